Source: an optimization exercise on an open RTL-to-GDS flow (aim: small area, a short achievable clock period and few clock cycles per item). Production flows keep margins and buffers that such runs may drop.
Where RTL was checked, it was by simulation tests only, not by an equivalence proof against the original.
Runs are listed by start time; runs that overlapped did not see each other's results, and the first one shown may already differ from the original design.
The series may have gaps, and a smaller design here may also do less where the tests do not look.
For runs 2 to 9, 11, 12, 14, 19, 25, 27, 28 and 35, only the layout was checked, not whether the RTL still works.

File: flow/config.mk
export PLATFORM = sky130hd
export DESIGN_NAME = Raptor64Mult
export DESIGN_NICKNAME = Raptor64Mult
export VERILOG_FILES = /design/flow/design.v
export SDC_FILE = /design/flow/constraint.sdc
export NUM_CORES = 4
export LEC_CHECK = 0
export CAP_MARGIN = 20
export CORE_MARGIN = 2
export CORE_UTILIZATION = 40
export SLEW_MARGIN = 20
File: flow/constraint.sdc
create_clock -name core_clock -period 10.0 [get_ports {clk}]
set_input_delay 2.0000 -clock core_clock [delete_from_list [all_inputs] [get_ports {clk}]]
set_output_delay 2.0000 -clock core_clock [all_outputs]
set_load 0.01 [all_outputs]
File: flow/design.v
module Raptor64Mult(rst, clk, ld, sgn, isMuli, a, b, imm, o, done);
parameter SGNADJO=3'd2;
parameter MULT=3'd3;
parameter IDLE=3'd4;
parameter DONE=3'd5;
input clk;
input rst;
input ld;
input sgn;
input isMuli;
input [63:0] a;
input [63:0] b;
input [63:0] imm;
output [127:0] o;
reg [127:0] o;
output done;
reg [63:0] aa,bb;
reg so;
reg [2:0] state;
reg [7:0] cnt;
wire cnt_done = cnt==8'd0;
assign done = state==DONE;
reg ce1;
reg [127:0] prod;
wire [79:0] p1 = bb * aa[15:0] + prod[127:64];
always @(posedge clk)
if (rst) begin
	aa <= 64'd0;
	bb <= 64'd0;
	prod <= 128'd0;
	o <= 128'd0;
	state <= IDLE;
end
else
begin
if (!cnt_done)
	cnt <= cnt - 8'd1;
case(state)
IDLE:
	if (ld) begin
		if (sgn) begin
			aa <= a[63] ? -a : a;
			bb <= isMuli ? (imm[63] ? -imm : imm) :(b[63] ? -b : b);
			so <= isMuli ? a[63] ^ imm[63] : a[63] ^ b[63];
		end
		else begin
			aa <= a;
			bb <= isMuli ? imm : b;
			so <= 1'b0;
		end
		prod <= 128'd0;
		cnt <= 8'd4;
		state <= MULT;
	end
MULT:
	if (!cnt_done) begin
		aa <= {16'b0,aa[63:16]};
		prod <= {16'b0,prod[127:16]};
		prod[127:48] <= p1;
	end
	else begin
		if (sgn) begin
			if (so)
				o <= -prod;
			else
				o <= prod;
		end
		else
			o <= prod;
		state <= DONE;
	end
DONE:
	state <= IDLE;
endcase
end
endmodule
File: flow/run.sh
#!/bin/bash
# synth_recipe.tcl (not shown) runs the flow's synth.tcl, then flattens the netlist and writes it again
# the make line also repeats each setting of config.mk as NAME=value (left out here)
make -C /OpenROAD-flow-scripts/flow DESIGN_CONFIG=/design/flow/config.mk WORK_HOME=/design/flow/orfs CLKGATE_MAP_FILE= SYNTH_SCRIPT=/design/flow/synth_recipe.tcl finish
==> flow_metrics.env, run 1 <==
export IMPL_outcome="finished clean"
export IMPL_ys_seq_area_share_pct=14.45
export IMPL_synth_top_family_by_area="adder cells"
export IMPL_netlist_top_cell_by_area="fa_1"
export IMPL_num_rows=136
export IMPL_grt_max_degree=211
export IMPL_ios=326
export IMPL_hold_violations=0
export IMPL_grt_pass1_vias=50243
export IMPL_drt_initial_drc_count=3503
export IMPL_nets=8179
export IMPL_rsz0062_at_grt="false"
export IMPL_clock_latency_ps=680
export IMPL_cts_tree="built"
export IMPL_setup_viol=0
export IMPL_relSlewSlack_pct=28.00
export IMPL_syn_area_mm2=0.05548
export IMPL_yosysMostFrequentCell="inv_1"
export IMPL_grt_pass1_wl_um=297200
export IMPL_crit_arrival_ps=8640
export IMPL_syn2layout_area_growth_pct=10.78
export IMPL_die_y_um=376.4
export IMPL_crit_required_ps=10520
export IMPL_drc=0
export IMPL_setup_tns_final_ps=0
export IMPL_route_vias_total=47638
export IMPL_crit_type="reg -> reg"
export IMPL_fmaxAchievable_mhz=123.2
export IMPL_synth_compound_area_share_pct=12.05
export IMPL_gp_congestion=0.9572
export IMPL_worst_slew_pin_slew_ps=1080
export IMPL_cts_hold_buf=0
export IMPL_coreArea_mm2=0.1375
export IMPL_synth_warnings=1
export IMPL_hold_class="reg -> reg"
export IMPL_cts_max_level=2
export IMPL_drt_wl_total_um=187400
export IMPL_rr_endpoint="prod[123]"
export IMPL_clockBufferDepth=3
export IMPL_r2r_cells=20
export IMPL_finalClockSkew_ps=49.50
export IMPL_cp_start_kind="flip-flop"
export IMPL_start_util_pct=40.35
export IMPL_synthTopCellsByCount="1213 x inv_1, 1165 x nand2_1, 930 x fa_1"
export IMPL_num_fill_cells=13809
export IMPL_antenna_found_initial=2
export IMPL_period_share_pct=81.20
export IMPL_crit_reg2reg_launch="aa[11]"
export IMPL_min_path_cells=2
export IMPL_synth_fa_ha_area_share_pct=37.17
export IMPL_postCtsSetupRepairBufs=0
export IMPL_synthMuxAreaShare_pct=0.07217
export IMPL_synth_xor_xnor_area_share_pct=5.652
export IMPL_min_to="o[124]"
export IMPL_die_x_um=376.4
export IMPL_drv_cap=0
export IMPL_synthTopCellsByArea="fa_1 34%, dfxtp_1 14%, inv_1 8.2%"
export IMPL_post_drt_wl_per_cell_um=21.48
export IMPL_syn_area_per_cell_um2=8.049
export IMPL_grt_overflow=0
export IMPL_synth_simple_area_share_pct=19.58
export IMPL_io_buffers=325
export IMPL_cp_max_fo=65
export IMPL_synth_edff_count=9
export IMPL_holdCritStartpoint="o[124]"
export IMPL_cts_resized=0
export IMPL_synth_top_area_share_pct=33.56
export IMPL_finalCriticalPeriod_ps=8120
export IMPL_clock_root_buffer="clkbuf_16"
export IMPL_ys_ff_latch=396
export IMPL_vias_per_cell=5.461
export IMPL_synth_cell_types=86
export IMPL_syn_instance_count=6893
export IMPL_ant_nets=0
export IMPL_cp_end_kind="flip-flop"
export IMPL_regArea_mm2=0.008068
export IMPL_drtPass1Iterations=6
export IMPL_yosys_most_used_dff="dfxtp_1"
export IMPL_grt_total_usage_pct=26.96
export IMPL_drv_slew=0
export IMPL_drive_gt1_share_pct=2.656
export IMPL_worst_r2r_setup_slack_ps=1880
export IMPL_clk_pin_slew_ps=70
export IMPL_multi_input_area_mm2=0.04139
export IMPL_clock_sinks=396
export IMPL_hpwl_um=145500
export IMPL_numCtsBuffers=47
export IMPL_synthArstFlopShare_pct=0
export IMPL_dieArea_mm2=0.1417
-- kinds of logic (layout without fill, tap and decap cells) --
kind of cell             Yosys count  count (layout)
AO/OA/AOI/OAI                   1080            1080
XOR/XNOR                         358             358
adder cells (fa/ha/maj)         1090            1090
buffers and inverters           1628            1663
flip-flops                       396             396
multiplexers                       4               4
other                              0               2
AND/OR/NAND/NOR                 2337            2337
-- worst max-delay path, stage by stage, from the launching register on --
cell      delay (ps)
dfxtp_4         1020
nand2_1          200
fa_1             560
inv_1             50
fa_1             470
fa_1             540
fa_1             550
fa_1             550
inv_1             60
fa_1             580
inv_1             50
ha_1             410
and4_1           260
nand2_1           60
nor3_1           420
o21ai_0          260
a21oi_1          770
o21ai_0          340
o311ai_0         520
xnor2_1          170
o21ai_0          100
-- metal layers --
| metal | part of all wire (%) | GRT usage [%] | vias up | wire [um] |
|---|---|---|---|---|
| met3 | 5.3 | 3.108 | 411 | 9871 |
| met4 | 5.5 | 13.07 | 0 | 10250 |
| met1 | 40 | 33.42 | 24117 | 74530 |
| met5 | 0 | 0 | - | 0 |
| li1 | - | - | 21539 | - |
| met2 | 50 | 46.58 | 1571 | 92780 |
-- area by class of cell --
type	count	share of cell area [%]
Clock buffer	64	2.150
Timing Repair Buffer	365	5.826
Sequential cell	396	13.13
Tap cell	1794	3.652
Multi-Input combinational cell	4869	67.34
Antenna cell	2	0.008143
Inverter	1213	7.408
Clock inverter	21	0.4886
-- placed cells by master, fill, tap and decap left out, types with 10 or more instances in the layout --
cell type           n
or3_1              54
a31oi_1            37
nand3_1           135
or2_2              11
clkbuf_16          48
xnor2_1           214
and3_1             32
inv_1            1213
nand2b_1           18
a21oi_1           412
ha_1              160
xor2_1            144
clkbuf_1           10
fa_1              930
o21a_1             11
buf_4              39
dfxtp_1           371
and2_1            349
a221oi_1           14
a21o_1             58
o41ai_1            19
nand2_1          1162
o21ai_0           217
a22oi_1            41
a211oi_1           86
nor4_1             37
and4_1             11
or4_1              26
o21bai_1           20
o211ai_1           27
dfxtp_4            12
o31ai_1            47
clkdlybuf4s50_1   323
nand4_1            41
nor3_1             82
nor2_1            317
-- state kept, by name (all words and copies together), names as in the netlist --
name	count
so	1
aa	64
o	128
prod	128
bb	64
state	3
cnt	8
-- how the worst max path moves through the flow --
stage | start | to | cells past startpoint
finish | aa[11] | prod[123] | 20
CTS | aa[9] | prod[113] | 24
global placement | aa[12] | prod[113] | 22
floorplan | aa[12] | prod[113] | 23
detailed placement | aa[9] | prod[113] | 24
global route | aa[12] | prod[113] | 21
-- metrics by stage --
step                      hold slack (ps)  std cells  setup slack, ps  area (um2)  util, %
after global routing                473.4       8722             1579       61460    44.70
after global placement              437.0       8636             2104       59820    43.51
after CTS                           452.0       8721             2022       61440    44.69
after detailed placement            442.4       8636             2094       59820    43.51
after floorplan                     424.0       6893             3033       55480        -
final                               450.9       8724             1880       61460    44.70
Testbench counts, summed over its fixed seeds: cycles 16,800, items 2,400.
Power of run 1 is not shown: the default activity estimate is doubtful for this run.
==> run 2: too many edits to list; what changed since run 1 <==
flow/design.v: 76 -> 1642 lines; modules unchanged: 0
  Raptor64Mult: edited, 76 -> 1642 lines, shown in part
==> module Raptor64Mult, changes in run 2, first 78 of 1703 lines <==
@@ -1,8 +1,4 @@
 module Raptor64Mult(rst, clk, ld, sgn, isMuli, a, b, imm, o, done);
-parameter SGNADJO=3'd2;
-parameter MULT=3'd3;
-parameter IDLE=3'd4;
-parameter DONE=3'd5;
 input clk;
 input rst;
 input ld;
@@ -12,65 +8,1635 @@
 input [63:0] b;
 input [63:0] imm;
 output [127:0] o;
-reg [127:0] o;
 output done;
-reg [63:0] aa,bb;
-reg so;
-reg [2:0] state;
-reg [7:0] cnt;
-wire cnt_done = cnt==8'd0;
-assign done = state==DONE;
-reg ce1;
-reg [127:0] prod;
-wire [79:0] p1 = bb * aa[15:0] + prod[127:64];
-always @(posedge clk)
-if (rst) begin
-	aa <= 64'd0;
-	bb <= 64'd0;
-	prod <= 128'd0;
-	o <= 128'd0;
-	state <= IDLE;
+reg [3:0] ph;             
+reg [64:0] ar;             
+reg [65:0] dr;             
+reg dprev;                 
+reg [65:0] sr, cr;         
+reg cin;                   
+wire [63:0] d = isMuli ? imm : b;
+wire first = ph[0];
+assign done = ph[3];
+always @(posedge clk) begin
+	if (rst)
+		ph <= 4'd0;
+	else
+		ph <= {ph[2:0], ld};
+	ar <= {sgn & a[63], a};
 end
-else
-begin
-if (!cnt_done)
-	cnt <= cnt - 8'd1;
-case(state)
-IDLE:
-	if (ld) begin
-		if (sgn) begin
-			aa <= a[63] ? -a : a;
-			bb <= isMuli ? (imm[63] ? -imm : imm) :(b[63] ? -b : b);
-			so <= isMuli ? a[63] ^ imm[63] : a[63] ^ b[63];
-		end
-		else begin
-			aa <= a;
-			bb <= isMuli ? imm : b;
-			so <= 1'b0;
-		end
-		prod <= 128'd0;
-		cnt <= 8'd4;
-		state <= MULT;
-	end
-MULT:
-	if (!cnt_done) begin
-		aa <= {16'b0,aa[63:16]};
-		prod <= {16'b0,prod[127:16]};
-		prod[127:48] <= p1;
-	end
-	else begin
-		if (sgn) begin
-			if (so)
-				o <= -prod;
==> run 2 against run 1 <==
Compared with the run above:
- flip-flop and latch count is 140 lower
- worst hold slack worse by 6.4 ps
- first-iteration DRC count is 130% higher
- critical endpoint is now dr[63]
- wire length is 35% higher
- synthesized area is 3.2% higher
- register-to-register slack better by 470 ps
- utilization is 1.1 points lower
==> flow_metrics.env, run 2 <==
export IMPL_min_path_cells=1
export IMPL_ios=326
export IMPL_drt_wl_total_um=252700
export IMPL_setup_slack_ps=2350
export IMPL_grt_total_usage_pct=33.34
export IMPL_dieArea_mm2=0.1462
export IMPL_grt_pass1_wl_um=369600
export IMPL_setup_tns_final_ps=0
export IMPL_drtPass1Iterations=9
export IMPL_grt_pass1_vias=54304
export IMPL_die_x_um=382.3
export IMPL_route_vias_total=59011
export IMPL_synth_simple_area_share_pct=12.40
export IMPL_netlist_top_cell_by_area="fa_1"
export IMPL_largest_register_ffs=66
export IMPL_clk_pin_slew_ps=60
export IMPL_cp_max_fo=64
export IMPL_ys_ff_latch=256
export IMPL_nets=8106
export IMPL_drc=0
export IMPL_final_cell_mix="761 x nand2_1, 707 x inv_1, 699 x a21oi_1, 699 x fa_1, 530 x o22ai_1"
export IMPL_ant_nets=0
export IMPL_critPathSlowestCell="dfxtp_2"
export IMPL_synth_top_family_by_area="adder cells"
export IMPL_cts_resized=0
export IMPL_clock_latency_ps=630
export IMPL_clock_root_buffer="clkbuf_16"
export IMPL_fmaxAchievable_mhz=130.7
export IMPL_synthTopCellsByArea="fa_1 24%, dfxtp_1 9.0%, maj3_1 6.9%"
export IMPL_start_util_pct=40.39
export IMPL_cts_hold_buf=0
export IMPL_cts_max_level=2
export IMPL_cp_start_kind="flip-flop"
export IMPL_synthArstFlopShare_pct=0
export IMPL_coreArea_mm2=0.1418
export IMPL_regMostFlops="dr"
export IMPL_drt_initial_drc_count=8119
export IMPL_crit_type="reg -> reg"
export IMPL_crit_arrival_ps=8120
export IMPL_clockBufferDepth=3
export IMPL_hold_violations=0
export IMPL_vias_per_cell=6.528
export IMPL_cts_tree="built"
export IMPL_drv_cap=0
export IMPL_top_regs="dr: 66 flops, ar: 65 flops, sr: 64 flops"
export IMPL_grt_max_degree=190
export IMPL_cp_common_cell="fa_1"
export IMPL_yosys_most_used_dff="dfxtp_1"
export IMPL_synth_warnings=1
export IMPL_clock_sinks=256
export IMPL_finalCriticalPeriod_ps=7650
export IMPL_synth_edff_count=0
export IMPL_grt_overflow=0
export IMPL_num_fill_cells=14299
export IMPL_finalClockSkew_ps=27.66
export IMPL_synth_compound_area_share_pct=30.16
export IMPL_slowest_delay_ps=950
export IMPL_ys_seq_area_share_pct=8.951
export IMPL_synth_fa_ha_area_share_pct=33.43
export IMPL_r2r_cells=21
export IMPL_synthTopCellsByCount="877 x clkbuf_1, 765 x nand2_1, 708 x inv_1"
export IMPL_cp_end_kind="flip-flop"
export IMPL_postCtsSetupRepairBufs=0
export IMPL_path_cells="clkinv_2 -> nand2_1 -> nand3b_1 -> o21ai_4 -> buf_4 -> a22oi_1 -> xor2_1 -> fa_1 -> fa_1 -> inv_1 -> fa_1 -> fa_1 -> ha_1 -> a21oi_1 -> o21ai_0 -> a21o_1 -> a21oi_1 -> o21bai_1 -> a221oi_1 -> xor2_1 -> o21ai_0"
export IMPL_outcome="finished clean"
export IMPL_worst_slew_pin_slew_ps=1199
export IMPL_yosysMostFrequentCell="clkbuf_1"
export IMPL_io_buffers=325
export IMPL_period_share_pct=76.50
export IMPL_synth_cell_types=81
export IMPL_num_rows=138
export IMPL_syn_instance_count=7625
export IMPL_antenna_found_initial=9
export IMPL_syn_area_per_cell_um2=7.509
export IMPL_numCtsBuffers=39
export IMPL_post_drt_wl_per_cell_um=27.96
export IMPL_syn_area_mm2=0.05726
export IMPL_drive_gt1_share_pct=4.814
export IMPL_die_y_um=382.3
export IMPL_layout_commonest_cell="nand2_1"
export IMPL_relSlewSlack_pct=19.19
export IMPL_synth_top_area_share_pct=24.44
export IMPL_setup_viol=0
export IMPL_hpwl_um=176800
export IMPL_synth_xor_xnor_area_share_pct=2.386
export IMPL_gp_congestion=1.000
export IMPL_rsz0062_at_grt="false"
export IMPL_synthMuxAreaShare_pct=1.095
export IMPL_crit_required_ps=10480
export IMPL_syn2layout_area_growth_pct=7.893
export IMPL_hold_class="reg -> reg"
export IMPL_drv_slew=0
export IMPL_pre_cts_slack_ps=2486
run 2: cell type report:
class                      instances  area, um2  share of cell area [%]
antenna                            3      7.507                 0.01215
clock buffer                      47       1056                   1.709
clock inverter                    24      359.1                  0.5813
inverter                         715       2685                   4.346
multi-input combinational       5629      45610                   73.83
sequential                       256       5255                   8.507
tap                             1890       2365                   3.828
timing repair buffer             475       4439                   7.186
run 2: worst paths after layout:
| kind | start | to | slack [ps] |
|---|---|---|---|
| worst max-delay path | ph[0] | dr[63] | 2350 |
| worst min-delay path | ph[1] | ph[2] | 440 |
| worst max register to register | ph[0] | dr[63] | 2350 |
| worst min register to register | ph[1] | ph[2] | 440 |
run 2: kinds of logic after synthesis:
group,after synthesis
adders and majority gates,1190
buffers and inverters,1740
xor gates and xnor gates,156
and+or+nand+nor,1578
muxes,62
DFF,256
AOI/OAI and AO/OA,2643
run 2: layer usage:
metal  vias up  share of wire [%]  global-route usage (%)  routed length, um
met3       711                 14                   11.03              34370
met4         8                5.8                   15.81              14720
met1     28779                 38                   43.54              96970
met5         -              0.078                  0.7937                198
met2      3964                 42                   49.38             106400
li1      25549                  -                       -                  -
run 2: per-stage QoR:
step | utilization (%) | hold slack (ps) | std cells | instance area (um2)
after CTS | 43.55 | 450.7 | 9035 | 61740
after detailed placement | 42.56 | 435.0 | 8964 | 60330
after global placement | 42.54 | 419.3 | 8963 | 60310
after floorplan | - | 350.1 | 7625 | 57260
after global routing | 43.57 | 463.3 | 9036 | 61770
final | 43.58 | 444.5 | 9039 | 61780
run 2: worst max-delay path: cells and delay by family (launching register included):
family                     cells  cell delay, ps
AOI/OAI and AO/OA              9            1560
buffers and inverters          3            1460
xor gates and xnor gates       2             390
adders and majority gates      5            2410
DFF                            1             950
and+or+nand+nor                2             610
Power of run 2 is not shown: default switching activity piles up to over one toggle a cycle in this logic, so the estimate is an artifact.
## Run 3: large edit since run 2, in outline
flow/design.v: 1642 -> 1346 lines; modules unchanged: 0
  Raptor64Mult: edited, 1642 -> 1346 lines, shown in part
==> module Raptor64Mult, changes in run 3, first 49 of 2417 lines <==
@@ -9,21 +9,23 @@
 input [63:0] imm;
 output [127:0] o;
 output done;
-reg [3:0] ph;             
+reg [4:0] ph;             
 reg [64:0] ar;             
-reg [65:0] dr;             
+reg [63:0] dr;             
 reg dprev;                 
 reg [65:0] sr, cr;         
 reg cin;                   
+reg corr;                  
 wire [63:0] d = isMuli ? imm : b;
 wire first = ph[0];
-assign done = ph[3];
+assign done = ph[4];
 always @(posedge clk) begin
 	if (rst)
-		ph <= 4'd0;
+		ph <= 5'd0;
 	else
-		ph <= {ph[2:0], ld};
+		ph <= {ph[3:0], ld};
 	ar <= {sgn & a[63], a};
+	corr <= ~sgn & d[63];
 end
 wire x0_0 = dprev & ~first, x1_0 = dr[0], x2_0 = dr[1];
 wire one_0 = x1_0 ^ x0_0;
@@ -81,27 +83,7 @@
 wire [65:0] m_7;
 assign m_7 = ({66{one_7}} & {ar[64], ar}) | ({66{two_7}} & {ar, 1'b0});
 wire [65:0] r_7 = m_7 ^ {66{neg_7}};
-wire x0_8 = dr[15], x1_8 = dr[16], x2_8 = dr[17];
-wire one_8 = x1_8 ^ x0_8;
-wire two_8 = (x2_8 & ~x1_8 & ~x0_8) | (~x2_8 & x1_8 & x0_8);
-wire neg_8 = x2_8;
-wire [65:0] m_8;
-assign m_8 = ({66{one_8}} & {ar[64], ar}) | ({66{two_8}} & {ar, 1'b0});
-wire [65:0] r_8 = m_8 ^ {66{neg_8}};
-wire x0_9 = dr[17], x1_9 = dr[18], x2_9 = dr[19];
-wire one_9 = x1_9 ^ x0_9;
-wire two_9 = (x2_9 & ~x1_9 & ~x0_9) | (~x2_9 & x1_9 & x0_9);
-wire neg_9 = x2_9;
-wire [65:0] m_9;
-assign m_9 = ({66{one_9}} & {ar[64], ar}) | ({66{two_9}} & {ar, 1'b0});
-wire [65:0] r_9 = m_9 ^ {66{neg_9}};
-wire x0_10 = dr[19], x1_10 = dr[20], x2_10 = dr[21];
-wire one_10 = x1_10 ^ x0_10;
==> run 3 against run 2 <==
Compared with the run above:
- flip-flop and latch count up 3
- final area is 22% lower
- clock skew grew 1.8 ps
- critical path depth shrank 8
- synthesized area decreased by 23%
- wire length decreased by 33%
- sequential share of layout area rose by 2.4 points
- worst hold slack better by 7.1 ps
- synthesized cell count shrank 25%
- non-clock buffer count is 33 lower
- first-iteration DRC count shrank 38%
- fmax is 5.6% higher
==> flow_metrics.env, run 3 <==
export IMPL_outcome="finished clean"
export IMPL_drive_gt1_share_pct=4.428
export IMPL_synth_xor_xnor_area_share_pct=2.937
export IMPL_met1_usage_pct=39.54
export IMPL_finalCriticalPeriod_ps=7247
export IMPL_synth_fa_ha_area_share_pct=31.45
export IMPL_num_rows=121
export IMPL_setup_viol=0
export IMPL_top_regs="ar: 65 flops, dr: 64 flops, sr: 64 flops"
export IMPL_synth_top_area_share_pct=26.12
export IMPL_hold_class="reg -> reg"
export IMPL_die_y_um=335.1
export IMPL_hpwl_um=120800
export IMPL_nets=6274
export IMPL_synthTopCellsByArea="fa_1 26%, dfxtp_1 12%, a22oi_1 6.4%"
export IMPL_period_share_pct=72.47
export IMPL_antenna_found_initial=3
export IMPL_synth_top_family_by_area="adder cells"
export IMPL_rsz0062_at_grt="false"
export IMPL_num_fill_cells=10875
export IMPL_finalClockSkew_ps=29.43
export IMPL_crit_required_ps=8000
export IMPL_use_met3_pct=7.496
export IMPL_final_cell_mix="572 x fa_1, 556 x inv_1, 480 x a21oi_1"
export IMPL_numCtsBuffers=34
export IMPL_dpl_instance_area_mm2=0.04698
export IMPL_largest_register_ffs=65
export IMPL_grt_overflow=0
export IMPL_critPathSlowestCell="o31ai_1"
export IMPL_crit_type="reg -> out"
export IMPL_drt_initial_drc_count=5071
export IMPL_clockBufferDepth=3
export IMPL_synth_cell_types=82
export IMPL_drv_slew=0
export IMPL_cts_tree="built"
export IMPL_route_vias_total=41991
export IMPL_cts_resized=0
export IMPL_yosysMostFrequentCell="clkbuf_1"
export IMPL_coreArea_mm2=0.1089
export IMPL_synthMuxAreaShare_pct=1.444
export IMPL_use_met2_pct=45.87
export IMPL_ant_nets=0
export IMPL_ios=326
export IMPL_path_cells="ha_1 -> inv_1 -> fa_1 -> nand2b_1 -> a21oi_1 -> o211ai_2 -> nand4_1 -> a21oi_2 -> o31ai_1 -> nand3_1 -> o21ai_0 -> xnor2_1 -> clkdlybuf4s50_1"
export IMPL_die_x_um=335.1
export IMPL_dieArea_mm2=0.1123
export IMPL_synth_compound_area_share_pct=28.90
export IMPL_syn_area_per_cell_um2=7.716
export IMPL_fmaxAchievable_mhz=138.0
export IMPL_clock_root_buffer="clkbuf_16"
export IMPL_netlist_top_cell_by_area="fa_1"
export IMPL_clk_pin_slew_ps=60
export IMPL_drc=0
export IMPL_worst_r2r_setup_slack_ps=3260
export IMPL_yosys_most_used_dff="dfxtp_1"
export IMPL_cp_max_fo=6
export IMPL_slowest_delay_ps=1080
export IMPL_cts_hold_buf=0
export IMPL_synth_edff_count=0
export IMPL_syn_instance_count=5682
export IMPL_grt_max_degree=114
export IMPL_synthTopCellsByCount="623 x clkbuf_1, 572 x fa_1, 558 x inv_1"
export IMPL_cts_max_level=2
export IMPL_drtPass1Iterations=6
export IMPL_io_buffers=325
export IMPL_crit_arrival_ps=5250
export IMPL_design_area_mm2=0.04815
export IMPL_postCtsSetupRepairBufs=0
export IMPL_ys_ff_latch=259
export IMPL_synthArstFlopShare_pct=0
export IMPL_cp_end_kind="output port"
export IMPL_syn2layout_area_growth_pct=9.823
export IMPL_synth_warnings=1
export IMPL_start_util_pct=40.28
export IMPL_synth_simple_area_share_pct=12.03
export IMPL_regMostFlops="ar"
export IMPL_post_drt_wl_per_cell_um=24.58
export IMPL_hold_violations=0
export IMPL_setup_tns_final_ps=0
export IMPL_gp_congestion=0.9575
export IMPL_worst_slew_pin_slew_ps=1236
export IMPL_drt_wl_total_um=168700
export IMPL_layout_commonest_cell="fa_1"
export IMPL_vias_per_cell=6.119
export IMPL_clock_sinks=259
export IMPL_grt_pass1_wl_um=255800
export IMPL_ys_seq_area_share_pct=11.83
export IMPL_relSlewSlack_pct=16.91
export IMPL_drv_cap=0
export IMPL_syn_area_mm2=0.04384
export IMPL_top_usage_layer="met2"
export IMPL_clock_latency_ps=600
export IMPL_grt_total_usage_pct=29.60
export IMPL_grt_pass1_vias=39728
export IMPL_cp_start_kind="flip-flop"
## run 3: path summary, 6_finish.rpt
check                end  startpoint  cells after the start
setup / recovery  o[110]         cin                     13
hold / removal     ph[3]       ph[2]                      1
setup reg to reg  dr[63]       dr[1]                     16
hold reg to reg    ph[3]       ph[2]                      1
## run 3: per-layer routing
metal	part of all wire (%)	vias up	wire length, um
met1	40	20628	68130
li1	-	19038	-
met5	0	-	0
met2	45	2023	76060
met3	10	302	17120
met4	4.4	0	7361
## run 3: critical path, delay by kind of cell, from the launching register on
kind | cells | cell delay, ps
simple gates | 3 | 770
fa+ha+maj | 2 | 630
buf+inv | 2 | 640
xor+xnor | 1 | 150
flops | 1 | 390
compound gates | 5 | 2070
## run 3: kinds of logic after synthesis
logic type               after synthesis
adder cells (fa/ha/maj)              784
multiplexers                          63
XOR/XNOR                             147
buffers and inverters               1301
AND/OR/NAND/NOR                     1152
AO/OA/AOI/OAI                       1976
flip-flops                           259
## run 3: area by class of cell
cell class | instances | area (um2) | share of cell area (%)
sequential | 259 | 5243 | 10.89
clock buffer | 47 | 950.9 | 1.975
tap | 1414 | 1769 | 3.674
inverter | 559 | 2100 | 4.360
timing repair buffer | 442 | 4134 | 8.586
multi-input combinational | 4122 | 33750 | 70.10
clock inverter | 14 | 188.9 | 0.3924
antenna | 5 | 12.51 | 0.02599
## run 3: metrics by stage
step	hold slack, ps	util [%]	setup slack, ps	std cells
floorplan	393.8	-	4950	5682
global placement	421.1	43.16	3374	6796
detailed placement	445.2	43.16	3330	6796
CTS	458.3	44.20	3023	6857
global route	475.6	44.22	2563	6857
finish	451.6	44.23	2753	6862
Power of run 3 is not shown: the default activity estimate is doubtful for this run.
==> run 4: too many edits to list; what changed since run 3 <==
flow/design.v: 1346 -> 1066 lines; modules unchanged: 0
  Raptor64Mult: edited, 1346 -> 1044 lines, shown in part
  bsel: new, 5 lines
  bseln: new, 5 lines
  fa3: new, 6 lines
  fa1c: new, 6 lines
==> module Raptor64Mult, changes in run 4, first 20 of 2253 lines <==
@@ -9,81 +9,506 @@
 input [63:0] imm;
 output [127:0] o;
 output done;
-reg [4:0] ph;             
-reg [64:0] ar;             
-reg [63:0] dr;             
-reg dprev;                 
-reg [65:0] sr, cr;         
-reg cin;                   
-reg corr;                  
+reg [6:0] ph;        
+reg [64:0] ar;        
+reg [69:0] dr;        
+reg [65:0] sr, cr;    
+reg [13:0] lsr, lcr;  
+reg [6:0] lneg;      
+reg cin;              
+reg [6:0] one0, two0, neg0;  
+reg [57:0] oh;        
==> module bsel as of run 4 <==
module bsel(a1, a0, one, two, neg, r);
input a1, a0, one, two, neg;
output r;
assign r = ((one & a1) | (two & a0)) ^ neg;
endmodule
==> module bseln as of run 4 <==
module bseln(a1, a0, one, two, neg, r);
input a1, a0, one, two, neg;
output r;
assign r = ~(((one & a1) | (two & a0)) ^ neg);
endmodule
==> module fa3 as of run 4 <==
module fa3(x, y, z, s, c);
input x, y, z;
output s, c;
assign s = x ^ y ^ z;
assign c = (x & y) | (x & z) | (y & z);
endmodule
==> module fa1c as of run 4 <==
module fa1c(x, y, s, c);
input x, y;
output s, c;
assign s = ~(x ^ y);
assign c = x | y;
endmodule
--- a/flow/config.mk
+++ b/flow/config.mk
@@ -5,7 +5,11 @@
 export SDC_FILE = /design/flow/constraint.sdc
 export NUM_CORES = 4
 export LEC_CHECK = 0
+export ABC_CLOCK_PERIOD_IN_PS = 3500
 export CAP_MARGIN = 20
 export CORE_MARGIN = 2
-export CORE_UTILIZATION = 40
+export CORE_UTILIZATION = 55
+export SETUP_SLACK_MARGIN = 5
 export SLEW_MARGIN = 20
+export SYNTH_HIERARCHICAL = 1
+export SYNTH_MINIMUM_KEEP_SIZE = 0
==> run 4 against run 3 <==
Compared with the run above:
- register-to-register slack better by 1900 ps
- non-clock buffer count is 84 lower
- final area is 20% lower
- sequential share of layout area is 8.6 points higher
- clock skew is 10 ps higher
- fmax is 49% higher
- synthesized cell count is 52% lower
- worst setup slack better by 2400 ps
- die area is 45% lower
- worst hold slack worse by 12 ps
- highest routed layer is now met5
==> flow_metrics.env, run 4 <==
export IMPL_hold_class="reg -> reg"
export IMPL_path_cells="inv_1 -> fa_1 -> inv_1 -> fa_2 -> a21o_1 -> a21oi_2 -> o21bai_1 -> a21oi_2 -> o21bai_2 -> nand2b_1 -> nand2_2 -> o41ai_4 -> o21ai_2 -> fa_2 -> a211oi_4 -> o21ai_2 -> a21oi_4 -> o21ai_4 -> a31oi_4 -> o21ai_4 -> and3_4 -> o311ai_2 -> a21o_1 -> xnor2_1"
export IMPL_synth_top_area_share_pct=27.89
export IMPL_drtPass1Iterations=5
export IMPL_gp_congestion=0.9365
export IMPL_netlist_top_cell_by_area="fa_1"
export IMPL_syn_area_per_cell_um2=12.01
export IMPL_drv_cap=0
export IMPL_synthTopCellsByCount="500 x xnor2_1, 455 x a22oi_2, 454 x fa_1"
export IMPL_critPathSlowestCell="fa_2"
export IMPL_die_x_um=247.4
export IMPL_route_vias_total=24361
export IMPL_ant_nets=0
export IMPL_crit_arrival_ps=5380
export IMPL_ys_seq_area_share_pct=22.86
export IMPL_holdCritStartpoint="ph[5]"
export IMPL_clk_pin_slew_ps=60
export IMPL_drt_wl_total_um=114500
export IMPL_synth_cell_types=64
export IMPL_syn2layout_area_growth_pct=18.56
export IMPL_grt_pass1_wl_um=168200
export IMPL_clock_latency_ps=610
export IMPL_grt_overflow=0
export IMPL_hold_violations=0
export IMPL_num_fill_cells=4570
export IMPL_syn_instance_count=2714
export IMPL_regArea_mm2=0.007530
export IMPL_cts_max_level=2
export IMPL_yosysMostFrequentCell="xnor2_1"
export IMPL_synth_edff_count=0
export IMPL_worst_r2r_setup_slack_ps=5140
export IMPL_yosys_most_used_dff="dfxtp_1"
export IMPL_place_inst=3797
export IMPL_grt_max_degree=93
export IMPL_setup_viol=0
export IMPL_numCtsBuffers=45
export IMPL_crit_reg2reg_launch="lsr[0]"
export IMPL_drv_slew=0
export IMPL_hpwl_um=79030
export IMPL_syn_area_mm2=0.03258
export IMPL_slowest_delay_ps=430
export IMPL_grt_pass1_vias=25959
export IMPL_outcome="finished clean"
export IMPL_crit_required_ps=10520
export IMPL_cp_start_kind="flip-flop"
export IMPL_crit_type="reg -> reg"
export IMPL_synthArstFlopShare_pct=0
export IMPL_rsz0062_at_grt="false"
export IMPL_die_y_um=247.4
export IMPL_clock_sinks=372
export IMPL_final_cell_mix="500 x xnor2_1, 455 x a22oi_2, 451 x fa_1"
export IMPL_setup_tns_final_ps=0
export IMPL_start_util_pct=55.42
export IMPL_fin_hold_ws_ps=439.9
export IMPL_multi_input_area_mm2=0.02491
export IMPL_drt_initial_drc_count=2277
export IMPL_min_path_cells=1
export IMPL_synthTopCellsByArea="fa_1 28%, dfxtp_1 23%, a22oi_2 17%"
export IMPL_setup_worst_path_start="lsr[0]"
export IMPL_layout_commonest_cell="xnor2_1"
export IMPL_io_buffers=325
export IMPL_utilization_pct=65.70
export IMPL_cp_end_kind="flip-flop"
export IMPL_ios=326
export IMPL_largest_register_ffs=70
export IMPL_vias_per_cell=6.269
export IMPL_finalCriticalPeriod_ps=4856
export IMPL_grt_total_usage_pct=37.32
export IMPL_ys_ff_latch=372
export IMPL_nets=3801
export IMPL_cts_tree="built"
export IMPL_r2r_cells=24
export IMPL_fmaxAchievable_mhz=205.9
export IMPL_period_share_pct=48.56
export IMPL_cp_max_fo=4
export IMPL_regMostFlops="dr"
export IMPL_worst_slew_pin_slew_ps=1170
export IMPL_finalClockSkew_ps=39.56
export IMPL_clock_root_buffer="clkbuf_16"
export IMPL_synth_warnings=7
export IMPL_drive_gt1_share_pct=20.19
export IMPL_antenna_found_initial=4
export IMPL_dieArea_mm2=0.06121
export IMPL_post_drt_wl_per_cell_um=29.46
export IMPL_coreArea_mm2=0.05880
export IMPL_top_regs="dr: 70 flops, ar: 65 flops, sr: 64 flops"
export IMPL_relSlewSlack_pct=21.90
export IMPL_cts_hold_buf=0
export IMPL_num_rows=89
export IMPL_instances_no_fill=3886
export IMPL_drc=0
export IMPL_clockBufferDepth=3
run 4: cell types whose count changed after synthesis, moves of 125 or more:
cell and delta:
nand2_1 -275, o22ai_1 -369, a21oi_1 -360, nor2_1 -342, maj3_1 -125, a22oi_1 -373, inv_1 -500, xnor2_1 +387
o21ai_0 -297, clkbuf_1 -589, a22oi_2 +455
run 4: area by class of cell:
| type | instances | share of cell area, % |
|---|---|---|
| diodes | 2 | 0.01296 |
| inverters | 59 | 0.5733 |
| flip-flops and latches | 372 | 19.49 |
| well taps | 773 | 2.504 |
| clock inverters | 24 | 0.6121 |
| repair buffers | 358 | 9.059 |
| multi-input cells | 2241 | 64.48 |
| clock buffers | 57 | 3.271 |
run 4: what timing repair did:
item | 4_1_cts | 5_1_grt
gates cloned | 0 | 0
pin swaps | 3 | 16
setup endpoints to repair | 24 | 25
buffers inserted | 1 | 5
gates resized for setup | 9 | 21
run 4: critical path: cells and delay by family, from the launching register on:
| family | cells | cell delay [ps] |
|---|---|---|
| AOI/OAI and AO/OA | 15 | 2920 |
| xor gates and xnor gates | 1 | 130 |
| adders and majority gates | 3 | 980 |
| buffers and inverters | 2 | 130 |
| DFF | 1 | 300 |
| and+or+nand+nor | 3 | 360 |
run 4: cells by family after synthesis:
kind of cell             count (synthesis)  synth area share, %
buffers and inverters                  107                1.263
flip-flops                             372                22.86
adder cells (fa/ha/maj)                527                30.70
other                                    1              0.01151
AND/OR/NAND/NOR                        360                5.760
multiplexers                            65                2.004
XOR/XNOR                               536                14.41
AO/OA/AOI/OAI                          746                23.00
run 4: metrics by stage:
step	worst slack, ps	cell area, um2
after floorplan	5016	32630
after global placement	4579	36920
after detailed placement	4448	36920
after CTS	5013	38470
after global routing	4930	38630
final	5144	38630
run 4: worst paths after layout:
check,end
min,ph[6]
min reg2reg,ph[6]
max reg2reg,oh[57]
max,oh[57]
run 4: routing by layer:
| metal | vias to the layer above | part of all wire [%] | GRT usage (%) |
|---|---|---|---|
| met1 | 12491 | 41 | 50.73 |
| met3 | 263 | 9.0 | 9.040 |
| met2 | 1286 | 46 | 58.22 |
| li1 | 10319 | - | - |
| met4 | 2 | 3.6 | 13.47 |
| met5 | - | 0.0079 | 0 |
run 4: Yosys stat by module, one instance, submodules excluded:
module | area (um2) | cells | flip-flops and latches
bseln | 21.27 | 2 | 0
fa3 | 20.02 | 1 | 0
fa1c | 27.53 | 5 | 0
Raptor64Mult | 13730 | 1324 | 372
bsel | 21.27 | 2 | 0
Power of run 4 is not shown: the default activity estimate is doubtful for this run.
--- run 5: outline of the changes from run 4 ---
flow/design.v: 1066 -> 1625 lines; modules unchanged: 4
  Raptor64Mult: edited, 1044 -> 1603 lines, shown in part
==> module Raptor64Mult, changes in run 5, first 45 of 1447 lines <==
@@ -9,32 +9,31 @@
 input [63:0] imm;
 output [127:0] o;
 output done;
-reg [6:0] ph;        
+reg [3:0] ph;        
 reg [64:0] ar;        
-reg [69:0] dr;        
+reg [65:0] dr;        
 reg [65:0] sr, cr;    
-reg [13:0] lsr, lcr;  
-reg [6:0] lneg;      
+reg [21:0] lsr, lcr;  
+reg [10:0] lneg;      
 reg cin;              
-reg [6:0] one0, two0, neg0;  
-reg [57:0] oh;        
+reg [10:0] one0, two0, neg0;  
 wire [63:0] d = isMuli ? imm : b;
-wire [84:0] dx = {{20{sgn & d[63]}}, d, 1'b0};   
+wire [88:0] dx = {{24{sgn & d[63]}}, d, 1'b0};   
 wire first = ph[0];
-assign done = ph[6];
-wire [14:0] nx = ld ? dx[14:0] : dr[14:0];
-wire [6:0] one_n, two_n, neg_n;
+assign done = ph[3];
+wire [22:0] nx = ld ? dx[22:0] : dr[22:0];
+wire [10:0] one_n, two_n, neg_n;
 genvar k;
-generate for (k = 0; k < 7; k = k + 1) begin : enc
+generate for (k = 0; k < 11; k = k + 1) begin : enc
 	assign one_n[k] = nx[2*k+1] ^ nx[2*k];
 	assign two_n[k] = (nx[2*k+2] & ~nx[2*k+1] & ~nx[2*k]) | (~nx[2*k+2] & nx[2*k+1] & nx[2*k]);
 	assign neg_n[k] = nx[2*k+2];
 end endgenerate
 always @(posedge clk) begin
 	if (rst)
-		ph <= 7'd0;
+		ph <= 4'd0;
 	else
-		ph <= {ph[5:0], ld};
+		ph <= {ph[2:0], ld};
 	ar <= {sgn & a[63], a};
 	one0 <= one_n;
 	two0 <= two_n;
--- a/flow/config.mk
+++ b/flow/config.mk
@@ -5,7 +5,7 @@
 export SDC_FILE = /design/flow/constraint.sdc
 export NUM_CORES = 4
 export LEC_CHECK = 0
-export ABC_CLOCK_PERIOD_IN_PS = 3500
+export ABC_CLOCK_PERIOD_IN_PS = 4000
 export CAP_MARGIN = 20
 export CORE_MARGIN = 2
 export CORE_UTILIZATION = 55
==> run 5 against run 4 <==
Compared with the run above:
- still clean on timing, DRC and antenna
- fmax fell by 15%
- synthesized cell count rose by 41%
- utilization rose by 0.83 points
- non-clock buffer count rose by 172
- cell count rose by 39%
- flip-flop and latch count fell by 41
- register-to-register slack got worse by 90 ps
- global-route usage rose by 4.1 points
- highest routed layer unchanged
==> flow_metrics.env, run 5 <==
export IMPL_outcome="finished clean"
export IMPL_clock_sinks=331
export IMPL_regMostFlops="dr"
export IMPL_ys_seq_area_share_pct=14.83
export IMPL_drive_gt1_share_pct=30.85
export IMPL_synth_edff_count=0
export IMPL_synthArstFlopShare_pct=0
export IMPL_yosysMostFrequentCell="xnor2_1"
export IMPL_io_buffers=325
export IMPL_grt_overflow=0
export IMPL_largest_register_ffs=66
export IMPL_ant_nets=0
export IMPL_grt_pass1_wl_um=249800
export IMPL_numCtsBuffers=42
export IMPL_finalCriticalPeriod_ps=5730
export IMPL_drc=0
export IMPL_drtPass1Iterations=5
export IMPL_cp_start_kind="flip-flop"
export IMPL_antenna_found_initial=2
export IMPL_syn_area_mm2=0.04468
export IMPL_clock_root_buffer="clkbuf_16"
export IMPL_syn2layout_area_growth_pct=19.75
export IMPL_instances_no_fill=5390
export IMPL_die_y_um=289.0
export IMPL_crit_type="reg -> out"
export IMPL_clock_latency_ps=600
export IMPL_min_path_cells=1
export IMPL_r2r_cells=8
export IMPL_synth_warnings=7
export IMPL_top_regs="dr: 66 flops, ar: 65 flops, sr: 64 flops"
export IMPL_coreArea_mm2=0.08042
export IMPL_cts_tree="built"
export IMPL_num_fill_cells=6448
export IMPL_regArea_mm2=0.006775
export IMPL_layout_commonest_cell="xnor2_1"
export IMPL_pre_cts_slack_ps=3763
export IMPL_place_inst=5228
export IMPL_clockBufferDepth=3
export IMPL_clk_pin_slew_ps=60
export IMPL_cp_max_fo=5
export IMPL_grt_max_degree=92
export IMPL_hpwl_um=123300
export IMPL_yosys_most_used_dff="dfxtp_1"
export IMPL_setup_slack_ps=4270
export IMPL_multi_input_area_mm2=0.03886
export IMPL_synth_top_area_share_pct=31.72
export IMPL_setup_viol=0
export IMPL_ios=326
export IMPL_die_x_um=289.0
export IMPL_finalClockSkew_ps=32.24
export IMPL_num_rows=104
export IMPL_hold_violations=0
export IMPL_crit_arrival_ps=3730
export IMPL_ys_ff_latch=331
export IMPL_cts_hold_buf=0
export IMPL_drt_initial_drc_count=3166
export IMPL_rsz0062_at_grt="true"
export IMPL_dieArea_mm2=0.08354
export IMPL_vias_per_cell=6.587
export IMPL_post_drt_wl_per_cell_um=32.74
export IMPL_gp_congestion=0.9889
export IMPL_grt_pass1_vias=36540
export IMPL_nets=5284
export IMPL_syn_instance_count=3840
export IMPL_cp_end_kind="output port"
export IMPL_fmaxAchievable_mhz=174.5
export IMPL_setup_tns_final_ps=0
export IMPL_hold_class="reg -> reg"
export IMPL_drt_wl_total_um=176500
export IMPL_relSlewSlack_pct=29.77
export IMPL_cts_max_level=2
export IMPL_route_vias_total=35504
export IMPL_netlist_top_cell_by_area="fa_1"
export IMPL_synthTopCellsByCount="764 x xnor2_1, 715 x a22oi_2, 708 x fa_1"
export IMPL_final_cell_mix="736 x xnor2_1, 717 x a22oi_2, 706 x fa_1"
export IMPL_worst_slew_pin_slew_ps=1053
export IMPL_synthTopCellsByArea="fa_1 32%, a22oi_2 20%, xnor2_1 15%"
export IMPL_synth_cell_types=81
export IMPL_grt_total_usage_pct=41.46
export IMPL_syn_area_per_cell_um2=11.64
export IMPL_drv_cap=0
export IMPL_drv_slew=0
export IMPL_period_share_pct=57.30
export IMPL_start_util_pct=55.56
export IMPL_crit_required_ps=8000
## run 5: cell types whose count changed in the layout (fill, tap and decap cells not counted), moves of 31 or more
cell and delta:
clkdlybuf4s50_1 -76, ha_1 -31, nand2_1 +58, dfxtp_1 -70
fa_1 +255, xnor2_1 +236, buf_4 +121, buf_2 +48
buf_6 +56, a22oi_2 +262
## run 5: area by class of cell
class / count / area share, %
flip-flops and latches: 331 / 12.66
multi-input cells: 3307 / 72.63
well taps: 1060 / 2.479
diodes: 3 / 0.01403
inverters: 83 / 0.5823
repair buffers: 530 / 9.082
clock inverters: 20 / 0.3344
clock buffers: 56 / 2.214
## run 5: routing by layer
metal	share of wire, %	global-route usage, %
met2	46	66.16
met5	0.0068	0
met3	9.8	9.039
met4	7.9	27.50
met1	36	50.75
## run 5: modules after synthesis (local to each module, per instance)
module	copies in the design	cell area (um2)	cells
Raptor64Mult	1	15060	1654
fa1c	10	27.53	5
bseln	11	21.27	2
fa3	706	20.02	1
bsel	704	21.27	2
## run 5: path summary, 6_finish.rpt
kind,from,to,slack [ps]
hold / removal,ph[1],ph[2],430
setup / recovery,cr[2],o[121],4270
setup reg to reg,neg0[1],cr[9],5050
hold reg to reg,ph[1],ph[2],430
## run 5: cells by family after synthesis
logic type	synth area share (%)
other cells	0.008393
compound gates	25.49
xor+xnor	15.86
fa+ha+maj	34.07
simple gates	6.063
mux	1.487
buf+inv	2.190
flops	14.83
## run 5: per-stage QoR
| step | util [%] | cell area (um2) | hold slack [ps] |
|---|---|---|---|
| after detailed placement | 61.77 | 49670 | 426.6 |
| after global placement | 61.77 | 49670 | 419.3 |
| after floorplan | - | 44760 | 413.8 |
| after global routing | 66.53 | 53500 | 467.6 |
| final | 66.54 | 53510 | 434.8 |
| after CTS | 65.28 | 52500 | 441.2 |
## run 5: timing repair
action,in CTS,in global routing
setup buffers,52,31
pin swaps,89,77
gates cloned,0,0
endpoints found under the setup margin,90,92
resized for setup,537,155
endpoints found under the hold margin,0,0
## run 5: worst max-delay path, stage by stage, from the launching register on
cell	delay (ps)
dfxtp_2	330
ha_4	270
a2111oi_4	340
o221a_1	270
nor3_2	60
or3_4	370
nor4_4	310
buf_4	170
nor3_4	60
o31ai_4	260
buf_4	180
a2111oi_4	60
a311o_1	340
buf_2	140
Power of run 5 is left out: the tool's default activity adds up to more than one toggle a clock period on the data nets, which glitch-free logic cannot reach.
--- run 6: outline of the changes from run 5 ---
flow/design.v: 1625 -> 2000 lines; modules unchanged: 2
  Raptor64Mult: edited, 1603 -> 1967 lines, shown in part
  bmx: new, 5 lines
  bx: new, 5 lines
  bxn: new, 5 lines
  ha2: new, 6 lines
  removed: bsel, bseln
==> module Raptor64Mult, changes in run 6, first 27 of 3408 lines <==
@@ -9,773 +9,1424 @@
 input [63:0] imm;
 output [127:0] o;
 output done;
-reg [3:0] ph;        
+reg [6:0] ph;        
 reg [64:0] ar;        
-reg [65:0] dr;        
+reg [69:0] dr;        
 reg [65:0] sr, cr;    
-reg [21:0] lsr, lcr;  
-reg [10:0] lneg;      
-reg cin;              
-reg [10:0] one0, two0, neg0;  
+reg [13:0] lsr, lcr;  
+reg [6:0] lneg;      
+reg [1:0] cin;        
+reg [6:0] one0, two0, neg0;  
+reg [6:0] one1, two1, neg1;  
+reg [6:0] one2, two2, neg2;  
+reg [57:0] oh;        
 wire [63:0] d = isMuli ? imm : b;
-wire [88:0] dx = {{24{sgn & d[63]}}, d, 1'b0};   
+wire [84:0] dx = {{20{sgn & d[63]}}, d, 1'b0};   
 wire first = ph[0];
-assign done = ph[3];
-wire [22:0] nx = ld ? dx[22:0] : dr[22:0];
==> module bmx as of run 6 <==
module bmx(a1, a0, one, two, m);
input a1, a0, one, two;
output m;
assign m = (one & a1) | (two & a0);
endmodule
==> module bx as of run 6 <==
module bx(m, neg, r);
input m, neg;
output r;
assign r = m ^ neg;
endmodule
==> module bxn as of run 6 <==
module bxn(m, neg, r);
input m, neg;
output r;
assign r = ~(m ^ neg);
endmodule
==> module ha2 as of run 6 <==
module ha2(x, y, s, c);
input x, y;
output s, c;
assign s = x ^ y;
assign c = x & y;
endmodule
--- a/flow/config.mk
+++ b/flow/config.mk
@@ -5,7 +5,7 @@
 export SDC_FILE = /design/flow/constraint.sdc
 export NUM_CORES = 4
 export LEC_CHECK = 0
-export ABC_CLOCK_PERIOD_IN_PS = 4000
+export ABC_CLOCK_PERIOD_IN_PS = 3000
 export CAP_MARGIN = 20
 export CORE_MARGIN = 2
 export CORE_UTILIZATION = 55
==> run 6 against run 5 <==
Compared with the run above:
- via count fell by 26%
- register-to-register slack improved by 210 ps
- sequential share of layout area rose by 7.5 points
- clock-buffer cell count decreased by 1
- largest cell class unchanged
==> flow_metrics.env, run 6 <==
export IMPL_outcome="finished clean"
export IMPL_relSlewSlack_pct=16.54
export IMPL_pre_cts_slack_ps=5508
export IMPL_dr_max_layer_used="met4"
export IMPL_vias_per_cell=6.422
export IMPL_crit_arrival_ps=2840
export IMPL_yosysMostFrequentCell="xor2_1"
export IMPL_clock_sinks=385
export IMPL_post_drt_wl_per_cell_um=27.91
export IMPL_yosys_most_used_dff="dfxtp_1"
export IMPL_start_util_pct=55.45
export IMPL_die_x_um=247.7
export IMPL_finalClockSkew_ps=43.22
export IMPL_period_share_pct=48.43
export IMPL_ys_ff_latch=385
export IMPL_io_buffers=325
export IMPL_setup_viol=0
export IMPL_drv_slew=0
export IMPL_setup_tns_final_ps=0
export IMPL_cp_end_kind="output port"
export IMPL_antenna_found_initial=6
export IMPL_synth_top_family_by_area="adder cells"
export IMPL_synth_edff_count=0
export IMPL_drt_wl_total_um=113900
export IMPL_nets=4062
export IMPL_top_regs="dr: 70 flops, ar: 65 flops"
export IMPL_cts_max_level=2
export IMPL_met3WireLength_um=11900
export IMPL_clock_root_buffer="clkbuf_16"
export IMPL_syn_area_per_cell_um2=11.14
export IMPL_drtPass1Iterations=5
export IMPL_rsz0062_at_grt="false"
export IMPL_grt_max_degree=92
export IMPL_gp_congestion=0.9713
export IMPL_setup_slack_ps=5157
export IMPL_synth_cell_types=69
export IMPL_cts_resized=0
export IMPL_drc=0
export IMPL_met1Wirelength_um=45560
export IMPL_synth_top_area_share_pct=27.64
export IMPL_worst_slew_pin_slew_ps=1239
export IMPL_hpwl_um=80150
export IMPL_syn_area_mm2=0.03266
export IMPL_design_area_mm2=0.03858
export IMPL_ys_seq_area_share_pct=23.60
export IMPL_crit_buf_inv=2
export IMPL_synth_compound_area_share_pct=18.64
export IMPL_cts_hold_buf=0
export IMPL_finalCriticalPeriod_ps=4843
export IMPL_postCtsSetupRepairBufs=0
export IMPL_synth_simple_area_share_pct=6.872
export IMPL_die_y_um=247.7
export IMPL_cp_max_fo=39
export IMPL_clk_pin_slew_ps=60
export IMPL_route_vias_total=26213
export IMPL_clock_latency_ps=610
export IMPL_instances_no_fill=4082
export IMPL_drv_cap=0
export IMPL_critPathSlowestCell="dfxtp_4"
export IMPL_cp_top_family="buffers and inverters"
export IMPL_synthMuxAreaShare_pct=2.034
export IMPL_drive_gt1_share_pct=4.324
export IMPL_crit_required_ps=8000
export IMPL_dieArea_mm2=0.06136
export IMPL_cts_tree="built"
export IMPL_grt_total_usage_pct=36.81
export IMPL_wl_met2_um=51120
export IMPL_synthTopCellsByArea="fa_1 28%, dfxtp_1 24%, xor2_1 13%"
export IMPL_syn2layout_area_growth_pct=18.10
export IMPL_clockBufferDepth=3
export IMPL_hold_violations=0
export IMPL_synthTopCellsByCount="479 x xor2_1, 455 x a22o_1, 451 x fa_1"
export IMPL_final_cell_mix="479 x xor2_1, 455 x a22o_1, 451 x fa_1"
export IMPL_drt_initial_drc_count=2428
export IMPL_crit_type="reg -> out"
export IMPL_layout_commonest_cell="xor2_1"
export IMPL_grt_pass1_wl_um=169100
export IMPL_cp_start_kind="flip-flop"
export IMPL_synthArstFlopShare_pct=0
export IMPL_largest_register_ffs=70
export IMPL_grt_overflow=0
export IMPL_place_inst=3995
export IMPL_synth_warnings=7
export IMPL_dpl_instance_area_mm2=0.03688
export IMPL_numCtsBuffers=46
export IMPL_slowest_delay_ps=780
export IMPL_regMostFlops="dr"
export IMPL_path_cells="buf_4 -> clkdlybuf4s50_1"
export IMPL_hold_class="reg -> reg"
export IMPL_synth_fa_ha_area_share_pct=33.16
export IMPL_ant_nets=0
export IMPL_num_rows=89
export IMPL_fmaxAchievable_mhz=206.5
export IMPL_netlist_top_cell_by_area="fa_1"
export IMPL_ios=326
export IMPL_synth_xor_xnor_area_share_pct=14.40
export IMPL_syn_instance_count=2933
export IMPL_grt_pass1_vias=27110
export IMPL_coreArea_mm2=0.05891
run 6: area by class of cell:
cell class / instances / area, um2
Multi-Input combinational cell: 2438 / 24540
Sequential cell: 385 / 7777
Fill cell: 4649 / 20330
Clock inverter: 30 / 441.7
Timing Repair Buffer: 345 / 3398
Clock buffer: 55 / 1245
Inverter: 54 / 202.7
Tap cell: 773 / 967.2
Antenna cell: 2 / 5.005
run 6: worst paths after layout:
kind | from | end | slack [ps] | cells past startpoint
worst min register to register | ph[2] | ph[3] | 440 | 1
worst min-delay path | ph[2] | ph[3] | 440 | 1
worst max register to register | lsr[4] | oh[35] | 5260 | 13
worst max-delay path | dr[0] | o[0] | 5160 | 2
run 6: through the flow:
stage / util [%] / hold WS, ps
finish: 65.49 / 442.4
global route: 65.48 / 462.6
CTS: 65.48 / 449.0
detailed placement: 62.61 / 429.5
global placement: 62.61 / 426.6
floorplan: - / 413.8
run 6: per-layer routing:
layer  vias to the layer above  GRT usage, %
met3                       305         8.488
li1                      11143             -
met2                      1694         56.04
met4                         0         16.56
met1                     13071         50.17
met5                         -             0
run 6: cell families after synthesis:
logic type | count (synthesis)
buffers and inverters | 111
adder cells (fa/ha/maj) | 595
multiplexers | 66
other | 1
AO/OA/AOI/OAI | 802
flip-flops | 385
AND/OR/NAND/NOR | 436
XOR/XNOR | 537
run 6: modules after synthesis, one instance, submodules excluded:
module / cells inside / times used
fa3: 1 / 442
fa1c: 5 / 2
bxn: 1 / 7
ha2: 1 / 8
bx: 1 / 448
Raptor64Mult: 1563 / 1
bmx: 1 / 455
Power of run 6 is not shown: the default activity estimate is doubtful for this run.
## Run 7: large edit since run 6, in outline
flow/design.v: 2000 -> 3082 lines; modules unchanged: 6
  Raptor64Mult: edited, 1967 -> 3049 lines, shown in part
==> module Raptor64Mult, changes in run 7, first 53 of 2094 lines <==
@@ -9,34 +9,34 @@
 input [63:0] imm;
 output [127:0] o;
 output done;
-reg [6:0] ph;        
+reg [4:0] ph;        
 reg [64:0] ar;        
-reg [69:0] dr;        
+reg [65:0] dr;        
 reg [65:0] sr, cr;    
-reg [13:0] lsr, lcr;  
-reg [6:0] lneg;      
+reg [21:0] lsr, lcr;  
+reg [10:0] lneg;      
 reg [1:0] cin;        
-reg [6:0] one0, two0, neg0;  
-reg [6:0] one1, two1, neg1;  
-reg [6:0] one2, two2, neg2;  
-reg [57:0] oh;        
+reg [10:0] one0, two0, neg0;  
+reg [10:0] one1, two1, neg1;  
+reg [10:0] one2, two2, neg2;  
+reg [61:0] oh;        
 wire [63:0] d = isMuli ? imm : b;
-wire [84:0] dx = {{20{sgn & d[63]}}, d, 1'b0};   
+wire [88:0] dx = {{24{sgn & d[63]}}, d, 1'b0};   
 wire first = ph[0];
-assign done = ph[6];
-wire [14:0] nx = ld ? dx[14:0] : dr[14:0];
-wire [6:0] one_n, two_n, neg_n;
+assign done = ph[4];
+wire [22:0] nx = ld ? dx[22:0] : dr[22:0];
+wire [10:0] one_n, two_n, neg_n;
 genvar k;
-generate for (k = 0; k < 7; k = k + 1) begin : enc
+generate for (k = 0; k < 11; k = k + 1) begin : enc
 	assign one_n[k] = nx[2*k+1] ^ nx[2*k];
 	assign two_n[k] = (nx[2*k+2] & ~nx[2*k+1] & ~nx[2*k]) | (~nx[2*k+2] & nx[2*k+1] & nx[2*k]);
 	assign neg_n[k] = nx[2*k+2];
 end endgenerate
 always @(posedge clk) begin
 	if (rst)
-		ph <= 7'd0;
+		ph <= 5'd0;
 	else
-		ph <= {ph[5:0], ld};
+		ph <= {ph[3:0], ld};
 	ar <= {sgn & a[63], a};
 	one0 <= one_n;
 	two0 <= two_n;
@@ -1427,6 +1427,794 @@
 wire m_6_65;
 bmx u_m6_65 (.a1(ar[64]), .a0(ar[64]), .one(one2[6]), .two(two2[6]), .m(m_6_65));
==> run 7 against run 6 <==
Compared with the run above:
- wire length up 50%
- critical endpoint unchanged
- synthesized area up 36%
- utilization down 1.6 points
- fmax up 1.1%
- flip-flop and latch count up 30
- clock skew down 0.54 ps
- cell count up 34%
- synthesized cell count up 36%
- first-iteration DRC count up 32%
==> flow_metrics.env, run 7 <==
export IMPL_outcome="finished clean"
export IMPL_critPathSlowestCell="dfxtp_4"
export IMPL_coreArea_mm2=0.08042
export IMPL_drv_cap=0
export IMPL_ant_nets=0
export IMPL_start_util_pct=55.41
export IMPL_drive_gt1_share_pct=5.964
export IMPL_drv_slew=0
export IMPL_synthTopCellsByArea="fa_1 32%, dfxtp_1 19%, xor2_1 15%"
export IMPL_hold_class="reg -> reg"
export IMPL_synth_cell_types=83
export IMPL_grt_overflow=0
export IMPL_gp_congestion=0.9012
export IMPL_final_cell_mix="743 x xor2_1, 715 x a22o_1, 704 x fa_1"
export IMPL_synth_warnings=7
export IMPL_drt_initial_drc_count=3206
export IMPL_drt_wl_total_um=170700
export IMPL_synth_top_family_by_area="adder cells"
export IMPL_die_x_um=288.6
export IMPL_finalCriticalPeriod_ps=4792
export IMPL_cts_max_level=2
export IMPL_cp_end_kind="output port"
export IMPL_synth_edff_count=0
export IMPL_clock_latency_ps=660
export IMPL_nets=5444
export IMPL_grt_pass1_vias=37259
export IMPL_synthMuxAreaShare_pct=1.558
export IMPL_grt_pass1_wl_um=247200
export IMPL_grt_total_usage_pct=40.73
export IMPL_syn_area_mm2=0.04456
export IMPL_route_vias_total=35792
export IMPL_synthArstFlopShare_pct=0
export IMPL_drtPass1Iterations=7
export IMPL_ios=326
export IMPL_path_cells="buf_6 -> clkdlybuf4s50_1"
export IMPL_top_regs="dr: 66 flops, ar: 65 flops"
export IMPL_clk_pin_slew_ps=70
export IMPL_clockBufferDepth=3
export IMPL_die_y_um=288.6
export IMPL_worst_r2r_setup_slack_ps=5320
export IMPL_synth_xor_xnor_area_share_pct=16.02
export IMPL_synth_compound_area_share_pct=19.86
export IMPL_slowest_delay_ps=790
export IMPL_io_buffers=325
export IMPL_synthTopCellsByCount="743 x xor2_1, 715 x a22o_1, 704 x fa_1"
export IMPL_ys_ff_latch=415
export IMPL_cts_tree="built"
export IMPL_finalClockSkew_ps=42.69
export IMPL_syn_instance_count=3977
export IMPL_cp_start_kind="flip-flop"
export IMPL_synth_simple_area_share_pct=5.933
export IMPL_ys_seq_area_share_pct=18.64
export IMPL_clock_root_buffer="clkbuf_16"
export IMPL_crit_arrival_ps=2790
export IMPL_drc=0
export IMPL_largest_register_ffs=66
export IMPL_crit_required_ps=8000
export IMPL_regMostFlops="dr"
export IMPL_synth_fa_ha_area_share_pct=36.51
export IMPL_num_rows=104
export IMPL_yosys_most_used_dff="dfxtp_1"
export IMPL_rsz0062_at_grt="false"
export IMPL_post_drt_wl_per_cell_um=31.15
export IMPL_crit_type="reg -> out"
export IMPL_setup_tns_final_ps=0
export IMPL_vias_per_cell=6.534
export IMPL_worst_slew_pin_slew_ps=1252
export IMPL_layout_commonest_cell="xor2_1"
export IMPL_syn_area_per_cell_um2=11.20
export IMPL_hold_violations=0
export IMPL_period_share_pct=47.92
export IMPL_syn2layout_area_growth_pct=15.35
export IMPL_antenna_found_initial=8
export IMPL_yosysMostFrequentCell="xor2_1"
export IMPL_dieArea_mm2=0.08331
export IMPL_setup_viol=0
export IMPL_netlist_top_cell_by_area="fa_1"
export IMPL_synth_top_area_share_pct=31.63
export IMPL_grt_max_degree=80
export IMPL_clock_sinks=415
export IMPL_relSlewSlack_pct=16.56
export IMPL_hpwl_um=111100
export IMPL_fmaxAchievable_mhz=208.7
export IMPL_numCtsBuffers=51
export IMPL_cp_max_fo=45
==> run 7: changes by cell type in the layout (fill, tap and decap cells not counted), sizes merged, moves of 37 or more <==
cell	previous run	this run
a22o	455	715
xor2	479	743
fa	451	704
o21ai	74	116
buf	22	92
nand2	89	126
==> run 7: final cells by class <==
type / instances / area [um2]
timing repair buffer: 415 / 3935
tap: 1060 / 1326
antenna: 8 / 20.02
fill: 6611 / 29020
sequential: 415 / 8386
inverter: 83 / 311.5
clock buffer: 68 / 1430
clock inverter: 26 / 379.1
multi-input combinational: 3403 / 35610
==> run 7: per-stage QoR <==
| stage | utilization, % | worst slack, ps | hold slack, ps | std cells | cell area [um2] |
|---|---|---|---|---|---|
| after floorplan | - | 5189 | 413.8 | 3978 | 44580 |
| after global placement | 61.60 | 5467 | 440.7 | 5375 | 49540 |
| after detailed placement | 61.61 | 5409 | 430.7 | 5375 | 49550 |
| after CTS | 63.87 | 5247 | 443.5 | 5469 | 51360 |
| after global routing | 63.91 | 5208 | 459.4 | 5475 | 51390 |
| final | 63.92 | 5208 | 438.6 | 5478 | 51400 |
==> run 7: kinds of logic after synthesis <==
logic type,after synthesis
xor gates and xnor gates,815
AOI/OAI and AO/OA,1129
other,1
buffers and inverters,160
muxes,69
adders and majority gates,878
and+or+nand+nor,510
DFF,415
==> run 7: critical path, delay by kind of cell (launching register included) <==
family | cells | cell delay, ps
DFF | 1 | 790
buffers and inverters | 2 | 1320
==> run 7: per-layer routing <==
| layer | vias up | global-route usage (%) | share of wire [%] |
|---|---|---|---|
| li1 | 14997 | - | - |
| met1 | 17705 | 46.61 | 35 |
| met2 | 2347 | 65.13 | 46 |
| met3 | 737 | 10.21 | 9.9 |
| met4 | 6 | 32.71 | 9.4 |
| met5 | - | 0 | 0.018 |
==> run 7: worst paths after layout <==
| check | startpoint | to | cells past startpoint |
|---|---|---|---|
| setup reg to reg | one2[4] | sr[23] | 8 |
| hold reg to reg | ph[1] | ph[2] | 1 |
| setup / recovery | dr[0] | o[0] | 2 |
| hold / removal | ph[1] | ph[2] | 1 |
==> run 7: timing repair <==
action | 4_1_cts | 5_1_grt
setup endpoints to repair | 1 | 0
hold buffers | 0 | 0
setup buffers | 0 | 0
gates resized for setup | 1 | 0
==> run 7: Yosys stat by module (local to each module, per instance) <==
module / cells inside / copies in the design / area, um2 / flip-flops and latches
bx: 1 / 704 / 8.758 / 0
fa3: 1 / 691 / 20.02 / 0
bxn: 1 / 11 / 8.758 / 0
ha2: 1 / 15 / 12.51 / 0
bmx: 1 / 715 / 8.758 / 0
fa1c: 5 / 5 / 27.53 / 0
Raptor64Mult: 1816 / 1 / 17880 / 415
Power of run 7 is not shown: default switching activity piles up to over one toggle a cycle in this logic, so the estimate is an artifact.
==> run 8: too many edits to list; what changed since run 7 <==
flow/design.v: 3082 -> 2014 lines; modules unchanged: 6
  Raptor64Mult: edited, 3049 -> 1981 lines, shown in part
==> module Raptor64Mult, changes in run 8, first 54 of 2110 lines <==
@@ -9,34 +9,34 @@
 input [63:0] imm;
 output [127:0] o;
 output done;
-reg [4:0] ph;        
+reg [6:0] ph;        
 reg [64:0] ar;        
-reg [65:0] dr;        
+reg [69:0] dr;        
 reg [65:0] sr, cr;    
-reg [21:0] lsr, lcr;  
-reg [10:0] lneg;      
-reg [1:0] cin;        
-reg [10:0] one0, two0, neg0;  
-reg [10:0] one1, two1, neg1;  
-reg [10:0] one2, two2, neg2;  
-reg [61:0] oh;        
+reg [13:0] lsr, lcr;  
+reg nbit;             
+reg ca, cb;           
+reg [6:0] one0, two0, neg0;  
+reg [6:0] one1, two1, neg1;  
+reg [6:0] one2, two2, neg2;  
+reg [57:0] oh;        
 wire [63:0] d = isMuli ? imm : b;
-wire [88:0] dx = {{24{sgn & d[63]}}, d, 1'b0};   
+wire [84:0] dx = {{20{sgn & d[63]}}, d, 1'b0};   
 wire first = ph[0];
-assign done = ph[4];
-wire [22:0] nx = ld ? dx[22:0] : dr[22:0];
-wire [10:0] one_n, two_n, neg_n;
+assign done = ph[6];
+wire [14:0] nx = ld ? dx[14:0] : dr[14:0];
+wire [6:0] one_n, two_n, neg_n;
 genvar k;
-generate for (k = 0; k < 11; k = k + 1) begin : enc
+generate for (k = 0; k < 7; k = k + 1) begin : enc
 	assign one_n[k] = nx[2*k+1] ^ nx[2*k];
 	assign two_n[k] = (nx[2*k+2] & ~nx[2*k+1] & ~nx[2*k]) | (~nx[2*k+2] & nx[2*k+1] & nx[2*k]);
-	assign neg_n[k] = nx[2*k+2];
+	assign neg_n[k] = nx[2*k+2] & ~(nx[2*k+1] & nx[2*k]);
 end endgenerate
 always @(posedge clk) begin
 	if (rst)
-		ph <= 5'd0;
+		ph <= 7'd0;
 	else
-		ph <= {ph[3:0], ld};
+		ph <= {ph[5:0], ld};
 	ar <= {sgn & a[63], a};
 	one0 <= one_n;
 	two0 <= two_n;
@@ -1427,794 +1427,6 @@
 wire m_6_65;
==> run 8 against run 7 <==
Compared with the run above:
- global-route usage decreased by 4.7 points
- register-to-register slack better by 490 ps
- flip-flop and latch count down 34
- wire length decreased by 34%
- critical path type is now reg -> reg
- highest routed layer unchanged
==> flow_metrics.env, run 8 <==
export IMPL_cp_start_kind="flip-flop"
export IMPL_drtPass1Iterations=6
export IMPL_vias_per_cell=6.342
export IMPL_clockBufferDepth=3
export IMPL_drc=0
export IMPL_synthTopCellsByArea="fa_1 28%, dfxtp_1 23%, xor2_1 13%"
export IMPL_yosysMostFrequentCell="xor2_1"
export IMPL_syn_area_per_cell_um2=10.99
export IMPL_num_antenna_cells=0
export IMPL_ys_ff_latch=381
export IMPL_largest_register_ffs=70
export IMPL_grt_total_usage_pct=36.07
export IMPL_setup_worst_path_start="neg2[5]"
export IMPL_drv_cap=0
export IMPL_cts_hold_buf=0
export IMPL_relSlewSlack_pct=22.61
export IMPL_ys_seq_area_share_pct=23.19
export IMPL_cts_tree="built"
export IMPL_post_drt_wl_per_cell_um=27.21
export IMPL_synthTopCellsByCount="470 x xor2_1, 463 x fa_1, 457 x a22o_1"
export IMPL_rsz0062_at_grt="false"
export IMPL_top_regs="dr: 70 flops, sr: 66 flops, ar: 65 flops"
export IMPL_ant_nets=0
export IMPL_dieArea_mm2=0.06176
export IMPL_grt_max_degree=92
export IMPL_finalClockSkew_ps=22.72
export IMPL_syn2layout_area_growth_pct=17.24
export IMPL_hold_class="reg -> reg"
export IMPL_cp_common_cell="fa_1"
export IMPL_antenna_found_initial=1
export IMPL_hpwl_um=78750
export IMPL_regMostFlops="dr"
export IMPL_drv_slew=0
export IMPL_cts_resized=0
export IMPL_io_buffers=325
export IMPL_synth_top_area_share_pct=28.18
export IMPL_ios=326
export IMPL_setup_tns_final_ps=0
export IMPL_die_x_um=248.5
export IMPL_endpoint="sr[22]"
export IMPL_cp_max_fo=47
export IMPL_drt_initial_drc_count=2445
export IMPL_cp_end_kind="flip-flop"
export IMPL_num_rows=89
export IMPL_gp_congestion=0.9632
export IMPL_postCtsSetupRepairBufs=0
export IMPL_min_path_cells=1
export IMPL_grt_pass1_vias=27698
export IMPL_finalCriticalPeriod_ps=4188
export IMPL_yosys_most_used_dff="dfxtp_1"
export IMPL_clock_latency_ps=620
export IMPL_cts_max_level=2
export IMPL_hold_violations=0
export IMPL_start_util_pct=55.72
export IMPL_rr_endpoint="sr[22]"
export IMPL_numCtsBuffers=46
export IMPL_worst_slew_pin_slew_ps=1161
export IMPL_drt_wl_total_um=112200
export IMPL_syn_area_mm2=0.03289
export IMPL_outcome="finished clean"
export IMPL_synthArstFlopShare_pct=0
export IMPL_synth_edff_count=0
export IMPL_fmaxAchievable_mhz=238.8
export IMPL_layout_commonest_cell="xor2_1"
export IMPL_clk_pin_slew_ps=60
export IMPL_path_cells="buf_4 -> xor2_1 -> fa_1 -> fa_1 -> fa_1 -> fa_1 -> nor2b_1"
export IMPL_syn_instance_count=2993
export IMPL_crit_required_ps=10470
export IMPL_route_vias_total=26154
export IMPL_worst_r2r_setup_slack_ps=5810
export IMPL_r2r_cells=7
export IMPL_synth_cell_types=83
export IMPL_clock_root_buffer="clkbuf_16"
export IMPL_netlist_top_cell_by_area="fa_1"
export IMPL_nets=4079
export IMPL_final_cell_mix="470 x xor2_1, 463 x fa_1, 457 x a22o_1"
export IMPL_coreArea_mm2=0.05902
export IMPL_crit_reg2reg_launch="neg2[5]"
export IMPL_clock_sinks=381
export IMPL_grt_overflow=0
export IMPL_crit_arrival_ps=4660
export IMPL_die_y_um=248.5
export IMPL_drive_gt1_share_pct=4.566
export IMPL_slowest_delay_ps=860
export IMPL_crit_type="reg -> reg"
export IMPL_grt_pass1_wl_um=170600
export IMPL_period_share_pct=41.88
export IMPL_critPathSlowestCell="buf_4"
export IMPL_setup_viol=0
export IMPL_synth_warnings=7
-- run 8: layer usage --
layer	part of all wire [%]	up-vias	track usage [%]
li1	-	11252	-
met1	37	13002	44.68
met2	48	1529	60.60
met3	8.2	369	5.757
met4	6.1	2	19.26
met5	0.0089	-	0
-- run 8: critical path: cells and delay by family (launching register included) --
family,cells,cell delay (ps)
adder cells (fa/ha/maj),4,2050
flip-flops,1,710
XOR/XNOR,1,220
AND/OR/NAND/NOR,1,140
buffers and inverters,1,860
-- run 8: logic make-up after synthesis --
logic type / after synthesis / share of synthesized area [%]
AOI/OAI and AO/OA: 808 / 18.94
xor gates and xnor gates: 524 / 13.96
adders and majority gates: 568 / 32.18
buffers and inverters: 159 / 1.978
DFF: 381 / 23.19
muxes: 64 / 1.952
other: 1 / 0.01140
and+or+nand+nor: 488 / 7.788
-- run 8: worst min-delay path by stage --
stage,to,slack (ps),startpoint
2_1_floorplan,ph[1],410,ph[0]
4_1_cts,ph[6],430,ph[5]
6_report,ph[6],430,ph[5]
3_3_place_gp,ph[1],430,ph[0]
5_1_grt,ph[3],460,ph[2]
3_5_place_dp,ph[1],420,ph[0]
-- run 8: cell type report --
| type | instances | area (um2) |
|---|---|---|
| clock buffers | 61 | 1308 |
| clock inverters | 24 | 257.7 |
| fillers | 4763 | 20460 |
| inverters | 86 | 322.8 |
| multi-input cells | 2454 | 24610 |
| flip-flops and latches | 381 | 7684 |
| well taps | 773 | 967.2 |
| repair buffers | 345 | 3406 |
-- run 8: Yosys stat by module (local to each module, per instance) --
| module | flip-flops and latches | copies in the design |
|---|---|---|
| bmx | 0 | 455 |
| ha2 | 0 | 13 |
| fa3 | 0 | 449 |
| fa1c | 0 | 2 |
| Raptor64Mult | 381 | 1 |
| bxn | 0 | 7 |
| bx | 0 | 448 |
-- run 8: stage by stage --
| step | util, % | instances | setup slack (ps) | cell area (um2) | hold WS [ps] |
|---|---|---|---|---|---|
| CTS | 65.33 | 4124 | 5890 | 38560 | 430.5 |
| floorplan | - | 2994 | 5197 | 32890 | 413.8 |
| global route | 65.33 | 4124 | 5712 | 38560 | 457.4 |
| detailed placement | 62.68 | 4039 | 5766 | 36990 | 423.1 |
| global placement | 62.68 | 4039 | 5852 | 36990 | 426.0 |
| finish | 65.33 | 4124 | 5812 | 38560 | 425.2 |
Power of run 8 is not shown: the default activity estimate is doubtful for this run.
--- run 9: outline of the changes from run 8 ---
flow/design.v: 2014 -> 3101 lines; modules unchanged: 6
  Raptor64Mult: edited, 1981 -> 3068 lines, not shown
==> run 9 against run 8 <==
Compared with the run above:
- clock skew is 26 ps higher
- first-iteration DRC count rose by 60%
- wire length up 61%
- final area is 35% higher
- global-route usage grew 7.2 points
- worst setup slack got worse by 2300 ps
- sequential share of layout area decreased by 6.5 points
- flip-flop and latch count decreased by 37
- utilization is 0.39 points higher
- synthesized area increased by 34%
- fmax shrank 36%
- worst hold slack better by 15 ps
- largest cell class unchanged
- highest routed layer unchanged
==> flow_metrics.env, run 9 <==
export IMPL_post_drt_wl_per_cell_um=32.59
export IMPL_fmaxAchievable_mhz=153.8
export IMPL_yosys_most_used_dff="dfxtp_1"
export IMPL_clk_pin_slew_ps=60
export IMPL_numCtsBuffers=45
export IMPL_drtPass1Iterations=6
export IMPL_rr_endpoint="sr[8]"
export IMPL_r2r_cells=8
export IMPL_cp_end_kind="output port"
export IMPL_drv_cap=0
export IMPL_clockBufferDepth=3
export IMPL_start_util_pct=55.65
export IMPL_num_rows=103
export IMPL_die_x_um=286.9
export IMPL_synth_edff_count=0
export IMPL_synth_cell_types=74
export IMPL_ant_nets=0
export IMPL_clock_root_buffer="clkbuf_16"
export IMPL_cp_max_fo=4
export IMPL_gp_congestion=0.9978
export IMPL_ys_seq_area_share_pct=15.64
export IMPL_rsz0062_at_grt="true"
export IMPL_syn_area_mm2=0.04403
export IMPL_relSlewSlack_pct=14.32
export IMPL_synthTopCellsByCount="748 x xor2_1, 724 x fa_1, 716 x a22o_1"
export IMPL_hold_violations=0
export IMPL_hpwl_um=121600
export IMPL_grt_total_usage_pct=43.29
export IMPL_vias_per_cell=6.717
export IMPL_drt_initial_drc_count=3900
export IMPL_drc=0
export IMPL_grt_pass1_wl_um=260500
export IMPL_grt_pass1_vias=38765
export IMPL_yosysMostFrequentCell="xor2_1"
export IMPL_setup_viol=0
export IMPL_grt_overflow=0
export IMPL_final_cell_mix="732 x xor2_1, 716 x a22o_1, 716 x fa_1"
export IMPL_top_regs="dr: 66 flops, sr: 66 flops, ar: 65 flops"
export IMPL_synthArstFlopShare_pct=0
export IMPL_worst_r2r_setup_slack_ps=5050
export IMPL_min_path_cells=1
export IMPL_ios=326
export IMPL_period_share_pct=65.03
export IMPL_route_vias_total=37192
export IMPL_syn_instance_count=4029
export IMPL_netlist_top_cell_by_area="fa_1"
export IMPL_syn2layout_area_growth_pct=18.11
export IMPL_cts_tree="built"
export IMPL_synth_warnings=7
export IMPL_crit_arrival_ps=4500
export IMPL_cp_start_kind="flip-flop"
export IMPL_syn_area_per_cell_um2=10.93
export IMPL_cts_hold_buf=0
export IMPL_dieArea_mm2=0.08234
export IMPL_coreArea_mm2=0.07913
export IMPL_io_buffers=325
export IMPL_finalClockSkew_ps=48.43
export IMPL_die_y_um=286.9
export IMPL_crit_type="reg -> out"
export IMPL_worst_slew_pin_slew_ps=1285
export IMPL_finalCriticalPeriod_ps=6503
export IMPL_drive_gt1_share_pct=11.68
export IMPL_crit_reg2reg_launch="neg2[0]"
export IMPL_setup_tns_final_ps=0
export IMPL_ys_ff_latch=344
export IMPL_drv_slew=0
export IMPL_holdCritStartpoint="ph[0]"
export IMPL_synth_top_area_share_pct=32.92
export IMPL_min_to="ph[1]"
export IMPL_nets=5514
export IMPL_drt_wl_total_um=180400
export IMPL_grt_max_degree=211
export IMPL_outcome="finished clean"
export IMPL_crit_required_ps=8000
export IMPL_cts_max_level=2
export IMPL_hold_class="reg -> reg"
export IMPL_layout_commonest_cell="xor2_1"
export IMPL_clock_latency_ps=620
export IMPL_antenna_found_initial=4
export IMPL_synthTopCellsByArea="fa_1 33%, dfxtp_1 16%, xor2_1 15%"
export IMPL_clock_sinks=344
run 9: worst max path at each step:
stage | depth (start not counted) | endpoint | slack [ps] | from
3_3_place_gp | 12 | o[123] | 3290 | lsr[1]
2_1_floorplan | 12 | o[110] | 4780 | lsr[6]
5_1_grt | 15 | o[112] | 3420 | lsr[6]
3_5_place_dp | 12 | o[123] | 3220 | lsr[1]
4_1_cts | 15 | o[112] | 3460 | lsr[6]
6_report | 15 | o[112] | 3500 | lsr[6]
run 9: kinds of logic (layout without fill, tap and decap cells):
kind of cell             Yosys count  after routing  share of synthesized area [%]
buffers and inverters            227            683                          2.341
multiplexers                      66             66                          1.506
AND/OR/NAND/NOR                  573            573                          6.763
XOR/XNOR                         817            817                          16.25
adder cells (fa/ha/maj)          867            867                          36.98
other                              1              3                       0.008516
AO/OA/AOI/OAI                   1134           1134                          20.51
flip-flops                       344            344                          15.64
run 9: per-layer routing:
layer	track usage, %	wire length (um)	up-vias
met1	51.42	62900	18370
met2	68.05	81730	2774
met4	33.14	16520	2
met3	10.39	19270	856
li1	-	-	15190
met5	0	12	-
run 9: cell type report:
| type | instances | area, um2 |
|---|---|---|
| multi-input cells | 3459 | 37310 |
| flip-flops and latches | 344 | 6987 |
| repair buffers | 504 | 4563 |
| inverters | 96 | 360.3 |
| clock inverters | 24 | 252.7 |
| well taps | 1050 | 1314 |
| fillers | 6416 | 27120 |
| diodes | 1 | 2.502 |
| clock buffers | 59 | 1219 |
run 9: metrics by stage:
| step | hold WS, ps | instance area [um2] | setup slack [ps] | cells | utilization, % |
|---|---|---|---|---|---|
| final | 440.6 | 52000 | 3497 | 5537 | 65.72 |
| after global routing | 454.6 | 52000 | 3423 | 5536 | 65.72 |
| after CTS | 436.5 | 51350 | 3457 | 5506 | 64.89 |
| after detailed placement | 423.9 | 48790 | 3216 | 5365 | 61.66 |
| after global placement | 415.9 | 48790 | 3288 | 5365 | 61.65 |
| after floorplan | 413.8 | 44130 | 4781 | 4030 | - |
run 9: Yosys stat by module, one instance, submodules excluded:
module / times used / cell area (um2)
Raptor64Mult: 1 / 17020
ha2: 24 / 12.51
fa3: 702 / 20.02
bx: 704 / 8.758
bmx: 715 / 8.758
fa1c: 5 / 27.53
bxn: 11 / 8.758
run 9: repair_timing:
item                                   CTS  global route
resized for setup                      441           119
endpoints found under the hold margin    0             0
pin swaps                               79            66
setup buffers                           58            30
setup endpoints to repair               81           123
run 9: worst max-delay path: stages, from the launching register on:
cell and delay [ps]:
dfxtp_2 360, ha_4 140, inv_2 30, fa_2 360, a21boi_4 150, a31o_4 230
or4_4 570, a2111oi_4 470, o211ai_1 290, buf_4 220, a2111oi_4 300, a211oi_2 80
buf_6 170, o21bai_1 150, xor2_1 230, buf_2 170
Power of run 9 is left out: the tool's default activity adds up to more than one toggle a clock period on the data nets, which glitch-free logic cannot reach.
## Run 10: large edit since run 9, in outline
flow/design.v: 3101 -> 2540 lines; modules unchanged: 6
  Raptor64Mult: edited, 3068 -> 2480 lines, shown in part
  pgc: new, 6 lines
  gpn: new, 6 lines
  gn: new, 5 lines
  digq: new, 10 lines
==> module Raptor64Mult, changes in run 10, first 31 of 2647 lines <==
@@ -9,44 +9,43 @@
 input [63:0] imm;
 output [127:0] o;
 output done;
-reg [3:0] ph;        
+reg [6:0] ph;        
 reg [64:0] ar;        
-reg [65:0] dr;        
+reg [69:0] dr;        
 reg [65:0] sr, cr;    
-reg [21:0] lsr, lcr;  
+reg [13:0] lsr, lcr;  
+reg busy;            
+reg shf;             
 reg nbit;             
 reg ca, cb;           
-reg [10:0] one0, two0, neg0;  
-reg [10:0] one1, two1, neg1;  
-reg [10:0] one2, two2, neg2;  
+wire [6:0] one0, two0, neg0;  
+wire [6:0] one1, two1, neg1;  
+wire [6:0] one2, two2, neg2;  
+reg [57:0] oh;        
 wire [63:0] d = isMuli ? imm : b;
-wire [88:0] dx = {{24{sgn & d[63]}}, d, 1'b0};   
+wire [84:0] dx = {{20{sgn & d[63]}}, d, 1'b0};   
 wire first = ph[0];
-assign done = ph[3];
-wire [22:0] nx = ld ? dx[22:0] : dr[22:0];
-wire [10:0] one_n, two_n, neg_n;
+assign done = ph[6];
==> module pgc as of run 10 <==
module pgc(a, b, p, g);
input a, b;
output p, g;
assign p = a ^ b;
assign g = a & b;
endmodule
==> module gpn as of run 10 <==
module gpn(gh, ph, gl, pl, go, po);
input gh, ph, gl, pl;
output go, po;
assign go = gh | (ph & gl);
assign po = ph & pl;
endmodule
==> module gn as of run 10 <==
module gn(gh, ph, gl, go);
input gh, ph, gl;
output go;
assign go = gh | (ph & gl);
endmodule
==> module digq as of run 10 <==
module digq(clk, one_n, two_n, neg_n, one, two, neg);
input clk;
input [6:0] one_n, two_n, neg_n;
output reg [6:0] one, two, neg;
always @(posedge clk) begin
	one <= one_n;
	two <= two_n;
	neg <= neg_n;
end
endmodule
==> run 10 against run 9 <==
Compared with the run above:
- still clean
- worst setup slack improved by 2600 ps
- non-clock buffer count is 153 lower
- critical path depth fell by 8
- worst hold slack better by 17 ps
- final area shrank 25%
- register-to-register slack better by 1000 ps
==> flow_metrics.env, run 10 <==
export IMPL_outcome="finished clean"
export IMPL_num_fill_cells=4752
export IMPL_postCtsSetupRepairBufs=0
export IMPL_finalCriticalPeriod_ps=3907
export IMPL_finalClockSkew_ps=42.33
export IMPL_syn_area_mm2=0.03326
export IMPL_drv_slew=0
export IMPL_place_inst=3953
export IMPL_drc=0
export IMPL_syn_area_per_cell_um2=11.62
export IMPL_numCtsBuffers=50
export IMPL_vias_per_cell=6.050
export IMPL_synth_top_area_share_pct=27.21
export IMPL_route_vias_total=24483
export IMPL_clk_pin_slew_ps=60
export IMPL_drt_wl_total_um=103200
export IMPL_crit_required_ps=10530
export IMPL_ys_seq_area_share_pct=25.58
export IMPL_grt_total_usage_pct=33.30
export IMPL_grt_pass1_vias=26117
export IMPL_synth_cell_types=55
export IMPL_pre_cts_slack_ps=5657
export IMPL_die_y_um=249.9
export IMPL_start_util_pct=55.41
export IMPL_regMostFlops="dr"
export IMPL_drt_initial_drc_count=1847
export IMPL_cts_resized=0
export IMPL_rsz0062_at_grt="false"
export IMPL_yosys_most_used_dff="dfxtp_1"
export IMPL_synth_warnings=8
export IMPL_clock_root_buffer="clkbuf_16"
export IMPL_multi_input_area_mm2=0.02446
export IMPL_hpwl_um=74910
export IMPL_clock_latency_ps=640
export IMPL_grt_overflow=0
export IMPL_clock_sinks=425
export IMPL_utilization_pct=65.40
export IMPL_cts_hold_buf=0
export IMPL_ys_ff_latch=425
export IMPL_drive_gt1_share_pct=3.953
export IMPL_setup_slack_ps=6093
export IMPL_synthTopCellsByCount="512 x xor2_1, 455 x a22o_1, 452 x fa_1"
export IMPL_regArea_mm2=0.008523
export IMPL_nets=3992
export IMPL_cp_start_kind="flip-flop"
export IMPL_final_cell_mix="512 x xor2_1, 455 x a22o_1, 452 x fa_1"
export IMPL_netlist_top_cell_by_area="fa_1"
export IMPL_cp_max_fo=22
export IMPL_num_rows=90
export IMPL_post_drt_wl_per_cell_um=25.50
export IMPL_synthTopCellsByArea="fa_1 27%, dfxtp_1 26%, xor2_1 13%"
export IMPL_antenna_found_initial=2
export IMPL_ios=326
export IMPL_drtPass1Iterations=6
export IMPL_io_buffers=325
export IMPL_clockBufferDepth=3
export IMPL_layout_commonest_cell="xor2_1"
export IMPL_yosysMostFrequentCell="xor2_1"
export IMPL_top_regs="dr: 70 flops, sr: 66 flops, ar: 65 flops"
export IMPL_largest_register_ffs=70
export IMPL_fmaxAchievable_mhz=255.9
export IMPL_syn2layout_area_growth_pct=18.02
export IMPL_setup_tns_final_ps=0
export IMPL_setup_viol=0
export IMPL_crit_type="reg -> reg"
export IMPL_synth_edff_count=0
export IMPL_syn_instance_count=2862
export IMPL_drv_cap=0
export IMPL_grt_max_degree=121
export IMPL_die_x_um=249.9
export IMPL_cts_tree="built"
export IMPL_instances_no_fill=4047
export IMPL_period_share_pct=39.07
export IMPL_grt_pass1_wl_um=159200
export IMPL_ant_nets=0
export IMPL_relSlewSlack_pct=18.41
export IMPL_coreArea_mm2=0.06002
export IMPL_gp_congestion=0.9027
export IMPL_hold_violations=0
export IMPL_synthArstFlopShare_pct=0
export IMPL_dieArea_mm2=0.06245
export IMPL_hold_class="reg -> reg"
export IMPL_cts_max_level=2
export IMPL_cp_end_kind="flip-flop"
export IMPL_worst_slew_pin_slew_ps=1222
export IMPL_crit_arrival_ps=4430
-- run 10: final timing paths --
path | startpoint | end | slack (ps) | cells past startpoint
max | u_q1.two[4] | sr[23] | 6090 | 7
min | ph[4] | ph[5] | 460 | 1
max reg2reg | u_q1.two[4] | sr[23] | 6090 | 7
min reg2reg | ph[4] | ph[5] | 460 | 1
-- run 10: logic make-up (layout without fill, tap and decap cells) --
kind of cell / after synthesis / after routing / share of synthesized area, %
AOI/OAI and AO/OA: 770 / 770 / 18.60
adders and majority gates: 571 / 571 / 31.69
xor gates and xnor gates: 527 / 527 / 13.88
and+or+nand+nor: 432 / 432 / 7.333
DFF: 425 / 425 / 25.58
buffers and inverters: 69 / 469 / 0.8804
muxes: 67 / 67 / 2.032
other: 1 / 4 / 0.01128
-- run 10: routing by layer --
metal | up-vias | routed length (um) | GRT usage, %
met5 | - | 0 | 0
met4 | 0 | 4043 | 12.00
met3 | 242 | 8335 | 6.373
met2 | 1179 | 48740 | 54.56
met1 | 12253 | 42080 | 44.11
li1 | 10809 | - | -
-- run 10: through the flow --
step	hold slack, ps	cell area [um2]
4_1_cts	461.0	39220
3_3_place_gp	443.2	37500
3_5_place_dp	438.7	37500
5_1_grt	476.6	39250
2_1_floorplan	359.3	33260
6_report	457.6	39250
-- run 10: critical path: stages (launching register included) --
cell	delay, ps
dfxtp_1	1130
a22o_1	270
xor2_1	230
fa_1	510
fa_1	460
fa_1	490
fa_1	530
and2_1	180
-- run 10: layout make-up --
class / count / area share (%)
Inverter: 27 / 0.2582
Tap cell: 782 / 2.493
Multi-Input combinational cell: 2369 / 62.32
Sequential cell: 425 / 21.71
Clock buffer: 61 / 3.395
Timing Repair Buffer: 351 / 8.811
Clock inverter: 30 / 1.001
Antenna cell: 2 / 0.01275
-- run 10: Yosys stat by module, one instance, submodules excluded, a selection --
| module | cells inside | area (um2) |
|---|---|---|
| Raptor64Mult | 1010 | 11570 |
| bmx | 1 | 8.758 |
| bx | 1 | 8.758 |
| bxn | 1 | 8.758 |
| digq | 21 | 420.4 |
| fa1c | 5 | 27.53 |
| fa3 | 1 | 20.02 |
| gn | 1 | 7.507 |
| ha2 | 1 | 12.51 |
| pgc | 1 | 12.51 |
Testbench counts for the RTL of run 10, summed over its fixed seeds: cycles 19,200, items 2,400.
Power of run 10 is not shown: the default activity estimate is doubtful for this run.
--- run 11: outline of the changes from run 10 ---
flow/design.v: 2540 -> 3724 lines; modules unchanged: 9
  Raptor64Mult: edited, 2480 -> 3664 lines, shown in part
  digq: edited, 10 -> 10 lines
==> module Raptor64Mult, changes in run 11, first 43 of 2395 lines <==
@@ -9,38 +9,38 @@
 input [63:0] imm;
 output [127:0] o;
 output done;
-reg [6:0] ph;        
+reg [4:0] ph;        
 reg [64:0] ar;        
-reg [69:0] dr;        
+reg [65:0] dr;        
 reg [65:0] sr, cr;    
-reg [13:0] lsr, lcr;  
+reg [21:0] lsr, lcr;  
 reg busy;            
 reg shf;             
 reg nbit;             
 reg ca, cb;           
-wire [6:0] one0, two0, neg0;  
-wire [6:0] one1, two1, neg1;  
-wire [6:0] one2, two2, neg2;  
-reg [57:0] oh;        
+wire [10:0] one0, two0, neg0;  
+wire [10:0] one1, two1, neg1;  
+wire [10:0] one2, two2, neg2;  
+reg [61:0] oh;        
 wire [63:0] d = isMuli ? imm : b;
-wire [84:0] dx = {{20{sgn & d[63]}}, d, 1'b0};   
+wire [88:0] dx = {{24{sgn & d[63]}}, d, 1'b0};   
 wire first = ph[0];
-assign done = ph[6];
-wire [14:0] nx = busy ? dr[14:0] : dx[14:0];
-wire [6:0] one_n, two_n, neg_n;
+assign done = ph[4];
+wire [22:0] nx = busy ? dr[22:0] : dx[22:0];
+wire [10:0] one_n, two_n, neg_n;
 genvar k;
-generate for (k = 0; k < 7; k = k + 1) begin : enc
+generate for (k = 0; k < 11; k = k + 1) begin : enc
 	assign one_n[k] = nx[2*k+1] ^ nx[2*k];
 	assign two_n[k] = (nx[2*k+2] & ~nx[2*k+1] & ~nx[2*k]) | (~nx[2*k+2] & nx[2*k+1] & nx[2*k]);
 	assign neg_n[k] = nx[2*k+2] & ~(nx[2*k+1] & nx[2*k]);
 end endgenerate
 always @(posedge clk) begin
 	if (rst)
==> module digq as of run 11 <==
module digq(clk, one_n, two_n, neg_n, one, two, neg);
input clk;
input [10:0] one_n, two_n, neg_n;
output reg [10:0] one, two, neg;
always @(posedge clk) begin
	one <= one_n;
	two <= two_n;
	neg <= neg_n;
end
endmodule
==> run 11 against run 10 <==
Compared with the run above:
- utilization down 0.82 points
- cell count up 36%
- still clean on timing, DRC and antenna
- synthesized cell count up 37%
- clock skew down 17 ps
- sequential share of layout area down 3.7 points
- worst setup slack worse by 550 ps
- final area up 35%
- register-to-register slack worse by 550 ps
- synthesized area up 37%
- non-clock buffer count up 91
- fmax down 12%
- via count up 43%
==> flow_metrics.env, run 11 <==
export IMPL_vias_per_cell=6.366
export IMPL_outcome="finished clean"
export IMPL_final_cell_mix="772 x xor2_1, 715 x a22o_1, 705 x fa_1"
export IMPL_finalClockSkew_ps=25.81
export IMPL_num_antenna_cells=0
export IMPL_crit_type="reg -> reg"
export IMPL_hold_class="reg -> reg"
export IMPL_io_buffers=325
export IMPL_yosysMostFrequentCell="xor2_1"
export IMPL_cp_start_kind="flip-flop"
export IMPL_drv_slew=0
export IMPL_coreArea_mm2=0.08211
export IMPL_die_y_um=292.0
export IMPL_clock_latency_ps=670
export IMPL_gp_congestion=0.9756
export IMPL_crit_arrival_ps=5000
export IMPL_postCtsSetupRepairBufs=0
export IMPL_syn_instance_count=3921
export IMPL_cp_common_cell="fa_1"
export IMPL_synthArstFlopShare_pct=0
export IMPL_grt_max_degree=98
export IMPL_setup_tns_final_ps=0
export IMPL_ys_ff_latch=475
export IMPL_cts_resized=0
export IMPL_dpl_instance_area_mm2=0.05087
export IMPL_netlist_top_cell_by_area="fa_1"
export IMPL_die_x_um=292.0
export IMPL_grt_pass1_vias=36260
export IMPL_synth_top_area_share_pct=30.93
export IMPL_cts_hold_buf=0
export IMPL_ys_seq_area_share_pct=20.84
export IMPL_rsz0062_at_grt="false"
export IMPL_post_drt_wl_per_cell_um=30.27
export IMPL_ios=326
export IMPL_syn_area_mm2=0.04563
export IMPL_drt_initial_drc_count=3478
export IMPL_drv_cap=0
export IMPL_clockBufferDepth=3
export IMPL_clock_sinks=475
export IMPL_num_rows=105
export IMPL_drtPass1Iterations=5
export IMPL_drt_wl_total_um=166200
export IMPL_top_regs="dr: 66 flops, sr: 66 flops, ar: 65 flops"
export IMPL_cp_top_family="adder cells"
export IMPL_grt_total_usage_pct=39.16
export IMPL_dieArea_mm2=0.08529
export IMPL_cp_max_fo=22
export IMPL_grt_overflow=0
export IMPL_worst_slew_pin_slew_ps=1292
export IMPL_synthTopCellsByCount="772 x xor2_1, 715 x a22o_1, 705 x fa_1"
export IMPL_setup_viol=0
export IMPL_fmaxAchievable_mhz=224.3
export IMPL_hold_violations=0
export IMPL_slowest_delay_ps=1140
export IMPL_drc=0
export IMPL_clock_root_buffer="clkbuf_16"
export IMPL_clk_pin_slew_ps=60
export IMPL_crit_buf_inv=0
export IMPL_relSlewSlack_pct=13.72
export IMPL_yosys_most_used_dff="dfxtp_1"
export IMPL_setup_slack_ps=5542
export IMPL_critPathSlowestCell="dfxtp_1"
export IMPL_syn2layout_area_growth_pct=16.20
export IMPL_path_cells="a22o_1 -> xor2_1 -> fa_1 -> fa_1 -> fa_1 -> fa_1 -> fa_1 -> and2_1"
export IMPL_syn_area_per_cell_um2=11.64
export IMPL_synth_cell_types=59
export IMPL_numCtsBuffers=57
export IMPL_hpwl_um=115300
export IMPL_utilization_pct=64.58
export IMPL_antenna_found_initial=4
export IMPL_ant_nets=0
export IMPL_cts_max_level=2
export IMPL_nets=5438
export IMPL_synth_warnings=8
export IMPL_cp_end_kind="flip-flop"
export IMPL_drive_gt1_share_pct=5.860
export IMPL_pre_cts_slack_ps=5374
export IMPL_period_share_pct=44.58
export IMPL_layout_commonest_cell="xor2_1"
export IMPL_design_area_mm2=0.05302
export IMPL_finalCriticalPeriod_ps=4458
export IMPL_synthTopCellsByArea="fa_1 31%, dfxtp_1 21%, xor2_1 15%"
export IMPL_start_util_pct=55.57
export IMPL_grt_pass1_wl_um=246800
export IMPL_crit_required_ps=10540
export IMPL_cts_tree="built"
export IMPL_synth_edff_count=0
export IMPL_num_fill_cells=6645
export IMPL_route_vias_total=34948
[run 11: cell type report]
cell class	instances	area [um2]	area share [%]
clock buffer	67	1514	2.855
clock inverter	41	619.3	1.168
inverter	45	168.9	0.3186
timing repair buffer	442	4136	7.801
sequential	475	9534	17.98
tap	1070	1339	2.525
multi-input combinational	3350	35710	67.35
[run 11: cells by family (layout without fill, tap and decap cells)]
kind of cell | after synthesis | after routing | share of synthesized area [%]
AOI/OAI and AO/OA | 1101 | 1101 | 19.64
adders and majority gates | 870 | 870 | 35.45
xor gates and xnor gates | 798 | 798 | 15.32
and+or+nand+nor | 511 | 511 | 6.337
DFF | 475 | 475 | 20.84
buffers and inverters | 97 | 595 | 0.9076
muxes | 68 | 68 | 1.503
other | 1 | 2 | 0.008218
[run 11: layer usage]
metal | up-vias | wire length (um) | global-route usage (%)
met5 | - | 11 | 0
met4 | 2 | 8332 | 16.56
met3 | 401 | 15330 | 7.688
met2 | 2038 | 74680 | 60.44
met1 | 17686 | 67810 | 54.02
li1 | 14821 | - | -
[run 11: Yosys stat by module, one instance, submodules excluded]
module / cell area (um2) / times used / flops+latches
Raptor64Mult: 12880 / 1 / 376
bx: 8.758 / 704 / 0
digq: 660.6 / 3 / 33
bxn: 8.758 / 11 / 0
gpn: 13.76 / 160 / 0
bmx: 8.758 / 715 / 0
ha2: 12.51 / 24 / 0
gn: 7.507 / 66 / 0
pgc: 12.51 / 84 / 0
fa1c: 27.53 / 5 / 0
fa3: 20.02 / 702 / 0
[run 11: per-stage QoR]
step                      cells  hold slack (ps)
final                      5490            448.7
after detailed placement   5381            428.7
after global routing       5490            463.1
after global placement     5381            419.7
after CTS                  5489            432.7
after floorplan            3922            329.0
[run 11: worst paths after layout]
| kind | startpoint | end | slack (ps) | cells past startpoint |
|---|---|---|---|---|
| worst min register to register | ph[3] | ph[4] | 450 | 1 |
| worst max-delay path | u_q2.two[2] | sr[28] | 5540 | 8 |
| worst max register to register | u_q2.two[2] | sr[28] | 5540 | 8 |
| worst min-delay path | ph[3] | ph[4] | 450 | 1 |
[run 11: worst register-to-register path, stage by stage, from the launching register on]
cell	delay [ps]
dfxtp_1	1140
a22o_1	290
xor2_1	320
fa_1	510
fa_1	480
fa_1	430
fa_1	560
fa_1	440
and2_1	180
Power of run 11 is left out: the tool's default activity adds up to more than one toggle a clock period on the data nets, which glitch-free logic cannot reach.
--- run 12: outline of the changes from run 11 ---
flow/design.v: 3724 -> 2544 lines; modules unchanged: 9
  Raptor64Mult: edited, 3664 -> 2484 lines, shown in part
  digq: edited, 10 -> 10 lines
==> module Raptor64Mult, changes in run 12, first 42 of 4126 lines <==
@@ -9,43 +9,47 @@
 input [63:0] imm;
 output [127:0] o;
 output done;
-reg [4:0] ph;        
+reg [6:0] ph;        
 reg [64:0] ar;        
-reg [65:0] dr;        
+reg [69:0] dr;        
 reg [65:0] sr, cr;    
-reg [21:0] lsr, lcr;  
+reg [13:0] lsr, lcr;  
 reg busy;            
 reg shf;             
 reg nbit;             
 reg ca, cb;           
-wire [10:0] one0, two0, neg0;  
-wire [10:0] one1, two1, neg1;  
-wire [10:0] one2, two2, neg2;  
-reg [61:0] oh;        
+wire [6:0] one0, two0, neg0;  
+wire [6:0] one1, two1, neg1;  
+wire [6:0] one2, two2, neg2;  
+wire [6:0] one3, two3, neg3;  
+wire [6:0] one4, two4, neg4;  
+reg [57:0] oh;        
 wire [63:0] d = isMuli ? imm : b;
-wire [88:0] dx = {{24{sgn & d[63]}}, d, 1'b0};   
+wire [84:0] dx = {{20{sgn & d[63]}}, d, 1'b0};   
 wire first = ph[0];
-assign done = ph[4];
-wire [22:0] nx = busy ? dr[22:0] : dx[22:0];
-wire [10:0] one_n, two_n, neg_n;
+assign done = ph[6];
+wire [14:0] nx = busy ? dr[14:0] : dx[14:0];
+wire [6:0] one_n, two_n, neg_n;
 genvar k;
-generate for (k = 0; k < 11; k = k + 1) begin : enc
+generate for (k = 0; k < 7; k = k + 1) begin : enc
 	assign one_n[k] = nx[2*k+1] ^ nx[2*k];
 	assign two_n[k] = (nx[2*k+2] & ~nx[2*k+1] & ~nx[2*k]) | (~nx[2*k+2] & nx[2*k+1] & nx[2*k]);
 	assign neg_n[k] = nx[2*k+2] & ~(nx[2*k+1] & nx[2*k]);
==> module digq as of run 12 <==
module digq(clk, one_n, two_n, neg_n, one, two, neg);
input clk;
input [6:0] one_n, two_n, neg_n;
output reg [6:0] one, two, neg;
always @(posedge clk) begin
	one <= one_n;
	two <= two_n;
	neg <= neg_n;
end
endmodule
==> run 12 against run 11 <==
Compared with the run above:
- register-to-register slack improved by 810 ps
- fmax grew 20%
- critical path type is now in -> reg
- utilization rose by 0.46 points
- critical path depth fell by 3
- sequential share of layout area increased by 5.4 points
- clock-buffer cell count is 3 lower
- global-route usage down 5.9 points
- highest routed layer is now met4
- critical endpoint is now u_q2.two[4]
- worst setup slack better by 760 ps
- synthesized cell count down 26%
- worst hold slack improved by 7.4 ps
==> flow_metrics.env, run 12 <==
export IMPL_outcome="finished clean"
export IMPL_cts_tree="built"
export IMPL_syn_area_mm2=0.03410
export IMPL_crit_type="in -> reg"
export IMPL_hpwl_um=79440
export IMPL_syn2layout_area_growth_pct=17.28
export IMPL_setup_viol=0
export IMPL_cp_end_kind="flip-flop"
export IMPL_io_buffers=325
export IMPL_drt_initial_drc_count=1874
export IMPL_netlist_top_cell_by_area="dfxtp_1"
export IMPL_grt_pass1_vias=25884
export IMPL_yosys_most_used_dff="dfxtp_1"
export IMPL_hold_class="reg -> reg"
export IMPL_cp_max_fo=64
export IMPL_clock_sinks=467
export IMPL_cts_max_level=2
export IMPL_drv_slew=0
export IMPL_worst_slew_pin_slew_ps=1128
export IMPL_final_cell_mix="512 x xor2_1, 463 x dfxtp_1, 455 x a22o_1"
export IMPL_num_antenna_cells=0
export IMPL_period_share_pct=37.01
export IMPL_synth_top_area_share_pct=27.42
export IMPL_cp_start_kind="input pin"
export IMPL_setup_worst_path_start="isMuli"
export IMPL_setup_slack_ps=6299
export IMPL_synth_edff_count=0
export IMPL_antenna_found_initial=0
export IMPL_grt_max_degree=112
export IMPL_fmaxAchievable_mhz=270.2
export IMPL_post_drt_wl_per_cell_um=25.66
export IMPL_grt_total_usage_pct=33.30
export IMPL_synthArstFlopShare_pct=0
export IMPL_num_fill_cells=4928
export IMPL_worst_r2r_setup_slack_ps=6350
export IMPL_finalClockSkew_ps=22.27
export IMPL_clk_pin_slew_ps=70
export IMPL_regMostFlops="dr"
export IMPL_synthTopCellsByArea="dfxtp_1 27%, fa_1 27%, xor2_1 13%"
export IMPL_route_vias_total=24341
export IMPL_crit_arrival_ps=4140
export IMPL_synth_warnings=8
export IMPL_clock_latency_ps=630
export IMPL_crit_required_ps=10440
export IMPL_rsz0062_at_grt="false"
export IMPL_ant_nets=0
export IMPL_pre_cts_slack_ps=5689
export IMPL_drc=0
export IMPL_grt_pass1_wl_um=160800
export IMPL_clockBufferDepth=3
export IMPL_syn_instance_count=2904
export IMPL_coreArea_mm2=0.06148
export IMPL_drv_cap=0
export IMPL_hold_violations=0
export IMPL_die_x_um=253.0
export IMPL_setup_tns_final_ps=0
export IMPL_drive_gt1_share_pct=3.076
export IMPL_syn_area_per_cell_um2=11.74
export IMPL_drt_wl_total_um=104500
export IMPL_yosysMostFrequentCell="xor2_1"
export IMPL_ys_seq_area_share_pct=27.42
export IMPL_vias_per_cell=5.976
export IMPL_num_rows=91
export IMPL_numCtsBuffers=50
export IMPL_cts_resized=0
export IMPL_cts_hold_buf=0
export IMPL_gp_congestion=0.9005
export IMPL_top_regs="dr: 70 flops, sr: 66 flops, ar: 65 flops"
export IMPL_relSlewSlack_pct=24.67
export IMPL_die_y_um=253.0
export IMPL_dieArea_mm2=0.06400
export IMPL_postCtsSetupRepairBufs=0
export IMPL_layout_commonest_cell="xor2_1"
export IMPL_synth_cell_types=55
export IMPL_nets=4013
export IMPL_drtPass1Iterations=6
export IMPL_synthTopCellsByCount="512 x xor2_1, 467 x dfxtp_1, 455 x a22o_1"
export IMPL_finalCriticalPeriod_ps=3701
export IMPL_grt_overflow=0
export IMPL_ios=326
export IMPL_holdCritStartpoint="ph[5]"
export IMPL_start_util_pct=55.46
export IMPL_crit_reg2reg_launch="u_q0.neg[0]"
export IMPL_clock_root_buffer="clkbuf_16"
export IMPL_ys_ff_latch=467
export IMPL_largest_register_ffs=70
## run 12: critical path, stage by stage
cell	delay, ps
buf_4	790
mux2i_1	390
o21a_1	270
inv_1	110
o31ai_1	570
## run 12: worst paths after layout
kind / depth (start not counted) / endpoint
worst max-delay path: 5 / u_q2.two[4]
worst max register to register: 6 / lsr[12]
worst min-delay path: 1 / ph[6]
worst min register to register: 1 / ph[6]
## run 12: stage by stage
step | std cells | hold slack [ps] | utilization, % | area [um2]
4_1_cts | 4073 | 455.8 | 65.04 | 39990
3_5_place_dp | 3983 | 442.7 | 62.12 | 38190
2_1_floorplan | 2905 | 359.3 | - | 34100
5_1_grt | 4073 | 470.0 | 65.04 | 39990
3_3_place_gp | 3983 | 445.0 | 62.12 | 38190
6_report | 4073 | 456.2 | 65.04 | 39990
## run 12: per-module statistics from Yosys (local to each module, per instance), a selection
module | copies in the design | area (um2) | flip-flops and latches
Raptor64Mult | 1 | 11570 | 362
bx | 448 | 8.758 | 0
bxn | 7 | 8.758 | 0
digq | 5 | 420.4 | 21
fa1c | 2 | 27.53 | 0
gn | 61 | 7.507 | 0
gpn | 137 | 13.76 | 0
ha2 | 13 | 12.51 | 0
pgc | 72 | 12.51 | 0
## run 12: cell families after synthesis
kind of cell / Yosys count / share of synthesized area [%]
compound gates: 770 / 18.14
fa+ha+maj: 571 / 30.90
xor+xnor: 527 / 13.54
flops: 467 / 27.42
simple gates: 432 / 7.152
buf+inv: 69 / 0.8587
mux: 67 / 1.981
other cells: 1 / 0.01100
## run 12: area by class of cell
type                    count  area, um2  share of cell area [%]
clock buffers              64       1354                   3.385
flip-flops and latches    467       9359                   23.40
well taps                 790      988.4                   2.472
repair buffers            330       3288                   8.223
inverters                  27      101.3                  0.2534
clock inverters            26      439.2                   1.098
multi-input cells        2369      24460                   61.17
## run 12: layer usage
| metal | track usage [%] | share of wire [%] |
|---|---|---|
| met1 | 44.41 | 41 |
| met2 | 53.96 | 47 |
| met3 | 6.990 | 8.3 |
| met4 | 11.53 | 3.6 |
| met5 | 0 | 0 |
Power of run 12 is not shown: the default activity estimate is doubtful for this run.
==> run 13: changes to the inputs <==
==> flow/design.v: back to that of run 10 <==
==> flow/flow/run.sh (new file) <==
#!/bin/bash
# Own layout flow: the standard layout (standard.sh, unchanged synthesis and
# steps), run with a larger setup repair margin than config.mk accepts, so that
# repair_timing keeps working on paths until they fit in a shorter period.
# The clock, constraints and design are the standard flow's; only the repair target moves.
set -euo pipefail
MARGIN=$(cat flow/margin.txt)
sed -e "s/SETUP_SLACK_MARGIN=[-0-9.]*/SETUP_SLACK_MARGIN=${MARGIN}/" standard.sh > standard_margin.sh
grep -q "SETUP_SLACK_MARGIN=${MARGIN}" standard_margin.sh
bash standard_margin.sh > standard_margin.log 2>&1
==> flow/flow/margin.txt (new file) <==
6.8
==> flow/standard.sh (new file) <==
#!/bin/bash
# synth_recipe.tcl (not shown) runs the flow's synth.tcl, then flattens the netlist and writes it again
# the make line also repeats each setting of config.mk as NAME=value (left out here)
make -C /OpenROAD-flow-scripts/flow DESIGN_CONFIG=/design/flow/config.mk WORK_HOME=/design/flow/orfs CLKGATE_MAP_FILE= SYNTH_SCRIPT=/design/flow/synth_recipe.tcl "${@:-finish}"
--- a/flow/config.mk
+++ b/flow/config.mk
@@ -6,10 +6,10 @@
 export NUM_CORES = 4
 export LEC_CHECK = 0
 export ABC_CLOCK_PERIOD_IN_PS = 3000
-export CAP_MARGIN = 20
+export CAP_MARGIN = 50
 export CORE_MARGIN = 2
 export CORE_UTILIZATION = 55
 export SETUP_SLACK_MARGIN = 5
-export SLEW_MARGIN = 20
+export SLEW_MARGIN = 70
 export SYNTH_HIERARCHICAL = 1
 export SYNTH_MINIMUM_KEEP_SIZE = 0
removed: flow/run.sh
==> run 13 against run 12 <==
Compared with the run above:
- non-clock buffer count rose by 201
- register-to-register slack gained 320 ps
- clock-buffer cell count fell by 7
- critical endpoint is now sr[34]
- still clean
- worst hold slack worse by 18 ps
- synthesized cell count is 1.4% lower
- cell count rose by 3.7%
- utilization increased by 8.5 points
- worst setup slack improved by 370 ps
- final area is 10% higher
- critical path depth up 3
==> flow_metrics.env, run 13 <==
export IMPL_grt_overflow=0
export IMPL_multi_input_area_mm2=0.02649
export IMPL_clock_root_buffer="clkbuf_16"
export IMPL_synthTopCellsByArea="fa_1 27%, dfxtp_1 26%, xor2_1 13%"
export IMPL_drt_initial_drc_count=2818
export IMPL_synth_top_area_share_pct=27.21
export IMPL_drive_gt1_share_pct=27.51
export IMPL_ys_ff_latch=425
export IMPL_antenna_found_initial=1
export IMPL_synth_cell_types=55
export IMPL_yosysMostFrequentCell="xor2_1"
export IMPL_ys_seq_area_share_pct=25.58
export IMPL_regMostFlops="dr"
export IMPL_final_cell_mix="441 x a22o_1, 327 x xor2_1, 291 x and2_1"
export IMPL_synth_warnings=8
export IMPL_netlist_top_cell_by_area="fa_1"
export IMPL_grt_total_usage_pct=35.67
export IMPL_io_buffers=325
export IMPL_coreArea_mm2=0.06002
export IMPL_ios=326
export IMPL_cts_hold_buf=0
export IMPL_drv_slew=0
export IMPL_path_cells="buf_12 -> a22o_1 -> xor2_2 -> fa_2 -> fa_2 -> fa_2 -> fa_1 -> and2_1"
export IMPL_die_x_um=249.9
export IMPL_ant_nets=0
export IMPL_synthArstFlopShare_pct=0
export IMPL_num_fill_cells=4054
export IMPL_cp_max_fo=11
export IMPL_hold_class="reg -> reg"
export IMPL_die_y_um=249.9
export IMPL_dieArea_mm2=0.06245
export IMPL_critPathSlowestCell="fa_2"
export IMPL_cp_end_kind="flip-flop"
export IMPL_period_share_pct=33.34
export IMPL_setup_tns_final_ps=0
export IMPL_nets=4171
export IMPL_largest_register_ffs=70
export IMPL_numCtsBuffers=49
export IMPL_cts_max_level=2
export IMPL_syn_instance_count=2862
export IMPL_synthTopCellsByCount="512 x xor2_1, 455 x a22o_1, 452 x fa_1"
export IMPL_slowest_delay_ps=610
export IMPL_hold_violations=0
export IMPL_cp_common_cell="fa_2"
export IMPL_grt_pass1_vias=27242
export IMPL_clock_sinks=425
export IMPL_clockBufferDepth=3
export IMPL_rsz0062_at_grt="true"
export IMPL_worst_slew_pin_slew_ps=543.9
export IMPL_grt_max_degree=54
export IMPL_clk_pin_slew_ps=70
export IMPL_cp_start_kind="flip-flop"
export IMPL_yosys_most_used_dff="dfxtp_1"
export IMPL_gp_congestion=0.8997
export IMPL_finalCriticalPeriod_ps=3334
export IMPL_drv_cap=0
export IMPL_crit_type="reg -> reg"
export IMPL_post_drt_wl_per_cell_um=28.24
export IMPL_route_vias_total=26679
export IMPL_drt_wl_total_um=119300
export IMPL_cts_tree="built"
export IMPL_drtPass1Iterations=6
export IMPL_syn_area_mm2=0.03326
export IMPL_num_rows=90
export IMPL_utilization_pct=73.55
export IMPL_fmaxAchievable_mhz=300.0
export IMPL_outcome="finished clean"
export IMPL_syn2layout_area_growth_pct=32.74
export IMPL_crit_arrival_ps=3840
export IMPL_relSlewSlack_pct=63.43
export IMPL_syn_area_per_cell_um2=11.62
export IMPL_finalClockSkew_ps=53.89
export IMPL_start_util_pct=55.41
export IMPL_synth_edff_count=0
export IMPL_clock_latency_ps=630
export IMPL_hpwl_um=77080
export IMPL_top_regs="dr: 70 flops, sr: 66 flops, ar: 65 flops"
export IMPL_grt_pass1_wl_um=168800
export IMPL_vias_per_cell=6.316
export IMPL_setup_viol=0
export IMPL_layout_commonest_cell="a22o_1"
export IMPL_regArea_mm2=0.009027
export IMPL_crit_required_ps=10510
export IMPL_fin_hold_ws_ps=438.1
export IMPL_num_antenna_cells=0
export IMPL_drc=0
run 13: cells by family after synthesis:
| kind of cell | after synthesis | share of synthesized area, % |
|---|---|---|
| AOI/OAI and AO/OA | 770 | 18.60 |
| and+or+nand+nor | 432 | 7.333 |
| xor gates and xnor gates | 527 | 13.88 |
| adders and majority gates | 571 | 31.69 |
| buffers and inverters | 69 | 0.8804 |
| muxes | 67 | 2.032 |
| other | 1 | 0.01128 |
| DFF | 425 | 25.58 |
run 13: cell type report:
type / instances / share of cell area, %
Inverter: 27 / 0.2296
Clock buffer: 57 / 2.891
Tap cell: 782 / 2.216
Multi-Input combinational cell: 2369 / 60.01
Timing Repair Buffer: 531 / 13.34
Sequential cell: 425 / 20.45
Clock inverter: 33 / 0.8616
run 13: metal layers:
metal  track usage [%]  vias up  part of all wire (%)
met4             15.82        2                   6.2
met2             57.83     1866                    46
met5                 0        -                 0.011
li1                  -    10995                     -
met1             45.58    13349                    37
met3             8.385      467                    11
run 13: path summary, 6_finish.rpt:
path / endpoint / slack [ps] / cells past startpoint / start
hold reg to reg: ph[6] / 440 / 1 / ph[5]
setup / recovery: sr[34] / 6670 / 8 / u_q1.one[2]
hold / removal: ph[6] / 440 / 1 / ph[5]
setup reg to reg: sr[34] / 6670 / 8 / u_q1.one[2]
run 13: timing repair:
item	CTS	global route
buffers inserted	81	82
pin swaps	34	221
gates resized for setup	564	401
hold endpoints to repair	0	0
setup endpoints to repair	175	122
run 13: per-stage QoR:
stage                     cells  worst slack [ps]  instance area [um2]
after floorplan            2863              6827                33290
after global placement     3937              5919                37400
after detailed placement   3963              6390                38360
after CTS                  4134              6573                41190
after global routing       4224              6465                44140
final                      4224              6666                44140
run 13: Yosys stat by module, one instance, submodules excluded:
module	cells	flops+latches	copies in the design
pgc	1	0	72
bmx	1	0	455
ha2	1	0	13
gpn	2	0	137
Raptor64Mult	1010	362	1
digq	21	21	3
bx	1	0	448
fa1c	5	0	2
gn	1	0	61
bxn	1	0	7
fa3	1	0	449
run 13: critical path: cells and delay by family (launching register included):
kind / cells / cell delay, ps
fa+ha+maj: 4 / 1980
buf+inv: 1 / 170
flops: 1 / 400
xor+xnor: 1 / 240
compound gates: 1 / 260
simple gates: 1 / 170
Testbench counts for the RTL of run 13, summed over its fixed seeds: cycles 19,200, items 2,400.
Power of run 13 is not shown: the default activity estimate is doubtful for this run.
==> run 14: changes to the inputs <==
==> flow/design.v: back to that of run 12 <==
==> flow/run.sh (new file) <==
#!/bin/bash
# synth_recipe.tcl (not shown) runs the flow's synth.tcl, then flattens the netlist and writes it again
# the make line also repeats each setting of config.mk as NAME=value (left out here)
make -C /OpenROAD-flow-scripts/flow DESIGN_CONFIG=/design/flow/config.mk WORK_HOME=/design/flow/orfs CLKGATE_MAP_FILE= SYNTH_SCRIPT=/design/flow/synth_recipe.tcl finish
removed: flow/flow/run.sh
removed: flow/flow/margin.txt
removed: flow/standard.sh
==> run 14 against run 13 <==
Compared with the run above:
- still clean
- utilization shrank 7.5 points
- first-iteration DRC count shrank 28%
- via count shrank 7.8%
- sequential share of layout area grew 3.3 points
- worst hold slack gained 27 ps
- final area shrank 8.0%
- clock skew shrank 20 ps
- cell count shrank 3.1%
- fmax shrank 10%
- synthesized cell count grew 1.5%
- wire length shrank 11%
==> flow_metrics.env, run 14 <==
export IMPL_synthArstFlopShare_pct=0
export IMPL_yosysMostFrequentCell="xor2_1"
export IMPL_slowest_delay_ps=670
export IMPL_ys_seq_area_share_pct=27.42
export IMPL_cp_top_family="buffers and inverters"
export IMPL_crit_required_ps=8000
export IMPL_cts_resized=0
export IMPL_holdCritStartpoint="dr[21]"
export IMPL_clock_root_buffer="clkbuf_16"
export IMPL_hold_class="reg -> reg"
export IMPL_io_buffers=325
export IMPL_hpwl_um=80750
export IMPL_grt_overflow=0
export IMPL_crit_arrival_ps=1710
export IMPL_period_share_pct=37.07
export IMPL_rr_endpoint="sr[28]"
export IMPL_outcome="finished clean"
export IMPL_layout_commonest_cell="xor2_1"
export IMPL_drt_wl_total_um=105700
export IMPL_cts_hold_buf=0
export IMPL_synthTopCellsByCount="512 x xor2_1, 467 x dfxtp_1, 455 x a22o_1"
export IMPL_synth_cell_types=55
export IMPL_fmaxAchievable_mhz=269.8
export IMPL_numCtsBuffers=51
export IMPL_vias_per_cell=6.009
export IMPL_syn_area_mm2=0.03410
export IMPL_grt_total_usage_pct=33.69
export IMPL_clockBufferDepth=3
export IMPL_cts_max_level=2
export IMPL_r2r_cells=7
export IMPL_cts_tree="built"
export IMPL_crit_type="reg -> out"
export IMPL_syn_instance_count=2904
export IMPL_postCtsSetupRepairBufs=0
export IMPL_synth_top_area_share_pct=27.42
export IMPL_synth_warnings=8
export IMPL_cp_max_fo=2
export IMPL_ant_nets=0
export IMPL_post_drt_wl_per_cell_um=25.83
export IMPL_yosys_most_used_dff="dfxtp_1"
export IMPL_min_to="dr[7]"
export IMPL_hold_violations=0
export IMPL_drv_cap=0
export IMPL_die_x_um=253.0
export IMPL_drc=0
export IMPL_grt_max_degree=50
export IMPL_ios=326
export IMPL_route_vias_total=24593
export IMPL_worst_r2r_setup_slack_ps=6650
export IMPL_gp_congestion=0.9005
export IMPL_synthTopCellsByArea="dfxtp_1 27%, fa_1 27%, xor2_1 13%"
export IMPL_largest_register_ffs=70
export IMPL_antenna_found_initial=0
export IMPL_syn2layout_area_growth_pct=19.16
export IMPL_clock_sinks=467
export IMPL_top_regs="dr: 70 flops, sr: 66 flops, ar: 65 flops"
export IMPL_drv_slew=0
export IMPL_die_y_um=253.0
export IMPL_clk_pin_slew_ps=70
export IMPL_start_util_pct=55.46
export IMPL_critPathSlowestCell="clkdlybuf4s50_1"
export IMPL_finalCriticalPeriod_ps=3707
export IMPL_netlist_top_cell_by_area="dfxtp_1"
export IMPL_synth_edff_count=0
export IMPL_drtPass1Iterations=6
export IMPL_finalClockSkew_ps=34.10
export IMPL_crit_buf_inv=1
export IMPL_path_cells="clkdlybuf4s50_1"
export IMPL_setup_tns_final_ps=0
export IMPL_drt_initial_drc_count=2033
export IMPL_syn_area_per_cell_um2=11.74
export IMPL_final_cell_mix="512 x xor2_1, 455 x a22o_1, 452 x fa_1"
export IMPL_rsz0062_at_grt="false"
export IMPL_crit_reg2reg_launch="ar[39]"
export IMPL_num_rows=91
export IMPL_regMostFlops="dr"
export IMPL_cp_end_kind="output port"
export IMPL_coreArea_mm2=0.06148
export IMPL_setup_viol=0
export IMPL_grt_pass1_wl_um=162100
export IMPL_nets=4027
export IMPL_min_path_cells=2
export IMPL_grt_pass1_vias=26115
export IMPL_drive_gt1_share_pct=9.116
export IMPL_ys_ff_latch=467
export IMPL_dieArea_mm2=0.06400
export IMPL_cp_start_kind="flip-flop"
export IMPL_clock_latency_ps=650
run 14: cell type report:
cell class | instances | area (um2)
antenna | 1 | 2.502
clock buffer | 58 | 1343
clock inverter | 38 | 480.5
fill | 4834 | 20850
inverter | 27 | 101.3
multi-input combinational | 2369 | 24490
sequential | 467 | 9641
tap | 790 | 988.4
timing repair buffer | 343 | 3581
run 14: logic make-up after synthesis:
| logic type | count (synthesis) | synth area share, % |
|---|---|---|
| AO/OA/AOI/OAI | 770 | 18.14 |
| XOR/XNOR | 527 | 13.54 |
| adder cells (fa/ha/maj) | 571 | 30.90 |
| buffers and inverters | 69 | 0.8587 |
| flip-flops | 467 | 27.42 |
| multiplexers | 67 | 1.981 |
| other | 1 | 0.01100 |
| AND/OR/NAND/NOR | 432 | 7.152 |
run 14: worst max-delay path by stage:
stage	start	end	slack [ps]	depth (start not counted)
6_report	dr[9]	o[9]	6290	1
2_1_floorplan	isMuli	dr[68]	6830	5
3_3_place_gp	isMuli	u_q0.two[4]	5800	5
3_5_place_dp	imm[7]	u_q4.two[4]	6240	5
5_1_grt	dr[9]	o[9]	6250	1
4_1_cts	dr[9]	o[9]	6280	1
run 14: per-stage QoR:
| step | hold WS [ps] | area, um2 | worst slack, ps | util, % | cells |
|---|---|---|---|---|---|
| final | 465.4 | 40630 | 6293 | 66.08 | 4093 |
| after global routing | 481.8 | 40630 | 6254 | 66.08 | 4092 |
| after CTS | 461.0 | 40570 | 6283 | 65.98 | 4091 |
| after detailed placement | 446.7 | 38740 | 6245 | 63.01 | 3995 |
| after global placement | 445.0 | 38190 | 5798 | 62.12 | 3983 |
| after floorplan | 359.3 | 34100 | 6827 | - | 2905 |
run 14: modules after synthesis, one instance, submodules excluded, excerpt:
module	cells	cell area [um2]
Raptor64Mult	1010	11570
bmx	1	8.758
bx	1	8.758
bxn	1	8.758
digq	21	420.4
fa1c	5	27.53
gn	1	7.507
gpn	2	13.76
ha2	1	12.51
pgc	1	12.51
run 14: routing by layer:
layer	up-vias	share of wire (%)	GRT usage (%)	wire (um)
met3	210	7.7	6.671	8145
li1	10902	-	-	-
met4	0	3.5	10.55	3714
met2	1077	48	55.56	50410
met5	-	0	0	0
met1	12404	41	44.83	43450
Power of run 14 is not shown: the default activity estimate is doubtful for this run.
==> run 15: changes to the inputs <==
==> flow/design.v: back to that of run 10 <==
==> run 15 against run 14 <==
Compared with the run above:
- synthesized cell count fell by 1.4%
- utilization increased by 0.52 points
- still clean on timing, DRC and antenna
- flip-flop and latch count is 42 lower
- non-clock buffer count rose by 21
==> flow_metrics.env, run 15 <==
export IMPL_ys_ff_latch=425
export IMPL_antenna_found_initial=1
export IMPL_top_regs="dr: 70 flops, sr: 66 flops, ar: 65 flops"
export IMPL_worst_r2r_setup_slack_ps=6650
export IMPL_syn_area_mm2=0.03326
export IMPL_crit_buf_inv=1
export IMPL_slowest_delay_ps=640
export IMPL_hold_class="reg -> reg"
export IMPL_largest_register_ffs=70
export IMPL_num_fill_cells=4627
export IMPL_grt_pass1_wl_um=160700
export IMPL_route_vias_total=24631
export IMPL_drt_wl_total_um=104000
export IMPL_grt_overflow=0
export IMPL_io_buffers=325
export IMPL_regMostFlops="dr"
export IMPL_synthArstFlopShare_pct=0
export IMPL_gp_congestion=0.9027
export IMPL_drv_cap=0
export IMPL_layout_commonest_cell="xor2_1"
export IMPL_synth_top_family_by_area="adder cells"
export IMPL_hold_violations=0
export IMPL_rsz0062_at_grt="false"
export IMPL_ios=326
export IMPL_crit_arrival_ps=1650
export IMPL_start_util_pct=55.41
export IMPL_drc=0
export IMPL_clk_pin_slew_ps=60
export IMPL_finalCriticalPeriod_ps=3646
export IMPL_synthTopCellsByCount="512 x xor2_1, 455 x a22o_1, 452 x fa_1"
export IMPL_cp_max_fo=3
export IMPL_die_y_um=249.9
export IMPL_clock_sinks=425
export IMPL_synth_cell_types=55
export IMPL_synthMuxAreaShare_pct=2.032
export IMPL_path_cells="clkdlybuf4s50_1"
export IMPL_drtPass1Iterations=5
export IMPL_cp_end_kind="output port"
export IMPL_setup_tns_final_ps=0
export IMPL_hpwl_um=76020
export IMPL_ys_seq_area_share_pct=25.58
export IMPL_crit_required_ps=8000
export IMPL_setup_viol=0
export IMPL_vias_per_cell=6.067
export IMPL_dieArea_mm2=0.06245
export IMPL_ant_nets=0
export IMPL_yosysMostFrequentCell="xor2_1"
export IMPL_numCtsBuffers=49
export IMPL_post_drt_wl_per_cell_um=25.62
export IMPL_drv_slew=0
export IMPL_synth_top_area_share_pct=27.21
export IMPL_critPathSlowestCell="clkdlybuf4s50_1"
export IMPL_final_cell_mix="512 x xor2_1, 455 x a22o_1, 452 x fa_1"
export IMPL_cts_resized=0
export IMPL_synth_xor_xnor_area_share_pct=13.88
export IMPL_die_x_um=249.9
export IMPL_fmaxAchievable_mhz=274.3
export IMPL_cts_tree="built"
export IMPL_drt_initial_drc_count=2050
export IMPL_coreArea_mm2=0.06002
export IMPL_synth_simple_area_share_pct=7.333
export IMPL_synth_compound_area_share_pct=18.60
export IMPL_crit_type="reg -> out"
export IMPL_outcome="finished clean"
export IMPL_syn2layout_area_growth_pct=20.20
export IMPL_synth_warnings=8
export IMPL_synth_edff_count=0
export IMPL_synth_fa_ha_area_share_pct=31.69
export IMPL_clockBufferDepth=3
export IMPL_period_share_pct=36.46
export IMPL_grt_pass1_vias=26306
export IMPL_cp_top_family="buffers and inverters"
export IMPL_synthTopCellsByArea="fa_1 27%, dfxtp_1 26%, xor2_1 13%"
export IMPL_netlist_top_cell_by_area="fa_1"
export IMPL_clock_root_buffer="clkbuf_16"
export IMPL_grt_max_degree=66
export IMPL_postCtsSetupRepairBufs=0
export IMPL_clock_latency_ps=640
export IMPL_cts_max_level=2
export IMPL_syn_area_per_cell_um2=11.62
export IMPL_cp_start_kind="flip-flop"
export IMPL_num_rows=90
export IMPL_finalClockSkew_ps=36.16
export IMPL_drive_gt1_share_pct=7.629
export IMPL_cts_hold_buf=0
export IMPL_grt_total_usage_pct=33.56
export IMPL_yosys_most_used_dff="dfxtp_1"
export IMPL_syn_instance_count=2862
export IMPL_nets=4004
[run 15: worst paths after layout]
kind,cells past startpoint,startpoint,to
max,1,dr[2],o[2]
max reg2reg,8,u_q0.one[0],lsr[13]
min,2,dr[69],dr[55]
min reg2reg,2,dr[69],dr[55]
[run 15: kinds of logic after synthesis]
logic type | after synthesis
fa+ha+maj | 571
flops | 425
simple gates | 432
mux | 67
compound gates | 770
buf+inv | 69
other cells | 1
xor+xnor | 527
[run 15: per-module statistics from Yosys (local to each module, per instance), a selection]
module	times used	area, um2
gn	61	7.507
digq	3	420.4
Raptor64Mult	1	11570
pgc	72	12.51
bmx	455	8.758
ha2	13	12.51
fa3	449	20.02
gpn	137	13.76
fa1c	2	27.53
bx	448	8.758
[run 15: final cells by class]
class / count / area (um2) / area share [%]
clock inverters: 31 / 455.4 / 1.139
clock buffers: 61 / 1341 / 3.355
multi-input cells: 2369 / 24490 / 61.26
flip-flops and latches: 425 / 8760 / 21.91
inverters: 27 / 101.3 / 0.2535
repair buffers: 364 / 3847 / 9.625
well taps: 782 / 978.4 / 2.448
diodes: 1 / 2.502 / 0.006260
[run 15: through the flow]
step                hold slack, ps  cell area (um2)  util [%]  setup slack, ps  std cells
floorplan                    359.3            33260         -             6622       2863
global placement             443.2            37500     62.48             5707       3953
detailed placement           440.7            38110     63.49             6039       3966
CTS                          457.1            39900     66.48             6306       4058
global route                 468.2            39970     66.60             6279       4059
finish                       454.1            39970     66.60             6354       4060
[run 15: layer usage]
layer	vias to the layer above	part of all wire (%)	global-route usage, %
met5	-	0	0
met4	0	4.0	13.03
met3	208	8.2	6.216
met2	1204	47	54.19
met1	12380	41	44.91
li1	10839	-	-
Testbench counts for the RTL of run 15, summed over its fixed seeds: cycles 19,200, items 2,400.
Power of run 15 is not shown: the default activity estimate is doubtful for this run.
==> run 16: changes to the inputs <==
--- a/flow/design.v
+++ b/flow/design.v
@@ -26,13 +26,24 @@
 wire [84:0] dx = {{20{sgn & d[63]}}, d, 1'b0};   
 wire first = ph[0];
 assign done = ph[6];
-wire [14:0] nx = busy ? dr[14:0] : dx[14:0];
+wire [14:0] xr = dr[14:0];
+wire [14:0] xb = {b[13:0], 1'b0};
+wire [14:0] xi = {imm[13:0], 1'b0};
 wire [6:0] one_n, two_n, neg_n;
 genvar k;
 generate for (k = 0; k < 7; k = k + 1) begin : enc
-	assign one_n[k] = nx[2*k+1] ^ nx[2*k];
-	assign two_n[k] = (nx[2*k+2] & ~nx[2*k+1] & ~nx[2*k]) | (~nx[2*k+2] & nx[2*k+1] & nx[2*k]);
-	assign neg_n[k] = nx[2*k+2] & ~(nx[2*k+1] & nx[2*k]);
+	wire one_r = xr[2*k+1] ^ xr[2*k];
+	wire two_r = (xr[2*k+2] & ~xr[2*k+1] & ~xr[2*k]) | (~xr[2*k+2] & xr[2*k+1] & xr[2*k]);
+	wire neg_r = xr[2*k+2] & ~(xr[2*k+1] & xr[2*k]);
+	wire one_b = xb[2*k+1] ^ xb[2*k];
+	wire two_b = (xb[2*k+2] & ~xb[2*k+1] & ~xb[2*k]) | (~xb[2*k+2] & xb[2*k+1] & xb[2*k]);
+	wire neg_b = xb[2*k+2] & ~(xb[2*k+1] & xb[2*k]);
+	wire one_i = xi[2*k+1] ^ xi[2*k];
+	wire two_i = (xi[2*k+2] & ~xi[2*k+1] & ~xi[2*k]) | (~xi[2*k+2] & xi[2*k+1] & xi[2*k]);
+	wire neg_i = xi[2*k+2] & ~(xi[2*k+1] & xi[2*k]);
+	assign one_n[k] = busy ? one_r : isMuli ? one_i : one_b;
+	assign two_n[k] = busy ? two_r : isMuli ? two_i : two_b;
+	assign neg_n[k] = busy ? neg_r : isMuli ? neg_i : neg_b;
 end endgenerate
 always @(posedge clk) begin
 	if (rst)
@@ -1484,178 +1495,178 @@
 wire s897, c898, s899, c900, s901, c902, s903, c904, s905, c906, s907, c908, s909, c910, s911, c912;
 wire s913, c914, s915, c916, s917, c918, s919, c920, s921, c922, s923, c924, s925, c926, s927, c928;
 wire s929, c930, s931, c932, s933, c934, s935, c936;
-ha2 u_s1 (.x(sr[6]), .y(cr[6]), .s(s1), .c(c2));
-ha2 u_s3 (.x(sr[7]), .y(cr[7]), .s(s3), .c(c4));
-fa3 u_s5 (.x(sr[8]), .y(cr[8]), .z(neg2[4]), .s(s5), .c(c6));
+ha2 u_s1 (.x((sr[6] & ~first)), .y((cr[6] & ~first)), .s(s1), .c(c2));
+ha2 u_s3 (.x((sr[7] & ~first)), .y((cr[7] & ~first)), .s(s3), .c(c4));
+fa3 u_s5 (.x((sr[8] & ~first)), .y((cr[8] & ~first)), .z(neg2[4]), .s(s5), .c(c6));
 ha2 u_s7 (.x(r_0[8]), .y(r_1[6]), .s(s7), .c(c8));
-fa3 u_s9 (.x(sr[9]), .y(cr[9]), .z(r_0[9]), .s(s9), .c(c10));
+fa3 u_s9 (.x((sr[9] & ~first)), .y((cr[9] & ~first)), .z(r_0[9]), .s(s9), .c(c10));
 ha2 u_s11 (.x(r_1[7]), .y(r_2[5]), .s(s11), .c(c12));
-fa3 u_s13 (.x(sr[10]), .y(cr[10]), .z(neg2[5]), .s(s13), .c(c14));
+fa3 u_s13 (.x((sr[10] & ~first)), .y((cr[10] & ~first)), .z(neg2[5]), .s(s13), .c(c14));
 fa3 u_s15 (.x(r_0[10]), .y(r_1[8]), .z(r_2[6]), .s(s15), .c(c16));
 ha2 u_s17 (.x(r_3[4]), .y(r_4[2]), .s(s17), .c(c18));
-fa3 u_s19 (.x(sr[11]), .y(cr[11]), .z(r_0[11]), .s(s19), .c(c20));
+fa3 u_s19 (.x((sr[11] & ~first)), .y((cr[11] & ~first)), .z(r_0[11]), .s(s19), .c(c20));
 fa3 u_s21 (.x(r_1[9]), .y(r_2[7]), .z(r_3[5]), .s(s21), .c(c22));
 ha2 u_s23 (.x(r_4[3]), .y(r_5[1]), .s(s23), .c(c24));
-fa3 u_s25 (.x(sr[12]), .y(cr[12]), .z(r_0[12]), .s(s25), .c(c26));
+fa3 u_s25 (.x((sr[12] & ~first)), .y((cr[12] & ~first)), .z(r_0[12]), .s(s25), .c(c26));
 fa3 u_s27 (.x(r_1[10]), .y(r_2[8]), .z(r_3[6]), .s(s27), .c(c28));
 fa3 u_s29 (.x(r_4[4]), .y(r_5[2]), .z(r_6[0]), .s(s29), .c(c30));
-fa3 u_s31 (.x(sr[13]), .y(cr[13]), .z(r_0[13]), .s(s31), .c(c32));
+fa3 u_s31 (.x((sr[13] & ~first)), .y((cr[13] & ~first)), .z(r_0[13]), .s(s31), .c(c32));
 fa3 u_s33 (.x(r_1[11]), .y(r_2[9]), .z(r_3[7]), .s(s33), .c(c34));
 fa3 u_s35 (.x(r_4[5]), .y(r_5[3]), .z(r_6[1]), .s(s35), .c(c36));
-fa3 u_s37 (.x(sr[14]), .y(cr[14]), .z(r_0[14]), .s(s37), .c(c38));
+fa3 u_s37 (.x((sr[14] & ~first)), .y((cr[14] & ~first)), .z(r_0[14]), .s(s37), .c(c38));
 fa3 u_s39 (.x(r_1[12]), .y(r_2[10]), .z(r_3[8]), .s(s39), .c(c40));
 fa3 u_s41 (.x(r_4[6]), .y(r_5[4]), .z(r_6[2]), .s(s41), .c(c42));
-fa3 u_s43 (.x(sr[15]), .y(cr[15]), .z(r_0[15]), .s(s43), .c(c44));
+fa3 u_s43 (.x((sr[15] & ~first)), .y((cr[15] & ~first)), .z(r_0[15]), .s(s43), .c(c44));
 fa3 u_s45 (.x(r_1[13]), .y(r_2[11]), .z(r_3[9]), .s(s45), .c(c46));
 fa3 u_s47 (.x(r_4[7]), .y(r_5[5]), .z(r_6[3]), .s(s47), .c(c48));
-fa3 u_s49 (.x(sr[16]), .y(cr[16]), .z(r_0[16]), .s(s49), .c(c50));
+fa3 u_s49 (.x((sr[16] & ~first)), .y((cr[16] & ~first)), .z(r_0[16]), .s(s49), .c(c50));
 fa3 u_s51 (.x(r_1[14]), .y(r_2[12]), .z(r_3[10]), .s(s51), .c(c52));
 fa3 u_s53 (.x(r_4[8]), .y(r_5[6]), .z(r_6[4]), .s(s53), .c(c54));
-fa3 u_s55 (.x(sr[17]), .y(cr[17]), .z(r_0[17]), .s(s55), .c(c56));
+fa3 u_s55 (.x((sr[17] & ~first)), .y((cr[17] & ~first)), .z(r_0[17]), .s(s55), .c(c56));
 fa3 u_s57 (.x(r_1[15]), .y(r_2[13]), .z(r_3[11]), .s(s57), .c(c58));
 fa3 u_s59 (.x(r_4[9]), .y(r_5[7]), .z(r_6[5]), .s(s59), .c(c60));
-fa3 u_s61 (.x(sr[18]), .y(cr[18]), .z(r_0[18]), .s(s61), .c(c62));
+fa3 u_s61 (.x((sr[18] & ~first)), .y((cr[18] & ~first)), .z(r_0[18]), .s(s61), .c(c62));
 fa3 u_s63 (.x(r_1[16]), .y(r_2[14]), .z(r_3[12]), .s(s63), .c(c64));
 fa3 u_s65 (.x(r_4[10]), .y(r_5[8]), .z(r_6[6]), .s(s65), .c(c66));
-fa3 u_s67 (.x(sr[19]), .y(cr[19]), .z(r_0[19]), .s(s67), .c(c68));
+fa3 u_s67 (.x((sr[19] & ~first)), .y((cr[19] & ~first)), .z(r_0[19]), .s(s67), .c(c68));
 fa3 u_s69 (.x(r_1[17]), .y(r_2[15]), .z(r_3[13]), .s(s69), .c(c70));
 fa3 u_s71 (.x(r_4[11]), .y(r_5[9]), .z(r_6[7]), .s(s71), .c(c72));
-fa3 u_s73 (.x(sr[20]), .y(cr[20]), .z(r_0[20]), .s(s73), .c(c74));
+fa3 u_s73 (.x((sr[20] & ~first)), .y((cr[20] & ~first)), .z(r_0[20]), .s(s73), .c(c74));
 fa3 u_s75 (.x(r_1[18]), .y(r_2[16]), .z(r_3[14]), .s(s75), .c(c76));
 fa3 u_s77 (.x(r_4[12]), .y(r_5[10]), .z(r_6[8]), .s(s77), .c(c78));
-fa3 u_s79 (.x(sr[21]), .y(cr[21]), .z(r_0[21]), .s(s79), .c(c80));
+fa3 u_s79 (.x((sr[21] & ~first)), .y((cr[21] & ~first)), .z(r_0[21]), .s(s79), .c(c80));
 fa3 u_s81 (.x(r_1[19]), .y(r_2[17]), .z(r_3[15]), .s(s81), .c(c82));
 fa3 u_s83 (.x(r_4[13]), .y(r_5[11]), .z(r_6[9]), .s(s83), .c(c84));
-fa3 u_s85 (.x(sr[22]), .y(cr[22]), .z(r_0[22]), .s(s85), .c(c86));
+fa3 u_s85 (.x((sr[22] & ~first)), .y((cr[22] & ~first)), .z(r_0[22]), .s(s85), .c(c86));
 fa3 u_s87 (.x(r_1[20]), .y(r_2[18]), .z(r_3[16]), .s(s87), .c(c88));
 fa3 u_s89 (.x(r_4[14]), .y(r_5[12]), .z(r_6[10]), .s(s89), .c(c90));
-fa3 u_s91 (.x(sr[23]), .y(cr[23]), .z(r_0[23]), .s(s91), .c(c92));
+fa3 u_s91 (.x((sr[23] & ~first)), .y((cr[23] & ~first)), .z(r_0[23]), .s(s91), .c(c92));
 fa3 u_s93 (.x(r_1[21]), .y(r_2[19]), .z(r_3[17]), .s(s93), .c(c94));
 fa3 u_s95 (.x(r_4[15]), .y(r_5[13]), .z(r_6[11]), .s(s95), .c(c96));
-fa3 u_s97 (.x(sr[24]), .y(cr[24]), .z(r_0[24]), .s(s97), .c(c98));
+fa3 u_s97 (.x((sr[24] & ~first)), .y((cr[24] & ~first)), .z(r_0[24]), .s(s97), .c(c98));
 fa3 u_s99 (.x(r_1[22]), .y(r_2[20]), .z(r_3[18]), .s(s99), .c(c100));
 fa3 u_s101 (.x(r_4[16]), .y(r_5[14]), .z(r_6[12]), .s(s101), .c(c102));
-fa3 u_s103 (.x(sr[25]), .y(cr[25]), .z(r_0[25]), .s(s103), .c(c104));
+fa3 u_s103 (.x((sr[25] & ~first)), .y((cr[25] & ~first)), .z(r_0[25]), .s(s103), .c(c104));
 fa3 u_s105 (.x(r_1[23]), .y(r_2[21]), .z(r_3[19]), .s(s105), .c(c106));
 fa3 u_s107 (.x(r_4[17]), .y(r_5[15]), .z(r_6[13]), .s(s107), .c(c108));
-fa3 u_s109 (.x(sr[26]), .y(cr[26]), .z(r_0[26]), .s(s109), .c(c110));
+fa3 u_s109 (.x((sr[26] & ~first)), .y((cr[26] & ~first)), .z(r_0[26]), .s(s109), .c(c110));
 fa3 u_s111 (.x(r_1[24]), .y(r_2[22]), .z(r_3[20]), .s(s111), .c(c112));
 fa3 u_s113 (.x(r_4[18]), .y(r_5[16]), .z(r_6[14]), .s(s113), .c(c114));
-fa3 u_s115 (.x(sr[27]), .y(cr[27]), .z(r_0[27]), .s(s115), .c(c116));
+fa3 u_s115 (.x((sr[27] & ~first)), .y((cr[27] & ~first)), .z(r_0[27]), .s(s115), .c(c116));
 fa3 u_s117 (.x(r_1[25]), .y(r_2[23]), .z(r_3[21]), .s(s117), .c(c118));
 fa3 u_s119 (.x(r_4[19]), .y(r_5[17]), .z(r_6[15]), .s(s119), .c(c120));
-fa3 u_s121 (.x(sr[28]), .y(cr[28]), .z(r_0[28]), .s(s121), .c(c122));
+fa3 u_s121 (.x((sr[28] & ~first)), .y((cr[28] & ~first)), .z(r_0[28]), .s(s121), .c(c122));
 fa3 u_s123 (.x(r_1[26]), .y(r_2[24]), .z(r_3[22]), .s(s123), .c(c124));
 fa3 u_s125 (.x(r_4[20]), .y(r_5[18]), .z(r_6[16]), .s(s125), .c(c126));
-fa3 u_s127 (.x(sr[29]), .y(cr[29]), .z(r_0[29]), .s(s127), .c(c128));
+fa3 u_s127 (.x((sr[29] & ~first)), .y((cr[29] & ~first)), .z(r_0[29]), .s(s127), .c(c128));
 fa3 u_s129 (.x(r_1[27]), .y(r_2[25]), .z(r_3[23]), .s(s129), .c(c130));
 fa3 u_s131 (.x(r_4[21]), .y(r_5[19]), .z(r_6[17]), .s(s131), .c(c132));
-fa3 u_s133 (.x(sr[30]), .y(cr[30]), .z(r_0[30]), .s(s133), .c(c134));
+fa3 u_s133 (.x((sr[30] & ~first)), .y((cr[30] & ~first)), .z(r_0[30]), .s(s133), .c(c134));
 fa3 u_s135 (.x(r_1[28]), .y(r_2[26]), .z(r_3[24]), .s(s135), .c(c136));
 fa3 u_s137 (.x(r_4[22]), .y(r_5[20]), .z(r_6[18]), .s(s137), .c(c138));
-fa3 u_s139 (.x(sr[31]), .y(cr[31]), .z(r_0[31]), .s(s139), .c(c140));
+fa3 u_s139 (.x((sr[31] & ~first)), .y((cr[31] & ~first)), .z(r_0[31]), .s(s139), .c(c140));
 fa3 u_s141 (.x(r_1[29]), .y(r_2[27]), .z(r_3[25]), .s(s141), .c(c142));
 fa3 u_s143 (.x(r_4[23]), .y(r_5[21]), .z(r_6[19]), .s(s143), .c(c144));
-fa3 u_s145 (.x(sr[32]), .y(cr[32]), .z(r_0[32]), .s(s145), .c(c146));
+fa3 u_s145 (.x((sr[32] & ~first)), .y((cr[32] & ~first)), .z(r_0[32]), .s(s145), .c(c146));
 fa3 u_s147 (.x(r_1[30]), .y(r_2[28]), .z(r_3[26]), .s(s147), .c(c148));
 fa3 u_s149 (.x(r_4[24]), .y(r_5[22]), .z(r_6[20]), .s(s149), .c(c150));
-fa3 u_s151 (.x(sr[33]), .y(cr[33]), .z(r_0[33]), .s(s151), .c(c152));
+fa3 u_s151 (.x((sr[33] & ~first)), .y((cr[33] & ~first)), .z(r_0[33]), .s(s151), .c(c152));
 fa3 u_s153 (.x(r_1[31]), .y(r_2[29]), .z(r_3[27]), .s(s153), .c(c154));
 fa3 u_s155 (.x(r_4[25]), .y(r_5[23]), .z(r_6[21]), .s(s155), .c(c156));
-fa3 u_s157 (.x(sr[34]), .y(cr[34]), .z(r_0[34]), .s(s157), .c(c158));
+fa3 u_s157 (.x((sr[34] & ~first)), .y((cr[34] & ~first)), .z(r_0[34]), .s(s157), .c(c158));
 fa3 u_s159 (.x(r_1[32]), .y(r_2[30]), .z(r_3[28]), .s(s159), .c(c160));
 fa3 u_s161 (.x(r_4[26]), .y(r_5[24]), .z(r_6[22]), .s(s161), .c(c162));
-fa3 u_s163 (.x(sr[35]), .y(cr[35]), .z(r_0[35]), .s(s163), .c(c164));
+fa3 u_s163 (.x((sr[35] & ~first)), .y((cr[35] & ~first)), .z(r_0[35]), .s(s163), .c(c164));
 fa3 u_s165 (.x(r_1[33]), .y(r_2[31]), .z(r_3[29]), .s(s165), .c(c166));
 fa3 u_s167 (.x(r_4[27]), .y(r_5[25]), .z(r_6[23]), .s(s167), .c(c168));
-fa3 u_s169 (.x(sr[36]), .y(cr[36]), .z(r_0[36]), .s(s169), .c(c170));
+fa3 u_s169 (.x((sr[36] & ~first)), .y((cr[36] & ~first)), .z(r_0[36]), .s(s169), .c(c170));
 fa3 u_s171 (.x(r_1[34]), .y(r_2[32]), .z(r_3[30]), .s(s171), .c(c172));
 fa3 u_s173 (.x(r_4[28]), .y(r_5[26]), .z(r_6[24]), .s(s173), .c(c174));
-fa3 u_s175 (.x(sr[37]), .y(cr[37]), .z(r_0[37]), .s(s175), .c(c176));
+fa3 u_s175 (.x((sr[37] & ~first)), .y((cr[37] & ~first)), .z(r_0[37]), .s(s175), .c(c176));
 fa3 u_s177 (.x(r_1[35]), .y(r_2[33]), .z(r_3[31]), .s(s177), .c(c178));
 fa3 u_s179 (.x(r_4[29]), .y(r_5[27]), .z(r_6[25]), .s(s179), .c(c180));
-fa3 u_s181 (.x(sr[38]), .y(cr[38]), .z(r_0[38]), .s(s181), .c(c182));
+fa3 u_s181 (.x((sr[38] & ~first)), .y((cr[38] & ~first)), .z(r_0[38]), .s(s181), .c(c182));
 fa3 u_s183 (.x(r_1[36]), .y(r_2[34]), .z(r_3[32]), .s(s183), .c(c184));
 fa3 u_s185 (.x(r_4[30]), .y(r_5[28]), .z(r_6[26]), .s(s185), .c(c186));
-fa3 u_s187 (.x(sr[39]), .y(cr[39]), .z(r_0[39]), .s(s187), .c(c188));
+fa3 u_s187 (.x((sr[39] & ~first)), .y((cr[39] & ~first)), .z(r_0[39]), .s(s187), .c(c188));
 fa3 u_s189 (.x(r_1[37]), .y(r_2[35]), .z(r_3[33]), .s(s189), .c(c190));
 fa3 u_s191 (.x(r_4[31]), .y(r_5[29]), .z(r_6[27]), .s(s191), .c(c192));
-fa3 u_s193 (.x(sr[40]), .y(cr[40]), .z(r_0[40]), .s(s193), .c(c194));
+fa3 u_s193 (.x((sr[40] & ~first)), .y((cr[40] & ~first)), .z(r_0[40]), .s(s193), .c(c194));
 fa3 u_s195 (.x(r_1[38]), .y(r_2[36]), .z(r_3[34]), .s(s195), .c(c196));
 fa3 u_s197 (.x(r_4[32]), .y(r_5[30]), .z(r_6[28]), .s(s197), .c(c198));
-fa3 u_s199 (.x(sr[41]), .y(cr[41]), .z(r_0[41]), .s(s199), .c(c200));
+fa3 u_s199 (.x((sr[41] & ~first)), .y((cr[41] & ~first)), .z(r_0[41]), .s(s199), .c(c200));
 fa3 u_s201 (.x(r_1[39]), .y(r_2[37]), .z(r_3[35]), .s(s201), .c(c202));
 fa3 u_s203 (.x(r_4[33]), .y(r_5[31]), .z(r_6[29]), .s(s203), .c(c204));
-fa3 u_s205 (.x(sr[42]), .y(cr[42]), .z(r_0[42]), .s(s205), .c(c206));
+fa3 u_s205 (.x((sr[42] & ~first)), .y((cr[42] & ~first)), .z(r_0[42]), .s(s205), .c(c206));
 fa3 u_s207 (.x(r_1[40]), .y(r_2[38]), .z(r_3[36]), .s(s207), .c(c208));
 fa3 u_s209 (.x(r_4[34]), .y(r_5[32]), .z(r_6[30]), .s(s209), .c(c210));
-fa3 u_s211 (.x(sr[43]), .y(cr[43]), .z(r_0[43]), .s(s211), .c(c212));
+fa3 u_s211 (.x((sr[43] & ~first)), .y((cr[43] & ~first)), .z(r_0[43]), .s(s211), .c(c212));
 fa3 u_s213 (.x(r_1[41]), .y(r_2[39]), .z(r_3[37]), .s(s213), .c(c214));
 fa3 u_s215 (.x(r_4[35]), .y(r_5[33]), .z(r_6[31]), .s(s215), .c(c216));
-fa3 u_s217 (.x(sr[44]), .y(cr[44]), .z(r_0[44]), .s(s217), .c(c218));
+fa3 u_s217 (.x((sr[44] & ~first)), .y((cr[44] & ~first)), .z(r_0[44]), .s(s217), .c(c218));
 fa3 u_s219 (.x(r_1[42]), .y(r_2[40]), .z(r_3[38]), .s(s219), .c(c220));
 fa3 u_s221 (.x(r_4[36]), .y(r_5[34]), .z(r_6[32]), .s(s221), .c(c222));
-fa3 u_s223 (.x(sr[45]), .y(cr[45]), .z(r_0[45]), .s(s223), .c(c224));
+fa3 u_s223 (.x((sr[45] & ~first)), .y((cr[45] & ~first)), .z(r_0[45]), .s(s223), .c(c224));
 fa3 u_s225 (.x(r_1[43]), .y(r_2[41]), .z(r_3[39]), .s(s225), .c(c226));
 fa3 u_s227 (.x(r_4[37]), .y(r_5[35]), .z(r_6[33]), .s(s227), .c(c228));
-fa3 u_s229 (.x(sr[46]), .y(cr[46]), .z(r_0[46]), .s(s229), .c(c230));
+fa3 u_s229 (.x((sr[46] & ~first)), .y((cr[46] & ~first)), .z(r_0[46]), .s(s229), .c(c230));
 fa3 u_s231 (.x(r_1[44]), .y(r_2[42]), .z(r_3[40]), .s(s231), .c(c232));
 fa3 u_s233 (.x(r_4[38]), .y(r_5[36]), .z(r_6[34]), .s(s233), .c(c234));
-fa3 u_s235 (.x(sr[47]), .y(cr[47]), .z(r_0[47]), .s(s235), .c(c236));
+fa3 u_s235 (.x((sr[47] & ~first)), .y((cr[47] & ~first)), .z(r_0[47]), .s(s235), .c(c236));
 fa3 u_s237 (.x(r_1[45]), .y(r_2[43]), .z(r_3[41]), .s(s237), .c(c238));
 fa3 u_s239 (.x(r_4[39]), .y(r_5[37]), .z(r_6[35]), .s(s239), .c(c240));
-fa3 u_s241 (.x(sr[48]), .y(cr[48]), .z(r_0[48]), .s(s241), .c(c242));
+fa3 u_s241 (.x((sr[48] & ~first)), .y((cr[48] & ~first)), .z(r_0[48]), .s(s241), .c(c242));
 fa3 u_s243 (.x(r_1[46]), .y(r_2[44]), .z(r_3[42]), .s(s243), .c(c244));
 fa3 u_s245 (.x(r_4[40]), .y(r_5[38]), .z(r_6[36]), .s(s245), .c(c246));
-fa3 u_s247 (.x(sr[49]), .y(cr[49]), .z(r_0[49]), .s(s247), .c(c248));
+fa3 u_s247 (.x((sr[49] & ~first)), .y((cr[49] & ~first)), .z(r_0[49]), .s(s247), .c(c248));
 fa3 u_s249 (.x(r_1[47]), .y(r_2[45]), .z(r_3[43]), .s(s249), .c(c250));
 fa3 u_s251 (.x(r_4[41]), .y(r_5[39]), .z(r_6[37]), .s(s251), .c(c252));
-fa3 u_s253 (.x(sr[50]), .y(cr[50]), .z(r_0[50]), .s(s253), .c(c254));
+fa3 u_s253 (.x((sr[50] & ~first)), .y((cr[50] & ~first)), .z(r_0[50]), .s(s253), .c(c254));
 fa3 u_s255 (.x(r_1[48]), .y(r_2[46]), .z(r_3[44]), .s(s255), .c(c256));
 fa3 u_s257 (.x(r_4[42]), .y(r_5[40]), .z(r_6[38]), .s(s257), .c(c258));
-fa3 u_s259 (.x(sr[51]), .y(cr[51]), .z(r_0[51]), .s(s259), .c(c260));
+fa3 u_s259 (.x((sr[51] & ~first)), .y((cr[51] & ~first)), .z(r_0[51]), .s(s259), .c(c260));
 fa3 u_s261 (.x(r_1[49]), .y(r_2[47]), .z(r_3[45]), .s(s261), .c(c262));
 fa3 u_s263 (.x(r_4[43]), .y(r_5[41]), .z(r_6[39]), .s(s263), .c(c264));
-fa3 u_s265 (.x(sr[52]), .y(cr[52]), .z(r_0[52]), .s(s265), .c(c266));
+fa3 u_s265 (.x((sr[52] & ~first)), .y((cr[52] & ~first)), .z(r_0[52]), .s(s265), .c(c266));
 fa3 u_s267 (.x(r_1[50]), .y(r_2[48]), .z(r_3[46]), .s(s267), .c(c268));
 fa3 u_s269 (.x(r_4[44]), .y(r_5[42]), .z(r_6[40]), .s(s269), .c(c270));
-fa3 u_s271 (.x(sr[53]), .y(cr[53]), .z(r_0[53]), .s(s271), .c(c272));
+fa3 u_s271 (.x((sr[53] & ~first)), .y((cr[53] & ~first)), .z(r_0[53]), .s(s271), .c(c272));
 fa3 u_s273 (.x(r_1[51]), .y(r_2[49]), .z(r_3[47]), .s(s273), .c(c274));
 fa3 u_s275 (.x(r_4[45]), .y(r_5[43]), .z(r_6[41]), .s(s275), .c(c276));
-fa3 u_s277 (.x(sr[54]), .y(cr[54]), .z(r_0[54]), .s(s277), .c(c278));
+fa3 u_s277 (.x((sr[54] & ~first)), .y((cr[54] & ~first)), .z(r_0[54]), .s(s277), .c(c278));
 fa3 u_s279 (.x(r_1[52]), .y(r_2[50]), .z(r_3[48]), .s(s279), .c(c280));
 fa3 u_s281 (.x(r_4[46]), .y(r_5[44]), .z(r_6[42]), .s(s281), .c(c282));
-fa3 u_s283 (.x(sr[55]), .y(cr[55]), .z(r_0[55]), .s(s283), .c(c284));
+fa3 u_s283 (.x((sr[55] & ~first)), .y((cr[55] & ~first)), .z(r_0[55]), .s(s283), .c(c284));
 fa3 u_s285 (.x(r_1[53]), .y(r_2[51]), .z(r_3[49]), .s(s285), .c(c286));
 fa3 u_s287 (.x(r_4[47]), .y(r_5[45]), .z(r_6[43]), .s(s287), .c(c288));
-fa3 u_s289 (.x(sr[56]), .y(cr[56]), .z(r_0[56]), .s(s289), .c(c290));
+fa3 u_s289 (.x((sr[56] & ~first)), .y((cr[56] & ~first)), .z(r_0[56]), .s(s289), .c(c290));
 fa3 u_s291 (.x(r_1[54]), .y(r_2[52]), .z(r_3[50]), .s(s291), .c(c292));
 fa3 u_s293 (.x(r_4[48]), .y(r_5[46]), .z(r_6[44]), .s(s293), .c(c294));
-fa3 u_s295 (.x(sr[57]), .y(cr[57]), .z(r_0[57]), .s(s295), .c(c296));
+fa3 u_s295 (.x((sr[57] & ~first)), .y((cr[57] & ~first)), .z(r_0[57]), .s(s295), .c(c296));
 fa3 u_s297 (.x(r_1[55]), .y(r_2[53]), .z(r_3[51]), .s(s297), .c(c298));
 fa3 u_s299 (.x(r_4[49]), .y(r_5[47]), .z(r_6[45]), .s(s299), .c(c300));
-fa3 u_s301 (.x(sr[58]), .y(cr[58]), .z(r_0[58]), .s(s301), .c(c302));
+fa3 u_s301 (.x((sr[58] & ~first)), .y((cr[58] & ~first)), .z(r_0[58]), .s(s301), .c(c302));
 fa3 u_s303 (.x(r_1[56]), .y(r_2[54]), .z(r_3[52]), .s(s303), .c(c304));
 fa3 u_s305 (.x(r_4[50]), .y(r_5[48]), .z(r_6[46]), .s(s305), .c(c306));
-fa3 u_s307 (.x(sr[59]), .y(cr[59]), .z(r_0[59]), .s(s307), .c(c308));
+fa3 u_s307 (.x((sr[59] & ~first)), .y((cr[59] & ~first)), .z(r_0[59]), .s(s307), .c(c308));
 fa3 u_s309 (.x(r_1[57]), .y(r_2[55]), .z(r_3[53]), .s(s309), .c(c310));
 fa3 u_s311 (.x(r_4[51]), .y(r_5[49]), .z(r_6[47]), .s(s311), .c(c312));
-fa3 u_s313 (.x(sr[60]), .y(cr[60]), .z(r_0[60]), .s(s313), .c(c314));
+fa3 u_s313 (.x((sr[60] & ~first)), .y((cr[60] & ~first)), .z(r_0[60]), .s(s313), .c(c314));
 fa3 u_s315 (.x(r_1[58]), .y(r_2[56]), .z(r_3[54]), .s(s315), .c(c316));
 fa3 u_s317 (.x(r_4[52]), .y(r_5[50]), .z(r_6[48]), .s(s317), .c(c318));
-fa3 u_s319 (.x(sr[61]), .y(cr[61]), .z(r_0[61]), .s(s319), .c(c320));
+fa3 u_s319 (.x((sr[61] & ~first)), .y((cr[61] & ~first)), .z(r_0[61]), .s(s319), .c(c320));
 fa3 u_s321 (.x(r_1[59]), .y(r_2[57]), .z(r_3[55]), .s(s321), .c(c322));
 fa3 u_s323 (.x(r_4[53]), .y(r_5[51]), .z(r_6[49]), .s(s323), .c(c324));
-fa3 u_s325 (.x(sr[62]), .y(cr[62]), .z(r_0[62]), .s(s325), .c(c326));
+fa3 u_s325 (.x((sr[62] & ~first)), .y((cr[62] & ~first)), .z(r_0[62]), .s(s325), .c(c326));
 fa3 u_s327 (.x(r_1[60]), .y(r_2[58]), .z(r_3[56]), .s(s327), .c(c328));
 fa3 u_s329 (.x(r_4[54]), .y(r_5[52]), .z(r_6[50]), .s(s329), .c(c330));
-fa3 u_s331 (.x(sr[63]), .y(cr[63]), .z(r_0[63]), .s(s331), .c(c332));
+fa3 u_s331 (.x((sr[63] & ~first)), .y((cr[63] & ~first)), .z(r_0[63]), .s(s331), .c(c332));
 fa3 u_s333 (.x(r_1[61]), .y(r_2[59]), .z(r_3[57]), .s(s333), .c(c334));
 fa3 u_s335 (.x(r_4[55]), .y(r_5[53]), .z(r_6[51]), .s(s335), .c(c336));
-fa3 u_s337 (.x(sr[64]), .y(cr[64]), .z(r_0[64]), .s(s337), .c(c338));
+fa3 u_s337 (.x((sr[64] & ~first)), .y((cr[64] & ~first)), .z(r_0[64]), .s(s337), .c(c338));
 fa3 u_s339 (.x(r_1[62]), .y(r_2[60]), .z(r_3[58]), .s(s339), .c(c340));
 fa3 u_s341 (.x(r_4[56]), .y(r_5[54]), .z(r_6[52]), .s(s341), .c(c342));
-fa3 u_s343 (.x(sr[65]), .y(cr[65]), .z(r_0[65]), .s(s343), .c(c344));
+fa3 u_s343 (.x((sr[65] | first)), .y((cr[65] & ~first)), .z(r_0[65]), .s(s343), .c(c344));
 fa3 u_s345 (.x(r_1[63]), .y(r_2[61]), .z(r_3[59]), .s(s345), .c(c346));
 fa3 u_s347 (.x(r_4[57]), .y(r_5[55]), .z(r_6[53]), .s(s347), .c(c348));
 fa1c u_s349 (.x(r_1[64]), .y(r_2[62]), .s(s349), .c(c350));
@@ -1663,11 +1674,11 @@
 fa3 u_s353 (.x(r_1[65]), .y(r_2[63]), .z(r_3[61]), .s(s353), .c(c354));
 assign s355 = ~r_2[64];
 assign c356 = r_2[64];
-ha2 u_s357 (.x(sr[2]), .y(cr[2]), .s(s357), .c(c358));
-ha2 u_s359 (.x(sr[3]), .y(cr[3]), .s(s359), .c(c360));
-fa3 u_s361 (.x(sr[4]), .y(cr[4]), .z(neg2[2]), .s(s361), .c(c362));
+ha2 u_s357 (.x((sr[2] & ~first)), .y((cr[2] & ~first)), .s(s357), .c(c358));
+ha2 u_s359 (.x((sr[3] & ~first)), .y((cr[3] & ~first)), .s(s359), .c(c360));
+fa3 u_s361 (.x((sr[4] & ~first)), .y((cr[4] & ~first)), .z(neg2[2]), .s(s361), .c(c362));
 ha2 u_s363 (.x(r_0[4]), .y(r_1[2]), .s(s363), .c(c364));
-fa3 u_s365 (.x(sr[5]), .y(cr[5]), .z(r_0[5]), .s(s365), .c(c366));
+fa3 u_s365 (.x((sr[5] & ~first)), .y((cr[5] & ~first)), .z(r_0[5]), .s(s365), .c(c366));
 ha2 u_s367 (.x(r_1[3]), .y(r_2[1]), .s(s367), .c(c368));
 fa3 u_s369 (.x(neg2[3]), .y(s1), .z(r_0[6]), .s(s369), .c(c370));
 fa3 u_s371 (.x(r_1[4]), .y(r_2[2]), .z(r_3[0]), .s(s371), .c(c372));
@@ -1802,8 +1813,8 @@
 fa3 u_s629 (.x(r_3[65]), .y(r_4[63]), .z(r_5[61]), .s(s629), .c(c630));
 assign s631 = ~r_4[64];
 assign c632 = r_4[64];
-ha2 u_s633 (.x(sr[0]), .y(cr[0]), .s(s633), .c(c634));
-ha2 u_s635 (.x(sr[1]), .y(cr[1]), .s(s635), .c(c636));
+ha2 u_s633 (.x((sr[0] & ~first)), .y((cr[0] & ~first)), .s(s633), .c(c634));
+ha2 u_s635 (.x((sr[1] & ~first)), .y((cr[1] & ~first)), .s(s635), .c(c636));
 fa3 u_s637 (.x(neg2[1]), .y(s357), .z(r_0[2]), .s(s637), .c(c638));
 fa3 u_s639 (.x(c358), .y(s359), .z(r_0[3]), .s(s639), .c(c640));
 fa3 u_s641 (.x(c360), .y(r_2[0]), .z(s361), .s(s641), .c(c642));
@@ -1958,16 +1969,16 @@
 assign c936 = r_6[64];
 wire [79:0] ts = {1'b0, 1'b1, r_6[65], s935, s933, s931, s929, s927, s925, s923, s921, s919, s917, s915, s913, s911, s909, s907, s905, s903, s901, s899, s897, s895, s893, s891, s889, s887, s885, s883, s881, s879, s877, s875, s873, s871, s869, s867, s865, s863, s861, s859, s857, s855, s853, s851, s849, s847, s845, s843, s841, s839, s837, s835, s833, s831, s829, s827, s825, s823, s821, s819, s817, s815, s813, s811, s809, s807, s805, s803, s801, s799, s797, s795, s793, s791, s789, s787, s785, s783};
 wire [79:0] tc = {1'b0, 1'b0, c936, c934, c932, c930, c928, c926, c924, c922, c920, c918, c916, c914, c912, c910, c908, c906, c904, c902, c900, c898, c896, c894, c892, c890, c888, c886, c884, c882, c880, c878, c876, c874, c872, c870, c868, c866, c864, c862, c860, c858, c856, c854, c852, c850, c848, c846, c844, c842, c840, c838, c836, c834, c832, c830, c828, c826, c824, c822, c820, c818, c816, c814, c812, c810, c808, c806, c804, c802, c800, c798, c796, c794, c792, c790, c788, c786, c784, 1'b0};
-wire [15:0] lo = lsr + {lcr[13:1], ca} + {nbit, 12'b0} + cb;
+wire [15:0] lo = (lsr & {14{~first}}) + ({lcr[13:1], ca} & {14{~first}}) + {nbit, 12'b0} + cb;
 always @(posedge clk) begin
 	if (shf)
 		dr <= {lo[13:0], dr[69:14]};
 	else
 		dr <= dx[83:14];
-	sr <= busy ? ts[79:14] : 66'h20000000000000000;
-	cr <= busy ? tc[79:14] : 66'h0;
-	lsr <= busy ? ts[13:0] : 14'h0;
-	lcr <= busy ? tc[13:0] : 14'h0;
+	sr <= ts[79:14];
+	cr <= tc[79:14];
+	lsr <= ts[13:0];
+	lcr <= tc[13:0];
 	nbit <= busy & neg2[6];
 	ca <= busy & (lo[15] | lo[14]);
 	cb <= busy & lo[15];
==> run 16 against run 15 <==
Compared with the run above:
- clock-buffer cell count rose by 8
- worst hold slack got worse by 8.7 ps
- fmax fell by 5.2%
- global-route usage rose by 1.4 points
- non-clock buffer count fell by 1
- largest cell class unchanged
- highest routed layer unchanged
==> flow_metrics.env, run 16 <==
export IMPL_die_x_um=251.5
export IMPL_vias_per_cell=6.220
export IMPL_nets=4103
export IMPL_crit_buf_inv=1
export IMPL_grt_pass1_vias=26949
export IMPL_ys_seq_area_share_pct=25.13
export IMPL_synthTopCellsByCount="512 x xor2_1, 455 x a22o_1, 452 x fa_1"
export IMPL_rr_endpoint="dr[67]"
export IMPL_regMostFlops="dr"
export IMPL_setup_worst_path_start="dr[4]"
export IMPL_synthTopCellsByArea="fa_1 27%, dfxtp_1 25%, xor2_1 13%"
export IMPL_synth_top_area_share_pct=26.85
export IMPL_endpoint="o[4]"
export IMPL_path_cells="clkdlybuf4s50_1"
export IMPL_ant_nets=0
export IMPL_cts_max_level=2
export IMPL_hold_violations=0
export IMPL_finalCriticalPeriod_ps=3845
export IMPL_setup_viol=0
export IMPL_cp_max_fo=7
export IMPL_final_cell_mix="512 x xor2_1, 455 x a22o_1, 452 x fa_1"
export IMPL_outcome="finished clean"
export IMPL_grt_max_degree=89
export IMPL_slowest_delay_ps=660
export IMPL_relSlewSlack_pct=65.51
export IMPL_crit_type="reg -> out"
export IMPL_clock_sinks=423
export IMPL_cts_resized=0
export IMPL_coreArea_mm2=0.06047
export IMPL_regArea_mm2=0.008757
export IMPL_synth_cell_types=58
export IMPL_io_buffers=325
export IMPL_clockBufferDepth=3
export IMPL_die_y_um=251.5
export IMPL_hold_class="reg -> reg"
export IMPL_cts_hold_buf=0
export IMPL_post_drt_wl_per_cell_um=26.93
export IMPL_num_fill_cells=4691
export IMPL_postCtsSetupRepairBufs=0
export IMPL_cp_depth=1
export IMPL_route_vias_total=25790
export IMPL_clk_pin_slew_ps=60
export IMPL_top_regs="dr: 70 flops, ar: 65 flops"
export IMPL_gp_congestion=0.9402
export IMPL_drt_wl_total_um=111700
export IMPL_yosys_most_used_dff="dfxtp_1"
export IMPL_syn_area_mm2=0.03370
export IMPL_drv_cap=0
export IMPL_hpwl_um=81630
export IMPL_syn2layout_area_growth_pct=19.80
export IMPL_antenna_found_initial=0
export IMPL_period_share_pct=38.45
export IMPL_netlist_top_cell_by_area="fa_1"
export IMPL_grt_pass1_wl_um=166800
export IMPL_largest_register_ffs=70
export IMPL_multi_input_area_mm2=0.02494
export IMPL_clock_latency_ps=620
export IMPL_syn_instance_count=2956
export IMPL_start_util_pct=55.74
export IMPL_finalClockSkew_ps=27.95
export IMPL_worst_slew_pin_slew_ps=503.0
export IMPL_worst_r2r_setup_slack_ps=6630
export IMPL_dieArea_mm2=0.06327
export IMPL_drt_initial_drc_count=2672
export IMPL_drc=0
export IMPL_crit_reg2reg_launch="ph[0]"
export IMPL_synth_edff_count=0
export IMPL_synth_warnings=8
export IMPL_cts_tree="built"
export IMPL_r2r_cells=12
export IMPL_crit_required_ps=8000
export IMPL_num_rows=90
export IMPL_drive_gt1_share_pct=7.699
export IMPL_ios=326
export IMPL_fmaxAchievable_mhz=260.1
export IMPL_grt_total_usage_pct=34.97
export IMPL_crit_arrival_ps=1840
export IMPL_yosysMostFrequentCell="xor2_1"
export IMPL_syn_area_per_cell_um2=11.40
export IMPL_cp_end_kind="output port"
export IMPL_cp_top_family="buffers and inverters"
export IMPL_rsz0062_at_grt="false"
export IMPL_cp_start_kind="flip-flop"
export IMPL_clock_root_buffer="clkbuf_16"
export IMPL_num_antenna_cells=0
export IMPL_setup_tns_final_ps=0
export IMPL_critPathSlowestCell="clkdlybuf4s50_1"
export IMPL_drtPass1Iterations=5
export IMPL_synthArstFlopShare_pct=0
export IMPL_grt_overflow=0
export IMPL_drv_slew=0
export IMPL_numCtsBuffers=49
export IMPL_layout_commonest_cell="xor2_1"
export IMPL_ys_ff_latch=423
## run 16: changes by cell type in the layout (fill, tap and decap cells not counted), moves of 7 or more
| cell | previous run | this run |
|---|---|---|
| nor2b_1 | 9 | 161 |
| ha_1 | 119 | 131 |
| mux2i_1 | 63 | 56 |
| nand2_1 | 89 | 135 |
| and2_1 | 293 | 138 |
| o22ai_1 | 0 | 7 |
| o21ai_0 | 46 | 84 |
| nor2_1 | 16 | 23 |
| o21ai_1 | 23 | 8 |
| dfxtp_4 | 46 | 54 |
| dfxtp_1 | 316 | 300 |
## run 16: through the flow
| step | std cells | util (%) | worst slack [ps] | hold WS [ps] | cell area [um2] |
|---|---|---|---|---|---|
| 2_1_floorplan | 2957 | - | 6657 | 413.8 | 33710 |
| 3_3_place_gp | 4036 | 62.67 | 5983 | 430.4 | 37900 |
| 3_5_place_dp | 4048 | 63.71 | 6332 | 432.9 | 38530 |
| 4_1_cts | 4140 | 66.52 | 6116 | 446.4 | 40220 |
| 5_1_grt | 4146 | 66.77 | 6121 | 475.0 | 40380 |
| 6_report | 4146 | 66.77 | 6155 | 445.4 | 40380 |
## run 16: per-module statistics from Yosys (local to each module, per instance), excerpt
module	cells inside	times used
bx	1	448
gn	1	61
fa3	1	449
bmx	1	455
pgc	1	72
ha2	1	13
gpn	2	137
bxn	1	7
digq	21	3
## run 16: logic make-up (layout without fill, tap and decap cells)
family / Yosys count / after routing / share of synthesized area, %
simple gates: 483 / 483 / 7.785
mux: 59 / 59 / 1.760
compound gates: 803 / 803 / 18.97
other cells: 1 / 2 / 0.01113
buf+inv: 77 / 484 / 0.9466
fa+ha+maj: 583 / 583 / 31.71
flops: 423 / 423 / 25.13
xor+xnor: 527 / 527 / 13.69
## run 16: worst min path at each step
stage,from,end,slack (ps),cells after the start
after global routing,ph[5],ph[6],480,1
final,ph[5],ph[6],450,1
after global placement,ph[5],ph[6],430,1
after detailed placement,ph[5],ph[6],430,1
after CTS,ph[5],ph[6],450,1
after floorplan,ph[5],ph[6],410,1
## run 16: per-layer routing
layer / global-route usage (%) / up-vias / wire length, um
li1: - / 11163 / -
met1: 47.59 / 12973 / 45820
met2: 54.89 / 1398 / 51180
met3: 8.150 / 256 / 10450
met4: 12.30 / 0 / 4220
met5: 0 / - / 0
## run 16: layout make-up
class / count / share of cell area [%]
clock buffer: 69 / 3.502
clock inverter: 23 / 0.6972
inverter: 29 / 0.2696
multi-input combinational: 2457 / 61.76
sequential: 423 / 21.69
tap: 782 / 2.423
timing repair buffer: 363 / 9.659
Testbench counts for the RTL of run 16, summed over its fixed seeds: cycles 19,200, items 2,400.
Power of run 16 is not shown: the default activity estimate is doubtful for this run.
==> run 17: changes to the inputs <==
==> flow/flow/run.sh (new file) <==
#!/bin/bash
# Own layout flow: the standard layout (standard.sh, unchanged synthesis and
# steps), run with a larger setup repair margin than config.mk accepts, so that
# repair_timing keeps working on paths until they fit in a shorter period.
# The clock, constraints and design are the standard flow's; only the repair target moves.
set -euo pipefail
MARGIN=$(cat flow/margin.txt)
sed -e "s/SETUP_SLACK_MARGIN=[-0-9.]*/SETUP_SLACK_MARGIN=${MARGIN}/" standard.sh > standard_margin.sh
grep -q "SETUP_SLACK_MARGIN=${MARGIN}" standard_margin.sh
bash standard_margin.sh > standard_margin.log 2>&1
==> flow/flow/margin.txt (new file) <==
6.6
==> flow/standard.sh (new file) <==
#!/bin/bash
# synth_recipe.tcl (not shown) runs the flow's synth.tcl, then flattens the netlist and writes it again
# the make line also repeats each setting of config.mk as NAME=value (left out here)
make -C /OpenROAD-flow-scripts/flow DESIGN_CONFIG=/design/flow/config.mk WORK_HOME=/design/flow/orfs CLKGATE_MAP_FILE= SYNTH_SCRIPT=/design/flow/synth_recipe.tcl "${@:-finish}"
removed: flow/run.sh
==> run 17 against run 16 <==
Compared with the run above:
- still clean on timing, DRC and antenna
- wire length increased by 0.16%
- fmax is 14% higher
- critical path depth is the same
- die area unchanged
- flip-flop and latch count is the same
- synthesized area is the same
- highest routed layer unchanged
==> flow_metrics.env, run 17 <==
export IMPL_outcome="finished clean"
export IMPL_path_cells="dlygate4sd2_1"
export IMPL_largest_register_ffs=70
export IMPL_syn_area_mm2=0.03370
export IMPL_drive_gt1_share_pct=8.108
export IMPL_num_fill_cells=4750
export IMPL_grt_total_usage_pct=34.97
export IMPL_synth_cell_types=58
export IMPL_grt_pass1_vias=26986
export IMPL_crit_arrival_ps=1370
export IMPL_final_cell_mix="512 x xor2_1, 455 x a22o_1, 452 x fa_1"
export IMPL_holdCritStartpoint="ph[5]"
export IMPL_io_buffers=325
export IMPL_coreArea_mm2=0.06047
export IMPL_nets=4106
export IMPL_grt_overflow=0
export IMPL_hpwl_um=81630
export IMPL_synthTopCellsByArea="fa_1 27%, dfxtp_1 25%, xor2_1 13%"
export IMPL_ys_ff_latch=423
export IMPL_cts_max_level=2
export IMPL_min_path_cells=1
export IMPL_finalClockSkew_ps=28.66
export IMPL_regMostFlops="dr"
export IMPL_num_rows=90
export IMPL_start_util_pct=55.74
export IMPL_ant_nets=0
export IMPL_setup_tns_final_ps=0
export IMPL_hold_class="reg -> reg"
export IMPL_slowest_delay_ps=430
export IMPL_synth_warnings=8
export IMPL_crit_buf_inv=1
export IMPL_syn2layout_area_growth_pct=19.50
export IMPL_synth_edff_count=0
export IMPL_cts_hold_buf=0
export IMPL_drc=0
export IMPL_drv_cap=0
export IMPL_use_met2_pct=55.00
export IMPL_rr_endpoint="sr[42]"
export IMPL_worst_r2r_setup_slack_ps=6770
export IMPL_netlist_top_cell_by_area="fa_1"
export IMPL_drt_wl_total_um=111800
export IMPL_ios=326
export IMPL_relSlewSlack_pct=65.73
export IMPL_drt_initial_drc_count=2655
export IMPL_syn_instance_count=2956
export IMPL_cts_tree="built"
export IMPL_clock_sinks=423
export IMPL_finalCriticalPeriod_ps=3366
export IMPL_grt_max_degree=89
export IMPL_gp_congestion=0.9402
export IMPL_setup_viol=0
export IMPL_crit_type="reg -> out"
export IMPL_crit_reg2reg_launch="ar[43]"
export IMPL_syn_area_per_cell_um2=11.40
export IMPL_cp_start_kind="flip-flop"
export IMPL_min_to="ph[6]"
export IMPL_synth_top_area_share_pct=26.85
export IMPL_cp_top_family="flip-flops"
export IMPL_worst_slew_pin_slew_ps=499.8
export IMPL_yosysMostFrequentCell="xor2_1"
export IMPL_crit_required_ps=8000
export IMPL_fmaxAchievable_mhz=297.1
export IMPL_route_vias_total=25911
export IMPL_synthArstFlopShare_pct=0
export IMPL_post_drt_wl_per_cell_um=26.95
export IMPL_cp_end_kind="output port"
export IMPL_numCtsBuffers=49
export IMPL_ys_seq_area_share_pct=25.13
export IMPL_rsz0062_at_grt="false"
export IMPL_cp_max_fo=7
export IMPL_yosys_most_used_dff="dfxtp_1"
export IMPL_layout_commonest_cell="xor2_1"
export IMPL_use_met3_pct=8.078
export IMPL_dieArea_mm2=0.06327
export IMPL_critPathSlowestCell="dfxtp_2"
export IMPL_met1_usage_pct=47.61
export IMPL_die_y_um=251.5
export IMPL_drtPass1Iterations=5
export IMPL_hold_violations=0
export IMPL_drv_slew=0
export IMPL_clockBufferDepth=3
export IMPL_r2r_cells=6
export IMPL_top_regs="dr: 70 flops, ar: 65 flops"
export IMPL_clk_pin_slew_ps=60
export IMPL_top_usage_layer="met2"
export IMPL_grt_pass1_wl_um=166900
export IMPL_die_x_um=251.5
export IMPL_clock_latency_ps=620
export IMPL_clock_root_buffer="clkbuf_16"
export IMPL_synthTopCellsByCount="512 x xor2_1, 455 x a22o_1, 452 x fa_1"
export IMPL_period_share_pct=33.66
export IMPL_vias_per_cell=6.244
export IMPL_antenna_found_initial=0
-- run 17: timing repair --
item                                    CTS  global route
endpoints found under the setup margin  129            18
buffers inserted                          0             3
resized for setup                       150             6
-- run 17: per-stage QoR --
stage               hold WS (ps)  instance area [um2]  setup WS [ps]  std cells  util, %
finish                     445.3                40280           6634       4150    66.61
CTS                        446.4                40100           6560       4140    66.31
floorplan                  413.8                33710           6657       2957        -
global route               468.7                40270           6604       4149    66.60
detailed placement         432.9                38530           6332       4048    63.71
global placement           430.4                37900           5983       4036    62.67
-- run 17: cell type report --
type                       count  area [um2]  share of cell area [%]
tap                          782       978.4                   2.429
timing repair buffer         366        3760                   9.335
multi-input combinational   2457       24940                   61.91
sequential                   423        8791                   21.83
inverter                      29       112.6                  0.2796
clock inverter                23       281.5                  0.6990
clock buffer                  69        1414                   3.510
antenna                        1       2.502                0.006213
-- run 17: cell families after synthesis --
group,after synthesis,synth area share (%)
compound gates,803,18.97
fa+ha+maj,583,31.71
xor+xnor,527,13.69
flops,423,25.13
mux,59,1.760
simple gates,483,7.785
other cells,1,0.01113
buf+inv,77,0.9466
-- run 17: worst max-delay path by stage --
stage | from | endpoint | slack, ps | cells after the start
3_3_place_gp | isMuli | u_q2.one[2] | 5980 | 4
6_report | dr[2] | o[2] | 6630 | 1
5_1_grt | dr[2] | o[2] | 6600 | 1
2_1_floorplan | ph[0] | lsr[10] | 6660 | 8
3_5_place_dp | isMuli | dr[68] | 6330 | 5
4_1_cts | dr[4] | o[4] | 6560 | 1
-- run 17: Yosys stat by module, one instance, submodules excluded, a selection --
module        cells inside  flip-flops and latches  cell area [um2]
gn                       1                       0            7.507
pgc                      1                       0            12.51
Raptor64Mult          1104                     360            12020
fa3                      1                       0            20.02
bmx                      1                       0            8.758
digq                    21                      21            420.4
bx                       1                       0            8.758
bxn                      1                       0            8.758
-- run 17: routing by layer --
metal / vias up / routed length [um]
li1: 11170 / -
met1: 13072 / 45670
met2: 1438 / 51340
met3: 231 / 10810
met4: 0 / 4020
met5: - / 0
Power of run 17 is not shown: the default activity estimate is doubtful for this run.
==> run 18: changes to the inputs <==
==> flow/flow/margin.txt (replaced) <==
6.9
==> run 18 against run 17 <==
Compared with the run above:
- still clean on timing, DRC and antenna
- sequential share of layout area shrank 0.79 points
- clock skew shrank 9.8 ps
- cell count grew 3.3%
- utilization grew 4.6 points
- register-to-register slack gained 99 ps
- critical path depth grew 7
- fmax grew 7.5%
- first-iteration DRC count grew 7.9%
- flip-flop and latch count is the same
- worst hold slack lost 0.90 ps
- wire length grew 10%
- worst setup slack gained 240 ps
- critical endpoint is now lsr[13]
==> flow_metrics.env, run 18 <==
export IMPL_clk_pin_slew_ps=60
export IMPL_min_to="dr[7]"
export IMPL_clock_sinks=423
export IMPL_synth_top_area_share_pct=26.85
export IMPL_start_util_pct=55.74
export IMPL_rr_endpoint="lsr[13]"
export IMPL_hold_violations=0
export IMPL_grt_total_usage_pct=37.50
export IMPL_drc=0
export IMPL_holdCritStartpoint="dr[21]"
export IMPL_finalClockSkew_ps=18.87
export IMPL_r2r_cells=8
export IMPL_syn_instance_count=2956
export IMPL_yosysMostFrequentCell="xor2_1"
export IMPL_grt_max_degree=46
export IMPL_outcome="finished clean"
export IMPL_clockBufferDepth=3
export IMPL_drv_slew=0
export IMPL_numCtsBuffers=50
export IMPL_ant_nets=0
export IMPL_die_x_um=251.5
export IMPL_netlist_top_cell_by_area="fa_1"
export IMPL_ios=326
export IMPL_drt_wl_total_um=123600
export IMPL_setup_viol=0
export IMPL_drive_gt1_share_pct=21.02
export IMPL_dieArea_mm2=0.06327
export IMPL_rsz0062_at_grt="true"
export IMPL_clock_latency_ps=620
export IMPL_coreArea_mm2=0.06047
export IMPL_route_vias_total=27457
export IMPL_setup_tns_final_ps=0
export IMPL_synthTopCellsByCount="512 x xor2_1, 455 x a22o_1, 452 x fa_1"
export IMPL_synth_cell_types=58
export IMPL_post_drt_wl_per_cell_um=28.84
export IMPL_syn_area_mm2=0.03370
export IMPL_grt_pass1_wl_um=177000
export IMPL_final_cell_mix="459 x xor2_1, 452 x a22o_1, 389 x fa_1"
export IMPL_num_fill_cells=4355
export IMPL_utilization_pct=71.18
export IMPL_die_y_um=251.5
export IMPL_drtPass1Iterations=7
export IMPL_regMostFlops="dr"
export IMPL_num_rows=90
export IMPL_gp_congestion=0.9479
export IMPL_top_regs="dr: 70 flops, ar: 65 flops"
export IMPL_min_path_cells=2
export IMPL_synth_edff_count=0
export IMPL_vias_per_cell=6.408
export IMPL_io_buffers=325
export IMPL_worst_r2r_setup_slack_ps=6870
export IMPL_finalCriticalPeriod_ps=3131
export IMPL_cp_max_fo=13
export IMPL_antenna_found_initial=2
export IMPL_cts_max_level=2
export IMPL_hold_class="reg -> reg"
export IMPL_ys_ff_latch=423
export IMPL_syn2layout_area_growth_pct=27.71
export IMPL_grt_pass1_vias=27920
export IMPL_hpwl_um=83080
export IMPL_clock_root_buffer="clkbuf_16"
export IMPL_period_share_pct=31.31
export IMPL_layout_commonest_cell="xor2_1"
export IMPL_crit_arrival_ps=3620
export IMPL_cp_start_kind="flip-flop"
export IMPL_yosys_most_used_dff="dfxtp_1"
export IMPL_grt_overflow=0
export IMPL_fmaxAchievable_mhz=319.4
export IMPL_crit_reg2reg_launch="ph[0]"
export IMPL_synthTopCellsByArea="fa_1 27%, dfxtp_1 25%, xor2_1 13%"
export IMPL_crit_required_ps=10490
export IMPL_crit_type="reg -> reg"
export IMPL_largest_register_ffs=70
export IMPL_cp_end_kind="flip-flop"
export IMPL_ys_seq_area_share_pct=25.13
export IMPL_nets=4241
export IMPL_syn_area_per_cell_um2=11.40
export IMPL_synth_warnings=8
export IMPL_drv_cap=0
export IMPL_synthArstFlopShare_pct=0
export IMPL_drt_initial_drc_count=2866
export IMPL_cts_tree="built"
-- run 18: modules after synthesis (local to each module, per instance), a selection --
module / times used / cell area, um2
bmx: 455 / 8.758
bx: 448 / 8.758
bxn: 7 / 8.758
digq: 3 / 420.4
fa1c: 2 / 27.53
gn: 61 / 7.507
gpn: 137 / 13.76
pgc: 72 / 12.51
-- run 18: timing repair --
item,CTS,global route
hold buffers,0,0
endpoints found under the setup margin,215,111
setup buffers,70,53
pin swaps,24,69
gates cloned,7,4
endpoints found under the hold margin,0,0
resized for setup,731,153
-- run 18: final cells by class --
type	instances	area, um2	share of cell area (%)
multi-input combinational	2457	25570	59.39
sequential	423	9056	21.04
timing repair buffer	500	5537	12.86
clock buffer	61	1376	3.197
tap	782	978.4	2.273
clock inverter	32	415.4	0.9651
inverter	29	112.6	0.2616
antenna	1	2.502	0.005814
-- run 18: worst max-delay path by stage --
stage | startpoint | endpoint | slack, ps | cells past startpoint
after floorplan | u_q0.neg[4] | lsr[13] | 6910 | 5
after global placement | isMuli | dr[68] | 5690 | 6
after detailed placement | isMuli | dr[68] | 6160 | 6
after CTS | dr[5] | o[5] | 6860 | 1
after global routing | u_q2.one[4] | sr[46] | 6820 | 7
final | ph[0] | lsr[13] | 6870 | 8
-- run 18: cells by family after synthesis --
logic type / share of synthesized area [%]
AO/OA/AOI/OAI: 18.97
XOR/XNOR: 13.69
adder cells (fa/ha/maj): 31.71
buffers and inverters: 0.9466
flip-flops: 25.13
multiplexers: 1.760
other: 0.01113
AND/OR/NAND/NOR: 7.785
-- run 18: layer usage --
layer  vias up  global-route usage (%)  share of wire [%]
met5         -                       0              0.022
met4         4                   16.80                5.8
met3       477                   11.36                 12
met2      1870                   57.12                 44
met1     13706                   49.37                 38
li1      11400                       -                  -
-- run 18: critical path, cell delays in order, from the launching register on --
cell	delay, ps
dfxtp_4	370
buf_12	170
buf_16	180
buf_16	170
nor2b_1	80
fa_1	450
fa_1	480
fa_1	630
fa_1	440
-- run 18: through the flow --
step / std cells / worst slack [ps] / hold slack, ps / cell area, um2
floorplan: 2957 / 6911 / 413.8 / 33750
detailed placement: 4052 / 6161 / 426.5 / 38800
global placement: 4026 / 5694 / 433.4 / 37840
CTS: 4222 / 6862 / 450.9 / 41590
finish: 4285 / 6869 / 444.4 / 43040
global route: 4284 / 6821 / 467.6 / 43040
Power of run 18 is not shown: the default activity estimate is doubtful for this run.
## Run 19: large edit since run 18, in outline
flow/design.v: 2551 -> 2549 lines; modules unchanged: 10
  Raptor64Mult: edited, 2491 -> 2489 lines, not shown
==> flow/flow/margin.txt (replaced) <==
6.6
--- a/flow/config.mk
+++ b/flow/config.mk
@@ -8,7 +8,7 @@
 export ABC_CLOCK_PERIOD_IN_PS = 3000
 export CAP_MARGIN = 50
 export CORE_MARGIN = 2
-export CORE_UTILIZATION = 55
+export CORE_UTILIZATION = 65
 export SETUP_SLACK_MARGIN = 5
 export SLEW_MARGIN = 70
 export SYNTH_HIERARCHICAL = 1
==> run 19 against run 18 <==
Compared with the run above:
- first-iteration DRC count is 13% higher
- clock-buffer cell count is 6 higher
- synthesized cell count is 0.71% lower
- critical path type is now reg -> out
- global-route usage is 4.3 points higher
- non-clock buffer count is 114 lower
- worst hold slack better by 2.4 ps
- highest routed layer unchanged
- via count is 1.0% lower
==> flow_metrics.env, run 19 <==
export IMPL_fin_hold_ws_ps=446.8
export IMPL_synth_warnings=8
export IMPL_drv_slew=0
export IMPL_num_rows=82
export IMPL_numCtsBuffers=48
export IMPL_grt_pass1_vias=28704
export IMPL_r2r_cells=7
export IMPL_largest_register_ffs=70
export IMPL_ant_nets=0
export IMPL_clockBufferDepth=3
export IMPL_cp_depth=1
export IMPL_syn_instance_count=2935
export IMPL_grt_total_usage_pct=41.80
export IMPL_syn_area_mm2=0.03328
export IMPL_cp_end_kind="output port"
export IMPL_dieArea_mm2=0.05303
export IMPL_worst_r2r_setup_slack_ps=6650
export IMPL_route_vias_total=27170
export IMPL_synth_cell_types=58
export IMPL_coreArea_mm2=0.05038
export IMPL_ys_ff_latch=402
export IMPL_cp_max_fo=4
export IMPL_gp_congestion=1.030
export IMPL_vias_per_cell=6.730
export IMPL_path_cells="dlygate4sd2_1"
export IMPL_die_y_um=230.3
export IMPL_grt_overflow=0
export IMPL_yosysMostFrequentCell="xor2_1"
export IMPL_setup_tns_final_ps=0
export IMPL_synthTopCellsByCount="512 x xor2_1, 455 x a22o_1, 452 x fa_1"
export IMPL_grt_max_degree=64
export IMPL_syn_area_per_cell_um2=11.34
export IMPL_drt_wl_total_um=111000
export IMPL_start_util_pct=66.07
export IMPL_hold_violations=0
export IMPL_crit_type="reg -> out"
export IMPL_outcome="finished clean"
export IMPL_cts_max_level=2
export IMPL_final_cell_mix="512 x xor2_1, 455 x a22o_1, 452 x fa_1"
export IMPL_clock_sinks=402
export IMPL_die_x_um=230.3
export IMPL_synthTopCellsByArea="fa_1 27%, dfxtp_1 24%, xor2_1 13%"
export IMPL_ys_seq_area_share_pct=24.18
export IMPL_period_share_pct=33.64
export IMPL_regMostFlops="dr"
export IMPL_drv_cap=0
export IMPL_clock_root_buffer="clkbuf_16"
export IMPL_setup_viol=0
export IMPL_cp_start_kind="flip-flop"
export IMPL_clk_pin_slew_ps=60
export IMPL_post_drt_wl_per_cell_um=27.50
export IMPL_drt_initial_drc_count=3244
export IMPL_layout_commonest_cell="xor2_1"
export IMPL_synthArstFlopShare_pct=0
export IMPL_hpwl_um=76970
export IMPL_pre_cts_slack_ps=6361
export IMPL_crit_arrival_ps=1360
export IMPL_synth_top_area_share_pct=27.19
export IMPL_finalCriticalPeriod_ps=3364
export IMPL_antenna_found_initial=7
export IMPL_hold_class="reg -> reg"
export IMPL_crit_buf_inv=1
export IMPL_critPathSlowestCell="dfxtp_1"
export IMPL_ios=326
export IMPL_cp_top_family="flip-flops"
export IMPL_yosys_most_used_dff="dfxtp_1"
export IMPL_drc=0
export IMPL_synth_edff_count=0
export IMPL_setup_slack_ps=6636
export IMPL_clock_latency_ps=630
export IMPL_min_path_cells=1
export IMPL_grt_pass1_wl_um=169000
export IMPL_slowest_delay_ps=430
export IMPL_top_regs="dr: 70 flops, ar: 65 flops"
export IMPL_io_buffers=325
export IMPL_rsz0062_at_grt="false"
export IMPL_netlist_top_cell_by_area="fa_1"
export IMPL_finalClockSkew_ps=20.79
export IMPL_fmaxAchievable_mhz=297.2
export IMPL_syn2layout_area_growth_pct=20.26
export IMPL_crit_required_ps=8000
export IMPL_drive_gt1_share_pct=7.878
export IMPL_drtPass1Iterations=6
export IMPL_nets=4104
export IMPL_cts_tree="built"
[run 19: cell count changes in the layout (fill, tap and decap cells not counted), sizes merged, moves of 3 or more]
| cell | change |
|---|---|
| buf | -237 |
| dlygate4sd2 | +128 |
| dfxtp | -21 |
| clkinv | -7 |
| bufbuf | -4 |
| bufinv | -3 |
| clkbuf | +3 |
[run 19: repair_timing]
item                                    4_1_cts  5_1_grt
cloned                                        0        0
endpoints found under the setup margin      131       44
hold buffers                                  0        0
buffers inserted                              0        1
resized for setup                           142        4
[run 19: kinds of logic after synthesis]
logic type                 Yosys count  share of synthesized area, %
buffers and inverters               77                        0.9586
adders and majority gates          583                         32.11
and+or+nand+nor                    483                         7.883
xor gates and xnor gates           527                         13.87
other                                1                       0.01127
DFF                                402                         24.18
AOI/OAI and AO/OA                  803                         19.21
muxes                               59                         1.782
[run 19: modules after synthesis (local to each module, per instance)]
| module | cells inside | flip-flops and latches | area [um2] | times used |
|---|---|---|---|---|
| pgc | 1 | 0 | 12.51 | 72 |
| ha2 | 1 | 0 | 12.51 | 13 |
| fa1c | 5 | 0 | 27.53 | 2 |
| bmx | 1 | 0 | 8.758 | 455 |
| Raptor64Mult | 1104 | 360 | 12020 | 1 |
| gn | 1 | 0 | 7.507 | 61 |
| fa3 | 1 | 0 | 20.02 | 449 |
| bxn | 1 | 0 | 8.758 | 7 |
| digq | 21 | 21 | 420.4 | 2 |
| bx | 1 | 0 | 8.758 | 448 |
| gpn | 2 | 0 | 13.76 | 137 |
[run 19: through the flow]
step                      util (%)  instances  area, um2
after detailed placement     76.00       3942      38290
after CTS                    79.14       4032      39870
after floorplan                  -       2936      33300
after global routing         79.45       4037      40030
after global placement       74.36       3919      37460
final                        79.45       4037      40030
[run 19: final timing paths]
path,startpoint,endpoint
max,dr[11],o[11]
min,ph[5],ph[6]
max reg2reg,u_q0.one[6],sr[1]
min reg2reg,ph[5],ph[6]
[run 19: layout make-up]
class                      instances  area [um2]
antenna                            1       2.502
clock buffer                      67        1405
clock inverter                    23       306.5
fill                            3211       10350
inverter                          29       112.6
multi-input combinational       2457       24950
sequential                       402        8237
tap                              672       840.8
timing repair buffer             386        4174
[run 19: layer usage]
layer  routed length [um]  share of wire [%]  vias to the layer above  track usage, %
met1                40530                 37                    13522           53.31
met5                   52              0.047                        -               0
met4                 6724                6.1                        6           20.50
li1                     -                  -                    11134               -
met2                51600                 46                     1992           66.63
met3                12090                 11                      516           10.52
Power of run 19 is not shown: the default activity estimate is doubtful for this run.
==> run 20: changes to the inputs <==
==> flow/design.v: back to that of run 16 <==
==> flow/flow/run.sh (replaced) <==
#!/bin/bash
set -euo pipefail
MARGIN=$(cat flow/margin.txt)
export BUFFER_PORTS_ARGS="-buffer_cell $(cat flow/bufcell.txt)"
sed -e "s/SETUP_SLACK_MARGIN=[-0-9.]*/SETUP_SLACK_MARGIN=${MARGIN}/" standard.sh > standard_margin.sh
grep -q "SETUP_SLACK_MARGIN=${MARGIN}" standard_margin.sh
bash standard_margin.sh > standard_margin.log 2>&1
==> flow/flow/bufcell.txt (new file) <==
sky130_fd_sc_hd__buf_1
--- a/flow/config.mk
+++ b/flow/config.mk
@@ -8,7 +8,7 @@
 export ABC_CLOCK_PERIOD_IN_PS = 3000
 export CAP_MARGIN = 50
 export CORE_MARGIN = 2
-export CORE_UTILIZATION = 65
+export CORE_UTILIZATION = 55
 export SETUP_SLACK_MARGIN = 5
 export SLEW_MARGIN = 70
 export SYNTH_HIERARCHICAL = 1
==> run 20 against run 19 <==
Compared with the run above:
- clock-buffer cell count rose by 1
- non-clock buffer count fell by 15
- final area decreased by 3.8%
- worst setup slack gained 5.2 ps
- still clean
- critical path type unchanged
==> flow_metrics.env, run 20 <==
export IMPL_crit_buf_inv=1
export IMPL_synth_edff_count=0
export IMPL_crit_type="reg -> out"
export IMPL_hold_violations=0
export IMPL_clock_latency_ps=630
export IMPL_cp_max_fo=7
export IMPL_setup_viol=0
export IMPL_syn_area_per_cell_um2=11.40
export IMPL_synthTopCellsByCount="512 x xor2_1, 455 x a22o_1, 452 x fa_1"
export IMPL_post_drt_wl_per_cell_um=26.85
export IMPL_met1Wirelength_um=45330
export IMPL_synthTopCellsByArea="fa_1 27%, dfxtp_1 25%, xor2_1 13%"
export IMPL_clock_root_buffer="clkbuf_16"
export IMPL_ant_nets=0
export IMPL_cp_top_family="flip-flops"
export IMPL_regMostFlops="dr"
export IMPL_drc=0
export IMPL_top_regs="dr: 70 flops, ar: 65 flops"
export IMPL_vias_per_cell=6.215
export IMPL_synthArstFlopShare_pct=0
export IMPL_netlist_top_cell_by_area="fa_1"
export IMPL_design_area_mm2=0.03851
export IMPL_period_share_pct=33.59
export IMPL_grt_overflow=0
export IMPL_start_util_pct=55.74
export IMPL_ios=326
export IMPL_layout_commonest_cell="xor2_1"
export IMPL_gp_congestion=0.9503
export IMPL_setup_tns_final_ps=0
export IMPL_setup_slack_ps=6641
export IMPL_yosys_most_used_dff="dfxtp_1"
export IMPL_hpwl_um=81250
export IMPL_num_rows=90
export IMPL_crit_required_ps=8000
export IMPL_outcome="finished clean"
export IMPL_utilization_pct=63.68
export IMPL_dr_max_layer_used="met5"
export IMPL_synth_cell_types=58
export IMPL_largest_register_ffs=70
export IMPL_final_cell_mix="512 x xor2_1, 455 x a22o_1, 452 x fa_1"
export IMPL_dpl_instance_area_mm2=0.03652
export IMPL_grt_pass1_vias=26841
export IMPL_cp_start_kind="flip-flop"
export IMPL_drive_gt1_share_pct=8.180
export IMPL_clock_sinks=423
export IMPL_crit_arrival_ps=1360
export IMPL_critPathSlowestCell="dfxtp_1"
export IMPL_rsz0062_at_grt="false"
export IMPL_drv_cap=0
export IMPL_fmaxAchievable_mhz=297.7
export IMPL_cp_end_kind="output port"
export IMPL_route_vias_total=25840
export IMPL_drt_wl_total_um=111600
export IMPL_clk_pin_slew_ps=60
export IMPL_coreArea_mm2=0.06047
export IMPL_nets=4112
export IMPL_grt_max_degree=60
export IMPL_numCtsBuffers=50
export IMPL_dieArea_mm2=0.06327
export IMPL_finalClockSkew_ps=21.73
export IMPL_syn2layout_area_growth_pct=14.25
export IMPL_drtPass1Iterations=8
export IMPL_wl_met2_um=49910
export IMPL_hold_class="reg -> reg"
export IMPL_path_cells="buf_2"
export IMPL_grt_pass1_wl_um=167400
export IMPL_syn_instance_count=2956
export IMPL_synth_top_area_share_pct=26.85
export IMPL_antenna_found_initial=9
export IMPL_cts_hold_buf=0
export IMPL_finalCriticalPeriod_ps=3359
export IMPL_clockBufferDepth=3
export IMPL_yosysMostFrequentCell="xor2_1"
export IMPL_grt_total_usage_pct=35.06
export IMPL_die_x_um=251.5
export IMPL_ys_ff_latch=423
export IMPL_slowest_delay_ps=480
export IMPL_ys_seq_area_share_pct=25.13
export IMPL_cts_max_level=2
export IMPL_drv_slew=0
export IMPL_syn_area_mm2=0.03370
export IMPL_pre_cts_slack_ps=6275
export IMPL_cts_tree="built"
export IMPL_die_y_um=251.5
export IMPL_met3WireLength_um=11200
export IMPL_drt_initial_drc_count=2419
export IMPL_synth_warnings=8
export IMPL_io_buffers=325
## run 20: metal layers
layer | GRT usage, % | vias up
met5 | 0 | -
met4 | 14.81 | 12
met3 | 9.656 | 301
met2 | 53.64 | 1444
met1 | 46.94 | 12912
li1 | - | 11171
## run 20: worst paths after layout
path                            startpoint       to  cells after the start  slack (ps)
worst max register to register       ph[0]  lsr[10]                      7        6720
worst min-delay path                 ph[5]    ph[6]                      1         440
worst max-delay path                 dr[6]     o[6]                      1        6640
worst min register to register       ph[5]    ph[6]                      1         440
## run 20: cell families (layout without fill, tap and decap cells)
family                   count (synthesis)  in the layout  share of synthesized area, %
AND/OR/NAND/NOR                        483            483                         7.785
other                                    1              4                       0.01113
AO/OA/AOI/OAI                          803            803                         18.97
buffers and inverters                   77            494                        0.9466
XOR/XNOR                               527            527                         13.69
adder cells (fa/ha/maj)                583            583                         31.71
flip-flops                             423            423                         25.13
multiplexers                            59             59                         1.760
## run 20: area by class of cell
class                   count  area [um2]
diodes                      2       5.005
clock buffers              68        1461
clock inverters            26       305.3
fillers                  4889       21960
inverters                  29       112.6
multi-input cells        2457       24940
flip-flops and latches    423        8740
well taps                 782       978.4
repair buffers            371        1963
## run 20: metrics by stage
stage          instances  hold slack, ps
2_1_floorplan       2957           413.8
3_3_place_gp        4043           431.5
3_5_place_dp        4056           434.1
4_1_cts             4150           447.7
5_1_grt             4156           465.8
6_report            4158           444.5
## run 20: modules after synthesis, one instance, submodules excluded
module        cell area, um2  times used
Raptor64Mult           12020           1
digq                   420.4           3
fa1c                   27.53           2
fa3                    20.02         449
gpn                    13.76         137
ha2                    12.51          13
pgc                    12.51          72
bmx                    8.758         455
bx                     8.758         448
bxn                    8.758           7
gn                     7.507          61
## run 20: timing repair
item / 4_1_cts / 5_1_grt
setup endpoints to repair: 56 / 26
pin swaps: 0 / 0
cloned: 0 / 1
resized for setup: 11 / 7
setup buffers: 0 / 2
Testbench counts for the RTL of run 20, summed over its fixed seeds: cycles 19,200, items 2,400.
Power of run 20 is not shown: the default activity estimate is doubtful for this run.
==> run 21: changes to the inputs <==
--- a/flow/design.v
+++ b/flow/design.v
@@ -2056,435 +2056,327 @@
 pgc u_fa_pg69 (.a(sr[55]), .b(cr[55]), .p(fa_p[69]), .g(fa_g[69]));
 pgc u_fa_pg70 (.a(sr[56]), .b(cr[56]), .p(fa_p[70]), .g(fa_g[70]));
 pgc u_fa_pg71 (.a(sr[57]), .b(cr[57]), .p(fa_p[71]), .g(fa_g[71]));
-wire fa_G0_1;
-gn u_fa_G0_1 (.gh(fa_g[0]), .ph(fa_p[0]), .gl(cb), .go(fa_G0_1));
-wire fa_G0_3, fa_P0_3;
-gpn u_fa_G0_3 (.gh(fa_g[2]), .ph(fa_p[2]), .gl(fa_g[1]), .pl(fa_p[1]), .go(fa_G0_3), .po(fa_P0_3));
-wire fa_G0_5, fa_P0_5;
-gpn u_fa_G0_5 (.gh(fa_g[4]), .ph(fa_p[4]), .gl(fa_g[3]), .pl(fa_p[3]), .go(fa_G0_5), .po(fa_P0_5));
-wire fa_G0_7, fa_P0_7;
-gpn u_fa_G0_7 (.gh(fa_g[6]), .ph(fa_p[6]), .gl(fa_g[5]), .pl(fa_p[5]), .go(fa_G0_7), .po(fa_P0_7));
-wire fa_G0_9, fa_P0_9;
-gpn u_fa_G0_9 (.gh(fa_g[8]), .ph(fa_p[8]), .gl(fa_g[7]), .pl(fa_p[7]), .go(fa_G0_9), .po(fa_P0_9));
-wire fa_G0_11, fa_P0_11;
-gpn u_fa_G0_11 (.gh(fa_g[10]), .ph(fa_p[10]), .gl(fa_g[9]), .pl(fa_p[9]), .go(fa_G0_11), .po(fa_P0_11));
-wire fa_G0_13, fa_P0_13;
-gpn u_fa_G0_13 (.gh(fa_g[12]), .ph(fa_p[12]), .gl(fa_g[11]), .pl(fa_p[11]), .go(fa_G0_13), .po(fa_P0_13));
-wire fa_G0_15, fa_P0_15;
-gpn u_fa_G0_15 (.gh(fa_g[14]), .ph(fa_p[14]), .gl(fa_g[13]), .pl(fa_p[13]), .go(fa_G0_15), .po(fa_P0_15));
-wire fa_G0_17, fa_P0_17;
-gpn u_fa_G0_17 (.gh(fa_g[16]), .ph(fa_p[16]), .gl(fa_g[15]), .pl(fa_p[15]), .go(fa_G0_17), .po(fa_P0_17));
-wire fa_G0_19, fa_P0_19;
-gpn u_fa_G0_19 (.gh(fa_g[18]), .ph(fa_p[18]), .gl(fa_g[17]), .pl(fa_p[17]), .go(fa_G0_19), .po(fa_P0_19));
-wire fa_G0_21, fa_P0_21;
-gpn u_fa_G0_21 (.gh(fa_g[20]), .ph(fa_p[20]), .gl(fa_g[19]), .pl(fa_p[19]), .go(fa_G0_21), .po(fa_P0_21));
-wire fa_G0_23, fa_P0_23;
-gpn u_fa_G0_23 (.gh(fa_g[22]), .ph(fa_p[22]), .gl(fa_g[21]), .pl(fa_p[21]), .go(fa_G0_23), .po(fa_P0_23));
-wire fa_G0_25, fa_P0_25;
-gpn u_fa_G0_25 (.gh(fa_g[24]), .ph(fa_p[24]), .gl(fa_g[23]), .pl(fa_p[23]), .go(fa_G0_25), .po(fa_P0_25));
-wire fa_G0_27, fa_P0_27;
-gpn u_fa_G0_27 (.gh(fa_g[26]), .ph(fa_p[26]), .gl(fa_g[25]), .pl(fa_p[25]), .go(fa_G0_27), .po(fa_P0_27));
-wire fa_G0_29, fa_P0_29;
-gpn u_fa_G0_29 (.gh(fa_g[28]), .ph(fa_p[28]), .gl(fa_g[27]), .pl(fa_p[27]), .go(fa_G0_29), .po(fa_P0_29));
-wire fa_G0_31, fa_P0_31;
-gpn u_fa_G0_31 (.gh(fa_g[30]), .ph(fa_p[30]), .gl(fa_g[29]), .pl(fa_p[29]), .go(fa_G0_31), .po(fa_P0_31));
-wire fa_G0_33, fa_P0_33;
-gpn u_fa_G0_33 (.gh(fa_g[32]), .ph(fa_p[32]), .gl(fa_g[31]), .pl(fa_p[31]), .go(fa_G0_33), .po(fa_P0_33));
-wire fa_G0_35, fa_P0_35;
-gpn u_fa_G0_35 (.gh(fa_g[34]), .ph(fa_p[34]), .gl(fa_g[33]), .pl(fa_p[33]), .go(fa_G0_35), .po(fa_P0_35));
-wire fa_G0_37, fa_P0_37;
-gpn u_fa_G0_37 (.gh(fa_g[36]), .ph(fa_p[36]), .gl(fa_g[35]), .pl(fa_p[35]), .go(fa_G0_37), .po(fa_P0_37));
-wire fa_G0_39, fa_P0_39;
-gpn u_fa_G0_39 (.gh(fa_g[38]), .ph(fa_p[38]), .gl(fa_g[37]), .pl(fa_p[37]), .go(fa_G0_39), .po(fa_P0_39));
-wire fa_G0_41, fa_P0_41;
-gpn u_fa_G0_41 (.gh(fa_g[40]), .ph(fa_p[40]), .gl(fa_g[39]), .pl(fa_p[39]), .go(fa_G0_41), .po(fa_P0_41));
-wire fa_G0_43, fa_P0_43;
-gpn u_fa_G0_43 (.gh(fa_g[42]), .ph(fa_p[42]), .gl(fa_g[41]), .pl(fa_p[41]), .go(fa_G0_43), .po(fa_P0_43));
-wire fa_G0_45, fa_P0_45;
-gpn u_fa_G0_45 (.gh(fa_g[44]), .ph(fa_p[44]), .gl(fa_g[43]), .pl(fa_p[43]), .go(fa_G0_45), .po(fa_P0_45));
-wire fa_G0_47, fa_P0_47;
-gpn u_fa_G0_47 (.gh(fa_g[46]), .ph(fa_p[46]), .gl(fa_g[45]), .pl(fa_p[45]), .go(fa_G0_47), .po(fa_P0_47));
-wire fa_G0_49, fa_P0_49;
-gpn u_fa_G0_49 (.gh(fa_g[48]), .ph(fa_p[48]), .gl(fa_g[47]), .pl(fa_p[47]), .go(fa_G0_49), .po(fa_P0_49));
-wire fa_G0_51, fa_P0_51;
-gpn u_fa_G0_51 (.gh(fa_g[50]), .ph(fa_p[50]), .gl(fa_g[49]), .pl(fa_p[49]), .go(fa_G0_51), .po(fa_P0_51));
-wire fa_G0_53, fa_P0_53;
-gpn u_fa_G0_53 (.gh(fa_g[52]), .ph(fa_p[52]), .gl(fa_g[51]), .pl(fa_p[51]), .go(fa_G0_53), .po(fa_P0_53));
-wire fa_G0_55, fa_P0_55;
-gpn u_fa_G0_55 (.gh(fa_g[54]), .ph(fa_p[54]), .gl(fa_g[53]), .pl(fa_p[53]), .go(fa_G0_55), .po(fa_P0_55));
-wire fa_G0_57, fa_P0_57;
-gpn u_fa_G0_57 (.gh(fa_g[56]), .ph(fa_p[56]), .gl(fa_g[55]), .pl(fa_p[55]), .go(fa_G0_57), .po(fa_P0_57));
-wire fa_G0_59, fa_P0_59;
-gpn u_fa_G0_59 (.gh(fa_g[58]), .ph(fa_p[58]), .gl(fa_g[57]), .pl(fa_p[57]), .go(fa_G0_59), .po(fa_P0_59));
-wire fa_G0_61, fa_P0_61;
-gpn u_fa_G0_61 (.gh(fa_g[60]), .ph(fa_p[60]), .gl(fa_g[59]), .pl(fa_p[59]), .go(fa_G0_61), .po(fa_P0_61));
-wire fa_G0_63, fa_P0_63;
-gpn u_fa_G0_63 (.gh(fa_g[62]), .ph(fa_p[62]), .gl(fa_g[61]), .pl(fa_p[61]), .go(fa_G0_63), .po(fa_P0_63));
-wire fa_G0_65, fa_P0_65;
-gpn u_fa_G0_65 (.gh(fa_g[64]), .ph(fa_p[64]), .gl(fa_g[63]), .pl(fa_p[63]), .go(fa_G0_65), .po(fa_P0_65));
-wire fa_G0_67, fa_P0_67;
-gpn u_fa_G0_67 (.gh(fa_g[66]), .ph(fa_p[66]), .gl(fa_g[65]), .pl(fa_p[65]), .go(fa_G0_67), .po(fa_P0_67));
-wire fa_G0_69, fa_P0_69;
-gpn u_fa_G0_69 (.gh(fa_g[68]), .ph(fa_p[68]), .gl(fa_g[67]), .pl(fa_p[67]), .go(fa_G0_69), .po(fa_P0_69));
-wire fa_G0_71, fa_P0_71;
-gpn u_fa_G0_71 (.gh(fa_g[70]), .ph(fa_p[70]), .gl(fa_g[69]), .pl(fa_p[69]), .go(fa_G0_71), .po(fa_P0_71));
-wire fa_G1_2;
-gn u_fa_G1_2 (.gh(fa_g[1]), .ph(fa_p[1]), .gl(fa_G0_1), .go(fa_G1_2));
-wire fa_G1_3;
-gn u_fa_G1_3 (.gh(fa_G0_3), .ph(fa_P0_3), .gl(fa_G0_1), .go(fa_G1_3));
-wire fa_G1_6, fa_P1_6;
-gpn u_fa_G1_6 (.gh(fa_g[5]), .ph(fa_p[5]), .gl(fa_G0_5), .pl(fa_P0_5), .go(fa_G1_6), .po(fa_P1_6));
-wire fa_G1_7, fa_P1_7;
-gpn u_fa_G1_7 (.gh(fa_G0_7), .ph(fa_P0_7), .gl(fa_G0_5), .pl(fa_P0_5), .go(fa_G1_7), .po(fa_P1_7));
-wire fa_G1_10, fa_P1_10;
-gpn u_fa_G1_10 (.gh(fa_g[9]), .ph(fa_p[9]), .gl(fa_G0_9), .pl(fa_P0_9), .go(fa_G1_10), .po(fa_P1_10));
-wire fa_G1_11, fa_P1_11;
-gpn u_fa_G1_11 (.gh(fa_G0_11), .ph(fa_P0_11), .gl(fa_G0_9), .pl(fa_P0_9), .go(fa_G1_11), .po(fa_P1_11));
-wire fa_G1_14, fa_P1_14;
-gpn u_fa_G1_14 (.gh(fa_g[13]), .ph(fa_p[13]), .gl(fa_G0_13), .pl(fa_P0_13), .go(fa_G1_14), .po(fa_P1_14));
-wire fa_G1_15, fa_P1_15;
-gpn u_fa_G1_15 (.gh(fa_G0_15), .ph(fa_P0_15), .gl(fa_G0_13), .pl(fa_P0_13), .go(fa_G1_15), .po(fa_P1_15));
-wire fa_G1_18, fa_P1_18;
-gpn u_fa_G1_18 (.gh(fa_g[17]), .ph(fa_p[17]), .gl(fa_G0_17), .pl(fa_P0_17), .go(fa_G1_18), .po(fa_P1_18));
-wire fa_G1_19, fa_P1_19;
-gpn u_fa_G1_19 (.gh(fa_G0_19), .ph(fa_P0_19), .gl(fa_G0_17), .pl(fa_P0_17), .go(fa_G1_19), .po(fa_P1_19));
-wire fa_G1_22, fa_P1_22;
-gpn u_fa_G1_22 (.gh(fa_g[21]), .ph(fa_p[21]), .gl(fa_G0_21), .pl(fa_P0_21), .go(fa_G1_22), .po(fa_P1_22));
-wire fa_G1_23, fa_P1_23;
-gpn u_fa_G1_23 (.gh(fa_G0_23), .ph(fa_P0_23), .gl(fa_G0_21), .pl(fa_P0_21), .go(fa_G1_23), .po(fa_P1_23));
-wire fa_G1_26, fa_P1_26;
-gpn u_fa_G1_26 (.gh(fa_g[25]), .ph(fa_p[25]), .gl(fa_G0_25), .pl(fa_P0_25), .go(fa_G1_26), .po(fa_P1_26));
-wire fa_G1_27, fa_P1_27;
-gpn u_fa_G1_27 (.gh(fa_G0_27), .ph(fa_P0_27), .gl(fa_G0_25), .pl(fa_P0_25), .go(fa_G1_27), .po(fa_P1_27));
-wire fa_G1_30, fa_P1_30;
-gpn u_fa_G1_30 (.gh(fa_g[29]), .ph(fa_p[29]), .gl(fa_G0_29), .pl(fa_P0_29), .go(fa_G1_30), .po(fa_P1_30));
-wire fa_G1_31, fa_P1_31;
-gpn u_fa_G1_31 (.gh(fa_G0_31), .ph(fa_P0_31), .gl(fa_G0_29), .pl(fa_P0_29), .go(fa_G1_31), .po(fa_P1_31));
-wire fa_G1_34, fa_P1_34;
-gpn u_fa_G1_34 (.gh(fa_g[33]), .ph(fa_p[33]), .gl(fa_G0_33), .pl(fa_P0_33), .go(fa_G1_34), .po(fa_P1_34));
-wire fa_G1_35, fa_P1_35;
-gpn u_fa_G1_35 (.gh(fa_G0_35), .ph(fa_P0_35), .gl(fa_G0_33), .pl(fa_P0_33), .go(fa_G1_35), .po(fa_P1_35));
-wire fa_G1_38, fa_P1_38;
-gpn u_fa_G1_38 (.gh(fa_g[37]), .ph(fa_p[37]), .gl(fa_G0_37), .pl(fa_P0_37), .go(fa_G1_38), .po(fa_P1_38));
-wire fa_G1_39, fa_P1_39;
-gpn u_fa_G1_39 (.gh(fa_G0_39), .ph(fa_P0_39), .gl(fa_G0_37), .pl(fa_P0_37), .go(fa_G1_39), .po(fa_P1_39));
-wire fa_G1_42, fa_P1_42;
-gpn u_fa_G1_42 (.gh(fa_g[41]), .ph(fa_p[41]), .gl(fa_G0_41), .pl(fa_P0_41), .go(fa_G1_42), .po(fa_P1_42));
-wire fa_G1_43, fa_P1_43;
-gpn u_fa_G1_43 (.gh(fa_G0_43), .ph(fa_P0_43), .gl(fa_G0_41), .pl(fa_P0_41), .go(fa_G1_43), .po(fa_P1_43));
-wire fa_G1_46, fa_P1_46;
-gpn u_fa_G1_46 (.gh(fa_g[45]), .ph(fa_p[45]), .gl(fa_G0_45), .pl(fa_P0_45), .go(fa_G1_46), .po(fa_P1_46));
-wire fa_G1_47, fa_P1_47;
-gpn u_fa_G1_47 (.gh(fa_G0_47), .ph(fa_P0_47), .gl(fa_G0_45), .pl(fa_P0_45), .go(fa_G1_47), .po(fa_P1_47));
-wire fa_G1_50, fa_P1_50;
-gpn u_fa_G1_50 (.gh(fa_g[49]), .ph(fa_p[49]), .gl(fa_G0_49), .pl(fa_P0_49), .go(fa_G1_50), .po(fa_P1_50));
-wire fa_G1_51, fa_P1_51;
-gpn u_fa_G1_51 (.gh(fa_G0_51), .ph(fa_P0_51), .gl(fa_G0_49), .pl(fa_P0_49), .go(fa_G1_51), .po(fa_P1_51));
-wire fa_G1_54, fa_P1_54;
-gpn u_fa_G1_54 (.gh(fa_g[53]), .ph(fa_p[53]), .gl(fa_G0_53), .pl(fa_P0_53), .go(fa_G1_54), .po(fa_P1_54));
-wire fa_G1_55, fa_P1_55;
-gpn u_fa_G1_55 (.gh(fa_G0_55), .ph(fa_P0_55), .gl(fa_G0_53), .pl(fa_P0_53), .go(fa_G1_55), .po(fa_P1_55));
-wire fa_G1_58, fa_P1_58;
-gpn u_fa_G1_58 (.gh(fa_g[57]), .ph(fa_p[57]), .gl(fa_G0_57), .pl(fa_P0_57), .go(fa_G1_58), .po(fa_P1_58));
-wire fa_G1_59, fa_P1_59;
-gpn u_fa_G1_59 (.gh(fa_G0_59), .ph(fa_P0_59), .gl(fa_G0_57), .pl(fa_P0_57), .go(fa_G1_59), .po(fa_P1_59));
-wire fa_G1_62, fa_P1_62;
-gpn u_fa_G1_62 (.gh(fa_g[61]), .ph(fa_p[61]), .gl(fa_G0_61), .pl(fa_P0_61), .go(fa_G1_62), .po(fa_P1_62));
-wire fa_G1_63, fa_P1_63;
-gpn u_fa_G1_63 (.gh(fa_G0_63), .ph(fa_P0_63), .gl(fa_G0_61), .pl(fa_P0_61), .go(fa_G1_63), .po(fa_P1_63));
-wire fa_G1_66, fa_P1_66;
-gpn u_fa_G1_66 (.gh(fa_g[65]), .ph(fa_p[65]), .gl(fa_G0_65), .pl(fa_P0_65), .go(fa_G1_66), .po(fa_P1_66));
-wire fa_G1_67, fa_P1_67;
-gpn u_fa_G1_67 (.gh(fa_G0_67), .ph(fa_P0_67), .gl(fa_G0_65), .pl(fa_P0_65), .go(fa_G1_67), .po(fa_P1_67));
-wire fa_G1_70, fa_P1_70;
-gpn u_fa_G1_70 (.gh(fa_g[69]), .ph(fa_p[69]), .gl(fa_G0_69), .pl(fa_P0_69), .go(fa_G1_70), .po(fa_P1_70));
-wire fa_G1_71, fa_P1_71;
-gpn u_fa_G1_71 (.gh(fa_G0_71), .ph(fa_P0_71), .gl(fa_G0_69), .pl(fa_P0_69), .go(fa_G1_71), .po(fa_P1_71));
-wire fa_G2_4;
-gn u_fa_G2_4 (.gh(fa_g[3]), .ph(fa_p[3]), .gl(fa_G1_3), .go(fa_G2_4));
-wire fa_G2_5;
-gn u_fa_G2_5 (.gh(fa_G0_5), .ph(fa_P0_5), .gl(fa_G1_3), .go(fa_G2_5));
-wire fa_G2_6;
-gn u_fa_G2_6 (.gh(fa_G1_6), .ph(fa_P1_6), .gl(fa_G1_3), .go(fa_G2_6));
-wire fa_G2_7;
-gn u_fa_G2_7 (.gh(fa_G1_7), .ph(fa_P1_7), .gl(fa_G1_3), .go(fa_G2_7));
-wire fa_G2_12, fa_P2_12;
-gpn u_fa_G2_12 (.gh(fa_g[11]), .ph(fa_p[11]), .gl(fa_G1_11), .pl(fa_P1_11), .go(fa_G2_12), .po(fa_P2_12));
-wire fa_G2_13, fa_P2_13;
-gpn u_fa_G2_13 (.gh(fa_G0_13), .ph(fa_P0_13), .gl(fa_G1_11), .pl(fa_P1_11), .go(fa_G2_13), .po(fa_P2_13));
-wire fa_G2_14, fa_P2_14;
-gpn u_fa_G2_14 (.gh(fa_G1_14), .ph(fa_P1_14), .gl(fa_G1_11), .pl(fa_P1_11), .go(fa_G2_14), .po(fa_P2_14));
-wire fa_G2_15, fa_P2_15;
-gpn u_fa_G2_15 (.gh(fa_G1_15), .ph(fa_P1_15), .gl(fa_G1_11), .pl(fa_P1_11), .go(fa_G2_15), .po(fa_P2_15));
-wire fa_G2_20, fa_P2_20;
-gpn u_fa_G2_20 (.gh(fa_g[19]), .ph(fa_p[19]), .gl(fa_G1_19), .pl(fa_P1_19), .go(fa_G2_20), .po(fa_P2_20));
-wire fa_G2_21, fa_P2_21;
-gpn u_fa_G2_21 (.gh(fa_G0_21), .ph(fa_P0_21), .gl(fa_G1_19), .pl(fa_P1_19), .go(fa_G2_21), .po(fa_P2_21));
-wire fa_G2_22, fa_P2_22;
-gpn u_fa_G2_22 (.gh(fa_G1_22), .ph(fa_P1_22), .gl(fa_G1_19), .pl(fa_P1_19), .go(fa_G2_22), .po(fa_P2_22));
-wire fa_G2_23, fa_P2_23;
-gpn u_fa_G2_23 (.gh(fa_G1_23), .ph(fa_P1_23), .gl(fa_G1_19), .pl(fa_P1_19), .go(fa_G2_23), .po(fa_P2_23));
-wire fa_G2_28, fa_P2_28;
-gpn u_fa_G2_28 (.gh(fa_g[27]), .ph(fa_p[27]), .gl(fa_G1_27), .pl(fa_P1_27), .go(fa_G2_28), .po(fa_P2_28));
-wire fa_G2_29, fa_P2_29;
-gpn u_fa_G2_29 (.gh(fa_G0_29), .ph(fa_P0_29), .gl(fa_G1_27), .pl(fa_P1_27), .go(fa_G2_29), .po(fa_P2_29));
-wire fa_G2_30, fa_P2_30;
-gpn u_fa_G2_30 (.gh(fa_G1_30), .ph(fa_P1_30), .gl(fa_G1_27), .pl(fa_P1_27), .go(fa_G2_30), .po(fa_P2_30));
-wire fa_G2_31, fa_P2_31;
-gpn u_fa_G2_31 (.gh(fa_G1_31), .ph(fa_P1_31), .gl(fa_G1_27), .pl(fa_P1_27), .go(fa_G2_31), .po(fa_P2_31));
-wire fa_G2_36, fa_P2_36;
-gpn u_fa_G2_36 (.gh(fa_g[35]), .ph(fa_p[35]), .gl(fa_G1_35), .pl(fa_P1_35), .go(fa_G2_36), .po(fa_P2_36));
-wire fa_G2_37, fa_P2_37;
-gpn u_fa_G2_37 (.gh(fa_G0_37), .ph(fa_P0_37), .gl(fa_G1_35), .pl(fa_P1_35), .go(fa_G2_37), .po(fa_P2_37));
-wire fa_G2_38, fa_P2_38;
-gpn u_fa_G2_38 (.gh(fa_G1_38), .ph(fa_P1_38), .gl(fa_G1_35), .pl(fa_P1_35), .go(fa_G2_38), .po(fa_P2_38));
-wire fa_G2_39, fa_P2_39;
-gpn u_fa_G2_39 (.gh(fa_G1_39), .ph(fa_P1_39), .gl(fa_G1_35), .pl(fa_P1_35), .go(fa_G2_39), .po(fa_P2_39));
-wire fa_G2_44, fa_P2_44;
-gpn u_fa_G2_44 (.gh(fa_g[43]), .ph(fa_p[43]), .gl(fa_G1_43), .pl(fa_P1_43), .go(fa_G2_44), .po(fa_P2_44));
-wire fa_G2_45, fa_P2_45;
-gpn u_fa_G2_45 (.gh(fa_G0_45), .ph(fa_P0_45), .gl(fa_G1_43), .pl(fa_P1_43), .go(fa_G2_45), .po(fa_P2_45));
-wire fa_G2_46, fa_P2_46;
-gpn u_fa_G2_46 (.gh(fa_G1_46), .ph(fa_P1_46), .gl(fa_G1_43), .pl(fa_P1_43), .go(fa_G2_46), .po(fa_P2_46));
-wire fa_G2_47, fa_P2_47;
-gpn u_fa_G2_47 (.gh(fa_G1_47), .ph(fa_P1_47), .gl(fa_G1_43), .pl(fa_P1_43), .go(fa_G2_47), .po(fa_P2_47));
-wire fa_G2_52, fa_P2_52;
-gpn u_fa_G2_52 (.gh(fa_g[51]), .ph(fa_p[51]), .gl(fa_G1_51), .pl(fa_P1_51), .go(fa_G2_52), .po(fa_P2_52));
-wire fa_G2_53, fa_P2_53;
-gpn u_fa_G2_53 (.gh(fa_G0_53), .ph(fa_P0_53), .gl(fa_G1_51), .pl(fa_P1_51), .go(fa_G2_53), .po(fa_P2_53));
-wire fa_G2_54, fa_P2_54;
-gpn u_fa_G2_54 (.gh(fa_G1_54), .ph(fa_P1_54), .gl(fa_G1_51), .pl(fa_P1_51), .go(fa_G2_54), .po(fa_P2_54));
-wire fa_G2_55, fa_P2_55;
-gpn u_fa_G2_55 (.gh(fa_G1_55), .ph(fa_P1_55), .gl(fa_G1_51), .pl(fa_P1_51), .go(fa_G2_55), .po(fa_P2_55));
-wire fa_G2_60, fa_P2_60;
-gpn u_fa_G2_60 (.gh(fa_g[59]), .ph(fa_p[59]), .gl(fa_G1_59), .pl(fa_P1_59), .go(fa_G2_60), .po(fa_P2_60));
-wire fa_G2_61, fa_P2_61;
-gpn u_fa_G2_61 (.gh(fa_G0_61), .ph(fa_P0_61), .gl(fa_G1_59), .pl(fa_P1_59), .go(fa_G2_61), .po(fa_P2_61));
-wire fa_G2_62, fa_P2_62;
-gpn u_fa_G2_62 (.gh(fa_G1_62), .ph(fa_P1_62), .gl(fa_G1_59), .pl(fa_P1_59), .go(fa_G2_62), .po(fa_P2_62));
-wire fa_G2_63, fa_P2_63;
-gpn u_fa_G2_63 (.gh(fa_G1_63), .ph(fa_P1_63), .gl(fa_G1_59), .pl(fa_P1_59), .go(fa_G2_63), .po(fa_P2_63));
-wire fa_G2_68, fa_P2_68;
-gpn u_fa_G2_68 (.gh(fa_g[67]), .ph(fa_p[67]), .gl(fa_G1_67), .pl(fa_P1_67), .go(fa_G2_68), .po(fa_P2_68));
-wire fa_G2_69, fa_P2_69;
-gpn u_fa_G2_69 (.gh(fa_G0_69), .ph(fa_P0_69), .gl(fa_G1_67), .pl(fa_P1_67), .go(fa_G2_69), .po(fa_P2_69));
-wire fa_G2_70, fa_P2_70;
-gpn u_fa_G2_70 (.gh(fa_G1_70), .ph(fa_P1_70), .gl(fa_G1_67), .pl(fa_P1_67), .go(fa_G2_70), .po(fa_P2_70));
-wire fa_G2_71, fa_P2_71;
-gpn u_fa_G2_71 (.gh(fa_G1_71), .ph(fa_P1_71), .gl(fa_G1_67), .pl(fa_P1_67), .go(fa_G2_71), .po(fa_P2_71));
-wire fa_G3_8;
-gn u_fa_G3_8 (.gh(fa_g[7]), .ph(fa_p[7]), .gl(fa_G2_7), .go(fa_G3_8));
-wire fa_G3_9;
-gn u_fa_G3_9 (.gh(fa_G0_9), .ph(fa_P0_9), .gl(fa_G2_7), .go(fa_G3_9));
-wire fa_G3_10;
-gn u_fa_G3_10 (.gh(fa_G1_10), .ph(fa_P1_10), .gl(fa_G2_7), .go(fa_G3_10));
-wire fa_G3_11;
-gn u_fa_G3_11 (.gh(fa_G1_11), .ph(fa_P1_11), .gl(fa_G2_7), .go(fa_G3_11));
-wire fa_G3_12;
-gn u_fa_G3_12 (.gh(fa_G2_12), .ph(fa_P2_12), .gl(fa_G2_7), .go(fa_G3_12));
-wire fa_G3_13;
-gn u_fa_G3_13 (.gh(fa_G2_13), .ph(fa_P2_13), .gl(fa_G2_7), .go(fa_G3_13));
-wire fa_G3_14;
-gn u_fa_G3_14 (.gh(fa_G2_14), .ph(fa_P2_14), .gl(fa_G2_7), .go(fa_G3_14));
-wire fa_G3_15;
-gn u_fa_G3_15 (.gh(fa_G2_15), .ph(fa_P2_15), .gl(fa_G2_7), .go(fa_G3_15));
-wire fa_G3_24, fa_P3_24;
-gpn u_fa_G3_24 (.gh(fa_g[23]), .ph(fa_p[23]), .gl(fa_G2_23), .pl(fa_P2_23), .go(fa_G3_24), .po(fa_P3_24));
-wire fa_G3_25, fa_P3_25;
-gpn u_fa_G3_25 (.gh(fa_G0_25), .ph(fa_P0_25), .gl(fa_G2_23), .pl(fa_P2_23), .go(fa_G3_25), .po(fa_P3_25));
-wire fa_G3_26, fa_P3_26;
-gpn u_fa_G3_26 (.gh(fa_G1_26), .ph(fa_P1_26), .gl(fa_G2_23), .pl(fa_P2_23), .go(fa_G3_26), .po(fa_P3_26));
-wire fa_G3_27, fa_P3_27;
-gpn u_fa_G3_27 (.gh(fa_G1_27), .ph(fa_P1_27), .gl(fa_G2_23), .pl(fa_P2_23), .go(fa_G3_27), .po(fa_P3_27));
-wire fa_G3_28, fa_P3_28;
-gpn u_fa_G3_28 (.gh(fa_G2_28), .ph(fa_P2_28), .gl(fa_G2_23), .pl(fa_P2_23), .go(fa_G3_28), .po(fa_P3_28));
-wire fa_G3_29, fa_P3_29;
-gpn u_fa_G3_29 (.gh(fa_G2_29), .ph(fa_P2_29), .gl(fa_G2_23), .pl(fa_P2_23), .go(fa_G3_29), .po(fa_P3_29));
-wire fa_G3_30, fa_P3_30;
-gpn u_fa_G3_30 (.gh(fa_G2_30), .ph(fa_P2_30), .gl(fa_G2_23), .pl(fa_P2_23), .go(fa_G3_30), .po(fa_P3_30));
-wire fa_G3_31, fa_P3_31;
-gpn u_fa_G3_31 (.gh(fa_G2_31), .ph(fa_P2_31), .gl(fa_G2_23), .pl(fa_P2_23), .go(fa_G3_31), .po(fa_P3_31));
-wire fa_G3_40, fa_P3_40;
-gpn u_fa_G3_40 (.gh(fa_g[39]), .ph(fa_p[39]), .gl(fa_G2_39), .pl(fa_P2_39), .go(fa_G3_40), .po(fa_P3_40));
-wire fa_G3_41, fa_P3_41;
-gpn u_fa_G3_41 (.gh(fa_G0_41), .ph(fa_P0_41), .gl(fa_G2_39), .pl(fa_P2_39), .go(fa_G3_41), .po(fa_P3_41));
-wire fa_G3_42, fa_P3_42;
-gpn u_fa_G3_42 (.gh(fa_G1_42), .ph(fa_P1_42), .gl(fa_G2_39), .pl(fa_P2_39), .go(fa_G3_42), .po(fa_P3_42));
-wire fa_G3_43, fa_P3_43;
-gpn u_fa_G3_43 (.gh(fa_G1_43), .ph(fa_P1_43), .gl(fa_G2_39), .pl(fa_P2_39), .go(fa_G3_43), .po(fa_P3_43));
-wire fa_G3_44, fa_P3_44;
-gpn u_fa_G3_44 (.gh(fa_G2_44), .ph(fa_P2_44), .gl(fa_G2_39), .pl(fa_P2_39), .go(fa_G3_44), .po(fa_P3_44));
-wire fa_G3_45, fa_P3_45;
-gpn u_fa_G3_45 (.gh(fa_G2_45), .ph(fa_P2_45), .gl(fa_G2_39), .pl(fa_P2_39), .go(fa_G3_45), .po(fa_P3_45));
-wire fa_G3_46, fa_P3_46;
-gpn u_fa_G3_46 (.gh(fa_G2_46), .ph(fa_P2_46), .gl(fa_G2_39), .pl(fa_P2_39), .go(fa_G3_46), .po(fa_P3_46));
-wire fa_G3_47, fa_P3_47;
-gpn u_fa_G3_47 (.gh(fa_G2_47), .ph(fa_P2_47), .gl(fa_G2_39), .pl(fa_P2_39), .go(fa_G3_47), .po(fa_P3_47));
-wire fa_G3_56, fa_P3_56;
-gpn u_fa_G3_56 (.gh(fa_g[55]), .ph(fa_p[55]), .gl(fa_G2_55), .pl(fa_P2_55), .go(fa_G3_56), .po(fa_P3_56));
-wire fa_G3_57, fa_P3_57;
-gpn u_fa_G3_57 (.gh(fa_G0_57), .ph(fa_P0_57), .gl(fa_G2_55), .pl(fa_P2_55), .go(fa_G3_57), .po(fa_P3_57));
-wire fa_G3_58, fa_P3_58;
-gpn u_fa_G3_58 (.gh(fa_G1_58), .ph(fa_P1_58), .gl(fa_G2_55), .pl(fa_P2_55), .go(fa_G3_58), .po(fa_P3_58));
-wire fa_G3_59, fa_P3_59;
-gpn u_fa_G3_59 (.gh(fa_G1_59), .ph(fa_P1_59), .gl(fa_G2_55), .pl(fa_P2_55), .go(fa_G3_59), .po(fa_P3_59));
-wire fa_G3_60, fa_P3_60;
-gpn u_fa_G3_60 (.gh(fa_G2_60), .ph(fa_P2_60), .gl(fa_G2_55), .pl(fa_P2_55), .go(fa_G3_60), .po(fa_P3_60));
-wire fa_G3_61, fa_P3_61;
-gpn u_fa_G3_61 (.gh(fa_G2_61), .ph(fa_P2_61), .gl(fa_G2_55), .pl(fa_P2_55), .go(fa_G3_61), .po(fa_P3_61));
-wire fa_G3_62, fa_P3_62;
-gpn u_fa_G3_62 (.gh(fa_G2_62), .ph(fa_P2_62), .gl(fa_G2_55), .pl(fa_P2_55), .go(fa_G3_62), .po(fa_P3_62));
-wire fa_G3_63, fa_P3_63;
-gpn u_fa_G3_63 (.gh(fa_G2_63), .ph(fa_P2_63), .gl(fa_G2_55), .pl(fa_P2_55), .go(fa_G3_63), .po(fa_P3_63));
-wire fa_G3_72, fa_P3_72;
-gpn u_fa_G3_72 (.gh(fa_g[71]), .ph(fa_p[71]), .gl(fa_G2_71), .pl(fa_P2_71), .go(fa_G3_72), .po(fa_P3_72));
-wire fa_G4_16;
-gn u_fa_G4_16 (.gh(fa_g[15]), .ph(fa_p[15]), .gl(fa_G3_15), .go(fa_G4_16));
-wire fa_G4_17;
-gn u_fa_G4_17 (.gh(fa_G0_17), .ph(fa_P0_17), .gl(fa_G3_15), .go(fa_G4_17));
-wire fa_G4_18;
-gn u_fa_G4_18 (.gh(fa_G1_18), .ph(fa_P1_18), .gl(fa_G3_15), .go(fa_G4_18));
-wire fa_G4_19;
-gn u_fa_G4_19 (.gh(fa_G1_19), .ph(fa_P1_19), .gl(fa_G3_15), .go(fa_G4_19));
-wire fa_G4_20;
-gn u_fa_G4_20 (.gh(fa_G2_20), .ph(fa_P2_20), .gl(fa_G3_15), .go(fa_G4_20));
-wire fa_G4_21;
-gn u_fa_G4_21 (.gh(fa_G2_21), .ph(fa_P2_21), .gl(fa_G3_15), .go(fa_G4_21));
-wire fa_G4_22;
-gn u_fa_G4_22 (.gh(fa_G2_22), .ph(fa_P2_22), .gl(fa_G3_15), .go(fa_G4_22));
-wire fa_G4_23;
-gn u_fa_G4_23 (.gh(fa_G2_23), .ph(fa_P2_23), .gl(fa_G3_15), .go(fa_G4_23));
-wire fa_G4_24;
-gn u_fa_G4_24 (.gh(fa_G3_24), .ph(fa_P3_24), .gl(fa_G3_15), .go(fa_G4_24));
-wire fa_G4_25;
-gn u_fa_G4_25 (.gh(fa_G3_25), .ph(fa_P3_25), .gl(fa_G3_15), .go(fa_G4_25));
-wire fa_G4_26;
-gn u_fa_G4_26 (.gh(fa_G3_26), .ph(fa_P3_26), .gl(fa_G3_15), .go(fa_G4_26));
-wire fa_G4_27;
-gn u_fa_G4_27 (.gh(fa_G3_27), .ph(fa_P3_27), .gl(fa_G3_15), .go(fa_G4_27));
-wire fa_G4_28;
-gn u_fa_G4_28 (.gh(fa_G3_28), .ph(fa_P3_28), .gl(fa_G3_15), .go(fa_G4_28));
-wire fa_G4_29;
-gn u_fa_G4_29 (.gh(fa_G3_29), .ph(fa_P3_29), .gl(fa_G3_15), .go(fa_G4_29));
-wire fa_G4_30;
-gn u_fa_G4_30 (.gh(fa_G3_30), .ph(fa_P3_30), .gl(fa_G3_15), .go(fa_G4_30));
-wire fa_G4_31;
-gn u_fa_G4_31 (.gh(fa_G3_31), .ph(fa_P3_31), .gl(fa_G3_15), .go(fa_G4_31));
-wire fa_G4_48, fa_P4_48;
-gpn u_fa_G4_48 (.gh(fa_g[47]), .ph(fa_p[47]), .gl(fa_G3_47), .pl(fa_P3_47), .go(fa_G4_48), .po(fa_P4_48));
-wire fa_G4_49, fa_P4_49;
-gpn u_fa_G4_49 (.gh(fa_G0_49), .ph(fa_P0_49), .gl(fa_G3_47), .pl(fa_P3_47), .go(fa_G4_49), .po(fa_P4_49));
-wire fa_G4_50, fa_P4_50;
-gpn u_fa_G4_50 (.gh(fa_G1_50), .ph(fa_P1_50), .gl(fa_G3_47), .pl(fa_P3_47), .go(fa_G4_50), .po(fa_P4_50));
-wire fa_G4_51, fa_P4_51;
-gpn u_fa_G4_51 (.gh(fa_G1_51), .ph(fa_P1_51), .gl(fa_G3_47), .pl(fa_P3_47), .go(fa_G4_51), .po(fa_P4_51));
-wire fa_G4_52, fa_P4_52;
-gpn u_fa_G4_52 (.gh(fa_G2_52), .ph(fa_P2_52), .gl(fa_G3_47), .pl(fa_P3_47), .go(fa_G4_52), .po(fa_P4_52));
-wire fa_G4_53, fa_P4_53;
-gpn u_fa_G4_53 (.gh(fa_G2_53), .ph(fa_P2_53), .gl(fa_G3_47), .pl(fa_P3_47), .go(fa_G4_53), .po(fa_P4_53));
-wire fa_G4_54, fa_P4_54;
-gpn u_fa_G4_54 (.gh(fa_G2_54), .ph(fa_P2_54), .gl(fa_G3_47), .pl(fa_P3_47), .go(fa_G4_54), .po(fa_P4_54));
-wire fa_G4_55, fa_P4_55;
-gpn u_fa_G4_55 (.gh(fa_G2_55), .ph(fa_P2_55), .gl(fa_G3_47), .pl(fa_P3_47), .go(fa_G4_55), .po(fa_P4_55));
-wire fa_G4_56, fa_P4_56;
-gpn u_fa_G4_56 (.gh(fa_G3_56), .ph(fa_P3_56), .gl(fa_G3_47), .pl(fa_P3_47), .go(fa_G4_56), .po(fa_P4_56));
-wire fa_G4_57, fa_P4_57;
-gpn u_fa_G4_57 (.gh(fa_G3_57), .ph(fa_P3_57), .gl(fa_G3_47), .pl(fa_P3_47), .go(fa_G4_57), .po(fa_P4_57));
-wire fa_G4_58, fa_P4_58;
-gpn u_fa_G4_58 (.gh(fa_G3_58), .ph(fa_P3_58), .gl(fa_G3_47), .pl(fa_P3_47), .go(fa_G4_58), .po(fa_P4_58));
-wire fa_G4_59, fa_P4_59;
-gpn u_fa_G4_59 (.gh(fa_G3_59), .ph(fa_P3_59), .gl(fa_G3_47), .pl(fa_P3_47), .go(fa_G4_59), .po(fa_P4_59));
-wire fa_G4_60, fa_P4_60;
-gpn u_fa_G4_60 (.gh(fa_G3_60), .ph(fa_P3_60), .gl(fa_G3_47), .pl(fa_P3_47), .go(fa_G4_60), .po(fa_P4_60));
-wire fa_G4_61, fa_P4_61;
-gpn u_fa_G4_61 (.gh(fa_G3_61), .ph(fa_P3_61), .gl(fa_G3_47), .pl(fa_P3_47), .go(fa_G4_61), .po(fa_P4_61));
-wire fa_G4_62, fa_P4_62;
-gpn u_fa_G4_62 (.gh(fa_G3_62), .ph(fa_P3_62), .gl(fa_G3_47), .pl(fa_P3_47), .go(fa_G4_62), .po(fa_P4_62));
-wire fa_G4_63, fa_P4_63;
-gpn u_fa_G4_63 (.gh(fa_G3_63), .ph(fa_P3_63), .gl(fa_G3_47), .pl(fa_P3_47), .go(fa_G4_63), .po(fa_P4_63));
-wire fa_G5_32;
-gn u_fa_G5_32 (.gh(fa_g[31]), .ph(fa_p[31]), .gl(fa_G4_31), .go(fa_G5_32));
-wire fa_G5_33;
-gn u_fa_G5_33 (.gh(fa_G0_33), .ph(fa_P0_33), .gl(fa_G4_31), .go(fa_G5_33));
-wire fa_G5_34;
-gn u_fa_G5_34 (.gh(fa_G1_34), .ph(fa_P1_34), .gl(fa_G4_31), .go(fa_G5_34));
-wire fa_G5_35;
-gn u_fa_G5_35 (.gh(fa_G1_35), .ph(fa_P1_35), .gl(fa_G4_31), .go(fa_G5_35));
-wire fa_G5_36;
-gn u_fa_G5_36 (.gh(fa_G2_36), .ph(fa_P2_36), .gl(fa_G4_31), .go(fa_G5_36));
-wire fa_G5_37;
-gn u_fa_G5_37 (.gh(fa_G2_37), .ph(fa_P2_37), .gl(fa_G4_31), .go(fa_G5_37));
-wire fa_G5_38;
-gn u_fa_G5_38 (.gh(fa_G2_38), .ph(fa_P2_38), .gl(fa_G4_31), .go(fa_G5_38));
-wire fa_G5_39;
-gn u_fa_G5_39 (.gh(fa_G2_39), .ph(fa_P2_39), .gl(fa_G4_31), .go(fa_G5_39));
-wire fa_G5_40;
-gn u_fa_G5_40 (.gh(fa_G3_40), .ph(fa_P3_40), .gl(fa_G4_31), .go(fa_G5_40));
-wire fa_G5_41;
-gn u_fa_G5_41 (.gh(fa_G3_41), .ph(fa_P3_41), .gl(fa_G4_31), .go(fa_G5_41));
-wire fa_G5_42;
-gn u_fa_G5_42 (.gh(fa_G3_42), .ph(fa_P3_42), .gl(fa_G4_31), .go(fa_G5_42));
-wire fa_G5_43;
-gn u_fa_G5_43 (.gh(fa_G3_43), .ph(fa_P3_43), .gl(fa_G4_31), .go(fa_G5_43));
-wire fa_G5_44;
-gn u_fa_G5_44 (.gh(fa_G3_44), .ph(fa_P3_44), .gl(fa_G4_31), .go(fa_G5_44));
-wire fa_G5_45;
-gn u_fa_G5_45 (.gh(fa_G3_45), .ph(fa_P3_45), .gl(fa_G4_31), .go(fa_G5_45));
-wire fa_G5_46;
-gn u_fa_G5_46 (.gh(fa_G3_46), .ph(fa_P3_46), .gl(fa_G4_31), .go(fa_G5_46));
-wire fa_G5_47;
-gn u_fa_G5_47 (.gh(fa_G3_47), .ph(fa_P3_47), .gl(fa_G4_31), .go(fa_G5_47));
-wire fa_G5_48;
-gn u_fa_G5_48 (.gh(fa_G4_48), .ph(fa_P4_48), .gl(fa_G4_31), .go(fa_G5_48));
-wire fa_G5_49;
-gn u_fa_G5_49 (.gh(fa_G4_49), .ph(fa_P4_49), .gl(fa_G4_31), .go(fa_G5_49));
-wire fa_G5_50;
-gn u_fa_G5_50 (.gh(fa_G4_50), .ph(fa_P4_50), .gl(fa_G4_31), .go(fa_G5_50));
-wire fa_G5_51;
-gn u_fa_G5_51 (.gh(fa_G4_51), .ph(fa_P4_51), .gl(fa_G4_31), .go(fa_G5_51));
-wire fa_G5_52;
-gn u_fa_G5_52 (.gh(fa_G4_52), .ph(fa_P4_52), .gl(fa_G4_31), .go(fa_G5_52));
-wire fa_G5_53;
-gn u_fa_G5_53 (.gh(fa_G4_53), .ph(fa_P4_53), .gl(fa_G4_31), .go(fa_G5_53));
-wire fa_G5_54;
-gn u_fa_G5_54 (.gh(fa_G4_54), .ph(fa_P4_54), .gl(fa_G4_31), .go(fa_G5_54));
-wire fa_G5_55;
-gn u_fa_G5_55 (.gh(fa_G4_55), .ph(fa_P4_55), .gl(fa_G4_31), .go(fa_G5_55));
-wire fa_G5_56;
-gn u_fa_G5_56 (.gh(fa_G4_56), .ph(fa_P4_56), .gl(fa_G4_31), .go(fa_G5_56));
-wire fa_G5_57;
-gn u_fa_G5_57 (.gh(fa_G4_57), .ph(fa_P4_57), .gl(fa_G4_31), .go(fa_G5_57));
-wire fa_G5_58;
-gn u_fa_G5_58 (.gh(fa_G4_58), .ph(fa_P4_58), .gl(fa_G4_31), .go(fa_G5_58));
-wire fa_G5_59;
-gn u_fa_G5_59 (.gh(fa_G4_59), .ph(fa_P4_59), .gl(fa_G4_31), .go(fa_G5_59));
-wire fa_G5_60;
-gn u_fa_G5_60 (.gh(fa_G4_60), .ph(fa_P4_60), .gl(fa_G4_31), .go(fa_G5_60));
-wire fa_G5_61;
-gn u_fa_G5_61 (.gh(fa_G4_61), .ph(fa_P4_61), .gl(fa_G4_31), .go(fa_G5_61));
-wire fa_G5_62;
-gn u_fa_G5_62 (.gh(fa_G4_62), .ph(fa_P4_62), .gl(fa_G4_31), .go(fa_G5_62));
-wire fa_G5_63;
-gn u_fa_G5_63 (.gh(fa_G4_63), .ph(fa_P4_63), .gl(fa_G4_31), .go(fa_G5_63));
-wire fa_G6_64;
-gn u_fa_G6_64 (.gh(fa_g[63]), .ph(fa_p[63]), .gl(fa_G5_63), .go(fa_G6_64));
-wire fa_G6_65;
-gn u_fa_G6_65 (.gh(fa_G0_65), .ph(fa_P0_65), .gl(fa_G5_63), .go(fa_G6_65));
-wire fa_G6_66;
-gn u_fa_G6_66 (.gh(fa_G1_66), .ph(fa_P1_66), .gl(fa_G5_63), .go(fa_G6_66));
-wire fa_G6_67;
-gn u_fa_G6_67 (.gh(fa_G1_67), .ph(fa_P1_67), .gl(fa_G5_63), .go(fa_G6_67));
-wire fa_G6_68;
-gn u_fa_G6_68 (.gh(fa_G2_68), .ph(fa_P2_68), .gl(fa_G5_63), .go(fa_G6_68));
-wire fa_G6_69;
-gn u_fa_G6_69 (.gh(fa_G2_69), .ph(fa_P2_69), .gl(fa_G5_63), .go(fa_G6_69));
-wire fa_G6_70;
-gn u_fa_G6_70 (.gh(fa_G2_70), .ph(fa_P2_70), .gl(fa_G5_63), .go(fa_G6_70));
-wire fa_G6_71;
-gn u_fa_G6_71 (.gh(fa_G2_71), .ph(fa_P2_71), .gl(fa_G5_63), .go(fa_G6_71));
-wire fa_G6_72;
-gn u_fa_G6_72 (.gh(fa_G3_72), .ph(fa_P3_72), .gl(fa_G5_63), .go(fa_G6_72));
-wire [71:0] fin = {(fa_p[71] ^ fa_G6_71), (fa_p[70] ^ fa_G6_70), (fa_p[69] ^ fa_G6_69), (fa_p[68] ^ fa_G6_68), (fa_p[67] ^ fa_G6_67), (fa_p[66] ^ fa_G6_66), (fa_p[65] ^ fa_G6_65), (fa_p[64] ^ fa_G6_64), (fa_p[63] ^ fa_G5_63), (fa_p[62] ^ fa_G5_62), (fa_p[61] ^ fa_G5_61), (fa_p[60] ^ fa_G5_60), (fa_p[59] ^ fa_G5_59), (fa_p[58] ^ fa_G5_58), (fa_p[57] ^ fa_G5_57), (fa_p[56] ^ fa_G5_56), (fa_p[55] ^ fa_G5_55), (fa_p[54] ^ fa_G5_54), (fa_p[53] ^ fa_G5_53), (fa_p[52] ^ fa_G5_52), (fa_p[51] ^ fa_G5_51), (fa_p[50] ^ fa_G5_50), (fa_p[49] ^ fa_G5_49), (fa_p[48] ^ fa_G5_48), (fa_p[47] ^ fa_G5_47), (fa_p[46] ^ fa_G5_46), (fa_p[45] ^ fa_G5_45), (fa_p[44] ^ fa_G5_44), (fa_p[43] ^ fa_G5_43), (fa_p[42] ^ fa_G5_42), (fa_p[41] ^ fa_G5_41), (fa_p[40] ^ fa_G5_40), (fa_p[39] ^ fa_G5_39), (fa_p[38] ^ fa_G5_38), (fa_p[37] ^ fa_G5_37), (fa_p[36] ^ fa_G5_36), (fa_p[35] ^ fa_G5_35), (fa_p[34] ^ fa_G5_34), (fa_p[33] ^ fa_G5_33), (fa_p[32] ^ fa_G5_32), (fa_p[31] ^ fa_G4_31), (fa_p[30] ^ fa_G4_30), (fa_p[29] ^ fa_G4_29), (fa_p[28] ^ fa_G4_28), (fa_p[27] ^ fa_G4_27), (fa_p[26] ^ fa_G4_26), (fa_p[25] ^ fa_G4_25), (fa_p[24] ^ fa_G4_24), (fa_p[23] ^ fa_G4_23), (fa_p[22] ^ fa_G4_22), (fa_p[21] ^ fa_G4_21), (fa_p[20] ^ fa_G4_20), (fa_p[19] ^ fa_G4_19), (fa_p[18] ^ fa_G4_18), (fa_p[17] ^ fa_G4_17), (fa_p[16] ^ fa_G4_16), (fa_p[15] ^ fa_G3_15), (fa_p[14] ^ fa_G3_14), (fa_p[13] ^ fa_G3_13), (fa_p[12] ^ fa_G3_12), (fa_p[11] ^ fa_G3_11), (fa_p[10] ^ fa_G3_10), (fa_p[9] ^ fa_G3_9), (fa_p[8] ^ fa_G3_8), (fa_p[7] ^ fa_G2_7), (fa_p[6] ^ fa_G2_6), (fa_p[5] ^ fa_G2_5), (fa_p[4] ^ fa_G2_4), (fa_p[3] ^ fa_G1_3), (fa_p[2] ^ fa_G1_2), (fa_p[1] ^ fa_G0_1), (fa_p[0] ^ cb)};
+wire fa_Ga_1;
+gn u_fa_Ga_1 (.gh(fa_g[0]), .ph(fa_p[0]), .gl(cb), .go(fa_Ga_1));
+wire fa_Ga_3, fa_Pa_3;
+gpn u_fa_Ga_3 (.gh(fa_g[2]), .ph(fa_p[2]), .gl(fa_g[1]), .pl(fa_p[1]), .go(fa_Ga_3), .po(fa_Pa_3));
+wire fa_Ga_5, fa_Pa_5;
+gpn u_fa_Ga_5 (.gh(fa_g[4]), .ph(fa_p[4]), .gl(fa_g[3]), .pl(fa_p[3]), .go(fa_Ga_5), .po(fa_Pa_5));
+wire fa_Ga_7, fa_Pa_7;
+gpn u_fa_Ga_7 (.gh(fa_g[6]), .ph(fa_p[6]), .gl(fa_g[5]), .pl(fa_p[5]), .go(fa_Ga_7), .po(fa_Pa_7));
+wire fa_Ga_9, fa_Pa_9;
+gpn u_fa_Ga_9 (.gh(fa_g[8]), .ph(fa_p[8]), .gl(fa_g[7]), .pl(fa_p[7]), .go(fa_Ga_9), .po(fa_Pa_9));
+wire fa_Ga_11, fa_Pa_11;
+gpn u_fa_Ga_11 (.gh(fa_g[10]), .ph(fa_p[10]), .gl(fa_g[9]), .pl(fa_p[9]), .go(fa_Ga_11), .po(fa_Pa_11));
+wire fa_Ga_13, fa_Pa_13;
+gpn u_fa_Ga_13 (.gh(fa_g[12]), .ph(fa_p[12]), .gl(fa_g[11]), .pl(fa_p[11]), .go(fa_Ga_13), .po(fa_Pa_13));
+wire fa_Ga_15, fa_Pa_15;
+gpn u_fa_Ga_15 (.gh(fa_g[14]), .ph(fa_p[14]), .gl(fa_g[13]), .pl(fa_p[13]), .go(fa_Ga_15), .po(fa_Pa_15));
+wire fa_Ga_17, fa_Pa_17;
+gpn u_fa_Ga_17 (.gh(fa_g[16]), .ph(fa_p[16]), .gl(fa_g[15]), .pl(fa_p[15]), .go(fa_Ga_17), .po(fa_Pa_17));
+wire fa_Ga_19, fa_Pa_19;
+gpn u_fa_Ga_19 (.gh(fa_g[18]), .ph(fa_p[18]), .gl(fa_g[17]), .pl(fa_p[17]), .go(fa_Ga_19), .po(fa_Pa_19));
+wire fa_Ga_21, fa_Pa_21;
+gpn u_fa_Ga_21 (.gh(fa_g[20]), .ph(fa_p[20]), .gl(fa_g[19]), .pl(fa_p[19]), .go(fa_Ga_21), .po(fa_Pa_21));
+wire fa_Ga_23, fa_Pa_23;
+gpn u_fa_Ga_23 (.gh(fa_g[22]), .ph(fa_p[22]), .gl(fa_g[21]), .pl(fa_p[21]), .go(fa_Ga_23), .po(fa_Pa_23));
+wire fa_Ga_25, fa_Pa_25;
+gpn u_fa_Ga_25 (.gh(fa_g[24]), .ph(fa_p[24]), .gl(fa_g[23]), .pl(fa_p[23]), .go(fa_Ga_25), .po(fa_Pa_25));
+wire fa_Ga_27, fa_Pa_27;
+gpn u_fa_Ga_27 (.gh(fa_g[26]), .ph(fa_p[26]), .gl(fa_g[25]), .pl(fa_p[25]), .go(fa_Ga_27), .po(fa_Pa_27));
+wire fa_Ga_29, fa_Pa_29;
+gpn u_fa_Ga_29 (.gh(fa_g[28]), .ph(fa_p[28]), .gl(fa_g[27]), .pl(fa_p[27]), .go(fa_Ga_29), .po(fa_Pa_29));
+wire fa_Ga_31, fa_Pa_31;
+gpn u_fa_Ga_31 (.gh(fa_g[30]), .ph(fa_p[30]), .gl(fa_g[29]), .pl(fa_p[29]), .go(fa_Ga_31), .po(fa_Pa_31));
+wire fa_Ga_33, fa_Pa_33;
+gpn u_fa_Ga_33 (.gh(fa_g[32]), .ph(fa_p[32]), .gl(fa_g[31]), .pl(fa_p[31]), .go(fa_Ga_33), .po(fa_Pa_33));
+wire fa_Ga_35, fa_Pa_35;
+gpn u_fa_Ga_35 (.gh(fa_g[34]), .ph(fa_p[34]), .gl(fa_g[33]), .pl(fa_p[33]), .go(fa_Ga_35), .po(fa_Pa_35));
+wire fa_Ga_37, fa_Pa_37;
+gpn u_fa_Ga_37 (.gh(fa_g[36]), .ph(fa_p[36]), .gl(fa_g[35]), .pl(fa_p[35]), .go(fa_Ga_37), .po(fa_Pa_37));
+wire fa_Ga_39, fa_Pa_39;
+gpn u_fa_Ga_39 (.gh(fa_g[38]), .ph(fa_p[38]), .gl(fa_g[37]), .pl(fa_p[37]), .go(fa_Ga_39), .po(fa_Pa_39));
+wire fa_Ga_41, fa_Pa_41;
+gpn u_fa_Ga_41 (.gh(fa_g[40]), .ph(fa_p[40]), .gl(fa_g[39]), .pl(fa_p[39]), .go(fa_Ga_41), .po(fa_Pa_41));
+wire fa_Ga_43, fa_Pa_43;
+gpn u_fa_Ga_43 (.gh(fa_g[42]), .ph(fa_p[42]), .gl(fa_g[41]), .pl(fa_p[41]), .go(fa_Ga_43), .po(fa_Pa_43));
+wire fa_Ga_45, fa_Pa_45;
+gpn u_fa_Ga_45 (.gh(fa_g[44]), .ph(fa_p[44]), .gl(fa_g[43]), .pl(fa_p[43]), .go(fa_Ga_45), .po(fa_Pa_45));
+wire fa_Ga_47, fa_Pa_47;
+gpn u_fa_Ga_47 (.gh(fa_g[46]), .ph(fa_p[46]), .gl(fa_g[45]), .pl(fa_p[45]), .go(fa_Ga_47), .po(fa_Pa_47));
+wire fa_Ga_49, fa_Pa_49;
+gpn u_fa_Ga_49 (.gh(fa_g[48]), .ph(fa_p[48]), .gl(fa_g[47]), .pl(fa_p[47]), .go(fa_Ga_49), .po(fa_Pa_49));
+wire fa_Ga_51, fa_Pa_51;
+gpn u_fa_Ga_51 (.gh(fa_g[50]), .ph(fa_p[50]), .gl(fa_g[49]), .pl(fa_p[49]), .go(fa_Ga_51), .po(fa_Pa_51));
+wire fa_Ga_53, fa_Pa_53;
+gpn u_fa_Ga_53 (.gh(fa_g[52]), .ph(fa_p[52]), .gl(fa_g[51]), .pl(fa_p[51]), .go(fa_Ga_53), .po(fa_Pa_53));
+wire fa_Ga_55, fa_Pa_55;
+gpn u_fa_Ga_55 (.gh(fa_g[54]), .ph(fa_p[54]), .gl(fa_g[53]), .pl(fa_p[53]), .go(fa_Ga_55), .po(fa_Pa_55));
+wire fa_Ga_57, fa_Pa_57;
+gpn u_fa_Ga_57 (.gh(fa_g[56]), .ph(fa_p[56]), .gl(fa_g[55]), .pl(fa_p[55]), .go(fa_Ga_57), .po(fa_Pa_57));
+wire fa_Ga_59, fa_Pa_59;
+gpn u_fa_Ga_59 (.gh(fa_g[58]), .ph(fa_p[58]), .gl(fa_g[57]), .pl(fa_p[57]), .go(fa_Ga_59), .po(fa_Pa_59));
+wire fa_Ga_61, fa_Pa_61;
+gpn u_fa_Ga_61 (.gh(fa_g[60]), .ph(fa_p[60]), .gl(fa_g[59]), .pl(fa_p[59]), .go(fa_Ga_61), .po(fa_Pa_61));
+wire fa_Ga_63, fa_Pa_63;
+gpn u_fa_Ga_63 (.gh(fa_g[62]), .ph(fa_p[62]), .gl(fa_g[61]), .pl(fa_p[61]), .go(fa_Ga_63), .po(fa_Pa_63));
+wire fa_Ga_65, fa_Pa_65;
+gpn u_fa_Ga_65 (.gh(fa_g[64]), .ph(fa_p[64]), .gl(fa_g[63]), .pl(fa_p[63]), .go(fa_Ga_65), .po(fa_Pa_65));
+wire fa_Ga_67, fa_Pa_67;
+gpn u_fa_Ga_67 (.gh(fa_g[66]), .ph(fa_p[66]), .gl(fa_g[65]), .pl(fa_p[65]), .go(fa_Ga_67), .po(fa_Pa_67));
+wire fa_Ga_69, fa_Pa_69;
+gpn u_fa_Ga_69 (.gh(fa_g[68]), .ph(fa_p[68]), .gl(fa_g[67]), .pl(fa_p[67]), .go(fa_Ga_69), .po(fa_Pa_69));
+wire fa_Ga_71, fa_Pa_71;
+gpn u_fa_Ga_71 (.gh(fa_g[70]), .ph(fa_p[70]), .gl(fa_g[69]), .pl(fa_p[69]), .go(fa_Ga_71), .po(fa_Pa_71));
+wire fa_Gs0_3;
+gn u_fa_Gs0_3 (.gh(fa_Ga_3), .ph(fa_Pa_3), .gl(fa_Ga_1), .go(fa_Gs0_3));
+wire fa_Gs0_7, fa_Ps0_7;
+gpn u_fa_Gs0_7 (.gh(fa_Ga_7), .ph(fa_Pa_7), .gl(fa_Ga_5), .pl(fa_Pa_5), .go(fa_Gs0_7), .po(fa_Ps0_7));
+wire fa_Gs0_11, fa_Ps0_11;
+gpn u_fa_Gs0_11 (.gh(fa_Ga_11), .ph(fa_Pa_11), .gl(fa_Ga_9), .pl(fa_Pa_9), .go(fa_Gs0_11), .po(fa_Ps0_11));
+wire fa_Gs0_15, fa_Ps0_15;
+gpn u_fa_Gs0_15 (.gh(fa_Ga_15), .ph(fa_Pa_15), .gl(fa_Ga_13), .pl(fa_Pa_13), .go(fa_Gs0_15), .po(fa_Ps0_15));
+wire fa_Gs0_19, fa_Ps0_19;
+gpn u_fa_Gs0_19 (.gh(fa_Ga_19), .ph(fa_Pa_19), .gl(fa_Ga_17), .pl(fa_Pa_17), .go(fa_Gs0_19), .po(fa_Ps0_19));
+wire fa_Gs0_23, fa_Ps0_23;
+gpn u_fa_Gs0_23 (.gh(fa_Ga_23), .ph(fa_Pa_23), .gl(fa_Ga_21), .pl(fa_Pa_21), .go(fa_Gs0_23), .po(fa_Ps0_23));
+wire fa_Gs0_27, fa_Ps0_27;
+gpn u_fa_Gs0_27 (.gh(fa_Ga_27), .ph(fa_Pa_27), .gl(fa_Ga_25), .pl(fa_Pa_25), .go(fa_Gs0_27), .po(fa_Ps0_27));
+wire fa_Gs0_31, fa_Ps0_31;
+gpn u_fa_Gs0_31 (.gh(fa_Ga_31), .ph(fa_Pa_31), .gl(fa_Ga_29), .pl(fa_Pa_29), .go(fa_Gs0_31), .po(fa_Ps0_31));
+wire fa_Gs0_35, fa_Ps0_35;
+gpn u_fa_Gs0_35 (.gh(fa_Ga_35), .ph(fa_Pa_35), .gl(fa_Ga_33), .pl(fa_Pa_33), .go(fa_Gs0_35), .po(fa_Ps0_35));
+wire fa_Gs0_39, fa_Ps0_39;
+gpn u_fa_Gs0_39 (.gh(fa_Ga_39), .ph(fa_Pa_39), .gl(fa_Ga_37), .pl(fa_Pa_37), .go(fa_Gs0_39), .po(fa_Ps0_39));
+wire fa_Gs0_43, fa_Ps0_43;
+gpn u_fa_Gs0_43 (.gh(fa_Ga_43), .ph(fa_Pa_43), .gl(fa_Ga_41), .pl(fa_Pa_41), .go(fa_Gs0_43), .po(fa_Ps0_43));
+wire fa_Gs0_47, fa_Ps0_47;
+gpn u_fa_Gs0_47 (.gh(fa_Ga_47), .ph(fa_Pa_47), .gl(fa_Ga_45), .pl(fa_Pa_45), .go(fa_Gs0_47), .po(fa_Ps0_47));
+wire fa_Gs0_51, fa_Ps0_51;
+gpn u_fa_Gs0_51 (.gh(fa_Ga_51), .ph(fa_Pa_51), .gl(fa_Ga_49), .pl(fa_Pa_49), .go(fa_Gs0_51), .po(fa_Ps0_51));
+wire fa_Gs0_55, fa_Ps0_55;
+gpn u_fa_Gs0_55 (.gh(fa_Ga_55), .ph(fa_Pa_55), .gl(fa_Ga_53), .pl(fa_Pa_53), .go(fa_Gs0_55), .po(fa_Ps0_55));
+wire fa_Gs0_59, fa_Ps0_59;
+gpn u_fa_Gs0_59 (.gh(fa_Ga_59), .ph(fa_Pa_59), .gl(fa_Ga_57), .pl(fa_Pa_57), .go(fa_Gs0_59), .po(fa_Ps0_59));
+wire fa_Gs0_63, fa_Ps0_63;
+gpn u_fa_Gs0_63 (.gh(fa_Ga_63), .ph(fa_Pa_63), .gl(fa_Ga_61), .pl(fa_Pa_61), .go(fa_Gs0_63), .po(fa_Ps0_63));
+wire fa_Gs0_67, fa_Ps0_67;
+gpn u_fa_Gs0_67 (.gh(fa_Ga_67), .ph(fa_Pa_67), .gl(fa_Ga_65), .pl(fa_Pa_65), .go(fa_Gs0_67), .po(fa_Ps0_67));
+wire fa_Gs0_71, fa_Ps0_71;
+gpn u_fa_Gs0_71 (.gh(fa_Ga_71), .ph(fa_Pa_71), .gl(fa_Ga_69), .pl(fa_Pa_69), .go(fa_Gs0_71), .po(fa_Ps0_71));
+wire fa_Gs1_5;
+gn u_fa_Gs1_5 (.gh(fa_Ga_5), .ph(fa_Pa_5), .gl(fa_Gs0_3), .go(fa_Gs1_5));
+wire fa_Gs1_7;
+gn u_fa_Gs1_7 (.gh(fa_Gs0_7), .ph(fa_Ps0_7), .gl(fa_Gs0_3), .go(fa_Gs1_7));
+wire fa_Gs1_13, fa_Ps1_13;
+gpn u_fa_Gs1_13 (.gh(fa_Ga_13), .ph(fa_Pa_13), .gl(fa_Gs0_11), .pl(fa_Ps0_11), .go(fa_Gs1_13), .po(fa_Ps1_13));
+wire fa_Gs1_15, fa_Ps1_15;
+gpn u_fa_Gs1_15 (.gh(fa_Gs0_15), .ph(fa_Ps0_15), .gl(fa_Gs0_11), .pl(fa_Ps0_11), .go(fa_Gs1_15), .po(fa_Ps1_15));
+wire fa_Gs1_21, fa_Ps1_21;
+gpn u_fa_Gs1_21 (.gh(fa_Ga_21), .ph(fa_Pa_21), .gl(fa_Gs0_19), .pl(fa_Ps0_19), .go(fa_Gs1_21), .po(fa_Ps1_21));
+wire fa_Gs1_23, fa_Ps1_23;
+gpn u_fa_Gs1_23 (.gh(fa_Gs0_23), .ph(fa_Ps0_23), .gl(fa_Gs0_19), .pl(fa_Ps0_19), .go(fa_Gs1_23), .po(fa_Ps1_23));
+wire fa_Gs1_29, fa_Ps1_29;
+gpn u_fa_Gs1_29 (.gh(fa_Ga_29), .ph(fa_Pa_29), .gl(fa_Gs0_27), .pl(fa_Ps0_27), .go(fa_Gs1_29), .po(fa_Ps1_29));
+wire fa_Gs1_31, fa_Ps1_31;
+gpn u_fa_Gs1_31 (.gh(fa_Gs0_31), .ph(fa_Ps0_31), .gl(fa_Gs0_27), .pl(fa_Ps0_27), .go(fa_Gs1_31), .po(fa_Ps1_31));
+wire fa_Gs1_37, fa_Ps1_37;
+gpn u_fa_Gs1_37 (.gh(fa_Ga_37), .ph(fa_Pa_37), .gl(fa_Gs0_35), .pl(fa_Ps0_35), .go(fa_Gs1_37), .po(fa_Ps1_37));
+wire fa_Gs1_39, fa_Ps1_39;
+gpn u_fa_Gs1_39 (.gh(fa_Gs0_39), .ph(fa_Ps0_39), .gl(fa_Gs0_35), .pl(fa_Ps0_35), .go(fa_Gs1_39), .po(fa_Ps1_39));
+wire fa_Gs1_45, fa_Ps1_45;
+gpn u_fa_Gs1_45 (.gh(fa_Ga_45), .ph(fa_Pa_45), .gl(fa_Gs0_43), .pl(fa_Ps0_43), .go(fa_Gs1_45), .po(fa_Ps1_45));
+wire fa_Gs1_47, fa_Ps1_47;
+gpn u_fa_Gs1_47 (.gh(fa_Gs0_47), .ph(fa_Ps0_47), .gl(fa_Gs0_43), .pl(fa_Ps0_43), .go(fa_Gs1_47), .po(fa_Ps1_47));
+wire fa_Gs1_53, fa_Ps1_53;
+gpn u_fa_Gs1_53 (.gh(fa_Ga_53), .ph(fa_Pa_53), .gl(fa_Gs0_51), .pl(fa_Ps0_51), .go(fa_Gs1_53), .po(fa_Ps1_53));
+wire fa_Gs1_55, fa_Ps1_55;
+gpn u_fa_Gs1_55 (.gh(fa_Gs0_55), .ph(fa_Ps0_55), .gl(fa_Gs0_51), .pl(fa_Ps0_51), .go(fa_Gs1_55), .po(fa_Ps1_55));
+wire fa_Gs1_61, fa_Ps1_61;
+gpn u_fa_Gs1_61 (.gh(fa_Ga_61), .ph(fa_Pa_61), .gl(fa_Gs0_59), .pl(fa_Ps0_59), .go(fa_Gs1_61), .po(fa_Ps1_61));
+wire fa_Gs1_63, fa_Ps1_63;
+gpn u_fa_Gs1_63 (.gh(fa_Gs0_63), .ph(fa_Ps0_63), .gl(fa_Gs0_59), .pl(fa_Ps0_59), .go(fa_Gs1_63), .po(fa_Ps1_63));
+wire fa_Gs1_69, fa_Ps1_69;
+gpn u_fa_Gs1_69 (.gh(fa_Ga_69), .ph(fa_Pa_69), .gl(fa_Gs0_67), .pl(fa_Ps0_67), .go(fa_Gs1_69), .po(fa_Ps1_69));
+wire fa_Gs1_71, fa_Ps1_71;
+gpn u_fa_Gs1_71 (.gh(fa_Gs0_71), .ph(fa_Ps0_71), .gl(fa_Gs0_67), .pl(fa_Ps0_67), .go(fa_Gs1_71), .po(fa_Ps1_71));
+wire fa_Gs2_9;
+gn u_fa_Gs2_9 (.gh(fa_Ga_9), .ph(fa_Pa_9), .gl(fa_Gs1_7), .go(fa_Gs2_9));
+wire fa_Gs2_11;
+gn u_fa_Gs2_11 (.gh(fa_Gs0_11), .ph(fa_Ps0_11), .gl(fa_Gs1_7), .go(fa_Gs2_11));
+wire fa_Gs2_13;
+gn u_fa_Gs2_13 (.gh(fa_Gs1_13), .ph(fa_Ps1_13), .gl(fa_Gs1_7), .go(fa_Gs2_13));
+wire fa_Gs2_15;
+gn u_fa_Gs2_15 (.gh(fa_Gs1_15), .ph(fa_Ps1_15), .gl(fa_Gs1_7), .go(fa_Gs2_15));
+wire fa_Gs2_25, fa_Ps2_25;
+gpn u_fa_Gs2_25 (.gh(fa_Ga_25), .ph(fa_Pa_25), .gl(fa_Gs1_23), .pl(fa_Ps1_23), .go(fa_Gs2_25), .po(fa_Ps2_25));
+wire fa_Gs2_27, fa_Ps2_27;
+gpn u_fa_Gs2_27 (.gh(fa_Gs0_27), .ph(fa_Ps0_27), .gl(fa_Gs1_23), .pl(fa_Ps1_23), .go(fa_Gs2_27), .po(fa_Ps2_27));
+wire fa_Gs2_29, fa_Ps2_29;
+gpn u_fa_Gs2_29 (.gh(fa_Gs1_29), .ph(fa_Ps1_29), .gl(fa_Gs1_23), .pl(fa_Ps1_23), .go(fa_Gs2_29), .po(fa_Ps2_29));
+wire fa_Gs2_31, fa_Ps2_31;
+gpn u_fa_Gs2_31 (.gh(fa_Gs1_31), .ph(fa_Ps1_31), .gl(fa_Gs1_23), .pl(fa_Ps1_23), .go(fa_Gs2_31), .po(fa_Ps2_31));
+wire fa_Gs2_41, fa_Ps2_41;
+gpn u_fa_Gs2_41 (.gh(fa_Ga_41), .ph(fa_Pa_41), .gl(fa_Gs1_39), .pl(fa_Ps1_39), .go(fa_Gs2_41), .po(fa_Ps2_41));
+wire fa_Gs2_43, fa_Ps2_43;
+gpn u_fa_Gs2_43 (.gh(fa_Gs0_43), .ph(fa_Ps0_43), .gl(fa_Gs1_39), .pl(fa_Ps1_39), .go(fa_Gs2_43), .po(fa_Ps2_43));
+wire fa_Gs2_45, fa_Ps2_45;
+gpn u_fa_Gs2_45 (.gh(fa_Gs1_45), .ph(fa_Ps1_45), .gl(fa_Gs1_39), .pl(fa_Ps1_39), .go(fa_Gs2_45), .po(fa_Ps2_45));
+wire fa_Gs2_47, fa_Ps2_47;
+gpn u_fa_Gs2_47 (.gh(fa_Gs1_47), .ph(fa_Ps1_47), .gl(fa_Gs1_39), .pl(fa_Ps1_39), .go(fa_Gs2_47), .po(fa_Ps2_47));
+wire fa_Gs2_57, fa_Ps2_57;
+gpn u_fa_Gs2_57 (.gh(fa_Ga_57), .ph(fa_Pa_57), .gl(fa_Gs1_55), .pl(fa_Ps1_55), .go(fa_Gs2_57), .po(fa_Ps2_57));
+wire fa_Gs2_59, fa_Ps2_59;
+gpn u_fa_Gs2_59 (.gh(fa_Gs0_59), .ph(fa_Ps0_59), .gl(fa_Gs1_55), .pl(fa_Ps1_55), .go(fa_Gs2_59), .po(fa_Ps2_59));
+wire fa_Gs2_61, fa_Ps2_61;
+gpn u_fa_Gs2_61 (.gh(fa_Gs1_61), .ph(fa_Ps1_61), .gl(fa_Gs1_55), .pl(fa_Ps1_55), .go(fa_Gs2_61), .po(fa_Ps2_61));
+wire fa_Gs2_63, fa_Ps2_63;
+gpn u_fa_Gs2_63 (.gh(fa_Gs1_63), .ph(fa_Ps1_63), .gl(fa_Gs1_55), .pl(fa_Ps1_55), .go(fa_Gs2_63), .po(fa_Ps2_63));
+wire fa_Gs3_17;
+gn u_fa_Gs3_17 (.gh(fa_Ga_17), .ph(fa_Pa_17), .gl(fa_Gs2_15), .go(fa_Gs3_17));
+wire fa_Gs3_19;
+gn u_fa_Gs3_19 (.gh(fa_Gs0_19), .ph(fa_Ps0_19), .gl(fa_Gs2_15), .go(fa_Gs3_19));
+wire fa_Gs3_21;
+gn u_fa_Gs3_21 (.gh(fa_Gs1_21), .ph(fa_Ps1_21), .gl(fa_Gs2_15), .go(fa_Gs3_21));
+wire fa_Gs3_23;
+gn u_fa_Gs3_23 (.gh(fa_Gs1_23), .ph(fa_Ps1_23), .gl(fa_Gs2_15), .go(fa_Gs3_23));
+wire fa_Gs3_25;
+gn u_fa_Gs3_25 (.gh(fa_Gs2_25), .ph(fa_Ps2_25), .gl(fa_Gs2_15), .go(fa_Gs3_25));
+wire fa_Gs3_27;
+gn u_fa_Gs3_27 (.gh(fa_Gs2_27), .ph(fa_Ps2_27), .gl(fa_Gs2_15), .go(fa_Gs3_27));
+wire fa_Gs3_29;
+gn u_fa_Gs3_29 (.gh(fa_Gs2_29), .ph(fa_Ps2_29), .gl(fa_Gs2_15), .go(fa_Gs3_29));
+wire fa_Gs3_31;
+gn u_fa_Gs3_31 (.gh(fa_Gs2_31), .ph(fa_Ps2_31), .gl(fa_Gs2_15), .go(fa_Gs3_31));
+wire fa_Gs3_49, fa_Ps3_49;
+gpn u_fa_Gs3_49 (.gh(fa_Ga_49), .ph(fa_Pa_49), .gl(fa_Gs2_47), .pl(fa_Ps2_47), .go(fa_Gs3_49), .po(fa_Ps3_49));
+wire fa_Gs3_51, fa_Ps3_51;
+gpn u_fa_Gs3_51 (.gh(fa_Gs0_51), .ph(fa_Ps0_51), .gl(fa_Gs2_47), .pl(fa_Ps2_47), .go(fa_Gs3_51), .po(fa_Ps3_51));
+wire fa_Gs3_53, fa_Ps3_53;
+gpn u_fa_Gs3_53 (.gh(fa_Gs1_53), .ph(fa_Ps1_53), .gl(fa_Gs2_47), .pl(fa_Ps2_47), .go(fa_Gs3_53), .po(fa_Ps3_53));
+wire fa_Gs3_55, fa_Ps3_55;
+gpn u_fa_Gs3_55 (.gh(fa_Gs1_55), .ph(fa_Ps1_55), .gl(fa_Gs2_47), .pl(fa_Ps2_47), .go(fa_Gs3_55), .po(fa_Ps3_55));
+wire fa_Gs3_57, fa_Ps3_57;
+gpn u_fa_Gs3_57 (.gh(fa_Gs2_57), .ph(fa_Ps2_57), .gl(fa_Gs2_47), .pl(fa_Ps2_47), .go(fa_Gs3_57), .po(fa_Ps3_57));
+wire fa_Gs3_59, fa_Ps3_59;
+gpn u_fa_Gs3_59 (.gh(fa_Gs2_59), .ph(fa_Ps2_59), .gl(fa_Gs2_47), .pl(fa_Ps2_47), .go(fa_Gs3_59), .po(fa_Ps3_59));
+wire fa_Gs3_61, fa_Ps3_61;
+gpn u_fa_Gs3_61 (.gh(fa_Gs2_61), .ph(fa_Ps2_61), .gl(fa_Gs2_47), .pl(fa_Ps2_47), .go(fa_Gs3_61), .po(fa_Ps3_61));
+wire fa_Gs3_63, fa_Ps3_63;
+gpn u_fa_Gs3_63 (.gh(fa_Gs2_63), .ph(fa_Ps2_63), .gl(fa_Gs2_47), .pl(fa_Ps2_47), .go(fa_Gs3_63), .po(fa_Ps3_63));
+wire fa_Gs4_33;
+gn u_fa_Gs4_33 (.gh(fa_Ga_33), .ph(fa_Pa_33), .gl(fa_Gs3_31), .go(fa_Gs4_33));
+wire fa_Gs4_35;
+gn u_fa_Gs4_35 (.gh(fa_Gs0_35), .ph(fa_Ps0_35), .gl(fa_Gs3_31), .go(fa_Gs4_35));
+wire fa_Gs4_37;
+gn u_fa_Gs4_37 (.gh(fa_Gs1_37), .ph(fa_Ps1_37), .gl(fa_Gs3_31), .go(fa_Gs4_37));
+wire fa_Gs4_39;
+gn u_fa_Gs4_39 (.gh(fa_Gs1_39), .ph(fa_Ps1_39), .gl(fa_Gs3_31), .go(fa_Gs4_39));
+wire fa_Gs4_41;
+gn u_fa_Gs4_41 (.gh(fa_Gs2_41), .ph(fa_Ps2_41), .gl(fa_Gs3_31), .go(fa_Gs4_41));
+wire fa_Gs4_43;
+gn u_fa_Gs4_43 (.gh(fa_Gs2_43), .ph(fa_Ps2_43), .gl(fa_Gs3_31), .go(fa_Gs4_43));
+wire fa_Gs4_45;
+gn u_fa_Gs4_45 (.gh(fa_Gs2_45), .ph(fa_Ps2_45), .gl(fa_Gs3_31), .go(fa_Gs4_45));
+wire fa_Gs4_47;
+gn u_fa_Gs4_47 (.gh(fa_Gs2_47), .ph(fa_Ps2_47), .gl(fa_Gs3_31), .go(fa_Gs4_47));
+wire fa_Gs4_49;
+gn u_fa_Gs4_49 (.gh(fa_Gs3_49), .ph(fa_Ps3_49), .gl(fa_Gs3_31), .go(fa_Gs4_49));
+wire fa_Gs4_51;
+gn u_fa_Gs4_51 (.gh(fa_Gs3_51), .ph(fa_Ps3_51), .gl(fa_Gs3_31), .go(fa_Gs4_51));
+wire fa_Gs4_53;
+gn u_fa_Gs4_53 (.gh(fa_Gs3_53), .ph(fa_Ps3_53), .gl(fa_Gs3_31), .go(fa_Gs4_53));
+wire fa_Gs4_55;
+gn u_fa_Gs4_55 (.gh(fa_Gs3_55), .ph(fa_Ps3_55), .gl(fa_Gs3_31), .go(fa_Gs4_55));
+wire fa_Gs4_57;
+gn u_fa_Gs4_57 (.gh(fa_Gs3_57), .ph(fa_Ps3_57), .gl(fa_Gs3_31), .go(fa_Gs4_57));
+wire fa_Gs4_59;
+gn u_fa_Gs4_59 (.gh(fa_Gs3_59), .ph(fa_Ps3_59), .gl(fa_Gs3_31), .go(fa_Gs4_59));
+wire fa_Gs4_61;
+gn u_fa_Gs4_61 (.gh(fa_Gs3_61), .ph(fa_Ps3_61), .gl(fa_Gs3_31), .go(fa_Gs4_61));
+wire fa_Gs4_63;
+gn u_fa_Gs4_63 (.gh(fa_Gs3_63), .ph(fa_Ps3_63), .gl(fa_Gs3_31), .go(fa_Gs4_63));
+wire fa_Gs5_65;
+gn u_fa_Gs5_65 (.gh(fa_Ga_65), .ph(fa_Pa_65), .gl(fa_Gs4_63), .go(fa_Gs5_65));
+wire fa_Gs5_67;
+gn u_fa_Gs5_67 (.gh(fa_Gs0_67), .ph(fa_Ps0_67), .gl(fa_Gs4_63), .go(fa_Gs5_67));
+wire fa_Gs5_69;
+gn u_fa_Gs5_69 (.gh(fa_Gs1_69), .ph(fa_Ps1_69), .gl(fa_Gs4_63), .go(fa_Gs5_69));
+wire fa_Gs5_71;
+gn u_fa_Gs5_71 (.gh(fa_Gs1_71), .ph(fa_Ps1_71), .gl(fa_Gs4_63), .go(fa_Gs5_71));
+wire fa_Gf_2;
+gn u_fa_Gf_2 (.gh(fa_g[1]), .ph(fa_p[1]), .gl(fa_Ga_1), .go(fa_Gf_2));
+wire fa_Gf_4;
+gn u_fa_Gf_4 (.gh(fa_g[3]), .ph(fa_p[3]), .gl(fa_Gs0_3), .go(fa_Gf_4));
+wire fa_Gf_6;
+gn u_fa_Gf_6 (.gh(fa_g[5]), .ph(fa_p[5]), .gl(fa_Gs1_5), .go(fa_Gf_6));
+wire fa_Gf_8;
+gn u_fa_Gf_8 (.gh(fa_g[7]), .ph(fa_p[7]), .gl(fa_Gs1_7), .go(fa_Gf_8));
+wire fa_Gf_10;
+gn u_fa_Gf_10 (.gh(fa_g[9]), .ph(fa_p[9]), .gl(fa_Gs2_9), .go(fa_Gf_10));
+wire fa_Gf_12;
+gn u_fa_Gf_12 (.gh(fa_g[11]), .ph(fa_p[11]), .gl(fa_Gs2_11), .go(fa_Gf_12));
+wire fa_Gf_14;
+gn u_fa_Gf_14 (.gh(fa_g[13]), .ph(fa_p[13]), .gl(fa_Gs2_13), .go(fa_Gf_14));
+wire fa_Gf_16;
+gn u_fa_Gf_16 (.gh(fa_g[15]), .ph(fa_p[15]), .gl(fa_Gs2_15), .go(fa_Gf_16));
+wire fa_Gf_18;
+gn u_fa_Gf_18 (.gh(fa_g[17]), .ph(fa_p[17]), .gl(fa_Gs3_17), .go(fa_Gf_18));
+wire fa_Gf_20;
+gn u_fa_Gf_20 (.gh(fa_g[19]), .ph(fa_p[19]), .gl(fa_Gs3_19), .go(fa_Gf_20));
+wire fa_Gf_22;
+gn u_fa_Gf_22 (.gh(fa_g[21]), .ph(fa_p[21]), .gl(fa_Gs3_21), .go(fa_Gf_22));
+wire fa_Gf_24;
+gn u_fa_Gf_24 (.gh(fa_g[23]), .ph(fa_p[23]), .gl(fa_Gs3_23), .go(fa_Gf_24));
+wire fa_Gf_26;
+gn u_fa_Gf_26 (.gh(fa_g[25]), .ph(fa_p[25]), .gl(fa_Gs3_25), .go(fa_Gf_26));
+wire fa_Gf_28;
+gn u_fa_Gf_28 (.gh(fa_g[27]), .ph(fa_p[27]), .gl(fa_Gs3_27), .go(fa_Gf_28));
+wire fa_Gf_30;
+gn u_fa_Gf_30 (.gh(fa_g[29]), .ph(fa_p[29]), .gl(fa_Gs3_29), .go(fa_Gf_30));
+wire fa_Gf_32;
+gn u_fa_Gf_32 (.gh(fa_g[31]), .ph(fa_p[31]), .gl(fa_Gs3_31), .go(fa_Gf_32));
+wire fa_Gf_34;
+gn u_fa_Gf_34 (.gh(fa_g[33]), .ph(fa_p[33]), .gl(fa_Gs4_33), .go(fa_Gf_34));
+wire fa_Gf_36;
+gn u_fa_Gf_36 (.gh(fa_g[35]), .ph(fa_p[35]), .gl(fa_Gs4_35), .go(fa_Gf_36));
+wire fa_Gf_38;
+gn u_fa_Gf_38 (.gh(fa_g[37]), .ph(fa_p[37]), .gl(fa_Gs4_37), .go(fa_Gf_38));
+wire fa_Gf_40;
+gn u_fa_Gf_40 (.gh(fa_g[39]), .ph(fa_p[39]), .gl(fa_Gs4_39), .go(fa_Gf_40));
+wire fa_Gf_42;
+gn u_fa_Gf_42 (.gh(fa_g[41]), .ph(fa_p[41]), .gl(fa_Gs4_41), .go(fa_Gf_42));
+wire fa_Gf_44;
+gn u_fa_Gf_44 (.gh(fa_g[43]), .ph(fa_p[43]), .gl(fa_Gs4_43), .go(fa_Gf_44));
+wire fa_Gf_46;
+gn u_fa_Gf_46 (.gh(fa_g[45]), .ph(fa_p[45]), .gl(fa_Gs4_45), .go(fa_Gf_46));
+wire fa_Gf_48;
+gn u_fa_Gf_48 (.gh(fa_g[47]), .ph(fa_p[47]), .gl(fa_Gs4_47), .go(fa_Gf_48));
+wire fa_Gf_50;
+gn u_fa_Gf_50 (.gh(fa_g[49]), .ph(fa_p[49]), .gl(fa_Gs4_49), .go(fa_Gf_50));
+wire fa_Gf_52;
+gn u_fa_Gf_52 (.gh(fa_g[51]), .ph(fa_p[51]), .gl(fa_Gs4_51), .go(fa_Gf_52));
+wire fa_Gf_54;
+gn u_fa_Gf_54 (.gh(fa_g[53]), .ph(fa_p[53]), .gl(fa_Gs4_53), .go(fa_Gf_54));
+wire fa_Gf_56;
+gn u_fa_Gf_56 (.gh(fa_g[55]), .ph(fa_p[55]), .gl(fa_Gs4_55), .go(fa_Gf_56));
+wire fa_Gf_58;
+gn u_fa_Gf_58 (.gh(fa_g[57]), .ph(fa_p[57]), .gl(fa_Gs4_57), .go(fa_Gf_58));
+wire fa_Gf_60;
+gn u_fa_Gf_60 (.gh(fa_g[59]), .ph(fa_p[59]), .gl(fa_Gs4_59), .go(fa_Gf_60));
+wire fa_Gf_62;
+gn u_fa_Gf_62 (.gh(fa_g[61]), .ph(fa_p[61]), .gl(fa_Gs4_61), .go(fa_Gf_62));
+wire fa_Gf_64;
+gn u_fa_Gf_64 (.gh(fa_g[63]), .ph(fa_p[63]), .gl(fa_Gs4_63), .go(fa_Gf_64));
+wire fa_Gf_66;
+gn u_fa_Gf_66 (.gh(fa_g[65]), .ph(fa_p[65]), .gl(fa_Gs5_65), .go(fa_Gf_66));
+wire fa_Gf_68;
+gn u_fa_Gf_68 (.gh(fa_g[67]), .ph(fa_p[67]), .gl(fa_Gs5_67), .go(fa_Gf_68));
+wire fa_Gf_70;
+gn u_fa_Gf_70 (.gh(fa_g[69]), .ph(fa_p[69]), .gl(fa_Gs5_69), .go(fa_Gf_70));
+wire fa_Gf_72;
+gn u_fa_Gf_72 (.gh(fa_g[71]), .ph(fa_p[71]), .gl(fa_Gs5_71), .go(fa_Gf_72));
+wire [71:0] fin = {(fa_p[71] ^ fa_Gs5_71), (fa_p[70] ^ fa_Gf_70), (fa_p[69] ^ fa_Gs5_69), (fa_p[68] ^ fa_Gf_68), (fa_p[67] ^ fa_Gs5_67), (fa_p[66] ^ fa_Gf_66), (fa_p[65] ^ fa_Gs5_65), (fa_p[64] ^ fa_Gf_64), (fa_p[63] ^ fa_Gs4_63), (fa_p[62] ^ fa_Gf_62), (fa_p[61] ^ fa_Gs4_61), (fa_p[60] ^ fa_Gf_60), (fa_p[59] ^ fa_Gs4_59), (fa_p[58] ^ fa_Gf_58), (fa_p[57] ^ fa_Gs4_57), (fa_p[56] ^ fa_Gf_56), (fa_p[55] ^ fa_Gs4_55), (fa_p[54] ^ fa_Gf_54), (fa_p[53] ^ fa_Gs4_53), (fa_p[52] ^ fa_Gf_52), (fa_p[51] ^ fa_Gs4_51), (fa_p[50] ^ fa_Gf_50), (fa_p[49] ^ fa_Gs4_49), (fa_p[48] ^ fa_Gf_48), (fa_p[47] ^ fa_Gs4_47), (fa_p[46] ^ fa_Gf_46), (fa_p[45] ^ fa_Gs4_45), (fa_p[44] ^ fa_Gf_44), (fa_p[43] ^ fa_Gs4_43), (fa_p[42] ^ fa_Gf_42), (fa_p[41] ^ fa_Gs4_41), (fa_p[40] ^ fa_Gf_40), (fa_p[39] ^ fa_Gs4_39), (fa_p[38] ^ fa_Gf_38), (fa_p[37] ^ fa_Gs4_37), (fa_p[36] ^ fa_Gf_36), (fa_p[35] ^ fa_Gs4_35), (fa_p[34] ^ fa_Gf_34), (fa_p[33] ^ fa_Gs4_33), (fa_p[32] ^ fa_Gf_32), (fa_p[31] ^ fa_Gs3_31), (fa_p[30] ^ fa_Gf_30), (fa_p[29] ^ fa_Gs3_29), (fa_p[28] ^ fa_Gf_28), (fa_p[27] ^ fa_Gs3_27), (fa_p[26] ^ fa_Gf_26), (fa_p[25] ^ fa_Gs3_25), (fa_p[24] ^ fa_Gf_24), (fa_p[23] ^ fa_Gs3_23), (fa_p[22] ^ fa_Gf_22), (fa_p[21] ^ fa_Gs3_21), (fa_p[20] ^ fa_Gf_20), (fa_p[19] ^ fa_Gs3_19), (fa_p[18] ^ fa_Gf_18), (fa_p[17] ^ fa_Gs3_17), (fa_p[16] ^ fa_Gf_16), (fa_p[15] ^ fa_Gs2_15), (fa_p[14] ^ fa_Gf_14), (fa_p[13] ^ fa_Gs2_13), (fa_p[12] ^ fa_Gf_12), (fa_p[11] ^ fa_Gs2_11), (fa_p[10] ^ fa_Gf_10), (fa_p[9] ^ fa_Gs2_9), (fa_p[8] ^ fa_Gf_8), (fa_p[7] ^ fa_Gs1_7), (fa_p[6] ^ fa_Gf_6), (fa_p[5] ^ fa_Gs1_5), (fa_p[4] ^ fa_Gf_4), (fa_p[3] ^ fa_Gs0_3), (fa_p[2] ^ fa_Gf_2), (fa_p[1] ^ fa_Ga_1), (fa_p[0] ^ cb)};
 always @(posedge clk)
 	oh <= fin[71:14];
 assign o = {oh, dr};
--- a/flow/config.mk
+++ b/flow/config.mk
@@ -9,6 +9,7 @@
 export CAP_MARGIN = 50
 export CORE_MARGIN = 2
 export CORE_UTILIZATION = 55
+export CTS_BUF_LIST = sky130_fd_sc_hd__clkbuf_4 sky130_fd_sc_hd__clkbuf_8
 export SETUP_SLACK_MARGIN = 5
 export SLEW_MARGIN = 70
 export SYNTH_HIERARCHICAL = 1
==> run 21 against run 20 <==
Compared with the run above:
- still clean
- final area decreased by 1.7%
- flip-flop and latch count stayed put
- die area is 1.9% lower
- fmax down 0.48%
- wire length fell by 2.0%
- non-clock buffer count down 7
- utilization increased by 0.21 points
- sequential share of layout area grew 0.41 points
- largest cell class unchanged
- highest routed layer unchanged
==> flow_metrics.env, run 21 <==
export IMPL_cp_start_kind="flip-flop"
export IMPL_syn_area_per_cell_um2=11.56
export IMPL_clock_root_buffer="clkbuf_8"
export IMPL_nets=4036
export IMPL_syn2layout_area_growth_pct=14.56
export IMPL_cts_max_level=3
export IMPL_cts_tree="built"
export IMPL_met1_usage_pct=48.32
export IMPL_route_vias_total=25357
export IMPL_grt_max_degree=74
export IMPL_hpwl_um=78030
export IMPL_grt_total_usage_pct=35.39
export IMPL_io_buffers=325
export IMPL_worst_slew_pin_slew_ps=472.5
export IMPL_period_share_pct=33.75
export IMPL_yosys_most_used_dff="dfxtp_1"
export IMPL_ant_nets=0
export IMPL_setup_viol=0
export IMPL_outcome="finished clean"
export IMPL_die_x_um=249.1
export IMPL_largest_register_ffs=70
export IMPL_min_path_cells=1
export IMPL_antenna_found_initial=7
export IMPL_rsz0062_at_grt="true"
export IMPL_rr_endpoint="dr[67]"
export IMPL_drt_wl_total_um=109400
export IMPL_multi_input_area_mm2=0.02434
export IMPL_min_to="ph[6]"
export IMPL_synthArstFlopShare_pct=0
export IMPL_synth_edff_count=0
export IMPL_drv_cap=0
export IMPL_setup_tns_final_ps=0
export IMPL_synthTopCellsByCount="512 x xor2_1, 455 x a22o_1, 452 x fa_1"
export IMPL_synth_warnings=8
export IMPL_top_usage_layer="met2"
export IMPL_regArea_mm2=0.008745
export IMPL_grt_overflow=0
export IMPL_holdCritStartpoint="ph[5]"
export IMPL_synth_cell_types=58
export IMPL_num_rows=89
export IMPL_fmaxAchievable_mhz=296.3
export IMPL_yosysMostFrequentCell="xor2_1"
export IMPL_hold_violations=0
export IMPL_netlist_top_cell_by_area="fa_1"
export IMPL_path_cells="buf_1"
export IMPL_relSlewSlack_pct=67.60
export IMPL_vias_per_cell=6.194
export IMPL_drive_gt1_share_pct=10.14
export IMPL_use_met2_pct=55.98
export IMPL_clock_latency_ps=700
export IMPL_regMostFlops="dr"
export IMPL_coreArea_mm2=0.05924
export IMPL_clk_pin_slew_ps=70
export IMPL_cp_top_family="flip-flops"
export IMPL_final_cell_mix="512 x xor2_1, 455 x a22o_1, 452 x fa_1"
export IMPL_finalCriticalPeriod_ps=3375
export IMPL_top_regs="dr: 70 flops, ar: 65 flops"
export IMPL_grt_pass1_wl_um=167100
export IMPL_syn_instance_count=2859
export IMPL_cp_end_kind="output port"
export IMPL_slowest_delay_ps=500
export IMPL_cp_max_fo=2
export IMPL_critPathSlowestCell="dfxtp_1"
export IMPL_cts_hold_buf=0
export IMPL_numCtsBuffers=78
export IMPL_drt_initial_drc_count=2225
export IMPL_ios=326
export IMPL_grt_pass1_vias=27024
export IMPL_start_util_pct=55.77
export IMPL_post_drt_wl_per_cell_um=26.72
export IMPL_use_met3_pct=6.332
export IMPL_crit_arrival_ps=1380
export IMPL_crit_type="reg -> out"
export IMPL_gp_congestion=0.9746
export IMPL_drv_slew=0
export IMPL_crit_required_ps=8000
export IMPL_crit_buf_inv=1
export IMPL_clockBufferDepth=3
export IMPL_die_y_um=249.1
export IMPL_clock_sinks=423
export IMPL_syn_area_mm2=0.03304
export IMPL_drtPass1Iterations=5
export IMPL_synthTopCellsByArea="fa_1 27%, dfxtp_1 26%, xor2_1 14%"
export IMPL_postCtsSetupRepairBufs=0
export IMPL_layout_commonest_cell="xor2_1"
export IMPL_r2r_cells=13
export IMPL_ys_ff_latch=423
export IMPL_hold_class="reg -> reg"
export IMPL_crit_reg2reg_launch="ph[0]"
export IMPL_ys_seq_area_share_pct=25.63
export IMPL_worst_r2r_setup_slack_ps=6720
export IMPL_dieArea_mm2=0.06204
export IMPL_num_fill_cells=4852
export IMPL_drc=0
export IMPL_finalClockSkew_ps=46.52
export IMPL_synth_top_area_share_pct=27.39
[run 21: cell types whose count changed after synthesis]
cell,change
and2_1,-49
a21o_1,-48
[run 21: timing repair]
item                       4_1_cts  5_1_grt
gates cloned                     0        1
setup endpoints to repair       10        4
gates resized for setup         10        5
[run 21: how the worst max path moves through the flow]
stage               startpoint       to  slack, ps  cells past startpoint
finish                  dr[42]    o[42]       6620                      1
global route            isMuli   dr[68]       6570                      8
CTS                     isMuli   dr[68]       6540                      8
detailed placement      isMuli   dr[68]       5800                      8
global placement        isMuli   dr[68]       5370                      6
floorplan                ph[0]  lsr[10]       6660                      8
[run 21: metal layers]
layer	up-vias	routed length, um
met1	12817	45510
met4	2	4504
met5	-	10
met3	307	8846
li1	10883	-
met2	1348	50520
[run 21: final cells by class]
type                            instances  area share [%]
Inverter                               29          0.2975
Clock inverter                         32           1.048
Tap cell                              773           2.555
Clock buffer                          107           3.775
Antenna cell                            6         0.03967
Sequential cell                       423           23.10
Timing Repair Buffer                  364           4.880
Multi-Input combinational cell       2360           64.30
[run 21: logic make-up (layout without fill, tap and decap cells)]
family,Yosys count,count (layout),share of synthesized area (%)
other cells,1,8,0.01135
mux,59,59,1.795
xor+xnor,527,527,13.97
compound gates,755,755,18.26
simple gates,434,434,7.014
flops,423,423,25.63
buf+inv,77,532,0.9657
fa+ha+maj,583,583,32.35
[run 21: per-module statistics from Yosys, one instance, submodules excluded]
module / cells inside / cell area [um2] / flops+latches
bmx: 1 / 8.758 / 0
Raptor64Mult: 1104 / 12020 / 360
bxn: 1 / 8.758 / 0
pgc: 1 / 12.51 / 0
bx: 1 / 8.758 / 0
gpn: 2 / 13.76 / 0
gn: 1 / 7.507 / 0
fa1c: 5 / 27.53 / 0
fa3: 1 / 20.02 / 0
digq: 21 / 420.4 / 21
ha2: 1 / 12.51 / 0
[run 21: metrics by stage]
step	std cells	utilization, %	setup slack [ps]	hold WS, ps	cell area, um2
6_report	4094	63.89	6625	443.5	37850
4_1_cts	4084	63.57	6543	445.4	37660
3_5_place_dp	3945	60.45	5804	431.7	35810
5_1_grt	4094	63.89	6573	463.1	37850
2_1_floorplan	2860	-	6657	413.8	33040
3_3_place_gp	3933	59.43	5368	423.4	35210
[run 21: worst reg2reg max path: stages (launching register included)]
cell        delay, ps
dfxtp_4           370
buf_8             200
clkinvlp_4        220
nand2_1           110
fa_1              400
inv_1              70
ha_1              200
inv_1              80
fa_1              450
nand2b_1          190
a21o_1            200
a21oi_4           250
a311oi_1          140
a211o_1           290
Testbench counts for the RTL of run 21, summed over its fixed seeds: cycles 19,200, items 2,400.
Power of run 21 is not shown: the default activity estimate is doubtful for this run.
==> run 22: changes to the inputs <==
--- a/flow/config.mk
+++ b/flow/config.mk
@@ -9,7 +9,6 @@
 export CAP_MARGIN = 50
 export CORE_MARGIN = 2
 export CORE_UTILIZATION = 55
-export CTS_BUF_LIST = sky130_fd_sc_hd__clkbuf_4 sky130_fd_sc_hd__clkbuf_8
 export SETUP_SLACK_MARGIN = 5
 export SLEW_MARGIN = 70
 export SYNTH_HIERARCHICAL = 1
==> run 22 against run 21 <==
Compared with the run above:
- still clean
- cell count is 1.2% lower
- clock skew is 16 ps lower
- via count is 0.87% lower
- register-to-register slack hardly changed
- flip-flop and latch count stayed put
- non-clock buffer count stayed put
- global-route usage is 0.22 points lower
- critical path depth is 7 higher
- critical endpoint is now dr[68]
==> flow_metrics.env, run 22 <==
export IMPL_coreArea_mm2=0.05924
export IMPL_drc=0
export IMPL_syn_area_per_cell_um2=11.56
export IMPL_final_cell_mix="512 x xor2_1, 455 x a22o_1, 452 x fa_1"
export IMPL_cp_max_fo=33
export IMPL_regMostFlops="dr"
export IMPL_cp_start_kind="input pin"
export IMPL_synthMuxAreaShare_pct=1.795
export IMPL_post_drt_wl_per_cell_um=26.85
export IMPL_yosys_most_used_dff="dfxtp_1"
export IMPL_drv_cap=0
export IMPL_slowest_delay_ps=390
export IMPL_nets=4007
export IMPL_start_util_pct=55.77
export IMPL_ys_ff_latch=423
export IMPL_cp_common_cell="buf_16"
export IMPL_clock_sinks=423
export IMPL_synth_top_family_by_area="adder cells"
export IMPL_setup_tns_final_ps=0
export IMPL_synthTopCellsByCount="512 x xor2_1, 455 x a22o_1, 452 x fa_1"
export IMPL_dieArea_mm2=0.06204
export IMPL_ys_seq_area_share_pct=25.63
export IMPL_netlist_top_cell_by_area="fa_1"
export IMPL_layout_commonest_cell="xor2_1"
export IMPL_crit_arrival_ps=3800
export IMPL_finalClockSkew_ps=30.94
export IMPL_outcome="finished clean"
export IMPL_grt_total_usage_pct=35.17
export IMPL_clockBufferDepth=3
export IMPL_clock_latency_ps=610
export IMPL_drive_gt1_share_pct=8.206
export IMPL_syn2layout_area_growth_pct=14.16
export IMPL_critPathSlowestCell="mux2_2"
export IMPL_multi_input_area_mm2=0.02434
export IMPL_synth_simple_area_share_pct=7.014
export IMPL_antenna_found_initial=8
export IMPL_cts_tree="built"
export IMPL_synth_xor_xnor_area_share_pct=13.97
export IMPL_grt_pass1_wl_um=166600
export IMPL_synth_compound_area_share_pct=18.26
export IMPL_top_regs="dr: 70 flops, ar: 65 flops"
export IMPL_synth_warnings=8
export IMPL_cts_hold_buf=0
export IMPL_die_x_um=249.1
export IMPL_crit_required_ps=10470
export IMPL_ios=326
export IMPL_synth_fa_ha_area_share_pct=32.35
export IMPL_synth_top_area_share_pct=27.39
export IMPL_num_rows=89
export IMPL_drt_wl_total_um=108600
export IMPL_crit_type="in -> reg"
export IMPL_cp_end_kind="flip-flop"
export IMPL_drtPass1Iterations=8
export IMPL_vias_per_cell=6.216
export IMPL_synth_cell_types=58
export IMPL_grt_overflow=0
export IMPL_clk_pin_slew_ps=60
export IMPL_numCtsBuffers=49
export IMPL_synthArstFlopShare_pct=0
export IMPL_syn_instance_count=2859
export IMPL_syn_area_mm2=0.03304
export IMPL_synth_edff_count=0
export IMPL_ant_nets=0
export IMPL_fmaxAchievable_mhz=300.7
export IMPL_setup_viol=0
export IMPL_yosysMostFrequentCell="xor2_1"
export IMPL_relSlewSlack_pct=67.04
export IMPL_route_vias_total=25136
export IMPL_drv_slew=0
export IMPL_cts_max_level=2
export IMPL_largest_register_ffs=70
export IMPL_grt_pass1_vias=26691
export IMPL_path_cells="buf_6 -> buf_8 -> buf_16 -> buf_16 -> mux2_2 -> nand3_4 -> o311ai_0 -> or3_1"
export IMPL_finalCriticalPeriod_ps=3326
export IMPL_worst_slew_pin_slew_ps=480.7
export IMPL_gp_congestion=0.9746
export IMPL_hold_violations=0
export IMPL_clock_root_buffer="clkbuf_16"
export IMPL_regArea_mm2=0.008733
export IMPL_synthTopCellsByArea="fa_1 27%, dfxtp_1 26%, xor2_1 14%"
export IMPL_rsz0062_at_grt="true"
export IMPL_drt_initial_drc_count=2096
export IMPL_num_fill_cells=4827
export IMPL_grt_max_degree=74
export IMPL_hpwl_um=78030
export IMPL_die_y_um=249.1
export IMPL_period_share_pct=33.26
export IMPL_io_buffers=325
export IMPL_hold_class="reg -> reg"
## run 22: metrics by stage
step	cells	utilization [%]	worst slack (ps)	cell area [um2]	hold slack [ps]
floorplan	2860	-	6657	33040	413.8
CTS	4036	63.38	6591	37550	445.5
finish	4044	63.66	6674	37710	437.0
detailed placement	3945	60.45	5804	35810	431.7
global placement	3933	59.43	5368	35210	423.4
global route	4044	63.66	6547	37710	458.4
## run 22: layout make-up
type	count	share of cell area (%)
Inverter	29	0.2986
Clock buffer	65	3.822
Sequential cell	423	23.16
Antenna cell	5	0.03318
Clock inverter	25	0.6536
Timing Repair Buffer	364	4.943
Multi-Input combinational cell	2360	64.53
Tap cell	773	2.565
## run 22: critical path, delay by kind of cell
kind | cells | cell delay [ps]
AO/OA/AOI/OAI | 1 | 150
buffers and inverters | 4 | 740
AND/OR/NAND/NOR | 2 | 500
multiplexers | 1 | 390
## run 22: per-module statistics from Yosys, one instance, submodules excluded
module | copies in the design | flip-flops and latches | area, um2
ha2 | 13 | 0 | 12.51
gn | 62 | 0 | 7.507
gpn | 88 | 0 | 13.76
fa1c | 2 | 0 | 27.53
digq | 3 | 21 | 420.4
bxn | 7 | 0 | 8.758
Raptor64Mult | 1 | 360 | 12020
bx | 448 | 0 | 8.758
pgc | 72 | 0 | 12.51
fa3 | 449 | 0 | 20.02
bmx | 455 | 0 | 8.758
## run 22: cells by family after synthesis
family | after synthesis
compound gates | 755
xor+xnor | 527
fa+ha+maj | 583
buf+inv | 77
flops | 423
mux | 59
other cells | 1
simple gates | 434
## run 22: worst paths after layout
path,start,to,slack [ps],depth (start not counted)
worst max-delay path,isMuli,dr[68],6670,8
worst min register to register,ph[5],ph[6],440,1
worst min-delay path,ph[5],ph[6],440,1
worst max register to register,u_q2.neg[2],sr[48],6720,7
## run 22: metal layers
metal,GRT usage [%],part of all wire [%],wire length (um)
met2,56.35,47,50510
met4,12.94,3.7,4014
met1,48.49,42,45590
met3,5.538,7.8,8463
met5,0,0.0092,10
## run 22: repair_timing
item / CTS / global route
cloned: 1 / 0
endpoints found under the setup margin: 2 / 2
gates resized for setup: 3 / 4
buffers inserted: 0 / 0
pin swaps: 0 / 0
Power of run 22 is not shown: the default activity estimate is doubtful for this run.
==> run 23: changes to the inputs <==
==> flow/flow/margin.txt (replaced) <==
6.8
==> run 23 against run 22 <==
Compared with the run above:
- worst setup slack better by 130 ps
- flip-flop and latch count stayed put
- synthesized area stayed put
- synthesized cell count stayed put
- critical path type is now reg -> reg
- highest routed layer unchanged
==> flow_metrics.env, run 23 <==
export IMPL_outcome="finished clean"
export IMPL_start_util_pct=55.77
export IMPL_pre_cts_slack_ps=5838
export IMPL_cp_start_kind="flip-flop"
export IMPL_wl_met2_um=52330
export IMPL_cp_max_fo=13
export IMPL_syn2layout_area_growth_pct=16.54
export IMPL_dr_max_layer_used="met5"
export IMPL_worst_slew_pin_slew_ps=526.4
export IMPL_syn_area_per_cell_um2=11.56
export IMPL_grt_total_usage_pct=35.73
export IMPL_synthTopCellsByCount="512 x xor2_1, 455 x a22o_1, 452 x fa_1"
export IMPL_hpwl_um=79030
export IMPL_relSlewSlack_pct=63.91
export IMPL_final_cell_mix="511 x xor2_1, 455 x a22o_1, 419 x fa_1"
export IMPL_die_x_um=249.1
export IMPL_hold_violations=0
export IMPL_ys_seq_area_share_pct=25.63
export IMPL_clock_root_buffer="clkbuf_16"
export IMPL_clock_sinks=423
export IMPL_min_path_cells=1
export IMPL_setup_slack_ps=6800
export IMPL_crit_required_ps=10480
export IMPL_nets=4043
export IMPL_dieArea_mm2=0.06204
export IMPL_setup_viol=0
export IMPL_die_y_um=249.1
export IMPL_num_rows=89
export IMPL_drt_initial_drc_count=2329
export IMPL_setup_tns_final_ps=0
export IMPL_clk_pin_slew_ps=70
export IMPL_grt_pass1_wl_um=167500
export IMPL_grt_pass1_vias=26738
export IMPL_clock_latency_ps=610
export IMPL_largest_register_ffs=70
export IMPL_io_buffers=325
export IMPL_syn_area_mm2=0.03304
export IMPL_finalCriticalPeriod_ps=3200
export IMPL_synth_edff_count=0
export IMPL_fmaxAchievable_mhz=312.5
export IMPL_critPathSlowestCell="fa_1"
export IMPL_yosys_most_used_dff="dfxtp_1"
export IMPL_fin_hold_ws_ps=454.1
export IMPL_grt_max_degree=61
export IMPL_cts_hold_buf=0
export IMPL_drc=0
export IMPL_drt_wl_total_um=111900
export IMPL_cp_end_kind="flip-flop"
export IMPL_cts_tree="built"
export IMPL_ios=326
export IMPL_post_drt_wl_per_cell_um=27.41
export IMPL_numCtsBuffers=50
export IMPL_met1Wirelength_um=46400
export IMPL_crit_type="reg -> reg"
export IMPL_cp_common_cell="fa_1"
export IMPL_synth_top_area_share_pct=27.39
export IMPL_drv_slew=0
export IMPL_utilization_pct=64.99
export IMPL_ant_nets=0
export IMPL_antenna_found_initial=7
export IMPL_synth_cell_types=58
export IMPL_finalClockSkew_ps=26.99
export IMPL_regMostFlops="dr"
export IMPL_drv_cap=0
export IMPL_slowest_delay_ps=570
export IMPL_top_regs="dr: 70 flops, ar: 65 flops"
export IMPL_synthTopCellsByArea="fa_1 27%, dfxtp_1 26%, xor2_1 14%"
export IMPL_drive_gt1_share_pct=13.04
export IMPL_period_share_pct=32.00
export IMPL_vias_per_cell=6.237
export IMPL_clockBufferDepth=3
export IMPL_crit_arrival_ps=3680
export IMPL_drtPass1Iterations=5
export IMPL_hold_class="reg -> reg"
export IMPL_layout_commonest_cell="xor2_1"
export IMPL_synth_warnings=8
export IMPL_synthArstFlopShare_pct=0
export IMPL_coreArea_mm2=0.05924
export IMPL_path_cells="buf_16 -> buf_4 -> bufbuf_16 -> nor2b_1 -> fa_1 -> fa_1 -> fa_1 -> fa_1"
export IMPL_syn_instance_count=2859
export IMPL_rsz0062_at_grt="true"
export IMPL_yosysMostFrequentCell="xor2_1"
export IMPL_cts_max_level=2
export IMPL_gp_congestion=1.047
export IMPL_netlist_top_cell_by_area="fa_1"
export IMPL_r2r_cells=8
export IMPL_route_vias_total=25465
export IMPL_grt_overflow=0
export IMPL_met3WireLength_um=8867
export IMPL_ys_ff_latch=423
[run 23: kinds of logic after synthesis]
| kind of cell | count (synthesis) | share of synthesized area [%] |
|---|---|---|
| multiplexers | 59 | 1.795 |
| buffers and inverters | 77 | 0.9657 |
| other | 1 | 0.01135 |
| XOR/XNOR | 527 | 13.97 |
| adder cells (fa/ha/maj) | 583 | 32.35 |
| AND/OR/NAND/NOR | 434 | 7.014 |
| flip-flops | 423 | 25.63 |
| AO/OA/AOI/OAI | 755 | 18.26 |
[run 23: routing by layer]
layer | vias to the layer above | global-route usage [%]
li1 | 10888 | -
met1 | 12989 | 49.33
met2 | 1323 | 57.59
met3 | 263 | 5.266
met4 | 2 | 12.86
met5 | - | 0
[run 23: repair_timing]
action	4_1_cts	5_1_grt
endpoints found under the hold margin	0	0
resized for setup	103	67
endpoints found under the setup margin	133	62
gates cloned	6	0
pin swaps	15	44
buffers inserted	16	11
[run 23: metrics by stage]
stage	cells	cell area, um2
after floorplan	2860	33050
after global placement	3937	35240
after CTS	4065	38090
after global routing	4083	38500
after detailed placement	3950	35870
final	4083	38500
[run 23: final cells by class]
type	instances	area, um2
antenna	6	15.01
clock buffer	61	1354
clock inverter	32	310.3
fill	4715	20740
inverter	29	112.6
multi-input combinational	2360	24600
sequential	423	8776
tap	773	967.2
timing repair buffer	399	2369
[run 23: path summary, 6_finish.rpt]
path	from	to	slack, ps
hold reg to reg	ph[5]	ph[6]	450
setup / recovery	ph[0]	sr[10]	6800
setup reg to reg	ph[0]	sr[10]	6800
hold / removal	ph[5]	ph[6]	450
[run 23: critical path: cells and delay by family, from the launching register on]
family | cells | cell delay [ps]
buf+inv | 3 | 670
flops | 1 | 380
fa+ha+maj | 4 | 1940
simple gates | 1 | 80
[run 23: modules after synthesis, one instance, submodules excluded]
| module | flops+latches | cell area (um2) | cells inside | times used |
|---|---|---|---|---|
| Raptor64Mult | 360 | 12020 | 1104 | 1 |
| bmx | 0 | 8.758 | 1 | 455 |
| bx | 0 | 8.758 | 1 | 448 |
| bxn | 0 | 8.758 | 1 | 7 |
| digq | 21 | 420.4 | 21 | 3 |
| fa1c | 0 | 27.53 | 5 | 2 |
| fa3 | 0 | 20.02 | 1 | 449 |
| gn | 0 | 7.507 | 1 | 62 |
| gpn | 0 | 13.76 | 2 | 88 |
| ha2 | 0 | 12.51 | 1 | 13 |
| pgc | 0 | 12.51 | 1 | 72 |
Power of run 23 is not shown: the default activity estimate is doubtful for this run.
==> run 24: changes to the inputs <==
==> flow/flow/margin.txt (replaced) <==
6.7
==> run 24 against run 23 <==
Compared with the run above:
- die area unchanged
- final area down 1.5%
- highest routed layer unchanged
- synthesized cell count unchanged
- clock skew down 5.8 ps
- via count down 1.0%
- first-iteration DRC count down 5.4%
==> flow_metrics.env, run 24 <==
export IMPL_synthArstFlopShare_pct=0
export IMPL_synthMuxAreaShare_pct=1.795
export IMPL_drc=0
export IMPL_instances_no_fill=4050
export IMPL_synth_top_family_by_area="adder cells"
export IMPL_synth_top_area_share_pct=27.39
export IMPL_grt_total_usage_pct=36.05
export IMPL_netlist_top_cell_by_area="fa_1"
export IMPL_grt_max_degree=46
export IMPL_yosysMostFrequentCell="xor2_1"
export IMPL_grt_pass1_vias=26708
export IMPL_cp_max_fo=4
export IMPL_route_vias_total=25200
export IMPL_syn_area_per_cell_um2=11.56
export IMPL_cp_start_kind="flip-flop"
export IMPL_clock_root_buffer="clkbuf_16"
export IMPL_synth_cell_types=58
export IMPL_crit_arrival_ps=1260
export IMPL_top_regs="dr: 70 flops, ar: 65 flops"
export IMPL_drive_gt1_share_pct=8.733
export IMPL_critPathSlowestCell="dfxtp_1"
export IMPL_ios=326
export IMPL_synth_warnings=8
export IMPL_io_buffers=325
export IMPL_outcome="finished clean"
export IMPL_syn2layout_area_growth_pct=14.74
export IMPL_crit_buf_inv=1
export IMPL_synth_simple_area_share_pct=7.014
export IMPL_period_share_pct=32.58
export IMPL_crit_type="reg -> out"
export IMPL_slowest_delay_ps=440
export IMPL_multi_input_area_mm2=0.02433
export IMPL_finalClockSkew_ps=21.16
export IMPL_synthTopCellsByArea="fa_1 27%, dfxtp_1 26%, xor2_1 14%"
export IMPL_clockBufferDepth=3
export IMPL_use_met2_pct=57.24
export IMPL_die_y_um=249.1
export IMPL_dieArea_mm2=0.06204
export IMPL_yosys_most_used_dff="dfxtp_1"
export IMPL_drv_slew=0
export IMPL_synth_edff_count=0
export IMPL_setup_viol=0
export IMPL_top_usage_layer="met2"
export IMPL_layout_commonest_cell="xor2_1"
export IMPL_syn_instance_count=2859
export IMPL_syn_area_mm2=0.03304
export IMPL_drt_wl_total_um=111500
export IMPL_rsz0062_at_grt="true"
export IMPL_start_util_pct=55.77
export IMPL_cp_top_family="flip-flops"
export IMPL_cts_max_level=2
export IMPL_num_fill_cells=4818
export IMPL_crit_required_ps=8000
export IMPL_synthTopCellsByCount="512 x xor2_1, 455 x a22o_1, 452 x fa_1"
export IMPL_cp_end_kind="output port"
export IMPL_synth_xor_xnor_area_share_pct=13.97
export IMPL_drv_cap=0
export IMPL_regMostFlops="dr"
export IMPL_numCtsBuffers=49
export IMPL_die_x_um=249.1
export IMPL_drt_initial_drc_count=2203
export IMPL_hpwl_um=80060
export IMPL_synth_compound_area_share_pct=18.26
export IMPL_setup_worst_path_start="dr[9]"
export IMPL_ys_ff_latch=423
export IMPL_gp_congestion=1.005
export IMPL_ys_seq_area_share_pct=25.63
export IMPL_coreArea_mm2=0.05924
export IMPL_hold_class="reg -> reg"
export IMPL_vias_per_cell=6.222
export IMPL_post_drt_wl_per_cell_um=27.54
export IMPL_place_inst=3951
export IMPL_synth_fa_ha_area_share_pct=32.35
export IMPL_nets=4014
export IMPL_met1_usage_pct=49.31
export IMPL_setup_tns_final_ps=0
export IMPL_cts_tree="built"
export IMPL_grt_pass1_wl_um=169200
export IMPL_ant_nets=0
export IMPL_finalCriticalPeriod_ps=3258
export IMPL_crit_reg2reg_launch="u_q2.neg[1]"
export IMPL_num_rows=89
export IMPL_clock_sinks=423
export IMPL_clk_pin_slew_ps=60
export IMPL_fmaxAchievable_mhz=306.9
export IMPL_final_cell_mix="510 x xor2_1, 455 x a22o_1, 452 x fa_1"
export IMPL_hold_violations=0
export IMPL_clock_latency_ps=620
export IMPL_regArea_mm2=0.008746
export IMPL_drtPass1Iterations=5
export IMPL_holdCritStartpoint="ph[5]"
export IMPL_largest_register_ffs=70
export IMPL_grt_overflow=0
export IMPL_use_met3_pct=6.029
export IMPL_path_cells="buf_1"
export IMPL_antenna_found_initial=7
run 24: metal layers:
metal / wire, um / part of all wire, %
met5: 69 / 0.062
met4: 4836 / 4.3
met3: 8759 / 7.9
met2: 51330 / 46
met1: 46520 / 42
run 24: path summary, 6_finish.rpt:
check	end	slack (ps)	depth (start not counted)
min reg2reg	ph[6]	450	1
min	ph[6]	450	1
max reg2reg	sr[46]	6760	6
max	o[9]	6740	1
run 24: cells by family (layout without fill, tap and decap cells):
logic type / Yosys count / count (layout)
mux: 59 / 59
fa+ha+maj: 583 / 583
xor+xnor: 527 / 527
other cells: 1 / 4
compound gates: 755 / 755
buf+inv: 77 / 492
flops: 423 / 423
simple gates: 434 / 434
run 24: metrics by stage:
stage | hold WS (ps) | instance area [um2] | setup WS, ps | utilization [%]
floorplan | 413.8 | 33040 | 6715 | -
global placement | 446.5 | 35210 | 5830 | 59.43
detailed placement | 427.6 | 35990 | 6402 | 60.75
CTS | 459.2 | 37750 | 6685 | 63.72
global route | 476.6 | 37910 | 6652 | 63.98
finish | 452.0 | 37910 | 6742 | 63.98
run 24: Yosys stat by module, one instance, submodules excluded:
module	cells	flip-flops and latches	cell area [um2]
fa3	1	0	20.02
bmx	1	0	8.758
gpn	2	0	13.76
pgc	1	0	12.51
bx	1	0	8.758
digq	21	21	420.4
gn	1	0	7.507
bxn	1	0	8.758
fa1c	5	0	27.53
Raptor64Mult	1104	360	12020
ha2	1	0	12.51
run 24: repair_timing:
action                     4_1_cts  5_1_grt
setup endpoints to repair       30       26
hold buffers                     0        0
cloned                           0        1
hold endpoints to repair         0        0
resized for setup               11        8
setup buffers                    2        0
run 24: layout make-up:
| class | instances | area share (%) |
|---|---|---|
| Multi-Input combinational cell | 2360 | 64.18 |
| Sequential cell | 423 | 23.07 |
| Timing Repair Buffer | 371 | 5.318 |
| Clock buffer | 63 | 3.614 |
| Tap cell | 773 | 2.552 |
| Clock inverter | 29 | 0.9507 |
| Inverter | 29 | 0.2971 |
| Antenna cell | 2 | 0.01320 |
Power of run 24 is not shown: the default activity estimate is doubtful for this run.
==> run 25: changes to the inputs <==
--- a/flow/design.v
+++ b/flow/design.v
@@ -15,35 +15,27 @@
 reg [65:0] sr, cr;    
 reg [13:0] lsr, lcr;  
 reg busy;            
-reg shf;             
 reg nbit;             
 reg ca, cb;           
 wire [6:0] one0, two0, neg0;  
 wire [6:0] one1, two1, neg1;  
 wire [6:0] one2, two2, neg2;  
-reg [57:0] oh;        
-wire [63:0] d = isMuli ? imm : b;
-wire [84:0] dx = {{20{sgn & d[63]}}, d, 1'b0};   
 wire first = ph[0];
 assign done = ph[6];
-wire [14:0] xr = dr[14:0];
-wire [14:0] xb = {b[13:0], 1'b0};
-wire [14:0] xi = {imm[13:0], 1'b0};
+wire [70:0] bx = {{6{sgn & b[63]}}, b, 1'b0};
+wire [70:0] ix = {{6{sgn & imm[63]}}, imm, 1'b0};
+wire [14:0] xb = ({15{~busy}} & bx[14:0]) | ({15{ph[0]}} & bx[28:14]) | ({15{ph[1]}} & bx[42:28]) | ({15{ph[2]}} & bx[56:42]) | ({15{ph[3]}} & bx[70:56]);
+wire [14:0] xi = ({15{~busy}} & ix[14:0]) | ({15{ph[0]}} & ix[28:14]) | ({15{ph[1]}} & ix[42:28]) | ({15{ph[2]}} & ix[56:42]) | ({15{ph[3]}} & ix[70:56]);
+wire [14:0] xd = isMuli ? xi : xb;
 wire [6:0] one_n, two_n, neg_n;
 genvar k;
 generate for (k = 0; k < 7; k = k + 1) begin : enc
-	wire one_r = xr[2*k+1] ^ xr[2*k];
-	wire two_r = (xr[2*k+2] & ~xr[2*k+1] & ~xr[2*k]) | (~xr[2*k+2] & xr[2*k+1] & xr[2*k]);
-	wire neg_r = xr[2*k+2] & ~(xr[2*k+1] & xr[2*k]);
-	wire one_b = xb[2*k+1] ^ xb[2*k];
-	wire two_b = (xb[2*k+2] & ~xb[2*k+1] & ~xb[2*k]) | (~xb[2*k+2] & xb[2*k+1] & xb[2*k]);
-	wire neg_b = xb[2*k+2] & ~(xb[2*k+1] & xb[2*k]);
-	wire one_i = xi[2*k+1] ^ xi[2*k];
-	wire two_i = (xi[2*k+2] & ~xi[2*k+1] & ~xi[2*k]) | (~xi[2*k+2] & xi[2*k+1] & xi[2*k]);
-	wire neg_i = xi[2*k+2] & ~(xi[2*k+1] & xi[2*k]);
-	assign one_n[k] = busy ? one_r : isMuli ? one_i : one_b;
-	assign two_n[k] = busy ? two_r : isMuli ? two_i : two_b;
-	assign neg_n[k] = busy ? neg_r : isMuli ? neg_i : neg_b;
+	wire one_d = xd[2*k+1] ^ xd[2*k];
+	wire two_d = (xd[2*k+2] & ~xd[2*k+1] & ~xd[2*k]) | (~xd[2*k+2] & xd[2*k+1] & xd[2*k]);
+	wire neg_d = xd[2*k+2] & ~(xd[2*k+1] & xd[2*k]);
+	assign one_n[k] = one_d;
+	assign two_n[k] = two_d;
+	assign neg_n[k] = neg_d;
 end endgenerate
 always @(posedge clk) begin
 	if (rst)
@@ -51,8 +43,7 @@
 	else
 		ph <= {ph[5:0], ld};
 	busy <= ~rst & (ld | ph[0] | ph[1] | ph[2] | ph[3]);
-	shf <= ~rst & (ld | ph[0] | ph[1] | ph[2] | ph[3] | ph[4]);
-	ar <= {sgn & a[63], a};
+	ar <= ph[5] ? {7'b0, fin[71:14]} : {sgn & a[63], a};
 end
 digq u_q0 (.clk(clk), .one_n(one_n), .two_n(two_n), .neg_n(neg_n), .one(one0), .two(two0), .neg(neg0));
 digq u_q1 (.clk(clk), .one_n(one_n), .two_n(two_n), .neg_n(neg_n), .one(one1), .two(two1), .neg(neg1));
@@ -1971,10 +1962,7 @@
 wire [79:0] tc = {1'b0, 1'b0, c936, c934, c932, c930, c928, c926, c924, c922, c920, c918, c916, c914, c912, c910, c908, c906, c904, c902, c900, c898, c896, c894, c892, c890, c888, c886, c884, c882, c880, c878, c876, c874, c872, c870, c868, c866, c864, c862, c860, c858, c856, c854, c852, c850, c848, c846, c844, c842, c840, c838, c836, c834, c832, c830, c828, c826, c824, c822, c820, c818, c816, c814, c812, c810, c808, c806, c804, c802, c800, c798, c796, c794, c792, c790, c788, c786, c784, 1'b0};
 wire [15:0] lo = (lsr & {14{~first}}) + ({lcr[13:1], ca} & {14{~first}}) + {nbit, 12'b0} + cb;
 always @(posedge clk) begin
-	if (shf)
-		dr <= {lo[13:0], dr[69:14]};
-	else
-		dr <= dx[83:14];
+	dr <= {lo[13:0], dr[69:14]};
 	sr <= ts[79:14];
 	cr <= tc[79:14];
 	lsr <= ts[13:0];
@@ -2377,9 +2365,7 @@
 wire fa_Gf_72;
 gn u_fa_Gf_72 (.gh(fa_g[71]), .ph(fa_p[71]), .gl(fa_Gs5_71), .go(fa_Gf_72));
 wire [71:0] fin = {(fa_p[71] ^ fa_Gs5_71), (fa_p[70] ^ fa_Gf_70), (fa_p[69] ^ fa_Gs5_69), (fa_p[68] ^ fa_Gf_68), (fa_p[67] ^ fa_Gs5_67), (fa_p[66] ^ fa_Gf_66), (fa_p[65] ^ fa_Gs5_65), (fa_p[64] ^ fa_Gf_64), (fa_p[63] ^ fa_Gs4_63), (fa_p[62] ^ fa_Gf_62), (fa_p[61] ^ fa_Gs4_61), (fa_p[60] ^ fa_Gf_60), (fa_p[59] ^ fa_Gs4_59), (fa_p[58] ^ fa_Gf_58), (fa_p[57] ^ fa_Gs4_57), (fa_p[56] ^ fa_Gf_56), (fa_p[55] ^ fa_Gs4_55), (fa_p[54] ^ fa_Gf_54), (fa_p[53] ^ fa_Gs4_53), (fa_p[52] ^ fa_Gf_52), (fa_p[51] ^ fa_Gs4_51), (fa_p[50] ^ fa_Gf_50), (fa_p[49] ^ fa_Gs4_49), (fa_p[48] ^ fa_Gf_48), (fa_p[47] ^ fa_Gs4_47), (fa_p[46] ^ fa_Gf_46), (fa_p[45] ^ fa_Gs4_45), (fa_p[44] ^ fa_Gf_44), (fa_p[43] ^ fa_Gs4_43), (fa_p[42] ^ fa_Gf_42), (fa_p[41] ^ fa_Gs4_41), (fa_p[40] ^ fa_Gf_40), (fa_p[39] ^ fa_Gs4_39), (fa_p[38] ^ fa_Gf_38), (fa_p[37] ^ fa_Gs4_37), (fa_p[36] ^ fa_Gf_36), (fa_p[35] ^ fa_Gs4_35), (fa_p[34] ^ fa_Gf_34), (fa_p[33] ^ fa_Gs4_33), (fa_p[32] ^ fa_Gf_32), (fa_p[31] ^ fa_Gs3_31), (fa_p[30] ^ fa_Gf_30), (fa_p[29] ^ fa_Gs3_29), (fa_p[28] ^ fa_Gf_28), (fa_p[27] ^ fa_Gs3_27), (fa_p[26] ^ fa_Gf_26), (fa_p[25] ^ fa_Gs3_25), (fa_p[24] ^ fa_Gf_24), (fa_p[23] ^ fa_Gs3_23), (fa_p[22] ^ fa_Gf_22), (fa_p[21] ^ fa_Gs3_21), (fa_p[20] ^ fa_Gf_20), (fa_p[19] ^ fa_Gs3_19), (fa_p[18] ^ fa_Gf_18), (fa_p[17] ^ fa_Gs3_17), (fa_p[16] ^ fa_Gf_16), (fa_p[15] ^ fa_Gs2_15), (fa_p[14] ^ fa_Gf_14), (fa_p[13] ^ fa_Gs2_13), (fa_p[12] ^ fa_Gf_12), (fa_p[11] ^ fa_Gs2_11), (fa_p[10] ^ fa_Gf_10), (fa_p[9] ^ fa_Gs2_9), (fa_p[8] ^ fa_Gf_8), (fa_p[7] ^ fa_Gs1_7), (fa_p[6] ^ fa_Gf_6), (fa_p[5] ^ fa_Gs1_5), (fa_p[4] ^ fa_Gf_4), (fa_p[3] ^ fa_Gs0_3), (fa_p[2] ^ fa_Gf_2), (fa_p[1] ^ fa_Ga_1), (fa_p[0] ^ cb)};
-always @(posedge clk)
-	oh <= fin[71:14];
-assign o = {oh, dr};
+assign o = {ar[57:0], dr};
 endmodule
 module pgc(a, b, p, g);
 input a, b;
==> run 25 against run 24 <==
Compared with the run above:
- still clean on timing, DRC and antenna
- clock skew grew 18 ps
- wire length shrank 2.6%
- utilization is 0.16 points lower
- sequential share of layout area decreased by 2.0 points
- non-clock buffer count increased by 72
- largest cell class unchanged
==> flow_metrics.env, run 25 <==
export IMPL_outcome="finished clean"
export IMPL_drv_cap=0
export IMPL_critPathSlowestCell="dfxtp_4"
export IMPL_num_fill_cells=4719
export IMPL_synth_top_area_share_pct=28.54
export IMPL_hpwl_um=76700
export IMPL_hold_violations=0
export IMPL_setup_viol=0
export IMPL_drt_wl_total_um=108600
export IMPL_netlist_top_cell_by_area="fa_1"
export IMPL_crit_required_ps=8000
export IMPL_vias_per_cell=6.315
export IMPL_layout_commonest_cell="a22o_1"
export IMPL_yosys_most_used_dff="dfxtp_1"
export IMPL_syn_instance_count=2769
export IMPL_synth_compound_area_share_pct=19.76
export IMPL_cp_start_kind="flip-flop"
export IMPL_ys_ff_latch=364
export IMPL_regMostFlops="dr"
export IMPL_syn_area_per_cell_um2=11.45
export IMPL_setup_worst_path_start="ar[31]"
export IMPL_gp_congestion=0.9115
export IMPL_synth_simple_area_share_pct=6.961
export IMPL_num_rows=88
export IMPL_die_x_um=244.1
export IMPL_instances_no_fill=3955
export IMPL_cp_depth=1
export IMPL_ant_nets=0
export IMPL_cts_tree="built"
export IMPL_clock_sinks=364
export IMPL_cts_hold_buf=0
export IMPL_period_share_pct=32.87
export IMPL_route_vias_total=24977
export IMPL_clockBufferDepth=3
export IMPL_path_cells="buf_1"
export IMPL_synthTopCellsByCount="460 x a22o_1, 452 x fa_1, 452 x xor2_1"
export IMPL_top_regs="dr: 70 flops, ar: 65 flops"
export IMPL_hold_class="reg -> reg"
export IMPL_clk_pin_slew_ps=70
export IMPL_grt_pass1_vias=26588
export IMPL_drive_gt1_share_pct=10.38
export IMPL_cts_max_level=2
export IMPL_grt_total_usage_pct=36.61
export IMPL_largest_register_ffs=70
export IMPL_grt_pass1_wl_um=164500
export IMPL_worst_r2r_setup_slack_ps=6730
export IMPL_yosysMostFrequentCell="a22o_1"
export IMPL_finalClockSkew_ps=38.89
export IMPL_grt_max_degree=70
export IMPL_numCtsBuffers=45
export IMPL_grt_overflow=0
export IMPL_clock_root_buffer="clkbuf_16"
export IMPL_synthArstFlopShare_pct=0
export IMPL_finalCriticalPeriod_ps=3287
export IMPL_synth_xor_xnor_area_share_pct=14.61
export IMPL_crit_arrival_ps=1290
export IMPL_ys_seq_area_share_pct=22.98
export IMPL_crit_buf_inv=1
export IMPL_post_drt_wl_per_cell_um=27.46
export IMPL_cp_max_fo=15
export IMPL_dieArea_mm2=0.05958
export IMPL_crit_reg2reg_launch="sr[18]"
export IMPL_synthTopCellsByArea="fa_1 29%, dfxtp_1 23%, a22o_1 13%"
export IMPL_io_buffers=325
export IMPL_cp_end_kind="output port"
export IMPL_syn_area_mm2=0.03171
export IMPL_clock_latency_ps=640
export IMPL_synth_top_family_by_area="adder cells"
export IMPL_antenna_found_initial=1
export IMPL_fmaxAchievable_mhz=304.3
export IMPL_synth_warnings=8
export IMPL_die_y_um=244.1
export IMPL_drc=0
export IMPL_endpoint="o[101]"
export IMPL_synthMuxAreaShare_pct=0.09865
export IMPL_crit_type="reg -> out"
export IMPL_nets=3922
export IMPL_drv_slew=0
export IMPL_rsz0062_at_grt="false"
export IMPL_setup_tns_final_ps=0
export IMPL_rr_endpoint="ar[52]"
export IMPL_cp_top_family="flip-flops"
export IMPL_slowest_delay_ps=500
export IMPL_drt_initial_drc_count=2189
export IMPL_drtPass1Iterations=5
export IMPL_place_inst=3802
export IMPL_ios=326
export IMPL_synth_edff_count=0
export IMPL_syn2layout_area_growth_pct=15.47
export IMPL_coreArea_mm2=0.05737
export IMPL_synth_cell_types=52
export IMPL_start_util_pct=55.27
export IMPL_r2r_cells=11
export IMPL_final_cell_mix="460 x a22o_1, 452 x xor2_1, 452 x fa_1"
export IMPL_synth_fa_ha_area_share_pct=33.23
[run 25: changes by cell type after synthesis, sizes merged, moves of 12 or more]
cell	delta
mux2i	-55
dfxtp	-59
nand2	-107
a21oi	+60
xnor2	+62
a222oi	+14
nor2	+48
a22oi	+36
buf	+57
ha	-12
xor2	-60
o21ai	-87
[run 25: area by class of cell]
type	count	area [um2]	share of cell area [%]
tap	765	957.2	2.614
multi-input combinational	2270	23760	64.89
timing repair buffer	443	2566	7.009
clock inverter	26	270.3	0.7382
sequential	364	7705	21.04
antenna	1	2.502	0.006835
clock buffer	56	1239	3.383
inverter	30	115.1	0.3144
[run 25: repair_timing]
action,4_1_cts,5_1_grt
resized for setup,61,4
setup endpoints to repair,77,15
pin swaps,0,1
endpoints found under the hold margin,0,0
setup buffers,44,23
gates cloned,1,0
[run 25: per-module statistics from Yosys (local to each module, per instance)]
module | cells | copies in the design | cell area [um2]
Raptor64Mult | 1014 | 1 | 10690
digq | 21 | 3 | 420.4
fa1c | 5 | 2 | 27.53
fa3 | 1 | 449 | 20.02
gpn | 2 | 88 | 13.76
ha2 | 1 | 13 | 12.51
pgc | 1 | 72 | 12.51
bmx | 1 | 455 | 8.758
bx | 1 | 448 | 8.758
bxn | 1 | 7 | 8.758
gn | 1 | 62 | 7.507
[run 25: cells by family (layout without fill, tap and decap cells)]
kind of cell | Yosys count | count (layout)
buf+inv | 136 | 555
fa+ha+maj | 571 | 571
simple gates | 394 | 394
other cells | 1 | 3
flops | 364 | 364
mux | 3 | 3
xor+xnor | 529 | 529
compound gates | 771 | 771
[run 25: metrics by stage]
step | util (%) | area [um2] | hold slack (ps) | worst slack (ps)
after floorplan | - | 31740 | 381.7 | 6702
after global placement | 58.33 | 33460 | 332.5 | 6072
after detailed placement | 59.80 | 34310 | 338.5 | 6328
after CTS | 63.40 | 36370 | 348.4 | 6611
after global routing | 63.82 | 36610 | 352.6 | 6694
final | 63.82 | 36610 | 346.3 | 6713
[run 25: how the worst min path moves through the flow]
stage,startpoint,end,depth (start not counted)
floorplan,dr[14],dr[0],0
global placement,dr[41],dr[27],0
detailed placement,dr[50],dr[36],0
CTS,dr[49],dr[35],0
global route,dr[49],dr[35],0
finish,dr[49],dr[35],0
[run 25: per-layer routing]
metal / wire length, um / global-route usage (%)
met5: 0 / 0
met4: 4002 / 13.61
met3: 8996 / 6.673
met2: 51910 / 59.85
met1: 43710 / 48.66
Power of run 25 is not shown: the default activity estimate is doubtful for this run.
==> run 26: changes to the inputs <==
--- a/flow/design.v
+++ b/flow/design.v
@@ -1960,7 +1960,7 @@
 assign c936 = r_6[64];
 wire [79:0] ts = {1'b0, 1'b1, r_6[65], s935, s933, s931, s929, s927, s925, s923, s921, s919, s917, s915, s913, s911, s909, s907, s905, s903, s901, s899, s897, s895, s893, s891, s889, s887, s885, s883, s881, s879, s877, s875, s873, s871, s869, s867, s865, s863, s861, s859, s857, s855, s853, s851, s849, s847, s845, s843, s841, s839, s837, s835, s833, s831, s829, s827, s825, s823, s821, s819, s817, s815, s813, s811, s809, s807, s805, s803, s801, s799, s797, s795, s793, s791, s789, s787, s785, s783};
 wire [79:0] tc = {1'b0, 1'b0, c936, c934, c932, c930, c928, c926, c924, c922, c920, c918, c916, c914, c912, c910, c908, c906, c904, c902, c900, c898, c896, c894, c892, c890, c888, c886, c884, c882, c880, c878, c876, c874, c872, c870, c868, c866, c864, c862, c860, c858, c856, c854, c852, c850, c848, c846, c844, c842, c840, c838, c836, c834, c832, c830, c828, c826, c824, c822, c820, c818, c816, c814, c812, c810, c808, c806, c804, c802, c800, c798, c796, c794, c792, c790, c788, c786, c784, 1'b0};
-wire [15:0] lo = (lsr & {14{~first}}) + ({lcr[13:1], ca} & {14{~first}}) + {nbit, 12'b0} + cb;
+wire [15:0] lo = lsr + {lcr[13:1], ca} + {nbit, 12'b0} + cb;
 always @(posedge clk) begin
 	dr <= {lo[13:0], dr[69:14]};
 	sr <= ts[79:14];
@@ -1968,8 +1968,8 @@
 	lsr <= ts[13:0];
 	lcr <= tc[13:0];
 	nbit <= busy & neg2[6];
-	ca <= busy & (lo[15] | lo[14]);
-	cb <= busy & lo[15];
+	ca <= busy & ~first & (lo[15] | lo[14]);
+	cb <= busy & ~first & lo[15];
 end
 wire [71:0] fa_p, fa_g;
 pgc u_fa_pg0 (.a(lsr[0]), .b(ca), .p(fa_p[0]), .g(fa_g[0]));
==> run 26 against run 25 <==
Compared with the run above:
- critical path depth stayed put
- die area hardly changed
- non-clock buffer count is 14 lower
- first-iteration DRC count is 3.6% higher
- register-to-register slack better by 40 ps
- final area hardly changed
- wire length is 0.79% higher
- worst setup slack better by 2.3 ps
- cell count is 0.78% lower
==> flow_metrics.env, run 26 <==
export IMPL_post_drt_wl_per_cell_um=27.90
export IMPL_synth_warnings=8
export IMPL_period_share_pct=32.84
export IMPL_wl_met2_um=52470
export IMPL_start_util_pct=55.87
export IMPL_yosysMostFrequentCell="a22o_1"
export IMPL_cp_end_kind="output port"
export IMPL_setup_viol=0
export IMPL_clock_sinks=364
export IMPL_cp_max_fo=15
export IMPL_crit_reg2reg_launch="u_q1.one[3]"
export IMPL_hpwl_um=77200
export IMPL_antenna_found_initial=0
export IMPL_synth_edff_count=0
export IMPL_ios=326
export IMPL_finalCriticalPeriod_ps=3284
export IMPL_dieArea_mm2=0.05954
export IMPL_ys_seq_area_share_pct=23.00
export IMPL_crit_type="reg -> out"
export IMPL_clock_root_buffer="clkbuf_16"
export IMPL_grt_max_degree=70
export IMPL_synth_cell_types=56
export IMPL_coreArea_mm2=0.05671
export IMPL_yosys_most_used_dff="dfxtp_1"
export IMPL_fmaxAchievable_mhz=304.5
export IMPL_largest_register_ffs=70
export IMPL_vias_per_cell=6.370
export IMPL_final_cell_mix="463 x a22o_1, 452 x xor2_1, 452 x fa_1"
export IMPL_grt_pass1_wl_um=165300
export IMPL_num_antenna_cells=0
export IMPL_worst_r2r_setup_slack_ps=6770
export IMPL_clockBufferDepth=3
export IMPL_critPathSlowestCell="dfxtp_4"
export IMPL_clk_pin_slew_ps=60
export IMPL_crit_required_ps=8000
export IMPL_dr_max_layer_used="met4"
export IMPL_nets=3899
export IMPL_syn_area_per_cell_um2=11.50
export IMPL_numCtsBuffers=45
export IMPL_rr_endpoint="sr[33]"
export IMPL_synthTopCellsByArea="fa_1 29%, dfxtp_1 23%, a22o_1 13%"
export IMPL_ant_nets=0
export IMPL_met3WireLength_um=8943
export IMPL_clock_latency_ps=620
export IMPL_drtPass1Iterations=6
export IMPL_cp_start_kind="flip-flop"
export IMPL_syn2layout_area_growth_pct=15.66
export IMPL_gp_congestion=0.9272
export IMPL_cp_top_family="flip-flops"
export IMPL_regMostFlops="dr"
export IMPL_met1Wirelength_um=43570
export IMPL_route_vias_total=24994
export IMPL_ys_ff_latch=364
export IMPL_drt_wl_total_um=109500
export IMPL_crit_arrival_ps=1280
export IMPL_num_rows=87
export IMPL_layout_commonest_cell="a22o_1"
export IMPL_drc=0
export IMPL_min_to="dr[8]"
export IMPL_syn_instance_count=2756
export IMPL_hold_class="reg -> reg"
export IMPL_grt_overflow=0
export IMPL_outcome="finished clean"
export IMPL_cts_tree="built"
export IMPL_holdCritStartpoint="dr[22]"
export IMPL_netlist_top_cell_by_area="fa_1"
export IMPL_syn_area_mm2=0.03168
export IMPL_drt_initial_drc_count=2267
export IMPL_setup_tns_final_ps=0
export IMPL_grt_total_usage_pct=36.69
export IMPL_drv_slew=0
export IMPL_grt_pass1_vias=26569
export IMPL_rsz0062_at_grt="true"
export IMPL_finalClockSkew_ps=29.54
export IMPL_r2r_cells=7
export IMPL_slowest_delay_ps=480
export IMPL_drive_gt1_share_pct=9.501
export IMPL_cts_max_level=2
export IMPL_crit_buf_inv=1
export IMPL_synth_top_area_share_pct=28.56
export IMPL_synthTopCellsByCount="463 x a22o_1, 452 x fa_1, 452 x xor2_1"
export IMPL_die_y_um=244.0
export IMPL_drv_cap=0
export IMPL_hold_violations=0
export IMPL_min_path_cells=0
export IMPL_path_cells="buf_2"
export IMPL_synthArstFlopShare_pct=0
export IMPL_top_regs="dr: 70 flops, ar: 65 flops"
export IMPL_die_x_um=244.0
export IMPL_io_buffers=325
## run 26: cell count changes after synthesis, moves of 8 or more
cell,before,now
a22oi_1,36,24
inv_1,27,35
nand3_1,14,6
nor2b_1,166,142
o21ai_0,1,12
## run 26: layout make-up
class                   instances  area [um2]
flip-flops and latches        364        7689
clock inverters                32       513.0
clock buffers                  52        1182
inverters                      37       141.4
well taps                     756       945.9
fillers                      4629       20070
multi-input cells            2254       23630
repair buffers                429        2542
## run 26: how the worst max path moves through the flow
| stage | start | end | slack [ps] | cells after the start |
|---|---|---|---|---|
| final | ar[50] | o[120] | 6720 | 1 |
| after global routing | u_q1.one[3] | sr[18] | 6700 | 7 |
| after CTS | ar[11] | o[81] | 6700 | 1 |
| after detailed placement | isMuli | u_q2.two[4] | 6120 | 8 |
| after global placement | isMuli | u_q1.one[6] | 5750 | 6 |
| after floorplan | ph[0] | lsr[10] | 6700 | 9 |
## run 26: logic make-up after synthesis
kind of cell	Yosys count	synth area share, %
AOI/OAI and AO/OA	781	20.10
xor gates and xnor gates	527	14.57
adders and majority gates	571	33.26
buffers and inverters	139	2.500
DFF	364	23.00
muxes	2	0.07108
other	1	0.01184
and+or+nand+nor	371	6.492
## run 26: what timing repair did
item                                    CTS  global route
gates cloned                              0             2
endpoints found under the setup margin  105            51
hold buffers                              0             0
gates resized for setup                  59             7
buffers inserted                         23            18
## run 26: routing by layer
| metal | vias to the layer above | GRT usage, % |
|---|---|---|
| met2 | 1389 | 60.78 |
| met5 | - | 0 |
| met3 | 300 | 6.047 |
| met1 | 12803 | 48.39 |
| met4 | 0 | 14.01 |
| li1 | 10502 | - |
## run 26: Yosys stat by module (local to each module, per instance), a selection
module  times used  cell area [um2]  flip-flops and latches  cells inside
digq             3            420.4                      21            21
bx             448            8.758                       0             1
ha2             13            12.51                       0             1
pgc             72            12.51                       0             1
bmx            455            8.758                       0             1
fa1c             2            27.53                       0             5
fa3            449            20.02                       0             1
## run 26: through the flow
stage	std cells	area, um2	hold WS (ps)	worst slack, ps	util, %
after global routing	3924	36650	359.6	6697	64.61
after detailed placement	3793	34270	334.7	6122	60.43
final	3924	36650	349.4	6716	64.61
after global placement	3763	33420	334.6	5752	58.93
after floorplan	2757	31690	381.7	6698	-
after CTS	3900	36290	351.6	6700	63.99
Testbench counts for the RTL of run 26, summed over its fixed seeds: cycles 19,200, items 2,400.
Power of run 26 is not shown: the default activity estimate is doubtful for this run.
==> run 27: too many edits to list; what changed since run 26 <==
flow/design.v: 2429 -> 2427 lines; modules unchanged: 10
  Raptor64Mult: edited, 2369 -> 2367 lines, not shown
--- a/flow/config.mk
+++ b/flow/config.mk
@@ -8,7 +8,10 @@
 export ABC_CLOCK_PERIOD_IN_PS = 3000
 export CAP_MARGIN = 50
 export CORE_MARGIN = 2
-export CORE_UTILIZATION = 55
+export CORE_UTILIZATION = 62
+export CTS_BUF_LIST = sky130_fd_sc_hd__clkbuf_16
+export CTS_CLUSTER_DIAMETER = 100
+export CTS_CLUSTER_SIZE = 24
 export SETUP_SLACK_MARGIN = 5
 export SLEW_MARGIN = 70
 export SYNTH_HIERARCHICAL = 1
==> run 27 against run 26 <==
Compared with the run above:
- die area is 12% lower
- clock-buffer cell count shrank 29
- via count increased by 0.72%
- worst setup slack worse by 31 ps
- synthesized area decreased by 1.3%
- non-clock buffer count is 19 higher
- cell count shrank 3.3%
- sequential share of layout area fell by 0.89 points
- first-iteration DRC count is 26% higher
==> flow_metrics.env, run 27 <==
export IMPL_finalClockSkew_ps=25.27
export IMPL_crit_required_ps=8000
export IMPL_synth_edff_count=0
export IMPL_rsz0062_at_grt="true"
export IMPL_ys_ff_latch=343
export IMPL_layout_commonest_cell="a22o_1"
export IMPL_crit_buf_inv=1
export IMPL_synth_cell_types=56
export IMPL_finalCriticalPeriod_ps=3315
export IMPL_setup_tns_final_ps=0
export IMPL_relSlewSlack_pct=65.91
export IMPL_clock_latency_ps=580
export IMPL_start_util_pct=62.57
export IMPL_coreArea_mm2=0.04997
export IMPL_clockBufferDepth=3
export IMPL_utilization_pct=71.98
export IMPL_fmaxAchievable_mhz=301.7
export IMPL_setup_viol=0
export IMPL_clock_root_buffer="clkbuf_16"
export IMPL_fin_hold_ws_ps=349.7
export IMPL_syn_area_per_cell_um2=11.43
export IMPL_io_buffers=325
export IMPL_crit_reg2reg_launch="u_q0.one[6]"
export IMPL_synthTopCellsByCount="463 x a22o_1, 452 x fa_1, 452 x xor2_1"
export IMPL_drt_initial_drc_count=2860
export IMPL_drt_wl_total_um=106000
export IMPL_drv_cap=0
export IMPL_hpwl_um=74130
export IMPL_rr_endpoint="sr[31]"
export IMPL_regMostFlops="dr"
export IMPL_yosysMostFrequentCell="a22o_1"
export IMPL_syn_instance_count=2735
export IMPL_grt_pass1_vias=26501
export IMPL_yosys_most_used_dff="dfxtp_1"
export IMPL_synthArstFlopShare_pct=0
export IMPL_ant_nets=0
export IMPL_ys_seq_area_share_pct=21.96
export IMPL_instances_no_fill=3794
export IMPL_worst_slew_pin_slew_ps=511.3
export IMPL_synth_warnings=8
export IMPL_drive_gt1_share_pct=10.36
export IMPL_outcome="finished clean"
export IMPL_gp_congestion=1.076
export IMPL_netlist_top_cell_by_area="fa_1"
export IMPL_hold_violations=0
export IMPL_grt_total_usage_pct=40.10
export IMPL_synthTopCellsByArea="fa_1 29%, dfxtp_1 22%, a22o_1 13%"
export IMPL_cp_start_kind="flip-flop"
export IMPL_top_regs="dr: 70 flops, ar: 65 flops"
export IMPL_drtPass1Iterations=9
export IMPL_setup_worst_path_start="ar[4]"
export IMPL_drv_slew=0
export IMPL_route_vias_total=25174
export IMPL_cts_hold_buf=0
export IMPL_slowest_delay_ps=520
export IMPL_cts_tree="built"
export IMPL_die_x_um=228.6
export IMPL_cp_depth=1
export IMPL_syn_area_mm2=0.03126
export IMPL_numCtsBuffers=22
export IMPL_grt_max_degree=59
export IMPL_antenna_found_initial=7
export IMPL_num_rows=82
export IMPL_hold_class="reg -> reg"
export IMPL_cts_max_level=1
export IMPL_drc=0
export IMPL_path_cells="buf_2"
export IMPL_post_drt_wl_per_cell_um=27.94
export IMPL_syn2layout_area_growth_pct=15.04
export IMPL_worst_r2r_setup_slack_ps=6740
export IMPL_place_inst=3701
export IMPL_largest_register_ffs=70
export IMPL_endpoint="o[74]"
export IMPL_crit_arrival_ps=1310
export IMPL_nets=3874
export IMPL_cp_top_family="flip-flops"
export IMPL_clock_sinks=343
export IMPL_grt_overflow=0
export IMPL_clk_pin_slew_ps=90
export IMPL_dieArea_mm2=0.05224
export IMPL_die_y_um=228.6
export IMPL_period_share_pct=33.15
export IMPL_cp_max_fo=15
export IMPL_vias_per_cell=6.635
export IMPL_ios=326
export IMPL_crit_type="reg -> out"
export IMPL_cp_end_kind="output port"
export IMPL_synth_top_area_share_pct=28.94
export IMPL_grt_pass1_wl_um=160400
export IMPL_r2r_cells=8
export IMPL_critPathSlowestCell="dfxtp_4"
export IMPL_final_cell_mix="463 x a22o_1, 440 x xor2_1, 426 x fa_1"
## run 27: cell types whose count changed in the layout (fill, tap and decap cells not counted), sizes merged, moves of 2 or more
cell / delta
diode: +3
clkinv: -14
buf: +21
bufinv: -11
inv: +9
dfxtp: -21
clkbuf: -30
clkinvlp: -2
## run 27: cell type report
type                    count  area, um2
fillers                  3645      14000
clock inverters            14      147.6
multi-input cells        2254      23800
repair buffers            448       3231
diodes                      3      7.507
clock buffers              23      575.6
inverters                  37      138.9
flip-flops and latches    343       7226
well taps                 672      840.8
## run 27: stage by stage
step | setup slack [ps] | instance area, um2
2_1_floorplan | 6710 | 31290
3_3_place_gp | 5838 | 32900
3_5_place_dp | 6330 | 34290
4_1_cts | 6700 | 35430
5_1_grt | 6672 | 35960
6_report | 6685 | 35960
## run 27: what timing repair did
| item | CTS | global route |
|---|---|---|
| buffers inserted | 23 | 20 |
| cloned | 2 | 2 |
| gates resized for setup | 71 | 36 |
| endpoints found under the setup margin | 122 | 44 |
| pin swaps | 0 | 12 |
## run 27: worst min-delay path by stage
stage,end,cells past startpoint,start
finish,dr[4],0,dr[18]
global route,dr[18],0,dr[32]
CTS,dr[22],0,dr[36]
detailed placement,dr[50],0,dr[64]
global placement,dr[12],0,dr[26]
floorplan,dr[0],0,dr[14]
## run 27: logic make-up (layout without fill, tap and decap cells)
| logic type | count (synthesis) | after routing | synth area share (%) |
|---|---|---|---|
| compound gates | 781 | 781 | 20.37 |
| xor+xnor | 527 | 527 | 14.76 |
| fa+ha+maj | 571 | 571 | 33.71 |
| buf+inv | 139 | 522 | 2.533 |
| flops | 343 | 343 | 21.96 |
| mux | 2 | 2 | 0.07204 |
| other cells | 1 | 5 | 0.01200 |
| simple gates | 371 | 371 | 6.580 |
## run 27: routing by layer
layer | share of wire (%) | GRT usage (%)
met1 | 38 | 53.42
met2 | 46 | 62.74
met3 | 11 | 9.631
met4 | 4.5 | 17.34
met5 | 0.056 | 0
## run 27: modules after synthesis, one instance, submodules excluded, excerpt
module	cells	times used	cell area (um2)	flip-flops and latches
Raptor64Mult	1001	1	10670	301
bmx	1	455	8.758	0
bx	1	448	8.758	0
bxn	1	7	8.758	0
digq	21	2	420.4	21
fa1c	5	2	27.53	0
fa3	1	449	20.02	0
gn	1	62	7.507	0
gpn	2	88	13.76	0
ha2	1	13	12.51	0
Power of run 27 is not shown: the default activity estimate is doubtful for this run.
==> run 28: changes to the inputs <==
--- a/flow/config.mk
+++ b/flow/config.mk
@@ -11,7 +11,7 @@
 export CORE_UTILIZATION = 62
 export CTS_BUF_LIST = sky130_fd_sc_hd__clkbuf_16
 export CTS_CLUSTER_DIAMETER = 100
-export CTS_CLUSTER_SIZE = 24
+export CTS_CLUSTER_SIZE = 28
 export SETUP_SLACK_MARGIN = 5
 export SLEW_MARGIN = 70
 export SYNTH_HIERARCHICAL = 1
==> run 28 against run 27 <==
Compared with the run above:
- largest cell class unchanged
- first-iteration DRC count grew 5.7%
- wire length grew 0.78%
- flip-flop and latch count is the same
==> flow_metrics.env, run 28 <==
export IMPL_yosys_most_used_dff="dfxtp_1"
export IMPL_crit_buf_inv=1
export IMPL_crit_arrival_ps=1290
export IMPL_grt_total_usage_pct=40.45
export IMPL_outcome="finished clean"
export IMPL_io_buffers=325
export IMPL_die_y_um=228.6
export IMPL_setup_tns_final_ps=0
export IMPL_grt_overflow=0
export IMPL_start_util_pct=62.57
export IMPL_largest_register_ffs=70
export IMPL_nets=3900
export IMPL_grt_pass1_vias=26660
export IMPL_final_cell_mix="463 x a22o_1, 441 x xor2_1, 422 x fa_1"
export IMPL_ys_ff_latch=343
export IMPL_grt_pass1_wl_um=161600
export IMPL_synthArstFlopShare_pct=0
export IMPL_route_vias_total=25413
export IMPL_hpwl_um=74130
export IMPL_clock_sinks=343
export IMPL_syn_area_per_cell_um2=11.43
export IMPL_clk_pin_slew_ps=100
export IMPL_top_usage_layer="met2"
export IMPL_finalClockSkew_ps=23.46
export IMPL_cts_tree="built"
export IMPL_synth_top_area_share_pct=28.94
export IMPL_drc=0
export IMPL_setup_viol=0
export IMPL_num_rows=82
export IMPL_cp_top_family="flip-flops"
export IMPL_hold_class="reg -> reg"
export IMPL_grt_max_degree=59
export IMPL_ant_nets=0
export IMPL_gp_congestion=1.076
export IMPL_finalCriticalPeriod_ps=3290
export IMPL_coreArea_mm2=0.04997
export IMPL_cp_end_kind="output port"
export IMPL_vias_per_cell=6.651
export IMPL_synthTopCellsByArea="fa_1 29%, dfxtp_1 22%, a22o_1 13%"
export IMPL_syn_area_mm2=0.03126
export IMPL_clock_latency_ps=620
export IMPL_netlist_top_cell_by_area="fa_1"
export IMPL_ios=326
export IMPL_clock_root_buffer="clkbuf_16"
export IMPL_synth_edff_count=0
export IMPL_num_fill_cells=3589
export IMPL_syn2layout_area_growth_pct=16.02
export IMPL_synthTopCellsByCount="463 x a22o_1, 452 x fa_1, 452 x xor2_1"
export IMPL_drv_cap=0
export IMPL_use_met2_pct=63.02
export IMPL_regMostFlops="dr"
export IMPL_fin_hold_ws_ps=355.4
export IMPL_post_drt_wl_per_cell_um=27.96
export IMPL_numCtsBuffers=22
export IMPL_crit_required_ps=8000
export IMPL_crit_type="reg -> out"
export IMPL_syn_instance_count=2735
export IMPL_synth_warnings=8
export IMPL_drive_gt1_share_pct=11.41
export IMPL_cts_hold_buf=0
export IMPL_drt_initial_drc_count=3022
export IMPL_use_met3_pct=10.07
export IMPL_antenna_found_initial=6
export IMPL_path_cells="buf_1"
export IMPL_yosysMostFrequentCell="a22o_1"
export IMPL_dieArea_mm2=0.05224
export IMPL_ys_seq_area_share_pct=21.96
export IMPL_clockBufferDepth=3
export IMPL_cts_max_level=1
export IMPL_synth_cell_types=56
export IMPL_drv_slew=0
export IMPL_top_regs="dr: 70 flops, ar: 65 flops"
export IMPL_slowest_delay_ps=500
export IMPL_rsz0062_at_grt="true"
export IMPL_period_share_pct=32.90
export IMPL_critPathSlowestCell="dfxtp_4"
export IMPL_hold_violations=0
export IMPL_fmaxAchievable_mhz=303.9
export IMPL_die_x_um=228.6
export IMPL_drt_wl_total_um=106800
export IMPL_cp_start_kind="flip-flop"
export IMPL_drtPass1Iterations=14
export IMPL_layout_commonest_cell="a22o_1"
export IMPL_met1_usage_pct=53.72
export IMPL_cp_max_fo=15
==> run 28: cell families (layout without fill, tap and decap cells) <==
logic type,count (synthesis),in the layout,synth area share (%)
flops,343,343,21.96
buf+inv,139,550,2.533
other cells,1,4,0.01200
simple gates,371,371,6.580
mux,2,2,0.07204
compound gates,781,781,20.37
fa+ha+maj,571,571,33.71
xor+xnor,527,527,14.76
==> run 28: worst register-to-register path, cell delays in order (launching register included) <==
cell,delay (ps)
dfxtp_4,370
buf_8,160
buf_8,170
a22o_1,260
xor2_1,260
fa_2,510
fa_1,450
fa_1,550
fa_1,420
==> run 28: final cells by class <==
| class | instances | area, um2 | area share (%) |
|---|---|---|---|
| clock buffers | 22 | 550.5 | 1.518 |
| inverters | 37 | 138.9 | 0.3829 |
| clock inverters | 17 | 309.0 | 0.8520 |
| flip-flops and latches | 343 | 7226 | 19.92 |
| diodes | 2 | 5.005 | 0.01380 |
| well taps | 672 | 840.8 | 2.318 |
| repair buffers | 474 | 3401 | 9.376 |
| multi-input cells | 2254 | 23800 | 65.62 |
==> run 28: what timing repair did <==
item                                    4_1_cts  5_1_grt
gates cloned                                  2        2
endpoints found under the setup margin      122       51
setup buffers                                44       26
resized for setup                            71       40
pin swaps                                     0       10
hold endpoints to repair                      0        0
==> run 28: Yosys stat by module (local to each module, per instance), a selection <==
module        area, um2  times used  cells  flip-flops and latches
Raptor64Mult      10670           1   1001                     301
bxn               8.758           7      1                       0
gn                7.507          62      1                       0
digq              420.4           2     21                      21
bmx               8.758         455      1                       0
pgc               12.51          72      1                       0
fa3               20.02         449      1                       0
fa1c              27.53           2      5                       0
==> run 28: final timing paths <==
| kind | startpoint | end | slack [ps] | depth (start not counted) |
|---|---|---|---|---|
| setup / recovery | ar[23] | o[93] | 6710 | 1 |
| hold / removal | dr[36] | dr[22] | 360 | 0 |
| setup reg to reg | u_q1.one[2] | sr[26] | 6730 | 8 |
| hold reg to reg | dr[36] | dr[22] | 360 | 0 |
==> run 28: metal layers <==
layer / wire length [um] / up-vias
li1: - / 10454
met1: 40170 / 12782
met2: 48790 / 1776
met3: 12590 / 395
met4: 5246 / 6
met5: 52 / -
==> run 28: per-stage QoR <==
step | std cells | util (%) | worst slack (ps) | cell area, um2
2_1_floorplan | 2736 | - | 6710 | 31290
3_3_place_gp | 3653 | 65.84 | 5838 | 32900
3_5_place_dp | 3701 | 68.63 | 6330 | 34290
4_1_cts | 3786 | 71.50 | 6701 | 35720
5_1_grt | 3820 | 72.59 | 6679 | 36270
6_report | 3821 | 72.59 | 6710 | 36270
Power of run 28 is not shown: the default activity estimate is doubtful for this run.
==> run 29: changes to the inputs <==
==> flow/design.v: back to that of run 26 <==
--- a/flow/config.mk
+++ b/flow/config.mk
@@ -11,7 +11,7 @@
 export CORE_UTILIZATION = 62
 export CTS_BUF_LIST = sky130_fd_sc_hd__clkbuf_16
 export CTS_CLUSTER_DIAMETER = 100
-export CTS_CLUSTER_SIZE = 28
+export CTS_CLUSTER_SIZE = 24
 export SETUP_SLACK_MARGIN = 5
 export SLEW_MARGIN = 70
 export SYNTH_HIERARCHICAL = 1
==> run 29 against run 28 <==
Compared with the run above:
- still clean on timing, DRC and antenna
- clock-buffer cell count decreased by 1
- flip-flop and latch count up 21
- clock skew increased by 8.0 ps
- critical path type unchanged
==> flow_metrics.env, run 29 <==
export IMPL_drt_wl_total_um=104500
export IMPL_route_vias_total=24677
export IMPL_syn_area_per_cell_um2=11.50
export IMPL_cts_max_level=1
export IMPL_clock_latency_ps=590
export IMPL_design_area_mm2=0.03529
export IMPL_clockBufferDepth=3
export IMPL_vias_per_cell=6.558
export IMPL_synthTopCellsByCount="463 x a22o_1, 452 x fa_1, 452 x xor2_1"
export IMPL_yosysMostFrequentCell="a22o_1"
export IMPL_die_y_um=230.1
export IMPL_coreArea_mm2=0.05027
export IMPL_start_util_pct=63.02
export IMPL_final_cell_mix="463 x a22o_1, 452 x fa_1, 450 x xor2_1"
export IMPL_antenna_found_initial=4
export IMPL_slowest_delay_ps=500
export IMPL_cp_max_fo=15
export IMPL_fmaxAchievable_mhz=304.2
export IMPL_drt_initial_drc_count=2673
export IMPL_clk_pin_slew_ps=100
export IMPL_crit_type="reg -> out"
export IMPL_clock_sinks=364
export IMPL_die_x_um=230.1
export IMPL_setup_viol=0
export IMPL_fin_hold_ws_ps=353.5
export IMPL_ys_seq_area_share_pct=23.00
export IMPL_ios=326
export IMPL_clock_root_buffer="clkbuf_16"
export IMPL_hpwl_um=75630
export IMPL_syn2layout_area_growth_pct=11.38
export IMPL_drive_gt1_share_pct=7.934
export IMPL_post_drt_wl_per_cell_um=27.77
export IMPL_ys_ff_latch=364
export IMPL_synth_cell_types=56
export IMPL_synth_edff_count=0
export IMPL_grt_pass1_vias=25868
export IMPL_path_cells="buf_1"
export IMPL_num_fill_cells=3788
export IMPL_cp_end_kind="output port"
export IMPL_finalCriticalPeriod_ps=3287
export IMPL_finalClockSkew_ps=31.44
export IMPL_dr_max_layer_used="met5"
export IMPL_grt_pass1_wl_um=158400
export IMPL_grt_total_usage_pct=39.47
export IMPL_crit_arrival_ps=1290
export IMPL_cts_tree="built"
export IMPL_hold_violations=0
export IMPL_numCtsBuffers=21
export IMPL_synth_warnings=8
export IMPL_io_buffers=325
export IMPL_syn_area_mm2=0.03168
export IMPL_regMostFlops="dr"
export IMPL_top_regs="dr: 70 flops, ar: 65 flops"
export IMPL_dieArea_mm2=0.05293
export IMPL_cp_top_family="flip-flops"
export IMPL_ant_nets=0
export IMPL_met1Wirelength_um=40410
export IMPL_num_rows=82
export IMPL_drc=0
export IMPL_yosys_most_used_dff="dfxtp_1"
export IMPL_period_share_pct=32.87
export IMPL_drv_slew=0
export IMPL_met3WireLength_um=10400
export IMPL_netlist_top_cell_by_area="fa_1"
export IMPL_nets=3842
export IMPL_drv_cap=0
export IMPL_outcome="finished clean"
export IMPL_synthTopCellsByArea="fa_1 29%, dfxtp_1 23%, a22o_1 13%"
export IMPL_crit_buf_inv=1
export IMPL_dpl_instance_area_mm2=0.03406
export IMPL_critPathSlowestCell="dfxtp_4"
export IMPL_crit_required_ps=8000
export IMPL_syn_instance_count=2756
export IMPL_gp_congestion=1.155
export IMPL_layout_commonest_cell="a22o_1"
export IMPL_largest_register_ffs=70
export IMPL_hold_class="reg -> reg"
export IMPL_grt_max_degree=70
export IMPL_setup_tns_final_ps=0
export IMPL_synth_top_area_share_pct=28.56
export IMPL_cp_start_kind="flip-flop"
export IMPL_drtPass1Iterations=5
export IMPL_rsz0062_at_grt="false"
export IMPL_synthArstFlopShare_pct=0
export IMPL_wl_met2_um=48580
export IMPL_grt_overflow=0
## run 29: cell count changes in the layout (fill, tap and decap cells not counted), moves of 5 or more
| cell | previous run | this run |
|---|---|---|
| fa_1 | 422 | 452 |
| xor2_2 | 11 | 2 |
| buf_6 | 1 | 8 |
| fa_2 | 30 | 0 |
| xor2_1 | 441 | 450 |
| dfxtp_2 | 20 | 9 |
| buf_4 | 73 | 32 |
| buf_8 | 25 | 3 |
| buf_16 | 38 | 19 |
| inv_1 | 36 | 41 |
| dfxtp_1 | 234 | 246 |
| dfxtp_4 | 89 | 109 |
| buf_2 | 8 | 3 |
## run 29: timing repair
item	in CTS	in global routing
setup buffers	7	14
gates cloned	0	1
hold buffers	0	0
setup endpoints to repair	105	60
gates resized for setup	62	10
pin swaps	0	1
## run 29: kinds of logic after synthesis
kind of cell	share of synthesized area, %
AOI/OAI and AO/OA	20.10
adders and majority gates	33.26
xor gates and xnor gates	14.57
and+or+nand+nor	6.492
DFF	23.00
buffers and inverters	2.500
muxes	0.07108
other	0.01184
## run 29: worst paths after layout
path,from,end,slack [ps],cells after the start
hold reg to reg,dr[55],dr[41],350,0
hold / removal,dr[55],dr[41],350,0
setup reg to reg,ph[0],sr[18],6760,8
setup / recovery,ar[17],o[87],6710,1
## run 29: cell type report
type | count | area, um2 | share of cell area, %
flip-flops and latches | 364 | 7707 | 21.84
well taps | 672 | 840.8 | 2.383
clock buffers | 21 | 525.5 | 1.489
multi-input cells | 2254 | 23700 | 67.16
diodes | 3 | 7.507 | 0.02127
inverters | 37 | 140.1 | 0.3971
repair buffers | 396 | 2243 | 6.357
clock inverters | 16 | 122.6 | 0.3475
## run 29: layer usage
layer	GRT usage, %	vias to the layer above
li1	-	10369
met1	52.41	12471
met2	63.05	1530
met3	8.259	305
met4	16.65	2
met5	0	-
## run 29: modules after synthesis, one instance, submodules excluded
module	copies in the design	cell area, um2	cells	flip-flops and latches
Raptor64Mult	1	10670	1001	301
digq	3	420.4	21	21
fa1c	2	27.53	5	0
fa3	449	20.02	1	0
gpn	88	13.76	2	0
ha2	13	12.51	1	0
pgc	72	12.51	1	0
bmx	455	8.758	1	0
bx	448	8.758	1	0
bxn	7	8.758	1	0
gn	62	7.507	1	0
## run 29: through the flow
step / worst slack [ps] / std cells / util (%)
final: 6713 / 3763 / 70.19
after global routing: 6692 / 3763 / 70.19
after CTS: 6704 / 3737 / 69.46
after detailed placement: 6067 / 3693 / 67.74
after global placement: 5725 / 3675 / 66.21
after floorplan: 6698 / 2757 / -
Testbench counts for the RTL of run 29, summed over its fixed seeds: cycles 19,200, items 2,400.
Power of run 29 is not shown: the default activity estimate is doubtful for this run.
==> run 30: changes to the inputs <==
--- a/flow/config.mk
+++ b/flow/config.mk
@@ -8,7 +8,7 @@
 export ABC_CLOCK_PERIOD_IN_PS = 3000
 export CAP_MARGIN = 50
 export CORE_MARGIN = 2
-export CORE_UTILIZATION = 62
+export CORE_UTILIZATION = 68
 export CTS_BUF_LIST = sky130_fd_sc_hd__clkbuf_16
 export CTS_CLUSTER_DIAMETER = 100
 export CTS_CLUSTER_SIZE = 24
==> run 30 against run 29 <==
Compared with the run above:
- worst hold slack hardly changed
- critical path depth stayed put
- non-clock buffer count is 1 higher
==> flow_metrics.env, run 30 <==
export IMPL_synth_warnings=8
export IMPL_num_fill_cells=3180
export IMPL_outcome="finished clean"
export IMPL_ios=326
export IMPL_drv_cap=0
export IMPL_drc=0
export IMPL_setup_worst_path_start="dr[57]"
export IMPL_cp_top_family="flip-flops"
export IMPL_setup_tns_final_ps=0
export IMPL_synth_edff_count=0
export IMPL_min_to="dr[11]"
export IMPL_vias_per_cell=6.814
export IMPL_io_buffers=325
export IMPL_holdCritStartpoint="dr[25]"
export IMPL_worst_r2r_setup_slack_ps=6800
export IMPL_drtPass1Iterations=9
export IMPL_clock_latency_ps=590
export IMPL_drv_slew=0
export IMPL_crit_arrival_ps=1300
export IMPL_min_path_cells=0
export IMPL_syn2layout_area_growth_pct=10.55
export IMPL_grt_max_degree=70
export IMPL_rr_endpoint="sr[0]"
export IMPL_route_vias_total=25211
export IMPL_largest_register_ffs=70
export IMPL_grt_total_usage_pct=43.39
export IMPL_r2r_cells=6
export IMPL_start_util_pct=68.49
export IMPL_critPathSlowestCell="dfxtp_1"
export IMPL_hold_class="reg -> reg"
export IMPL_synthArstFlopShare_pct=0
export IMPL_syn_instance_count=2756
export IMPL_regArea_mm2=0.007699
export IMPL_path_cells="buf_1"
export IMPL_clock_sinks=364
export IMPL_cts_tree="built"
export IMPL_fin_hold_ws_ps=353.9
export IMPL_layout_commonest_cell="a22o_1"
export IMPL_setup_viol=0
export IMPL_synthTopCellsByArea="fa_1 29%, dfxtp_1 23%, a22o_1 13%"
export IMPL_die_x_um=219.9
export IMPL_cp_start_kind="flip-flop"
export IMPL_clock_root_buffer="clkbuf_16"
export IMPL_top_regs="dr: 70 flops, ar: 65 flops"
export IMPL_cp_max_fo=3
export IMPL_cts_hold_buf=0
export IMPL_clk_pin_slew_ps=100
export IMPL_ys_ff_latch=364
export IMPL_fmaxAchievable_mhz=302.7
export IMPL_crit_required_ps=8000
export IMPL_regMostFlops="dr"
export IMPL_synth_top_area_share_pct=28.56
export IMPL_final_cell_mix="463 x a22o_1, 452 x xor2_1, 452 x fa_1"
export IMPL_ys_seq_area_share_pct=23.00
export IMPL_hpwl_um=74280
export IMPL_yosys_most_used_dff="dfxtp_1"
export IMPL_drt_initial_drc_count=2747
export IMPL_synthTopCellsByCount="463 x a22o_1, 452 x fa_1, 452 x xor2_1"
export IMPL_ant_nets=0
export IMPL_slowest_delay_ps=520
export IMPL_yosysMostFrequentCell="a22o_1"
export IMPL_clockBufferDepth=3
export IMPL_crit_reg2reg_launch="u_q0.neg[3]"
export IMPL_crit_type="reg -> out"
export IMPL_hold_violations=0
export IMPL_dieArea_mm2=0.04833
export IMPL_multi_input_area_mm2=0.02365
export IMPL_syn_area_mm2=0.03168
export IMPL_coreArea_mm2=0.04626
export IMPL_cp_end_kind="output port"
export IMPL_die_y_um=219.9
export IMPL_syn_area_per_cell_um2=11.50
export IMPL_synth_cell_types=56
export IMPL_cts_max_level=1
export IMPL_finalCriticalPeriod_ps=3304
export IMPL_crit_buf_inv=1
export IMPL_netlist_top_cell_by_area="fa_1"
export IMPL_finalClockSkew_ps=26.63
export IMPL_drive_gt1_share_pct=7.448
export IMPL_grt_pass1_wl_um=157200
export IMPL_post_drt_wl_per_cell_um=28.06
export IMPL_num_rows=79
export IMPL_numCtsBuffers=21
export IMPL_rsz0062_at_grt="false"
export IMPL_antenna_found_initial=4
export IMPL_drt_wl_total_um=103800
export IMPL_gp_congestion=1.024
export IMPL_nets=3843
export IMPL_grt_overflow=0
export IMPL_grt_pass1_vias=25959
export IMPL_period_share_pct=33.04
-- run 30: cell counts after synthesis --
No cell type changed its count.
-- run 30: worst max-delay path by stage --
stage                             end  slack, ps  cells past startpoint
after floorplan               lsr[10]       6700                      9
after detailed placement  u_q1.neg[2]       6110                      6
after global placement         sr[51]       5870                      6
after global routing           o[124]       6700                      1
after CTS                      o[120]       6650                      1
final                           o[57]       6700                      1
-- run 30: Yosys stat by module, one instance, submodules excluded --
| module | area (um2) | cells inside | times used | flops+latches |
|---|---|---|---|---|
| fa1c | 27.53 | 5 | 2 | 0 |
| fa3 | 20.02 | 1 | 449 | 0 |
| ha2 | 12.51 | 1 | 13 | 0 |
| digq | 420.4 | 21 | 3 | 21 |
| bmx | 8.758 | 1 | 455 | 0 |
| gpn | 13.76 | 2 | 88 | 0 |
| gn | 7.507 | 1 | 62 | 0 |
| pgc | 12.51 | 1 | 72 | 0 |
| bxn | 8.758 | 1 | 7 | 0 |
| bx | 8.758 | 1 | 448 | 0 |
| Raptor64Mult | 10670 | 1001 | 1 | 301 |
-- run 30: area by class of cell --
type,count,area share (%)
diodes,5,0.03572
inverters,37,0.3965
clock inverters,15,0.4608
multi-input cells,2254,67.52
well taps,607,2.168
clock buffers,21,1.500
repair buffers,397,5.934
flip-flops and latches,364,21.98
-- run 30: stage by stage --
stage / cells / utilization (%) / setup WS (ps) / area [um2]
finish: 3700 / 75.71 / 6696 / 35020
global route: 3698 / 75.70 / 6700 / 35020
CTS: 3671 / 75.03 / 6648 / 34710
detailed placement: 3633 / 73.21 / 6106 / 33870
global placement: 3611 / 71.78 / 5872 / 33210
floorplan: 2757 / - / 6698 / 31690
-- run 30: cells by family after synthesis --
group | after synthesis | synth area share, %
AO/OA/AOI/OAI | 781 | 20.10
buffers and inverters | 139 | 2.500
AND/OR/NAND/NOR | 371 | 6.492
multiplexers | 2 | 0.07108
adder cells (fa/ha/maj) | 571 | 33.26
other | 1 | 0.01184
flip-flops | 364 | 23.00
XOR/XNOR | 527 | 14.57
-- run 30: worst register-to-register path: stages, from the launching register on --
cell and delay (ps):
dfxtp_4 530, buf_4 320, xor2_1 250, fa_1 500
fa_1 460, fa_1 570, fa_1 430
-- run 30: timing repair --
action,4_1_cts,5_1_grt
gates resized for setup,57,3
buffers inserted,2,21
setup endpoints to repair,58,51
-- run 30: routing by layer --
layer	global-route usage [%]	up-vias	part of all wire (%)	wire length [um]
met2	67.66	1836	46	47930
met1	57.63	12596	37	38280
met3	10.34	402	12	12170
met4	19.91	2	5.2	5449
li1	-	10375	-	-
met5	0	-	0.013	13
Power of run 30 is not shown: the default activity estimate is doubtful for this run.
==> run 31: changes to the inputs <==
--- a/flow/config.mk
+++ b/flow/config.mk
@@ -6,13 +6,13 @@
 export NUM_CORES = 4
 export LEC_CHECK = 0
 export ABC_CLOCK_PERIOD_IN_PS = 3000
-export CAP_MARGIN = 50
+export CAP_MARGIN = 30
 export CORE_MARGIN = 2
-export CORE_UTILIZATION = 68
+export CORE_UTILIZATION = 62
 export CTS_BUF_LIST = sky130_fd_sc_hd__clkbuf_16
 export CTS_CLUSTER_DIAMETER = 100
 export CTS_CLUSTER_SIZE = 24
 export SETUP_SLACK_MARGIN = 5
-export SLEW_MARGIN = 70
+export SLEW_MARGIN = 40
 export SYNTH_HIERARCHICAL = 1
 export SYNTH_MINIMUM_KEEP_SIZE = 0
==> run 31 against run 30 <==
Compared with the run above:
- still clean on timing, DRC and antenna
- first-iteration DRC count is 4.1% higher
- die area is 9.5% higher
- flip-flop and latch count stayed put
- synthesized cell count stayed put
- clock-buffer cell count is 2 higher
- critical path depth stayed put
- worst hold slack worse by 0.89 ps
- highest routed layer is now met4
==> flow_metrics.env, run 31 <==
export IMPL_synthArstFlopShare_pct=0
export IMPL_r2r_cells=5
export IMPL_cp_top_family="flip-flops"
export IMPL_clock_root_buffer="clkbuf_16"
export IMPL_grt_overflow=0
export IMPL_antenna_found_initial=1
export IMPL_layout_commonest_cell="a22o_1"
export IMPL_synth_top_area_share_pct=28.56
export IMPL_synth_simple_area_share_pct=6.492
export IMPL_grt_pass1_wl_um=159200
export IMPL_period_share_pct=32.82
export IMPL_nets=3847
export IMPL_io_buffers=325
export IMPL_drt_initial_drc_count=2861
export IMPL_cp_start_kind="flip-flop"
export IMPL_cts_max_level=1
export IMPL_clock_sinks=364
export IMPL_synthMuxAreaShare_pct=0.07108
export IMPL_pre_cts_slack_ps=5760
export IMPL_grt_pass1_vias=25732
export IMPL_numCtsBuffers=23
export IMPL_grt_max_degree=70
export IMPL_start_util_pct=63.02
export IMPL_synth_edff_count=0
export IMPL_grt_total_usage_pct=39.71
export IMPL_setup_worst_path_start="ar[34]"
export IMPL_outcome="finished clean"
export IMPL_route_vias_total=25020
export IMPL_synth_top_family_by_area="adder cells"
export IMPL_gp_congestion=1.155
export IMPL_crit_arrival_ps=1280
export IMPL_cts_tree="built"
export IMPL_synthTopCellsByCount="463 x a22o_1, 452 x fa_1, 452 x xor2_1"
export IMPL_syn_instance_count=2756
export IMPL_cp_depth=1
export IMPL_finalCriticalPeriod_ps=3282
export IMPL_fmaxAchievable_mhz=304.7
export IMPL_crit_reg2reg_launch="u_q1.neg[0]"
export IMPL_path_cells="buf_1"
export IMPL_hpwl_um=74020
export IMPL_vias_per_cell=6.644
export IMPL_finalClockSkew_ps=53.01
export IMPL_synth_xor_xnor_area_share_pct=14.57
export IMPL_worst_slew_pin_slew_ps=838.2
export IMPL_die_y_um=230.1
export IMPL_final_cell_mix="463 x a22o_1, 452 x xor2_1, 452 x fa_1"
export IMPL_drive_gt1_share_pct=7.759
export IMPL_rr_endpoint="sr[16]"
export IMPL_drtPass1Iterations=6
export IMPL_drt_wl_total_um=106300
export IMPL_cp_end_kind="output port"
export IMPL_cp_max_fo=15
export IMPL_worst_r2r_setup_slack_ps=6740
export IMPL_dieArea_mm2=0.05293
export IMPL_syn_area_per_cell_um2=11.50
export IMPL_syn_area_mm2=0.03168
export IMPL_endpoint="o[104]"
export IMPL_clk_pin_slew_ps=90
export IMPL_crit_required_ps=8000
export IMPL_synthTopCellsByArea="fa_1 29%, dfxtp_1 23%, a22o_1 13%"
export IMPL_drv_slew=0
export IMPL_drc=0
export IMPL_yosysMostFrequentCell="a22o_1"
export IMPL_setup_slack_ps=6718
export IMPL_yosys_most_used_dff="dfxtp_1"
export IMPL_slowest_delay_ps=490
export IMPL_syn2layout_area_growth_pct=10.40
export IMPL_ys_seq_area_share_pct=23.00
export IMPL_crit_buf_inv=1
export IMPL_crit_type="reg -> out"
export IMPL_num_rows=82
export IMPL_largest_register_ffs=70
export IMPL_clockBufferDepth=3
export IMPL_hold_violations=0
export IMPL_hold_class="reg -> reg"
export IMPL_setup_viol=0
export IMPL_netlist_top_cell_by_area="fa_1"
export IMPL_synth_cell_types=56
export IMPL_die_x_um=230.1
export IMPL_regMostFlops="dr"
export IMPL_critPathSlowestCell="dfxtp_4"
export IMPL_rsz0062_at_grt="true"
export IMPL_ant_nets=0
export IMPL_cts_hold_buf=0
export IMPL_setup_tns_final_ps=0
export IMPL_synth_warnings=8
export IMPL_synth_compound_area_share_pct=20.10
export IMPL_relSlewSlack_pct=43.86
export IMPL_ios=326
export IMPL_coreArea_mm2=0.05027
export IMPL_ys_ff_latch=364
export IMPL_top_regs="dr: 70 flops, ar: 65 flops"
export IMPL_clock_latency_ps=620
export IMPL_drv_cap=0
export IMPL_post_drt_wl_per_cell_um=28.21
export IMPL_synth_fa_ha_area_share_pct=33.26
## run 31: cell counts after synthesis
No cell type changed its count.
## run 31: final cells by class
cell class	instances	area (um2)
inverter	37	138.9
multi-input combinational	2254	23620
antenna	1	2.502
sequential	364	7679
clock inverter	16	150.1
tap	672	840.8
timing repair buffer	399	1974
clock buffer	23	575.6
fill	3852	15290
## run 31: worst min path at each step
stage / from / end / slack (ps) / cells after the start
4_1_cts: dr[40] / dr[26] / 350 / 0
2_1_floorplan: dr[14] / dr[0] / 380 / 0
3_3_place_gp: dr[14] / dr[0] / 330 / 0
6_report: dr[23] / dr[9] / 350 / 0
3_5_place_dp: dr[15] / dr[1] / 330 / 0
5_1_grt: dr[15] / dr[1] / 360 / 0
## run 31: logic make-up after synthesis
family                     count (synthesis)
DFF                                      364
buffers and inverters                    139
and+or+nand+nor                          371
AOI/OAI and AO/OA                        781
muxes                                      2
adders and majority gates                571
xor gates and xnor gates                 527
other                                      1
## run 31: per-stage QoR
stage / std cells / instance area, um2 / hold WS [ps] / utilization (%)
floorplan: 2757 / 31690 / 381.7 / -
finish: 3766 / 34980 / 353.0 / 69.58
global route: 3766 / 34980 / 356.7 / 69.58
CTS: 3741 / 34570 / 354.2 / 68.77
global placement: 3675 / 33290 / 333.4 / 66.21
detailed placement: 3676 / 33350 / 334.0 / 66.34
## run 31: per-module statistics from Yosys (local to each module, per instance), excerpt
module        flops+latches  times used
Raptor64Mult            301           1
bmx                       0         455
bx                        0         448
bxn                       0           7
digq                     21           3
fa1c                      0           2
fa3                       0         449
gn                        0          62
gpn                       0          88
ha2                       0          13
## run 31: per-layer routing
| metal | GRT usage (%) | vias to the layer above | wire, um |
|---|---|---|---|
| met3 | 7.676 | 356 | 10470 |
| met1 | 53.37 | 12666 | 41150 |
| li1 | - | 10378 | - |
| met4 | 16.57 | 0 | 5417 |
| met2 | 63.24 | 1620 | 49210 |
| met5 | 0 | - | 0 |
## run 31: repair_timing
action	4_1_cts	5_1_grt
cloned	1	3
setup endpoints to repair	181	102
pin swaps	0	0
buffers inserted	25	21
endpoints found under the hold margin	0	0
gates resized for setup	127	54
## run 31: worst reg2reg max path, delay by kind of cell (launching register included)
kind	cells	cell delay, ps
xor+xnor	1	380
fa+ha+maj	4	1920
flops	1	860
Power of run 31 is not shown: the default activity estimate is doubtful for this run.
==> run 32: changes to the inputs <==
==> flow/config.mk (replaced) <==
export PLATFORM = sky130hd
export DESIGN_NAME = Raptor64Mult
export DESIGN_NICKNAME = Raptor64Mult
export VERILOG_FILES = /design/flow/design.v
export SDC_FILE = /design/flow/constraint.sdc
export NUM_CORES = 4
export LEC_CHECK = 0
export ABC_CLOCK_PERIOD_IN_PS = 5000
export CAP_MARGIN = 50
export CORE_MARGIN = 2
export CORE_UTILIZATION = 62
export CTS_BUF_LIST = sky130_fd_sc_hd__clkbuf_16
export CTS_CLUSTER_DIAMETER = 100
export CTS_CLUSTER_SIZE = 24
export SETUP_SLACK_MARGIN = 5
export SLEW_MARGIN = 70
export SYNTH_HIERARCHICAL = 1
export SYNTH_MINIMUM_KEEP_SIZE = 0
==> run 32 against run 31 <==
Compared with the run above:
- critical path depth stayed put
- cell count hardly changed
- via count is 1.4% lower
- wire length is 1.6% lower
- clock skew is 22 ps lower
- largest cell class unchanged
==> flow_metrics.env, run 32 <==
export IMPL_outcome="finished clean"
export IMPL_start_util_pct=63.02
export IMPL_clock_latency_ps=590
export IMPL_crit_buf_inv=1
export IMPL_path_cells="buf_1"
export IMPL_hpwl_um=75630
export IMPL_num_rows=82
export IMPL_ant_nets=0
export IMPL_slowest_delay_ps=500
export IMPL_hold_class="reg -> reg"
export IMPL_met1_usage_pct=52.41
export IMPL_synth_top_area_share_pct=28.56
export IMPL_setup_tns_final_ps=0
export IMPL_cts_tree="built"
export IMPL_drc=0
export IMPL_use_met3_pct=8.259
export IMPL_rsz0062_at_grt="false"
export IMPL_cp_top_family="flip-flops"
export IMPL_antenna_found_initial=4
export IMPL_syn_area_per_cell_um2=11.50
export IMPL_clock_root_buffer="clkbuf_16"
export IMPL_top_regs="dr: 70 flops, ar: 65 flops"
export IMPL_grt_pass1_wl_um=158400
export IMPL_critPathSlowestCell="dfxtp_4"
export IMPL_clk_pin_slew_ps=100
export IMPL_drt_initial_drc_count=2673
export IMPL_place_inst=3693
export IMPL_syn_area_mm2=0.03168
export IMPL_yosysMostFrequentCell="a22o_1"
export IMPL_post_drt_wl_per_cell_um=27.77
export IMPL_largest_register_ffs=70
export IMPL_worst_r2r_setup_slack_ps=6760
export IMPL_ys_ff_latch=364
export IMPL_vias_per_cell=6.558
export IMPL_die_y_um=230.1
export IMPL_dieArea_mm2=0.05293
export IMPL_regMostFlops="dr"
export IMPL_grt_total_usage_pct=39.47
export IMPL_synthArstFlopShare_pct=0
export IMPL_route_vias_total=24677
export IMPL_synthTopCellsByCount="463 x a22o_1, 452 x fa_1, 452 x xor2_1"
export IMPL_synthTopCellsByArea="fa_1 29%, dfxtp_1 23%, a22o_1 13%"
export IMPL_clock_sinks=364
export IMPL_coreArea_mm2=0.05027
export IMPL_cp_start_kind="flip-flop"
export IMPL_finalClockSkew_ps=31.44
export IMPL_cts_hold_buf=0
export IMPL_dpl_instance_area_mm2=0.03406
export IMPL_synth_edff_count=0
export IMPL_clockBufferDepth=3
export IMPL_crit_required_ps=8000
export IMPL_grt_max_degree=70
export IMPL_ys_seq_area_share_pct=23.00
export IMPL_grt_overflow=0
export IMPL_crit_arrival_ps=1290
export IMPL_cts_max_level=1
export IMPL_gp_congestion=1.155
export IMPL_final_cell_mix="463 x a22o_1, 452 x fa_1, 450 x xor2_1"
export IMPL_synth_warnings=8
export IMPL_drive_gt1_share_pct=7.934
export IMPL_grt_pass1_vias=25868
export IMPL_setup_viol=0
export IMPL_io_buffers=325
export IMPL_crit_type="reg -> out"
export IMPL_period_share_pct=32.87
export IMPL_layout_commonest_cell="a22o_1"
export IMPL_yosys_most_used_dff="dfxtp_1"
export IMPL_top_usage_layer="met2"
export IMPL_design_area_mm2=0.03529
export IMPL_syn2layout_area_growth_pct=11.38
export IMPL_nets=3842
export IMPL_numCtsBuffers=21
export IMPL_syn_instance_count=2756
export IMPL_die_x_um=230.1
export IMPL_netlist_top_cell_by_area="fa_1"
export IMPL_finalCriticalPeriod_ps=3287
export IMPL_drv_slew=0
export IMPL_cp_end_kind="output port"
export IMPL_drt_wl_total_um=104500
export IMPL_num_fill_cells=3788
export IMPL_use_met2_pct=63.05
export IMPL_hold_violations=0
export IMPL_ios=326
export IMPL_fmaxAchievable_mhz=304.2
export IMPL_instances_no_fill=3763
export IMPL_cp_max_fo=15
export IMPL_drv_cap=0
export IMPL_synth_cell_types=56
export IMPL_drtPass1Iterations=5
==> run 32: cell counts after synthesis <==
No cell type changed its count.
==> run 32: kinds of logic after synthesis <==
logic type      Yosys count  synth area share, %
fa+ha+maj               571                33.26
simple gates            371                6.492
xor+xnor                527                14.57
flops                   364                23.00
mux                       2              0.07108
other cells               1              0.01184
compound gates          781                20.10
buf+inv                 139                2.500
==> run 32: worst paths after layout <==
check	from	end	depth (start not counted)
max	ar[17]	o[87]	1
min	dr[55]	dr[41]	0
max reg2reg	ph[0]	sr[18]	8
min reg2reg	dr[55]	dr[41]	0
==> run 32: cell type report <==
class / instances / area (um2) / share of cell area, %
Antenna cell: 3 / 7.507 / 0.02127
Sequential cell: 364 / 7707 / 21.84
Clock buffer: 21 / 525.5 / 1.489
Multi-Input combinational cell: 2254 / 23700 / 67.16
Inverter: 37 / 140.1 / 0.3971
Clock inverter: 16 / 122.6 / 0.3475
Timing Repair Buffer: 396 / 2243 / 6.357
Tap cell: 672 / 840.8 / 2.383
==> run 32: per-module statistics from Yosys (local to each module, per instance), excerpt <==
module,cell area (um2),cells inside
fa1c,27.53,5
gn,7.507,1
bxn,8.758,1
digq,420.4,21
ha2,12.51,1
bmx,8.758,1
Raptor64Mult,10670,1001
gpn,13.76,2
pgc,12.51,1
==> run 32: layer usage <==
metal | part of all wire, % | vias to the layer above
met5 | 0.012 | -
met3 | 9.9 | 305
met1 | 39 | 12471
met4 | 4.9 | 2
met2 | 46 | 1530
li1 | - | 10369
==> run 32: timing repair <==
action,4_1_cts,5_1_grt
endpoints found under the setup margin,105,60
hold endpoints to repair,0,0
setup buffers,7,14
cloned,0,1
pin swaps,0,1
gates resized for setup,62,10
==> run 32: stage by stage <==
stage | util [%] | setup WS [ps] | hold slack, ps
after floorplan | - | 6698 | 381.7
after global placement | 66.21 | 5725 | 333.4
after detailed placement | 67.74 | 6067 | 337.0
after CTS | 69.46 | 6704 | 354.4
after global routing | 70.19 | 6692 | 358.4
final | 70.19 | 6713 | 353.5
Power of run 32 is not shown: the default activity estimate is doubtful for this run.
==> run 33: changes to the inputs <==
--- a/flow/design.v
+++ b/flow/design.v
@@ -1427,6 +1427,12 @@
 wire m_6_65;
 bmx u_m6_65 (.a1(ar[64]), .a0(ar[64]), .one(one2[6]), .two(two2[6]), .m(m_6_65));
 bxn u_x6_65 (.m(m_6_65), .neg(neg2[6]), .r(r_6[65]));
+wire fst0;
+fstq u_f0 (.clk(clk), .d(~rst & ld), .q(fst0));
+wire fst1;
+fstq u_f1 (.clk(clk), .d(~rst & ld), .q(fst1));
+wire fst2;
+fstq u_f2 (.clk(clk), .d(~rst & ld), .q(fst2));
 wire s1, c2, s3, c4, s5, c6, s7, c8, s9, c10, s11, c12, s13, c14, s15, c16;
 wire s17, c18, s19, c20, s21, c22, s23, c24, s25, c26, s27, c28, s29, c30, s31, c32;
 wire s33, c34, s35, c36, s37, c38, s39, c40, s41, c42, s43, c44, s45, c46, s47, c48;
@@ -1486,178 +1492,178 @@
 wire s897, c898, s899, c900, s901, c902, s903, c904, s905, c906, s907, c908, s909, c910, s911, c912;
 wire s913, c914, s915, c916, s917, c918, s919, c920, s921, c922, s923, c924, s925, c926, s927, c928;
 wire s929, c930, s931, c932, s933, c934, s935, c936;
-ha2 u_s1 (.x((sr[6] & ~first)), .y((cr[6] & ~first)), .s(s1), .c(c2));
-ha2 u_s3 (.x((sr[7] & ~first)), .y((cr[7] & ~first)), .s(s3), .c(c4));
-fa3 u_s5 (.x((sr[8] & ~first)), .y((cr[8] & ~first)), .z(neg2[4]), .s(s5), .c(c6));
+ha2 u_s1 (.x((sr[6] & ~fst0)), .y((cr[6] & ~fst0)), .s(s1), .c(c2));
+ha2 u_s3 (.x((sr[7] & ~fst0)), .y((cr[7] & ~fst0)), .s(s3), .c(c4));
+fa3 u_s5 (.x((sr[8] & ~fst0)), .y((cr[8] & ~fst0)), .z(neg2[4]), .s(s5), .c(c6));
 ha2 u_s7 (.x(r_0[8]), .y(r_1[6]), .s(s7), .c(c8));
-fa3 u_s9 (.x((sr[9] & ~first)), .y((cr[9] & ~first)), .z(r_0[9]), .s(s9), .c(c10));
+fa3 u_s9 (.x((sr[9] & ~fst0)), .y((cr[9] & ~fst0)), .z(r_0[9]), .s(s9), .c(c10));
 ha2 u_s11 (.x(r_1[7]), .y(r_2[5]), .s(s11), .c(c12));
-fa3 u_s13 (.x((sr[10] & ~first)), .y((cr[10] & ~first)), .z(neg2[5]), .s(s13), .c(c14));
+fa3 u_s13 (.x((sr[10] & ~fst0)), .y((cr[10] & ~fst0)), .z(neg2[5]), .s(s13), .c(c14));
 fa3 u_s15 (.x(r_0[10]), .y(r_1[8]), .z(r_2[6]), .s(s15), .c(c16));
 ha2 u_s17 (.x(r_3[4]), .y(r_4[2]), .s(s17), .c(c18));
-fa3 u_s19 (.x((sr[11] & ~first)), .y((cr[11] & ~first)), .z(r_0[11]), .s(s19), .c(c20));
+fa3 u_s19 (.x((sr[11] & ~fst0)), .y((cr[11] & ~fst0)), .z(r_0[11]), .s(s19), .c(c20));
 fa3 u_s21 (.x(r_1[9]), .y(r_2[7]), .z(r_3[5]), .s(s21), .c(c22));
 ha2 u_s23 (.x(r_4[3]), .y(r_5[1]), .s(s23), .c(c24));
-fa3 u_s25 (.x((sr[12] & ~first)), .y((cr[12] & ~first)), .z(r_0[12]), .s(s25), .c(c26));
+fa3 u_s25 (.x((sr[12] & ~fst0)), .y((cr[12] & ~fst0)), .z(r_0[12]), .s(s25), .c(c26));
 fa3 u_s27 (.x(r_1[10]), .y(r_2[8]), .z(r_3[6]), .s(s27), .c(c28));
 fa3 u_s29 (.x(r_4[4]), .y(r_5[2]), .z(r_6[0]), .s(s29), .c(c30));
-fa3 u_s31 (.x((sr[13] & ~first)), .y((cr[13] & ~first)), .z(r_0[13]), .s(s31), .c(c32));
+fa3 u_s31 (.x((sr[13] & ~fst0)), .y((cr[13] & ~fst0)), .z(r_0[13]), .s(s31), .c(c32));
 fa3 u_s33 (.x(r_1[11]), .y(r_2[9]), .z(r_3[7]), .s(s33), .c(c34));
 fa3 u_s35 (.x(r_4[5]), .y(r_5[3]), .z(r_6[1]), .s(s35), .c(c36));
-fa3 u_s37 (.x((sr[14] & ~first)), .y((cr[14] & ~first)), .z(r_0[14]), .s(s37), .c(c38));
+fa3 u_s37 (.x((sr[14] & ~fst0)), .y((cr[14] & ~fst0)), .z(r_0[14]), .s(s37), .c(c38));
 fa3 u_s39 (.x(r_1[12]), .y(r_2[10]), .z(r_3[8]), .s(s39), .c(c40));
 fa3 u_s41 (.x(r_4[6]), .y(r_5[4]), .z(r_6[2]), .s(s41), .c(c42));
-fa3 u_s43 (.x((sr[15] & ~first)), .y((cr[15] & ~first)), .z(r_0[15]), .s(s43), .c(c44));
+fa3 u_s43 (.x((sr[15] & ~fst0)), .y((cr[15] & ~fst0)), .z(r_0[15]), .s(s43), .c(c44));
 fa3 u_s45 (.x(r_1[13]), .y(r_2[11]), .z(r_3[9]), .s(s45), .c(c46));
 fa3 u_s47 (.x(r_4[7]), .y(r_5[5]), .z(r_6[3]), .s(s47), .c(c48));
-fa3 u_s49 (.x((sr[16] & ~first)), .y((cr[16] & ~first)), .z(r_0[16]), .s(s49), .c(c50));
+fa3 u_s49 (.x((sr[16] & ~fst0)), .y((cr[16] & ~fst0)), .z(r_0[16]), .s(s49), .c(c50));
 fa3 u_s51 (.x(r_1[14]), .y(r_2[12]), .z(r_3[10]), .s(s51), .c(c52));
 fa3 u_s53 (.x(r_4[8]), .y(r_5[6]), .z(r_6[4]), .s(s53), .c(c54));
-fa3 u_s55 (.x((sr[17] & ~first)), .y((cr[17] & ~first)), .z(r_0[17]), .s(s55), .c(c56));
+fa3 u_s55 (.x((sr[17] & ~fst0)), .y((cr[17] & ~fst0)), .z(r_0[17]), .s(s55), .c(c56));
 fa3 u_s57 (.x(r_1[15]), .y(r_2[13]), .z(r_3[11]), .s(s57), .c(c58));
 fa3 u_s59 (.x(r_4[9]), .y(r_5[7]), .z(r_6[5]), .s(s59), .c(c60));
-fa3 u_s61 (.x((sr[18] & ~first)), .y((cr[18] & ~first)), .z(r_0[18]), .s(s61), .c(c62));
+fa3 u_s61 (.x((sr[18] & ~fst0)), .y((cr[18] & ~fst0)), .z(r_0[18]), .s(s61), .c(c62));
 fa3 u_s63 (.x(r_1[16]), .y(r_2[14]), .z(r_3[12]), .s(s63), .c(c64));
 fa3 u_s65 (.x(r_4[10]), .y(r_5[8]), .z(r_6[6]), .s(s65), .c(c66));
-fa3 u_s67 (.x((sr[19] & ~first)), .y((cr[19] & ~first)), .z(r_0[19]), .s(s67), .c(c68));
+fa3 u_s67 (.x((sr[19] & ~fst0)), .y((cr[19] & ~fst0)), .z(r_0[19]), .s(s67), .c(c68));
 fa3 u_s69 (.x(r_1[17]), .y(r_2[15]), .z(r_3[13]), .s(s69), .c(c70));
 fa3 u_s71 (.x(r_4[11]), .y(r_5[9]), .z(r_6[7]), .s(s71), .c(c72));
-fa3 u_s73 (.x((sr[20] & ~first)), .y((cr[20] & ~first)), .z(r_0[20]), .s(s73), .c(c74));
+fa3 u_s73 (.x((sr[20] & ~fst0)), .y((cr[20] & ~fst0)), .z(r_0[20]), .s(s73), .c(c74));
 fa3 u_s75 (.x(r_1[18]), .y(r_2[16]), .z(r_3[14]), .s(s75), .c(c76));
 fa3 u_s77 (.x(r_4[12]), .y(r_5[10]), .z(r_6[8]), .s(s77), .c(c78));
-fa3 u_s79 (.x((sr[21] & ~first)), .y((cr[21] & ~first)), .z(r_0[21]), .s(s79), .c(c80));
+fa3 u_s79 (.x((sr[21] & ~fst0)), .y((cr[21] & ~fst0)), .z(r_0[21]), .s(s79), .c(c80));
 fa3 u_s81 (.x(r_1[19]), .y(r_2[17]), .z(r_3[15]), .s(s81), .c(c82));
 fa3 u_s83 (.x(r_4[13]), .y(r_5[11]), .z(r_6[9]), .s(s83), .c(c84));
-fa3 u_s85 (.x((sr[22] & ~first)), .y((cr[22] & ~first)), .z(r_0[22]), .s(s85), .c(c86));
+fa3 u_s85 (.x((sr[22] & ~fst1)), .y((cr[22] & ~fst1)), .z(r_0[22]), .s(s85), .c(c86));
 fa3 u_s87 (.x(r_1[20]), .y(r_2[18]), .z(r_3[16]), .s(s87), .c(c88));
 fa3 u_s89 (.x(r_4[14]), .y(r_5[12]), .z(r_6[10]), .s(s89), .c(c90));
-fa3 u_s91 (.x((sr[23] & ~first)), .y((cr[23] & ~first)), .z(r_0[23]), .s(s91), .c(c92));
+fa3 u_s91 (.x((sr[23] & ~fst1)), .y((cr[23] & ~fst1)), .z(r_0[23]), .s(s91), .c(c92));
 fa3 u_s93 (.x(r_1[21]), .y(r_2[19]), .z(r_3[17]), .s(s93), .c(c94));
 fa3 u_s95 (.x(r_4[15]), .y(r_5[13]), .z(r_6[11]), .s(s95), .c(c96));
-fa3 u_s97 (.x((sr[24] & ~first)), .y((cr[24] & ~first)), .z(r_0[24]), .s(s97), .c(c98));
+fa3 u_s97 (.x((sr[24] & ~fst1)), .y((cr[24] & ~fst1)), .z(r_0[24]), .s(s97), .c(c98));
 fa3 u_s99 (.x(r_1[22]), .y(r_2[20]), .z(r_3[18]), .s(s99), .c(c100));
 fa3 u_s101 (.x(r_4[16]), .y(r_5[14]), .z(r_6[12]), .s(s101), .c(c102));
-fa3 u_s103 (.x((sr[25] & ~first)), .y((cr[25] & ~first)), .z(r_0[25]), .s(s103), .c(c104));
+fa3 u_s103 (.x((sr[25] & ~fst1)), .y((cr[25] & ~fst1)), .z(r_0[25]), .s(s103), .c(c104));
 fa3 u_s105 (.x(r_1[23]), .y(r_2[21]), .z(r_3[19]), .s(s105), .c(c106));
 fa3 u_s107 (.x(r_4[17]), .y(r_5[15]), .z(r_6[13]), .s(s107), .c(c108));
-fa3 u_s109 (.x((sr[26] & ~first)), .y((cr[26] & ~first)), .z(r_0[26]), .s(s109), .c(c110));
+fa3 u_s109 (.x((sr[26] & ~fst1)), .y((cr[26] & ~fst1)), .z(r_0[26]), .s(s109), .c(c110));
 fa3 u_s111 (.x(r_1[24]), .y(r_2[22]), .z(r_3[20]), .s(s111), .c(c112));
 fa3 u_s113 (.x(r_4[18]), .y(r_5[16]), .z(r_6[14]), .s(s113), .c(c114));
-fa3 u_s115 (.x((sr[27] & ~first)), .y((cr[27] & ~first)), .z(r_0[27]), .s(s115), .c(c116));
+fa3 u_s115 (.x((sr[27] & ~fst1)), .y((cr[27] & ~fst1)), .z(r_0[27]), .s(s115), .c(c116));
 fa3 u_s117 (.x(r_1[25]), .y(r_2[23]), .z(r_3[21]), .s(s117), .c(c118));
 fa3 u_s119 (.x(r_4[19]), .y(r_5[17]), .z(r_6[15]), .s(s119), .c(c120));
-fa3 u_s121 (.x((sr[28] & ~first)), .y((cr[28] & ~first)), .z(r_0[28]), .s(s121), .c(c122));
+fa3 u_s121 (.x((sr[28] & ~fst1)), .y((cr[28] & ~fst1)), .z(r_0[28]), .s(s121), .c(c122));
 fa3 u_s123 (.x(r_1[26]), .y(r_2[24]), .z(r_3[22]), .s(s123), .c(c124));
 fa3 u_s125 (.x(r_4[20]), .y(r_5[18]), .z(r_6[16]), .s(s125), .c(c126));
-fa3 u_s127 (.x((sr[29] & ~first)), .y((cr[29] & ~first)), .z(r_0[29]), .s(s127), .c(c128));
+fa3 u_s127 (.x((sr[29] & ~fst1)), .y((cr[29] & ~fst1)), .z(r_0[29]), .s(s127), .c(c128));
 fa3 u_s129 (.x(r_1[27]), .y(r_2[25]), .z(r_3[23]), .s(s129), .c(c130));
 fa3 u_s131 (.x(r_4[21]), .y(r_5[19]), .z(r_6[17]), .s(s131), .c(c132));
-fa3 u_s133 (.x((sr[30] & ~first)), .y((cr[30] & ~first)), .z(r_0[30]), .s(s133), .c(c134));
+fa3 u_s133 (.x((sr[30] & ~fst1)), .y((cr[30] & ~fst1)), .z(r_0[30]), .s(s133), .c(c134));
 fa3 u_s135 (.x(r_1[28]), .y(r_2[26]), .z(r_3[24]), .s(s135), .c(c136));
 fa3 u_s137 (.x(r_4[22]), .y(r_5[20]), .z(r_6[18]), .s(s137), .c(c138));
-fa3 u_s139 (.x((sr[31] & ~first)), .y((cr[31] & ~first)), .z(r_0[31]), .s(s139), .c(c140));
+fa3 u_s139 (.x((sr[31] & ~fst1)), .y((cr[31] & ~fst1)), .z(r_0[31]), .s(s139), .c(c140));
 fa3 u_s141 (.x(r_1[29]), .y(r_2[27]), .z(r_3[25]), .s(s141), .c(c142));
 fa3 u_s143 (.x(r_4[23]), .y(r_5[21]), .z(r_6[19]), .s(s143), .c(c144));
-fa3 u_s145 (.x((sr[32] & ~first)), .y((cr[32] & ~first)), .z(r_0[32]), .s(s145), .c(c146));
+fa3 u_s145 (.x((sr[32] & ~fst1)), .y((cr[32] & ~fst1)), .z(r_0[32]), .s(s145), .c(c146));
 fa3 u_s147 (.x(r_1[30]), .y(r_2[28]), .z(r_3[26]), .s(s147), .c(c148));
 fa3 u_s149 (.x(r_4[24]), .y(r_5[22]), .z(r_6[20]), .s(s149), .c(c150));
-fa3 u_s151 (.x((sr[33] & ~first)), .y((cr[33] & ~first)), .z(r_0[33]), .s(s151), .c(c152));
+fa3 u_s151 (.x((sr[33] & ~fst1)), .y((cr[33] & ~fst1)), .z(r_0[33]), .s(s151), .c(c152));
 fa3 u_s153 (.x(r_1[31]), .y(r_2[29]), .z(r_3[27]), .s(s153), .c(c154));
 fa3 u_s155 (.x(r_4[25]), .y(r_5[23]), .z(r_6[21]), .s(s155), .c(c156));
-fa3 u_s157 (.x((sr[34] & ~first)), .y((cr[34] & ~first)), .z(r_0[34]), .s(s157), .c(c158));
+fa3 u_s157 (.x((sr[34] & ~fst1)), .y((cr[34] & ~fst1)), .z(r_0[34]), .s(s157), .c(c158));
 fa3 u_s159 (.x(r_1[32]), .y(r_2[30]), .z(r_3[28]), .s(s159), .c(c160));
 fa3 u_s161 (.x(r_4[26]), .y(r_5[24]), .z(r_6[22]), .s(s161), .c(c162));
-fa3 u_s163 (.x((sr[35] & ~first)), .y((cr[35] & ~first)), .z(r_0[35]), .s(s163), .c(c164));
+fa3 u_s163 (.x((sr[35] & ~fst1)), .y((cr[35] & ~fst1)), .z(r_0[35]), .s(s163), .c(c164));
 fa3 u_s165 (.x(r_1[33]), .y(r_2[31]), .z(r_3[29]), .s(s165), .c(c166));
 fa3 u_s167 (.x(r_4[27]), .y(r_5[25]), .z(r_6[23]), .s(s167), .c(c168));
-fa3 u_s169 (.x((sr[36] & ~first)), .y((cr[36] & ~first)), .z(r_0[36]), .s(s169), .c(c170));
+fa3 u_s169 (.x((sr[36] & ~fst1)), .y((cr[36] & ~fst1)), .z(r_0[36]), .s(s169), .c(c170));
 fa3 u_s171 (.x(r_1[34]), .y(r_2[32]), .z(r_3[30]), .s(s171), .c(c172));
 fa3 u_s173 (.x(r_4[28]), .y(r_5[26]), .z(r_6[24]), .s(s173), .c(c174));
-fa3 u_s175 (.x((sr[37] & ~first)), .y((cr[37] & ~first)), .z(r_0[37]), .s(s175), .c(c176));
+fa3 u_s175 (.x((sr[37] & ~fst1)), .y((cr[37] & ~fst1)), .z(r_0[37]), .s(s175), .c(c176));
 fa3 u_s177 (.x(r_1[35]), .y(r_2[33]), .z(r_3[31]), .s(s177), .c(c178));
 fa3 u_s179 (.x(r_4[29]), .y(r_5[27]), .z(r_6[25]), .s(s179), .c(c180));
-fa3 u_s181 (.x((sr[38] & ~first)), .y((cr[38] & ~first)), .z(r_0[38]), .s(s181), .c(c182));
+fa3 u_s181 (.x((sr[38] & ~fst1)), .y((cr[38] & ~fst1)), .z(r_0[38]), .s(s181), .c(c182));
 fa3 u_s183 (.x(r_1[36]), .y(r_2[34]), .z(r_3[32]), .s(s183), .c(c184));
 fa3 u_s185 (.x(r_4[30]), .y(r_5[28]), .z(r_6[26]), .s(s185), .c(c186));
-fa3 u_s187 (.x((sr[39] & ~first)), .y((cr[39] & ~first)), .z(r_0[39]), .s(s187), .c(c188));
+fa3 u_s187 (.x((sr[39] & ~fst1)), .y((cr[39] & ~fst1)), .z(r_0[39]), .s(s187), .c(c188));
 fa3 u_s189 (.x(r_1[37]), .y(r_2[35]), .z(r_3[33]), .s(s189), .c(c190));
 fa3 u_s191 (.x(r_4[31]), .y(r_5[29]), .z(r_6[27]), .s(s191), .c(c192));
-fa3 u_s193 (.x((sr[40] & ~first)), .y((cr[40] & ~first)), .z(r_0[40]), .s(s193), .c(c194));
+fa3 u_s193 (.x((sr[40] & ~fst1)), .y((cr[40] & ~fst1)), .z(r_0[40]), .s(s193), .c(c194));
 fa3 u_s195 (.x(r_1[38]), .y(r_2[36]), .z(r_3[34]), .s(s195), .c(c196));
 fa3 u_s197 (.x(r_4[32]), .y(r_5[30]), .z(r_6[28]), .s(s197), .c(c198));
-fa3 u_s199 (.x((sr[41] & ~first)), .y((cr[41] & ~first)), .z(r_0[41]), .s(s199), .c(c200));
+fa3 u_s199 (.x((sr[41] & ~fst1)), .y((cr[41] & ~fst1)), .z(r_0[41]), .s(s199), .c(c200));
 fa3 u_s201 (.x(r_1[39]), .y(r_2[37]), .z(r_3[35]), .s(s201), .c(c202));
 fa3 u_s203 (.x(r_4[33]), .y(r_5[31]), .z(r_6[29]), .s(s203), .c(c204));
-fa3 u_s205 (.x((sr[42] & ~first)), .y((cr[42] & ~first)), .z(r_0[42]), .s(s205), .c(c206));
+fa3 u_s205 (.x((sr[42] & ~fst1)), .y((cr[42] & ~fst1)), .z(r_0[42]), .s(s205), .c(c206));
 fa3 u_s207 (.x(r_1[40]), .y(r_2[38]), .z(r_3[36]), .s(s207), .c(c208));
 fa3 u_s209 (.x(r_4[34]), .y(r_5[32]), .z(r_6[30]), .s(s209), .c(c210));
-fa3 u_s211 (.x((sr[43] & ~first)), .y((cr[43] & ~first)), .z(r_0[43]), .s(s211), .c(c212));
+fa3 u_s211 (.x((sr[43] & ~fst1)), .y((cr[43] & ~fst1)), .z(r_0[43]), .s(s211), .c(c212));
 fa3 u_s213 (.x(r_1[41]), .y(r_2[39]), .z(r_3[37]), .s(s213), .c(c214));
 fa3 u_s215 (.x(r_4[35]), .y(r_5[33]), .z(r_6[31]), .s(s215), .c(c216));
-fa3 u_s217 (.x((sr[44] & ~first)), .y((cr[44] & ~first)), .z(r_0[44]), .s(s217), .c(c218));
+fa3 u_s217 (.x((sr[44] & ~fst2)), .y((cr[44] & ~fst2)), .z(r_0[44]), .s(s217), .c(c218));
 fa3 u_s219 (.x(r_1[42]), .y(r_2[40]), .z(r_3[38]), .s(s219), .c(c220));
 fa3 u_s221 (.x(r_4[36]), .y(r_5[34]), .z(r_6[32]), .s(s221), .c(c222));
-fa3 u_s223 (.x((sr[45] & ~first)), .y((cr[45] & ~first)), .z(r_0[45]), .s(s223), .c(c224));
+fa3 u_s223 (.x((sr[45] & ~fst2)), .y((cr[45] & ~fst2)), .z(r_0[45]), .s(s223), .c(c224));
 fa3 u_s225 (.x(r_1[43]), .y(r_2[41]), .z(r_3[39]), .s(s225), .c(c226));
 fa3 u_s227 (.x(r_4[37]), .y(r_5[35]), .z(r_6[33]), .s(s227), .c(c228));
-fa3 u_s229 (.x((sr[46] & ~first)), .y((cr[46] & ~first)), .z(r_0[46]), .s(s229), .c(c230));
+fa3 u_s229 (.x((sr[46] & ~fst2)), .y((cr[46] & ~fst2)), .z(r_0[46]), .s(s229), .c(c230));
 fa3 u_s231 (.x(r_1[44]), .y(r_2[42]), .z(r_3[40]), .s(s231), .c(c232));
 fa3 u_s233 (.x(r_4[38]), .y(r_5[36]), .z(r_6[34]), .s(s233), .c(c234));
-fa3 u_s235 (.x((sr[47] & ~first)), .y((cr[47] & ~first)), .z(r_0[47]), .s(s235), .c(c236));
+fa3 u_s235 (.x((sr[47] & ~fst2)), .y((cr[47] & ~fst2)), .z(r_0[47]), .s(s235), .c(c236));
 fa3 u_s237 (.x(r_1[45]), .y(r_2[43]), .z(r_3[41]), .s(s237), .c(c238));
 fa3 u_s239 (.x(r_4[39]), .y(r_5[37]), .z(r_6[35]), .s(s239), .c(c240));
-fa3 u_s241 (.x((sr[48] & ~first)), .y((cr[48] & ~first)), .z(r_0[48]), .s(s241), .c(c242));
+fa3 u_s241 (.x((sr[48] & ~fst2)), .y((cr[48] & ~fst2)), .z(r_0[48]), .s(s241), .c(c242));
 fa3 u_s243 (.x(r_1[46]), .y(r_2[44]), .z(r_3[42]), .s(s243), .c(c244));
 fa3 u_s245 (.x(r_4[40]), .y(r_5[38]), .z(r_6[36]), .s(s245), .c(c246));
-fa3 u_s247 (.x((sr[49] & ~first)), .y((cr[49] & ~first)), .z(r_0[49]), .s(s247), .c(c248));
+fa3 u_s247 (.x((sr[49] & ~fst2)), .y((cr[49] & ~fst2)), .z(r_0[49]), .s(s247), .c(c248));
 fa3 u_s249 (.x(r_1[47]), .y(r_2[45]), .z(r_3[43]), .s(s249), .c(c250));
 fa3 u_s251 (.x(r_4[41]), .y(r_5[39]), .z(r_6[37]), .s(s251), .c(c252));
-fa3 u_s253 (.x((sr[50] & ~first)), .y((cr[50] & ~first)), .z(r_0[50]), .s(s253), .c(c254));
+fa3 u_s253 (.x((sr[50] & ~fst2)), .y((cr[50] & ~fst2)), .z(r_0[50]), .s(s253), .c(c254));
 fa3 u_s255 (.x(r_1[48]), .y(r_2[46]), .z(r_3[44]), .s(s255), .c(c256));
 fa3 u_s257 (.x(r_4[42]), .y(r_5[40]), .z(r_6[38]), .s(s257), .c(c258));
-fa3 u_s259 (.x((sr[51] & ~first)), .y((cr[51] & ~first)), .z(r_0[51]), .s(s259), .c(c260));
+fa3 u_s259 (.x((sr[51] & ~fst2)), .y((cr[51] & ~fst2)), .z(r_0[51]), .s(s259), .c(c260));
 fa3 u_s261 (.x(r_1[49]), .y(r_2[47]), .z(r_3[45]), .s(s261), .c(c262));
 fa3 u_s263 (.x(r_4[43]), .y(r_5[41]), .z(r_6[39]), .s(s263), .c(c264));
-fa3 u_s265 (.x((sr[52] & ~first)), .y((cr[52] & ~first)), .z(r_0[52]), .s(s265), .c(c266));
+fa3 u_s265 (.x((sr[52] & ~fst2)), .y((cr[52] & ~fst2)), .z(r_0[52]), .s(s265), .c(c266));
 fa3 u_s267 (.x(r_1[50]), .y(r_2[48]), .z(r_3[46]), .s(s267), .c(c268));
 fa3 u_s269 (.x(r_4[44]), .y(r_5[42]), .z(r_6[40]), .s(s269), .c(c270));
-fa3 u_s271 (.x((sr[53] & ~first)), .y((cr[53] & ~first)), .z(r_0[53]), .s(s271), .c(c272));
+fa3 u_s271 (.x((sr[53] & ~fst2)), .y((cr[53] & ~fst2)), .z(r_0[53]), .s(s271), .c(c272));
 fa3 u_s273 (.x(r_1[51]), .y(r_2[49]), .z(r_3[47]), .s(s273), .c(c274));
 fa3 u_s275 (.x(r_4[45]), .y(r_5[43]), .z(r_6[41]), .s(s275), .c(c276));
-fa3 u_s277 (.x((sr[54] & ~first)), .y((cr[54] & ~first)), .z(r_0[54]), .s(s277), .c(c278));
+fa3 u_s277 (.x((sr[54] & ~fst2)), .y((cr[54] & ~fst2)), .z(r_0[54]), .s(s277), .c(c278));
 fa3 u_s279 (.x(r_1[52]), .y(r_2[50]), .z(r_3[48]), .s(s279), .c(c280));
 fa3 u_s281 (.x(r_4[46]), .y(r_5[44]), .z(r_6[42]), .s(s281), .c(c282));
-fa3 u_s283 (.x((sr[55] & ~first)), .y((cr[55] & ~first)), .z(r_0[55]), .s(s283), .c(c284));
+fa3 u_s283 (.x((sr[55] & ~fst2)), .y((cr[55] & ~fst2)), .z(r_0[55]), .s(s283), .c(c284));
 fa3 u_s285 (.x(r_1[53]), .y(r_2[51]), .z(r_3[49]), .s(s285), .c(c286));
 fa3 u_s287 (.x(r_4[47]), .y(r_5[45]), .z(r_6[43]), .s(s287), .c(c288));
-fa3 u_s289 (.x((sr[56] & ~first)), .y((cr[56] & ~first)), .z(r_0[56]), .s(s289), .c(c290));
+fa3 u_s289 (.x((sr[56] & ~fst2)), .y((cr[56] & ~fst2)), .z(r_0[56]), .s(s289), .c(c290));
 fa3 u_s291 (.x(r_1[54]), .y(r_2[52]), .z(r_3[50]), .s(s291), .c(c292));
 fa3 u_s293 (.x(r_4[48]), .y(r_5[46]), .z(r_6[44]), .s(s293), .c(c294));
-fa3 u_s295 (.x((sr[57] & ~first)), .y((cr[57] & ~first)), .z(r_0[57]), .s(s295), .c(c296));
+fa3 u_s295 (.x((sr[57] & ~fst2)), .y((cr[57] & ~fst2)), .z(r_0[57]), .s(s295), .c(c296));
 fa3 u_s297 (.x(r_1[55]), .y(r_2[53]), .z(r_3[51]), .s(s297), .c(c298));
 fa3 u_s299 (.x(r_4[49]), .y(r_5[47]), .z(r_6[45]), .s(s299), .c(c300));
-fa3 u_s301 (.x((sr[58] & ~first)), .y((cr[58] & ~first)), .z(r_0[58]), .s(s301), .c(c302));
+fa3 u_s301 (.x((sr[58] & ~fst2)), .y((cr[58] & ~fst2)), .z(r_0[58]), .s(s301), .c(c302));
 fa3 u_s303 (.x(r_1[56]), .y(r_2[54]), .z(r_3[52]), .s(s303), .c(c304));
 fa3 u_s305 (.x(r_4[50]), .y(r_5[48]), .z(r_6[46]), .s(s305), .c(c306));
-fa3 u_s307 (.x((sr[59] & ~first)), .y((cr[59] & ~first)), .z(r_0[59]), .s(s307), .c(c308));
+fa3 u_s307 (.x((sr[59] & ~fst2)), .y((cr[59] & ~fst2)), .z(r_0[59]), .s(s307), .c(c308));
 fa3 u_s309 (.x(r_1[57]), .y(r_2[55]), .z(r_3[53]), .s(s309), .c(c310));
 fa3 u_s311 (.x(r_4[51]), .y(r_5[49]), .z(r_6[47]), .s(s311), .c(c312));
-fa3 u_s313 (.x((sr[60] & ~first)), .y((cr[60] & ~first)), .z(r_0[60]), .s(s313), .c(c314));
+fa3 u_s313 (.x((sr[60] & ~fst2)), .y((cr[60] & ~fst2)), .z(r_0[60]), .s(s313), .c(c314));
 fa3 u_s315 (.x(r_1[58]), .y(r_2[56]), .z(r_3[54]), .s(s315), .c(c316));
 fa3 u_s317 (.x(r_4[52]), .y(r_5[50]), .z(r_6[48]), .s(s317), .c(c318));
-fa3 u_s319 (.x((sr[61] & ~first)), .y((cr[61] & ~first)), .z(r_0[61]), .s(s319), .c(c320));
+fa3 u_s319 (.x((sr[61] & ~fst2)), .y((cr[61] & ~fst2)), .z(r_0[61]), .s(s319), .c(c320));
 fa3 u_s321 (.x(r_1[59]), .y(r_2[57]), .z(r_3[55]), .s(s321), .c(c322));
 fa3 u_s323 (.x(r_4[53]), .y(r_5[51]), .z(r_6[49]), .s(s323), .c(c324));
-fa3 u_s325 (.x((sr[62] & ~first)), .y((cr[62] & ~first)), .z(r_0[62]), .s(s325), .c(c326));
+fa3 u_s325 (.x((sr[62] & ~fst2)), .y((cr[62] & ~fst2)), .z(r_0[62]), .s(s325), .c(c326));
 fa3 u_s327 (.x(r_1[60]), .y(r_2[58]), .z(r_3[56]), .s(s327), .c(c328));
 fa3 u_s329 (.x(r_4[54]), .y(r_5[52]), .z(r_6[50]), .s(s329), .c(c330));
-fa3 u_s331 (.x((sr[63] & ~first)), .y((cr[63] & ~first)), .z(r_0[63]), .s(s331), .c(c332));
+fa3 u_s331 (.x((sr[63] & ~fst2)), .y((cr[63] & ~fst2)), .z(r_0[63]), .s(s331), .c(c332));
 fa3 u_s333 (.x(r_1[61]), .y(r_2[59]), .z(r_3[57]), .s(s333), .c(c334));
 fa3 u_s335 (.x(r_4[55]), .y(r_5[53]), .z(r_6[51]), .s(s335), .c(c336));
-fa3 u_s337 (.x((sr[64] & ~first)), .y((cr[64] & ~first)), .z(r_0[64]), .s(s337), .c(c338));
+fa3 u_s337 (.x((sr[64] & ~fst2)), .y((cr[64] & ~fst2)), .z(r_0[64]), .s(s337), .c(c338));
 fa3 u_s339 (.x(r_1[62]), .y(r_2[60]), .z(r_3[58]), .s(s339), .c(c340));
 fa3 u_s341 (.x(r_4[56]), .y(r_5[54]), .z(r_6[52]), .s(s341), .c(c342));
-fa3 u_s343 (.x((sr[65] | first)), .y((cr[65] & ~first)), .z(r_0[65]), .s(s343), .c(c344));
+fa3 u_s343 (.x((sr[65] | fst2)), .y((cr[65] & ~fst2)), .z(r_0[65]), .s(s343), .c(c344));
 fa3 u_s345 (.x(r_1[63]), .y(r_2[61]), .z(r_3[59]), .s(s345), .c(c346));
 fa3 u_s347 (.x(r_4[57]), .y(r_5[55]), .z(r_6[53]), .s(s347), .c(c348));
 fa1c u_s349 (.x(r_1[64]), .y(r_2[62]), .s(s349), .c(c350));
@@ -1665,11 +1671,11 @@
 fa3 u_s353 (.x(r_1[65]), .y(r_2[63]), .z(r_3[61]), .s(s353), .c(c354));
 assign s355 = ~r_2[64];
 assign c356 = r_2[64];
-ha2 u_s357 (.x((sr[2] & ~first)), .y((cr[2] & ~first)), .s(s357), .c(c358));
-ha2 u_s359 (.x((sr[3] & ~first)), .y((cr[3] & ~first)), .s(s359), .c(c360));
-fa3 u_s361 (.x((sr[4] & ~first)), .y((cr[4] & ~first)), .z(neg2[2]), .s(s361), .c(c362));
+ha2 u_s357 (.x((sr[2] & ~fst0)), .y((cr[2] & ~fst0)), .s(s357), .c(c358));
+ha2 u_s359 (.x((sr[3] & ~fst0)), .y((cr[3] & ~fst0)), .s(s359), .c(c360));
+fa3 u_s361 (.x((sr[4] & ~fst0)), .y((cr[4] & ~fst0)), .z(neg2[2]), .s(s361), .c(c362));
 ha2 u_s363 (.x(r_0[4]), .y(r_1[2]), .s(s363), .c(c364));
-fa3 u_s365 (.x((sr[5] & ~first)), .y((cr[5] & ~first)), .z(r_0[5]), .s(s365), .c(c366));
+fa3 u_s365 (.x((sr[5] & ~fst0)), .y((cr[5] & ~fst0)), .z(r_0[5]), .s(s365), .c(c366));
 ha2 u_s367 (.x(r_1[3]), .y(r_2[1]), .s(s367), .c(c368));
 fa3 u_s369 (.x(neg2[3]), .y(s1), .z(r_0[6]), .s(s369), .c(c370));
 fa3 u_s371 (.x(r_1[4]), .y(r_2[2]), .z(r_3[0]), .s(s371), .c(c372));
@@ -1804,8 +1810,8 @@
 fa3 u_s629 (.x(r_3[65]), .y(r_4[63]), .z(r_5[61]), .s(s629), .c(c630));
 assign s631 = ~r_4[64];
 assign c632 = r_4[64];
-ha2 u_s633 (.x((sr[0] & ~first)), .y((cr[0] & ~first)), .s(s633), .c(c634));
-ha2 u_s635 (.x((sr[1] & ~first)), .y((cr[1] & ~first)), .s(s635), .c(c636));
+ha2 u_s633 (.x((sr[0] & ~fst0)), .y((cr[0] & ~fst0)), .s(s633), .c(c634));
+ha2 u_s635 (.x((sr[1] & ~fst0)), .y((cr[1] & ~fst0)), .s(s635), .c(c636));
 fa3 u_s637 (.x(neg2[1]), .y(s357), .z(r_0[2]), .s(s637), .c(c638));
 fa3 u_s639 (.x(c358), .y(s359), .z(r_0[3]), .s(s639), .c(c640));
 fa3 u_s641 (.x(c360), .y(r_2[0]), .z(s361), .s(s641), .c(c642));
@@ -2384,6 +2390,12 @@
 output go;
 assign go = gh | (ph & gl);
 endmodule
+module fstq(clk, d, q);
+input clk, d;
+output reg q;
+always @(posedge clk)
+	q <= d;
+endmodule
 module digq(clk, one_n, two_n, neg_n, one, two, neg);
 input clk;
 input [6:0] one_n, two_n, neg_n;
--- a/flow/config.mk
+++ b/flow/config.mk
@@ -5,7 +5,7 @@
 export SDC_FILE = /design/flow/constraint.sdc
 export NUM_CORES = 4
 export LEC_CHECK = 0
-export ABC_CLOCK_PERIOD_IN_PS = 5000
+export ABC_CLOCK_PERIOD_IN_PS = 3000
 export CAP_MARGIN = 50
 export CORE_MARGIN = 2
 export CORE_UTILIZATION = 62
==> run 33 against run 32 <==
Compared with the run above:
- synthesized cell count fell by 0.15%
- non-clock buffer count down 9
- register-to-register slack better by 40 ps
- cell count decreased by 0.40%
- largest cell class unchanged
==> flow_metrics.env, run 33 <==
export IMPL_die_y_um=229.8
export IMPL_finalCriticalPeriod_ps=3292
export IMPL_vias_per_cell=6.544
export IMPL_drive_gt1_share_pct=7.285
export IMPL_cts_max_level=1
export IMPL_grt_pass1_vias=25832
export IMPL_syn_area_mm2=0.03161
export IMPL_setup_tns_final_ps=0
export IMPL_fin_hold_ws_ps=332.3
export IMPL_synthTopCellsByArea="fa_1 29%, dfxtp_1 23%, a22o_1 13%"
export IMPL_hold_violations=0
export IMPL_slowest_delay_ps=520
export IMPL_final_cell_mix="460 x a22o_1, 452 x xor2_1, 452 x fa_1"
export IMPL_synth_warnings=9
export IMPL_io_buffers=325
export IMPL_antenna_found_initial=1
export IMPL_crit_buf_inv=1
export IMPL_dieArea_mm2=0.05280
export IMPL_drt_wl_total_um=101000
export IMPL_die_x_um=229.8
export IMPL_gp_congestion=0.9113
export IMPL_outcome="finished clean"
export IMPL_ant_nets=0
export IMPL_hpwl_um=72220
export IMPL_design_area_mm2=0.03499
export IMPL_crit_type="reg -> out"
export IMPL_clockBufferDepth=3
export IMPL_critPathSlowestCell="dfxtp_4"
export IMPL_top_regs="dr: 70 flops, ar: 65 flops"
export IMPL_grt_overflow=0
export IMPL_rsz0062_at_grt="false"
export IMPL_nets=3830
export IMPL_place_inst=3688
export IMPL_grt_max_degree=74
export IMPL_regMostFlops="dr"
export IMPL_dpl_instance_area_mm2=0.03379
export IMPL_synthArstFlopShare_pct=0
export IMPL_synth_simple_area_share_pct=6.428
export IMPL_cp_top_family="flip-flops"
export IMPL_clock_latency_ps=600
export IMPL_netlist_top_cell_by_area="fa_1"
export IMPL_layout_commonest_cell="a22o_1"
export IMPL_synth_top_family_by_area="adder cells"
export IMPL_hold_class="reg -> reg"
export IMPL_yosysMostFrequentCell="a22o_1"
export IMPL_synth_edff_count=0
export IMPL_crit_reg2reg_launch="u_q1.two[3]"
export IMPL_synth_top_area_share_pct=28.63
export IMPL_ys_ff_latch=367
export IMPL_cts_tree="built"
export IMPL_grt_pass1_wl_um=155200
export IMPL_syn2layout_area_growth_pct=10.71
export IMPL_ios=326
export IMPL_post_drt_wl_per_cell_um=26.96
export IMPL_ys_seq_area_share_pct=23.24
export IMPL_path_cells="buf_1"
export IMPL_instances_no_fill=3748
export IMPL_syn_area_per_cell_um2=11.49
export IMPL_synth_xor_xnor_area_share_pct=14.69
export IMPL_synth_compound_area_share_pct=19.85
export IMPL_drtPass1Iterations=5
export IMPL_holdCritStartpoint="dr[33]"
export IMPL_num_rows=82
export IMPL_grt_total_usage_pct=38.26
export IMPL_drc=0
export IMPL_numCtsBuffers=22
export IMPL_crit_arrival_ps=1290
export IMPL_cp_max_fo=15
export IMPL_cp_start_kind="flip-flop"
export IMPL_yosys_most_used_dff="dfxtp_1"
export IMPL_route_vias_total=24526
export IMPL_clk_pin_slew_ps=110
export IMPL_setup_worst_path_start="ar[29]"
export IMPL_synthMuxAreaShare_pct=0.1029
export IMPL_finalClockSkew_ps=34.14
export IMPL_period_share_pct=32.92
export IMPL_fmaxAchievable_mhz=303.8
export IMPL_crit_required_ps=8000
export IMPL_synth_fa_ha_area_share_pct=33.34
export IMPL_setup_viol=0
export IMPL_drv_cap=0
export IMPL_clock_root_buffer="clkbuf_16"
export IMPL_syn_instance_count=2752
export IMPL_largest_register_ffs=70
export IMPL_clock_sinks=367
export IMPL_cp_end_kind="output port"
export IMPL_coreArea_mm2=0.05027
export IMPL_drv_slew=0
export IMPL_drt_initial_drc_count=2687
export IMPL_synthTopCellsByCount="460 x a22o_1, 452 x fa_1, 452 x xor2_1"
export IMPL_start_util_pct=62.87
export IMPL_synth_cell_types=53
-- run 33: final cells by class --
type | instances | area [um2]
flip-flops and latches | 367 | 7732
well taps | 672 | 840.8
repair buffers | 387 | 1953
diodes | 1 | 2.502
multi-input cells | 2250 | 23620
clock inverters | 15 | 165.2
fillers | 3923 | 15280
inverters | 34 | 130.1
clock buffers | 22 | 550.5
-- run 33: routing by layer --
layer / vias up / share of wire, % / global-route usage (%)
li1: 10332 / - / -
met1: 12395 / 39 / 51.50
met2: 1511 / 47 / 62.47
met3: 288 / 9.2 / 6.647
met4: 0 / 4.1 / 13.83
met5: - / 0 / 0
-- run 33: per-stage QoR --
| stage | worst slack, ps | util [%] |
|---|---|---|
| finish | 6708 | 69.61 |
| CTS | 6701 | 68.93 |
| detailed placement | 6144 | 67.22 |
| global route | 6689 | 69.61 |
| floorplan | 6707 | - |
| global placement | 6164 | 66.29 |
-- run 33: cell families after synthesis --
logic type / after synthesis
adders and majority gates: 571
xor gates and xnor gates: 530
muxes: 3
AOI/OAI and AO/OA: 780
DFF: 367
and+or+nand+nor: 364
other: 1
buffers and inverters: 136
-- run 33: per-module statistics from Yosys, one instance, submodules excluded --
module / flops+latches / cell area [um2]
gpn: 0 / 13.76
bmx: 0 / 8.758
pgc: 0 / 12.51
Raptor64Mult: 301 / 10530
fa3: 0 / 20.02
digq: 21 / 420.4
bx: 0 / 8.758
ha2: 0 / 12.51
fa1c: 0 / 27.53
gn: 0 / 7.507
bxn: 0 / 8.758
fstq: 1 / 20.02
-- run 33: worst paths after layout --
path	endpoint	cells past startpoint	slack [ps]
hold reg to reg	dr[19]	0	330
setup / recovery	o[99]	1	6710
hold / removal	dr[19]	0	330
setup reg to reg	sr[26]	7	6800
-- run 33: repair_timing --
action	CTS	global route
setup buffers	0	20
setup endpoints to repair	57	31
endpoints found under the hold margin	0	0
hold buffers	0	0
resized for setup	57	9
Testbench counts for the RTL of run 33, summed over its fixed seeds: cycles 19,200, items 2,400.
Power of run 33 is not shown: the default activity estimate is doubtful for this run.
==> run 34: changes to the inputs <==
==> flow/flow/margin.txt (replaced) <==
6.8
==> run 34 against run 33 <==
Compared with the run above:
- final area grew 2.2%
- clock skew shrank 9.1 ps
- non-clock buffer count grew 72
- wire length grew 4.0%
- clock-buffer cell count grew 1
- synthesized area is the same
- worst setup slack gained 110 ps
- flip-flop and latch count is the same
- via count grew 2.0%
- synthesized cell count is the same
- critical path depth grew 6
- first-iteration DRC count grew 1.7%
==> flow_metrics.env, run 34 <==
export IMPL_drt_wl_total_um=105100
export IMPL_vias_per_cell=6.549
export IMPL_route_vias_total=25018
export IMPL_synth_edff_count=0
export IMPL_layout_commonest_cell="a22o_1"
export IMPL_post_drt_wl_per_cell_um=27.51
export IMPL_num_antenna_cells=0
export IMPL_cts_tree="built"
export IMPL_dpl_instance_area_mm2=0.03383
export IMPL_clk_pin_slew_ps=110
export IMPL_clock_latency_ps=610
export IMPL_dieArea_mm2=0.05280
export IMPL_num_rows=82
export IMPL_die_x_um=229.8
export IMPL_holdCritStartpoint="dr[23]"
export IMPL_cts_max_level=1
export IMPL_syn_area_mm2=0.03161
export IMPL_fmaxAchievable_mhz=314.4
export IMPL_ys_seq_area_share_pct=23.24
export IMPL_clock_root_buffer="clkbuf_16"
export IMPL_hpwl_um=73260
export IMPL_setup_tns_final_ps=0
export IMPL_gp_congestion=0.9613
export IMPL_cp_end_kind="flip-flop"
export IMPL_finalClockSkew_ps=25.07
export IMPL_hold_violations=0
export IMPL_start_util_pct=62.87
export IMPL_crit_reg2reg_launch="u_q0.one[2]"
export IMPL_crit_type="reg -> reg"
export IMPL_setup_slack_ps=6820
export IMPL_worst_r2r_setup_slack_ps=6820
export IMPL_cp_start_kind="flip-flop"
export IMPL_design_area_mm2=0.03577
export IMPL_hold_class="reg -> reg"
export IMPL_grt_overflow=0
export IMPL_yosys_most_used_dff="dfxtp_1"
export IMPL_min_path_cells=0
export IMPL_syn_area_per_cell_um2=11.49
export IMPL_grt_pass1_wl_um=158300
export IMPL_drive_gt1_share_pct=9.816
export IMPL_drv_cap=0
export IMPL_setup_viol=0
export IMPL_numCtsBuffers=23
export IMPL_clock_sinks=367
export IMPL_outcome="finished clean"
export IMPL_antenna_found_initial=0
export IMPL_rsz0062_at_grt="true"
export IMPL_r2r_cells=7
export IMPL_synth_fa_ha_area_share_pct=33.34
export IMPL_syn2layout_area_growth_pct=13.16
export IMPL_crit_arrival_ps=3660
export IMPL_finalCriticalPeriod_ps=3180
export IMPL_regMostFlops="dr"
export IMPL_drt_initial_drc_count=2732
export IMPL_yosysMostFrequentCell="a22o_1"
export IMPL_synth_warnings=9
export IMPL_crit_required_ps=10480
export IMPL_synthTopCellsByCount="460 x a22o_1, 452 x fa_1, 452 x xor2_1"
export IMPL_cp_max_fo=12
export IMPL_synth_top_family_by_area="adder cells"
export IMPL_place_inst=3690
export IMPL_drc=0
export IMPL_final_cell_mix="460 x a22o_1, 446 x xor2_1, 443 x fa_1"
export IMPL_die_y_um=229.8
export IMPL_instances_no_fill=3820
export IMPL_min_to="dr[9]"
export IMPL_synthTopCellsByArea="fa_1 29%, dfxtp_1 23%, a22o_1 13%"
export IMPL_largest_register_ffs=70
export IMPL_synth_simple_area_share_pct=6.428
export IMPL_grt_max_degree=74
export IMPL_syn_instance_count=2752
export IMPL_io_buffers=325
export IMPL_synth_top_area_share_pct=28.63
export IMPL_ant_nets=0
export IMPL_synth_xor_xnor_area_share_pct=14.69
export IMPL_synthArstFlopShare_pct=0
export IMPL_drtPass1Iterations=6
export IMPL_clockBufferDepth=3
export IMPL_coreArea_mm2=0.05027
export IMPL_ios=326
export IMPL_top_regs="dr: 70 flops, ar: 65 flops"
export IMPL_nets=3903
export IMPL_ys_ff_latch=367
export IMPL_period_share_pct=31.80
export IMPL_pre_cts_slack_ps=5993
export IMPL_grt_total_usage_pct=39.23
export IMPL_netlist_top_cell_by_area="fa_1"
export IMPL_synth_compound_area_share_pct=19.85
export IMPL_rr_endpoint="sr[8]"
export IMPL_drv_slew=0
export IMPL_grt_pass1_vias=26297
export IMPL_synth_cell_types=53
export IMPL_synthMuxAreaShare_pct=0.1029
==> run 34: kinds of logic after synthesis <==
kind of cell    Yosys count
simple gates            364
fa+ha+maj               571
other cells               1
flops                   367
buf+inv                 136
xor+xnor                530
compound gates          780
mux                       3
==> run 34: metal layers <==
metal	vias to the layer above	GRT usage [%]	routed length, um
met5	-	0	0
met3	274	8.395	10290
met1	12712	52.99	41260
met2	1563	63.46	49770
met4	0	12.56	3763
li1	10469	-	-
==> run 34: worst max-delay path by stage <==
stage | cells past startpoint | startpoint | endpoint
3_3_place_gp | 6 | isMuli | u_q0.two[4]
4_1_cts | 1 | ph[6] | done
3_5_place_dp | 6 | isMuli | u_q0.two[4]
6_report | 7 | u_q0.one[2] | sr[8]
5_1_grt | 7 | u_q0.one[2] | sr[4]
2_1_floorplan | 5 | isMuli | u_q0.two[4]
==> run 34: area by class of cell <==
type	count	area (um2)
fill	3724	14500
sequential	367	7754
clock buffer	23	575.6
timing repair buffer	459	2689
clock inverter	15	131.4
tap	672	840.8
multi-input combinational	2250	23650
inverter	34	130.1
==> run 34: through the flow <==
step / util, % / hold slack (ps)
after global routing: 71.15 / 356.3
after global placement: 66.26 / 335.0
final: 71.15 / 346.3
after CTS: 70.06 / 344.3
after floorplan: - / 381.7
after detailed placement: 67.30 / 333.3
==> run 34: timing repair <==
item,in CTS,in global routing
hold buffers,0,0
buffers inserted,65,24
pin swaps,0,12
resized for setup,66,43
gates cloned,0,0
setup endpoints to repair,76,58
==> run 34: modules after synthesis, one instance, submodules excluded, a selection <==
module,flops+latches,cells,times used
bmx,0,1,455
bxn,0,1,7
fa1c,0,5,2
fa3,0,1,449
gn,0,1,62
pgc,0,1,72
==> run 34: worst max-delay path, stage by stage (launching register included) <==
cell     delay [ps]
dfxtp_4         440
buf_6           200
a22o_1          240
xor2_1          160
fa_1            470
fa_1            530
fa_1            580
fa_1            420
Power of run 34 is not shown: the default activity estimate is doubtful for this run.
--- run 35: outline of the changes from run 34 ---
flow/design.v: 2441 -> 2443 lines; modules unchanged: 11
  Raptor64Mult: edited, 2375 -> 2377 lines, not shown
==> run 35 against run 34 <==
Compared with the run above:
- clock skew is 4.0 ps lower
- sequential share of layout area up 1.4 points
- fmax is 0.70% higher
- via count fell by 1.4%
- worst setup slack better by 22 ps
- final area shrank 0.12%
- worst hold slack barely moved
- non-clock buffer count shrank 34
- largest cell class unchanged
==> flow_metrics.env, run 35 <==
export IMPL_outcome="finished clean"
export IMPL_cts_max_level=1
export IMPL_regArea_mm2=0.008260
export IMPL_cp_max_fo=2
export IMPL_rr_endpoint="sr[50]"
export IMPL_crit_arrival_ps=1160
export IMPL_grt_pass1_wl_um=156100
export IMPL_clock_latency_ps=600
export IMPL_path_cells="buf_1"
export IMPL_synth_top_area_share_pct=28.25
export IMPL_synthTopCellsByCount="460 x a22o_1, 452 x fa_1, 452 x xor2_1"
export IMPL_numCtsBuffers=22
export IMPL_slowest_delay_ps=410
export IMPL_crit_buf_inv=1
export IMPL_ys_seq_area_share_pct=24.25
export IMPL_yosys_most_used_dff="dfxtp_1"
export IMPL_utilization_pct=69.78
export IMPL_setup_tns_final_ps=0
export IMPL_worst_r2r_setup_slack_ps=6840
export IMPL_ant_nets=0
export IMPL_cp_end_kind="output port"
export IMPL_coreArea_mm2=0.05120
export IMPL_clk_pin_slew_ps=90
export IMPL_post_drt_wl_per_cell_um=26.91
export IMPL_setup_worst_path_start="dr[14]"
export IMPL_dr_max_layer_used="met5"
export IMPL_crit_type="reg -> out"
export IMPL_regMostFlops="dr"
export IMPL_drtPass1Iterations=6
export IMPL_synth_edff_count=0
export IMPL_cp_start_kind="flip-flop"
export IMPL_nets=3889
export IMPL_finalClockSkew_ps=21.09
export IMPL_cp_depth=1
export IMPL_syn_area_per_cell_um2=11.55
export IMPL_syn_area_mm2=0.03203
export IMPL_fmaxAchievable_mhz=316.6
export IMPL_period_share_pct=31.58
export IMPL_synth_cell_types=53
export IMPL_drv_cap=0
export IMPL_ys_ff_latch=388
export IMPL_clockBufferDepth=3
export IMPL_drt_initial_drc_count=2730
export IMPL_ios=326
export IMPL_r2r_cells=7
export IMPL_endpoint="o[14]"
export IMPL_hpwl_um=74150
export IMPL_largest_register_ffs=70
export IMPL_synth_warnings=9
export IMPL_critPathSlowestCell="dfxtp_4"
export IMPL_crit_required_ps=8000
export IMPL_yosysMostFrequentCell="a22o_1"
export IMPL_top_regs="dr: 70 flops, ar: 65 flops"
export IMPL_clock_root_buffer="clkbuf_16"
export IMPL_drc=0
export IMPL_grt_total_usage_pct=38.48
export IMPL_finalCriticalPeriod_ps=3158
export IMPL_num_fill_cells=3816
export IMPL_antenna_found_initial=4
export IMPL_route_vias_total=24666
export IMPL_drive_gt1_share_pct=10.22
export IMPL_cts_hold_buf=0
export IMPL_cts_tree="built"
export IMPL_met1Wirelength_um=39500
export IMPL_synthArstFlopShare_pct=0
export IMPL_drv_slew=0
export IMPL_hold_violations=0
export IMPL_vias_per_cell=6.467
export IMPL_grt_overflow=0
export IMPL_grt_pass1_vias=25974
export IMPL_syn_instance_count=2773
export IMPL_num_rows=83
export IMPL_multi_input_area_mm2=0.02370
export IMPL_cp_top_family="flip-flops"
export IMPL_hold_class="reg -> reg"
export IMPL_dpl_instance_area_mm2=0.03403
export IMPL_netlist_top_cell_by_area="fa_1"
export IMPL_die_y_um=231.3
export IMPL_crit_reg2reg_launch="ar[57]"
export IMPL_syn2layout_area_growth_pct=11.55
export IMPL_final_cell_mix="460 x a22o_1, 445 x xor2_1, 441 x fa_1"
export IMPL_dieArea_mm2=0.05350
export IMPL_setup_viol=0
export IMPL_clock_sinks=388
export IMPL_gp_congestion=0.9602
export IMPL_layout_commonest_cell="a22o_1"
export IMPL_wl_met2_um=49970
export IMPL_rsz0062_at_grt="true"
export IMPL_die_x_um=231.3
export IMPL_start_util_pct=62.56
export IMPL_met3WireLength_um=9234
export IMPL_drt_wl_total_um=102600
export IMPL_synthTopCellsByArea="fa_1 28%, dfxtp_1 24%, a22o_1 13%"
export IMPL_grt_max_degree=74
export IMPL_design_area_mm2=0.03573
export IMPL_io_buffers=325
## run 35: routing by layer
metal  global-route usage, %  up-vias
met4                   13.45        4
met1                   51.27    12453
met3                   6.718      307
met5                       0        -
li1                        -    10461
met2                   63.53     1441
## run 35: modules after synthesis, one instance, submodules excluded, excerpt
module	cells	flops+latches	area (um2)
fa3	1	0	20.02
ha2	1	0	12.51
bxn	1	0	8.758
gn	1	0	7.507
pgc	1	0	12.51
fa1c	5	0	27.53
gpn	2	0	13.76
Raptor64Mult	994	301	10530
bx	1	0	8.758
fstq	1	1	20.02
digq	21	21	420.4
## run 35: cells by family after synthesis
kind of cell / share of synthesized area, %
buf+inv: 2.309
mux: 0.1016
flops: 24.25
compound gates: 19.59
xor+xnor: 14.49
simple gates: 6.344
fa+ha+maj: 32.90
other cells: 0.01171
## run 35: worst min-delay path by stage
stage / depth (start not counted) / startpoint / to
2_1_floorplan: 0 / dr[14] / dr[0]
3_3_place_gp: 0 / dr[23] / dr[9]
3_5_place_dp: 0 / dr[43] / dr[29]
4_1_cts: 0 / dr[43] / dr[29]
5_1_grt: 0 / dr[43] / dr[29]
6_report: 0 / dr[43] / dr[29]
## run 35: worst reg2reg max path, stage by stage, from the launching register on
cell and delay, ps:
dfxtp_4 360, buf_4 240, a22o_1 220, xor2_1 260
fa_1 510, fa_1 460, fa_1 560, fa_1 430
## run 35: per-stage QoR
stage	hold slack, ps	setup WS [ps]	std cells
2_1_floorplan	381.7	6807	2774
3_3_place_gp	333.9	5759	3698
3_5_place_dp	334.7	6043	3703
4_1_cts	346.9	6665	3804
5_1_grt	350.6	6758	3812
6_report	346.1	6842	3814
## run 35: layout make-up
cell class,count,area share [%]
sequential,388,23.12
clock inverter,13,0.3712
antenna,2,0.01401
multi-input combinational,2250,66.34
clock buffer,22,1.541
timing repair buffer,425,5.873
inverter,34,0.3642
tap,680,2.381
## run 35: timing repair
item | in CTS | in global routing
pin swaps | 0 | 5
endpoints found under the setup margin | 77 | 47
buffers inserted | 66 | 5
gates resized for setup | 72 | 41
gates cloned | 0 | 0
Power of run 35 is not shown: the default activity estimate is doubtful for this run.

## port drivers added, routing unchanged
Ports are ideal in the flow. The routed layouts listed here were re-timed in OpenROAD.
Step 1: set_driving_cell puts a clkbuf_16 on clk and a buf_2 on each other input, an assumption about the parent block.
Step 2 moves the port delays by t, midway between the first and last clock arrival at a register: inputs arrive t later, outputs are due t later. That takes back most of the time a late clock gives input paths.
Slacks: ideal ports / drivers / drivers and shift; pairs: ideal ports / drivers.
| run | t (ns) | setup WS [ns] | hold WS [ns] | worst data-port slew with drivers (ns) |
|---|---|---|---|---|
| run 1 | 0.727 | 1.880 / 1.880 / 1.880 | 0.451 / 0.451 / 0.451 | 0.06 |
| run 2 | 0.694 | 2.350 / 2.350 / 2.350 | 0.444 / 0.444 / 0.444 | 0.10 |
| run 3 | 0.659 | 2.753 / 2.678 / 3.261 | 0.452 / 0.452 / 0.452 | 0.07 |
| run 4 | 0.659 | 5.144 / 5.144 / 5.144 | 0.440 / 0.440 / 0.440 | 0.11 |
| run 5 | 0.658 | 4.270 / 4.194 / 4.852 | 0.435 / 0.435 / 0.435 | 0.13 |
| run 6 | 0.658 | 5.157 / 5.093 / 5.259 | 0.442 / 0.442 / 0.442 | 0.06 |
| run 7 | 0.710 | 5.208 / 5.135 / 5.320 | 0.439 / 0.439 / 0.439 | 0.09 |
| run 8 | 0.676 | 5.812 / 5.812 / 5.667 | 0.425 / 0.425 / 0.425 | 0.08 |
| run 9 | 0.664 | 3.497 / 3.425 / 4.089 | 0.441 / 0.441 / 0.441 | 0.09 |
| run 10 | 0.686 | 6.093 / 6.093 / 5.657 | 0.458 / 0.458 / 0.458 | 0.10 |
| run 11 | 0.730 | 5.542 / 5.542 / 5.309 | 0.449 / 0.449 / 0.449 | 0.10 |
| run 12 | 0.680 | 6.299 / 6.252 / 5.650 | 0.456 / 0.456 / 0.456 | 0.06 |
| run 13 | 0.673 | 6.666 / 6.666 / 6.130 | 0.438 / 0.438 / 0.438 | 0.07 |
| run 14 | 0.696 | 6.293 / 6.230 / 6.174 | 0.465 / 0.465 / 0.465 | 0.07 |
| run 15 | 0.679 | 6.354 / 6.292 / 5.992 | 0.454 / 0.454 / 0.454 | 0.09 |
| run 16 | 0.670 | 6.155 / 6.090 / 6.280 | 0.445 / 0.445 / 0.445 | 0.08 |
| run 17 | 0.669 | 6.634 / 6.568 / 6.287 | 0.445 / 0.445 / 0.445 | 0.08 |
| run 18 | 0.675 | 6.869 / 6.836 / 6.241 | 0.444 / 0.444 / 0.444 | 0.09 |
| run 19 | 0.677 | 6.636 / 6.577 / 6.380 | 0.447 / 0.447 / 0.447 | 0.10 |
| run 20 | 0.688 | 6.641 / 6.573 / 6.411 | 0.445 / 0.445 / 0.445 | 0.14 |
| run 21 | 0.738 | 6.625 / 6.564 / 5.981 | 0.443 / 0.443 / 0.443 | 0.13 |
| run 22 | 0.661 | 6.674 / 6.615 / 6.035 | 0.437 / 0.437 / 0.437 | 0.13 |
| run 23 | 0.662 | 6.800 / 6.758 / 6.242 | 0.454 / 0.454 / 0.454 | 0.12 |
| run 24 | 0.680 | 6.742 / 6.676 / 6.344 | 0.452 / 0.452 / 0.452 | 0.13 |
| run 25 | 0.681 | 6.713 / 6.648 / 6.345 | 0.346 / 0.346 / 0.346 | 0.11 |
| run 26 | 0.667 | 6.716 / 6.650 / 6.186 | 0.349 / 0.349 / 0.349 | 0.09 |
| run 27 | 0.635 | 6.685 / 6.622 / 6.233 | 0.350 / 0.350 / 0.350 | 0.10 |
| run 28 | 0.668 | 6.710 / 6.645 / 6.200 | 0.355 / 0.355 / 0.355 | 0.10 |
| run 29 | 0.638 | 6.713 / 6.652 / 6.167 | 0.353 / 0.353 / 0.353 | 0.11 |
| run 30 | 0.633 | 6.696 / 6.640 / 6.175 | 0.354 / 0.354 / 0.354 | 0.16 |
| run 31 | 0.655 | 6.718 / 6.657 / 6.104 | 0.353 / 0.353 / 0.353 | 0.11 |
| run 32 | 0.638 | 6.713 / 6.652 / 6.167 | 0.353 / 0.353 / 0.353 | 0.11 |
| run 33 | 0.651 | 6.708 / 6.641 / 6.200 | 0.332 / 0.332 / 0.332 | 0.19 |
| run 34 | 0.657 | 6.820 / 6.795 / 6.224 | 0.346 / 0.346 / 0.346 | 0.17 |
| run 35 | 0.651 | 6.842 / 6.777 / 6.249 | 0.346 / 0.346 / 0.346 | 0.09 |
After both steps setup and hold are still met in every run listed. The setup slack of run 12, which loses most, moves by -0.047 ns with the drivers and by -0.649 ns with both steps.
